This is an optimization exercise on Yosys and OpenROAD, whose aim is small area, not a production implementation.
At most, simulation tests tie the RTL to the original design; equivalence was not proved.
Runs are listed by start time; runs that overlapped did not see each other's results, and the first one shown may already differ from the original design.
Some runs may be left out. An edit can pass the tests and still lose a function that they never use.
For runs 5 to 8, only the layout was checked, not whether the RTL still works.
No activity file was given, so power comes from the tool's default toggle rates.

$ cat design/flow/font.mem
00
00
00
00
00
00
00
00
7e
81
a5
81
bd
99
81
7e
7e
ff
db
ff
c3
e7
ff
7e
6c
fe
fe
fe
7c
38
10
00
10
38
7c
fe
7c
38
10
00
38
7c
38
fe
fe
7c
38
7c
10
10
38
7c
fe
7c
38
7c
60
f0
f0
60
00
00
00
00
ff
ff
e7
c3
c3
e7
ff
ff
78
cc
84
84
cc
78
00
00
ff
c3
99
bd
bd
99
c3
ff
0f
07
0f
7d
cc
cc
cc
78
78
cc
cc
cc
78
30
fc
30
3f
33
3f
30
30
70
f0
e0
7f
63
7f
63
63
67
e6
c0
99
5a
3c
e7
e7
3c
5a
99
80
e0
f8
fe
f8
e0
80
00
02
0e
3e
fe
3e
0e
02
00
30
78
fc
30
30
fc
78
30
cc
cc
cc
cc
cc
00
cc
00
7f
db
db
7b
1b
1b
1b
00
3e
63
38
6c
6c
38
cc
78
fc
fc
fc
00
00
00
00
00
18
3c
7e
18
7e
3c
18
ff
30
78
fc
30
30
30
30
00
30
30
30
30
fc
78
30
00
18
0c
fe
0c
18
00
00
00
30
60
fe
60
30
00
00
00
c0
c0
c0
fe
00
00
00
00
24
66
ff
66
24
00
00
00
18
3c
7e
ff
ff
00
00
00
ff
ff
7e
3c
18
00
00
00
00
00
00
00
00
00
00
00
60
f0
f0
60
60
00
60
00
d8
d8
d8
00
00
00
00
00
6c
6c
fe
6c
fe
6c
6c
00
30
7c
c0
78
0c
f8
30
00
c6
cc
18
30
66
c6
00
00
38
6c
38
76
dc
cc
76
00
60
60
c0
00
00
00
00
00
30
60
c0
c0
c0
60
30
00
c0
60
30
30
30
60
c0
00
66
3c
ff
3c
66
00
00
00
30
30
fc
30
30
00
00
00
60
60
c0
00
00
00
00
00
fc
00
00
00
00
00
00
00
c0
c0
00
00
00
00
00
00
06
0c
18
30
60
c0
80
00
7c
c6
ce
de
f6
e6
7c
00
30
70
30
30
30
30
fc
00
78
cc
0c
38
60
cc
fc
00
78
cc
0c
38
0c
cc
78
00
1c
3c
6c
cc
fe
0c
1e
00
fc
c0
f8
0c
0c
cc
78
00
38
60
c0
f8
cc
cc
78
00
fc
cc
0c
18
30
30
30
00
78
cc
cc
78
cc
cc
78
00
78
cc
cc
7c
0c
18
70
00
c0
c0
00
00
c0
c0
00
00
60
60
00
00
60
60
c0
00
18
30
60
c0
60
30
18
00
fc
00
00
fc
00
00
00
00
c0
60
30
18
30
60
c0
00
78
cc
0c
18
30
00
30
00
7c
c6
de
de
de
c0
78
00
30
78
cc
cc
fc
cc
cc
00
fc
66
66
7c
66
66
fc
00
3c
66
c0
c0
c0
66
3c
00
f8
6c
66
66
66
6c
f8
00
fe
62
68
78
68
62
fe
00
fe
62
68
78
68
60
f0
00
3c
66
c0
c0
ce
66
3e
00
cc
cc
cc
fc
cc
cc
cc
00
f0
60
60
60
60
60
f0
00
1e
0c
0c
0c
cc
cc
78
00
e6
66
6c
78
6c
66
e6
00
f0
60
60
60
62
66
fe
00
c6
ee
fe
fe
d6
c6
c6
00
c6
e6
f6
de
ce
c6
c6
00
38
6c
c6
c6
c6
6c
38
00
fc
66
66
7c
60
60
f0
00
78
cc
cc
cc
dc
78
1c
00
fc
66
66
7c
6c
66
e6
00
78
cc
e0
70
1c
cc
78
00
fc
b4
30
30
30
30
78
00
cc
cc
cc
cc
cc
cc
fc
00
cc
cc
cc
cc
cc
78
30
00
c6
c6
c6
d6
fe
ee
c6
00
c6
c6
6c
38
38
6c
c6
00
cc
cc
cc
78
30
30
78
00
fe
c6
8c
18
32
66
fe
00
f0
c0
c0
c0
c0
c0
f0
00
c0
60
30
18
0c
06
02
00
f0
30
30
30
30
30
f0
00
10
38
6c
c6
00
00
00
00
ff
00
00
00
00
00
00
00
c0
c0
60
00
00
00
00
00
78
0c
7c
cc
76
00
00
00
e0
60
60
7c
66
66
dc
00
78
cc
c0
cc
78
00
00
00
1c
0c
0c
7c
cc
cc
76
00
78
cc
fc
c0
78
00
00
00
38
6c
60
f0
60
60
f0
00
76
cc
cc
7c
0c
f8
00
00
e0
60
6c
76
66
66
e6
00
60
00
e0
60
60
60
f0
00
0c
00
0c
0c
0c
cc
cc
78
e0
60
66
6c
78
6c
e6
00
e0
60
60
60
60
60
f0
00
cc
fe
fe
d6
c6
00
00
00
f8
cc
cc
cc
cc
00
00
00
78
cc
cc
cc
78
00
00
00
dc
66
66
7c
60
f0
00
00
76
cc
cc
7c
0c
1e
00
00
dc
76
66
60
f0
00
00
00
7c
c0
78
0c
f8
00
00
00
20
60
f8
60
60
68
30
00
cc
cc
cc
cc
76
00
00
00
cc
cc
cc
78
30
00
00
00
c6
d6
fe
fe
6c
00
00
00
c6
6c
38
6c
c6
00
00
00
cc
cc
cc
7c
0c
f8
00
00
fc
98
30
64
fc
00
00
00
1c
30
30
e0
30
30
1c
00
c0
c0
c0
00
c0
c0
c0
00
e0
30
30
1c
30
30
e0
00
76
dc
00
00
00
00
00
00
10
38
6c
c6
c6
fe
00
00
78
cc
c0
cc
78
18
0c
78
cc
00
cc
cc
cc
7e
00
00
1c
00
78
cc
fc
c0
78
00
7e
c3
3c
06
3e
66
3f
00
cc
00
78
0c
7c
cc
7e
00
e0
00
78
0c
7c
cc
7e
00
30
30
78
0c
7c
cc
7e
00
78
c0
c0
78
0c
38
00
00
7e
c3
3c
66
7e
60
3c
00
cc
00
78
cc
fc
c0
78
00
e0
00
78
cc
fc
c0
78
00
cc
00
70
30
30
30
78
00
7c
c6
38
18
18
18
3c
00
e0
00
70
30
30
30
78
00
c6
38
6c
c6
fe
c6
c6
00
30
30
00
78
cc
fc
cc
00
1c
00
fc
60
78
60
fc
00
7f
0c
7f
cc
7f
00
00
00
3e
6c
cc
fe
cc
cc
ce
00
78
cc
00
78
cc
cc
78
00
cc
00
78
cc
cc
78
00
00
e0
00
78
cc
cc
78
00
00
78
cc
00
cc
cc
cc
7e
00
e0
00
cc
cc
cc
7e
00
00
cc
00
cc
cc
7c
0c
f8
00
c3
18
3c
66
66
3c
18
00
cc
00
cc
cc
cc
cc
78
00
18
18
7e
c0
c0
7e
18
18
38
6c
64
f0
60
e6
fc
00
cc
cc
78
fc
30
fc
30
30
f8
cc
cc
fa
c6
cf
c6
c7
0e
1b
18
3c
18
18
d8
70
1c
00
78
0c
7c
cc
7e
00
70
00
e0
60
60
60
f0
00
1c
00
78
cc
cc
78
00
00
1c
00
cc
cc
cc
7e
00
00
f8
00
f8
cc
cc
cc
00
00
fc
00
cc
ec
fc
dc
cc
00
78
d8
d8
7c
00
fc
00
00
70
d8
d8
70
00
f8
00
00
30
00
30
60
c0
cc
78
00
fc
c0
c0
00
00
00
00
00
fc
0c
0c
00
00
00
00
00
c3
c6
cc
de
33
66
cc
0f
c3
c6
cc
db
37
6f
cf
03
c0
c0
00
c0
c0
c0
c0
00
33
66
cc
66
33
00
00
00
cc
66
33
66
cc
00
00
00
22
88
22
88
22
88
22
88
55
aa
55
aa
55
aa
55
aa
db
77
db
ee
db
77
db
ee
c0
c0
c0
c0
c0
c0
c0
c0
18
18
18
18
f8
18
18
18
18
18
f8
18
f8
18
18
18
36
36
36
36
f6
36
36
36
fe
36
36
36
00
00
00
00
f8
18
f8
18
18
18
00
00
36
36
f6
06
f6
36
36
36
d8
d8
d8
d8
d8
d8
d8
d8
fe
06
f6
36
36
36
00
00
36
36
f6
06
fe
00
00
00
36
36
36
36
fe
00
00
00
18
18
f8
18
f8
00
00
00
f8
18
18
18
00
00
00
00
c0
c0
c0
c0
f8
00
00
00
18
18
18
18
ff
00
00
00
ff
18
18
18
00
00
00
00
c0
c0
c0
c0
f8
c0
c0
c0
ff
00
00
00
00
00
00
00
18
18
18
18
ff
18
18
18
c0
c0
f8
c0
f8
c0
c0
c0
d8
d8
d8
d8
dc
d8
d8
d8
d8
d8
dc
c0
fc
00
00
00
fc
c0
dc
d8
d8
d8
00
00
36
36
f7
00
ff
00
00
00
ff
00
f7
36
36
36
00
00
d8
d8
dc
c0
dc
d8
d8
d8
ff
00
ff
00
00
00
00
00
36
36
f7
00
f7
36
36
36
18
18
ff
00
ff
00
00
00
36
36
36
36
ff
00
00
00
ff
00
ff
18
18
18
00
00
ff
36
36
36
00
00
00
00
d8
d8
d8
d8
fc
00
00
00
c0
c0
f8
c0
f8
00
00
00
f8
c0
f8
c0
c0
c0
00
00
fc
d8
d8
d8
00
00
00
00
36
36
36
36
ff
36
36
36
18
18
ff
18
ff
18
18
18
18
18
18
18
f8
00
00
00
f8
c0
c0
c0
00
00
00
00
ff
ff
ff
ff
ff
ff
ff
ff
ff
ff
ff
ff
00
00
00
00
f0
f0
f0
f0
f0
f0
f0
f0
f0
f0
f0
f0
f0
f0
f0
f0
ff
ff
ff
ff
00
00
00
00
76
dc
c8
dc
76
00
00
00
78
cc
f8
cc
f8
c0
c0
00
fc
cc
c0
c0
c0
c0
00
00
fe
6c
6c
6c
6c
6c
00
00
fc
cc
60
30
60
cc
fc
00
7e
d8
d8
d8
70
00
00
00
66
66
66
66
7c
60
c0
00
76
dc
18
18
18
18
00
00
fc
30
78
cc
cc
78
30
fc
38
6c
c6
fe
c6
6c
38
00
38
6c
c6
c6
6c
6c
ee
00
1c
30
18
7c
cc
cc
78
00
7e
db
db
7e
00
00
00
00
06
0c
7e
db
db
7e
60
c0
38
60
c0
f8
c0
60
38
00
78
cc
cc
cc
cc
cc
cc
00
fc
00
fc
00
fc
00
00
00
30
30
fc
30
30
00
fc
00
60
30
18
30
60
00
fc
00
18
30
60
30
18
00
fc
00
70
d8
d8
c0
c0
c0
c0
c0
18
18
18
18
18
d8
d8
70
30
30
00
fc
00
30
30
00
76
dc
00
76
dc
00
00
00
70
d8
d8
70
00
00
00
00
c0
c0
00
00
00
00
00
00
c0
00
00
00
00
00
00
00
0f
0c
0c
0c
ec
6c
3c
1c
f0
d8
d8
d8
d8
00
00
00
e0
30
60
c0
f0
00
00
00
f0
f0
f0
f0
00
00
00
00
00
00
00
00
00
00
00
00
$ cat design/flow/run.sh
#!/bin/bash
# synth_recipe.tcl (not shown) runs the flow's synth.tcl, then flattens the netlist and writes it again
# the make line also repeats each setting of config.mk as NAME=value (left out here)
make -C /OpenROAD-flow-scripts/flow DESIGN_CONFIG=/design/flow/config.mk WORK_HOME=/design/flow/orfs CLKGATE_MAP_FILE= SYNTH_SCRIPT=/design/flow/synth_recipe.tcl finish
$ cat design/flow/config.mk
export PLATFORM = sky130hd
export DESIGN_NAME = Top_Student
export DESIGN_NICKNAME = Top_Student
export VERILOG_FILES = /design/flow/design.v
export SDC_FILE = /design/flow/constraint.sdc
export NUM_CORES = 4
export LEC_CHECK = 0
export CAP_MARGIN = 20
export CORE_MARGIN = 2
export CORE_UTILIZATION = 30
export PLACE_DENSITY = 0.4
export SLEW_MARGIN = 20
export SYNTH_MEMORY_MAX_BITS = 32768
$ cat design/flow/constraint.sdc
create_clock -name core_clock -period 12.0 [get_ports {clk}]
set_input_delay 2.4000 -clock core_clock [delete_from_list [all_inputs] [get_ports {clk}]]
set_output_delay 2.4000 -clock core_clock [all_outputs]
set_load 0.01 [all_outputs]
$ cat design/flow/design.v
`timescale 1ns / 1ps
module blk_mem_gen_font (
    input             clka,
    input             rsta,
    input             ena,
    input      [10:0] addra,
    output reg [7:0]  douta
);
    reg [7:0] rom [0:2047];
    initial $readmemh("font.mem", rom);
    reg [7:0] rom_q;
    always @(posedge clka) begin
        if (rsta) begin
            rom_q <= 8'h00;
            douta <= 8'h00;
        end else if (ena) begin
            rom_q <= rom[addra];
            douta <= rom_q;
        end
    end
endmodule
`timescale 1ns / 1ps
module flexible_timer #(
    parameter [31:0] frequency = 32'd6250000
)(
    input CLOCK,
    input reset,
    output reg SLOW_CLOCK,
    output SLOW_FALL
);
    localparam BASYS_CLOCK = 100_000_000;
    localparam [31:0] MAX_COUNT = (frequency > 0) ? (BASYS_CLOCK / (2 * frequency)) - 1
                                                  : 32'hFFFFFFFF;  
    reg [31:0] COUNT;
    assign SLOW_FALL = (COUNT == MAX_COUNT) && SLOW_CLOCK;
    always @(posedge CLOCK) begin
        if (reset) begin
            COUNT <= 0;
            SLOW_CLOCK <= 1'b0;
        end else if (COUNT == MAX_COUNT) begin
            COUNT <= 0;
            SLOW_CLOCK <= ~SLOW_CLOCK;
        end else begin
            COUNT <= COUNT + 1;
        end
    end
endmodule
module Oled_Display(clk, sclk_in, tick, reset, frame_begin, sending_pixels,
  sample_pixel, pixel_index, pixel_data, cs, sdin, sclk, d_cn, resn, vccen,
  pmoden);
localparam Width = 96;
localparam Height = 64;
localparam PixelCount = Width * Height;
localparam PixelCountWidth = $clog2(PixelCount);
parameter ClkFreq = 6250000;  
input clk, reset;
input sclk_in;  
input tick;     
output frame_begin, sending_pixels, sample_pixel;
output [PixelCountWidth-1:0] pixel_index;
input [15:0] pixel_data;
output cs, sdin, sclk, d_cn, resn, vccen, pmoden;
localparam FrameFreq = 60;
localparam FrameDiv = ClkFreq / FrameFreq;
localparam FrameDivWidth = $clog2(FrameDiv);
reg [FrameDivWidth-1:0] frame_counter;
assign frame_begin = frame_counter == 0;
localparam PowerDelay = 20;  
localparam ResetDelay = 3;  
localparam VccEnDelay = 20;  
localparam StartupCompleteDelay = 100;  
localparam MaxDelay = StartupCompleteDelay;
localparam MaxDelayCount = (ClkFreq * MaxDelay) / 1000000;
reg [$clog2(MaxDelayCount)-1:0] delay;
localparam StateCount = 32;
localparam StateWidth = $clog2(StateCount);
localparam PowerUp = 5'b00000;
localparam Reset = 5'b00001;
localparam ReleaseReset = 5'b00011;
localparam EnableDriver = 5'b00010;
localparam DisplayOff = 5'b00110;
localparam SetRemapDisplayFormat = 5'b00111;
localparam SetStartLine = 5'b00101;
localparam SetOffset = 5'b00100;
localparam SetNormalDisplay = 5'b01100;
localparam SetMultiplexRatio = 5'b01101;
localparam SetMasterConfiguration = 5'b01111;
localparam DisablePowerSave = 5'b01110;
localparam SetPhaseAdjust = 5'b01010;
localparam SetDisplayClock = 5'b01011;
localparam SetSecondPrechargeA = 5'b01001;
localparam SetSecondPrechargeB = 5'b01000;
localparam SetSecondPrechargeC = 5'b11000;
localparam SetPrechargeLevel = 5'b11001;
localparam SetVCOMH = 5'b11011;
localparam SetMasterCurrent = 5'b11010;
localparam SetContrastA = 5'b11110;
localparam SetContrastB = 5'b11111;
localparam SetContrastC = 5'b11101;
localparam DisableScrolling = 5'b11100;
localparam ClearScreen = 5'b10100;
localparam VccEn = 5'b10101;
localparam DisplayOn = 5'b10111;
localparam PrepareNextFrame = 5'b10110;
localparam SetColAddress = 5'b10010;
localparam SetRowAddress = 5'b10011;
localparam WaitNextFrame = 5'b10001;
localparam SendPixel = 5'b10000;
assign sending_pixels = state == SendPixel;
assign resn = state != Reset;
assign d_cn = sending_pixels;
assign vccen = state == VccEn || state == DisplayOn ||
  state == PrepareNextFrame || state == SetColAddress ||
  state == SetRowAddress || state == WaitNextFrame || state == SendPixel;
assign pmoden = !reset;
reg [15:0] color;
reg [StateWidth-1:0] state;
wire [StateWidth-1:0] next_state = fsm_next_state(state, frame_begin, pixel_index);
function [StateWidth-1:0] fsm_next_state;
  input [StateWidth-1:0] state;
  input frame_begin;
  input [PixelCountWidth-1:0] pixels_remain;
  case (state)
    PowerUp: fsm_next_state = Reset;
    Reset: fsm_next_state = ReleaseReset;
    ReleaseReset: fsm_next_state = EnableDriver;
    EnableDriver: fsm_next_state = DisplayOff;
    DisplayOff: fsm_next_state = SetRemapDisplayFormat;
    SetRemapDisplayFormat: fsm_next_state = SetStartLine;
    SetStartLine: fsm_next_state = SetOffset;
    SetOffset: fsm_next_state = SetNormalDisplay;
    SetNormalDisplay: fsm_next_state = SetMultiplexRatio;
    SetMultiplexRatio: fsm_next_state = SetMasterConfiguration;
    SetMasterConfiguration: fsm_next_state = DisablePowerSave;
    DisablePowerSave: fsm_next_state = SetPhaseAdjust;
    SetPhaseAdjust: fsm_next_state = SetDisplayClock;
    SetDisplayClock: fsm_next_state = SetSecondPrechargeA;
    SetSecondPrechargeA: fsm_next_state = SetSecondPrechargeB;
    SetSecondPrechargeB: fsm_next_state = SetSecondPrechargeC;
    SetSecondPrechargeC: fsm_next_state = SetPrechargeLevel;
    SetPrechargeLevel: fsm_next_state = SetVCOMH;
    SetVCOMH: fsm_next_state = SetMasterCurrent;
    SetMasterCurrent: fsm_next_state = SetContrastA;
    SetContrastA: fsm_next_state = SetContrastB;
    SetContrastB: fsm_next_state = SetContrastC;
    SetContrastC: fsm_next_state = DisableScrolling;
    DisableScrolling: fsm_next_state = ClearScreen;
    ClearScreen: fsm_next_state = VccEn;
    VccEn: fsm_next_state = DisplayOn;
    DisplayOn: fsm_next_state = PrepareNextFrame;
    PrepareNextFrame: fsm_next_state = SetColAddress;
    SetColAddress: fsm_next_state = SetRowAddress;
    SetRowAddress: fsm_next_state = WaitNextFrame;
    WaitNextFrame: fsm_next_state = frame_begin ? SendPixel : WaitNextFrame;
    SendPixel: fsm_next_state = (pixel_index == PixelCount-1) ?
      PrepareNextFrame : SendPixel;
    default: fsm_next_state = PowerUp;
  endcase
endfunction
localparam SpiCommandMaxWidth = 40;
localparam SpiCommandBitCountWidth = $clog2(SpiCommandMaxWidth);
reg [SpiCommandBitCountWidth-1:0] spi_word_bit_count;
reg [SpiCommandMaxWidth-1:0] spi_word;
wire spi_busy = spi_word_bit_count != 0;
assign cs = !spi_busy;
assign sclk = sclk_in | !spi_busy;
assign sdin = spi_word[SpiCommandMaxWidth-1] & spi_busy;
assign sample_pixel = (state == WaitNextFrame && frame_begin) ||
  (sending_pixels && frame_counter[3:0] == 0);
assign pixel_index = sending_pixels ?
  frame_counter[FrameDivWidth-1:$clog2(16)] : 0;
always @(posedge clk) begin
  if (reset) begin
    frame_counter <= 0;
    delay <= 0;
    state <= 0;
    spi_word <= 0;
    spi_word_bit_count <= 0;
  end else if (tick) begin
    frame_counter <= (frame_counter == FrameDiv-1) ? 0 : frame_counter + 1;
    if (spi_word_bit_count > 1) begin
      spi_word_bit_count <= spi_word_bit_count - 1;
      spi_word <= {spi_word[SpiCommandMaxWidth-2:0], 1'b0};
    end else if (delay != 0) begin
      spi_word <= 0;
      spi_word_bit_count <= 0;
      delay <= delay - 1;
    end else begin
      state <= next_state;
      case (next_state)
        PowerUp: begin
          spi_word <= 0;
          spi_word_bit_count <= 0;
          delay <= (ClkFreq * PowerDelay) / 1000000;
        end
        Reset: begin
          spi_word <= 0;
          spi_word_bit_count <= 0;
          delay <= (ClkFreq * ResetDelay) / 1000000;
        end
        ReleaseReset: begin
          spi_word <= 0;
          spi_word_bit_count <= 0;
          delay <= (ClkFreq * ResetDelay) / 1000000;
        end
        EnableDriver: begin
          spi_word <= {16'hFD12, {SpiCommandMaxWidth-16{1'b0}}};
          spi_word_bit_count <= 16;
          delay <= 1;
        end
        DisplayOff: begin
          spi_word <= {8'hAE, {SpiCommandMaxWidth-8{1'b0}}};
          spi_word_bit_count <= 8;
          delay <= 1;
        end
        SetRemapDisplayFormat: begin
          spi_word <= {16'hA072, {SpiCommandMaxWidth-16{1'b0}}};
          spi_word_bit_count <= 16;
          delay <= 1;
        end
        SetStartLine: begin
          spi_word <= {16'hA100, {SpiCommandMaxWidth-16{1'b0}}};
          spi_word_bit_count <= 16;
          delay <= 1;
        end
        SetOffset: begin
          spi_word <= {16'hA200, {SpiCommandMaxWidth-16{1'b0}}};
          spi_word_bit_count <= 16;
          delay <= 1;
        end
        SetNormalDisplay: begin
          spi_word <= {8'hA4, {SpiCommandMaxWidth-8{1'b0}}};
          spi_word_bit_count <= 8;
          delay <= 1;
        end
        SetMultiplexRatio: begin
          spi_word <= {16'hA83F, {SpiCommandMaxWidth-16{1'b0}}};
          spi_word_bit_count <= 16;
          delay <= 1;
        end
        SetMasterConfiguration: begin
          spi_word <= {16'hAD8E, {SpiCommandMaxWidth-16{1'b0}}};
          spi_word_bit_count <= 16;
          delay <= 1;
        end
        DisablePowerSave: begin
          spi_word <= {16'hB00B, {SpiCommandMaxWidth-16{1'b0}}};
          spi_word_bit_count <= 16;
          delay <= 1;
        end
        SetPhaseAdjust: begin
          spi_word <= {16'hB131, {SpiCommandMaxWidth-16{1'b0}}};
          spi_word_bit_count <= 16;
          delay <= 1;
        end
        SetDisplayClock: begin
          spi_word <= {16'hB3F0, {SpiCommandMaxWidth-16{1'b0}}};
          spi_word_bit_count <= 16;
          delay <= 1;
        end
        SetSecondPrechargeA: begin
          spi_word <= {16'h8A64, {SpiCommandMaxWidth-16{1'b0}}};
          spi_word_bit_count <= 16;
          delay <= 1;
        end
        SetSecondPrechargeB: begin
          spi_word <= {16'h8B78, {SpiCommandMaxWidth-16{1'b0}}};
          spi_word_bit_count <= 16;
          delay <= 1;
        end
        SetSecondPrechargeC: begin
          spi_word <= {16'h8C64, {SpiCommandMaxWidth-16{1'b0}}};
          spi_word_bit_count <= 16;
          delay <= 1;
        end
        SetPrechargeLevel: begin
          spi_word <= {16'hBB3A, {SpiCommandMaxWidth-16{1'b0}}};
          spi_word_bit_count <= 16;
          delay <= 1;
        end
        SetVCOMH: begin
          spi_word <= {16'hBE3E, {SpiCommandMaxWidth-16{1'b0}}};
          spi_word_bit_count <= 16;
          delay <= 1;
        end
        SetMasterCurrent: begin
          spi_word <= {16'h8706, {SpiCommandMaxWidth-16{1'b0}}};
          spi_word_bit_count <= 16;
          delay <= 1;
        end
        SetContrastA: begin
          spi_word <= {16'h8191, {SpiCommandMaxWidth-16{1'b0}}};
          spi_word_bit_count <= 16;
          delay <= 1;
        end
        SetContrastB: begin
          spi_word <= {16'h8250, {SpiCommandMaxWidth-16{1'b0}}};
          spi_word_bit_count <= 16;
          delay <= 1;
        end
        SetContrastC: begin
          spi_word <= {16'h837D, {SpiCommandMaxWidth-16{1'b0}}};
          spi_word_bit_count <= 16;
          delay <= 1;
        end
        DisableScrolling: begin
          spi_word <= {8'h25, {SpiCommandMaxWidth-8{1'b0}}};
          spi_word_bit_count <= 8;
          delay <= 1;
        end
        ClearScreen: begin
          spi_word <= {40'h2500005F3F, {SpiCommandMaxWidth-40{1'b0}}};
          spi_word_bit_count <= 40;
          delay <= 1;
        end
        VccEn: begin
          spi_word <= 0;
          spi_word_bit_count <= 0;
          delay <= (ClkFreq * VccEnDelay) / 1000000;
        end
        DisplayOn: begin
          spi_word <= {8'hAF, {SpiCommandMaxWidth-8{1'b0}}};
          spi_word_bit_count <= 8;
          delay <= (ClkFreq * StartupCompleteDelay) / 1000000;
        end
        PrepareNextFrame: begin
          spi_word <= 0;
          spi_word_bit_count <= 0;
          delay <= 1;
        end
        SetColAddress: begin
          spi_word <= {24'h15005F, {SpiCommandMaxWidth-24{1'b0}}};
          spi_word_bit_count <= 24;
          delay <= 1;
        end
        SetRowAddress: begin
          spi_word <= {24'h75003F, {SpiCommandMaxWidth-24{1'b0}}};
          spi_word_bit_count <= 24;
          delay <= 1;
        end
        WaitNextFrame: begin
          spi_word <= 0;
          spi_word_bit_count <= 0;
          delay <= 0;
        end
        SendPixel: begin
          spi_word <= {pixel_data, {SpiCommandMaxWidth-16{1'b0}}};
          spi_word_bit_count <= 16;
          delay <= 0;
        end
        default: begin
          spi_word <= 0;
          spi_word_bit_count <= 0;
          delay <= 0;
        end
      endcase
    end
  end
end
endmodule
module vga_sync(
		input wire clk, reset,
		output wire hsync, vsync, video_on, p_tick,
		output wire [9:0] x, y
);
		localparam H_DISPLAY       = 640;  
		localparam H_L_BORDER      =  48;  
		localparam H_R_BORDER      =  16;  
		localparam H_RETRACE       =  96;  
		localparam H_MAX           = H_DISPLAY + H_L_BORDER + H_R_BORDER + H_RETRACE - 1;
		localparam START_H_RETRACE = H_DISPLAY + H_R_BORDER;
		localparam END_H_RETRACE   = H_DISPLAY + H_R_BORDER + H_RETRACE - 1;
		localparam V_DISPLAY       = 480;  
		localparam V_T_BORDER      =  10;  
		localparam V_B_BORDER      =  33;  
		localparam V_RETRACE       =   2;  
		localparam V_MAX           = V_DISPLAY + V_T_BORDER + V_B_BORDER + V_RETRACE - 1;
		localparam START_V_RETRACE = V_DISPLAY + V_B_BORDER;
		localparam END_V_RETRACE   = V_DISPLAY + V_B_BORDER + V_RETRACE - 1;
		reg [1:0] pixel_reg;
		wire [1:0] pixel_next;
		wire pixel_tick;
		always @(posedge clk, posedge reset) begin
				if (reset) pixel_reg <= 0;
				else pixel_reg <= pixel_next;
		end
		assign pixel_next = pixel_reg + 1;  
		assign pixel_tick = (pixel_reg == 0);  
		reg [9:0] h_count_reg, h_count_next, v_count_reg, v_count_next;
		reg vsync_reg, hsync_reg;
		wire vsync_next, hsync_next;
		always @ (posedge clk, posedge reset) begin
				if (reset) begin
						v_count_reg <= 0;
						h_count_reg <= 0;
						vsync_reg   <= 0;
						hsync_reg   <= 0;
				end else begin
						v_count_reg <= v_count_next;
						h_count_reg <= h_count_next;
						vsync_reg   <= vsync_next;
						hsync_reg   <= hsync_next;
				end
		end
		always @(*) begin
				h_count_next = pixel_tick ? 
											h_count_reg == H_MAX ? 0 : h_count_reg + 1
											: h_count_reg;
				v_count_next = pixel_tick && h_count_reg == H_MAX ? 
											(v_count_reg == V_MAX ? 0 : v_count_reg + 1) 
											: v_count_reg;
		end
        assign hsync_next = h_count_reg >= START_H_RETRACE && h_count_reg <= END_H_RETRACE;
        assign vsync_next = v_count_reg >= START_V_RETRACE && v_count_reg <= END_V_RETRACE;
        assign video_on = (h_count_reg < H_DISPLAY) && (v_count_reg < V_DISPLAY);
        assign hsync  = hsync_reg;
        assign vsync  = vsync_reg;
        assign x      = h_count_reg;
        assign y      = v_count_reg;
        assign p_tick = pixel_tick;
endmodule
`timescale 1ns / 1ps
module display_handler(
    input clk,
    input reset,
    input [15:0] oled_data,
    input [11:0] vga_pixel_data,
    output [12:0] pixel_index,
    output [7:0] JB,
    output VGA_Hsync,
    output VGA_Vsync,
    output [11:0] VGA_RGB,
    output [9:0] vga_x,
    output [9:0] vga_y,
    output vga_p_tick
);
    wire clk6p25m;
    wire clk6p25m_fall;
    flexible_timer #(.frequency(32'd25000000)) clk_6p25m(
        .CLOCK(clk),
        .reset(reset),
        .SLOW_CLOCK(clk6p25m),
        .SLOW_FALL(clk6p25m_fall)
    );
    Oled_Display oled_display_inst(
        .clk(clk),
        .sclk_in(clk6p25m),
        .tick(clk6p25m_fall),
        .reset(reset),
        .pixel_index(pixel_index),
        .pixel_data(oled_data),
        .cs(JB[0]), 
        .sdin(JB[1]), 
        .sclk(JB[3]), 
        .d_cn(JB[4]), 
        .resn(JB[5]), 
        .vccen(JB[6]),
        .pmoden(JB[7])
    );
    assign JB[2] = 1'b0;
    wire video_on;
    vga_sync vga_sync_unit (
        .clk(clk),
        .reset(reset),
        .hsync(VGA_Hsync),
        .vsync(VGA_Vsync),
        .video_on(video_on),
        .p_tick(vga_p_tick),
        .x(vga_x),
        .y(vga_y)
    );
    reg [11:0] rgb_reg;
    always @(posedge clk, posedge reset) begin
        if (reset) begin
            rgb_reg <= 12'd0;
        end else if (vga_p_tick) begin
            rgb_reg <= vga_pixel_data;  
        end
    end
    assign VGA_RGB = (video_on) ? rgb_reg : 12'b0;
endmodule
`timescale 1ns / 1ps
module debouncer (
    input  wire clk,
    input  wire reset,
    input  wire btn_in,
    output reg  btn_out
);
    localparam integer DEBOUNCE_COUNT = 1_000 - 1;  
    reg btn_ff;
    reg [24:0] count;
    reg btn_sync;
    always @(posedge clk) begin
        if (reset) btn_sync <= 0;
        else btn_sync <= btn_in;
    end
    always @(posedge clk) begin
      if (reset) begin
        btn_out <= 0;
        btn_ff <= 0;
        count <= 0;
      end else begin
        btn_out <= 0;   
        if (!btn_ff && btn_sync) begin
            btn_out <= 1;     
            btn_ff <= 1;      
            count <= 0;       
        end
        else if (btn_ff) begin
            if (btn_sync) begin
                count <= count;
            end 
            else begin
                if (count < DEBOUNCE_COUNT)
                    count <= count + 1;
                else
                    btn_ff <= 0;  
            end
        end
      end
    end
endmodule
module button_debouncer_array (
    input wire clk,
    input wire reset,
    input wire [4:0] btn,
    output wire [4:0] btn_debounced 
);
    debouncer debouncer_inst_0 (
        .clk      (clk),
        .reset    (reset),
        .btn_in   (btn[0]),
        .btn_out  (btn_debounced[0])
    );
    debouncer debouncer_inst_1 (
        .clk      (clk),
        .reset    (reset),
        .btn_in   (btn[1]),
        .btn_out  (btn_debounced[1])
    );
    debouncer debouncer_inst_2 (
        .clk      (clk),
        .reset    (reset),
        .btn_in   (btn[2]),
        .btn_out  (btn_debounced[2])
    );
    debouncer debouncer_inst_3 (
        .clk      (clk),
        .reset    (reset),
        .btn_in   (btn[3]),
        .btn_out  (btn_debounced[3])
    );
    debouncer debouncer_inst_4 (
        .clk      (clk),
        .reset    (reset),
        .btn_in   (btn[4]),
        .btn_out  (btn_debounced[4])
    );
endmodule
`timescale 1ns / 1ps
module off_module(
    output [15:0] off_screen_oled,
    output [11:0] off_screen_vga
);
    assign off_screen_oled = 16'h0000;
    assign off_screen_vga  = 12'h000;
endmodule
`timescale 1ns / 1ps
module welcome_drawer_oled(
    input [12:0] pixel_index,   
    output [15:0] oled_data     
);
    assign oled_data = 16'h0000;   
endmodule
`timescale 1ns / 1ps
module welcome_drawer_vga(
    input  clk,
    input  reset,
    input  [1:0] current_main_mode,
    input  [4:0] btn,
    input  [9:0] vga_x,
    input  [9:0] vga_y,
    output reg [11:0] vga_data,
    output reg        mode_req,
    output reg [1:0]  mode_target,
    input             mode_ack
);
    localparam MODE_WELCOME = 2'b01;
    localparam H_RES = 640;
    localparam V_RES = 480;
    localparam FONT_WIDTH  = 8;   
    localparam FONT_HEIGHT = 8;   
    localparam CHAR_COUNT_ROW_1 = 6;
    localparam X_START_ROW_1 = 296;
    localparam Y_START_ROW_1 = 208;
    reg [7:0] row_1_rom [0:5];
    initial begin
        row_1_rom[0] = 8'h45;  
        row_1_rom[1] = 8'h45;  
        row_1_rom[2] = 8'h32;  
        row_1_rom[3] = 8'h30;  
        row_1_rom[4] = 8'h32;  
        row_1_rom[5] = 8'h36;  
    end
    localparam CHAR_COUNT_ROW_2 = 10;
    localparam X_START_ROW_2 = 280;
    localparam Y_START_ROW_2 = 224;
    reg [7:0] row_2_rom [0:9];
    initial begin
        row_2_rom[0] = 8'h43;  
        row_2_rom[1] = 8'h41;  
        row_2_rom[2] = 8'h4C;  
        row_2_rom[3] = 8'h43;  
        row_2_rom[4] = 8'h55;  
        row_2_rom[5] = 8'h4C;  
        row_2_rom[6] = 8'h41;  
        row_2_rom[7] = 8'h54;  
        row_2_rom[8] = 8'h4F;  
        row_2_rom[9] = 8'h52;  
    end
    localparam CHAR_COUNT_ROW_3 = 10;
    localparam X_START_ROW_3 = 280;
    localparam Y_START_ROW_3 = 272;
    reg [7:0] row_3_rom [0:9];
    initial begin
        row_3_rom[0] = 8'h43;  
        row_3_rom[1] = 8'h41;  
        row_3_rom[2] = 8'h4C;  
        row_3_rom[3] = 8'h43;  
        row_3_rom[4] = 8'h55;  
        row_3_rom[5] = 8'h4C;  
        row_3_rom[6] = 8'h41;  
        row_3_rom[7] = 8'h54;  
        row_3_rom[8] = 8'h4F;  
        row_3_rom[9] = 8'h52;  
    end
    localparam CHAR_COUNT_ROW_4 = 7;
    localparam X_START_ROW_4 = 292;
    localparam Y_START_ROW_4 = 308;
    reg [7:0] row_4_rom [0:6];
    initial begin
        row_4_rom[0] = 8'h47;  
        row_4_rom[1] = 8'h52;  
        row_4_rom[2] = 8'h41;  
        row_4_rom[3] = 8'h50;  
        row_4_rom[4] = 8'h48;  
        row_4_rom[5] = 8'h45;  
        row_4_rom[6] = 8'h52;  
    end
    reg  [3:0] char_index_reg;
    reg  [7:0] char_code_reg;
    reg  [2:0] row_index_reg;  
    reg  [9:0] vga_x_d;
    reg  [9:0] vga_y_d;
    reg  [2:0] pixel_column_d;  
    wire [10:0] font_address;   
    wire [7:0] font_data_out;
    reg  [7:0] font_data_out_d;
    reg selection;
    blk_mem_gen_font font_rom_inst (
        .clka  (clk),
        .rsta  (reset),
        .ena   (1'b1),
        .addra (font_address),
        .douta (font_data_out)
    ); 
    localparam SELECTION_COLOR = 12'h000;
    localparam SELECTION_BG_COLOR = 12'hFFF;
    localparam TEXT_COLOR = 12'hFFF;
    localparam BG_COLOR   = 12'h000;
    assign font_address = {char_code_reg, row_index_reg};
    wire [7:0] font_data_eff;
    assign font_data_eff = font_data_out_d;
    wire [2:0] pixel_column_eff;
    assign pixel_column_eff = ((pixel_column_d + 7) & 3'b111);
    wire [2:0] font_bit_index;
    assign font_bit_index = (FONT_WIDTH - 1 - pixel_column_eff);
    wire in_row_1 = (
        ( (vga_x >= X_START_ROW_1) && (vga_x < (X_START_ROW_1 + CHAR_COUNT_ROW_1 * FONT_WIDTH)) &&
          (vga_y >= Y_START_ROW_1) && (vga_y < (Y_START_ROW_1 + FONT_HEIGHT)) )
    );
    wire in_row_2 = (
        ( (vga_x >= X_START_ROW_2) && (vga_x < (X_START_ROW_2 + CHAR_COUNT_ROW_2 * FONT_WIDTH)) &&
          (vga_y >= Y_START_ROW_2) && (vga_y < (Y_START_ROW_2 + FONT_HEIGHT)) )
    );
    wire in_row_3 = (
        ( (vga_x >= X_START_ROW_3) && (vga_x < (X_START_ROW_3 + CHAR_COUNT_ROW_3 * FONT_WIDTH)) &&
          (vga_y >= Y_START_ROW_3) && (vga_y < (Y_START_ROW_3 + FONT_HEIGHT)) )
    );
    wire in_row_4 = (
        ( (vga_x >= X_START_ROW_4) && (vga_x < (X_START_ROW_4 + CHAR_COUNT_ROW_4 * FONT_WIDTH)) &&
          (vga_y >= Y_START_ROW_4) && (vga_y < (Y_START_ROW_4 + FONT_HEIGHT)) )
    );
    always @(posedge clk) begin
        if (reset) begin
            selection       <= 1'b0;
            vga_x_d         <= 10'd0;
            vga_y_d         <= 10'd0;
            font_data_out_d <= 8'h00;
            char_index_reg  <= 4'b0;
            char_code_reg   <= 8'h00;
            row_index_reg   <= 3'b0;
            pixel_column_d  <= 3'b0;
        end else if (current_main_mode == MODE_WELCOME) begin
            if (btn[4]) begin
                selection <= 1'b1;
            end else if (btn[1]) begin
                selection <= 1'b0;
            end
            vga_x_d <= vga_x;
            vga_y_d <= vga_y;
             font_data_out_d <= font_data_out; 
            char_index_reg <= 4'b0;
            char_code_reg  <= 8'h20;  
            row_index_reg  <= 3'b0;
            pixel_column_d <= 3'b0;
            if (in_row_1) begin
                char_index_reg <= (vga_x - X_START_ROW_1) / FONT_WIDTH;
                char_code_reg  <= row_1_rom[(vga_x - X_START_ROW_1) / FONT_WIDTH];
                row_index_reg  <= vga_y - Y_START_ROW_1;
                pixel_column_d <= (vga_x - X_START_ROW_1) % FONT_WIDTH;
            end
            else if (in_row_2) begin
                char_index_reg <= (vga_x - X_START_ROW_2) / FONT_WIDTH;
                char_code_reg  <= row_2_rom[(vga_x - X_START_ROW_2) / FONT_WIDTH];
                row_index_reg  <= vga_y - Y_START_ROW_2;
                pixel_column_d <= (vga_x - X_START_ROW_2) % FONT_WIDTH;
            end
            else if ((selection == 1'b0) &&
                     (vga_x >= (X_START_ROW_3 - FONT_WIDTH)) && (vga_x < X_START_ROW_3) &&
                     (vga_y >= Y_START_ROW_3) && (vga_y < (Y_START_ROW_3 + FONT_HEIGHT))) begin
                char_index_reg <= 4'b0;
                char_code_reg  <= 8'h10;  
                row_index_reg  <= vga_y - Y_START_ROW_3;
                pixel_column_d <= (vga_x - (X_START_ROW_3 - FONT_WIDTH)) % FONT_WIDTH;
            end
            else if (in_row_3) begin
                char_index_reg <= (vga_x - X_START_ROW_3) / FONT_WIDTH;
                char_code_reg  <= row_3_rom[(vga_x - X_START_ROW_3) / FONT_WIDTH];
                row_index_reg  <= vga_y - Y_START_ROW_3;
                pixel_column_d <= (vga_x - X_START_ROW_3) % FONT_WIDTH;
            end
            else if ((selection == 1'b1) &&
                     (vga_x >= (X_START_ROW_4 - FONT_WIDTH)) && (vga_x < X_START_ROW_4) &&
                     (vga_y >= Y_START_ROW_4) && (vga_y < (Y_START_ROW_4 + FONT_HEIGHT))) begin
                char_index_reg <= 4'b0;
                char_code_reg  <= 8'h10;  
                row_index_reg  <= vga_y - Y_START_ROW_4;
                pixel_column_d <= (vga_x - (X_START_ROW_4 - FONT_WIDTH)) % FONT_WIDTH;
            end
            else if (in_row_4) begin
                char_index_reg <= (vga_x - X_START_ROW_4) / FONT_WIDTH;
                char_code_reg  <= row_4_rom[(vga_x - X_START_ROW_4) / FONT_WIDTH];
                row_index_reg  <= vga_y - Y_START_ROW_4;
                pixel_column_d <= (vga_x - X_START_ROW_4) % FONT_WIDTH;
            end
        end
    end
    always @(posedge clk) begin
        if (reset) begin
            vga_data <= 12'h000;
        end else if (current_main_mode == MODE_WELCOME) begin
            if ( (vga_x_d >= X_START_ROW_1) && (vga_x_d < (X_START_ROW_1 + CHAR_COUNT_ROW_1 * FONT_WIDTH)) &&
                (vga_y_d >= Y_START_ROW_1) && (vga_y_d < (Y_START_ROW_1 + FONT_HEIGHT)) ) 
            begin
                if ((font_data_eff[font_bit_index] == 1'b1)) begin
                    vga_data <= TEXT_COLOR;
                end else begin
                    vga_data <= BG_COLOR;
                end
            end
            else if ( (vga_x_d >= X_START_ROW_2) && (vga_x_d < (X_START_ROW_2 + CHAR_COUNT_ROW_2 * FONT_WIDTH)) &&
                    (vga_y_d >= Y_START_ROW_2) && (vga_y_d < (Y_START_ROW_2 + FONT_HEIGHT)) ) 
            begin
                if ((font_data_eff[font_bit_index] == 1'b1)) begin
                    vga_data <= TEXT_COLOR;
                end else begin
                    vga_data <= BG_COLOR;
                end
            end
            else if ((selection == 1'b0) &&
                     (vga_x_d >= (X_START_ROW_3 - FONT_WIDTH)) && (vga_x_d < X_START_ROW_3) &&
                     (vga_y_d >= Y_START_ROW_3) && (vga_y_d < (Y_START_ROW_3 + FONT_HEIGHT))) begin
                if (font_data_eff[font_bit_index] == 1'b1) begin
                    vga_data <= TEXT_COLOR;
                end else begin
                    vga_data <= BG_COLOR;
                end
            end
            else if ( (vga_x_d >= X_START_ROW_3) && (vga_x_d < (X_START_ROW_3 + CHAR_COUNT_ROW_3 * FONT_WIDTH)) &&
                    (vga_y_d >= Y_START_ROW_3) && (vga_y_d < (Y_START_ROW_3 + FONT_HEIGHT)) ) 
            begin
                if ((font_data_eff[font_bit_index] == 1'b1) && (~selection)) begin
                    vga_data <= TEXT_COLOR;
                end else if (~(font_data_eff[font_bit_index]) && (~selection)) begin
                    vga_data <= BG_COLOR;
                end else if ((font_data_eff[font_bit_index] == 1'b1) && (selection)) begin
                    vga_data <= TEXT_COLOR;
                end else begin
                    vga_data <= BG_COLOR;
                end
            end
            else if ((selection == 1'b1) &&
                     (vga_x_d >= (X_START_ROW_4 - FONT_WIDTH)) && (vga_x_d < X_START_ROW_4) &&
                     (vga_y_d >= Y_START_ROW_4) && (vga_y_d < (Y_START_ROW_4 + FONT_HEIGHT))) begin
                if (font_data_eff[font_bit_index] == 1'b1) begin
                    vga_data <= TEXT_COLOR;
                end else begin
                    vga_data <= BG_COLOR;
                end
            end
            else if ( (vga_x_d >= X_START_ROW_4) && (vga_x_d < (X_START_ROW_4 + CHAR_COUNT_ROW_4 * FONT_WIDTH)) &&
                    (vga_y_d >= Y_START_ROW_4) && (vga_y_d < (Y_START_ROW_4 + FONT_HEIGHT)) ) 
            begin
                if ((font_data_eff[font_bit_index] == 1'b1) && (selection)) begin
                    vga_data <= TEXT_COLOR;
                end else if (~(font_data_eff[font_bit_index]) && (selection)) begin
                    vga_data <= BG_COLOR;
                end else if ((font_data_eff[font_bit_index] == 1'b1) && (~selection)) begin
                    vga_data <= TEXT_COLOR;
                end else begin
                    vga_data <= BG_COLOR;
                end
            end
            else begin
                vga_data <= BG_COLOR;
            end
        end
    end
    always @(posedge clk) begin
        if (reset) begin
            mode_req    <= 1'b0;
            mode_target <= 2'b01;
        end else if (current_main_mode != MODE_WELCOME) begin
            mode_req    <= 1'b0;
            mode_target <= 2'b01;  
        end else begin
            if (mode_ack) begin
                mode_req <= 1'b0;
            end else if (btn[0]) begin
                mode_req <= 1'b1;
                mode_target <= (selection ? 2'b11 : 2'b10);
            end
        end
    end
endmodule
`timescale 1ns / 1ps
module welcome_mode_module (
    input  [1:0]  current_main_mode,
    input  [4:0]  btn,
    input         clk,
    input         reset,
    input  [15:0] sw,
    output        mode_req,
    output [1:0]  mode_target,
    input         mode_ack,
    input  [12:0] pixel_index,
    output [15:0] oled_data,
    input  [9:0]  vga_x,
    input  [9:0]  vga_y,
    output [11:0] vga_data
);
    localparam MODE_WELCOME = 2'b01;
    welcome_drawer_oled welcome_drawer_oled_inst (
        .pixel_index(pixel_index),
        .oled_data(oled_data)
    );
    welcome_drawer_vga welcome_drawer_vga_inst (
        .clk(clk),
        .reset(reset),
        .current_main_mode(current_main_mode),
        .btn(btn),
        .vga_x(vga_x),
        .vga_y(vga_y),
        .vga_data(vga_data),
        .mode_req(mode_req),
        .mode_target(mode_target),
        .mode_ack(mode_ack)
    );
endmodule
module oled_keypad (
    input clk,
    input reset,
    input enable,               
    input [12:0] pixel_index,   
    input [4:0] btn_debounced,  
    output reg [15:0] oled_data,
    output reg [4:0] key_code,                
    output reg key_valid,                     
    output reg [255:0] vga_expression,        
    output reg [5:0] vga_expr_length,         
    output reg vga_output_valid,              
    output reg vga_output_complete            
);
    localparam OLED_WIDTH = 96;
    localparam OLED_HEIGHT = 64;
    localparam FONT_WIDTH = 8;
    localparam FONT_HEIGHT = 8;
    localparam INPUT_Y_START = 0;         
    localparam INPUT_Y_END = 7;           
    localparam KEYPAD_Y_START = 12;       
    localparam PAGE_NUMBERS = 1'b0;
    localparam PAGE_FUNCTIONS = 1'b1;
    localparam WHITE = 16'hFFFF;
    localparam BLACK = 16'h0000;
    localparam PAGE1_ROWS = 4;
    localparam PAGE1_COLS = 5;
    localparam PAGE1_CELL_WIDTH = 19;     
    localparam PAGE1_CELL_HEIGHT = 13;    
    localparam PAGE1_TOTAL_WIDTH = PAGE1_COLS * PAGE1_CELL_WIDTH;   
    localparam PAGE1_X_START = (OLED_WIDTH - PAGE1_TOTAL_WIDTH) / 2;   
    localparam PAGE2_ROWS = 3;
    localparam PAGE2_COLS = 3;
    localparam PAGE2_CELL_WIDTH = 32;     
    localparam PAGE2_CELL_HEIGHT = 17;    
    localparam PAGE2_X_START = 0;
    localparam CHAR_SQRT = 8'hFB;    
    localparam CHAR_PI = 8'hE3;      
    localparam KEY_0 = 5'd0;
    localparam KEY_1 = 5'd1;
    localparam KEY_2 = 5'd2;
    localparam KEY_3 = 5'd3;
    localparam KEY_4 = 5'd4;
    localparam KEY_5 = 5'd5;
    localparam KEY_6 = 5'd6;
    localparam KEY_7 = 5'd7;
    localparam KEY_8 = 5'd8;
    localparam KEY_9 = 5'd9;
    localparam KEY_ADD = 5'd10;      
    localparam KEY_SUB = 5'd11;      
    localparam KEY_MUL = 5'd12;      
    localparam KEY_DIV = 5'd13;      
    localparam KEY_POW = 5'd14;      
    localparam KEY_SIN = 5'd15;      
    localparam KEY_COS = 5'd16;      
    localparam KEY_TAN = 5'd17;      
    localparam KEY_LN  = 5'd18;      
    localparam KEY_SQRT = 5'd19;     
    localparam KEY_PI = 5'd20;       
    localparam KEY_E  = 5'd21;       
    localparam KEY_DOT   = 5'd22;    
    localparam KEY_EQUAL = 5'd23;    
    localparam KEY_CLEAR = 5'd24;    
    localparam KEY_LPAREN = 5'd25;   
    localparam KEY_RPAREN = 5'd26;   
    localparam KEY_DELETE = 5'd27;   
    localparam KEY_FACTORIAL = 5'd28;  
    reg [7:0] page1_chars [0:3][0:4];   
    reg [2:0] page2_char_lengths [0:2][0:2];   
    initial begin
        page1_chars[0][0] = 8'h37;   
        page1_chars[0][1] = 8'h38;   
        page1_chars[0][2] = 8'h39;   
        page1_chars[0][3] = 8'h2F;   
        page1_chars[0][4] = 8'h43;   
        page1_chars[1][0] = 8'h34;   
        page1_chars[1][1] = 8'h35;   
        page1_chars[1][2] = 8'h36;   
        page1_chars[1][3] = 8'h2A;   
        page1_chars[1][4] = 8'h44;   
        page1_chars[2][0] = 8'h31;   
        page1_chars[2][1] = 8'h32;   
        page1_chars[2][2] = 8'h33;   
        page1_chars[2][3] = 8'h2D;   
        page1_chars[2][4] = 8'h2B;   
        page1_chars[3][0] = 8'h30;   
        page1_chars[3][1] = 8'h2E;   
        page1_chars[3][2] = 8'h5E;   
        page1_chars[3][3] = CHAR_SQRT;   
        page1_chars[3][4] = 8'h3D;   
        page2_char_lengths[0][0] = 3;   
        page2_char_lengths[0][1] = 3;   
        page2_char_lengths[0][2] = 3;   
        page2_char_lengths[1][0] = 1;   
        page2_char_lengths[1][1] = 1;   
        page2_char_lengths[1][2] = 1;   
        page2_char_lengths[2][0] = 2;   
        page2_char_lengths[2][1] = 1;   
        page2_char_lengths[2][2] = 1;   
    end
    reg [7:0] expression_buffer [0:31];
    reg [4:0] cursor_pos;
    reg [4:0] expression_length;
    reg [25:0] blink_counter;
    wire cursor_visible = blink_counter < 500000;
    always @(posedge clk) begin
        if (reset) begin
            blink_counter <= 0;
        end else begin
            blink_counter <= blink_counter + 1;
            if (blink_counter >= 1000000) begin
                blink_counter <= 0;
            end
        end
    end
    reg current_page;
    reg [2:0] selected_row;
    reg [2:0] selected_col;
    integer i;
    reg [4:0] btn_prev;
    wire [4:0] btn_pressed_raw = ~btn_debounced & btn_prev;
    wire [4:0] btn_pressed = enable ? btn_pressed_raw : 5'b00000;
    always @(posedge clk) begin
        if (reset) begin
            btn_prev <= 5'b11111;
            current_page <= PAGE_NUMBERS;
            selected_row <= 0;
            selected_col <= 0;
            cursor_pos <= 0;
            expression_length <= 0;
            vga_output_valid <= 0;
            vga_output_complete <= 0;
            vga_expr_length <= 0;
            key_code <= 5'b00000;
            key_valid <= 0;
        end else begin
            btn_prev <= btn_debounced;
            key_valid <= 0;
            vga_output_valid <= 0;
            vga_output_complete <= 0;
            if (enable && btn_pressed[1]) begin   
                if (selected_row > 0) selected_row <= selected_row - 1;
            end else if (enable && btn_pressed[4]) begin   
                if (current_page == PAGE_NUMBERS) begin
                    if (selected_row < 3) selected_row <= selected_row + 1;
                end else begin
                    if (selected_row < 2) selected_row <= selected_row + 1;
                end
            end else if (enable && btn_pressed[2]) begin   
                if (selected_col == 0 && current_page == PAGE_FUNCTIONS) begin
                    current_page <= PAGE_NUMBERS;
                    selected_row <= 0;
                    selected_col <= 4;
                end else if (selected_col > 0) begin
                    selected_col <= selected_col - 1;
                end
            end else if (enable && btn_pressed[3]) begin   
                if (current_page == PAGE_NUMBERS) begin
                    if (selected_col == 4) begin
                        current_page <= PAGE_FUNCTIONS;
                        selected_row <= 0;
                        selected_col <= 0;
                    end else begin
                        selected_col <= selected_col + 1;
                    end
                end else begin
                    if (selected_col < 2) selected_col <= selected_col + 1;
                end
            end else if (enable && btn_pressed[0]) begin   
                key_valid <= 1;
                if (current_page == PAGE_NUMBERS) begin
                    case ({selected_row[2:0], selected_col[2:0]})
                        6'b000_100: begin   
                            key_code <= KEY_CLEAR;
                            expression_length <= 0;
                            cursor_pos <= 0;
                        end
                        6'b001_100: begin   
                            key_code <= KEY_DELETE;
                            if (expression_length > 0) begin
                                expression_length <= expression_length - 1;
                                cursor_pos <= cursor_pos - 1;
                            end
                        end
                        6'b000_011,   
                        6'b001_011,   
                        6'b010_011,   
                        6'b010_100: begin   
                            case ({selected_row[2:0], selected_col[2:0]})
                                6'b000_011: key_code <= KEY_DIV;   
                                6'b001_011: key_code <= KEY_MUL;   
                                6'b010_011: key_code <= KEY_SUB;   
                                6'b010_100: key_code <= KEY_ADD;   
                            endcase
                            if (expression_length > 0) begin   
                                for (i = 0; i < 32; i = i + 1) begin
                                    vga_expression[i*8 +: 8] <= expression_buffer[i];
                                end
                                vga_expr_length <= expression_length;
                                vga_output_valid <= 1;   
                                case ({selected_row[2:0], selected_col[2:0]})
                                    6'b000_011: expression_buffer[0] <= 8'h2F;   
                                    6'b001_011: expression_buffer[0] <= 8'h2A;   
                                    6'b010_011: expression_buffer[0] <= 8'h2D;   
                                    6'b010_100: expression_buffer[0] <= 8'h2B;   
                                endcase
                                expression_length <= 1;
                                cursor_pos <= 1;
                            end
                        end
                        6'b011_100: begin   
                            key_code <= KEY_EQUAL;
                            if (expression_length > 0) begin   
                                for (i = 0; i < 32; i = i + 1) begin
                                    vga_expression[i*8 +: 8] <= expression_buffer[i];
                                end
                                vga_expr_length <= expression_length;
                                vga_output_complete <= 1;   
                                expression_length <= 0;
                                cursor_pos <= 0;
                            end
                        end
                        default: begin
                            case ({selected_row[2:0], selected_col[2:0]})
                                6'b000_000: key_code <= KEY_7;        
                                6'b000_001: key_code <= KEY_8;        
                                6'b000_010: key_code <= KEY_9;        
                                6'b001_000: key_code <= KEY_4;        
                                6'b001_001: key_code <= KEY_5;        
                                6'b001_010: key_code <= KEY_6;        
                                6'b010_000: key_code <= KEY_1;        
                                6'b010_001: key_code <= KEY_2;        
                                6'b010_010: key_code <= KEY_3;        
                                6'b011_000: key_code <= KEY_0;        
                                6'b011_001: key_code <= KEY_DOT;      
                                6'b011_010: key_code <= KEY_POW;      
                                6'b011_011: key_code <= KEY_SQRT;     
                                default: key_code <= 5'b11111;        
                            endcase
                            if (expression_length < 31) begin
                                case ({selected_row[2:0], selected_col[2:0]})
                                    6'b000_000: begin key_code <= 5'd7; expression_buffer[expression_length] <= 8'h37; end   
                                    6'b000_001: begin key_code <= 5'd8; expression_buffer[expression_length] <= 8'h38; end   
                                    6'b000_010: begin key_code <= 5'd9; expression_buffer[expression_length] <= 8'h39; end   
                                    6'b001_000: begin key_code <= 5'd4; expression_buffer[expression_length] <= 8'h34; end   
                                    6'b001_001: begin key_code <= 5'd5; expression_buffer[expression_length] <= 8'h35; end   
                                    6'b001_010: begin key_code <= 5'd6; expression_buffer[expression_length] <= 8'h36; end   
                                    6'b010_000: begin key_code <= 5'd1; expression_buffer[expression_length] <= 8'h31; end   
                                    6'b010_001: begin key_code <= 5'd2; expression_buffer[expression_length] <= 8'h32; end   
                                    6'b010_010: begin key_code <= 5'd3; expression_buffer[expression_length] <= 8'h33; end   
                                    6'b011_000: begin key_code <= 5'd0; expression_buffer[expression_length] <= 8'h30; end   
                                    6'b011_001: begin key_code <= 5'd22; expression_buffer[expression_length] <= 8'h2E; end   
                                    6'b011_010: begin key_code <= 5'd14; expression_buffer[expression_length] <= 8'h5E; end   
                                    6'b011_011: begin key_code <= 5'd19; expression_buffer[expression_length] <= CHAR_SQRT; end   
                                endcase
                                expression_length <= expression_length + 1;
                                cursor_pos <= cursor_pos + 1;
                            end
                        end
                    endcase
                end else begin   
                    case ({selected_row[1:0], selected_col[1:0]})
                        4'b00_00: begin   
                            key_code <= KEY_SIN;
                            if (expression_length + 2 < 31) begin
                                expression_buffer[expression_length] <= 8'h73;       
                                expression_buffer[expression_length+1] <= 8'h69;    
                                expression_buffer[expression_length+2] <= 8'h6E;    
                                expression_length <= expression_length + 3;
                                cursor_pos <= cursor_pos + 3;
                            end
                        end
                        4'b00_01: begin   
                            key_code <= KEY_COS;
                            if (expression_length + 2 < 31) begin
                                expression_buffer[expression_length] <= 8'h63;       
                                expression_buffer[expression_length+1] <= 8'h6F;    
                                expression_buffer[expression_length+2] <= 8'h73;    
                                expression_length <= expression_length + 3;
                                cursor_pos <= cursor_pos + 3;
                            end
                        end
                        4'b00_10: begin   
                            key_code <= KEY_TAN;
                            if (expression_length + 2 < 31) begin
                                expression_buffer[expression_length] <= 8'h74;       
                                expression_buffer[expression_length+1] <= 8'h61;    
                                expression_buffer[expression_length+2] <= 8'h6E;    
                                expression_length <= expression_length + 3;
                                cursor_pos <= cursor_pos + 3;
                            end
                        end
                        4'b01_00: begin   
                            key_code <= KEY_LPAREN;
                            if (expression_length < 31) begin
                                expression_buffer[expression_length] <= 8'h28;
                                expression_length <= expression_length + 1;
                                cursor_pos <= cursor_pos + 1;
                            end
                        end
                        4'b01_01: begin   
                            key_code <= KEY_RPAREN;
                            if (expression_length < 31) begin
                                expression_buffer[expression_length] <= 8'h29;
                                expression_length <= expression_length + 1;
                                cursor_pos <= cursor_pos + 1;
                            end
                        end
                        4'b01_10: begin   
                            key_code <= KEY_FACTORIAL;
                            if (expression_length < 31) begin
                                expression_buffer[expression_length] <= 8'h21;   
                                expression_length <= expression_length + 1;
                                cursor_pos <= cursor_pos + 1;
                            end
                        end
                        4'b10_00: begin   
                            key_code <= KEY_LN;
                            if (expression_length + 1 < 31) begin
                                expression_buffer[expression_length] <= 8'h6C;       
                                expression_buffer[expression_length+1] <= 8'h6E;    
                                expression_length <= expression_length + 2;
                                cursor_pos <= cursor_pos + 2;
                            end
                        end
                        4'b10_01: begin   
                            key_code <= KEY_PI;
                            if (expression_length < 31) begin
                                expression_buffer[expression_length] <= CHAR_PI;
                                expression_length <= expression_length + 1;
                                cursor_pos <= cursor_pos + 1;
                            end
                        end
                        4'b10_10: begin   
                            key_code <= KEY_E;
                            if (expression_length < 31) begin
                                expression_buffer[expression_length] <= 8'h65;
                                expression_length <= expression_length + 1;
                                cursor_pos <= cursor_pos + 1;
                            end
                        end
                    endcase
                end
            end
        end
    end
    wire [6:0] oled_x = pixel_index % OLED_WIDTH;
    wire [5:0] oled_y = pixel_index / OLED_WIDTH;
    reg [2:0] keypad_cell_row;
    reg [2:0] keypad_cell_col;
    reg in_keypad_cell;
    reg [2:0] cell_font_col;
    reg [2:0] cell_font_row;
    reg [4:0] input_char_idx;
    reg [2:0] input_font_col;
    reg [2:0] input_font_row;
    reg in_input_area;
    reg in_cursor_pos;
    reg [2:0] cell_row_lut;
    reg [2:0] cell_col_lut;
    reg [6:0] char_x_base;
    reg [5:0] char_y_base;
    reg signed [7:0] font_x_offset;
    reg signed [6:0] font_y_offset;
    reg [2:0] pixel_cell_row;
    reg [2:0] pixel_cell_col;
    reg [2:0] char_col_calc;
    reg s1_in_input_area;
    reg [4:0] s1_input_char_idx;
    reg [2:0] s1_input_font_col;
    reg [2:0] s1_input_font_row;
    reg s1_in_cursor_pos;
    reg s1_in_keypad_cell;
    reg [2:0] s1_cell_font_col;
    reg [2:0] s1_cell_font_row;
    reg [2:0] s1_keypad_cell_row;
    reg [2:0] s1_keypad_cell_col;
    reg [2:0] s1_char_col_calc;
    reg [2:0] s1_selected_row;
    reg [2:0] s1_selected_col;
    reg s1_current_page;
    reg [7:0] s2_char_code;
    reg [2:0] s2_font_row;
    reg [2:0] s2_font_col;
    reg s2_in_input_area;
    reg s2_in_cursor;
    reg s2_in_keypad_cell;
    reg s2_is_selected_cell;
    always @(*) begin
        keypad_cell_row = 0;
        keypad_cell_col = 0;
        in_keypad_cell = 0;
        cell_font_col = 0;
        cell_font_row = 0;
        input_char_idx = 31;   
        input_font_col = 0;
        input_font_row = 0;
        in_input_area = 0;     
        in_cursor_pos = 0;     
        cell_row_lut = 0;
        cell_col_lut = 0;
        char_x_base = 0;
        char_y_base = 0;
        font_x_offset = 0;
        font_y_offset = 0;
        pixel_cell_row = 0;
        pixel_cell_col = 0;
        char_col_calc = 0;
        if (oled_y >= INPUT_Y_START && oled_y <= INPUT_Y_END) begin
            input_font_row = oled_y - INPUT_Y_START;
            if (input_font_row < 8) begin   
                if (oled_x >= 2 && oled_x <= 9) begin
                    input_font_col = oled_x - 2;
                    if (input_font_col < 8) begin   
                        input_char_idx = 0;
                        if (input_char_idx < expression_length) in_input_area = 1;
                    end
                end
                else if (oled_x >= 11 && oled_x <= 18) begin
                    input_font_col = oled_x - 11;
                    if (input_font_col < 8) begin
                        input_char_idx = 1;
                        if (input_char_idx < expression_length) in_input_area = 1;
                    end
                end
                else if (oled_x >= 20 && oled_x <= 27) begin
                    input_font_col = oled_x - 20;
                    if (input_font_col < 8) begin
                        input_char_idx = 2;
                        if (input_char_idx < expression_length) in_input_area = 1;
                    end
                end
                else if (oled_x >= 29 && oled_x <= 36) begin
                    input_font_col = oled_x - 29;
                    if (input_font_col < 8) begin
                        input_char_idx = 3;
                        if (input_char_idx < expression_length) in_input_area = 1;
                    end
                end
                else if (oled_x >= 38 && oled_x <= 45) begin
                    input_font_col = oled_x - 38;
                    if (input_font_col < 8) begin
                        input_char_idx = 4;
                        if (input_char_idx < expression_length) in_input_area = 1;
                    end
                end
                else if (oled_x >= 47 && oled_x <= 54) begin
                    input_font_col = oled_x - 47;
                    if (input_font_col < 8) begin
                        input_char_idx = 5;
                        if (input_char_idx < expression_length) in_input_area = 1;
                    end
                end
                else if (oled_x >= 56 && oled_x <= 63) begin
                    input_font_col = oled_x - 56;
                    if (input_font_col < 8) begin
                        input_char_idx = 6;
                        if (input_char_idx < expression_length) in_input_area = 1;
                    end
                end
                else if (oled_x >= 65 && oled_x <= 72) begin
                    input_font_col = oled_x - 65;
                    if (input_font_col < 8) begin
                        input_char_idx = 7;
                        if (input_char_idx < expression_length) in_input_area = 1;
                    end
                end
                else if (oled_x >= 74 && oled_x <= 81) begin
                    input_font_col = oled_x - 74;
                    if (input_font_col < 8) begin
                        input_char_idx = 8;
                        if (input_char_idx < expression_length) in_input_area = 1;
                    end
                end
                else if (oled_x >= 83 && oled_x <= 90) begin
                    input_font_col = oled_x - 83;
                    if (input_font_col < 8) begin
                        input_char_idx = 9;
                        if (input_char_idx < expression_length) in_input_area = 1;
                    end
                end
                if (cursor_visible && oled_x == (2 + cursor_pos * 9)) begin
                    in_cursor_pos = 1;
                end
            end
        end
        else if (oled_y >= KEYPAD_Y_START) begin
            if (current_page == PAGE_NUMBERS) begin
                if (oled_x >= PAGE1_X_START && oled_x < (PAGE1_X_START + PAGE1_COLS * PAGE1_CELL_WIDTH)) begin
                    if (oled_y < 25) cell_row_lut = 0;
                    else if (oled_y < 38) cell_row_lut = 1;
                    else if (oled_y < 51) cell_row_lut = 2;
                    else cell_row_lut = 3;
                    if (oled_x < PAGE1_X_START + 19) cell_col_lut = 0;
                    else if (oled_x < PAGE1_X_START + 38) cell_col_lut = 1;
                    else if (oled_x < PAGE1_X_START + 57) cell_col_lut = 2;
                    else if (oled_x < PAGE1_X_START + 76) cell_col_lut = 3;
                    else cell_col_lut = 4;
                    if (cell_row_lut < PAGE1_ROWS && cell_col_lut < PAGE1_COLS) begin
                        pixel_cell_row = cell_row_lut;
                        pixel_cell_col = cell_col_lut;
                        keypad_cell_row = cell_row_lut;
                        keypad_cell_col = cell_col_lut;
                        char_x_base = PAGE1_X_START + cell_col_lut * PAGE1_CELL_WIDTH + 5;
                        char_y_base = KEYPAD_Y_START + cell_row_lut * PAGE1_CELL_HEIGHT + 2;
                        font_x_offset = oled_x - char_x_base;
                        font_y_offset = oled_y - char_y_base;
                        if (font_x_offset >= 0 && font_x_offset < 8 && font_y_offset >= 0 && font_y_offset < 8) begin
                            cell_font_col = font_x_offset;
                            cell_font_row = font_y_offset;
                            in_keypad_cell = 1;
                        end
                    end
                end
            end else begin
                if (oled_x < (PAGE2_COLS * PAGE2_CELL_WIDTH)) begin
                    if (oled_y < 29) cell_row_lut = 0;
                    else if (oled_y < 46) cell_row_lut = 1;
                    else cell_row_lut = 2;
                    if (oled_x < 32) cell_col_lut = 0;
                    else if (oled_x < 64) cell_col_lut = 1;
                    else cell_col_lut = 2;
                    if (cell_row_lut < PAGE2_ROWS && cell_col_lut < PAGE2_COLS) begin
                        pixel_cell_row = cell_row_lut;
                        pixel_cell_col = cell_col_lut;
                        keypad_cell_row = cell_row_lut;
                        keypad_cell_col = cell_col_lut;
                        case (page2_char_lengths[cell_row_lut][cell_col_lut])
                            1: char_x_base = cell_col_lut * PAGE2_CELL_WIDTH + 12;   
                            2: char_x_base = cell_col_lut * PAGE2_CELL_WIDTH + 8;    
                            3: char_x_base = cell_col_lut * PAGE2_CELL_WIDTH + 4;    
                            default: char_x_base = cell_col_lut * PAGE2_CELL_WIDTH + 12;
                        endcase
                        char_y_base = KEYPAD_Y_START + cell_row_lut * PAGE2_CELL_HEIGHT + 4;
                        font_x_offset = oled_x - char_x_base;
                        font_y_offset = oled_y - char_y_base;
                        if (font_y_offset >= 0 && font_y_offset < 8) begin
                            case (page2_char_lengths[cell_row_lut][cell_col_lut])
                                1: begin
                                    if (font_x_offset >= 0 && font_x_offset < 8) begin
                                        char_col_calc = 0;
                                        cell_font_col = font_x_offset;
                                        cell_font_row = font_y_offset;
                                        in_keypad_cell = 1;
                                    end
                                end
                                2: begin
                                    if (font_x_offset >= 0 && font_x_offset < 16) begin
                                        char_col_calc = font_x_offset / 8;
                                        cell_font_col = font_x_offset % 8;
                                        cell_font_row = font_y_offset;
                                        in_keypad_cell = 1;
                                    end
                                end
                                3: begin
                                    if (font_x_offset >= 0 && font_x_offset < 24) begin
                                        char_col_calc = font_x_offset / 8;
                                        cell_font_col = font_x_offset % 8;
                                        cell_font_row = font_y_offset;
                                        in_keypad_cell = 1;
                                    end
                                end
                            endcase
                        end
                    end
                end
            end
        end
    end
    always @(posedge clk) begin
        if (reset) begin
            s1_in_input_area   <= 1'b0;
            s1_input_char_idx  <= 5'd31;   
            s1_input_font_col  <= 3'd0;
            s1_input_font_row  <= 3'd0;
            s1_in_cursor_pos   <= 1'b0;
            s1_in_keypad_cell  <= 1'b0;
            s1_cell_font_col   <= 3'd0;
            s1_cell_font_row   <= 3'd0;
            s1_keypad_cell_row <= 3'd0;
            s1_keypad_cell_col <= 3'd0;
            s1_char_col_calc   <= 3'd0;
            s1_selected_row    <= 3'd0;
            s1_selected_col    <= 3'd0;
            s1_current_page    <= 1'b0;
        end else begin
            s1_in_input_area   <= in_input_area;
            s1_input_char_idx  <= input_char_idx;
            s1_input_font_col  <= input_font_col;
            s1_input_font_row  <= input_font_row;
            s1_in_cursor_pos   <= in_cursor_pos;
            s1_in_keypad_cell  <= in_keypad_cell;
            s1_cell_font_col   <= cell_font_col;
            s1_cell_font_row   <= cell_font_row;
            s1_keypad_cell_row <= keypad_cell_row;
            s1_keypad_cell_col <= keypad_cell_col;
            s1_char_col_calc   <= char_col_calc;
            s1_selected_row    <= selected_row;
            s1_selected_col    <= selected_col;
            s1_current_page    <= current_page;
        end
    end
    reg [7:0] selected_char;
    reg is_selected_cell;
    wire [7:0] s1_expression_char = (s1_input_char_idx < 32) ? expression_buffer[s1_input_char_idx] : 8'h20;
    always @(*) begin
        selected_char = 8'h20;  
        is_selected_cell = 1'b0;
        if (s1_in_keypad_cell) begin
            is_selected_cell = (s1_keypad_cell_row == s1_selected_row) && (s1_keypad_cell_col == s1_selected_col);
            if (s1_current_page == PAGE_NUMBERS) begin
                if (s1_keypad_cell_row < 4 && s1_keypad_cell_col < 5) begin
                    selected_char = page1_chars[s1_keypad_cell_row][s1_keypad_cell_col];
                end
            end else begin
                if (s1_keypad_cell_row < 3 && s1_keypad_cell_col < 3) begin
                    case ({s1_keypad_cell_row[1:0], s1_keypad_cell_col[1:0]})
                        4'b00_00: begin   
                            case (s1_char_col_calc)
                                0: selected_char = 8'h73;   
                                1: selected_char = 8'h69;   
                                2: selected_char = 8'h6E;   
                                default: selected_char = 8'h20;
                            endcase
                        end
                        4'b00_01: begin   
                            case (s1_char_col_calc)
                                0: selected_char = 8'h63;   
                                1: selected_char = 8'h6F;   
                                2: selected_char = 8'h73;   
                                default: selected_char = 8'h20;
                            endcase
                        end
                        4'b00_10: begin   
                            case (s1_char_col_calc)
                                0: selected_char = 8'h74;   
                                1: selected_char = 8'h61;   
                                2: selected_char = 8'h6E;   
                                default: selected_char = 8'h20;
                            endcase
                        end
                        4'b01_00: selected_char = 8'h28;   
                        4'b01_01: selected_char = 8'h29;   
                        4'b01_10: selected_char = 8'h21;   
                        4'b10_00: begin   
                            case (s1_char_col_calc)
                                0: selected_char = 8'h6C;   
                                1: selected_char = 8'h6E;   
                                default: selected_char = 8'h20;
                            endcase
                        end
                        4'b10_01: selected_char = CHAR_PI;   
                        4'b10_10: selected_char = 8'h65;     
                        default: selected_char = 8'h20;
                    endcase
                end
            end
        end else if (s1_in_input_area) begin
            selected_char = s1_expression_char;
        end
    end
    always @(posedge clk) begin
        if (reset) begin
            s2_char_code       <= 8'h20;
            s2_font_row        <= 3'd0;
            s2_font_col        <= 3'd0;
            s2_in_input_area   <= 1'b0;
            s2_in_cursor       <= 1'b0;
            s2_in_keypad_cell  <= 1'b0;
            s2_is_selected_cell<= 1'b0;
        end else begin
            if (s1_in_input_area) begin
                s2_char_code <= s1_expression_char;
                s2_font_row  <= s1_input_font_row;
                s2_font_col  <= s1_input_font_col;
            end else if (s1_in_keypad_cell) begin
                s2_char_code <= selected_char;
                s2_font_row  <= s1_cell_font_row;
                s2_font_col  <= s1_cell_font_col;
            end else begin
                s2_char_code <= 8'h20;   
                s2_font_row  <= 3'd0;
                s2_font_col  <= 3'd0;
            end
            s2_in_input_area   <= s1_in_input_area;
            s2_in_cursor       <= s1_in_cursor_pos;
            s2_in_keypad_cell  <= s1_in_keypad_cell;
            s2_is_selected_cell<= s1_in_keypad_cell ? is_selected_cell : 1'b0;
        end
    end
    wire [10:0] font_addr = {s2_char_code, s2_font_row[2:0]};
    wire [7:0] font_row_data;
    blk_mem_gen_font font_rom (
        .clka(clk),
        .rsta(reset),
        .ena(1'b1),
        .addra(font_addr),
        .douta(font_row_data)
    );
    reg [7:0] font_data_reg;
    reg [2:0] font_col_reg;
    reg is_selected_reg;
    reg in_input_reg;
    reg in_cursor_reg;
    reg in_keypad_reg;
    always @(posedge clk) begin
        if (reset) begin
            font_data_reg <= 8'h00;
            font_col_reg <= 0;
            is_selected_reg <= 0;
            in_input_reg <= 0;
            in_cursor_reg <= 0;
            in_keypad_reg <= 0;
        end else begin
            font_data_reg <= (s2_in_input_area || s2_in_keypad_cell) ? font_row_data : 8'h00;
            font_col_reg <= s2_font_col;
            is_selected_reg <= s2_in_keypad_cell ? s2_is_selected_cell : 1'b0;
            in_input_reg <= s2_in_input_area;
            in_cursor_reg <= s2_in_cursor;
            in_keypad_reg <= s2_in_keypad_cell;
        end
    end
    wire font_pixel = font_data_reg[7 - font_col_reg];
    always @(posedge clk) begin
        if (reset) begin
            oled_data <= BLACK;
        end else begin
            if (in_cursor_reg) begin
                oled_data <= WHITE;   
            end else if (in_input_reg) begin
                oled_data <= font_pixel ? WHITE : BLACK;   
            end else if (in_keypad_reg) begin
                oled_data <= is_selected_reg ? (font_pixel ? BLACK : WHITE) : (font_pixel ? WHITE : BLACK);
            end else begin
                oled_data <= BLACK;   
            end
        end
    end
endmodule
`timescale 1ns / 1ps
module key_to_ascii_converter(
    input clk,
    input rst,
    input [4:0] key_code,
    input key_valid,
    output reg [7:0] ascii_char,
    output reg char_valid
);
    localparam KEY_0 = 5'd0, KEY_1 = 5'd1, KEY_2 = 5'd2, KEY_3 = 5'd3;
    localparam KEY_4 = 5'd4, KEY_5 = 5'd5, KEY_6 = 5'd6, KEY_7 = 5'd7;
    localparam KEY_8 = 5'd8, KEY_9 = 5'd9;
    localparam KEY_ADD = 5'd10, KEY_SUB = 5'd11, KEY_MUL = 5'd12, KEY_DIV = 5'd13;
    localparam KEY_POW = 5'd14;
    localparam KEY_SIN = 5'd15, KEY_COS = 5'd16, KEY_TAN = 5'd17, KEY_LN = 5'd18;
    localparam KEY_SQRT = 5'd19;
    localparam KEY_PI = 5'd20, KEY_E = 5'd21;
    localparam KEY_DOT = 5'd22, KEY_EQUAL = 5'd23, KEY_CLEAR = 5'd24;
    localparam KEY_LPAREN = 5'd25, KEY_RPAREN = 5'd26;
    localparam KEY_DELETE = 5'd27, KEY_FACTORIAL = 5'd28;
    always @(posedge clk) begin
        if (rst) begin
            ascii_char <= 8'h00;
            char_valid <= 0;
        end else begin
            char_valid <= 0;   
            if (key_valid) begin
                char_valid <= 1;   
                case (key_code)
                    KEY_0: ascii_char <= 8'h30;   
                    KEY_1: ascii_char <= 8'h31;   
                    KEY_2: ascii_char <= 8'h32;   
                    KEY_3: ascii_char <= 8'h33;   
                    KEY_4: ascii_char <= 8'h34;   
                    KEY_5: ascii_char <= 8'h35;   
                    KEY_6: ascii_char <= 8'h36;   
                    KEY_7: ascii_char <= 8'h37;   
                    KEY_8: ascii_char <= 8'h38;   
                    KEY_9: ascii_char <= 8'h39;   
                    KEY_ADD: ascii_char <= 8'h2B;      
                    KEY_SUB: ascii_char <= 8'h2D;      
                    KEY_MUL: ascii_char <= 8'h2A;      
                    KEY_DIV: ascii_char <= 8'h2F;      
                    KEY_POW: ascii_char <= 8'h5E;      
                    KEY_DOT: ascii_char <= 8'h2E;      
                    KEY_EQUAL: ascii_char <= 8'h3D;    
                    KEY_LPAREN: ascii_char <= 8'h28;   
                    KEY_RPAREN: ascii_char <= 8'h29;   
                    KEY_SIN: ascii_char <= 8'h73;      
                    KEY_COS: ascii_char <= 8'h63;      
                    KEY_TAN: ascii_char <= 8'h74;      
                    KEY_LN: ascii_char <= 8'h6C;       
                    KEY_SQRT: ascii_char <= 8'hFB;     
                    KEY_PI: ascii_char <= 8'hE3;       
                    KEY_E: ascii_char <= 8'h65;        
                    KEY_CLEAR: ascii_char <= 8'h43;    
                    KEY_DELETE: ascii_char <= 8'h44;   
                    KEY_FACTORIAL: ascii_char <= 8'h21;  
                    default: ascii_char <= 8'h3F;      
                endcase
            end
        end
    end
endmodule
`timescale 1ns / 1ps
module calc_mode_module(
    input clk,
    input reset,
    input [511:0] shared_buffer,   
    input [6:0] shared_length,          
    input shared_complete,              
    input [12:0] pixel_index,
    output [15:0] oled_data,
    input [9:0] vga_x,
    input [9:0] vga_y,
    input vga_p_tick,
    output reg [11:0] vga_data
);
    assign oled_data = 16'h0000;
    reg [9:0] vga_x_reg, vga_y_reg;
    always @(posedge clk) begin
        if (reset) begin
            vga_x_reg <= 0;
            vga_y_reg <= 0;
        end else if (vga_p_tick) begin
            vga_x_reg <= vga_x;
            vga_y_reg <= vga_y;
        end
    end
    localparam TEXT_BOX_Y_START = 25;   
    localparam TEXT_BOX_Y_END = 65;     
    localparam TEXT_BOX_X_START = 60;    
    localparam TEXT_BOX_X_END = 580;     
    localparam CHAR_WIDTH = 8;
    localparam CHAR_HEIGHT = 8;
    localparam TEXT_START_X = 68;        
    localparam TEXT_START_Y = 41;        
    wire [9:0] text_x = vga_x_reg - TEXT_START_X;
    wire [9:0] text_y = vga_y_reg - TEXT_START_Y;
    wire [5:0] char_index = text_x[9:3];   
    wire [2:0] char_col = 7 - text_x[2:0];     
    wire [2:0] char_row = text_y[2:0];     
    wire in_text_render_area = (vga_x_reg >= TEXT_START_X &&
                                vga_y_reg >= TEXT_START_Y &&
                                vga_y_reg < TEXT_START_Y + CHAR_HEIGHT &&   
                                vga_x_reg < TEXT_START_X + (shared_length * CHAR_WIDTH) &&   
                                char_index < shared_length);   
    wire [7:0] current_char = (char_index < shared_length) ?
                              shared_buffer[char_index*8 +: 8] : 8'h20;
    wire [10:0] font_addr = {current_char, char_row};
    wire [7:0] font_row_data;
    blk_mem_gen_font font_rom (
        .clka(clk),
        .rsta(reset),
        .ena(1'b1),
        .addra(font_addr),
        .douta(font_row_data)
    );
    reg [25:0] blink_counter;
    wire cursor_visible = blink_counter < 500000;   
    always @(posedge clk) begin
        if (reset) begin
            blink_counter <= 0;
        end else begin
            blink_counter <= blink_counter + 1;
            if (blink_counter >= 1000000) begin
                blink_counter <= 0;
            end
        end
    end
    wire cursor_x_match = (vga_x_reg == (TEXT_START_X + shared_length * CHAR_WIDTH));
    wire buffer_full = (shared_length >= 64);
    wire cursor_visible_here = cursor_visible && shared_complete && cursor_x_match &&
                              (vga_y_reg >= TEXT_START_Y && vga_y_reg < TEXT_START_Y + CHAR_HEIGHT);
    wire in_text_box = (vga_y_reg >= TEXT_BOX_Y_START && vga_y_reg <= TEXT_BOX_Y_END &&
                        vga_x_reg >= TEXT_BOX_X_START && vga_x_reg <= TEXT_BOX_X_END);
    wire is_border = (vga_y_reg == TEXT_BOX_Y_START || vga_y_reg == TEXT_BOX_Y_END ||
                      vga_x_reg == TEXT_BOX_X_START || vga_x_reg == TEXT_BOX_X_END);
    always @(*) begin
        if (in_text_render_area) begin
            vga_data = font_row_data[char_col] ? 12'hFFF : 12'h000;   
        end else if (cursor_visible_here) begin
            vga_data = buffer_full ? 12'hF00 : 12'h0F0;   
        end else if (in_text_box) begin
            vga_data = is_border ? 12'hFFF : 12'h000;   
        end else begin
            vga_data = 12'h888;   
        end
    end
endmodule
`timescale 1ns / 1ps
module graph_mode_module(
    input clk,
    input reset,
    input [511:0] shared_buffer,   
    input [6:0] shared_length,          
    input shared_complete,              
    input [12:0] pixel_index,
    output [15:0] oled_data,
    input [9:0] vga_x,
    input [9:0] vga_y,
    input vga_p_tick,
    output reg [11:0] vga_data
);
    assign oled_data = 16'h0000;
    reg [9:0] vga_x_reg, vga_y_reg;
    always @(posedge clk) begin
        if (reset) begin
            vga_x_reg <= 0;
            vga_y_reg <= 0;
        end else if (vga_p_tick) begin
            vga_x_reg <= vga_x;
            vga_y_reg <= vga_y;
        end
    end
    localparam TEXT_BOX_Y_START = 25;   
    localparam TEXT_BOX_Y_END = 65;     
    localparam TEXT_BOX_X_START = 60;
    localparam TEXT_BOX_X_END = 580;
    localparam GRAPH_Y_START = 75;      
    localparam GRAPH_Y_END = 470;
    localparam CHAR_WIDTH = 8;
    localparam CHAR_HEIGHT = 8;
    localparam TEXT_START_X = 68;
    localparam TEXT_START_Y = 41;   
    wire [9:0] text_x = vga_x_reg - TEXT_START_X;
    wire [9:0] text_y = vga_y_reg - TEXT_START_Y;
    wire [5:0] char_index = text_x[9:3];   
    wire [2:0] char_col = 7 - text_x[2:0];     
    wire [2:0] char_row = text_y[2:0];     
    wire in_text_render_area = (vga_x_reg >= TEXT_START_X &&
                                vga_y_reg >= TEXT_START_Y &&
                                vga_y_reg < TEXT_START_Y + CHAR_HEIGHT &&   
                                vga_x_reg < TEXT_START_X + (shared_length * CHAR_WIDTH) &&   
                                char_index < shared_length);   
    wire [7:0] current_char = (char_index < shared_length) ?
                              shared_buffer[char_index*8 +: 8] : 8'h20;
    wire [10:0] font_addr = {current_char, char_row};
    wire [7:0] font_row_data;
    blk_mem_gen_font font_rom (
        .clka(clk),
        .rsta(reset),
        .ena(1'b1),
        .addra(font_addr),
        .douta(font_row_data)
    );
    wire in_text_box = (vga_y_reg >= TEXT_BOX_Y_START && vga_y_reg <= TEXT_BOX_Y_END &&
                        vga_x_reg >= TEXT_BOX_X_START && vga_x_reg <= TEXT_BOX_X_END);
    wire in_graph_area = (vga_y_reg >= GRAPH_Y_START && vga_y_reg <= GRAPH_Y_END &&
                          vga_x_reg >= TEXT_BOX_X_START && vga_x_reg <= TEXT_BOX_X_END);
    wire is_border = (vga_y_reg == TEXT_BOX_Y_START || vga_y_reg == TEXT_BOX_Y_END ||
                      vga_x_reg == TEXT_BOX_X_START || vga_x_reg == TEXT_BOX_X_END);
    always @(*) begin
        if (in_text_render_area) begin
            vga_data = font_row_data[char_col] ? 12'hFFF : 12'h000;   
        end else if (in_text_box) begin
            vga_data = is_border ? 12'hFFF : 12'h000;   
        end else if (in_graph_area) begin
            vga_data = 12'hCCF;   
        end else begin
            vga_data = 12'h888;   
        end
    end
endmodule
`timescale 1ns / 1ps
module Top_Student (
    input clk,
    input [4:0] btn,
    input [15:0] sw,
    output [7:0] JB,
    output VGA_Hsync,
    output VGA_Vsync,
    output [11:0] VGA_RGB,
    output [13:0] led,
    output [7:0] seg,
    output [3:0] an,
    output reg [1:0] current_main_mode
);
    wire reset = ~sw[15];
    localparam MODE_OFF           = 2'b00;  
    localparam MODE_WELCOME       = 2'b01;  
    localparam MODE_CALCULATOR    = 2'b10;  
    localparam MODE_GRAPHER       = 2'b11;  
    wire [15:0] oled_data;
    wire [12:0] pixel_index;
    wire [15:0] off_screen_oled;
    wire [15:0] welcome_screen_oled;
    wire [15:0] calculator_screen_oled;
    wire [15:0] grapher_screen_oled;
    wire [15:0] keypad_oled_raw;
    wire [15:0] keypad_oled = ((current_main_mode == MODE_CALCULATOR) ||
                               (current_main_mode == MODE_GRAPHER)) ? keypad_oled_raw : 16'h0000;
    assign oled_data =
        (current_main_mode == MODE_OFF)        ? off_screen_oled :
        (current_main_mode == MODE_WELCOME)    ? welcome_screen_oled :
        (current_main_mode == MODE_CALCULATOR) ? keypad_oled :
        (current_main_mode == MODE_GRAPHER)    ? keypad_oled :
        16'h0000;
    wire [11:0] vga_pixel_data;
    wire [9:0] vga_x, vga_y;
    wire vga_p_tick;
    wire [11:0] off_screen_vga;
    wire [11:0] welcome_screen_vga;
    wire [11:0] calculator_screen_vga;
    wire [11:0] grapher_screen_vga;
    wire [11:0] selected_vga_data =
        (current_main_mode == MODE_OFF)        ? off_screen_vga :
        (current_main_mode == MODE_WELCOME)    ? welcome_screen_vga :
        (current_main_mode == MODE_CALCULATOR) ? calculator_screen_vga :
        (current_main_mode == MODE_GRAPHER)    ? grapher_screen_vga :
        12'h000;
    reg [11:0] vga_pixel_data_reg;
    assign vga_pixel_data = vga_pixel_data_reg;
    display_handler display_handler_inst(
        .clk(clk),
        .reset(reset),
        .oled_data(oled_data),
        .vga_pixel_data(vga_pixel_data),
        .pixel_index(pixel_index),
        .JB(JB),
        .VGA_Hsync(VGA_Hsync),
        .VGA_Vsync(VGA_Vsync),
        .VGA_RGB(VGA_RGB),
        .vga_x(vga_x),
        .vga_y(vga_y),
        .vga_p_tick(vga_p_tick)
    );
    wire        welcome_mode_req;
    wire [1:0]  welcome_mode_target;
    reg         welcome_mode_ack;
    wire [4:0] btn_debounced;
    button_debouncer_array button_debouncer_array_inst(
        .clk(clk),
        .reset(reset),
        .btn(btn),
        .btn_debounced(btn_debounced)
    );
    off_module off_module_inst(
        .off_screen_oled(off_screen_oled),
        .off_screen_vga(off_screen_vga)
    );
    welcome_mode_module welcome_mode_module_inst(
        .current_main_mode(current_main_mode),
        .btn(btn_debounced),
        .clk(clk),
        .reset(reset),
        .sw(sw),
        .mode_req(welcome_mode_req),
        .mode_target(welcome_mode_target),
        .mode_ack(welcome_mode_ack),
        .pixel_index(pixel_index),
        .oled_data(welcome_screen_oled),
        .vga_x(vga_x),
        .vga_y(vga_y),
        .vga_data(welcome_screen_vga)
    );
    wire [4:0] keypad_key_code;
    wire keypad_key_valid_raw;
    wire keypad_enable = ((current_main_mode == MODE_CALCULATOR) || (current_main_mode == MODE_GRAPHER));
    wire keypad_key_valid = keypad_key_valid_raw;   
    oled_keypad oled_keypad_inst(
        .clk(clk),
        .reset(reset),
        .enable(keypad_enable),        
        .pixel_index(pixel_index),
        .btn_debounced(btn_debounced),
        .oled_data(keypad_oled_raw),   
        .key_code(keypad_key_code),
        .key_valid(keypad_key_valid_raw)
    );
    wire [7:0] ascii_char;
    wire ascii_valid;
    wire [4:0] current_key_code;   
    key_to_ascii_converter ascii_converter_inst(
        .clk(clk),
        .rst(reset),
        .key_code(keypad_key_code),
        .key_valid(keypad_key_valid),
        .ascii_char(ascii_char),
        .char_valid(ascii_valid)
    );
    reg [4:0] key_code_reg;
    always @(posedge clk) begin
        if (reset) begin
            key_code_reg <= 0;
        end else if (keypad_key_valid) begin
            key_code_reg <= keypad_key_code;
        end
    end
    assign current_key_code = key_code_reg;
    reg [511:0] shared_equation_buffer;   
    reg [6:0] shared_equation_length;      
    reg shared_equation_complete;          
    always @(posedge clk) begin
        if (reset) begin
            shared_equation_length <= 0;
            shared_equation_complete <= 0;
            shared_equation_buffer <= 512'b0;
        end else begin
            if (ascii_valid) begin
                case (ascii_char)
                    8'h43: begin   
                        shared_equation_length <= 0;
                        shared_equation_complete <= 0;
                        shared_equation_buffer <= 512'b0;
                    end
                    8'h44: begin   
                        if (shared_equation_length > 0) begin
                            shared_equation_length <= shared_equation_length - 1;
                        end
                        shared_equation_complete <= 0;   
                    end
                    8'h3D: begin   
                        if (!shared_equation_complete) begin
                            shared_equation_complete <= 1;
                        end
                    end
                    default: begin   
                        case (current_key_code)
                            5'd15: begin   
                                if (shared_equation_length + 3 <= 64) begin
                                    shared_equation_buffer[shared_equation_length*8 +: 8] <= 8'h73;       
                                    shared_equation_buffer[(shared_equation_length+1)*8 +: 8] <= 8'h69;  
                                    shared_equation_buffer[(shared_equation_length+2)*8 +: 8] <= 8'h6E;  
                                    shared_equation_length <= shared_equation_length + 3;
                                    shared_equation_complete <= 0;   
                                end
                            end
                            5'd16: begin   
                                if (shared_equation_length + 3 <= 64) begin
                                    shared_equation_buffer[shared_equation_length*8 +: 8] <= 8'h63;       
                                    shared_equation_buffer[(shared_equation_length+1)*8 +: 8] <= 8'h6F;  
                                    shared_equation_buffer[(shared_equation_length+2)*8 +: 8] <= 8'h73;  
                                    shared_equation_length <= shared_equation_length + 3;
                                    shared_equation_complete <= 0;   
                                end
                            end
                            5'd17: begin   
                                if (shared_equation_length + 3 <= 64) begin
                                    shared_equation_buffer[shared_equation_length*8 +: 8] <= 8'h74;       
                                    shared_equation_buffer[(shared_equation_length+1)*8 +: 8] <= 8'h61;  
                                    shared_equation_buffer[(shared_equation_length+2)*8 +: 8] <= 8'h6E;  
                                    shared_equation_length <= shared_equation_length + 3;
                                    shared_equation_complete <= 0;   
                                end
                            end
                            5'd18: begin   
                                if (shared_equation_length + 2 <= 64) begin
                                    shared_equation_buffer[shared_equation_length*8 +: 8] <= 8'h6C;       
                                    shared_equation_buffer[(shared_equation_length+1)*8 +: 8] <= 8'h6E;  
                                    shared_equation_length <= shared_equation_length + 2;
                                    shared_equation_complete <= 0;   
                                end
                            end
                            5'd19: begin   
                                if (shared_equation_length + 1 <= 64) begin
                                    shared_equation_buffer[shared_equation_length*8 +: 8] <= 8'hFB;
                                    shared_equation_length <= shared_equation_length + 1;
                                    shared_equation_complete <= 0;   
                                end
                            end
                            5'd20: begin   
                                if (shared_equation_length + 1 <= 64) begin
                                    shared_equation_buffer[shared_equation_length*8 +: 8] <= 8'hE3;
                                    shared_equation_length <= shared_equation_length + 1;
                                    shared_equation_complete <= 0;   
                                end
                            end
                            5'd21: begin   
                                if (shared_equation_length + 1 <= 64) begin
                                    shared_equation_buffer[shared_equation_length*8 +: 8] <= 8'h65;
                                    shared_equation_length <= shared_equation_length + 1;
                                    shared_equation_complete <= 0;   
                                end
                            end
                            5'd28: begin   
                                if (shared_equation_length + 1 <= 64) begin
                                    shared_equation_buffer[shared_equation_length*8 +: 8] <= 8'h21;
                                    shared_equation_length <= shared_equation_length + 1;
                                    shared_equation_complete <= 0;   
                                end
                            end
                            default: begin   
                                if (shared_equation_length < 64) begin
                                    shared_equation_buffer[shared_equation_length*8 +: 8] <= ascii_char;
                                    shared_equation_length <= shared_equation_length + 1;
                                    shared_equation_complete <= 0;   
                                end
                            end
                        endcase
                    end
                endcase
            end
        end
    end
    always @(posedge clk) begin
        if (reset) begin
            vga_pixel_data_reg <= 12'h000;   
        end else begin
            vga_pixel_data_reg <= selected_vga_data;
        end
    end
    assign led = {
        current_main_mode,                
        shared_equation_length[6:1],      
        keypad_key_valid,                 
        keypad_key_code                   
    };
    assign seg = 8'b11111111;   
    assign an  = 4'b1111;       
    calc_mode_module calc_mode_module_inst(
        .clk(clk),
        .reset(reset),
        .shared_buffer(shared_equation_buffer),
        .shared_length(shared_equation_length),
        .shared_complete(shared_equation_complete),
        .pixel_index(pixel_index),
        .oled_data(calculator_screen_oled),
        .vga_x(vga_x),
        .vga_y(vga_y),
        .vga_p_tick(vga_p_tick),
        .vga_data(calculator_screen_vga)
    );
    graph_mode_module graph_mode_module_inst(
        .clk(clk),
        .reset(reset),
        .shared_buffer(shared_equation_buffer),
        .shared_length(shared_equation_length),
        .shared_complete(shared_equation_complete),
        .pixel_index(pixel_index),
        .oled_data(grapher_screen_oled),
        .vga_x(vga_x),
        .vga_y(vga_y),
        .vga_p_tick(vga_p_tick),
        .vga_data(grapher_screen_vga)
    );
    reg resetted;
    always @ (posedge clk or posedge reset) begin
        if (reset) begin
            current_main_mode <= MODE_OFF;
            resetted <= 1'b0;
            welcome_mode_ack <= 1'b0;
        end else begin
            if (~resetted) begin
                current_main_mode <= MODE_WELCOME;
                resetted <= 1'b1;
                welcome_mode_ack <= 1'b0;
            end else begin
                if (current_main_mode == MODE_WELCOME) begin
                    if (welcome_mode_req) begin
                        current_main_mode <= welcome_mode_target;
                        welcome_mode_ack <= 1'b1;  
                    end else begin
                        welcome_mode_ack <= 1'b0;
                    end
                end else begin
                    welcome_mode_ack <= 1'b0;
                end
            end
        end
    end
endmodule
==> qor.txt, run 1 <==
DP Worst Slack - 565.4 ps
Logic pwr share - 0.043
Yosys top cell by area - dfxtp_1
synth top area cells - dfxtp_1 21%, a21oi_1 9.1%, o21ai_0 8.2%, nor2_1 7.6%, nand2_1 7.0%
DPL Wire Length - 492,700 µm
num rows - 227
footprint of the multi-input gates - 80,450 µm²
Reg2Reg Setup Slack - 880 ps
main combinational cell family by area after synthesis - compound AO/OA/AOI/OAI gates
reg2reg end - oled_keypad_inst.s1_cell_font_col[2]
Pre-Repair DR Iteration Count - 9
CP startpoint kind - register
Final Power - 10,710 µW
CTS tree - built
postcts setup bufs - 0
final setup fails - 0
global route overflow - 0
Synth Area in Compound Gates - 0.3509
initial core utilization - 0.3005
CTS Buf Count - 179
gpl congestion - 1.087
final net count - 16.08k
first-pass GRT wire length - 1,028,000 µm
worst min path class - register to register
Filler Cell Count - 41.60k
Biggest register - shared_equation_buffer
run status - no timing/DRC/antenna violations
CP Launch Point - display_handler_inst.oled_display_inst.state[2]
FF+latch area - 28,420 µm²
hold violation total from the final report - 0
Yosys top cell area share - 0.2061
commonest cells after routing, fill and taps aside - 2,257 x nor2_1, 2,113 x nand2_1, 2,071 x a21oi_1, 1,858 x o21ai_0, 1,163 x dfxtp_1
unrepaired setup endpoints after global routing - false
leakage power - 0.04346 µW
slew margin rel. - 0.04205
Crit. End Element - register
worst slew pin tran - 1422 ps
clk sinks - 1,344
library cells used by synthesis - 124
critical path arrival - 11,940 ps
Synth Warn # - 12
via count - 139.9k
Setup Crit Path Kind - register to register
Layout Utilization - 0.3325
Int Power - 8018 µW
crit path capture - oled_keypad_inst.s1_cell_font_col[2]
skew final - 71.03 ps
clock group share of total power - 0.530
most common cell after layout, fill and taps aside - nor2_1
share of layout cells above drive strength 1 - 0.09221
Hold Buf Count CTS - 0
largest net degree at the start of global routing - 173
WHS - 387.7 ps
mux share of post-synthesis cell area - 0.06819
Syn Area/Cell - 6.914 µm²
Synth Area in Adders - 0.02769
CP peak stage delay - 580 ps
Max Cap Viol - 0
Main synth FF type - dfxtp_1
Core Region - 381,400 µm²
DIE HEIGHT - 622.2 µm
FMAX - 89.95 MHz
Final Slew Violations - 0
Worst R2R Start - display_handler_inst.oled_display_inst.state[2]
Post-Syn Instances - 16.58k
r2r worst-path depth - 41
Crit path top cell by count - nand2_1
Sw Pwr - 2693 µW
overall routing resource usage - 0.3629
die area - 387,100 µm²
Port Buf Inserts - 43
fin crit share - 0.9264
Worst Slack Setup Final - 882.6 ps
Post-Syn Area - 114,600 µm²
DR WL/cell - 35.02 µm
WL final - 736,800 µm
min Tclk post-route - 11,120 ps
DRC - 0
EDFF count, synth - 128
Area growth, synth to finish - 10.62%
# H-tree levels - 4
Crit-path slowest cell - fa_1
biggest regs - shared_equation_buffer x512, oled_keypad_inst.expression_buffer x256, display_handler_inst.oled_display_inst.spi_word x40
initial antenna violation count - 70
drt initial violations - 19.16k
CP required - 12,820 ps
Clock Latency Late Sink - 920 ps
post-synthesis simple-gate area fraction - 0.2282
# IOs - 72
Post-Synth XOR/XNOR Area - 0.01912
switching portion of total power - 0.2514
Async SR Flop Fraction - 0.02679
part of the Yosys area used for sequential elements - 0.2475
Reg clk slew, reported paths - 60 ps
worst-path fanout max - 14
Routed Antenna Nets - 0
clock buffer depth - 4
die width - 622.2 µm
Max VDD drop - 0.0001052 V
Gates resized, CTS repair - 0
drt via density - 6.648
Setup TNS - 0 ps
max FFs per register - 512
CTS root buffer - clkbuf_16
vias in the first global route - 128.6k
P per Cell Area - 84.47 nW/µm²
synthesis-stage register bit count - 1,344
Flop pwr share - 0.427
==> layer usage <==
layer,track usage,routed length (µm)
met5,0,293
met4,0.2500,59900
met3,0.09960,76690
met2,0.5284,305600
met1,0.4633,294300
==> power by group through the flow <==
stage / Sequential [µW] / Combinational [µW] / Clock [µW]
2_1_floorplan: 4660 / 304 / 0
3_3_place_gp: 4670 / 465 / 0
3_5_place_dp: 4670 / 461 / 0
4_1_cts: 4570 / 463 / 5810
5_1_grt: 4570 / 499 / 5970
6_report: 4570 / 465 / 5680
==> through the flow <==
step / cells / cell area (µm²)
finish: 21040 / 126800
global route: 20990 / 126700
CTS: 20980 / 126400
detailed placement: 20660 / 120400
global placement: 20650 / 120300
floorplan: 16600 / 114700
==> cells in the mapped netlist (68+ instances only) <==
cell / count
nor2b_1: 79
a31oi_1: 239
o21ai_0: 1867
o311ai_0: 68
nor2_1: 2309
mux2i_1: 153
edfxtp_1: 128
o221a_2: 85
xnor2_1: 138
a22oi_1: 165
buf_1: 190
o31ai_1: 83
dfxtp_1: 1180
o211ai_1: 254
and3_1: 139
a32oi_1: 132
o22ai_1: 282
a311oi_1: 101
ha_1: 236
nand3_1: 383
and2_1: 140
o221ai_1: 138
nand2b_1: 91
nand2_1: 2125
mux4_2: 261
nand4_1: 82
clkbuf_1: 1305
or3_1: 69
xor2_1: 106
a221oi_1: 176
nor4_1: 97
a21oi_1: 2082
inv_1: 157
a211oi_1: 242
nor3_1: 380
==> kinds of logic (layout without fill, tap and decap cells) <==
kind of cell             count (synthesis)  in the layout
adder cells (fa/ha/maj)                248            248
other                                    2             74
AND/OR/NAND/NOR                       6061           6061
XOR/XNOR                               246            246
flip-flops                            1344           1344
buffers and inverters                 1728           1076
AO/OA/AOI/OAI                         6501           6501
multiplexers                           450            450
==> worst max-delay path: cells and delay by family (launching register included) <==
| kind | cells | cell delay, ps |
|---|---|---|
| AND/OR/NAND/NOR | 15 | 4010 |
| AO/OA/AOI/OAI | 11 | 3030 |
| flip-flops | 1 | 320 |
| XOR/XNOR | 2 | 410 |
| buffers and inverters | 7 | 1140 |
| multiplexers | 1 | 300 |
| adder cells (fa/ha/maj) | 5 | 1800 |
==> layout make-up <==
type | count | share of cell area
multi-input combinational | 13530 | 0.6344
sequential | 1344 | 0.2241
tap | 5038 | 0.04971
clock buffer | 261 | 0.04207
timing repair buffer | 579 | 0.03773
clock inverter | 60 | 0.005703
inverter | 176 | 0.005348
antenna | 48 | 0.0009472
==> worst min path at each step <==
stage / start / end / slack [ps] / cells after the start
floorplan: oled_keypad_inst.s1_selected_row[2] / oled_keypad_inst.s2_is_selected_cell / 370 / 1
global placement: display_handler_inst.vga_sync_unit.pixel_reg[0] / display_handler_inst.vga_sync_unit.pixel_reg[0] / 400 / 1
detailed placement: display_handler_inst.vga_sync_unit.pixel_reg[0] / display_handler_inst.vga_sync_unit.pixel_reg[0] / 400 / 1
CTS: oled_keypad_inst.font_rom.rom_q[3] / oled_keypad_inst.font_rom.douta[3] / 380 / 1
global route: oled_keypad_inst.font_rom.rom_q[3] / oled_keypad_inst.font_rom.douta[3] / 400 / 1
finish: oled_keypad_inst.font_rom.rom_q[3] / oled_keypad_inst.font_rom.douta[3] / 390 / 1
==> run 2, diff against run 1 <==
==> design/flow/design.v (replaced) <==
module glyph_rom (
    input      [5:0] code,
    input      [2:0] row,
    output reg [7:0] data
);
    always @(*) begin
        case ({code, row})
            9'd0: data = 8'h7C;
            9'd1: data = 8'hC6;
            9'd2: data = 8'hCE;
            9'd3: data = 8'hDE;
            9'd4: data = 8'hF6;
            9'd5: data = 8'hE6;
            9'd6: data = 8'h7C;
            9'd8: data = 8'h30;
            9'd9: data = 8'h70;
            9'd10: data = 8'h30;
            9'd11: data = 8'h30;
            9'd12: data = 8'h30;
            9'd13: data = 8'h30;
            9'd14: data = 8'hFC;
            9'd16: data = 8'h78;
            9'd17: data = 8'hCC;
            9'd18: data = 8'h0C;
            9'd19: data = 8'h38;
            9'd20: data = 8'h60;
            9'd21: data = 8'hCC;
            9'd22: data = 8'hFC;
            9'd24: data = 8'h78;
            9'd25: data = 8'hCC;
            9'd26: data = 8'h0C;
            9'd27: data = 8'h38;
            9'd28: data = 8'h0C;
            9'd29: data = 8'hCC;
            9'd30: data = 8'h78;
            9'd32: data = 8'h1C;
            9'd33: data = 8'h3C;
            9'd34: data = 8'h6C;
            9'd35: data = 8'hCC;
            9'd36: data = 8'hFE;
            9'd37: data = 8'h0C;
            9'd38: data = 8'h1E;
            9'd40: data = 8'hFC;
            9'd41: data = 8'hC0;
            9'd42: data = 8'hF8;
            9'd43: data = 8'h0C;
            9'd44: data = 8'h0C;
            9'd45: data = 8'hCC;
            9'd46: data = 8'h78;
            9'd48: data = 8'h38;
            9'd49: data = 8'h60;
            9'd50: data = 8'hC0;
            9'd51: data = 8'hF8;
            9'd52: data = 8'hCC;
            9'd53: data = 8'hCC;
            9'd54: data = 8'h78;
            9'd56: data = 8'hFC;
            9'd57: data = 8'hCC;
            9'd58: data = 8'h0C;
            9'd59: data = 8'h18;
            9'd60: data = 8'h30;
            9'd61: data = 8'h30;
            9'd62: data = 8'h30;
            9'd64: data = 8'h78;
            9'd65: data = 8'hCC;
            9'd66: data = 8'hCC;
            9'd67: data = 8'h78;
            9'd68: data = 8'hCC;
            9'd69: data = 8'hCC;
            9'd70: data = 8'h78;
            9'd72: data = 8'h78;
            9'd73: data = 8'hCC;
            9'd74: data = 8'hCC;
            9'd75: data = 8'h7C;
            9'd76: data = 8'h0C;
            9'd77: data = 8'h18;
            9'd78: data = 8'h70;
            9'd80: data = 8'h30;
            9'd81: data = 8'h30;
            9'd82: data = 8'hFC;
            9'd83: data = 8'h30;
            9'd84: data = 8'h30;
            9'd88: data = 8'hFC;
            9'd96: data = 8'h66;
            9'd97: data = 8'h3C;
            9'd98: data = 8'hFF;
            9'd99: data = 8'h3C;
            9'd100: data = 8'h66;
            9'd104: data = 8'h06;
            9'd105: data = 8'h0C;
            9'd106: data = 8'h18;
            9'd107: data = 8'h30;
            9'd108: data = 8'h60;
            9'd109: data = 8'hC0;
            9'd110: data = 8'h80;
            9'd112: data = 8'h10;
            9'd113: data = 8'h38;
            9'd114: data = 8'h6C;
            9'd115: data = 8'hC6;
            9'd120: data = 8'h7C;
            9'd121: data = 8'hC0;
            9'd122: data = 8'h78;
            9'd123: data = 8'h0C;
            9'd124: data = 8'hF8;
            9'd128: data = 8'h78;
            9'd129: data = 8'hCC;
            9'd130: data = 8'hC0;
            9'd131: data = 8'hCC;
            9'd132: data = 8'h78;
            9'd136: data = 8'h20;
            9'd137: data = 8'h60;
            9'd138: data = 8'hF8;
            9'd139: data = 8'h60;
            9'd140: data = 8'h60;
            9'd141: data = 8'h68;
            9'd142: data = 8'h30;
            9'd144: data = 8'hE0;
            9'd145: data = 8'h60;
            9'd146: data = 8'h60;
            9'd147: data = 8'h60;
            9'd148: data = 8'h60;
            9'd149: data = 8'h60;
            9'd150: data = 8'hF0;
            9'd152: data = 8'h0F;
            9'd153: data = 8'h0C;
            9'd154: data = 8'h0C;
            9'd155: data = 8'h0C;
            9'd156: data = 8'hEC;
            9'd157: data = 8'h6C;
            9'd158: data = 8'h3C;
            9'd159: data = 8'h1C;
            9'd160: data = 8'hFE;
            9'd161: data = 8'h6C;
            9'd162: data = 8'h6C;
            9'd163: data = 8'h6C;
            9'd164: data = 8'h6C;
            9'd165: data = 8'h6C;
            9'd168: data = 8'h78;
            9'd169: data = 8'hCC;
            9'd170: data = 8'hFC;
            9'd171: data = 8'hC0;
            9'd172: data = 8'h78;
            9'd176: data = 8'hC0;
            9'd177: data = 8'hC0;
            9'd184: data = 8'hF8;
            9'd185: data = 8'hCC;
            9'd186: data = 8'hCC;
            9'd187: data = 8'hCC;
            9'd188: data = 8'hCC;
            9'd192: data = 8'h3C;
            9'd193: data = 8'h66;
            9'd194: data = 8'hC0;
            9'd195: data = 8'hC0;
            9'd196: data = 8'hC0;
            9'd197: data = 8'h66;
            9'd198: data = 8'h3C;
            9'd200: data = 8'h30;
            9'd201: data = 8'h60;
            9'd202: data = 8'hC0;
            9'd203: data = 8'hC0;
            9'd204: data = 8'hC0;
            9'd205: data = 8'h60;
            9'd206: data = 8'h30;
            9'd208: data = 8'hC0;
            9'd209: data = 8'h60;
            9'd210: data = 8'h30;
            9'd211: data = 8'h30;
            9'd212: data = 8'h30;
            9'd213: data = 8'h60;
            9'd214: data = 8'hC0;
            9'd216: data = 8'hF8;
            9'd217: data = 8'h6C;
            9'd218: data = 8'h66;
            9'd219: data = 8'h66;
            9'd220: data = 8'h66;
            9'd221: data = 8'h6C;
            9'd222: data = 8'hF8;
            9'd224: data = 8'h60;
            9'd225: data = 8'hF0;
            9'd226: data = 8'hF0;
            9'd227: data = 8'h60;
            9'd228: data = 8'h60;
            9'd230: data = 8'h60;
            9'd232: data = 8'h60;
            9'd234: data = 8'hE0;
            9'd235: data = 8'h60;
            9'd236: data = 8'h60;
            9'd237: data = 8'h60;
            9'd238: data = 8'hF0;
            9'd240: data = 8'h78;
            9'd241: data = 8'hCC;
            9'd242: data = 8'hCC;
            9'd243: data = 8'hCC;
            9'd244: data = 8'h78;
            9'd248: data = 8'h78;
            9'd249: data = 8'h0C;
            9'd250: data = 8'h7C;
            9'd251: data = 8'hCC;
            9'd252: data = 8'h76;
            9'd256: data = 8'hFC;
            9'd259: data = 8'hFC;
            9'd264: data = 8'hFE;
            9'd265: data = 8'h62;
            9'd266: data = 8'h68;
            9'd267: data = 8'h78;
            9'd268: data = 8'h68;
            9'd269: data = 8'h62;
            9'd270: data = 8'hFE;
            9'd272: data = 8'h30;
            9'd273: data = 8'h78;
            9'd274: data = 8'hCC;
            9'd275: data = 8'hCC;
            9'd276: data = 8'hFC;
            9'd277: data = 8'hCC;
            9'd278: data = 8'hCC;
            9'd280: data = 8'hF0;
            9'd281: data = 8'h60;
            9'd282: data = 8'h60;
            9'd283: data = 8'h60;
            9'd284: data = 8'h62;
            9'd285: data = 8'h66;
            9'd286: data = 8'hFE;
            9'd288: data = 8'hCC;
            9'd289: data = 8'hCC;
            9'd290: data = 8'hCC;
            9'd291: data = 8'hCC;
            9'd292: data = 8'hCC;
            9'd293: data = 8'hCC;
            9'd294: data = 8'hFC;
            9'd296: data = 8'hFC;
            9'd297: data = 8'hB4;
            9'd298: data = 8'h30;
            9'd299: data = 8'h30;
            9'd300: data = 8'h30;
            9'd301: data = 8'h30;
            9'd302: data = 8'h78;
            9'd304: data = 8'h38;
            9'd305: data = 8'h6C;
            9'd306: data = 8'hC6;
            9'd307: data = 8'hC6;
            9'd308: data = 8'hC6;
            9'd309: data = 8'h6C;
            9'd310: data = 8'h38;
            9'd312: data = 8'hFC;
            9'd313: data = 8'h66;
            9'd314: data = 8'h66;
            9'd315: data = 8'h7C;
            9'd316: data = 8'h6C;
            9'd317: data = 8'h66;
            9'd318: data = 8'hE6;
            9'd320: data = 8'h3C;
            9'd321: data = 8'h66;
            9'd322: data = 8'hC0;
            9'd323: data = 8'hC0;
            9'd324: data = 8'hCE;
            9'd325: data = 8'h66;
            9'd326: data = 8'h3E;
            9'd328: data = 8'hFC;
            9'd329: data = 8'h66;
            9'd330: data = 8'h66;
            9'd331: data = 8'h7C;
            9'd332: data = 8'h60;
            9'd333: data = 8'h60;
            9'd334: data = 8'hF0;
            9'd336: data = 8'hCC;
            9'd337: data = 8'hCC;
            9'd338: data = 8'hCC;
            9'd339: data = 8'hFC;
            9'd340: data = 8'hCC;
            9'd341: data = 8'hCC;
            9'd342: data = 8'hCC;
            9'd344: data = 8'h80;
            9'd345: data = 8'hE0;
            9'd346: data = 8'hF8;
            9'd347: data = 8'hFE;
            9'd348: data = 8'hF8;
            9'd349: data = 8'hE0;
            9'd350: data = 8'h80;
            default: data = 8'h00;
        endcase
    end
endmodule
`timescale 1ns / 1ps
module Top_Student (
    input clk,
    input [4:0] btn,
    input [15:0] sw,
    output [7:0] JB,
    output VGA_Hsync,
    output VGA_Vsync,
    output [11:0] VGA_RGB,
    output [13:0] led,
    output [7:0] seg,
    output [3:0] an,
    output reg [1:0] current_main_mode
);
    wire reset = ~sw[15];
    localparam [5:0] CH_EQ = 6'd32, CH_E = 6'd33, CH_A = 6'd34, CH_L = 6'd35,
                     CH_U = 6'd36, CH_T = 6'd37, CH_O = 6'd38, CH_R = 6'd39,
                     CH_G = 6'd40, CH_P = 6'd41, CH_H = 6'd42, CH_ARROW = 6'd43,
                     CH_BLANK = 6'd63;
    reg [1:0] ph;
    reg [9:0] hc, vc;
    reg       hs_r, vs_r;
    always @(posedge clk or posedge reset) begin
        if (reset) begin
            ph   <= 2'd0;
            hc   <= 10'd0;
            vc   <= 10'd0;
            hs_r <= 1'b0;
            vs_r <= 1'b0;
        end else begin
            ph <= ph + 2'd1;
            if (ph == 2'd0) begin
                if (hc == 10'd799) begin
                    hc <= 10'd0;
                    vc <= (vc == 10'd524) ? 10'd0 : vc + 10'd1;
                end else begin
                    hc <= hc + 10'd1;
                end
            end
            hs_r <= (hc >= 10'd656) && (hc <= 10'd751);
            vs_r <= (vc >= 10'd513) && (vc <= 10'd514);
        end
    end
    wire ph0 = (ph == 2'd0);
    wire ph1 = (ph == 2'd1);
    wire ph2 = (ph == 2'd2);
    wire ph3 = (ph == 2'd3);
    assign VGA_Hsync = hs_r;
    assign VGA_Vsync = vs_r;
    wire video_on = (hc < 10'd640) && (vc < 10'd480);
    reg [4:0] bsync, bff, bout, bprev;
    reg [9:0] bcnt [0:4];
    integer i;
    always @(posedge clk) begin
        bprev <= bout;
        if (reset) begin
            bsync <= 5'd0;
            bff   <= 5'd0;
            bout  <= 5'd0;
        end else begin
            bsync <= btn;
            for (i = 0; i < 5; i = i + 1) begin
                bout[i] <= ~bff[i] & bsync[i];
                if (~bff[i] & bsync[i]) begin
                    bff[i]  <= 1'b1;
                    bcnt[i] <= 10'd0;
                end else if (bff[i] & ~bsync[i]) begin
                    if (bcnt[i] != 10'd999)
                        bcnt[i] <= bcnt[i] + 10'd1;
                    else
                        bff[i] <= 1'b0;
                end
            end
        end
    end
    reg req, tgt, sel, sel_d;
    wire welcome = (current_main_mode == 2'b01);
    always @(posedge clk or posedge reset) begin
        if (reset)
            current_main_mode <= 2'b00;
        else if (current_main_mode == 2'b00)
            current_main_mode <= 2'b01;
        else if (welcome && req)
            current_main_mode <= {1'b1, tgt};
    end
    always @(posedge clk) begin
        sel_d <= sel;
        if (welcome && bout[0])
            tgt <= sel;
        if (reset) begin
            req <= 1'b0;
            sel <= 1'b0;
        end else begin
            req <= welcome & (req | bout[0]);
            if (welcome) begin
                if (bout[4])
                    sel <= 1'b1;
                else if (bout[1])
                    sel <= 1'b0;
            end
        end
    end
    reg [19:0] blink;
    always @(posedge clk) begin
        if (reset)
            blink <= 20'd0;
        else if (blink >= 20'd1000000)
            blink <= 20'd0;
        else
            blink <= blink + 20'd1;
    end
    wire vis = (blink < 20'd500000);
    reg       kpage;
    reg [1:0] srow;
    reg [2:0] scol;
    reg [4:0] klen;
    reg [4:0] kcode;
    reg       kvalid;
    reg [4:0] kbuf [0:9];
    wire       en = current_main_mode[1];
    wire [4:0] pr = en ? bprev : 5'd0;    
    reg [4:0] kc;
    always @(*) begin
        kc = 5'd0;
        if (!kpage) begin
            case ({srow, scol})
                5'b00_000: kc = 5'd7;
                5'b00_001: kc = 5'd8;
                5'b00_010: kc = 5'd9;
                5'b00_011: kc = 5'd13;
                5'b00_100: kc = 5'd24;
                5'b01_000: kc = 5'd4;
                5'b01_001: kc = 5'd5;
                5'b01_010: kc = 5'd6;
                5'b01_011: kc = 5'd12;
                5'b01_100: kc = 5'd27;
                5'b10_000: kc = 5'd1;
                5'b10_001: kc = 5'd2;
                5'b10_010: kc = 5'd3;
                5'b10_011: kc = 5'd11;
                5'b10_100: kc = 5'd10;
                5'b11_000: kc = 5'd0;
                5'b11_001: kc = 5'd22;
                5'b11_010: kc = 5'd14;
                5'b11_011: kc = 5'd19;
                5'b11_100: kc = 5'd23;
                default:   kc = 5'd0;
            endcase
        end else begin
            case ({srow, scol[1:0]})
                4'b00_00: kc = 5'd15;
                4'b00_01: kc = 5'd16;
                4'b00_10: kc = 5'd17;
                4'b01_00: kc = 5'd25;
                4'b01_01: kc = 5'd26;
                4'b01_10: kc = 5'd28;
                4'b10_00: kc = 5'd18;
                4'b10_01: kc = 5'd20;
                4'b10_10: kc = 5'd21;
                default:  kc = 5'd0;
            endcase
        end
    end
    function [1:0] nchars;           
        input [4:0] k;
        nchars = (k == 5'd15 || k == 5'd16 || k == 5'd17) ? 2'd2 :
                 (k == 5'd18) ? 2'd1 : 2'd0;
    endfunction
    function [4:0] char1;
        input [4:0] k;
        char1 = (k == 5'd15) ? 5'd29 : (k == 5'd16) ? 5'd30 :
                (k == 5'd17) ? 5'd31 : 5'd23;
    endfunction
    function [4:0] char2;
        input [4:0] k;
        char2 = (k == 5'd16) ? 5'd15 : 5'd23;
    endfunction
    function [19:0] lanes;
        input [4:0] k;
        input [1:0] b;
        reg [4:0] s0, s1, s2;
        begin
            s0 = k; s1 = char1(k); s2 = char2(k);
            case (b)
                2'd0: lanes = {5'd0, s2, s1, s0};
                2'd1: lanes = {s2, s1, s0, 5'd0};
                2'd2: lanes = {s1, s0, 5'd0, s2};
                default: lanes = {s0, 5'd0, s2, s1};
            endcase
        end
    endfunction
    wire [1:0] kn = nchars(kc);
    wire k_is_op = (kc == 5'd10) || (kc == 5'd11) || (kc == 5'd12) || (kc == 5'd13);
    wire k_ctrl = (kc == 5'd23) || (kc == 5'd24) || (kc == 5'd27) || k_is_op;
    wire k_fits = (kn == 2'd2) ? (klen < 5'd29) : (kn == 2'd1) ? (klen < 5'd30) : (klen < 5'd31);
    wire centre = pr[0] & ~pr[1] & ~pr[2] & ~pr[3] & ~pr[4];
    wire k_op_wr = centre & k_is_op & (klen != 5'd0);
    wire k_app = centre & ~k_ctrl & k_fits;
    wire [4:0] kbase = k_is_op ? 5'd0 : klen;
    wire [1:0] kwn = k_is_op ? 2'd0 : kn;
    wire [19:0] klanes = lanes(kc, kbase[1:0]);
    always @(posedge clk) begin
        if (k_op_wr | k_app) begin
            for (i = 0; i < 10; i = i + 1) begin
                if ((kbase == i) || (kwn != 2'd0 && kbase + 5'd1 == i) ||
                    (kwn == 2'd2 && kbase + 5'd2 == i))
                    kbuf[i] <= klanes[(i % 4) * 5 +: 5];
            end
        end
    end
    always @(posedge clk) begin
        if (reset) begin
            kpage  <= 1'b0;
            srow   <= 2'd0;
            scol   <= 3'd0;
            klen   <= 5'd0;
            kcode  <= 5'd0;
            kvalid <= 1'b0;
        end else begin
            kvalid <= 1'b0;
            if (pr[1]) begin                                   
                if (srow != 2'd0) srow <= srow - 2'd1;
            end else if (pr[4]) begin                          
                if (!kpage) begin
                    if (srow != 2'd3) srow <= srow + 2'd1;
                end else begin
                    if (srow < 2'd2) srow <= srow + 2'd1;
                end
            end else if (pr[2]) begin                          
                if (scol == 3'd0 && kpage) begin
                    kpage <= 1'b0;
                    srow  <= 2'd0;
                    scol  <= 3'd4;
                end else if (scol != 3'd0) begin
                    scol <= scol - 3'd1;
                end
            end else if (pr[3]) begin                          
                if (!kpage) begin
                    if (scol == 3'd4) begin
                        kpage <= 1'b1;
                        srow  <= 2'd0;
                        scol  <= 3'd0;
                    end else begin
                        scol <= scol + 3'd1;
                    end
                end else begin
                    if (scol < 3'd2) scol <= scol + 3'd1;
                end
            end else if (pr[0]) begin                          
                kvalid <= 1'b1;
                kcode  <= kc;
                if (kc == 5'd24)
                    klen <= 5'd0;
                else if (kc == 5'd27) begin
                    if (klen != 5'd0) klen <= klen - 5'd1;
                end else if (k_is_op) begin
                    if (klen != 5'd0) klen <= 5'd1;
                end else if (kc == 5'd23)
                    klen <= 5'd0;
                else if (k_fits)
                    klen <= klen + {3'd0, kn} + 5'd1;
            end
        end
    end
    reg       kv_d;                  
    reg [6:0] len;
    reg       complete;
    reg [4:0] sbuf [0:63];
    wire [1:0] kn_s = nchars(kcode);
    wire       s_fits = (kn_s == 2'd2) ? (len < 7'd62) : (kn_s == 2'd1) ? (len < 7'd63) : (len < 7'd64);
    wire       s_ctrl = (kcode == 5'd23) || (kcode == 5'd24) || (kcode == 5'd27);
    wire       s_app = kv_d & ~s_ctrl & s_fits;
    wire [19:0] slanes = lanes(kcode, len[1:0]);
    always @(posedge clk) begin
        if (s_app) begin
            for (i = 0; i < 64; i = i + 1) begin
                if ((len == i) || (kn_s != 2'd0 && len + 7'd1 == i) ||
                    (kn_s == 2'd2 && len + 7'd2 == i))
                    sbuf[i] <= slanes[(i % 4) * 5 +: 5];
            end
        end
    end
    always @(posedge clk) begin
        if (reset) begin
            kv_d     <= 1'b0;
            len      <= 7'd0;
            complete <= 1'b0;
        end else begin
            kv_d <= kvalid;
            if (kv_d) begin
                if (kcode == 5'd24) begin
                    len      <= 7'd0;
                    complete <= 1'b0;
                end else if (kcode == 5'd27) begin
                    if (len != 7'd0) len <= len - 7'd1;
                    complete <= 1'b0;
                end else if (kcode == 5'd23) begin
                    complete <= 1'b1;
                end else if (s_fits) begin
                    len      <= len + {5'd0, kn_s} + 7'd1;
                    complete <= 1'b0;
                end
            end
        end
    end
    assign led = {current_main_mode, len[6:1], kvalid, kcode};
    assign seg = 8'b11111111;
    assign an  = 4'b1111;
    reg [4:0] st;
    reg [5:0] cnt;
    reg [9:0] dly;
    reg       pix;
    reg [3:0] flo;           
    reg [6:0] fx, fy;
    reg       obit;          
    wire fbegin  = (flo == 4'd0) && (fx == 7'd0) && (fy == 7'd0);
    wire sending = (st == 5'd31);
    wire [4:0] nst = (st == 5'd30) ? (fbegin ? 5'd31 : 5'd30) :
                     (st == 5'd31) ? ((fx == 7'd95 && fy == 7'd63) ? 5'd27 : 5'd31) :
                     st + 5'd1;
    reg [5:0] nbits;
    reg [9:0] ndly;
    always @(*) begin
        case (nst)
            5'd1, 5'd2:  begin nbits = 6'd0;  ndly = 10'd18;  end
            5'd4, 5'd8, 5'd23:
                         begin nbits = 6'd8;  ndly = 10'd1;   end
            5'd24:       begin nbits = 6'd40; ndly = 10'd1;   end
            5'd25:       begin nbits = 6'd0;  ndly = 10'd125; end
            5'd26:       begin nbits = 6'd8;  ndly = 10'd625; end
            5'd27:       begin nbits = 6'd0;  ndly = 10'd1;   end
            5'd28, 5'd29:begin nbits = 6'd24; ndly = 10'd1;   end
            5'd30:       begin nbits = 6'd0;  ndly = 10'd0;   end
            5'd31:       begin nbits = 6'd16; ndly = 10'd0;   end
            5'd0:        begin nbits = 6'd0;  ndly = 10'd125; end
            default:     begin nbits = 6'd16; ndly = 10'd1;   end
        endcase
    end
    always @(posedge clk) begin
        if (reset) begin
            st  <= 5'd0;
            cnt <= 6'd0;
            dly <= 10'd0;
            flo <= 4'd0;
            fx  <= 7'd0;
            fy  <= 7'd0;
        end else if (ph3) begin
            if (fy == 7'd67 && fx == 7'd78 && flo == 4'd5) begin
                flo <= 4'd0;
                fx  <= 7'd0;
                fy  <= 7'd0;
            end else begin
                flo <= flo + 4'd1;
                if (flo == 4'd15) begin
                    if (fx == 7'd95) begin
                        fx <= 7'd0;
                        fy <= fy + 7'd1;
                    end else begin
                        fx <= fx + 7'd1;
                    end
                end
            end
            if (cnt > 6'd1) begin
                cnt <= cnt - 6'd1;
            end else if (dly != 10'd0) begin
                cnt <= 6'd0;
                dly <= dly - 10'd1;
            end else begin
                st  <= nst;
                cnt <= nbits;
                dly <= ndly;
            end
        end
    end
    always @(posedge clk) begin
        if (ph3 && cnt <= 6'd1 && dly == 10'd0)
            pix <= current_main_mode[1] & obit;
    end
    reg [39:0] word;
    always @(*) begin
        case (st)
            5'd3:  word = 40'hFD12;
            5'd4:  word = 40'hAE;
            5'd5:  word = 40'hA072;
            5'd6:  word = 40'hA100;
            5'd7:  word = 40'hA200;
            5'd8:  word = 40'hA4;
            5'd9:  word = 40'hA83F;
            5'd10: word = 40'hAD8E;
            5'd11: word = 40'hB00B;
            5'd12: word = 40'hB131;
            5'd13: word = 40'hB3F0;
            5'd14: word = 40'h8A64;
            5'd15: word = 40'h8B78;
            5'd16: word = 40'h8C64;
            5'd17: word = 40'hBB3A;
            5'd18: word = 40'hBE3E;
            5'd19: word = 40'h8706;
            5'd20: word = 40'h8191;
            5'd21: word = 40'h8250;
            5'd22: word = 40'h837D;
            5'd23: word = 40'h25;
            5'd24: word = 40'h2500005F3F;
            5'd26: word = 40'hAF;
            5'd28: word = 40'h15005F;
            5'd29: word = 40'h75003F;
            5'd31: word = {40{pix}};
            default: word = 40'h0;
        endcase
    end
    wire [5:0] bitn = cnt - 6'd1;
    wire busy = (cnt != 6'd0);
    assign JB[0] = ~busy;
    assign JB[1] = busy & word[bitn];
    assign JB[2] = 1'b0;
    assign JB[3] = ph[1] | ~busy;
    assign JB[4] = sending;
    assign JB[5] = (st != 5'd1);
    assign JB[6] = (st >= 5'd25);
    oled_power_enable oled_power_enable_inst (
        .reset(reset),
        .pmoden(JB[7])
    );
    wire [6:0] ox = sending ? fx : 7'd0;
    wire [5:0] oy = sending ? fy[5:0] : 6'd0;
    reg       d_in_input, d_in_kp, d_cursor, d_selcell;
    reg [3:0] d_idx;
    reg [2:0] d_fcol, d_frow;
    reg [5:0] d_label;
    reg [1:0] d_r;
    reg [2:0] d_c;
    reg [2:0] d_bx;
    reg [5:0] d_by;
    reg [6:0] d_x0;
    reg [4:0] d_w;
    reg [6:0] d_dx;
    reg [5:0] d_dy;
    always @(*) begin
        d_in_input = 1'b0;
        d_in_kp    = 1'b0;
        d_cursor   = 1'b0;
        d_idx      = 4'd0;
        d_fcol     = 3'd0;
        d_frow     = 3'd0;
        d_label    = CH_BLANK;
        d_r        = 2'd0;
        d_c        = 3'd0;
        d_x0       = 7'd0;
        d_w        = 5'd0;
        d_by       = 6'd0;
        d_dx       = 7'd0;
        d_dy       = 6'd0;
        if (oy <= 6'd7) begin
            d_frow = oy[2:0];
            if      (ox >= 7'd2  && ox <= 7'd9)  begin d_idx = 4'd0; d_x0 = 7'd2;  d_in_input = 1'b1; end
            else if (ox >= 7'd11 && ox <= 7'd18) begin d_idx = 4'd1; d_x0 = 7'd11; d_in_input = 1'b1; end
            else if (ox >= 7'd20 && ox <= 7'd27) begin d_idx = 4'd2; d_x0 = 7'd20; d_in_input = 1'b1; end
            else if (ox >= 7'd29 && ox <= 7'd36) begin d_idx = 4'd3; d_x0 = 7'd29; d_in_input = 1'b1; end
            else if (ox >= 7'd38 && ox <= 7'd45) begin d_idx = 4'd4; d_x0 = 7'd38; d_in_input = 1'b1; end
            else if (ox >= 7'd47 && ox <= 7'd54) begin d_idx = 4'd5; d_x0 = 7'd47; d_in_input = 1'b1; end
            else if (ox >= 7'd56 && ox <= 7'd63) begin d_idx = 4'd6; d_x0 = 7'd56; d_in_input = 1'b1; end
            else if (ox >= 7'd65 && ox <= 7'd72) begin d_idx = 4'd7; d_x0 = 7'd65; d_in_input = 1'b1; end
            else if (ox >= 7'd74 && ox <= 7'd81) begin d_idx = 4'd8; d_x0 = 7'd74; d_in_input = 1'b1; end
            else if (ox >= 7'd83 && ox <= 7'd90) begin d_idx = 4'd9; d_x0 = 7'd83; d_in_input = 1'b1; end
            d_dx = ox - d_x0;
            d_fcol = d_dx[2:0];
            d_in_input = d_in_input && ({1'b0, d_idx} < klen);
            d_cursor = vis && ({2'b00, ox} == {4'd0, klen} * 9 + 9'd2);
        end else if (oy >= 6'd12) begin
            if (!kpage) begin
                if (ox < 7'd95) begin
                    if      (oy < 6'd25) begin d_r = 2'd0; d_by = 6'd14; end
                    else if (oy < 6'd38) begin d_r = 2'd1; d_by = 6'd27; end
                    else if (oy < 6'd51) begin d_r = 2'd2; d_by = 6'd40; end
                    else                 begin d_r = 2'd3; d_by = 6'd53; end
                    if      (ox < 7'd19) begin d_c = 3'd0; d_x0 = 7'd5;  end
                    else if (ox < 7'd38) begin d_c = 3'd1; d_x0 = 7'd24; end
                    else if (ox < 7'd57) begin d_c = 3'd2; d_x0 = 7'd43; end
                    else if (ox < 7'd76) begin d_c = 3'd3; d_x0 = 7'd62; end
                    else                 begin d_c = 3'd4; d_x0 = 7'd81; end
                    d_dx = ox - d_x0;
                    d_dy = oy - d_by;
                    if (ox >= d_x0 && d_dx < 7'd8 && oy >= d_by && d_dy < 6'd8) begin
                        d_in_kp = 1'b1;
                        d_fcol  = d_dx[2:0];
                        d_frow  = d_dy[2:0];
                    end
                    case ({d_r, d_c})
                        5'b00_000: d_label = 6'd7;
                        5'b00_001: d_label = 6'd8;
                        5'b00_010: d_label = 6'd9;
                        5'b00_011: d_label = 6'd13;
                        5'b00_100: d_label = 6'd24;
                        5'b01_000: d_label = 6'd4;
                        5'b01_001: d_label = 6'd5;
                        5'b01_010: d_label = 6'd6;
                        5'b01_011: d_label = 6'd12;
                        5'b01_100: d_label = 6'd27;
                        5'b10_000: d_label = 6'd1;
                        5'b10_001: d_label = 6'd2;
                        5'b10_010: d_label = 6'd3;
                        5'b10_011: d_label = 6'd11;
                        5'b10_100: d_label = 6'd10;
                        5'b11_000: d_label = 6'd0;
                        5'b11_001: d_label = 6'd22;
                        5'b11_010: d_label = 6'd14;
                        5'b11_011: d_label = 6'd19;
                        5'b11_100: d_label = CH_EQ;
                        default:   d_label = CH_BLANK;
                    endcase
                end
            end else begin
                if      (oy < 6'd29) begin d_r = 2'd0; d_by = 6'd16; end
                else if (oy < 6'd46) begin d_r = 2'd1; d_by = 6'd33; end
                else                 begin d_r = 2'd2; d_by = 6'd50; end
                if      (ox < 7'd32) d_c = 3'd0;
                else if (ox < 7'd64) d_c = 3'd1;
                else                 d_c = 3'd2;
                case ({d_r, d_c[1:0]})
                    4'b00_00, 4'b00_01, 4'b00_10: d_w = 5'd24;
                    4'b10_00:                     d_w = 5'd16;
                    default:                      d_w = 5'd8;
                endcase
                d_x0 = {d_c[1:0], 5'd0} + ((d_w == 5'd24) ? 7'd4 : (d_w == 5'd16) ? 7'd8 : 7'd12);
                d_dx = ox - d_x0;
                d_dy = oy - d_by;
                if (ox >= d_x0 && d_dx < {2'b00, d_w} && oy >= d_by && d_dy < 6'd8) begin
                    d_in_kp = 1'b1;
                    d_fcol  = d_dx[2:0];
                    d_frow  = d_dy[2:0];
                end
                case ({d_r, d_c[1:0], d_dx[4:3]})
                    6'b00_00_00: d_label = 6'd15;
                    6'b00_00_01: d_label = 6'd29;
                    6'b00_00_10: d_label = 6'd23;
                    6'b00_01_00: d_label = 6'd16;
                    6'b00_01_01: d_label = 6'd30;
                    6'b00_01_10: d_label = 6'd15;
                    6'b00_10_00: d_label = 6'd17;
                    6'b00_10_01: d_label = 6'd31;
                    6'b00_10_10: d_label = 6'd23;
                    6'b01_00_00: d_label = 6'd25;
                    6'b01_01_00: d_label = 6'd26;
                    6'b01_10_00: d_label = 6'd28;
                    6'b10_00_00: d_label = 6'd18;
                    6'b10_00_01: d_label = 6'd23;
                    6'b10_01_00: d_label = 6'd20;
                    6'b10_10_00: d_label = 6'd21;
                    default:     d_label = CH_BLANK;
                endcase
            end
        end
        d_selcell = d_in_kp && (d_r == srow) && (d_c == scol);
    end
    reg       a_buf;
    reg [5:0] a_code;
    reg [2:0] a_row;
    always @(posedge clk) begin
        if (ph1) begin
            a_buf  <= d_in_input;
            a_code <= d_in_input ? {2'b00, d_idx} : d_in_kp ? d_label : CH_BLANK;
            a_row  <= d_frow;
        end else if (ph2 && a_buf) begin
            a_code <= {1'b0, kbuf[a_code[3:0]]};
        end
    end
    wire [9:0] tx = hc - 10'd69;
    wire       t_before_len = (tx[9:3] < len);
    wire [5:0] calc_code = t_before_len ? {1'b0, sbuf[tx[8:3]]} : CH_BLANK;
    wire [2:0] calc_row = vc[2:0] - 3'd1;
    wire yb1 = (vc >= 10'd208) && (vc < 10'd216);
    wire yb2 = (vc >= 10'd224) && (vc < 10'd232);
    wire yb3 = (vc >= 10'd272) && (vc < 10'd280);
    wire yb4 = (vc >= 10'd308) && (vc < 10'd316);
    wire wr1 = yb1 && (hc >= 10'd296) && (hc < 10'd344);
    wire wr2 = yb2 && (hc >= 10'd280) && (hc < 10'd360);
    wire wa3 = yb3 && (hc >= 10'd272) && (hc < 10'd280);
    wire wr3 = yb3 && (hc >= 10'd280) && (hc < 10'd360);
    wire wa4 = yb4 && (hc >= 10'd284) && (hc < 10'd292);
    wire wr4 = yb4 && (hc >= 10'd292) && (hc < 10'd348);
    wire wtext = wr1 | wr2 | wr3 | wr4;
    wire wreg_s  = wtext | (~sel & wa3)   | (sel & wa4);
    wire wreg_sd = wtext | (~sel_d & wa3) | (sel_d & wa4);
    wire [9:0] w1x = hc - 10'd296;
    wire [9:0] w2x = hc - 10'd280;
    wire [9:0] w4x = hc - 10'd292;
    reg [5:0] wel_code;
    always @(*) begin
        wel_code = CH_BLANK;
        if (wr1) begin
            case (w1x[5:3])
                3'd0, 3'd1: wel_code = CH_E;
                3'd2, 3'd4: wel_code = 6'd2;
                3'd3:       wel_code = 6'd0;
                default:    wel_code = 6'd6;
            endcase
        end else if (wr2 | wr3) begin
            case (w2x[6:3])
                4'd0, 4'd3: wel_code = 6'd24;
                4'd1, 4'd6: wel_code = CH_A;
                4'd2, 4'd5: wel_code = CH_L;
                4'd4:       wel_code = CH_U;
                4'd7:       wel_code = CH_T;
                4'd8:       wel_code = CH_O;
                default:    wel_code = CH_R;
            endcase
        end else if ((~sel & wa3) | (sel & wa4)) begin
            wel_code = CH_ARROW;
        end else if (wr4) begin
            case (w4x[5:3])
                3'd0:       wel_code = CH_G;
                3'd1, 3'd6: wel_code = CH_R;
                3'd2:       wel_code = CH_A;
                3'd3:       wel_code = CH_P;
                3'd4:       wel_code = CH_H;
                default:    wel_code = CH_E;
            endcase
        end
    end
    wire [2:0] wel_row = yb4 ? (vc[2:0] ^ 3'd4) : vc[2:0];
    wire [2:0] wcol_next = (hc[2:0] + 3'd1) ^ (yb4 ? 3'd4 : 3'd0);
    wire [2:0] wel_bit = 3'd0 - wcol_next;
    wire [5:0] r_code = ph1 ? calc_code : ph2 ? wel_code : a_code;
    wire [2:0] r_row  = ph1 ? calc_row  : ph2 ? wel_row  : a_row;
    wire [2:0] r_bit  = ph1 ? (3'd7 - tx[2:0]) : ph2 ? wel_bit : (3'd7 - d_fcol);
    wire [7:0] r_data;
    glyph_rom glyph_rom_inst (
        .code(r_code),
        .row(r_row),
        .data(r_data)
    );
    wire r_pix = r_data[r_bit];
    reg t_pix;         
    reg w_pix, w_pix0;
    always @(posedge clk) begin
        if (ph1) t_pix <= r_pix;
        if (ph2) begin
            w_pix  <= r_pix;
            w_pix0 <= r_data[0];
        end
        if (ph3) obit <= d_cursor | (d_in_input & r_pix) | (d_in_kp & (d_selcell ^ r_pix));
    end
    reg w_on;
    always @(posedge clk)
        w_on <= wreg_s & (wreg_sd ? w_pix : w_pix0);
    localparam [2:0] C_BLACK = 3'd0, C_WHITE = 3'd1, C_RED = 3'd2,
                     C_GREEN = 3'd3, C_GRAY = 3'd4, C_LBLUE = 3'd5;
    wire rows_txt = (vc >= 10'd41) && (vc < 10'd49);
    wire render   = rows_txt && t_before_len;
    wire cur_here = vis && complete && rows_txt && (tx[2:0] == 3'd0) && (tx[9:3] == len);
    wire in_xbox  = (hc >= 10'd61) && (hc <= 10'd581);
    wire in_box   = in_xbox && (vc >= 10'd25) && (vc <= 10'd65);
    wire border   = (vc == 10'd25) || (vc == 10'd65) || (hc == 10'd61) || (hc == 10'd581);
    wire in_graph = in_xbox && (vc >= 10'd75) && (vc <= 10'd470);
    reg [2:0] col_next;
    always @(*) begin
        case (current_main_mode)
            2'b00: col_next = C_BLACK;
            2'b01: col_next = w_on ? C_WHITE : C_BLACK;
            2'b10: col_next = render ? (t_pix ? C_WHITE : C_BLACK) :
                              cur_here ? (len[6] ? C_RED : C_GREEN) :
                              in_box ? (border ? C_WHITE : C_BLACK) : C_GRAY;
            default: col_next = render ? (t_pix ? C_WHITE : C_BLACK) :
                                in_box ? (border ? C_WHITE : C_BLACK) :
                                in_graph ? C_LBLUE : C_GRAY;
        endcase
    end
    reg [2:0] col1;
    always @(posedge clk) begin
        if (reset) col1 <= C_BLACK;
        else col1 <= col_next;
    end
    reg [2:0] col2;
    always @(posedge clk or posedge reset) begin
        if (reset) col2 <= C_BLACK;
        else if (ph0) col2 <= col1;
    end
    reg [11:0] rgb;
    always @(*) begin
        case (col2)
            C_WHITE: rgb = 12'hFFF;
            C_RED:   rgb = 12'hF00;
            C_GREEN: rgb = 12'h0F0;
            C_GRAY:  rgb = 12'h888;
            C_LBLUE: rgb = 12'hCCF;
            default: rgb = 12'h000;
        endcase
    end
    assign VGA_RGB = video_on ? rgb : 12'h000;
endmodule
module oled_power_enable (
    input  reset,
    output pmoden
);
    assign pmoden = !reset;
endmodule
removed: design/flow/font.mem
==> run 2 against run 1 <==
  * Clock skew decreased by 38 ps
  * Sequential share of layout area rose by 16 points
  * Power fell by 54%
  * Synthesized cell count shrank 76%
  * Area after synthesis is 68% lower
  * Non-clock buffer count shrank 402
  * Register-to-register slack gained 2400 ps
  * First-iteration DRC count decreased by 79%
  * Global-route usage shrank 13 points
  * Worst hold slack got worse by 58 ps
  * Clock power decreased by 58%
  * Critical path depth decreased by 14
  * Largest cell class unchanged
==> qor.txt, run 2 <==
CP peak stage delay - 770 ps (+190 ps)
Post-Syn Area - 36,650 µm² (-68%)
die area - 125,000 µm² (-68%)
commonest cells after routing, fill and taps aside - 436 x edfxtp_1, 401 x nor2_1, 382 x nand2_1, 267 x a21oi_1, 214 x o21ai_0
Syn Area/Cell - 9.220 µm² (+33%)
largest net degree at the start of global routing - 65 (-62%)
initial core utilization - 0.3015 (+0.0009699)
Routed Antenna Nets - 0 (unchanged)
DRC - 0 (unchanged)
CP startpoint kind - register
drt initial violations - 4,027 (-79%)
drt via density - 5.845 (-12%)
EDFF count, synth - 436 (+240%)
DP Worst Slack - 3456 ps (+2891 ps)
via count - 32.93k (-76%)
gpl congestion - 0.9141 (-16%)
Setup TNS - 0 ps (unchanged)
vias in the first global route - 31.13k (-76%)
Hold Path Depth - 0 (-1)
top-count cell post-synth - edfxtp_1
Crit-path slowest cell - dfrtp_1
DR WL/cell - 26.76 µm (-24%)
overall routing resource usage - 0.2338 (-0.1290)
first-pass GRT wire length - 220,600 µm (-79%)
Hold Buf Count CTS - 0 (unchanged)
clk sinks - 577 (-57%)
CTS tree - built
critical path arrival - 9110 ps (-2830 ps)
Reg2Reg Setup Slack - 3290 ps (+2400 ps)
clock buffer depth - 3 (-1)
Main synth FF type - edfxtp_1
postcts setup bufs - 0 (unchanged)
Worst Slack Setup Final - 3285 ps (+2402 ps)
Core Region - 121,600 µm² (-68%)
Port Buf Inserts - 43 (unchanged)
Post-Syn Instances - 3,975 (-76%)
unrepaired setup endpoints after global routing - false
Max Cap Viol - 0 (unchanged)
synthesis-stage register bit count - 577 (-57%)
share of layout cells above drive strength 1 - 0.09034 (-0.001872)
FF+latch area - 16,060 µm² (-43%)
Crit path top cell by count - buf_4
Reg clk slew, reported paths - 70 ps (about the same)
CTS Buf Count - 72 (-60%)
min Tclk post-route - 8715 ps (-2402 ps)
Filler Cell Count - 12.44k (-70%)
num rows - 128 (-44%)
reg2reg end - obit
Crit. End Element - register
Synth Warn # - 5 (-7)
DPL Wire Length - 104,100 µm (-79%)
die width - 353.5 µm (-43%)
global route overflow - 0 (unchanged)
part of the Yosys area used for sequential elements - 0.4382 (+0.1908)
family with the most delay on the worst path - compound AO/OA/AOI/OAI gates
library cells used by synthesis - 105 (-15%)
Yosys top cell area share - 0.3572 (+0.1512)
CTS root buffer - clkbuf_16
run status - no timing/DRC/antenna violations
max FFs per register - 320 (-38%)
worst-path fanout max - 32 (+18)
Biggest register - sbuf
P per Cell Area - 118.3 nW/µm² (+40%)
Final Power - 4928 µW (-54%)
synth top area cells - edfxtp_1 36%, dfxtp_1 6.1%, ha_1 4.9%, nor2_1 4.1%, nand2_1 3.9%
Async SR Flop Fraction - 0.05026 (+0.02347)
Setup Crit Path Kind - register to register
Yosys top cell by area - edfxtp_1
Clock Latency Late Sink - 670 ps (-250 ps)
final net count - 4,122 (-74%)
Worst R2R Start - hc[3]
# H-tree levels - 3 (-1)
most common cell after layout, fill and taps aside - edfxtp_1
WHS - 329.8 ps (-57.90 ps)
initial antenna violation count - 10 (-86%)
Hold Path Sink - bprev[3]
leakage power - 0.01409 µW (-68%)
Area growth, synth to finish - 13.70%
Max VDD drop - 0.00008841 V (-16%)
biggest regs - sbuf x320, bcnt x50, kbuf x50
worst hold start - bout[3]
footprint of the multi-input gates - 19,040 µm² (-76%)
worst slew pin tran - 1218 ps (-203.6 ps)
WL final - 150,700 µm (-80%)
final setup fails - 0 (unchanged)
hold violation total from the final report - 0 (unchanged)
Worst Path Buf+Inv - 5 (-2)
Gates resized, CTS repair - 0 (unchanged)
fin crit share - 0.7262 (-0.2002)
worst min path class - register to register
r2r worst-path depth - 27 (-34%)
DIE HEIGHT - 353.5 µm (-43%)
skew final - 33.27 ps (-37.76 ps)
Synth top cells by count - 436 x edfxtp_1, 402 x nor2_1, 382 x nand2_1, 277 x a21oi_1, 222 x o21ai_0
CP required - 12,400 ps (-420 ps)
slew margin rel. - 0.1848 (+0.1427)
FMAX - 114.7 MHz (+28%)
Final Slew Violations - 0 (unchanged)
# IOs - 72 (unchanged)
Pre-Repair DR Iteration Count - 7 (-2)
## run 2: cell count changes after synthesis, moves of 182 or more
| cell | before | now |
|---|---|---|
| a31oi_1 | 239 | 57 |
| clkbuf_1 | 1305 | 181 |
| mux4_2 | 261 | 4 |
| nor3_1 | 380 | 107 |
| nand3_1 | 383 | 162 |
| a21oi_1 | 2082 | 277 |
| o211ai_1 | 254 | 32 |
| o21ai_0 | 1867 | 222 |
| dfxtp_1 | 1180 | 112 |
| nor2_1 | 2309 | 402 |
| edfxtp_1 | 128 | 436 |
| nand2_1 | 2125 | 382 |
| o22ai_1 | 282 | 34 |
## run 2: cell families after synthesis
group                    count (synthesis)  share of synthesized area
AO/OA/AOI/OAI                         1190                     0.2219
other                                    2                  0.0002049
flip-flops                             577                     0.4382
multiplexers                            71                    0.02161
AND/OR/NAND/NOR                       1437                     0.1863
adder cells (fa/ha/maj)                152                    0.05326
XOR/XNOR                               121                    0.02912
buffers and inverters                  425                    0.04936
## run 2: metrics by stage
stage | instance area (µm²) | util | std cells
after floorplan | 36690 | - | 3986
after global placement | 39040 | 0.3212 | 5497
after detailed placement | 39050 | 0.3212 | 5497
after CTS | 41630 | 0.3425 | 5629
after global routing | 41670 | 0.3428 | 5632
final | 41670 | 0.3428 | 5633
## run 2: layout make-up
cell class | count | area share
multi-input combinational | 2984 | 0.4569
sequential | 577 | 0.3854
tap | 1625 | 0.04879
clock buffer | 95 | 0.04774
timing repair buffer | 177 | 0.03450
clock inverter | 37 | 0.01423
inverter | 137 | 0.01234
antenna | 1 | 0.00006005
## run 2: power by group
part | internal (µW) | switching, µW | leakage (µW)
registers | 2170 | 30.3 | 0.00524
logic | 110 | 217 | 0.00759
clock network | 1440 | 952 | 0.00126
## run 2: per-layer routing
metal | GRT usage | up-vias | wire, µm
met3 | 0.03675 | 251 | 11350
met4 | 0.06911 | 0 | 4353
met2 | 0.3562 | 1487 | 65940
met5 | 0 | - | 0
met1 | 0.3398 | 16200 | 69070
li1 | - | 14990 | -
## run 2: worst max-delay path by stage
stage               startpoint  endpoint  slack (ps)  cells after the start
floorplan                st[0]      obit        5910                     27
global placement         hc[3]      obit        3130                     22
detailed placement       hc[3]      obit        3460                     27
CTS                      hc[3]      obit        3440                     27
global route             hc[3]      obit        2980                     27
finish                   hc[3]      obit        3290                     27
==> run 3, diff against run 2 <==
--- a/design/flow/design.v
+++ b/design/flow/design.v
@@ -331,7 +331,7 @@
     assign VGA_Vsync = vs_r;
     wire video_on = (hc < 10'd640) && (vc < 10'd480);
     reg [4:0] bsync, bff, bout, bprev;
-    reg [9:0] bcnt [0:4];
+    reg [9:0] bcnt [0:4];     
     integer i;
     always @(posedge clk) begin
         bprev <= bout;
@@ -345,10 +345,10 @@
                 bout[i] <= ~bff[i] & bsync[i];
                 if (~bff[i] & bsync[i]) begin
                     bff[i]  <= 1'b1;
-                    bcnt[i] <= 10'd0;
+                    bcnt[i] <= 10'd1;
                 end else if (bff[i] & ~bsync[i]) begin
-                    if (bcnt[i] != 10'd999)
-                        bcnt[i] <= bcnt[i] + 10'd1;
+                    if (bcnt[i] != 10'd982)
+                        bcnt[i] <= {bcnt[i][8:0], bcnt[i][9] ^ bcnt[i][6]};
                     else
                         bff[i] <= 1'b0;
                 end
@@ -383,15 +383,20 @@
         end
     end
     reg [19:0] blink;
+    reg        vis;
     always @(posedge clk) begin
-        if (reset)
-            blink <= 20'd0;
-        else if (blink >= 20'd1000000)
-            blink <= 20'd0;
-        else
-            blink <= blink + 20'd1;
+        if (reset) begin
+            blink <= 20'd1;
+            vis   <= 1'b1;
+        end else if (blink == 20'd564798) begin
+            blink <= 20'd1;
+            vis   <= 1'b1;
+        end else begin
+            blink <= {blink[18:0], blink[19] ^ blink[16]};
+            if (blink == 20'd964510)
+                vis <= 1'b0;
+        end
     end
-    wire vis = (blink < 20'd500000);
     reg       kpage;
     reg [1:0] srow;
     reg [2:0] scol;
@@ -547,21 +552,59 @@
     reg       kv_d;                  
     reg [6:0] len;
     reg       complete;
-    reg [4:0] sbuf [0:63];
     wire [1:0] kn_s = nchars(kcode);
     wire       s_fits = (kn_s == 2'd2) ? (len < 7'd62) : (kn_s == 2'd1) ? (len < 7'd63) : (len < 7'd64);
     wire       s_ctrl = (kcode == 5'd23) || (kcode == 5'd24) || (kcode == 5'd27);
     wire       s_app = kv_d & ~s_ctrl & s_fits;
-    wire [19:0] slanes = lanes(kcode, len[1:0]);
+    reg [5:0] rr;
+    reg [4:0] ring [0:63];
+    reg       pv;
+    reg [5:0] pbase;
+    reg [4:0] pk;
+    reg [1:0] pn;
+    reg [7:0] plife;
     always @(posedge clk) begin
-        if (s_app) begin
-            for (i = 0; i < 64; i = i + 1) begin
-                if ((len == i) || (kn_s != 2'd0 && len + 7'd1 == i) ||
-                    (kn_s == 2'd2 && len + 7'd2 == i))
-                    sbuf[i] <= slanes[(i % 4) * 5 +: 5];
-            end
+        if (reset) begin
+            pv <= 1'b0;
+        end else if (s_app) begin
+            pv    <= 1'b1;
+            pbase <= len[5:0];
+            pk    <= kcode;
+            pn    <= kn_s;
+            plife <= 8'd0;
+        end else if (pv) begin
+            plife <= plife + 8'd1;
+            if (plife == 8'd255)
+                pv <= 1'b0;
         end
     end
+    function [4:0] pchar;
+        input [4:0] k;
+        input [1:0] o;
+        pchar = (o == 2'd0) ? k : (o == 2'd1) ? char1(k) : char2(k);
+    endfunction
+    wire [5:0] w_off = ~rr - pbase;                     
+    wire       ring_wr = pv && (w_off <= {4'd0, pn});
+    always @(posedge clk) begin
+        rr <= rr + 6'd1;
+        for (i = 63; i > 0; i = i - 1)
+            ring[i] <= ring[i - 1];
+        ring[0] <= ring_wr ? pchar(pk, w_off[1:0]) : ring[63];
+    end
+    wire [9:0] tx = hc - 10'd69;
+    wire [5:0] ci = tx[8:3];
+    wire [5:0] cn = ci + 6'd1;
+    wire       cap = (~rr[4:0] == cn[4:0]);
+    wire [4:0] capv = (~rr[5] == cn[5]) ? ring[63] : ring[31];
+    reg  [4:0] nxt, cur;
+    always @(posedge clk) begin
+        if (cap)
+            nxt <= capv;
+        if (ph0 && tx[2:0] == 3'd7)
+            cur <= cap ? capv : nxt;
+    end
+    wire [5:0] r_off = ci - pbase;
+    wire [4:0] sval = (pv && r_off <= {4'd0, pn}) ? pchar(pk, r_off[1:0]) : cur;
     always @(posedge clk) begin
         if (reset) begin
             kv_d     <= 1'b0;
@@ -590,7 +633,7 @@
     assign an  = 4'b1111;
     reg [4:0] st;
     reg [5:0] cnt;
-    reg [9:0] dly;
+    reg [9:0] dly;           
     reg       pix;
     reg [3:0] flo;           
     reg [6:0] fx, fy;
@@ -604,25 +647,25 @@
     reg [9:0] ndly;
     always @(*) begin
         case (nst)
-            5'd1, 5'd2:  begin nbits = 6'd0;  ndly = 10'd18;  end
+            5'd1, 5'd2:  begin nbits = 6'd0;  ndly = 10'd658;  end
             5'd4, 5'd8, 5'd23:
-                         begin nbits = 6'd8;  ndly = 10'd1;   end
-            5'd24:       begin nbits = 6'd40; ndly = 10'd1;   end
-            5'd25:       begin nbits = 6'd0;  ndly = 10'd125; end
-            5'd26:       begin nbits = 6'd8;  ndly = 10'd625; end
-            5'd27:       begin nbits = 6'd0;  ndly = 10'd1;   end
-            5'd28, 5'd29:begin nbits = 6'd24; ndly = 10'd1;   end
-            5'd30:       begin nbits = 6'd0;  ndly = 10'd0;   end
-            5'd31:       begin nbits = 6'd16; ndly = 10'd0;   end
-            5'd0:        begin nbits = 6'd0;  ndly = 10'd125; end
-            default:     begin nbits = 6'd16; ndly = 10'd1;   end
+                         begin nbits = 6'd8;  ndly = 10'd838;  end
+            5'd24:       begin nbits = 6'd40; ndly = 10'd838;  end
+            5'd25:       begin nbits = 6'd0;  ndly = 10'd1005; end
+            5'd26:       begin nbits = 6'd8;  ndly = 10'd1;    end
+            5'd27:       begin nbits = 6'd0;  ndly = 10'd838;  end
+            5'd28, 5'd29:begin nbits = 6'd24; ndly = 10'd838;  end
+            5'd30:       begin nbits = 6'd0;  ndly = 10'd652;  end
+            5'd31:       begin nbits = 6'd16; ndly = 10'd652;  end
+            5'd0:        begin nbits = 6'd0;  ndly = 10'd1005; end
+            default:     begin nbits = 6'd16; ndly = 10'd838;  end
         endcase
     end
     always @(posedge clk) begin
         if (reset) begin
             st  <= 5'd0;
             cnt <= 6'd0;
-            dly <= 10'd0;
+            dly <= 10'd652;
             flo <= 4'd0;
             fx  <= 7'd0;
             fy  <= 7'd0;
@@ -644,9 +687,9 @@
             end
             if (cnt > 6'd1) begin
                 cnt <= cnt - 6'd1;
-            end else if (dly != 10'd0) begin
+            end else if (dly != 10'd652) begin
                 cnt <= 6'd0;
-                dly <= dly - 10'd1;
+                dly <= {dly[8:0], dly[9] ^ dly[6]};
             end else begin
                 st  <= nst;
                 cnt <= nbits;
@@ -655,7 +698,7 @@
         end
     end
     always @(posedge clk) begin
-        if (ph3 && cnt <= 6'd1 && dly == 10'd0)
+        if (ph3 && cnt <= 6'd1 && dly == 10'd652)
             pix <= current_main_mode[1] & obit;
     end
     reg [39:0] word;
@@ -846,9 +889,8 @@
             a_code <= {1'b0, kbuf[a_code[3:0]]};
         end
     end
-    wire [9:0] tx = hc - 10'd69;
     wire       t_before_len = (tx[9:3] < len);
-    wire [5:0] calc_code = t_before_len ? {1'b0, sbuf[tx[8:3]]} : CH_BLANK;
+    wire [5:0] calc_code = t_before_len ? {1'b0, sval} : CH_BLANK;
     wire [2:0] calc_row = vc[2:0] - 3'd1;
     wire yb1 = (vc >= 10'd208) && (vc < 10'd216);
     wire yb2 = (vc >= 10'd224) && (vc < 10'd232);
==> run 3 against run 2 <==
  * Core utilization down 0.18 points
  * Highest routed layer unchanged
  * Still clean
  * Clock skew up 11 ps
  * Largest power group is now sequential cells
  * Cell area down 18%
  * Clock power down 9.6%
==> qor.txt, run 3 <==
run status - no timing/DRC/antenna violations
min Tclk post-route - 8514 ps (-200.6 ps)
hold violation total from the final report - 0 (unchanged)
clock buffer depth - 3 (unchanged)
Syn Area/Cell - 9.247 µm² (+0.29%)
vias in the first global route - 24.23k (-22%)
commonest cells after routing, fill and taps aside - 445 x dfxtp_1, 283 x nor2_1, 269 x nand2_1, 215 x a21oi_1, 210 x o21ai_0
max FFs per register - 320 (unchanged)
worst slew pin tran - 1109 ps (-109.0 ps)
biggest regs - ring x320, bcnt x50, kbuf x50
Reg clk slew, reported paths - 60 ps (about the same)
CTS Buf Count - 71 (-1.4%)
share of layout cells above drive strength 1 - 0.07078 (-0.01956)
die area - 103,300 µm² (-17%)
postcts setup bufs - 0 (unchanged)
unrepaired setup endpoints after global routing - false
initial core utilization - 0.3023 (+0.0007803)
final setup fails - 0 (unchanged)
Routed Antenna Nets - 0 (unchanged)
Yosys top cell area share - 0.2947 (-0.06253)
overall routing resource usage - 0.1755 (-0.05836)
synthesis-stage register bit count - 616 (+6.8%)
num rows - 116 (-9.4%)
Main synth FF type - dfxtp_1
Max VDD drop - 0.00008466 V (-4.2%)
gpl congestion - 0.9279 (+1.5%)
CP required - 12,350 ps (-50 ps)
Gates resized, CTS repair - 0 (unchanged)
final net count - 3,412 (-17%)
Setup TNS - 0 ps (unchanged)
Yosys top cell by area - dfxtp_1
Layout Utilization - 0.3410 (-0.001804)
Crit. End Element - register
Synth top cells by count - 445 x dfxtp_1, 284 x nor2_1, 269 x nand2_1, 215 x a21oi_1, 210 x o21ai_0
Synth Warn # - 5 (unchanged)
DPL Wire Length - 64,620 µm (-38%)
Post-Syn Area - 30,230 µm² (-18%)
synth top area cells - dfxtp_1 29%, edfxtp_1 14%, ha_1 6.0%, a21oi_1 3.6%, nor2_1 3.5%
Area growth, synth to finish - 12.81%
Final Slew Violations - 0 (unchanged)
largest net degree at the start of global routing - 43 (-34%)
skew final - 44.34 ps (+11.07 ps)
FMAX - 117.4 MHz (+2.4%)
WL final - 92,040 µm (-39%)
worst min path class - register to register
global route overflow - 0 (unchanged)
CTS tree - built
DIE HEIGHT - 321.4 µm (-9.1%)
Hold Buf Count CTS - 0 (unchanged)
most common cell after layout, fill and taps aside - dfxtp_1
Pre-Repair DR Iteration Count - 6 (-1)
first-pass GRT wire length - 143,200 µm (-35%)
cell total after placement - 4,460 (-19%)
initial antenna violation count - 2 (-8)
fin crit share - 0.7095 (-0.01671)
CP startpoint kind - register
CTS root buffer - clkbuf_16
Final Non-Filler Cells - 4,592 (-18%)
Async SR Flop Fraction - 0.04708 (-0.003182)
worst-path fanout max - 27 (-16%)
drt initial violations - 1,824 (-55%)
critical path arrival - 8870 ps (-240 ps)
Biggest register - ring
leakage power - 0.01254 µW (-11%)
top-count cell post-synth - dfxtp_1
DR WL/cell - 20.04 µm (-25%)
# H-tree levels - 3 (unchanged)
Core Region - 100,000 µm² (-18%)
Max Cap Viol - 0 (unchanged)
DRC - 0 (unchanged)
slew margin rel. - 0.2555 (+0.07069)
Port Buf Inserts - 43 (unchanged)
# IOs - 72 (unchanged)
part of the Yosys area used for sequential elements - 0.4598 (+0.02156)
clk sinks - 616 (+6.8%)
library cells used by synthesis - 113 (+7.6%)
EDFF count, synth - 142 (-67%)
die width - 321.4 µm (-9.1%)
Post-Syn Instances - 3,269 (-18%)
drt via density - 5.350 (-8.5%)
P per Cell Area - 136.6 nW/µm² (+16%)
via count - 24.57k (-25%)
Clock Latency Late Sink - 640 ps (-30 ps)
Setup Crit Path Kind - register to register
[run 3: cell types whose count changed in the layout (fill, tap and decap cells not counted), sizes merged, moves of 20 or more]
cell / previous run / this run
nand3: 162 / 82
nor2: 407 / 288
edfxtp: 436 / 142
nand4: 51 / 31
nor3: 108 / 88
and3: 55 / 19
a22oi: 91 / 25
nand2: 385 / 271
buf: 134 / 50
nor2b: 41 / 81
a221oi: 38 / 15
dfxtp: 112 / 445
a21oi: 278 / 216
a222oi: 41 / 3
[run 3: power breakdown]
group          leakage, µW  switching [µW]  internal, µW  total [µW]
combinational      0.00608             195           108         302
sequential         0.00528            29.2          2160        2190
clock              0.00117             894          1270        2170
[run 3: worst paths after layout]
path	start	end	slack, ps	cells past startpoint
max	hc[3]	obit	3490	26
min	ring[57][1]	ring[58][1]	310	0
max reg2reg	hc[3]	obit	3490	26
min reg2reg	ring[57][1]	ring[58][1]	310	0
max in group asynchronous	sw[15]	hc[5]	9640	2
min in group asynchronous	sw[15]	vc[2]	1680	1
[run 3: worst max-delay path, stage by stage, from the launching register on]
cell and delay, ps:
dfrtp_1 790, inv_1 400, ha_1 330, nand2b_2 140
nand2_1 80, xnor2_1 530, inv_1 130, fa_1 600
inv_1 100, ha_1 280, nor2b_1 120, o21ai_0 220
o2111ai_1 340, nor3_2 430, o21ai_2 70, buf_4 250
nand2_1 580, buf_4 410, o21ai_0 220, nor2_1 170
o21ai_0 90, a2111oi_0 380, buf_4 210, o211ai_1 170
a211oi_4 540, xnor2_1 140, a221o_1 420
[run 3: through the flow]
step                total power, µW  worst slack (ps)  area (µm²)  hold WS [ps]
floorplan                      2429              5825       30270         309.6
global placement               2532              3366       31710         310.1
finish                         4658              3486       34100         305.8
CTS                            4744              3363       34100         308.2
detailed placement             2535              3407       31720         312.1
global route                   4859              2751       34100         318.1
[run 3: layout make-up]
type,count,area [µm²]
repair buffers,92,795.8
flip-flops and latches,616,13900
multi-input cells,2304,14840
inverters,150,563.0
fillers,10160,65900
clock buffers,94,1994
well taps,1298,1624
clock inverters,36,379.1
diodes,2,5.005
[run 3: metal layers]
metal | global-route usage | part of all wire | vias up
li1 | - | - | 11740
met1 | 0.2347 | 0.46 | 11890
met2 | 0.2821 | 0.45 | 754
met3 | 0.03142 | 0.055 | 189
met4 | 0.06428 | 0.034 | 0
met5 | 0 | 0 | -
[run 3: cell families after synthesis]
family                   Yosys count  synth area share
XOR/XNOR                         103           0.03084
flip-flops                       616            0.4598
AO/OA/AOI/OAI                    889            0.1942
adder cells (fa/ha/maj)          155           0.06639
multiplexers                      40           0.01366
other                              2         0.0002484
AND/OR/NAND/NOR                 1104            0.1835
buffers and inverters            360           0.05141
==> run 4, diff against run 3 <==
==> design/flow/config.mk (replaced) <==
export PLATFORM = sky130hd
export DESIGN_NAME = Top_Student
export DESIGN_NICKNAME = Top_Student
export VERILOG_FILES = /design/flow/design.v
export SDC_FILE = /design/flow/constraint.sdc
export NUM_CORES = 4
export LEC_CHECK = 0
export ABC_AREA = 1
export CAP_MARGIN = 20
export CORE_MARGIN = 2
export CORE_UTILIZATION = 45
export CTS_CLUSTER_SIZE = 30
export PLACE_DENSITY = 0.6
export SLEW_MARGIN = 20
export SYNTH_MEMORY_MAX_BITS = 32768
==> run 4 against run 3 <==
  * Combinational power grew about 20%
  * Highest routed layer unchanged
  * Cell count increased by 4.1%
  * Critical endpoint unchanged
  * Clock power down 6%
  * Global-route usage grew 4.2 points
==> qor.txt, run 4 <==
run status - no timing/DRC/antenna violations
clock group share of total power - 0.442 (-0.023)
slew margin rel. - 0.3022 (+0.04674)
share of layout cells above drive strength 1 - 0.06680 (-0.003974)
Logic pwr share - 0.079 (+0.014)
Max Cap Viol - 0 (unchanged)
DR WL/cell - 16.16 µm (-19%)
Hold Buf Count CTS - 0 (unchanged)
Int Power - 3481 µW (-1.7%)
Post-Syn Instances - 3,849 (+18%)
worst min path class - register to register
# H-tree levels - 2 (-1)
Post-Syn Area - 30,570 µm² (+1.1%)
DPL Wire Length - 56,380 µm (-13%)
DIE HEIGHT - 264.6 µm (-18%)
global route overflow - 0 (unchanged)
via count - 25.24k (+2.7%)
postcts setup bufs - 0 (unchanged)
Crit path top cell by count - nand2_1
largest net degree at the start of global routing - 58 (+35%)
commonest cells after routing, fill and taps aside - 825 x nand2_1, 504 x inv_1, 445 x dfxtp_1, 410 x nor2_1, 261 x nand3_1
DRC - 0 (unchanged)
Crit. End Element - register
gpl congestion - 0.9712 (+4.7%)
min Tclk post-route - 7561 ps (-953.5 ps)
hold violation total from the final report - 0 (unchanged)
top-count cell post-synth - nand2_1
Flop pwr share - 0.480 (+0.010)
Reg clk slew, reported paths - 70 ps (about the same)
drt initial violations - 2,052 (+13%)
leakage power - 0.01458 µW (+16%)
skew final - 50.52 ps (+6.180 ps)
Synth top cells by count - 825 x nand2_1, 504 x inv_1, 445 x dfxtp_1, 410 x nor2_1, 261 x nand3_1
Max VDD drop - 0.0001386 V (+64%)
CTS tree - built
synthesis-stage register bit count - 616 (unchanged)
most common cell after layout, fill and taps aside - nand2_1
first-pass GRT wire length - 124,300 µm (-13%)
Port Buf Inserts - 43 (unchanged)
vias in the first global route - 23.51k (-3.0%)
FMAX - 132.3 MHz (+13%)
part of the Yosys area used for sequential elements - 0.4547 (-0.005063)
CP required - 12,380 ps (+30 ps)
Final Power - 4597 µW (-1.3%)
CTS Buf Count - 61 (-14%)
Synth Warn # - 5 (unchanged)
final net count - 4,031 (+18%)
switching portion of total power - 0.2428 (+0.002808)
CP startpoint kind - register
Routed Antenna Nets - 0 (unchanged)
clock buffer depth - 3 (unchanged)
# IOs - 72 (unchanged)
critical path arrival - 7940 ps (-930 ps)
synth top area cells - dfxtp_1 29%, edfxtp_1 14%, nand2_1 10%, inv_1 6.2%, ha_1 6.0%
worst slew pin tran - 1037 ps (-72.24 ps)
Area growth, synth to finish - 10.14%
Main synth FF type - dfxtp_1
unrepaired setup endpoints after global routing - false
Syn Area/Cell - 7.941 µm² (-14%)
P per Cell Area - 136.5 nW/µm² (about the same)
max FFs per register - 320 (unchanged)
Setup TNS - 0 ps (unchanged)
Clock Latency Late Sink - 650 ps (about the same)
Sw Pwr - 1116 µW (-0.17%)
overall routing resource usage - 0.2180 (+0.04247)
EDFF count, synth - 142 (unchanged)
Gates resized, CTS repair - 0 (unchanged)
clk sinks - 616 (unchanged)
num rows - 95 (-18%)
Setup Crit Path Kind - register to register
CTS root buffer - clkbuf_16
r2r worst-path depth - 37 (+42%)
Crit-path slowest cell - nand2_2
die width - 264.6 µm (-18%)
Yosys top cell area share - 0.2915 (-0.003245)
library cells used by synthesis - 73 (-35%)
CP peak stage delay - 790 ps (about the same)
Async SR Flop Fraction - 0.04708 (unchanged)
drt via density - 5.278 (-1.3%)
worst-path fanout max - 50 (+85%)
biggest regs - ring x320, bcnt x50, kbuf x50
final setup fails - 0 (unchanged)
initial core utilization - 0.4551 (+0.1528)
Pre-Repair DR Iteration Count - 8 (+2)
WL final - 77,240 µm (-16%)
Biggest register - ring
Final Slew Violations - 0 (unchanged)
DP Worst Slack - 4525 ps (+1118 ps)
initial antenna violation count - 0 (-2)
Worst Slack Setup Final - 4439 ps (+953.5 ps)
fin crit share - 0.6301 (-0.07946)
Hold Path Depth - 0 (unchanged)
Core Region - 67,160 µm² (-33%)
die area - 70,020 µm² (-32%)
Yosys top cell by area - dfxtp_1
-- run 4: power by group through the flow --
stage	combinational, µW	clock [µW]	sequential, µW
floorplan	265	0	2230
global placement	355	0	2250
detailed placement	357	0	2250
CTS	360	2090	2200
global route	411	2170	2210
finish	362	2030	2210
-- run 4: kinds of logic after synthesis --
kind of cell / Yosys count / synth area share
fa+ha+maj: 155 / 0.06566
compound gates: 574 / 0.1140
flops: 616 / 0.4547
other cells: 2 / 0.0002457
buf+inv: 668 / 0.09288
xor+xnor: 70 / 0.02006
simple gates: 1764 / 0.2524
-- run 4: final cells by class --
cell class | count | area [µm²]
diodes | 1 | 2.502
clock inverters | 35 | 431.7
clock buffers | 81 | 1799
repair buffers | 54 | 510.5
multi-input cells | 2576 | 13870
flip-flops and latches | 616 | 13900
fillers | 6501 | 33490
inverters | 545 | 2056
well taps | 873 | 1092
-- run 4: through the flow --
stage / hold slack, ps / utilization / instance area (µm²) / instances
final: 302.6 / 0.5013 / 33660 / 4781
after global placement: 309.5 / 0.4680 / 31430 / 4664
after CTS: 300.4 / 0.5012 / 33660 / 4780
after floorplan: 309.6 / - / 30610 / 3860
after detailed placement: 312.1 / 0.4680 / 31430 / 4664
after global routing: 295.8 / 0.5012 / 33660 / 4780
-- run 4: worst max-delay path: cells and delay by family (launching register included) --
family | cells | cell delay, ps
simple gates | 26 | 3870
compound gates | 1 | 140
flops | 1 | 500
fa+ha+maj | 3 | 1240
buf+inv | 6 | 1020
xor+xnor | 1 | 500
-- run 4: per-layer routing --
layer,track usage,part of all wire,up-vias
met4,0.07110,0.030,0
met2,0.3437,0.44,800
li1,-,-,12640
met5,0,0,-
met1,0.3134,0.48,11640
met3,0.02239,0.057,157
-- run 4: worst paths after layout --
kind,endpoint,slack [ps],from
setup / recovery,obit,4440,hc[0]
setup reg to reg,obit,4440,hc[0]
hold reg to reg,ring[61][4],300,ring[60][4]
hold / removal,ring[61][4],300,ring[60][4]
max in group asynchronous,hc[1],9270,sw[15]
min in group asynchronous,vc[1],1690,sw[15]
==> run 5, diff against run 4 <==
--- a/design/flow/design.v
+++ b/design/flow/design.v
@@ -1,282 +1,964 @@
 module glyph_rom (
     input      [5:0] code,
     input      [2:0] row,
-    output reg [7:0] data
+    input      [2:0] col,
+    output reg       pix
 );
     always @(*) begin
-        case ({code, row})
-            9'd0: data = 8'h7C;
-            9'd1: data = 8'hC6;
-            9'd2: data = 8'hCE;
-            9'd3: data = 8'hDE;
-            9'd4: data = 8'hF6;
-            9'd5: data = 8'hE6;
-            9'd6: data = 8'h7C;
-            9'd8: data = 8'h30;
-            9'd9: data = 8'h70;
-            9'd10: data = 8'h30;
-            9'd11: data = 8'h30;
-            9'd12: data = 8'h30;
-            9'd13: data = 8'h30;
-            9'd14: data = 8'hFC;
-            9'd16: data = 8'h78;
-            9'd17: data = 8'hCC;
-            9'd18: data = 8'h0C;
-            9'd19: data = 8'h38;
-            9'd20: data = 8'h60;
-            9'd21: data = 8'hCC;
-            9'd22: data = 8'hFC;
-            9'd24: data = 8'h78;
-            9'd25: data = 8'hCC;
-            9'd26: data = 8'h0C;
-            9'd27: data = 8'h38;
-            9'd28: data = 8'h0C;
-            9'd29: data = 8'hCC;
-            9'd30: data = 8'h78;
-            9'd32: data = 8'h1C;
-            9'd33: data = 8'h3C;
-            9'd34: data = 8'h6C;
-            9'd35: data = 8'hCC;
-            9'd36: data = 8'hFE;
-            9'd37: data = 8'h0C;
-            9'd38: data = 8'h1E;
-            9'd40: data = 8'hFC;
-            9'd41: data = 8'hC0;
-            9'd42: data = 8'hF8;
-            9'd43: data = 8'h0C;
-            9'd44: data = 8'h0C;
-            9'd45: data = 8'hCC;
-            9'd46: data = 8'h78;
-            9'd48: data = 8'h38;
-            9'd49: data = 8'h60;
-            9'd50: data = 8'hC0;
-            9'd51: data = 8'hF8;
-            9'd52: data = 8'hCC;
-            9'd53: data = 8'hCC;
-            9'd54: data = 8'h78;
-            9'd56: data = 8'hFC;
-            9'd57: data = 8'hCC;
-            9'd58: data = 8'h0C;
-            9'd59: data = 8'h18;
-            9'd60: data = 8'h30;
-            9'd61: data = 8'h30;
-            9'd62: data = 8'h30;
-            9'd64: data = 8'h78;
-            9'd65: data = 8'hCC;
-            9'd66: data = 8'hCC;
-            9'd67: data = 8'h78;
-            9'd68: data = 8'hCC;
-            9'd69: data = 8'hCC;
-            9'd70: data = 8'h78;
-            9'd72: data = 8'h78;
-            9'd73: data = 8'hCC;
-            9'd74: data = 8'hCC;
-            9'd75: data = 8'h7C;
-            9'd76: data = 8'h0C;
-            9'd77: data = 8'h18;
-            9'd78: data = 8'h70;
-            9'd80: data = 8'h30;
-            9'd81: data = 8'h30;
-            9'd82: data = 8'hFC;
-            9'd83: data = 8'h30;
-            9'd84: data = 8'h30;
-            9'd88: data = 8'hFC;
-            9'd96: data = 8'h66;
-            9'd97: data = 8'h3C;
-            9'd98: data = 8'hFF;
-            9'd99: data = 8'h3C;
-            9'd100: data = 8'h66;
-            9'd104: data = 8'h06;
-            9'd105: data = 8'h0C;
-            9'd106: data = 8'h18;
-            9'd107: data = 8'h30;
-            9'd108: data = 8'h60;
-            9'd109: data = 8'hC0;
-            9'd110: data = 8'h80;
-            9'd112: data = 8'h10;
-            9'd113: data = 8'h38;
-            9'd114: data = 8'h6C;
-            9'd115: data = 8'hC6;
-            9'd120: data = 8'h7C;
-            9'd121: data = 8'hC0;
-            9'd122: data = 8'h78;
-            9'd123: data = 8'h0C;
-            9'd124: data = 8'hF8;
-            9'd128: data = 8'h78;
-            9'd129: data = 8'hCC;
-            9'd130: data = 8'hC0;
-            9'd131: data = 8'hCC;
-            9'd132: data = 8'h78;
-            9'd136: data = 8'h20;
-            9'd137: data = 8'h60;
-            9'd138: data = 8'hF8;
-            9'd139: data = 8'h60;
-            9'd140: data = 8'h60;
-            9'd141: data = 8'h68;
-            9'd142: data = 8'h30;
-            9'd144: data = 8'hE0;
-            9'd145: data = 8'h60;
-            9'd146: data = 8'h60;
-            9'd147: data = 8'h60;
-            9'd148: data = 8'h60;
-            9'd149: data = 8'h60;
-            9'd150: data = 8'hF0;
-            9'd152: data = 8'h0F;
-            9'd153: data = 8'h0C;
-            9'd154: data = 8'h0C;
-            9'd155: data = 8'h0C;
-            9'd156: data = 8'hEC;
-            9'd157: data = 8'h6C;
-            9'd158: data = 8'h3C;
-            9'd159: data = 8'h1C;
-            9'd160: data = 8'hFE;
-            9'd161: data = 8'h6C;
-            9'd162: data = 8'h6C;
-            9'd163: data = 8'h6C;
-            9'd164: data = 8'h6C;
-            9'd165: data = 8'h6C;
-            9'd168: data = 8'h78;
-            9'd169: data = 8'hCC;
-            9'd170: data = 8'hFC;
-            9'd171: data = 8'hC0;
-            9'd172: data = 8'h78;
-            9'd176: data = 8'hC0;
-            9'd177: data = 8'hC0;
-            9'd184: data = 8'hF8;
-            9'd185: data = 8'hCC;
-            9'd186: data = 8'hCC;
-            9'd187: data = 8'hCC;
-            9'd188: data = 8'hCC;
-            9'd192: data = 8'h3C;
-            9'd193: data = 8'h66;
-            9'd194: data = 8'hC0;
-            9'd195: data = 8'hC0;
-            9'd196: data = 8'hC0;
-            9'd197: data = 8'h66;
-            9'd198: data = 8'h3C;
-            9'd200: data = 8'h30;
-            9'd201: data = 8'h60;
-            9'd202: data = 8'hC0;
-            9'd203: data = 8'hC0;
-            9'd204: data = 8'hC0;
-            9'd205: data = 8'h60;
-            9'd206: data = 8'h30;
-            9'd208: data = 8'hC0;
-            9'd209: data = 8'h60;
-            9'd210: data = 8'h30;
-            9'd211: data = 8'h30;
-            9'd212: data = 8'h30;
-            9'd213: data = 8'h60;
-            9'd214: data = 8'hC0;
-            9'd216: data = 8'hF8;
-            9'd217: data = 8'h6C;
-            9'd218: data = 8'h66;
-            9'd219: data = 8'h66;
-            9'd220: data = 8'h66;
-            9'd221: data = 8'h6C;
-            9'd222: data = 8'hF8;
-            9'd224: data = 8'h60;
-            9'd225: data = 8'hF0;
-            9'd226: data = 8'hF0;
-            9'd227: data = 8'h60;
-            9'd228: data = 8'h60;
-            9'd230: data = 8'h60;
-            9'd232: data = 8'h60;
-            9'd234: data = 8'hE0;
-            9'd235: data = 8'h60;
-            9'd236: data = 8'h60;
-            9'd237: data = 8'h60;
-            9'd238: data = 8'hF0;
-            9'd240: data = 8'h78;
-            9'd241: data = 8'hCC;
-            9'd242: data = 8'hCC;
-            9'd243: data = 8'hCC;
-            9'd244: data = 8'h78;
-            9'd248: data = 8'h78;
-            9'd249: data = 8'h0C;
-            9'd250: data = 8'h7C;
-            9'd251: data = 8'hCC;
-            9'd252: data = 8'h76;
-            9'd256: data = 8'hFC;
-            9'd259: data = 8'hFC;
-            9'd264: data = 8'hFE;
-            9'd265: data = 8'h62;
-            9'd266: data = 8'h68;
-            9'd267: data = 8'h78;
-            9'd268: data = 8'h68;
-            9'd269: data = 8'h62;
-            9'd270: data = 8'hFE;
-            9'd272: data = 8'h30;
-            9'd273: data = 8'h78;
-            9'd274: data = 8'hCC;
-            9'd275: data = 8'hCC;
-            9'd276: data = 8'hFC;
-            9'd277: data = 8'hCC;
-            9'd278: data = 8'hCC;
-            9'd280: data = 8'hF0;
-            9'd281: data = 8'h60;
-            9'd282: data = 8'h60;
-            9'd283: data = 8'h60;
-            9'd284: data = 8'h62;
-            9'd285: data = 8'h66;
-            9'd286: data = 8'hFE;
-            9'd288: data = 8'hCC;
-            9'd289: data = 8'hCC;
-            9'd290: data = 8'hCC;
-            9'd291: data = 8'hCC;
-            9'd292: data = 8'hCC;
-            9'd293: data = 8'hCC;
-            9'd294: data = 8'hFC;
-            9'd296: data = 8'hFC;
-            9'd297: data = 8'hB4;
-            9'd298: data = 8'h30;
-            9'd299: data = 8'h30;
-            9'd300: data = 8'h30;
-            9'd301: data = 8'h30;
-            9'd302: data = 8'h78;
-            9'd304: data = 8'h38;
-            9'd305: data = 8'h6C;
-            9'd306: data = 8'hC6;
-            9'd307: data = 8'hC6;
-            9'd308: data = 8'hC6;
-            9'd309: data = 8'h6C;
-            9'd310: data = 8'h38;
-            9'd312: data = 8'hFC;
-            9'd313: data = 8'h66;
-            9'd314: data = 8'h66;
-            9'd315: data = 8'h7C;
-            9'd316: data = 8'h6C;
-            9'd317: data = 8'h66;
-            9'd318: data = 8'hE6;
-            9'd320: data = 8'h3C;
-            9'd321: data = 8'h66;
-            9'd322: data = 8'hC0;
-            9'd323: data = 8'hC0;
-            9'd324: data = 8'hCE;
-            9'd325: data = 8'h66;
-            9'd326: data = 8'h3E;
-            9'd328: data = 8'hFC;
-            9'd329: data = 8'h66;
-            9'd330: data = 8'h66;
-            9'd331: data = 8'h7C;
-            9'd332: data = 8'h60;
-            9'd333: data = 8'h60;
-            9'd334: data = 8'hF0;
-            9'd336: data = 8'hCC;
-            9'd337: data = 8'hCC;
-            9'd338: data = 8'hCC;
-            9'd339: data = 8'hFC;
-            9'd340: data = 8'hCC;
-            9'd341: data = 8'hCC;
-            9'd342: data = 8'hCC;
-            9'd344: data = 8'h80;
-            9'd345: data = 8'hE0;
-            9'd346: data = 8'hF8;
-            9'd347: data = 8'hFE;
-            9'd348: data = 8'hF8;
-            9'd349: data = 8'hE0;
-            9'd350: data = 8'h80;
-            default: data = 8'h00;
+        case ({code, row, col})
+            12'd2: pix = 1'b1;
+            12'd3: pix = 1'b1;
+            12'd4: pix = 1'b1;
+            12'd5: pix = 1'b1;
+            12'd6: pix = 1'b1;
+            12'd9: pix = 1'b1;
+            12'd10: pix = 1'b1;
+            12'd14: pix = 1'b1;
+            12'd15: pix = 1'b1;
+            12'd17: pix = 1'b1;
+            12'd18: pix = 1'b1;
+            12'd19: pix = 1'b1;
+            12'd22: pix = 1'b1;
+            12'd23: pix = 1'b1;
+            12'd25: pix = 1'b1;
+            12'd26: pix = 1'b1;
+            12'd27: pix = 1'b1;
+            12'd28: pix = 1'b1;
+            12'd30: pix = 1'b1;
+            12'd31: pix = 1'b1;
+            12'd33: pix = 1'b1;
+            12'd34: pix = 1'b1;
+            12'd36: pix = 1'b1;
+            12'd37: pix = 1'b1;
+            12'd38: pix = 1'b1;
+            12'd39: pix = 1'b1;
+            12'd41: pix = 1'b1;
+            12'd42: pix = 1'b1;
+            12'd45: pix = 1'b1;
+            12'd46: pix = 1'b1;
+            12'd47: pix = 1'b1;
+            12'd50: pix = 1'b1;
+            12'd51: pix = 1'b1;
+            12'd52: pix = 1'b1;
+            12'd53: pix = 1'b1;
+            12'd54: pix = 1'b1;
+            12'd68: pix = 1'b1;
+            12'd69: pix = 1'b1;
+            12'd76: pix = 1'b1;
+            12'd77: pix = 1'b1;
+            12'd78: pix = 1'b1;
+            12'd84: pix = 1'b1;
+            12'd85: pix = 1'b1;
+            12'd92: pix = 1'b1;
+            12'd93: pix = 1'b1;
+            12'd100: pix = 1'b1;
+            12'd101: pix = 1'b1;
+            12'd108: pix = 1'b1;
+            12'd109: pix = 1'b1;
+            12'd114: pix = 1'b1;
+            12'd115: pix = 1'b1;
+            12'd116: pix = 1'b1;
+            12'd117: pix = 1'b1;
+            12'd118: pix = 1'b1;
+            12'd119: pix = 1'b1;
+            12'd131: pix = 1'b1;
+            12'd132: pix = 1'b1;
+            12'd133: pix = 1'b1;
+            12'd134: pix = 1'b1;
+            12'd138: pix = 1'b1;
+            12'd139: pix = 1'b1;
+            12'd142: pix = 1'b1;
+            12'd143: pix = 1'b1;
+            12'd146: pix = 1'b1;
+            12'd147: pix = 1'b1;
+            12'd155: pix = 1'b1;
+            12'd156: pix = 1'b1;
+            12'd157: pix = 1'b1;
+            12'd165: pix = 1'b1;
+            12'd166: pix = 1'b1;
+            12'd170: pix = 1'b1;
+            12'd171: pix = 1'b1;
+            12'd174: pix = 1'b1;
+            12'd175: pix = 1'b1;
+            12'd178: pix = 1'b1;
+            12'd179: pix = 1'b1;
+            12'd180: pix = 1'b1;
+            12'd181: pix = 1'b1;
+            12'd182: pix = 1'b1;
+            12'd183: pix = 1'b1;
+            12'd195: pix = 1'b1;
+            12'd196: pix = 1'b1;
+            12'd197: pix = 1'b1;
+            12'd198: pix = 1'b1;
+            12'd202: pix = 1'b1;
+            12'd203: pix = 1'b1;
+            12'd206: pix = 1'b1;
+            12'd207: pix = 1'b1;
+            12'd210: pix = 1'b1;
+            12'd211: pix = 1'b1;
+            12'd219: pix = 1'b1;
+            12'd220: pix = 1'b1;
+            12'd221: pix = 1'b1;
+            12'd226: pix = 1'b1;
+            12'd227: pix = 1'b1;
+            12'd234: pix = 1'b1;
+            12'd235: pix = 1'b1;
+            12'd238: pix = 1'b1;
+            12'd239: pix = 1'b1;
+            12'd243: pix = 1'b1;
+            12'd244: pix = 1'b1;
+            12'd245: pix = 1'b1;
+            12'd246: pix = 1'b1;
+            12'd258: pix = 1'b1;
+            12'd259: pix = 1'b1;
+            12'd260: pix = 1'b1;
+            12'd266: pix = 1'b1;
+            12'd267: pix = 1'b1;
+            12'd268: pix = 1'b1;
+            12'd269: pix = 1'b1;
+            12'd274: pix = 1'b1;
+            12'd275: pix = 1'b1;
+            12'd277: pix = 1'b1;
+            12'd278: pix = 1'b1;
+            12'd282: pix = 1'b1;
+            12'd283: pix = 1'b1;
+            12'd286: pix = 1'b1;
+            12'd287: pix = 1'b1;
+            12'd289: pix = 1'b1;
+            12'd290: pix = 1'b1;
+            12'd291: pix = 1'b1;
+            12'd292: pix = 1'b1;
+            12'd293: pix = 1'b1;
+            12'd294: pix = 1'b1;
+            12'd295: pix = 1'b1;
+            12'd298: pix = 1'b1;
+            12'd299: pix = 1'b1;
+            12'd305: pix = 1'b1;
+            12'd306: pix = 1'b1;
+            12'd307: pix = 1'b1;
+            12'd308: pix = 1'b1;
+            12'd322: pix = 1'b1;
+            12'd323: pix = 1'b1;
+            12'd324: pix = 1'b1;
+            12'd325: pix = 1'b1;
+            12'd326: pix = 1'b1;
+            12'd327: pix = 1'b1;
+            12'd334: pix = 1'b1;
+            12'd335: pix = 1'b1;
+            12'd339: pix = 1'b1;
+            12'd340: pix = 1'b1;
+            12'd341: pix = 1'b1;
+            12'd342: pix = 1'b1;
+            12'd343: pix = 1'b1;
+            12'd346: pix = 1'b1;
+            12'd347: pix = 1'b1;
+            12'd354: pix = 1'b1;
+            12'd355: pix = 1'b1;
+            12'd362: pix = 1'b1;
+            12'd363: pix = 1'b1;
+            12'd366: pix = 1'b1;
+            12'd367: pix = 1'b1;
+            12'd371: pix = 1'b1;
+            12'd372: pix = 1'b1;
+            12'd373: pix = 1'b1;
+            12'd374: pix = 1'b1;
+            12'd387: pix = 1'b1;
+            12'd388: pix = 1'b1;
+            12'd389: pix = 1'b1;
+            12'd397: pix = 1'b1;
+            12'd398: pix = 1'b1;
+            12'd406: pix = 1'b1;
+            12'd407: pix = 1'b1;
+            12'd411: pix = 1'b1;
+            12'd412: pix = 1'b1;
+            12'd413: pix = 1'b1;
+            12'd414: pix = 1'b1;
+            12'd415: pix = 1'b1;
+            12'd418: pix = 1'b1;
+            12'd419: pix = 1'b1;
+            12'd422: pix = 1'b1;
+            12'd423: pix = 1'b1;
+            12'd426: pix = 1'b1;
+            12'd427: pix = 1'b1;
+            12'd430: pix = 1'b1;
+            12'd431: pix = 1'b1;
+            12'd435: pix = 1'b1;
+            12'd436: pix = 1'b1;
+            12'd437: pix = 1'b1;
+            12'd438: pix = 1'b1;
+            12'd450: pix = 1'b1;
+            12'd451: pix = 1'b1;
+            12'd452: pix = 1'b1;
+            12'd453: pix = 1'b1;
+            12'd454: pix = 1'b1;
+            12'd455: pix = 1'b1;
+            12'd458: pix = 1'b1;
+            12'd459: pix = 1'b1;
+            12'd462: pix = 1'b1;
+            12'd463: pix = 1'b1;
+            12'd466: pix = 1'b1;
+            12'd467: pix = 1'b1;
+            12'd475: pix = 1'b1;
+            12'd476: pix = 1'b1;
+            12'd484: pix = 1'b1;
+            12'd485: pix = 1'b1;
+            12'd492: pix = 1'b1;
+            12'd493: pix = 1'b1;
+            12'd500: pix = 1'b1;
+            12'd501: pix = 1'b1;
+            12'd515: pix = 1'b1;
+            12'd516: pix = 1'b1;
+            12'd517: pix = 1'b1;
+            12'd518: pix = 1'b1;
+            12'd522: pix = 1'b1;
+            12'd523: pix = 1'b1;
+            12'd526: pix = 1'b1;
+            12'd527: pix = 1'b1;
+            12'd530: pix = 1'b1;
+            12'd531: pix = 1'b1;
+            12'd534: pix = 1'b1;
+            12'd535: pix = 1'b1;
+            12'd539: pix = 1'b1;
+            12'd540: pix = 1'b1;
+            12'd541: pix = 1'b1;
+            12'd542: pix = 1'b1;
+            12'd546: pix = 1'b1;
+            12'd547: pix = 1'b1;
+            12'd550: pix = 1'b1;
+            12'd551: pix = 1'b1;
+            12'd554: pix = 1'b1;
+            12'd555: pix = 1'b1;
+            12'd558: pix = 1'b1;
+            12'd559: pix = 1'b1;
+            12'd563: pix = 1'b1;
+            12'd564: pix = 1'b1;
+            12'd565: pix = 1'b1;
+            12'd566: pix = 1'b1;
+            12'd579: pix = 1'b1;
+            12'd580: pix = 1'b1;
+            12'd581: pix = 1'b1;
+            12'd582: pix = 1'b1;
+            12'd586: pix = 1'b1;
+            12'd587: pix = 1'b1;
+            12'd590: pix = 1'b1;
+            12'd591: pix = 1'b1;
+            12'd594: pix = 1'b1;
+            12'd595: pix = 1'b1;
+            12'd598: pix = 1'b1;
+            12'd599: pix = 1'b1;
+            12'd602: pix = 1'b1;
+            12'd603: pix = 1'b1;
+            12'd604: pix = 1'b1;
+            12'd605: pix = 1'b1;
+            12'd606: pix = 1'b1;
+            12'd610: pix = 1'b1;
+            12'd611: pix = 1'b1;
+            12'd619: pix = 1'b1;
+            12'd620: pix = 1'b1;
+            12'd628: pix = 1'b1;
+            12'd629: pix = 1'b1;
+            12'd630: pix = 1'b1;
+            12'd644: pix = 1'b1;
+            12'd645: pix = 1'b1;
+            12'd652: pix = 1'b1;
+            12'd653: pix = 1'b1;
+            12'd658: pix = 1'b1;
+            12'd659: pix = 1'b1;
+            12'd660: pix = 1'b1;
+            12'd661: pix = 1'b1;
+            12'd662: pix = 1'b1;
+            12'd663: pix = 1'b1;
+            12'd668: pix = 1'b1;
+            12'd669: pix = 1'b1;
+            12'd676: pix = 1'b1;
+            12'd677: pix = 1'b1;
+            12'd706: pix = 1'b1;
+            12'd707: pix = 1'b1;
+            12'd708: pix = 1'b1;
+            12'd709: pix = 1'b1;
+            12'd710: pix = 1'b1;
+            12'd711: pix = 1'b1;
+            12'd769: pix = 1'b1;
+            12'd770: pix = 1'b1;
+            12'd773: pix = 1'b1;
+            12'd774: pix = 1'b1;
+            12'd778: pix = 1'b1;
+            12'd779: pix = 1'b1;
+            12'd780: pix = 1'b1;
+            12'd781: pix = 1'b1;
+            12'd784: pix = 1'b1;
+            12'd785: pix = 1'b1;
+            12'd786: pix = 1'b1;
+            12'd787: pix = 1'b1;
+            12'd788: pix = 1'b1;
+            12'd789: pix = 1'b1;
+            12'd790: pix = 1'b1;
+            12'd791: pix = 1'b1;
+            12'd794: pix = 1'b1;
+            12'd795: pix = 1'b1;
+            12'd796: pix = 1'b1;
+            12'd797: pix = 1'b1;
+            12'd801: pix = 1'b1;
+            12'd802: pix = 1'b1;
+            12'd805: pix = 1'b1;
+            12'd806: pix = 1'b1;
+            12'd833: pix = 1'b1;
+            12'd834: pix = 1'b1;
+            12'd842: pix = 1'b1;
+            12'd843: pix = 1'b1;
+            12'd851: pix = 1'b1;
+            12'd852: pix = 1'b1;
+            12'd860: pix = 1'b1;
+            12'd861: pix = 1'b1;
+            12'd869: pix = 1'b1;
+            12'd870: pix = 1'b1;
+            12'd878: pix = 1'b1;
+            12'd879: pix = 1'b1;
+            12'd887: pix = 1'b1;
+            12'd900: pix = 1'b1;
+            12'd907: pix = 1'b1;
+            12'd908: pix = 1'b1;
+            12'd909: pix = 1'b1;
+            12'd914: pix = 1'b1;
+            12'd915: pix = 1'b1;
+            12'd917: pix = 1'b1;
+            12'd918: pix = 1'b1;
+            12'd921: pix = 1'b1;
+            12'd922: pix = 1'b1;
+            12'd926: pix = 1'b1;
+            12'd927: pix = 1'b1;
+            12'd962: pix = 1'b1;
+            12'd963: pix = 1'b1;
+            12'd964: pix = 1'b1;
+            12'd965: pix = 1'b1;
+            12'd966: pix = 1'b1;
+            12'd974: pix = 1'b1;
+            12'd975: pix = 1'b1;
+            12'd979: pix = 1'b1;
+            12'd980: pix = 1'b1;
+            12'd981: pix = 1'b1;
+            12'd982: pix = 1'b1;
+            12'd986: pix = 1'b1;
+            12'd987: pix = 1'b1;
+            12'd995: pix = 1'b1;
+            12'd996: pix = 1'b1;
+            12'd997: pix = 1'b1;
+            12'd998: pix = 1'b1;
+            12'd999: pix = 1'b1;
+            12'd1027: pix = 1'b1;
+            12'd1028: pix = 1'b1;
+            12'd1029: pix = 1'b1;
+            12'd1030: pix = 1'b1;
+            12'd1034: pix = 1'b1;
+            12'd1035: pix = 1'b1;
+            12'd1038: pix = 1'b1;
+            12'd1039: pix = 1'b1;
+            12'd1046: pix = 1'b1;
+            12'd1047: pix = 1'b1;
+            12'd1050: pix = 1'b1;
+            12'd1051: pix = 1'b1;
+            12'd1054: pix = 1'b1;
+            12'd1055: pix = 1'b1;
+            12'd1059: pix = 1'b1;
+            12'd1060: pix = 1'b1;
+            12'd1061: pix = 1'b1;
+            12'd1062: pix = 1'b1;
+            12'd1093: pix = 1'b1;
+            12'd1101: pix = 1'b1;
+            12'd1102: pix = 1'b1;
+            12'd1107: pix = 1'b1;
+            12'd1108: pix = 1'b1;
+            12'd1109: pix = 1'b1;
+            12'd1110: pix = 1'b1;
+            12'd1111: pix = 1'b1;
+            12'd1117: pix = 1'b1;
+            12'd1118: pix = 1'b1;
+            12'd1125: pix = 1'b1;
+            12'd1126: pix = 1'b1;
+            12'd1131: pix = 1'b1;
+            12'd1133: pix = 1'b1;
+            12'd1134: pix = 1'b1;
+            12'd1140: pix = 1'b1;
+            12'd1141: pix = 1'b1;
+            12'd1157: pix = 1'b1;
+            12'd1158: pix = 1'b1;
+            12'd1159: pix = 1'b1;
+            12'd1165: pix = 1'b1;
+            12'd1166: pix = 1'b1;
+            12'd1173: pix = 1'b1;
+            12'd1174: pix = 1'b1;
+            12'd1181: pix = 1'b1;
+            12'd1182: pix = 1'b1;
+            12'd1189: pix = 1'b1;
+            12'd1190: pix = 1'b1;
+            12'd1197: pix = 1'b1;
+            12'd1198: pix = 1'b1;
+            12'd1204: pix = 1'b1;
+            12'd1205: pix = 1'b1;
+            12'd1206: pix = 1'b1;
+            12'd1207: pix = 1'b1;
+            12'd1216: pix = 1'b1;
+            12'd1217: pix = 1'b1;
+            12'd1218: pix = 1'b1;
+            12'd1219: pix = 1'b1;
+            12'd1226: pix = 1'b1;
+            12'd1227: pix = 1'b1;
+            12'd1234: pix = 1'b1;
+            12'd1235: pix = 1'b1;
+            12'd1242: pix = 1'b1;
+            12'd1243: pix = 1'b1;
+            12'd1250: pix = 1'b1;
+            12'd1251: pix = 1'b1;
+            12'd1253: pix = 1'b1;
+            12'd1254: pix = 1'b1;
+            12'd1255: pix = 1'b1;
+            12'd1258: pix = 1'b1;
+            12'd1259: pix = 1'b1;
+            12'd1261: pix = 1'b1;
+            12'd1262: pix = 1'b1;
+            12'd1266: pix = 1'b1;
+            12'd1267: pix = 1'b1;
+            12'd1268: pix = 1'b1;
+            12'd1269: pix = 1'b1;
+            12'd1274: pix = 1'b1;
+            12'd1275: pix = 1'b1;
+            12'd1276: pix = 1'b1;
+            12'd1281: pix = 1'b1;
+            12'd1282: pix = 1'b1;
+            12'd1283: pix = 1'b1;
+            12'd1284: pix = 1'b1;
+            12'd1285: pix = 1'b1;
+            12'd1286: pix = 1'b1;
+            12'd1287: pix = 1'b1;
+            12'd1290: pix = 1'b1;
+            12'd1291: pix = 1'b1;
+            12'd1293: pix = 1'b1;
+            12'd1294: pix = 1'b1;
+            12'd1298: pix = 1'b1;
+            12'd1299: pix = 1'b1;
+            12'd1301: pix = 1'b1;
+            12'd1302: pix = 1'b1;
+            12'd1306: pix = 1'b1;
+            12'd1307: pix = 1'b1;
+            12'd1309: pix = 1'b1;
+            12'd1310: pix = 1'b1;
+            12'd1314: pix = 1'b1;
+            12'd1315: pix = 1'b1;
+            12'd1317: pix = 1'b1;
+            12'd1318: pix = 1'b1;
+            12'd1322: pix = 1'b1;
+            12'd1323: pix = 1'b1;
+            12'd1325: pix = 1'b1;
+            12'd1326: pix = 1'b1;
+            12'd1347: pix = 1'b1;
+            12'd1348: pix = 1'b1;
+            12'd1349: pix = 1'b1;
+            12'd1350: pix = 1'b1;
+            12'd1354: pix = 1'b1;
+            12'd1355: pix = 1'b1;
+            12'd1358: pix = 1'b1;
+            12'd1359: pix = 1'b1;
+            12'd1362: pix = 1'b1;
+            12'd1363: pix = 1'b1;
+            12'd1364: pix = 1'b1;
+            12'd1365: pix = 1'b1;
+            12'd1366: pix = 1'b1;
+            12'd1367: pix = 1'b1;
+            12'd1374: pix = 1'b1;
+            12'd1375: pix = 1'b1;
+            12'd1379: pix = 1'b1;
+            12'd1380: pix = 1'b1;
+            12'd1381: pix = 1'b1;
+            12'd1382: pix = 1'b1;
+            12'd1414: pix = 1'b1;
+            12'd1415: pix = 1'b1;
+            12'd1422: pix = 1'b1;
+            12'd1423: pix = 1'b1;
+            12'd1475: pix = 1'b1;
+            12'd1476: pix = 1'b1;
+            12'd1477: pix = 1'b1;
+            12'd1478: pix = 1'b1;
+            12'd1479: pix = 1'b1;
+            12'd1482: pix = 1'b1;
+            12'd1483: pix = 1'b1;
+            12'd1486: pix = 1'b1;
+            12'd1487: pix = 1'b1;
+            12'd1490: pix = 1'b1;
+            12'd1491: pix = 1'b1;
+            12'd1494: pix = 1'b1;
+            12'd1495: pix = 1'b1;
+            12'd1498: pix = 1'b1;
+            12'd1499: pix = 1'b1;
+            12'd1502: pix = 1'b1;
+            12'd1503: pix = 1'b1;
+            12'd1506: pix = 1'b1;
+            12'd1507: pix = 1'b1;
+            12'd1510: pix = 1'b1;
+            12'd1511: pix = 1'b1;
+            12'd1538: pix = 1'b1;
+            12'd1539: pix = 1'b1;
+            12'd1540: pix = 1'b1;
+            12'd1541: pix = 1'b1;
+            12'd1545: pix = 1'b1;
+            12'd1546: pix = 1'b1;
+            12'd1549: pix = 1'b1;
+            12'd1550: pix = 1'b1;
+            12'd1558: pix = 1'b1;
+            12'd1559: pix = 1'b1;
+            12'd1566: pix = 1'b1;
+            12'd1567: pix = 1'b1;
+            12'd1574: pix = 1'b1;
+            12'd1575: pix = 1'b1;
+            12'd1577: pix = 1'b1;
+            12'd1578: pix = 1'b1;
+            12'd1581: pix = 1'b1;
+            12'd1582: pix = 1'b1;
+            12'd1586: pix = 1'b1;
+            12'd1587: pix = 1'b1;
+            12'd1588: pix = 1'b1;
+            12'd1589: pix = 1'b1;
+            12'd1604: pix = 1'b1;
+            12'd1605: pix = 1'b1;
+            12'd1613: pix = 1'b1;
+            12'd1614: pix = 1'b1;
+            12'd1622: pix = 1'b1;
+            12'd1623: pix = 1'b1;
+            12'd1630: pix = 1'b1;
+            12'd1631: pix = 1'b1;
+            12'd1638: pix = 1'b1;
+            12'd1639: pix = 1'b1;
+            12'd1645: pix = 1'b1;
+            12'd1646: pix = 1'b1;
+            12'd1652: pix = 1'b1;
+            12'd1653: pix = 1'b1;
+            12'd1670: pix = 1'b1;
+            12'd1671: pix = 1'b1;
+            12'd1677: pix = 1'b1;
+            12'd1678: pix = 1'b1;
+            12'd1684: pix = 1'b1;
+            12'd1685: pix = 1'b1;
+            12'd1692: pix = 1'b1;
+            12'd1693: pix = 1'b1;
+            12'd1700: pix = 1'b1;
+            12'd1701: pix = 1'b1;
+            12'd1709: pix = 1'b1;
+            12'd1710: pix = 1'b1;
+            12'd1718: pix = 1'b1;
+            12'd1719: pix = 1'b1;
+            12'd1731: pix = 1'b1;
+            12'd1732: pix = 1'b1;
+            12'd1733: pix = 1'b1;
+            12'd1734: pix = 1'b1;
+            12'd1735: pix = 1'b1;
+            12'd1738: pix = 1'b1;
+            12'd1739: pix = 1'b1;
+            12'd1741: pix = 1'b1;
+            12'd1742: pix = 1'b1;
+            12'd1745: pix = 1'b1;
+            12'd1746: pix = 1'b1;
+            12'd1749: pix = 1'b1;
+            12'd1750: pix = 1'b1;
+            12'd1753: pix = 1'b1;
+            12'd1754: pix = 1'b1;
+            12'd1757: pix = 1'b1;
+            12'd1758: pix = 1'b1;
+            12'd1761: pix = 1'b1;
+            12'd1762: pix = 1'b1;
+            12'd1765: pix = 1'b1;
+            12'd1766: pix = 1'b1;
+            12'd1770: pix = 1'b1;
+            12'd1771: pix = 1'b1;
+            12'd1773: pix = 1'b1;
+            12'd1774: pix = 1'b1;
+            12'd1779: pix = 1'b1;
+            12'd1780: pix = 1'b1;
+            12'd1781: pix = 1'b1;
+            12'd1782: pix = 1'b1;
+            12'd1783: pix = 1'b1;
+            12'd1797: pix = 1'b1;
+            12'd1798: pix = 1'b1;
+            12'd1804: pix = 1'b1;
+            12'd1805: pix = 1'b1;
+            12'd1806: pix = 1'b1;
+            12'd1807: pix = 1'b1;
+            12'd1812: pix = 1'b1;
+            12'd1813: pix = 1'b1;
+            12'd1814: pix = 1'b1;
+            12'd1815: pix = 1'b1;
+            12'd1821: pix = 1'b1;
+            12'd1822: pix = 1'b1;
+            12'd1829: pix = 1'b1;
+            12'd1830: pix = 1'b1;
+            12'd1845: pix = 1'b1;
+            12'd1846: pix = 1'b1;
+            12'd1861: pix = 1'b1;
+            12'd1862: pix = 1'b1;
+            12'd1877: pix = 1'b1;
+            12'd1878: pix = 1'b1;
+            12'd1879: pix = 1'b1;
+            12'd1885: pix = 1'b1;
+            12'd1886: pix = 1'b1;
+            12'd1893: pix = 1'b1;
+            12'd1894: pix = 1'b1;
+            12'd1901: pix = 1'b1;
+            12'd1902: pix = 1'b1;
+            12'd1908: pix = 1'b1;
+            12'd1909: pix = 1'b1;
+            12'd1910: pix = 1'b1;
+            12'd1911: pix = 1'b1;
+            12'd1923: pix = 1'b1;
+            12'd1924: pix = 1'b1;
+            12'd1925: pix = 1'b1;
+            12'd1926: pix = 1'b1;
+            12'd1930: pix = 1'b1;
+            12'd1931: pix = 1'b1;
+            12'd1934: pix = 1'b1;
+            12'd1935: pix = 1'b1;
+            12'd1938: pix = 1'b1;
+            12'd1939: pix = 1'b1;
+            12'd1942: pix = 1'b1;
+            12'd1943: pix = 1'b1;
+            12'd1946: pix = 1'b1;
+            12'd1947: pix = 1'b1;
+            12'd1950: pix = 1'b1;
+            12'd1951: pix = 1'b1;
+            12'd1955: pix = 1'b1;
+            12'd1956: pix = 1'b1;
+            12'd1957: pix = 1'b1;
+            12'd1958: pix = 1'b1;
+            12'd1987: pix = 1'b1;
+            12'd1988: pix = 1'b1;
+            12'd1989: pix = 1'b1;
+            12'd1990: pix = 1'b1;
+            12'd1994: pix = 1'b1;
+            12'd1995: pix = 1'b1;
+            12'd2002: pix = 1'b1;
+            12'd2003: pix = 1'b1;
+            12'd2004: pix = 1'b1;
+            12'd2005: pix = 1'b1;
+            12'd2006: pix = 1'b1;
+            12'd2010: pix = 1'b1;
+            12'd2011: pix = 1'b1;
+            12'd2014: pix = 1'b1;
+            12'd2015: pix = 1'b1;
+            12'd2017: pix = 1'b1;
+            12'd2018: pix = 1'b1;
+            12'd2020: pix = 1'b1;
+            12'd2021: pix = 1'b1;
+            12'd2022: pix = 1'b1;
+            12'd2050: pix = 1'b1;
+            12'd2051: pix = 1'b1;
+            12'd2052: pix = 1'b1;
+            12'd2053: pix = 1'b1;
+            12'd2054: pix = 1'b1;
+            12'd2055: pix = 1'b1;
+            12'd2074: pix = 1'b1;
+            12'd2075: pix = 1'b1;
+            12'd2076: pix = 1'b1;
+            12'd2077: pix = 1'b1;
+            12'd2078: pix = 1'b1;
+            12'd2079: pix = 1'b1;
+            12'd2113: pix = 1'b1;
+            12'd2114: pix = 1'b1;
+            12'd2115: pix = 1'b1;
+            12'd2116: pix = 1'b1;
+            12'd2117: pix = 1'b1;
+            12'd2118: pix = 1'b1;
+            12'd2119: pix = 1'b1;
+            12'd2121: pix = 1'b1;
+            12'd2125: pix = 1'b1;
+            12'd2126: pix = 1'b1;
+            12'd2131: pix = 1'b1;
+            12'd2133: pix = 1'b1;
+            12'd2134: pix = 1'b1;
+            12'd2139: pix = 1'b1;
+            12'd2140: pix = 1'b1;
+            12'd2141: pix = 1'b1;
+            12'd2142: pix = 1'b1;
+            12'd2147: pix = 1'b1;
+            12'd2149: pix = 1'b1;
+            12'd2150: pix = 1'b1;
+            12'd2153: pix = 1'b1;
+            12'd2157: pix = 1'b1;
+            12'd2158: pix = 1'b1;
+            12'd2161: pix = 1'b1;
+            12'd2162: pix = 1'b1;
+            12'd2163: pix = 1'b1;
+            12'd2164: pix = 1'b1;
+            12'd2165: pix = 1'b1;
+            12'd2166: pix = 1'b1;
+            12'd2167: pix = 1'b1;
+            12'd2180: pix = 1'b1;
+            12'd2181: pix = 1'b1;
+            12'd2187: pix = 1'b1;
+            12'd2188: pix = 1'b1;
+            12'd2189: pix = 1'b1;
+            12'd2190: pix = 1'b1;
+            12'd2194: pix = 1'b1;
+            12'd2195: pix = 1'b1;
+            12'd2198: pix = 1'b1;
+            12'd2199: pix = 1'b1;
+            12'd2202: pix = 1'b1;
+            12'd2203: pix = 1'b1;
+            12'd2206: pix = 1'b1;
+            12'd2207: pix = 1'b1;
+            12'd2210: pix = 1'b1;
+            12'd2211: pix = 1'b1;
+            12'd2212: pix = 1'b1;
+            12'd2213: pix = 1'b1;
+            12'd2214: pix = 1'b1;
+            12'd2215: pix = 1'b1;
+            12'd2218: pix = 1'b1;
+            12'd2219: pix = 1'b1;
+            12'd2222: pix = 1'b1;
+            12'd2223: pix = 1'b1;
+            12'd2226: pix = 1'b1;
+            12'd2227: pix = 1'b1;
+            12'd2230: pix = 1'b1;
+            12'd2231: pix = 1'b1;
+            12'd2244: pix = 1'b1;
+            12'd2245: pix = 1'b1;
+            12'd2246: pix = 1'b1;
+            12'd2247: pix = 1'b1;
+            12'd2253: pix = 1'b1;
+            12'd2254: pix = 1'b1;
+            12'd2261: pix = 1'b1;
+            12'd2262: pix = 1'b1;
+            12'd2269: pix = 1'b1;
+            12'd2270: pix = 1'b1;
+            12'd2273: pix = 1'b1;
+            12'd2277: pix = 1'b1;
+            12'd2278: pix = 1'b1;
+            12'd2281: pix = 1'b1;
+            12'd2282: pix = 1'b1;
+            12'd2285: pix = 1'b1;
+            12'd2286: pix = 1'b1;
+            12'd2289: pix = 1'b1;
+            12'd2290: pix = 1'b1;
+            12'd2291: pix = 1'b1;
+            12'd2292: pix = 1'b1;
+            12'd2293: pix = 1'b1;
+            12'd2294: pix = 1'b1;
+            12'd2295: pix = 1'b1;
+            12'd2306: pix = 1'b1;
+            12'd2307: pix = 1'b1;
+            12'd2310: pix = 1'b1;
+            12'd2311: pix = 1'b1;
+            12'd2314: pix = 1'b1;
+            12'd2315: pix = 1'b1;
+            12'd2318: pix = 1'b1;
+            12'd2319: pix = 1'b1;
+            12'd2322: pix = 1'b1;
+            12'd2323: pix = 1'b1;
+            12'd2326: pix = 1'b1;
+            12'd2327: pix = 1'b1;
+            12'd2330: pix = 1'b1;
+            12'd2331: pix = 1'b1;
+            12'd2334: pix = 1'b1;
+            12'd2335: pix = 1'b1;
+            12'd2338: pix = 1'b1;
+            12'd2339: pix = 1'b1;
+            12'd2342: pix = 1'b1;
+            12'd2343: pix = 1'b1;
+            12'd2346: pix = 1'b1;
+            12'd2347: pix = 1'b1;
+            12'd2350: pix = 1'b1;
+            12'd2351: pix = 1'b1;
+            12'd2354: pix = 1'b1;
+            12'd2355: pix = 1'b1;
+            12'd2356: pix = 1'b1;
+            12'd2357: pix = 1'b1;
+            12'd2358: pix = 1'b1;
+            12'd2359: pix = 1'b1;
+            12'd2370: pix = 1'b1;
+            12'd2371: pix = 1'b1;
+            12'd2372: pix = 1'b1;
+            12'd2373: pix = 1'b1;
+            12'd2374: pix = 1'b1;
+            12'd2375: pix = 1'b1;
+            12'd2378: pix = 1'b1;
+            12'd2380: pix = 1'b1;
+            12'd2381: pix = 1'b1;
+            12'd2383: pix = 1'b1;
+            12'd2388: pix = 1'b1;
+            12'd2389: pix = 1'b1;
+            12'd2396: pix = 1'b1;
+            12'd2397: pix = 1'b1;
+            12'd2404: pix = 1'b1;
+            12'd2405: pix = 1'b1;
+            12'd2412: pix = 1'b1;
+            12'd2413: pix = 1'b1;
+            12'd2419: pix = 1'b1;
+            12'd2420: pix = 1'b1;
+            12'd2421: pix = 1'b1;
+            12'd2422: pix = 1'b1;
+            12'd2435: pix = 1'b1;
+            12'd2436: pix = 1'b1;
+            12'd2437: pix = 1'b1;
+            12'd2442: pix = 1'b1;
+            12'd2443: pix = 1'b1;
+            12'd2445: pix = 1'b1;
+            12'd2446: pix = 1'b1;
+            12'd2449: pix = 1'b1;
+            12'd2450: pix = 1'b1;
+            12'd2454: pix = 1'b1;
+            12'd2455: pix = 1'b1;
+            12'd2457: pix = 1'b1;
+            12'd2458: pix = 1'b1;
+            12'd2462: pix = 1'b1;
+            12'd2463: pix = 1'b1;
+            12'd2465: pix = 1'b1;
+            12'd2466: pix = 1'b1;
+            12'd2470: pix = 1'b1;
+            12'd2471: pix = 1'b1;
+            12'd2474: pix = 1'b1;
+            12'd2475: pix = 1'b1;
+            12'd2477: pix = 1'b1;
+            12'd2478: pix = 1'b1;
+            12'd2483: pix = 1'b1;
+            12'd2484: pix = 1'b1;
+            12'd2485: pix = 1'b1;
+            12'd2498: pix = 1'b1;
+            12'd2499: pix = 1'b1;
+            12'd2500: pix = 1'b1;
+            12'd2501: pix = 1'b1;
+            12'd2502: pix = 1'b1;
+            12'd2503: pix = 1'b1;
+            12'd2505: pix = 1'b1;
+            12'd2506: pix = 1'b1;
+            12'd2509: pix = 1'b1;
+            12'd2510: pix = 1'b1;
+            12'd2513: pix = 1'b1;
+            12'd2514: pix = 1'b1;
+            12'd2517: pix = 1'b1;
+            12'd2518: pix = 1'b1;
+            12'd2522: pix = 1'b1;
+            12'd2523: pix = 1'b1;
+            12'd2524: pix = 1'b1;
+            12'd2525: pix = 1'b1;
+            12'd2526: pix = 1'b1;
+            12'd2530: pix = 1'b1;
+            12'd2531: pix = 1'b1;
+            12'd2533: pix = 1'b1;
+            12'd2534: pix = 1'b1;
+            12'd2537: pix = 1'b1;
+            12'd2538: pix = 1'b1;
+            12'd2541: pix = 1'b1;
+            12'd2542: pix = 1'b1;
+            12'd2545: pix = 1'b1;
+            12'd2546: pix = 1'b1;
+            12'd2549: pix = 1'b1;
+            12'd2550: pix = 1'b1;
+            12'd2551: pix = 1'b1;
+            12'd2562: pix = 1'b1;
+            12'd2563: pix = 1'b1;
+            12'd2564: pix = 1'b1;
+            12'd2565: pix = 1'b1;
+            12'd2569: pix = 1'b1;
+            12'd2570: pix = 1'b1;
+            12'd2573: pix = 1'b1;
+            12'd2574: pix = 1'b1;
+            12'd2582: pix = 1'b1;
+            12'd2583: pix = 1'b1;
+            12'd2590: pix = 1'b1;
+            12'd2591: pix = 1'b1;
+            12'd2593: pix = 1'b1;
+            12'd2594: pix = 1'b1;
+            12'd2595: pix = 1'b1;
+            12'd2598: pix = 1'b1;
+            12'd2599: pix = 1'b1;
+            12'd2601: pix = 1'b1;
+            12'd2602: pix = 1'b1;
+            12'd2605: pix = 1'b1;
+            12'd2606: pix = 1'b1;
+            12'd2609: pix = 1'b1;
+            12'd2610: pix = 1'b1;
+            12'd2611: pix = 1'b1;
+            12'd2612: pix = 1'b1;
+            12'd2613: pix = 1'b1;
+            12'd2626: pix = 1'b1;
+            12'd2627: pix = 1'b1;
+            12'd2628: pix = 1'b1;
+            12'd2629: pix = 1'b1;
+            12'd2630: pix = 1'b1;
+            12'd2631: pix = 1'b1;
+            12'd2633: pix = 1'b1;
+            12'd2634: pix = 1'b1;
+            12'd2637: pix = 1'b1;
+            12'd2638: pix = 1'b1;
+            12'd2641: pix = 1'b1;
+            12'd2642: pix = 1'b1;
+            12'd2645: pix = 1'b1;
+            12'd2646: pix = 1'b1;
+            12'd2650: pix = 1'b1;
+            12'd2651: pix = 1'b1;
+            12'd2652: pix = 1'b1;
+            12'd2653: pix = 1'b1;
+            12'd2654: pix = 1'b1;
+            12'd2661: pix = 1'b1;
+            12'd2662: pix = 1'b1;
+            12'd2669: pix = 1'b1;
+            12'd2670: pix = 1'b1;
+            12'd2676: pix = 1'b1;
+            12'd2677: pix = 1'b1;
+            12'd2678: pix = 1'b1;
+            12'd2679: pix = 1'b1;
+            12'd2690: pix = 1'b1;
+            12'd2691: pix = 1'b1;
+            12'd2694: pix = 1'b1;
+            12'd2695: pix = 1'b1;
+            12'd2698: pix = 1'b1;
+            12'd2699: pix = 1'b1;
+            12'd2702: pix = 1'b1;
+            12'd2703: pix = 1'b1;
+            12'd2706: pix = 1'b1;
+            12'd2707: pix = 1'b1;
+            12'd2710: pix = 1'b1;
+            12'd2711: pix = 1'b1;
+            12'd2714: pix = 1'b1;
+            12'd2715: pix = 1'b1;
+            12'd2716: pix = 1'b1;
+            12'd2717: pix = 1'b1;
+            12'd2718: pix = 1'b1;
+            12'd2719: pix = 1'b1;
+            12'd2722: pix = 1'b1;
+            12'd2723: pix = 1'b1;
+            12'd2726: pix = 1'b1;
+            12'd2727: pix = 1'b1;
+            12'd2730: pix = 1'b1;
+            12'd2731: pix = 1'b1;
+            12'd2734: pix = 1'b1;
+            12'd2735: pix = 1'b1;
+            12'd2738: pix = 1'b1;
+            12'd2739: pix = 1'b1;
+            12'd2742: pix = 1'b1;
+            12'd2743: pix = 1'b1;
+            12'd2759: pix = 1'b1;
+            12'd2765: pix = 1'b1;
+            12'd2766: pix = 1'b1;
+            12'd2767: pix = 1'b1;
+            12'd2771: pix = 1'b1;
+            12'd2772: pix = 1'b1;
+            12'd2773: pix = 1'b1;
+            12'd2774: pix = 1'b1;
+            12'd2775: pix = 1'b1;
+            12'd2777: pix = 1'b1;
+            12'd2778: pix = 1'b1;
+            12'd2779: pix = 1'b1;
+            12'd2780: pix = 1'b1;
+            12'd2781: pix = 1'b1;
+            12'd2782: pix = 1'b1;
+            12'd2783: pix = 1'b1;
+            12'd2787: pix = 1'b1;
+            12'd2788: pix = 1'b1;
+            12'd2789: pix = 1'b1;
+            12'd2790: pix = 1'b1;
+            12'd2791: pix = 1'b1;
+            12'd2797: pix = 1'b1;
+            12'd2798: pix = 1'b1;
+            12'd2799: pix = 1'b1;
+            12'd2807: pix = 1'b1;
+            default: pix = 1'b0;
         endcase
     end
 endmodule
@@ -355,7 +1037,7 @@
             end
         end
     end
-    reg req, tgt, sel, sel_d;
+    reg req, tgt, sel;
     wire welcome = (current_main_mode == 2'b01);
     always @(posedge clk or posedge reset) begin
         if (reset)
@@ -366,7 +1048,6 @@
             current_main_mode <= {1'b1, tgt};
     end
     always @(posedge clk) begin
-        sel_d <= sel;
         if (welcome && bout[0])
             tgt <= sel;
         if (reset) begin
@@ -559,18 +1240,12 @@
     reg [5:0] rr;
     reg [4:0] ring [0:63];
     reg       pv;
-    reg [5:0] pbase;
-    reg [4:0] pk;
-    reg [1:0] pn;
     reg [7:0] plife;
     always @(posedge clk) begin
         if (reset) begin
             pv <= 1'b0;
         end else if (s_app) begin
             pv    <= 1'b1;
-            pbase <= len[5:0];
-            pk    <= kcode;
-            pn    <= kn_s;
             plife <= 8'd0;
         end else if (pv) begin
             plife <= plife + 8'd1;
@@ -578,18 +1253,20 @@
                 pv <= 1'b0;
         end
     end
-    function [4:0] pchar;
+    function [4:0] echar;
         input [4:0] k;
-        input [1:0] o;
-        pchar = (o == 2'd0) ? k : (o == 2'd1) ? char1(k) : char2(k);
+        input [1:0] e;
+        echar = (e == 2'd2) ? k :
+                (e == 2'd1) ? ((nchars(k) == 2'd2) ? char1(k) : k) :
+                (nchars(k) == 2'd0) ? k : (k == 5'd16) ? 5'd15 : 5'd23;
     endfunction
-    wire [5:0] w_off = ~rr - pbase;                     
-    wire       ring_wr = pv && (w_off <= {4'd0, pn});
+    wire [5:0] w_e = len[5:0] + rr;                     
+    wire       ring_wr = pv && (w_e <= {4'd0, kn_s});
     always @(posedge clk) begin
         rr <= rr + 6'd1;
         for (i = 63; i > 0; i = i - 1)
             ring[i] <= ring[i - 1];
-        ring[0] <= ring_wr ? pchar(pk, w_off[1:0]) : ring[63];
+        ring[0] <= ring_wr ? echar(kcode, w_e[1:0]) : ring[63];
     end
     wire [9:0] tx = hc - 10'd69;
     wire [5:0] ci = tx[8:3];
@@ -603,8 +1280,8 @@
         if (ph0 && tx[2:0] == 3'd7)
             cur <= cap ? capv : nxt;
     end
-    wire [5:0] r_off = ci - pbase;
-    wire [4:0] sval = (pv && r_off <= {4'd0, pn}) ? pchar(pk, r_off[1:0]) : cur;
+    wire [5:0] r_e = len[5:0] - 6'd1 - ci;
+    wire [4:0] sval = (pv && r_e <= {4'd0, kn_s}) ? echar(kcode, r_e[1:0]) : cur;
     always @(posedge clk) begin
         if (reset) begin
             kv_d     <= 1'b0;
@@ -904,7 +1581,6 @@
     wire wr4 = yb4 && (hc >= 10'd292) && (hc < 10'd348);
     wire wtext = wr1 | wr2 | wr3 | wr4;
     wire wreg_s  = wtext | (~sel & wa3)   | (sel & wa4);
-    wire wreg_sd = wtext | (~sel_d & wa3) | (sel_d & wa4);
     wire [9:0] w1x = hc - 10'd296;
     wire [9:0] w2x = hc - 10'd280;
     wire [9:0] w4x = hc - 10'd292;
@@ -944,29 +1620,27 @@
     wire [2:0] wel_row = yb4 ? (vc[2:0] ^ 3'd4) : vc[2:0];
     wire [2:0] wcol_next = (hc[2:0] + 3'd1) ^ (yb4 ? 3'd4 : 3'd0);
     wire [2:0] wel_bit = 3'd0 - wcol_next;
-    wire [5:0] r_code = ph1 ? calc_code : ph2 ? wel_code : a_code;
-    wire [2:0] r_row  = ph1 ? calc_row  : ph2 ? wel_row  : a_row;
-    wire [2:0] r_bit  = ph1 ? (3'd7 - tx[2:0]) : ph2 ? wel_bit : (3'd7 - d_fcol);
-    wire [7:0] r_data;
+    wire [5:0] r_code = ph1 ? calc_code : ph3 ? a_code : wel_code;
+    wire [2:0] r_row  = ph1 ? calc_row  : ph3 ? a_row  : wel_row;
+    wire [2:0] r_bit  = ph1 ? (3'd7 - tx[2:0]) : ph3 ? (3'd7 - d_fcol) : wel_bit;
+    wire r_pix;
     glyph_rom glyph_rom_inst (
         .code(r_code),
         .row(r_row),
-        .data(r_data)
+        .col(r_bit),
+        .pix(r_pix)
     );
-    wire r_pix = r_data[r_bit];
     reg t_pix;         
-    reg w_pix, w_pix0;
+    reg w_pix;
     always @(posedge clk) begin
         if (ph1) t_pix <= r_pix;
-        if (ph2) begin
-            w_pix  <= r_pix;
-            w_pix0 <= r_data[0];
-        end
+        if (ph2)
+            w_pix <= r_pix;
         if (ph3) obit <= d_cursor | (d_in_input & r_pix) | (d_in_kp & (d_selcell ^ r_pix));
     end
     reg w_on;
     always @(posedge clk)
-        w_on <= wreg_s & (wreg_sd ? w_pix : w_pix0);
+        w_on <= wreg_s & w_pix;
     localparam [2:0] C_BLACK = 3'd0, C_WHITE = 3'd1, C_RED = 3'd2,
                      C_GREEN = 3'd3, C_GRAY = 3'd4, C_LBLUE = 3'd5;
     wire rows_txt = (vc >= 10'd41) && (vc < 10'd49);
==> design/flow/config.mk (replaced) <==
export PLATFORM = sky130hd
export DESIGN_NAME = Top_Student
export DESIGN_NICKNAME = Top_Student
export VERILOG_FILES = /design/flow/design.v
export SDC_FILE = /design/flow/constraint.sdc
export NUM_CORES = 4
export LEC_CHECK = 0
export CAP_MARGIN = 20
export CORE_MARGIN = 2
export CORE_UTILIZATION = 30
export CTS_BUF_LIST = sky130_fd_sc_hd__clkbuf_4
export PLACE_DENSITY = 0.4
export SLEW_MARGIN = 20
export SYNTH_MEMORY_MAX_BITS = 32768
==> run 5 against run 4 <==
  * Cell area is 3.3% lower
  * Combinational power is 17% lower
  * Highest routed layer unchanged
  * Setup slack lost 1300 ps
  * First-iteration DRC count is 3.0% lower
  * Non-clock buffer count rose by 35
  * Die area increased by 42%
  * Power down 7.9%
  * Largest cell class is now multi-input combinational cells
==> qor.txt, run 5 <==
Crit path top cell by count - ha_1
min Tclk post-route - 8905 ps (+1344 ps)
CTS tree - built
worst min path class - register to register
die width - 314.8 µm (+19%)
Gates resized, CTS repair - 0 (unchanged)
worst slew pin tran - 1046 ps (+8.729 ps)
Setup Crit Path Kind - register to register
DIE HEIGHT - 314.8 µm (+19%)
Syn Area/Cell - 9.305 µm² (+17%)
Yosys top cell area share - 0.3067 (+0.01529)
largest net degree at the start of global routing - 41 (-29%)
final setup fails - 0 (unchanged)
global route overflow - 0 (unchanged)
max FFs per register - 320 (unchanged)
DPL Wire Length - 58,540 µm (+3.8%)
Hold Buf Count CTS - 0 (unchanged)
drt initial violations - 1,991 (-3.0%)
CP required - 12,740 ps (+360 ps)
CP peak stage delay - 520 ps (-270 ps)
gpl congestion - 0.8889 (-8.5%)
vias in the first global route - 23.15k (-1.5%)
via count - 23.56k (-6.6%)
library cells used by synthesis - 101 (+38%)
Async SR Flop Fraction - 0.04825 (+0.001175)
family with the most delay on the worst path - compound AO/OA/AOI/OAI gates
Core Region - 95,290 µm² (+42%)
synth top area cells - dfxtp_1 31%, edfxtp_1 13%, ha_1 6.4%, nor2_1 3.9%, a21oi_1 3.4%
Max Cap Viol - 0 (unchanged)
slew margin rel. - 0.3028 (+0.0005570)
overall routing resource usage - 0.1696 (-0.04840)
Layout Utilization - 0.3418 (-0.1595)
leakage power - 0.01251 µW (-14%)
Port Buf Inserts - 43 (unchanged)
initial antenna violation count - 2 (+2)
Synth Warn # - 5 (unchanged)
CP Launch Point - st[0]
Worst R2R Start - st[0]
run status - no timing/DRC/antenna violations
Worst Path Buf+Inv - 7 (+1)
first-pass GRT wire length - 132,400 µm (+6.5%)
fin crit share - 0.7421 (+0.1120)
Post-Syn Area - 28,980 µm² (-5.2%)
num rows - 113 (+19%)
unrepaired setup endpoints after global routing - false
Main synth FF type - dfxtp_1
top-count cell post-synth - dfxtp_1
P per Cell Area - 129.9 nW/µm² (-4.8%)
Clock Latency Late Sink - 1010 ps (+360 ps)
initial core utilization - 0.3041 (-0.1511)
Setup TNS - 0 ps (unchanged)
# H-tree levels - 4 (+2)
r2r worst-path depth - 36 (-2.7%)
Crit-path slowest cell - ha_1
skew final - 54.22 ps (+3.699 ps)
part of the Yosys area used for sequential elements - 0.4644 (+0.009736)
postcts setup bufs - 0 (unchanged)
Reg clk slew, reported paths - 60 ps (about the same)
synthesis-stage register bit count - 601 (-2.4%)
Post-Syn Instances - 3,114 (-19%)
Routed Antenna Nets - 0 (unchanged)
crit path capture - obit
reg2reg end - obit
WL final - 84,850 µm (+9.9%)
commonest cells after routing, fill and taps aside - 444 x dfxtp_1, 304 x nor2_1, 240 x clkbuf_4, 236 x nand2_1, 196 x a21oi_1
drt via density - 5.163 (-2.2%)
EDFF count, synth - 128 (-9.9%)
Synth top cells by count - 444 x dfxtp_1, 304 x nor2_1, 236 x nand2_1, 196 x a21oi_1, 170 x o21ai_0
critical path arrival - 9650 ps (+1710 ps)
share of layout cells above drive strength 1 - 0.1128 (+0.04596)
hold violation total from the final report - 0 (unchanged)
DR WL/cell - 18.59 µm (+15%)
biggest regs - ring x320, bcnt x50, kbuf x50
Crit. End Element - register
CP startpoint kind - register
Reg2Reg Setup Slack - 3100 ps (-1340 ps)
CTS root buffer - clkbuf_4
worst-path fanout max - 13 (-74%)
clk sinks - 601 (-2.4%)
Crit. path cell count - 36 (-2.7%)
Pre-Repair DR Iteration Count - 6 (-2)
Max VDD drop - 0.00008480 V (-39%)
DRC - 0 (unchanged)
clock buffer depth - 3 (unchanged)
Yosys top cell by area - dfxtp_1
final net count - 3,354 (-17%)
die area - 99,090 µm² (+42%)
CTS Buf Count - 163 (+170%)
Biggest register - ring
Final Slew Violations - 0 (unchanged)
most common cell after layout, fill and taps aside - dfxtp_1
FMAX - 112.3 MHz (-15%)
# IOs - 72 (unchanged)
Area growth, synth to finish - 12.40%
-- run 5: cell count changes in the layout (fill, tap and decap cells not counted), sizes merged, moves of 39 or more --
cell,delta
nand2b,+39
nor2,-143
inv,-401
nor2b,+77
nand2,-617
clkbuf,+159
and2,+55
nand3,-189
xnor2,+65
-- run 5: kinds of logic (layout without fill, tap and decap cells) --
family                   after synthesis  in the layout  synth area share
AND/OR/NAND/NOR                     1057           1057            0.1797
AO/OA/AOI/OAI                        775            775            0.1791
adder cells (fa/ha/maj)              158            158           0.07056
buffers and inverters                346            511           0.04987
multiplexers                          56             56           0.02012
flip-flops                           601            601            0.4644
other                                  2             22         0.0002592
XOR/XNOR                             119            119           0.03597
-- run 5: per-layer routing --
layer	wire length (µm)	GRT usage	vias to the layer above
met2	37620	0.2608	706
li1	-	-	11400
met5	0	0	-
met3	4438	0.03302	171
met1	40320	0.2321	11290
met4	2471	0.07002	0
-- run 5: how the worst min path moves through the flow --
stage | from | to | slack, ps | depth (start not counted)
finish | ring[15][3] | ring[16][3] | 280 | 0
global route | ring[57][1] | ring[58][1] | 280 | 0
CTS | ring[15][3] | ring[16][3] | 260 | 0
detailed placement | ring[42][0] | ring[43][0] | 310 | 0
global placement | ring[30][1] | ring[31][1] | 310 | 0
floorplan | bout[2] | bprev[2] | 310 | 0
-- run 5: where the power goes --
| group | internal (µW) | switching (µW) |
|---|---|---|
| combinational | 108 | 192 |
| sequential | 2100 | 24.3 |
| clock | 930 | 873 |
| total | 3140 | 1090 |
-- run 5: final cells by class --
type                            instances  area, µm²
Clock inverter                         41      272.8
Clock buffer                          240       1802
Antenna cell                            9      22.52
Tap cell                             1265       1583
Inverter                              141      529.3
Fill cell                            9877      62720
Multi-Input combinational cell       2178      14130
Sequential cell                       601      13460
Timing Repair Buffer                   89      773.2
-- run 5: stage by stage --
stage | cells | area (µm²) | total power, µW | setup WS, ps | hold WS, ps
floorplan | 3125 | 29020 | 2369 | 4741 | 309.6
global placement | 4274 | 30470 | 2468 | 3207 | 309.8
detailed placement | 4274 | 30470 | 2472 | 3145 | 312.1
CTS | 4555 | 32550 | 4328 | 3124 | 260.8
global route | 4561 | 32560 | 4471 | 2563 | 279.7
finish | 4564 | 32570 | 4232 | 3095 | 277.7
==> run 6, diff against run 5 <==
--- a/design/flow/config.mk
+++ b/design/flow/config.mk
@@ -7,8 +7,9 @@
 export LEC_CHECK = 0
 export CAP_MARGIN = 20
 export CORE_MARGIN = 2
-export CORE_UTILIZATION = 30
-export CTS_BUF_LIST = sky130_fd_sc_hd__clkbuf_4
-export PLACE_DENSITY = 0.4
+export CORE_UTILIZATION = 40
+export CTS_BUF_LIST = sky130_fd_sc_hd__clkbuf_2 sky130_fd_sc_hd__clkbuf_4
+export CTS_CLUSTER_SIZE = 20
+export PLACE_DENSITY = 0.5
 export SLEW_MARGIN = 20
 export SYNTH_MEMORY_MAX_BITS = 32768
==> run 6 against run 5 <==
  * Still clean on timing, DRC and antenna
  * Non-clock buffer count unchanged
  * Cell count is 6.9% lower
  * Global-route usage grew 4.0 points
  * First-iteration DRC count rose by 6.6%
  * Die area fell by 25%
  * Core utilization is 11 points higher
  * Setup slack worse by 65 ps
  * Sequential cell count is the same
  * Area after synthesis unchanged
  * Clock skew is 22 ps higher
  * Critical endpoint unchanged
  * Largest power group unchanged
==> qor.txt, run 6 <==
run status - no timing/DRC/antenna violations
drt initial violations - 2,123 (+6.6%)
cell total after placement - 3,959 (-7.4%)
initial antenna violation count - 5 (+3)
met3 GRT Util - 0.04525 (+0.01223)
Crit path top cell by count - ha_1
Setup Crit Path Kind - register to register
gr busiest metal - met2
hold violation total from the final report - 0 (unchanged)
Filler Cell Count - 7,009 (-29%)
Reg2Reg Setup Slack - 3030 ps (-70 ps)
Yosys top cell by area - dfxtp_1
largest net degree at the start of global routing - 42 (+2.4%)
unrepaired setup endpoints after global routing - false
Hold Path Depth - 0 (unchanged)
Setup TNS - 0 ps (unchanged)
num rows - 98 (-13%)
Post-Syn Area - 28,980 µm² (unchanged)
Area growth, synth to finish - 11.07%
Gates resized, CTS repair - 0 (unchanged)
final standard cell area without fillers - 32,180 µm² (-1.2%)
CTS Buf Count - 157 (-3.7%)
Max VDD drop - 0.00008385 V (-1.1%)
Synth Area in Adders - 0.07056 (unchanged)
via count - 23.60k (+0.14%)
first-pass GRT wire length - 125,100 µm (-5.5%)
skew final - 76.24 ps (+22.02 ps)
Worst Path Buf+Inv - 5 (-2)
final setup fails - 0 (unchanged)
gpl congestion - 0.9544 (+7.4%)
clock buffer depth - 3 (unchanged)
Worst Slack Setup Final - 3030 ps (-65.12 ps)
commonest cells after routing, fill and taps aside - 444 x dfxtp_1, 304 x nor2_1, 236 x nand2_1, 229 x clkbuf_4, 196 x a21oi_1
library cells used by synthesis - 101 (unchanged)
Hold Path Sink - ring[4][3]
reg2reg end - obit
Reg clk slew, reported paths - 70 ps (about the same)
P per Cell Area - 131.0 nW/µm² (+0.80%)
r2r worst-path depth - 34 (-5.6%)
FF+latch area - 13,460 µm² (unchanged)
Yosys top cell area share - 0.3067 (unchanged)
DP Area - 30,080 µm² (-1.3%)
DP Worst Slack - 3178 ps (+32.55 ps)
# IOs - 72 (unchanged)
Clock Latency Late Sink - 1020 ps (about the same)
# H-tree levels - 4 (unchanged)
Crit-path slowest cell - ha_1
Final Slew Violations - 0 (unchanged)
Synth Warn # - 5 (unchanged)
CP startpoint kind - register
slew margin rel. - 0.2738 (-0.02898)
die width - 273.2 µm (-13%)
Max Cap Viol - 0 (unchanged)
part of the Yosys area used for sequential elements - 0.4644 (unchanged)
Post-Syn Instances - 3,114 (unchanged)
Port Buf Inserts - 43 (unchanged)
global route overflow - 0 (unchanged)
top-count cell post-synth - dfxtp_1
worst slew pin tran - 1089 ps (+43.47 ps)
Hold Buf Count CTS - 0 (unchanged)
max FFs per register - 320 (unchanged)
met1 usage - 0.2832 (+0.05108)
initial core utilization - 0.4047 (+0.1006)
CP required - 12,740 ps (about the same)
die area - 74,610 µm² (-25%)
WL final - 78,890 µm (-7.0%)
DRC - 0 (unchanged)
footprint of the multi-input gates - 14,140 µm² (about the same)
EDFF count, synth - 128 (unchanged)
clk sinks - 601 (unchanged)
vias in the first global route - 22.95k (-0.88%)
FMAX - 111.5 MHz (-0.73%)
fin crit share - 0.7475 (+0.005427)
share of layout cells above drive strength 1 - 0.1109 (-0.001857)
worst-path fanout max - 13 (unchanged)
Worst R2R Start - st[0]
Core Region - 71,610 µm² (-25%)
Main synth FF type - dfxtp_1
worst hold start - ring[3][3]
worst min path class - register to register
Crit. End Element - register
most common cell after layout, fill and taps aside - dfxtp_1
leakage power - 0.01250 µW (about the same)
postcts setup bufs - 0 (unchanged)
final net count - 3,348 (-0.18%)
overall routing resource usage - 0.2092 (+0.03968)
mux share of post-synthesis cell area - 0.02012 (unchanged)
routing usage on met2 - 0.3261 (+0.06533)
Synth Area in Compound Gates - 0.1791 (unchanged)
Post-Synth XOR/XNOR Area - 0.03597 (unchanged)
synth top area cells - dfxtp_1 31%, edfxtp_1 13%, ha_1 6.4%, nor2_1 3.9%, a21oi_1 3.4%
Routed Antenna Nets - 0 (unchanged)
family with the most delay on the worst path - compound AO/OA/AOI/OAI gates
Async SR Flop Fraction - 0.04825 (unchanged)
DPL Wire Length - 54,040 µm (-7.7%)
Pre-Repair DR Iteration Count - 6 (unchanged)
biggest regs - ring x320, bcnt x50, kbuf x50
post-synthesis simple-gate area fraction - 0.1797 (unchanged)
min Tclk post-route - 8970 ps (+65.12 ps)
drt via density - 5.550 (+7.5%)
Biggest register - ring
synthesis-stage register bit count - 601 (unchanged)
CTS root buffer - clkbuf_4
Final Non-Filler Cells - 4,251 (-6.9%)
DIE HEIGHT - 273.2 µm (-13%)
main combinational cell family by area after synthesis - simple AND/OR/NAND/NOR gates
Syn Area/Cell - 9.305 µm² (unchanged)
critical path arrival - 9710 ps (+60 ps)
CTS tree - built
DR WL/cell - 18.56 µm (-0.18%)
CP peak stage delay - 530 ps (about the same)
Synth top cells by count - 444 x dfxtp_1, 304 x nor2_1, 236 x nand2_1, 196 x a21oi_1, 170 x o21ai_0
run 6: worst max path at each step:
stage	startpoint	slack, ps	cells past startpoint	to
after floorplan	st[0]	4740	34	obit
after global placement	st[1]	3250	34	obit
after detailed placement	st[1]	3180	34	obit
after CTS	st[1]	3120	34	obit
after global routing	st[1]	2390	34	obit
final	st[0]	3030	34	obit
run 6: routing by layer:
metal	share of wire	wire length, µm
met2	0.45	35580
met4	0.027	2168
met5	0.00034	27
met1	0.46	36410
met3	0.060	4702
run 6: through the flow:
stage | hold WS (ps) | utilization | total power, µW
floorplan | 309.6 | - | 2369
detailed placement | 312.1 | 0.4201 | 2464
finish | 289.2 | 0.4494 | 4215
CTS | 281.9 | 0.4490 | 4294
global placement | 309.9 | 0.4200 | 2457
global route | 282.5 | 0.4494 | 4434
run 6: cell families (layout without fill, tap and decap cells):
logic type | Yosys count | count (layout)
AO/OA/AOI/OAI | 775 | 775
XOR/XNOR | 119 | 119
adder cells (fa/ha/maj) | 158 | 158
buffers and inverters | 346 | 512
flip-flops | 601 | 601
multiplexers | 56 | 56
other | 2 | 23
AND/OR/NAND/NOR | 1057 | 1057
run 6: power breakdown:
group | internal (µW) | total [µW] | switching (µW) | leakage (µW)
combinational | 106 | 293 | 187 | 0.00613
clock | 920 | 1790 | 871 | 0.00122
sequential | 2100 | 2130 | 26.3 | 0.00515
total | 3130 | 4220 | 1080 | 0.0125
run 6: final cells by class:
type                       count  share of cell area
multi-input combinational   2178              0.4394
tap                          950             0.03693
sequential                   601              0.4182
timing repair buffer          89             0.02395
inverter                     141             0.01645
antenna                       10           0.0007775
clock buffer                 229             0.05342
clock inverter                53             0.01089
==> run 7, diff against run 6 <==
--- a/design/flow/design.v
+++ b/design/flow/design.v
@@ -1012,27 +1012,25 @@
     assign VGA_Hsync = hs_r;
     assign VGA_Vsync = vs_r;
     wire video_on = (hc < 10'd640) && (vc < 10'd480);
-    reg [4:0] bsync, bff, bout, bprev;
-    reg [9:0] bcnt [0:4];     
+    reg [4:0] bsync, bout, bprev;
+    reg [9:0] bcnt [0:4];
     integer i;
     always @(posedge clk) begin
         bprev <= bout;
         if (reset) begin
             bsync <= 5'd0;
-            bff   <= 5'd0;
             bout  <= 5'd0;
+            for (i = 0; i < 5; i = i + 1)
+                bcnt[i] <= 10'd940;
         end else begin
             bsync <= btn;
             for (i = 0; i < 5; i = i + 1) begin
-                bout[i] <= ~bff[i] & bsync[i];
-                if (~bff[i] & bsync[i]) begin
-                    bff[i]  <= 1'b1;
-                    bcnt[i] <= 10'd1;
-                end else if (bff[i] & ~bsync[i]) begin
-                    if (bcnt[i] != 10'd982)
-                        bcnt[i] <= {bcnt[i][8:0], bcnt[i][9] ^ bcnt[i][6]};
-                    else
-                        bff[i] <= 1'b0;
+                bout[i] <= (bcnt[i] == 10'd940) & bsync[i];
+                if (bcnt[i] == 10'd940) begin
+                    if (bsync[i])
+                        bcnt[i] <= 10'd1;
+                end else if (~bsync[i]) begin
+                    bcnt[i] <= {bcnt[i][8:0], bcnt[i][9] ^ bcnt[i][6]};
                 end
             end
         end
@@ -1084,7 +1082,7 @@
     reg [4:0] klen;
     reg [4:0] kcode;
     reg       kvalid;
-    reg [4:0] kbuf [0:9];
+    reg [4:0] kring [0:9];           
     wire       en = current_main_mode[1];
     wire [4:0] pr = en ? bprev : 5'd0;    
     reg [4:0] kc;
@@ -1162,20 +1160,9 @@
     wire k_ctrl = (kc == 5'd23) || (kc == 5'd24) || (kc == 5'd27) || k_is_op;
     wire k_fits = (kn == 2'd2) ? (klen < 5'd29) : (kn == 2'd1) ? (klen < 5'd30) : (klen < 5'd31);
     wire centre = pr[0] & ~pr[1] & ~pr[2] & ~pr[3] & ~pr[4];
+    wire kvalid_next = centre;
     wire k_op_wr = centre & k_is_op & (klen != 5'd0);
     wire k_app = centre & ~k_ctrl & k_fits;
-    wire [4:0] kbase = k_is_op ? 5'd0 : klen;
-    wire [1:0] kwn = k_is_op ? 2'd0 : kn;
-    wire [19:0] klanes = lanes(kc, kbase[1:0]);
-    always @(posedge clk) begin
-        if (k_op_wr | k_app) begin
-            for (i = 0; i < 10; i = i + 1) begin
-                if ((kbase == i) || (kwn != 2'd0 && kbase + 5'd1 == i) ||
-                    (kwn == 2'd2 && kbase + 5'd2 == i))
-                    kbuf[i] <= klanes[(i % 4) * 5 +: 5];
-            end
-        end
-    end
     always @(posedge clk) begin
         if (reset) begin
             kpage  <= 1'b0;
@@ -1239,18 +1226,25 @@
     wire       s_app = kv_d & ~s_ctrl & s_fits;
     reg [5:0] rr;
     reg [4:0] ring [0:63];
-    reg       pv;
+    reg       pv, kpv;
     reg [7:0] plife;
     always @(posedge clk) begin
-        if (reset) begin
-            pv <= 1'b0;
-        end else if (s_app) begin
-            pv    <= 1'b1;
+        if (kvalid_next)
             plife <= 8'd0;
-        end else if (pv) begin
+        else if (plife != 8'd255)
             plife <= plife + 8'd1;
-            if (plife == 8'd255)
+        if (reset) begin
+            pv  <= 1'b0;
+            kpv <= 1'b0;
+        end else begin
+            if (s_app)
+                pv <= 1'b1;
+            else if (plife == 8'd255)
                 pv <= 1'b0;
+            if (k_op_wr | k_app)
+                kpv <= 1'b1;
+            else if (plife == 8'd255)
+                kpv <= 1'b0;
         end
     end
     function [4:0] echar;
@@ -1268,6 +1262,18 @@
             ring[i] <= ring[i - 1];
         ring[0] <= ring_wr ? echar(kcode, w_e[1:0]) : ring[63];
     end
+    reg [3:0] kr;
+    wire k_opk = (kcode == 5'd10) || (kcode == 5'd11) || (kcode == 5'd12) || (kcode == 5'd13);
+    wire [1:0] kn_k = k_opk ? 2'd0 : nchars(kcode);
+    wire [3:0] kw_l = 4'd9 - kr;                         
+    wire [4:0] kw_e = klen - 5'd1 - {1'b0, kw_l};
+    wire       kring_wr = kpv && (kw_e <= {3'd0, kn_k});
+    always @(posedge clk) begin
+        kr <= (kr == 4'd9) ? 4'd0 : kr + 4'd1;
+        for (i = 9; i > 0; i = i - 1)
+            kring[i] <= kring[i - 1];
+        kring[0] <= kring_wr ? echar(kcode, kw_e[1:0]) : kring[9];
+    end
     wire [9:0] tx = hc - 10'd69;
     wire [5:0] ci = tx[8:3];
     wire [5:0] cn = ci + 6'd1;
@@ -1314,6 +1320,7 @@
     reg       pix;
     reg [3:0] flo;           
     reg [6:0] fx, fy;
+    reg [3:0] u9, s9;        
     reg       obit;          
     wire fbegin  = (flo == 4'd0) && (fx == 7'd0) && (fy == 7'd0);
     wire sending = (st == 5'd31);
@@ -1346,19 +1353,31 @@
             flo <= 4'd0;
             fx  <= 7'd0;
             fy  <= 7'd0;
+            u9  <= 4'd7;
+            s9  <= 4'd0;
         end else if (ph3) begin
             if (fy == 7'd67 && fx == 7'd78 && flo == 4'd5) begin
                 flo <= 4'd0;
                 fx  <= 7'd0;
                 fy  <= 7'd0;
+                u9  <= 4'd7;
+                s9  <= 4'd0;
             end else begin
                 flo <= flo + 4'd1;
                 if (flo == 4'd15) begin
                     if (fx == 7'd95) begin
                         fx <= 7'd0;
                         fy <= fy + 7'd1;
+                        u9 <= 4'd7;
+                        s9 <= 4'd0;
                     end else begin
                         fx <= fx + 7'd1;
+                        if (u9 == 4'd8) begin
+                            u9 <= 4'd0;
+                            s9 <= s9 + 4'd1;
+                        end else begin
+                            u9 <= u9 + 4'd1;
+                        end
                     end
                 end
             end
@@ -1453,21 +1472,11 @@
         d_dx       = 7'd0;
         d_dy       = 6'd0;
         if (oy <= 6'd7) begin
-            d_frow = oy[2:0];
-            if      (ox >= 7'd2  && ox <= 7'd9)  begin d_idx = 4'd0; d_x0 = 7'd2;  d_in_input = 1'b1; end
-            else if (ox >= 7'd11 && ox <= 7'd18) begin d_idx = 4'd1; d_x0 = 7'd11; d_in_input = 1'b1; end
-            else if (ox >= 7'd20 && ox <= 7'd27) begin d_idx = 4'd2; d_x0 = 7'd20; d_in_input = 1'b1; end
-            else if (ox >= 7'd29 && ox <= 7'd36) begin d_idx = 4'd3; d_x0 = 7'd29; d_in_input = 1'b1; end
-            else if (ox >= 7'd38 && ox <= 7'd45) begin d_idx = 4'd4; d_x0 = 7'd38; d_in_input = 1'b1; end
-            else if (ox >= 7'd47 && ox <= 7'd54) begin d_idx = 4'd5; d_x0 = 7'd47; d_in_input = 1'b1; end
-            else if (ox >= 7'd56 && ox <= 7'd63) begin d_idx = 4'd6; d_x0 = 7'd56; d_in_input = 1'b1; end
-            else if (ox >= 7'd65 && ox <= 7'd72) begin d_idx = 4'd7; d_x0 = 7'd65; d_in_input = 1'b1; end
-            else if (ox >= 7'd74 && ox <= 7'd81) begin d_idx = 4'd8; d_x0 = 7'd74; d_in_input = 1'b1; end
-            else if (ox >= 7'd83 && ox <= 7'd90) begin d_idx = 4'd9; d_x0 = 7'd83; d_in_input = 1'b1; end
-            d_dx = ox - d_x0;
-            d_fcol = d_dx[2:0];
-            d_in_input = d_in_input && ({1'b0, d_idx} < klen);
-            d_cursor = vis && ({2'b00, ox} == {4'd0, klen} * 9 + 9'd2);
+            d_frow     = oy[2:0];
+            d_fcol     = u9[2:0];
+            d_idx      = s9 - 4'd1;
+            d_in_input = sending && (u9 != 4'd8) && (s9 != 4'd0) && (s9 <= 4'd10) && ({1'b0, s9} <= klen);
+            d_cursor   = sending && vis && (u9 == 4'd0) && ({1'b0, s9} == klen + 5'd1);
         end else if (oy >= 6'd12) begin
             if (!kpage) begin
                 if (ox < 7'd95) begin
@@ -1563,9 +1572,16 @@
             a_code <= d_in_input ? {2'b00, d_idx} : d_in_kp ? d_label : CH_BLANK;
             a_row  <= d_frow;
         end else if (ph2 && a_buf) begin
-            a_code <= {1'b0, kbuf[a_code[3:0]]};
+            a_code <= {1'b0, kval};
         end
     end
+    wire [3:0] kt = (u9 == 4'd8) ? s9 : s9 - 4'd1;
+    reg  [4:0] kcap;
+    always @(posedge clk)
+        if (kw_l == kt)
+            kcap <= kring[9];
+    wire [4:0] kr_e = klen - 5'd1 - {1'b0, a_code[3:0]};
+    wire [4:0] kval = (kpv && kr_e <= {3'd0, kn_k}) ? echar(kcode, kr_e[1:0]) : kcap;
     wire       t_before_len = (tx[9:3] < len);
     wire [5:0] calc_code = t_before_len ? {1'b0, sval} : CH_BLANK;
     wire [2:0] calc_row = vc[2:0] - 3'd1;
==> design/flow/config.mk (replaced) <==
export PLATFORM = sky130hd
export DESIGN_NAME = Top_Student
export DESIGN_NICKNAME = Top_Student
export VERILOG_FILES = /design/flow/design.v
export SDC_FILE = /design/flow/constraint.sdc
export NUM_CORES = 4
export LEC_CHECK = 0
export CAP_MARGIN = 20
export CORE_MARGIN = 2
export CORE_UTILIZATION = 30
export CTS_CLUSTER_DIAMETER = 80
export CTS_CLUSTER_SIZE = 30
export PLACE_DENSITY = 0.4
export SLEW_MARGIN = 20
export SYNTH_MEMORY_MAX_BITS = 32768
==> run 7 against run 6 <==
  * Core utilization decreased by 12 points
  * First-iteration DRC count decreased by 17%
  * Worst hold slack improved by 30 ps
  * Clock skew decreased by 48 ps
  * Fmax decreased by 11%
  * Global-route usage decreased by 5.2 points
  * Cell area decreased by 4.7%
  * Still clean on timing, DRC and antenna
  * Power decreased by 8.4%
  * Routed wire length decreased by 2.0%
  * Register-to-register slack got worse by 1100 ps
  * Sequential cell count increased by 13
==> qor.txt, run 7 <==
run status - no timing/DRC/antenna violations
drt via density - 5.124 (-7.7%)
WL final - 77,320 µm (-2.0%)
CP peak stage delay - 940 ps (+410 ps)
synth top area cells - dfxtp_1 40%, ha_1 6.6%, nand2_1 4.2%, a21oi_1 3.5%, nor2_1 3.2%
Reg2Reg Setup Slack - 1900 ps (-1130 ps)
vias in the first global route - 21.03k (-8.3%)
Biggest register - ring
critical path arrival - 10,430 ps (+720 ps)
Filler Cell Count - 9,491 (+35%)
synthesis-stage register bit count - 614 (+2.2%)
DPL Wire Length - 54,850 µm (+1.5%)
CTS root buffer - clkbuf_16
gr busiest metal - met2
Post-Syn Area - 28,020 µm² (-3.3%)
DIE HEIGHT - 309.6 µm (+13%)
Setup TNS - 0 ps (unchanged)
overall routing resource usage - 0.1576 (-0.05163)
final setup fails - 0 (unchanged)
worst min path class - register to register
Clock Latency Late Sink - 580 ps (-440 ps)
Main synth FF type - dfxtp_1
top-count cell post-synth - dfxtp_1
P per Cell Area - 125.9 nW/µm² (-3.9%)
Core Region - 92,910 µm² (+30%)
Routed Antenna Nets - 0 (unchanged)
Gates resized, CTS repair - 0 (unchanged)
DR WL/cell - 18.03 µm (-2.8%)
Yosys top cell by area - dfxtp_1
# H-tree levels - 2 (-2)
DP Worst Slack - 2118 ps (-1060 ps)
biggest regs - ring x320, bcnt x50, kring x50
max FFs per register - 320 (unchanged)
worst hold start - kring[4][4]
initial core utilization - 0.3016 (-0.1031)
CTS Buf Count - 36 (-77%)
Reg clk slew, reported paths - 110 ps (+40 ps)
skew final - 28.49 ps (-47.74 ps)
global route overflow - 0 (unchanged)
die area - 95,850 µm² (+28%)
Post-Syn Instances - 3,086 (-0.90%)
Max VDD drop - 0.00008746 V (+4.3%)
CP startpoint kind - register
Max Cap Viol - 0 (unchanged)
Final Slew Violations - 0 (unchanged)
Synth Warn # - 5 (unchanged)
FMAX - 99.00 MHz (-11%)
Crit-path slowest cell - ha_1
Hold Path Depth - 0 (unchanged)
clk sinks - 614 (+2.2%)
Port Buf Inserts - 43 (unchanged)
CP required - 12,330 ps (-410 ps)
DRC - 0 (unchanged)
num rows - 112 (+14%)
drt initial violations - 1,753 (-17%)
met3 GRT Util - 0.02603 (-0.01922)
postcts setup bufs - 0 (unchanged)
Async SR Flop Fraction - 0.04723 (-0.001022)
Hold Path Sink - kring[5][4]
WHS - 319.2 ps (+30.06 ps)
Final Power - 3862 µW (-8.4%)
min Tclk post-route - 10,100 ps (+1131 ps)
Pre-Repair DR Iteration Count - 7 (+1)
part of the Yosys area used for sequential elements - 0.4528 (-0.01160)
final net count - 3,193 (-4.6%)
Area growth, synth to finish - 9.503%
Worst R2R Start - st[0]
gpl congestion - 0.8462 (-11%)
die width - 309.6 µm (+13%)
Worst Slack Setup Final - 1899 ps (-1131 ps)
most common cell after layout, fill and taps aside - dfxtp_1
first-pass GRT wire length - 120,900 µm (-3.3%)
library cells used by synthesis - 109 (+7.9%)
Yosys top cell area share - 0.4001 (+0.09339)
worst-path fanout max - 22 (+9)
CTS tree - built
largest net degree at the start of global routing - 76 (+81%)
reg2reg end - obit
worst slew pin tran - 1029 ps (-60.03 ps)
commonest cells after routing, fill and taps aside - 560 x dfxtp_1, 310 x nand2_1, 238 x nor2_1, 197 x a21oi_1, 176 x o21ai_0
Setup Crit Path Kind - register to register
# IOs - 72 (unchanged)
Synth top cells by count - 560 x dfxtp_1, 310 x nand2_1, 238 x nor2_1, 197 x a21oi_1, 177 x o21ai_0
hold violation total from the final report - 0 (unchanged)
unrepaired setup endpoints after global routing - false
Layout Utilization - 0.3302 (-0.1192)
Crit path top cell by count - ha_1
met1 usage - 0.2215 (-0.06171)
Hold Buf Count CTS - 0 (unchanged)
r2r worst-path depth - 25 (-26%)
Crit. End Element - register
via count - 21.97k (-6.9%)
clock buffer depth - 3 (unchanged)
EDFF count, synth - 25 (-80%)
Syn Area/Cell - 9.079 µm² (-2.4%)
initial antenna violation count - 0 (-5)
leakage power - 0.01186 µW (-5.1%)
slew margin rel. - 0.2961 (+0.02228)
routing usage on met2 - 0.2493 (-0.07681)
share of layout cells above drive strength 1 - 0.04484 (-0.06607)
fin crit share - 0.8418 (+0.09425)
-- run 7: worst max-delay path by stage --
stage,startpoint,slack (ps),end,cells after the start
finish,st[0],1900,obit,25
global route,st[0],1300,obit,30
CTS,st[0],2050,obit,26
detailed placement,st[0],2120,obit,26
global placement,st[0],2050,obit,26
floorplan,st[0],4900,obit,32
-- run 7: metal layers --
metal / vias up / wire length [µm] / part of all wire
li1: 10720 / - / -
met1: 10540 / 37380 / 0.48
met2: 602 / 34250 / 0.44
met3: 103 / 4062 / 0.053
met4: 0 / 1623 / 0.021
met5: - / 0 / 0
-- run 7: layout make-up --
cell class / instances / area, µm² / share of cell area
Antenna cell: 1 / 2.502 / 0.00008157
Clock inverter: 20 / 350.3 / 0.01142
Multi-Input combinational cell: 2150 / 13980 / 0.4558
Clock buffer: 38 / 929.6 / 0.03030
Sequential cell: 614 / 12690 / 0.4135
Inverter: 142 / 535.5 / 0.01746
Timing Repair Buffer: 69 / 623.1 / 0.02031
Tap cell: 1254 / 1569 / 0.05114
-- run 7: logic make-up (layout without fill, tap and decap cells) --
family	count (synthesis)	in the layout	synth area share
flops	614	614	0.4528
compound gates	781	781	0.1853
other cells	2	14	0.0002681
mux	57	57	0.02094
simple gates	1018	1018	0.1777
buf+inv	333	269	0.05055
xor+xnor	118	118	0.03738
fa+ha+maj	163	163	0.07507
-- run 7: per-stage QoR --
stage,cell area [µm²],std cells
final,30680,4288
after global routing,30680,4287
after CTS,30670,4287
after detailed placement,29390,4229
after global placement,29380,4229
after floorplan,28060,3097
-- run 7: worst max-delay path, delay by kind of cell, from the launching register on --
kind            cells  cell delay [ps]
fa+ha+maj           5             2570
buf+inv             1               50
simple gates        2              620
compound gates     15             5290
xor+xnor            2              870
flops               1              440
-- run 7: where the power goes --
part | internal [µW] | switching [µW] | leakage, µW | total (µW)
logic | 120 | 163 | 0.00609 | 283
clock network | 642 | 777 | 0.000618 | 1420
registers | 2110 | 49.0 | 0.00516 | 2160
==> run 8, diff against run 7 <==
--- a/design/flow/config.mk
+++ b/design/flow/config.mk
@@ -8,8 +8,8 @@
 export CAP_MARGIN = 20
 export CORE_MARGIN = 2
 export CORE_UTILIZATION = 30
-export CTS_CLUSTER_DIAMETER = 80
-export CTS_CLUSTER_SIZE = 30
+export CTS_CLUSTER_DIAMETER = 50
+export CTS_CLUSTER_SIZE = 40
 export PLACE_DENSITY = 0.4
 export SLEW_MARGIN = 20
 export SYNTH_MEMORY_MAX_BITS = 32768
==> run 8 against run 7 <==
  * Critical path depth did not move
  * Fmax is 0.28% lower
  * Sequential cell count unchanged
  * Clock power is 56% higher
  * Die area is the same
==> qor.txt, run 8 <==
DRC - 0 (unchanged)
via count - 22.20k (+1.1%)
Crit path top cell by count - ha_1
part of the Yosys area used for sequential elements - 0.4528 (unchanged)
synth top area cells - dfxtp_1 40%, ha_1 6.6%, nand2_1 4.2%, a21oi_1 3.5%, nor2_1 3.2%
postcts setup bufs - 0 (unchanged)
largest net degree at the start of global routing - 76 (unchanged)
die area - 95,850 µm² (unchanged)
vias in the first global route - 21.40k (+1.7%)
unrepaired setup endpoints after global routing - false
CP Launch Point - st[0]
# IOs - 72 (unchanged)
critical path arrival - 10,470 ps (+40 ps)
Core Region - 92,910 µm² (unchanged)
r2r worst-path depth - 25 (unchanged)
Hold Buf Count CTS - 0 (unchanged)
skew final - 65.64 ps (+37.15 ps)
worst hold start - ring[24][0]
Crit. End Element - register
commonest cells after routing, fill and taps aside - 560 x dfxtp_1, 310 x nand2_1, 238 x nor2_1, 197 x a21oi_1, 176 x o21ai_0
library cells used by synthesis - 109 (unchanged)
share of layout cells above drive strength 1 - 0.06598 (+0.02114)
Post-Syn Area - 28,020 µm² (unchanged)
max FFs per register - 320 (unchanged)
Hold Path Depth - 0 (unchanged)
clock buffer depth - 3 (unchanged)
leakage power - 0.01247 µW (+5.1%)
Worst Slack Setup Final - 1870 ps (-28.41 ps)
fin crit share - 0.8441 (+0.002367)
DP Area - 29,390 µm² (unchanged)
global route overflow - 0 (unchanged)
Gates resized, CTS repair - 0 (unchanged)
final net count - 3,228 (+1.1%)
EDFF count, synth - 25 (unchanged)
final standard cell area without fillers - 31,930 µm² (+4.1%)
Area growth, synth to finish - 13.95%
drt via density - 5.090 (-0.66%)
CP required - 12,340 ps (about the same)
Yosys top cell area share - 0.4001 (unchanged)
num rows - 112 (unchanged)
slew margin rel. - 0.2713 (-0.02481)
top-count cell post-synth - dfxtp_1
Reg clk slew, reported paths - 80 ps (-30 ps)
min Tclk post-route - 10,130 ps (+28.41 ps)
Crit-path slowest cell - a2111oi_0
Biggest register - ring
die width - 309.6 µm (unchanged)
initial antenna violation count - 0 (unchanged)
final setup fails - 0 (unchanged)
CP peak stage delay - 930 ps (about the same)
# H-tree levels - 3 (+1)
worst-path fanout max - 22 (unchanged)
CTS Buf Count - 71 (+97%)
most common cell after layout, fill and taps aside - dfxtp_1
Max Cap Viol - 0 (unchanged)
clk sinks - 614 (unchanged)
Final Slew Violations - 0 (unchanged)
worst slew pin tran - 1093 ps (+63.82 ps)
Post-Syn Instances - 3,086 (unchanged)
run status - no timing/DRC/antenna violations
CP startpoint kind - register
CTS root buffer - clkbuf_16
Synth Warn # - 5 (unchanged)
gpl congestion - 0.8462 (unchanged)
Synth top cells by count - 560 x dfxtp_1, 310 x nand2_1, 238 x nor2_1, 197 x a21oi_1, 177 x o21ai_0
Max VDD drop - 0.00009051 V (+3.5%)
biggest regs - ring x320, bcnt x50, kring x50
Syn Area/Cell - 9.079 µm² (unchanged)
DPL Wire Length - 54,850 µm (unchanged)
Yosys top cell by area - dfxtp_1
FMAX - 98.72 MHz (-0.28%)
Filler Cell Count - 9,419 (-0.76%)
overall routing resource usage - 0.1596 (+0.002012)
Main synth FF type - dfxtp_1
Pre-Repair DR Iteration Count - 5 (-2)
Routed Antenna Nets - 0 (unchanged)
Setup Crit Path Kind - register to register
CTS tree - built
Port Buf Inserts - 43 (unchanged)
P per Cell Area - 145.9 nW/µm² (+16%)
Clock Latency Late Sink - 630 ps (+50 ps)
worst min path class - register to register
WL final - 77,680 µm (+0.47%)
Async SR Flop Fraction - 0.04723 (unchanged)
first-pass GRT wire length - 122,000 µm (+0.91%)
DR WL/cell - 17.81 µm (-1.2%)
Setup TNS - 0 ps (unchanged)
DIE HEIGHT - 309.6 µm (unchanged)
Worst R2R Start - st[0]
synthesis-stage register bit count - 614 (unchanged)
drt initial violations - 1,755 (+0.11%)
hold violation total from the final report - 0 (unchanged)
initial core utilization - 0.3016 (unchanged)
DP Worst Slack - 2118 ps (unchanged)
==> run 8: cell counts after synthesis <==
Identical to the previous run, type by type.
==> run 8: metal layers <==
layer	GRT usage	wire length, µm
met2	0.2472	34010
met1	0.2212	37240
met3	0.03361	4407
met5	0	0
met4	0.05012	2015
==> run 8: layout make-up <==
cell class / count / area [µm²] / share of cell area
multi-input combinational: 2150 / 13980 / 0.4380
sequential: 614 / 12690 / 0.3974
clock buffer: 82 / 1878 / 0.05883
tap: 1254 / 1569 / 0.04915
clock inverter: 50 / 648.1 / 0.02030
timing repair buffer: 69 / 623.1 / 0.01952
inverter: 142 / 535.5 / 0.01677
antenna: 1 / 2.502 / 0.00007838
==> run 8: worst paths after layout <==
check / to / slack (ps)
worst min register to register: ring[25][0] / 310
worst min-delay path: ring[25][0] / 310
max in group asynchronous: current_main_mode[1] / 9090
worst max-delay path: obit / 1870
min in group asynchronous: col2[1] / 2330
worst max register to register: obit / 1870
==> run 8: through the flow <==
| stage | hold WS [ps] | utilization | power [µW] | std cells |
|---|---|---|---|---|
| after floorplan | 309.6 | - | 2413 | 3097 |
| after global placement | 310.0 | 0.3162 | 2489 | 4229 |
| after detailed placement | 312.1 | 0.3164 | 2494 | 4229 |
| after CTS | 311.6 | 0.3435 | 4751 | 4361 |
| after global routing | 323.0 | 0.3436 | 4885 | 4361 |
| final | 309.5 | 0.3436 | 4659 | 4362 |
==> run 8: critical path, delay by kind of cell (launching register included) <==
kind | cells | cell delay (ps)
AOI/OAI and AO/OA | 14 | 5140
adders and majority gates | 5 | 2560
xor gates and xnor gates | 2 | 870
and+or+nand+nor | 3 | 760
DFF | 1 | 430
buffers and inverters | 1 | 60
==> run 8: power breakdown <==
group / total (µW) / internal (µW) / switching, µW
registers: 2160 / 2110 / 48.9
logic: 282 / 120 / 162
clock network: 2210 / 1240 / 974
==> run 8: logic make-up after synthesis <==
group,count (synthesis),synth area share
AND/OR/NAND/NOR,1018,0.1777
AO/OA/AOI/OAI,781,0.1853
flip-flops,614,0.4528
buffers and inverters,333,0.05055
adder cells (fa/ha/maj),163,0.07507
XOR/XNOR,118,0.03738
multiplexers,57,0.02094
other,2,0.0002681
==> run 9, diff against run 8 <==
--- a/design/flow/design.v
+++ b/design/flow/design.v
@@ -1227,23 +1227,24 @@
     reg [5:0] rr;
     reg [4:0] ring [0:63];
     reg       pv, kpv;
-    reg [7:0] plife;
+    reg [1:0] plife;
+    wire      pend_end = (plife == 2'd3) && (rr == 6'd63);
     always @(posedge clk) begin
         if (kvalid_next)
-            plife <= 8'd0;
-        else if (plife != 8'd255)
-            plife <= plife + 8'd1;
+            plife <= 2'd0;
+        else if (rr == 6'd63 && plife != 2'd3)
+            plife <= plife + 2'd1;
         if (reset) begin
             pv  <= 1'b0;
             kpv <= 1'b0;
         end else begin
             if (s_app)
                 pv <= 1'b1;
-            else if (plife == 8'd255)
+            else if (pend_end)
                 pv <= 1'b0;
             if (k_op_wr | k_app)
                 kpv <= 1'b1;
-            else if (plife == 8'd255)
+            else if (pend_end)
                 kpv <= 1'b0;
         end
     end
@@ -1315,7 +1316,7 @@
     assign seg = 8'b11111111;
     assign an  = 4'b1111;
     reg [4:0] st;
-    reg [5:0] cnt;
+    reg [5:0] bc;            
     reg [9:0] dly;           
     reg       pix;
     reg [3:0] flo;           
@@ -1327,28 +1328,29 @@
     wire [4:0] nst = (st == 5'd30) ? (fbegin ? 5'd31 : 5'd30) :
                      (st == 5'd31) ? ((fx == 7'd95 && fy == 7'd63) ? 5'd27 : 5'd31) :
                      st + 5'd1;
-    reg [5:0] nbits;
+    wire busy = (bc != 6'd63);
+    reg [5:0] nbits;         
     reg [9:0] ndly;
     always @(*) begin
         case (nst)
-            5'd1, 5'd2:  begin nbits = 6'd0;  ndly = 10'd658;  end
+            5'd1, 5'd2:  begin nbits = 6'd63;  ndly = 10'd658;  end
             5'd4, 5'd8, 5'd23:
-                         begin nbits = 6'd8;  ndly = 10'd838;  end
-            5'd24:       begin nbits = 6'd40; ndly = 10'd838;  end
-            5'd25:       begin nbits = 6'd0;  ndly = 10'd1005; end
-            5'd26:       begin nbits = 6'd8;  ndly = 10'd1;    end
-            5'd27:       begin nbits = 6'd0;  ndly = 10'd838;  end
-            5'd28, 5'd29:begin nbits = 6'd24; ndly = 10'd838;  end
-            5'd30:       begin nbits = 6'd0;  ndly = 10'd652;  end
-            5'd31:       begin nbits = 6'd16; ndly = 10'd652;  end
-            5'd0:        begin nbits = 6'd0;  ndly = 10'd1005; end
-            default:     begin nbits = 6'd16; ndly = 10'd838;  end
+                         begin nbits = 6'd7;  ndly = 10'd838;  end
+            5'd24:       begin nbits = 6'd39; ndly = 10'd838;  end
+            5'd25:       begin nbits = 6'd63;  ndly = 10'd1005; end
+            5'd26:       begin nbits = 6'd7;  ndly = 10'd1;    end
+            5'd27:       begin nbits = 6'd63;  ndly = 10'd838;  end
+            5'd28, 5'd29:begin nbits = 6'd23; ndly = 10'd838;  end
+            5'd30:       begin nbits = 6'd63;  ndly = 10'd652;  end
+            5'd31:       begin nbits = 6'd15; ndly = 10'd652;  end
+            5'd0:        begin nbits = 6'd63;  ndly = 10'd1005; end
+            default:     begin nbits = 6'd15; ndly = 10'd838;  end
         endcase
     end
     always @(posedge clk) begin
         if (reset) begin
             st  <= 5'd0;
-            cnt <= 6'd0;
+            bc  <= 6'd63;
             dly <= 10'd652;
             flo <= 4'd0;
             fx  <= 7'd0;
@@ -1381,20 +1383,20 @@
                     end
                 end
             end
-            if (cnt > 6'd1) begin
-                cnt <= cnt - 6'd1;
+            if (busy && bc != 6'd0) begin
+                bc <= bc - 6'd1;
             end else if (dly != 10'd652) begin
-                cnt <= 6'd0;
+                bc  <= 6'd63;
                 dly <= {dly[8:0], dly[9] ^ dly[6]};
             end else begin
                 st  <= nst;
-                cnt <= nbits;
+                bc  <= nbits;
                 dly <= ndly;
             end
         end
     end
     always @(posedge clk) begin
-        if (ph3 && cnt <= 6'd1 && dly == 10'd652)
+        if (ph3 && !(busy && bc != 6'd0) && dly == 10'd652)
             pix <= current_main_mode[1] & obit;
     end
     reg [39:0] word;
@@ -1429,10 +1431,8 @@
             default: word = 40'h0;
         endcase
     end
-    wire [5:0] bitn = cnt - 6'd1;
-    wire busy = (cnt != 6'd0);
     assign JB[0] = ~busy;
-    assign JB[1] = busy & word[bitn];
+    assign JB[1] = busy & word[bc];
     assign JB[2] = 1'b0;
     assign JB[3] = ph[1] | ~busy;
     assign JB[4] = sending;
--- a/design/flow/config.mk
+++ b/design/flow/config.mk
@@ -8,8 +8,8 @@
 export CAP_MARGIN = 20
 export CORE_MARGIN = 2
 export CORE_UTILIZATION = 30
-export CTS_CLUSTER_DIAMETER = 50
-export CTS_CLUSTER_SIZE = 40
+export CTS_CLUSTER_DIAMETER = 80
+export CTS_CLUSTER_SIZE = 30
 export PLACE_DENSITY = 0.4
 export SLEW_MARGIN = 20
 export SYNTH_MEMORY_MAX_BITS = 32768
==> run 9 against run 8 <==
  * Sequential power shrank 2%
  * Via count shrank 2.9%
  * Clock skew shrank 32 ps
  * Area after synthesis shrank 2.4%
  * Sequential share of layout area grew 2.2 points
  * Cell count shrank 4.1%
  * Routed wire length shrank 2.0%
==> qor.txt, run 9 <==
EDFF count, synth - 25 (unchanged)
drt initial violations - 1,786 (+1.8%)
Port Buf Inserts - 43 (unchanged)
final net count - 3,169 (-1.8%)
largest net degree at the start of global routing - 67 (-12%)
Filler Cell Count - 9,327 (-0.98%)
top-count cell post-synth - dfxtp_1
synthesis-stage register bit count - 608 (-0.98%)
die width - 306.0 µm (-1.2%)
Routed Antenna Nets - 0 (unchanged)
global route overflow - 0 (unchanged)
die area - 93,610 µm² (-2.3%)
via count - 21.56k (-2.9%)
# IOs - 72 (unchanged)
clk sinks - 608 (-0.98%)
Final Non-Filler Cells - 4,185 (-4.1%)
postcts setup bufs - 0 (unchanged)
Syn Area/Cell - 8.989 µm² (-0.99%)
WL final - 76,120 µm (-2.0%)
top routing layer in use - met4
DIE HEIGHT - 306.0 µm (-1.2%)
Max Cap Viol - 0 (unchanged)
part of the Yosys area used for sequential elements - 0.4594 (+0.006608)
Final Slew Violations - 0 (unchanged)
Async SR Flop Fraction - 0.04770 (+0.0004661)
critical path arrival - 9930 ps (-540 ps)
Yosys top cell by area - dfxtp_1
CTS root buffer - clkbuf_16
DP Worst Slack - 2782 ps (+663.9 ps)
Synth Warn # - 5 (unchanged)
diode count - 0 (-1)
CP required - 12,380 ps (+40 ps)
Worst Slack Setup Final - 2452 ps (+581.1 ps)
Crit path top cell by count - ha_1
share of layout cells above drive strength 1 - 0.04952 (-0.01646)
worst slew pin tran - 1009 ps (-84.58 ps)
Main synth FF type - dfxtp_1
hold violation total from the final report - 0 (unchanged)
Pre-Repair DR Iteration Count - 6 (+1)
DRC - 0 (unchanged)
DPL Wire Length - 54,110 µm (-1.4%)
Yosys top cell area share - 0.4055 (+0.005328)
r2r worst-path depth - 30 (+20%)
Synth top cells by count - 554 x dfxtp_1, 313 x nand2_1, 307 x nor2_1, 208 x a21oi_1, 156 x o21ai_0
Crit. End Element - register
Max VDD drop - 0.00009081 V (+0.32%)
Post-Syn Instances - 3,043 (-1.4%)
routed wl met3 - 3836 µm (-13%)
drt via density - 5.153 (+1.2%)
met2 WL post-DR - 34,010 µm (about the same)
max FFs per register - 320 (unchanged)
CP startpoint kind - register
leakage power - 0.01173 µW (-5.9%)
Hold Path Depth - 0 (unchanged)
num rows - 110 (-1.8%)
initial antenna violation count - 3 (+3)
CTS Buf Count - 36 (-49%)
run status - no timing/DRC/antenna violations
met1 wire length - 36,910 µm (-0.90%)
# H-tree levels - 2 (-1)
Core Region - 90,150 µm² (-3.0%)
Hold Buf Count CTS - 0 (unchanged)
FMAX - 104.7 MHz (+6.1%)
first-pass GRT wire length - 121,200 µm (-0.66%)
most common cell after layout, fill and taps aside - dfxtp_1
unrepaired setup endpoints after global routing - false
fin crit share - 0.7957 (-0.04842)
worst-path fanout max - 23 (+4.5%)
final setup fails - 0 (unchanged)
vias in the first global route - 20.89k (-2.4%)
Clock Latency Late Sink - 590 ps (-40 ps)
slew margin rel. - 0.3191 (+0.04785)
CP peak stage delay - 830 ps (-100 ps)
CTS tree - built
Post-Syn Area - 27,350 µm² (-2.4%)
worst min path class - register to register
gpl congestion - 0.8737 (+3.2%)
P per Cell Area - 125.1 nW/µm² (-14%)
min Tclk post-route - 9548 ps (-581.1 ps)
Setup TNS - 0 ps (unchanged)
library cells used by synthesis - 103 (-5.5%)
Reg clk slew, reported paths - 90 ps (about the same)
WHS - 322.0 ps (+12.53 ps)
Area growth, synth to finish - 9.560%
clock buffer depth - 3 (unchanged)
initial core utilization - 0.3034 (+0.001863)
Biggest register - ring
Setup Crit Path Kind - register to register
commonest cells after routing, fill and taps aside - 554 x dfxtp_1, 313 x nand2_1, 307 x nor2_1, 207 x a21oi_1, 155 x o21ai_0
Layout Utilization - 0.3324 (-0.01120)
Crit-path slowest cell - ha_1
synth top area cells - dfxtp_1 41%, ha_1 6.9%, nand2_1 4.3%, nor2_1 4.2%, a21oi_1 3.8%
overall routing resource usage - 0.1603 (+0.0006622)
biggest regs - ring x320, bcnt x50, kring x50
skew final - 34.04 ps (-31.60 ps)
cell total after placement - 4,125 (-2.5%)
DR WL/cell - 18.19 µm (+2.1%)
Gates resized, CTS repair - 0 (unchanged)
run 9: changes by cell type in the layout (fill, tap and decap cells not counted), moves of 14 or more:
cell	previous run	this run
and2_1	67	49
clkbuf_16	71	36
nand3_1	72	86
nor2_1	238	307
nor2b_1	56	23
o21ai_0	176	155
run 9: metrics by stage:
| step | cell area [µm²] | power (µW) |
|---|---|---|
| 2_1_floorplan | 27390 | 2364 |
| 3_3_place_gp | 28760 | 2433 |
| 3_5_place_dp | 28760 | 2440 |
| 4_1_cts | 29970 | 3821 |
| 5_1_grt | 29970 | 3939 |
| 6_report | 29970 | 3749 |
run 9: area by class of cell:
type,count,area (µm²),share of cell area
Tap cell,1176,1471,0.04910
Sequential cell,608,12570,0.4194
Multi-Input combinational cell,2114,13460,0.4490
Clock inverter,23,300.3,0.01002
Timing Repair Buffer,82,720.7,0.02405
Clock buffer,37,904.6,0.03019
Inverter,145,546.8,0.01825
run 9: final timing paths:
kind	start	to	slack, ps
worst max-delay path	st[0]	obit	2450
worst min-delay path	bout[2]	bprev[2]	320
worst max register to register	st[0]	obit	2450
worst min register to register	bout[2]	bprev[2]	320
max in group asynchronous	sw[15]	hc[1]	8920
min in group asynchronous	sw[15]	hs_r	1980
run 9: critical path: cells and delay by family (launching register included):
kind,cells,cell delay (ps)
fa+ha+maj,5,2210
xor+xnor,1,460
flops,1,450
compound gates,9,2510
simple gates,10,2950
buf+inv,5,760
run 9: kinds of logic after synthesis:
logic type	count (synthesis)	share of synthesized area
adder cells (fa/ha/maj)	163	0.07703
buffers and inverters	332	0.05110
XOR/XNOR	109	0.03490
other	2	0.0002746
multiplexers	50	0.01862
AND/OR/NAND/NOR	1040	0.1800
flip-flops	608	0.4594
AO/OA/AOI/OAI	739	0.1786
run 9: report_power, final:
| part | internal (µW) | switching, µW |
|---|---|---|
| clock network | 600 | 757 |
| registers | 2080 | 40.4 |
| logic | 110 | 159 |
| total | 2790 | 956 |
run 9: metal layers:
layer  global-route usage  vias to the layer above
met3              0.02302                       95
met5                    0                        -
li1                     -                    10570
met1               0.2277                    10320
met4              0.03769                        0
met2               0.2557                      573
==> run 10, diff against run 9 <==
--- a/design/flow/config.mk
+++ b/design/flow/config.mk
@@ -8,8 +8,8 @@
 export CAP_MARGIN = 20
 export CORE_MARGIN = 2
 export CORE_UTILIZATION = 30
-export CTS_CLUSTER_DIAMETER = 80
-export CTS_CLUSTER_SIZE = 30
+export CTS_CLUSTER_DIAMETER = 90
+export CTS_CLUSTER_SIZE = 35
 export PLACE_DENSITY = 0.4
 export SLEW_MARGIN = 20
 export SYNTH_MEMORY_MAX_BITS = 32768
==> run 10 against run 9 <==
  * Die area unchanged
  * Area after synthesis did not move
  * Non-clock buffer count stayed put
  * Clock skew up 2.2 ps
  * Critical path depth shrank 2
  * Via count increased by 0.25%
  * Synthesized cell count unchanged
  * Largest power group unchanged
  * Power decreased by 2.6%
  * Still clean
  * Clock-buffer cell count down 7
  * Register-to-register slack improved by 20 ps
==> qor.txt, run 10 <==
Post-Syn Area - 27,350 µm² (unchanged)
CTS tree - built
slew margin rel. - 0.3195 (+0.0003870)
part of the Yosys area used for sequential elements - 0.4594 (unchanged)
Main synth FF type - dfxtp_1
r2r worst-path depth - 28 (-6.7%)
DPL Wire Length - 54,110 µm (unchanged)
Pre-Repair DR Iteration Count - 5 (-1)
Yosys top cell by area - dfxtp_1
Routed Antenna Nets - 0 (unchanged)
DR WL/cell - 18.20 µm (about the same)
clock buffer depth - 3 (unchanged)
DP Worst Slack - 2782 ps (unchanged)
Reg2Reg Setup Slack - 2470 ps (+20 ps)
Crit. End Element - register
num rows - 110 (unchanged)
Worst R2R Start - st[0]
max FFs per register - 320 (unchanged)
Setup TNS - 0 ps (unchanged)
global route overflow - 0 (unchanged)
drt initial violations - 1,846 (+3.4%)
initial antenna violation count - 3 (unchanged)
Max VDD drop - 0.00009820 V (+8.1%)
library cells used by synthesis - 103 (unchanged)
Biggest register - ring
Worst Slack Setup Final - 2470 ps (+18.13 ps)
fin crit share - 0.7942 (-0.001511)
min Tclk post-route - 9530 ps (-18.13 ps)
WL final - 75,900 µm (-0.29%)
final net count - 3,162 (-0.22%)
Crit. path cell count - 28 (-6.7%)
# H-tree levels - 1 (-1)
drt via density - 5.183 (+0.58%)
first-pass GRT wire length - 120,800 µm (-0.35%)
diode count - 0 (unchanged)
top-count cell post-synth - dfxtp_1
run status - no timing/DRC/antenna violations
Crit path top cell by count - ha_1
hold violation total from the final report - 0 (unchanged)
CP required - 12,420 ps (+40 ps)
most common cell after layout, fill and taps aside - dfxtp_1
family with the most delay on the worst path - compound AO/OA/AOI/OAI gates
# IOs - 72 (unchanged)
gpl congestion - 0.8737 (unchanged)
die area - 93,610 µm² (unchanged)
via count - 21.62k (+0.25%)
EDFF count, synth - 25 (unchanged)
Syn Area/Cell - 8.989 µm² (unchanged)
Filler Cell Count - 9,321 (-0.064%)
leakage power - 0.01166 µW (-0.58%)
reg2reg end - obit
initial core utilization - 0.3034 (unchanged)
Async SR Flop Fraction - 0.04770 (unchanged)
share of layout cells above drive strength 1 - 0.04508 (-0.004443)
Hold Buf Count CTS - 0 (unchanged)
largest net degree at the start of global routing - 67 (unchanged)
overall routing resource usage - 0.1590 (-0.001300)
Worst Path Buf+Inv - 5 (unchanged)
DRC - 0 (unchanged)
Port Buf Inserts - 43 (unchanged)
Crit-path slowest cell - ha_1
worst slew pin tran - 1008 ps (-0.5724 ps)
Reg clk slew, reported paths - 110 ps (+20 ps)
CTS root buffer - clkbuf_16
Area growth, synth to finish - 9.204%
FMAX - 104.9 MHz (+0.19%)
CP peak stage delay - 830 ps (about the same)
WHS - 331.2 ps (+9.187 ps)
commonest cells after routing, fill and taps aside - 554 x dfxtp_1, 313 x nand2_1, 307 x nor2_1, 207 x a21oi_1, 155 x o21ai_0
Clock Latency Late Sink - 640 ps (+50 ps)
Gates resized, CTS repair - 0 (unchanged)
critical path arrival - 9950 ps (+20 ps)
CP Launch Point - st[0]
CTS Buf Count - 29 (-19%)
Synth top cells by count - 554 x dfxtp_1, 313 x nand2_1, 307 x nor2_1, 208 x a21oi_1, 156 x o21ai_0
Max Cap Viol - 0 (unchanged)
crit path capture - obit
worst min path class - register to register
final setup fails - 0 (unchanged)
worst-path fanout max - 23 (unchanged)
biggest regs - ring x320, bcnt x50, kring x50
Yosys top cell area share - 0.4055 (unchanged)
CP startpoint kind - register
clk sinks - 608 (unchanged)
Synth Warn # - 5 (unchanged)
Post-Syn Instances - 3,043 (unchanged)
vias in the first global route - 20.83k (-0.27%)
unrepaired setup endpoints after global routing - false
Setup Crit Path Kind - register to register
DIE HEIGHT - 306.0 µm (unchanged)
Core Region - 90,150 µm² (unchanged)
P per Cell Area - 122.3 nW/µm² (-2.3%)
synthesis-stage register bit count - 608 (unchanged)
postcts setup bufs - 0 (unchanged)
die width - 306.0 µm (unchanged)
skew final - 36.22 ps (+2.184 ps)
Final Slew Violations - 0 (unchanged)
synth top area cells - dfxtp_1 41%, ha_1 6.9%, nand2_1 4.3%, nor2_1 4.2%, a21oi_1 3.8%
==> run 10: cell types whose count changed in the layout (fill, tap and decap cells not counted) <==
| cell | previous run | this run |
|---|---|---|
| clkbuf_16 | 36 | 29 |
| clkinv_16 | 0 | 8 |
| clkinv_4 | 2 | 0 |
| clkinv_8 | 5 | 1 |
| clkinvlp_4 | 1 | 0 |
| inv_12 | 3 | 1 |
| inv_16 | 3 | 5 |
| inv_6 | 4 | 0 |
| inv_8 | 4 | 0 |
==> run 10: stage by stage <==
stage / std cells / total power [µW] / cell area, µm² / utilization
global route: 4171 / 3837 / 29870 / 0.3313
floorplan: 3054 / 2364 / 27390 / -
global placement: 4125 / 2433 / 28760 / 0.3190
detailed placement: 4125 / 2440 / 28760 / 0.3191
finish: 4171 / 3652 / 29870 / 0.3313
CTS: 4171 / 3720 / 29870 / 0.3313
==> run 10: how the worst min path moves through the flow <==
stage,to,slack [ps],cells after the start,start
6_report,ring[33][0],330,0,ring[32][0]
5_1_grt,ring[33][0],320,0,ring[32][0]
4_1_cts,ring[33][0],330,0,ring[32][0]
3_5_place_dp,ring[45][1],310,0,ring[44][1]
3_3_place_gp,ring[49][2],310,0,ring[48][2]
2_1_floorplan,bprev[2],310,0,bout[2]
==> run 10: cells by family after synthesis <==
logic type | synth area share
other | 0.0002746
DFF | 0.4594
buffers and inverters | 0.05110
adders and majority gates | 0.07703
xor gates and xnor gates | 0.03490
and+or+nand+nor | 0.1800
muxes | 0.01862
AOI/OAI and AO/OA | 0.1786
==> run 10: area by class of cell <==
class	instances	area, µm²	area share
flip-flops and latches	608	12570	0.4207
clock inverters	16	377.9	0.01265
multi-input cells	2114	13460	0.4505
well taps	1176	1471	0.04926
clock buffers	30	729.5	0.02442
inverters	145	546.8	0.01831
repair buffers	82	720.7	0.02413
==> run 10: report_power, final <==
group	internal [µW]	leakage [µW]	switching [µW]
clock	507	0.000517	753
sequential	2080	0.00513	40.5
combinational	110	0.00602	159
total	2700	0.0117	952
==> run 10: metal layers <==
metal  part of all wire  vias to the layer above  global-route usage
met4              0.018                        0             0.03391
met5                  0                        -                   0
met2               0.45                      552              0.2557
met1               0.48                    10420              0.2275
met3              0.047                       93             0.01963
li1                   -                    10550                   -
==> run 10: worst reg2reg max path, delay by kind of cell, from the launching register on <==
| kind | cells | cell delay [ps] |
|---|---|---|
| and+or+nand+nor | 6 | 1640 |
| xor gates and xnor gates | 1 | 460 |
| buffers and inverters | 5 | 760 |
| AOI/OAI and AO/OA | 11 | 3800 |
| DFF | 1 | 450 |
| adders and majority gates | 5 | 2210 |
==> run 11, diff against run 10 <==
--- a/design/flow/config.mk
+++ b/design/flow/config.mk
@@ -8,8 +8,9 @@
 export CAP_MARGIN = 20
 export CORE_MARGIN = 2
 export CORE_UTILIZATION = 30
-export CTS_CLUSTER_DIAMETER = 90
-export CTS_CLUSTER_SIZE = 35
+export CTS_CLUSTER_DIAMETER = 80
+export CTS_CLUSTER_SIZE = 30
+export GPL_TIMING_DRIVEN = 0
 export PLACE_DENSITY = 0.4
 export SLEW_MARGIN = 20
 export SYNTH_MEMORY_MAX_BITS = 32768
==> run 11 against run 10 <==
  * Combinational power up 6%
  * Core utilization rose by 0.75 points
  * Routed wire length increased by 12%
  * Cell count up 3.9%
  * Clock-buffer cell count is 11 higher
  * Critical endpoint unchanged
==> qor.txt, run 11 <==
Int Power - 2832 µW (+4.9%)
max FFs per register - 320 (unchanged)
Filler Cell Count - 9,263 (-0.62%)
worst hold start - ring[56][1]
switching portion of total power - 0.2479 (-0.01278)
slew margin rel. - 0.2937 (-0.02581)
Crit. End Element - register
Setup Crit Path Kind - register to register
Hold Buf Count CTS - 0 (unchanged)
Syn Area/Cell - 8.989 µm² (unchanged)
share of layout cells above drive strength 1 - 0.05100 (+0.005923)
global route overflow - 0 (unchanged)
largest net degree at the start of global routing - 32 (-52%)
CP peak stage delay - 570 ps (-260 ps)
Synth top cells by count - 554 x dfxtp_1, 313 x nand2_1, 307 x nor2_1, 208 x a21oi_1, 156 x o21ai_0
Port Buf Inserts - 43 (unchanged)
Final Slew Violations - 0 (unchanged)
leakage power - 0.01195 µW (+2.5%)
DR WL/cell - 19.55 µm (+7.4%)
DPL Wire Length - 62,940 µm (+16%)
Gates resized, CTS repair - 0 (unchanged)
gpl congestion - 0.9533 (+9.1%)
Worst Path Buf+Inv - 7 (+2)
fin crit share - 0.8052 (+0.01101)
FMAX - 103.5 MHz (-1.4%)
Synth Area in Adders - 0.07703 (unchanged)
mux share of post-synthesis cell area - 0.01862 (unchanged)
final net count - 3,320 (+5.0%)
Max Cap Viol - 0 (unchanged)
vias in the first global route - 21.77k (+4.5%)
reg2reg end - obit
synth top area cells - dfxtp_1 41%, ha_1 6.9%, nand2_1 4.3%, nor2_1 4.2%, a21oi_1 3.8%
Clock Latency Late Sink - 580 ps (-60 ps)
CP startpoint kind - register
Biggest register - ring
Post-Syn Instances - 3,043 (unchanged)
CTS tree - built
library cells used by synthesis - 103 (unchanged)
# IOs - 72 (unchanged)
Post-Syn Area - 27,350 µm² (unchanged)
overall routing resource usage - 0.1768 (+0.01785)
skew final - 44.07 ps (+7.850 ps)
Core Region - 90,150 µm² (unchanged)
part of the Yosys area used for sequential elements - 0.4594 (unchanged)
die area - 93,610 µm² (unchanged)
EDFF count, synth - 25 (unchanged)
clock group share of total power - 0.359 (+0.014)
WL final - 84,730 µm (+12%)
final setup fails - 0 (unchanged)
initial antenna violation count - 2 (-1)
Reg clk slew, reported paths - 100 ps (about the same)
Post-Synth XOR/XNOR Area - 0.03490 (unchanged)
Crit-path slowest cell - a2111o_1
via count - 22.40k (+3.6%)
main combinational cell family by area after synthesis - simple AND/OR/NAND/NOR gates
CTS root buffer - clkbuf_16
post-synthesis simple-gate area fraction - 0.1800 (unchanged)
Worst R2R Start - st[0]
# H-tree levels - 2 (+1)
first-pass GRT wire length - 131,000 µm (+8.5%)
commonest cells after routing, fill and taps aside - 554 x dfxtp_1, 313 x nand2_1, 307 x nor2_1, 208 x a21oi_1, 156 x o21ai_0
worst-path fanout max - 10 (-57%)
Hold Path Sink - ring[57][1]
postcts setup bufs - 0 (unchanged)
Max VDD drop - 0.00007805 V (-21%)
CTS Buf Count - 36 (+24%)
biggest regs - ring x320, bcnt x50, kring x50
worst min path class - register to register
final standard cell area without fillers - 30,550 µm² (+2.3%)
unrepaired setup endpoints after global routing - false
Pre-Repair DR Iteration Count - 6 (+1)
critical path arrival - 10,030 ps (+80 ps)
hold violation total from the final report - 0 (unchanged)
Sw Pwr - 933.5 µW (-2.0%)
most common cell after layout, fill and taps aside - dfxtp_1
Crit path top cell by count - ha_1
Logic pwr share - 0.076 (+0.002)
worst slew pin tran - 1050 ps (+42.52 ps)
DIE HEIGHT - 306.0 µm (unchanged)
DRC - 0 (unchanged)
CP required - 12,370 ps (-50 ps)
Async SR Flop Fraction - 0.04770 (unchanged)
Main synth FF type - dfxtp_1
Routed Antenna Nets - 0 (unchanged)
DP Area - 29,340 µm² (+2.0%)
Yosys top cell by area - dfxtp_1
initial core utilization - 0.3034 (unchanged)
P per Cell Area - 123.3 nW/µm² (+0.81%)
Yosys top cell area share - 0.4055 (unchanged)
clk sinks - 608 (unchanged)
clock buffer depth - 3 (unchanged)
Hold Path Depth - 0 (unchanged)
r2r worst-path depth - 37 (+32%)
drt via density - 5.169 (-0.26%)
Reg2Reg Setup Slack - 2340 ps (-130 ps)
die width - 306.0 µm (unchanged)
min Tclk post-route - 9662 ps (+132.1 ps)
top-count cell post-synth - dfxtp_1
Synth Area in Compound Gates - 0.1786 (unchanged)
family with the most delay on the worst path - compound AO/OA/AOI/OAI gates
run status - no timing/DRC/antenna violations
Flop pwr share - 0.566 (-0.015)
synthesis-stage register bit count - 608 (unchanged)
WHS - 294.3 ps (-36.92 ps)
Area growth, synth to finish - 11.68%
Synth Warn # - 5 (unchanged)
Setup TNS - 0 ps (unchanged)
num rows - 110 (unchanged)
drt initial violations - 1,702 (-7.8%)
==> run 11: cell counts after synthesis <==
No cell type changed its count.
==> run 11: area by class of cell <==
cell class / instances / area (µm²) / area share
Inverter: 145 / 546.8 / 0.01790
Clock buffer: 41 / 972.2 / 0.03183
Tap cell: 1176 / 1471 / 0.04817
Timing Repair Buffer: 46 / 460.4 / 0.01507
Antenna cell: 1 / 2.502 / 0.00008192
Multi-Input combinational cell: 2114 / 13470 / 0.4409
Sequential cell: 608 / 12570 / 0.4114
Buffer: 187 / 850.8 / 0.02785
Clock inverter: 16 / 209.0 / 0.006840
==> run 11: per-layer routing <==
layer  GRT usage  up-vias  share of wire
met3     0.01991      120          0.045
met4     0.04422        0          0.023
met2      0.2872      599           0.45
met1      0.2495    10820           0.48
li1            -    10860              -
met5           0        -              0
==> run 11: metrics by stage <==
stage | total power [µW] | worst slack, ps | instances | utilization
floorplan | 2364 | 5078 | 3054 | -
global placement | 2457 | 2017 | 4273 | 0.3250
detailed placement | 2464 | 2021 | 4275 | 0.3255
CTS | 3830 | 1943 | 4332 | 0.3386
global route | 3946 | 1714 | 4333 | 0.3388
finish | 3765 | 2338 | 4334 | 0.3388
==> run 11: worst max path at each step <==
stage           from   end  depth (start not counted)
2_1_floorplan  st[0]  obit                         36
3_3_place_gp   st[0]  obit                         34
3_5_place_dp   st[0]  obit                         36
4_1_cts        st[0]  obit                         36
5_1_grt        st[0]  obit                         37
6_report       st[0]  obit                         37
==> run 11: power by group through the flow <==
stage | clock network, µW | registers (µW) | logic (µW)
after global placement | 0 | 2170 | 282
after global routing | 1480 | 2140 | 324
after detailed placement | 0 | 2180 | 287
after floorplan | 0 | 2160 | 206
final | 1350 | 2130 | 285
after CTS | 1410 | 2130 | 288
==> run 11: cell families (layout without fill, tap and decap cells) <==
family	Yosys count	after routing
xor gates and xnor gates	109	109
muxes	50	50
other	2	14
buffers and inverters	332	435
AOI/OAI and AO/OA	739	739
and+or+nand+nor	1040	1040
adders and majority gates	163	163
DFF	608	608
==> run 11: worst register-to-register path, delay by kind of cell (launching register included) <==
| kind | cells | cell delay (ps) |
|---|---|---|
| compound gates | 13 | 3300 |
| flops | 1 | 460 |
| fa+ha+maj | 5 | 1810 |
| buf+inv | 7 | 1700 |
| simple gates | 12 | 2200 |
==> run 12, diff against run 11 <==
--- a/design/flow/config.mk
+++ b/design/flow/config.mk
@@ -8,8 +8,9 @@
 export CAP_MARGIN = 20
 export CORE_MARGIN = 2
 export CORE_UTILIZATION = 30
-export CTS_CLUSTER_DIAMETER = 80
-export CTS_CLUSTER_SIZE = 30
+export CTS_BUF_LIST = sky130_fd_sc_hd__clkbuf_8
+export CTS_CLUSTER_DIAMETER = 60
+export CTS_CLUSTER_SIZE = 20
 export GPL_TIMING_DRIVEN = 0
 export PLACE_DENSITY = 0.4
 export SLEW_MARGIN = 20
==> run 12 against run 11 <==
  * Critical path depth is 4 lower
  * Sequential cell count stayed put
  * Routed wire length is 0.34% higher
  * Critical endpoint unchanged
  * Highest routed layer unchanged
==> qor.txt, run 12 <==
global route overflow - 0 (unchanged)
Yosys top cell by area - dfxtp_1
FMAX - 103.2 MHz (-0.32%)
CP required - 12,500 ps (+130 ps)
worst min path class - register to register
Main synth FF type - dfxtp_1
Hold Buf Count CTS - 0 (unchanged)
CP startpoint kind - register
switching portion of total power - 0.2657 (+0.01775)
# IOs - 72 (unchanged)
die area - 93,610 µm² (unchanged)
Routed Antenna Nets - 0 (unchanged)
Yosys top cell area share - 0.4055 (unchanged)
vias in the first global route - 21.98k (+0.95%)
Layout Utilization - 0.3396 (+0.0007080)
commonest cells after routing, fill and taps aside - 554 x dfxtp_1, 313 x nand2_1, 307 x nor2_1, 208 x a21oi_1, 156 x o21ai_0
Max Cap Viol - 0 (unchanged)
Setup TNS - 0 ps (unchanged)
num rows - 110 (unchanged)
Core Region - 90,150 µm² (unchanged)
EDFF count, synth - 25 (unchanged)
run status - no timing/DRC/antenna violations
WL final - 85,020 µm (+0.34%)
Post-Syn Instances - 3,043 (unchanged)
clock buffer depth - 3 (unchanged)
leakage power - 0.01199 µW (+0.31%)
skew final - 43.65 ps (-0.4258 ps)
Gates resized, CTS repair - 0 (unchanged)
CTS root buffer - clkbuf_8
clock group share of total power - 0.359 (about the same)
most common cell after layout, fill and taps aside - dfxtp_1
unrepaired setup endpoints after global routing - false
Sw Pwr - 1002 µW (+7.3%)
postcts setup bufs - 0 (unchanged)
fin crit share - 0.8078 (+0.002581)
Reg clk slew, reported paths - 110 ps (about the same)
CP peak stage delay - 750 ps (+180 ps)
min Tclk post-route - 9693 ps (+30.97 ps)
hold violation total from the final report - 0 (unchanged)
worst-path fanout max - 12 (+2)
Crit path top cell by count - ha_1
largest net degree at the start of global routing - 29 (-9.4%)
library cells used by synthesis - 103 (unchanged)
via count - 22.58k (+0.79%)
Crit-path slowest cell - a2111oi_0
overall routing resource usage - 0.1779 (+0.001062)
drt via density - 5.169 (about the same)
part of the Yosys area used for sequential elements - 0.4594 (unchanged)
Clock Latency Late Sink - 710 ps (+130 ps)
max FFs per register - 320 (unchanged)
Int Power - 2769 µW (-2.2%)
final standard cell area without fillers - 30,610 µm² (+0.21%)
Setup Crit Path Kind - register to register
biggest regs - ring x320, bcnt x50, kring x50
DP Area - 29,340 µm² (unchanged)
slew margin rel. - 0.2700 (-0.02370)
die width - 306.0 µm (unchanged)
Port Buf Inserts - 43 (unchanged)
cell total after placement - 4,275 (unchanged)
initial antenna violation count - 3 (+1)
Max VDD drop - 0.00007721 V (-1.1%)
top-count cell post-synth - dfxtp_1
synthesis-stage register bit count - 608 (unchanged)
worst slew pin tran - 1087 ps (+36.17 ps)
Synth Warn # - 5 (unchanged)
DIE HEIGHT - 306.0 µm (unchanged)
initial core utilization - 0.3034 (unchanged)
CTS tree - built
final net count - 3,337 (+0.51%)
Syn Area/Cell - 8.989 µm² (unchanged)
synth top area cells - dfxtp_1 41%, ha_1 6.9%, nand2_1 4.3%, nor2_1 4.2%, a21oi_1 3.8%
CTS Buf Count - 53 (+47%)
Logic pwr share - 0.076 (about the same)
Biggest register - ring
drt initial violations - 1,536 (-9.8%)
final setup fails - 0 (unchanged)
Final Non-Filler Cells - 4,369 (+0.81%)
DR WL/cell - 19.46 µm (-0.47%)
Crit. End Element - register
gpl congestion - 0.9533 (unchanged)
critical path arrival - 10,190 ps (+160 ps)
Area growth, synth to finish - 11.91%
# H-tree levels - 2 (unchanged)
Flop pwr share - 0.565 (about the same)
clk sinks - 608 (unchanged)
first-pass GRT wire length - 131,700 µm (+0.49%)
DPL Wire Length - 62,940 µm (unchanged)
Synth top cells by count - 554 x dfxtp_1, 313 x nand2_1, 307 x nor2_1, 208 x a21oi_1, 156 x o21ai_0
P per Cell Area - 123.2 nW/µm² (about the same)
Final Slew Violations - 0 (unchanged)
Post-Syn Area - 27,350 µm² (unchanged)
Pre-Repair DR Iteration Count - 6 (unchanged)
Async SR Flop Fraction - 0.04770 (unchanged)
DRC - 0 (unchanged)
share of layout cells above drive strength 1 - 0.06174 (+0.01074)
WHS - 329.6 ps (+35.32 ps)
[run 12: cells by family (layout without fill, tap and decap cells)]
kind of cell             Yosys count  in the layout  synth area share
AO/OA/AOI/OAI                    739            739            0.1786
XOR/XNOR                         109            109           0.03490
adder cells (fa/ha/maj)          163            163           0.07703
buffers and inverters            332            469           0.05110
flip-flops                       608            608            0.4594
multiplexers                      50             50           0.01862
other                              2             15         0.0002746
AND/OR/NAND/NOR                 1040           1040            0.1800
[run 12: worst paths after layout]
kind                        startpoint  slack, ps  cells past startpoint           to
setup / recovery                 st[0]       2310                     33         obit
hold / removal             ring[25][3]        330                      0  ring[26][3]
setup reg to reg                 st[0]       2310                     33         obit
hold reg to reg            ring[25][3]        330                      0  ring[26][3]
max in group asynchronous       sw[15]      10060                      2        ph[1]
min in group asynchronous       sw[15]       1540                      1        vc[2]
[run 12: cell type report]
type	count	area, µm²
fillers	9285	59540
multi-input cells	2114	13470
flip-flops and latches	608	12570
well taps	1176	1471
plain buffers	187	850.8
clock buffers	55	757.0
inverters	145	546.8
clock inverters	36	485.5
repair buffers	46	460.4
diodes	2	5.005
[run 12: per-layer routing]
metal  GRT usage  up-vias  wire length [µm]
li1            -    10910                 -
met2      0.2871      647             38220
met3     0.02184      135              3980
met1      0.2496    10890             40790
met5           0        -                 0
met4     0.04915        0              2029
[run 12: stage by stage]
stage	setup WS [ps]	total power, µW
after detailed placement	2021	2464
after floorplan	5078	2364
after global placement	2017	2457
after CTS	1932	3844
final	2307	3771
after global routing	1690	3970
[run 12: worst max-delay path, delay by kind of cell (launching register included)]
family                     cells  cell delay, ps
and+or+nand+nor                9            1970
adders and majority gates      5            1370
DFF                            1             470
buffers and inverters          8            2190
xor gates and xnor gates       1             470
AOI/OAI and AO/OA             10            2970
[run 12: power groups by stage]
stage / combinational [µW] / clock [µW] / sequential, µW
6_report: 286 / 1360 / 2130
3_3_place_gp: 282 / 0 / 2170
5_1_grt: 324 / 1510 / 2140
2_1_floorplan: 206 / 0 / 2160
3_5_place_dp: 287 / 0 / 2180
4_1_cts: 288 / 1420 / 2130
==> run 13, diff against run 12 <==
==> design/flow/flow/run.sh (new file) <==
#!/bin/bash
# The standard layout (standard.sh, all steps), with each port's
# buffer made from the smallest buffer cell instead of the default one.
set -e
cp standard.sh standard_copy.sh.txt
export BUFFER_PORTS_ARGS="-buffer_cell sky130_fd_sc_hd__buf_1"
bash standard.sh > standard.log 2>&1
==> design/flow/standard.sh (new file) <==
#!/bin/bash
# synth_recipe.tcl (not shown) runs the flow's synth.tcl, then flattens the netlist and writes it again
# the make line also repeats each setting of config.mk as NAME=value (left out here)
make -C /OpenROAD-flow-scripts/flow DESIGN_CONFIG=/design/flow/config.mk WORK_HOME=/design/flow/orfs CLKGATE_MAP_FILE= SYNTH_SCRIPT=/design/flow/synth_recipe.tcl "${@:-finish}"
--- a/design/flow/config.mk
+++ b/design/flow/config.mk
@@ -8,10 +8,8 @@
 export CAP_MARGIN = 20
 export CORE_MARGIN = 2
 export CORE_UTILIZATION = 30
-export CTS_BUF_LIST = sky130_fd_sc_hd__clkbuf_8
-export CTS_CLUSTER_DIAMETER = 60
-export CTS_CLUSTER_SIZE = 20
-export GPL_TIMING_DRIVEN = 0
+export CTS_CLUSTER_DIAMETER = 80
+export CTS_CLUSTER_SIZE = 30
 export PLACE_DENSITY = 0.4
 export SLEW_MARGIN = 20
 export SYNTH_MEMORY_MAX_BITS = 32768
removed: design/flow/run.sh
==> run 13 against run 12 <==
  * Area after synthesis unchanged
  * Sequential cell count unchanged
  * Cell count decreased by 4.1%
  * Power increased by 0.62%
==> qor.txt, run 13 <==
die area - 93,610 µm² (unchanged)
Syn Area/Cell - 8.989 µm² (unchanged)
Clock Latency Late Sink - 610 ps (-100 ps)
Pre-Repair DR Iteration Count - 5 (-1)
Yosys top cell area share - 0.4055 (unchanged)
# IOs - 72 (unchanged)
Flop pwr share - 0.560 (-0.005)
biggest regs - ring x320, bcnt x50, kring x50
Post-Syn Area - 27,350 µm² (unchanged)
Yosys top cell by area - dfxtp_1
DRC - 0 (unchanged)
Crit. End Element - register
clock group share of total power - 0.372 (+0.013)
DIE HEIGHT - 306.0 µm (unchanged)
clock buffer depth - 3 (unchanged)
drt via density - 5.134 (-0.68%)
most common cell after layout, fill and taps aside - dfxtp_1
synth top area cells - dfxtp_1 41%, ha_1 6.9%, nand2_1 4.3%, nor2_1 4.2%, a21oi_1 3.8%
synthesis-stage register bit count - 608 (unchanged)
gpl congestion - 0.8774 (-8.0%)
leakage power - 0.01168 µW (-2.6%)
skew final - 44.36 ps (+0.7172 ps)
Main synth FF type - dfxtp_1
Port Buf Inserts - 43 (unchanged)
top-count cell post-synth - dfxtp_1
reg2reg end - obit
P per Cell Area - 127.3 nW/µm² (+3.3%)
largest net degree at the start of global routing - 65 (+120%)
Max VDD drop - 0.00009280 V (+20%)
Worst Slack Setup Final - 2525 ps (+218.1 ps)
EDFF count, synth - 25 (unchanged)
r2r worst-path depth - 33 (unchanged)
Setup TNS - 0 ps (unchanged)
num rows - 110 (unchanged)
Area growth, synth to finish - 8.989%
DP Worst Slack - 2673 ps (+652.7 ps)
Setup Crit Path Kind - register to register
die width - 306.0 µm (unchanged)
commonest cells after routing, fill and taps aside - 554 x dfxtp_1, 313 x nand2_1, 307 x nor2_1, 207 x a21oi_1, 155 x o21ai_0
Post-Syn Instances - 3,043 (unchanged)
FMAX - 105.5 MHz (+2.3%)
Final Non-Filler Cells - 4,189 (-4.1%)
Reg2Reg Setup Slack - 2520 ps (+220 ps)
hold violation total from the final report - 0 (unchanged)
overall routing resource usage - 0.1610 (-0.01693)
initial antenna violation count - 1 (-2)
WL final - 76,220 µm (-10%)
fin crit share - 0.7896 (-0.01818)
via count - 21.51k (-4.8%)
CP startpoint kind - register
diode count - 0 (-2)
Synth top cells by count - 554 x dfxtp_1, 313 x nand2_1, 307 x nor2_1, 208 x a21oi_1, 156 x o21ai_0
Synth Warn # - 5 (unchanged)
CP peak stage delay - 770 ps (+20 ps)
Int Power - 2829 µW (+2.2%)
worst slew pin tran - 1014 ps (-72.92 ps)
Core Region - 90,150 µm² (unchanged)
Routed Antenna Nets - 0 (unchanged)
initial core utilization - 0.3034 (unchanged)
CTS tree - built
library cells used by synthesis - 103 (unchanged)
Reg clk slew, reported paths - 100 ps (about the same)
first-pass GRT wire length - 121,800 µm (-7.5%)
Logic pwr share - 0.068 (-0.008)
CP required - 12,390 ps (-110 ps)
CTS root buffer - clkbuf_16
Crit-path slowest cell - o41ai_1
worst hold start - ring[58][1]
max FFs per register - 320 (unchanged)
Filler Cell Count - 9,316 (+0.33%)
share of layout cells above drive strength 1 - 0.05078 (-0.01096)
critical path arrival - 9870 ps (-320 ps)
vias in the first global route - 20.97k (-4.6%)
slew margin rel. - 0.3242 (+0.05418)
cell total after placement - 4,127 (-3.5%)
Hold Buf Count CTS - 0 (unchanged)
Sw Pwr - 965.6 µW (-3.6%)
Hold Path Sink - ring[59][1]
Async SR Flop Fraction - 0.04770 (unchanged)
Hold Path Depth - 0 (unchanged)
Final Slew Violations - 0 (unchanged)
drt initial violations - 1,680 (+9.4%)
clk sinks - 608 (unchanged)
DR WL/cell - 18.20 µm (-6.5%)
switching portion of total power - 0.2545 (-0.01119)
unrepaired setup endpoints after global routing - false
final net count - 3,173 (-4.9%)
Worst R2R Start - st[0]
postcts setup bufs - 0 (unchanged)
final setup fails - 0 (unchanged)
Max Cap Viol - 0 (unchanged)
global route overflow - 0 (unchanged)
worst-path fanout max - 23 (+11)
DPL Wire Length - 54,630 µm (-13%)
# H-tree levels - 2 (unchanged)
Biggest register - ring
CTS Buf Count - 38 (-28%)
worst min path class - register to register
Gates resized, CTS repair - 0 (unchanged)
run status - no timing/DRC/antenna violations
part of the Yosys area used for sequential elements - 0.4594 (unchanged)
min Tclk post-route - 9475 ps (-218.1 ps)
[run 13: cell counts after synthesis]
No cell type changed its count.
[run 13: area by class of cell]
cell class,instances,area [µm²],area share
Multi-Input combinational cell,2114,13460,0.4514
Sequential cell,608,12570,0.4216
Tap cell,1176,1471,0.04936
Clock buffer,40,979.7,0.03286
Inverter,145,546.8,0.01834
Timing Repair Buffer,84,473.0,0.01587
Clock inverter,22,317.8,0.01066
[run 13: kinds of logic (layout without fill, tap and decap cells)]
family          count (synthesis)  in the layout  synth area share
simple gates                 1040           1040            0.1800
compound gates                739            739            0.1786
flops                         608            608            0.4594
buf+inv                       332            291           0.05110
fa+ha+maj                     163            163           0.07703
xor+xnor                      109            109           0.03490
mux                            50             50           0.01862
other cells                     2             13         0.0002746
[run 13: worst max path at each step]
stage               startpoint  endpoint  slack [ps]  depth (start not counted)
floorplan                st[0]      obit        5080                         36
global placement         st[0]      obit        2620                         33
detailed placement       st[0]      obit        2670                         34
CTS                      st[0]      obit        2590                         34
global route             st[0]      obit        1970                         32
finish                   st[0]      obit        2520                         33
[run 13: worst max-delay path, delay by kind of cell, from the launching register on]
kind	cells	cell delay, ps
fa+ha+maj	4	1620
compound gates	14	4140
flops	1	440
buf+inv	5	1280
simple gates	10	1780
[run 13: through the flow]
stage / utilization / hold slack, ps / instance area [µm²] / total power [µW]
floorplan: - / 309.6 / 27390 / 2364
CTS: 0.3306 / 299.2 / 29810 / 3866
detailed placement: 0.3162 / 312.1 / 28510 / 2431
finish: 0.3307 / 305.8 / 29810 / 3794
global placement: 0.3162 / 309.5 / 28510 / 2424
global route: 0.3307 / 306.1 / 29810 / 3985
[run 13: power groups by stage]
stage / clock network [µW] / registers, µW / logic [µW]
floorplan: 0 / 2160 / 206
global placement: 0 / 2170 / 256
detailed placement: 0 / 2170 / 262
CTS: 1480 / 2120 / 263
global route: 1560 / 2130 / 296
finish: 1410 / 2120 / 259
[run 13: layer usage]
layer / share of wire / track usage / routed length [µm]
met1: 0.49 / 0.2281 / 37040
met2: 0.45 / 0.2580 / 34240
met3: 0.046 / 0.02274 / 3517
met4: 0.019 / 0.03735 / 1418
met5: 0.00016 / 0 / 12
==> run 14, diff against run 13 <==
==> design/flow/run.sh (new file) <==
#!/bin/bash
# synth_recipe.tcl (not shown) runs the flow's synth.tcl, then flattens the netlist and writes it again
# the make line also repeats each setting of config.mk as NAME=value (left out here)
make -C /OpenROAD-flow-scripts/flow DESIGN_CONFIG=/design/flow/config.mk WORK_HOME=/design/flow/orfs CLKGATE_MAP_FILE= SYNTH_SCRIPT=/design/flow/synth_recipe.tcl finish
--- a/design/flow/config.mk
+++ b/design/flow/config.mk
@@ -7,9 +7,9 @@
 export LEC_CHECK = 0
 export CAP_MARGIN = 20
 export CORE_MARGIN = 2
-export CORE_UTILIZATION = 30
+export CORE_UTILIZATION = 50
 export CTS_CLUSTER_DIAMETER = 80
 export CTS_CLUSTER_SIZE = 30
-export PLACE_DENSITY = 0.4
+export PLACE_DENSITY = 0.65
 export SLEW_MARGIN = 20
 export SYNTH_MEMORY_MAX_BITS = 32768
removed: design/flow/flow/run.sh
removed: design/flow/standard.sh
==> run 14 against run 13 <==
  * Still clean on timing, DRC and antenna
  * Via count rose by 1.1%
  * Clock power fell by 18%
  * Global-route usage increased by 7.0 points
  * Critical endpoint unchanged
  * Power is 6.4% lower
==> qor.txt, run 14 <==
family with the most delay on the worst path - simple AND/OR/NAND/NOR gates
CTS root buffer - clkbuf_16
Final Slew Violations - 0 (unchanged)
Gates resized, CTS repair - 0 (unchanged)
library cells used by synthesis - 103 (unchanged)
run status - no timing/DRC/antenna violations
skew final - 47.73 ps (+3.368 ps)
Hold Buf Count CTS - 0 (unchanged)
synthesis-stage register bit count - 608 (unchanged)
via count - 21.74k (+1.1%)
largest net degree at the start of global routing - 75 (+15%)
Pre-Repair DR Iteration Count - 5 (unchanged)
part of the Yosys area used for sequential elements - 0.4594 (unchanged)
min Tclk post-route - 9418 ps (-57.15 ps)
top-count cell post-synth - dfxtp_1
gpl congestion - 0.9625 (+9.7%)
# H-tree levels - 1 (-1)
DRC - 0 (unchanged)
drt initial violations - 1,737 (+3.4%)
EDFF count, synth - 25 (unchanged)
Main synth FF type - dfxtp_1
critical path arrival - 9730 ps (-140 ps)
Crit-path slowest cell - a2111oi_0
# IOs - 72 (unchanged)
Synth top cells by count - 554 x dfxtp_1, 313 x nand2_1, 307 x nor2_1, 208 x a21oi_1, 156 x o21ai_0
hold violation total from the final report - 0 (unchanged)
Final Non-Filler Cells - 3,679 (-12%)
biggest regs - ring x320, bcnt x50, kring x50
Setup Crit Path Kind - register to register
Biggest register - ring
WL final - 67,050 µm (-12%)
Yosys top cell area share - 0.4055 (unchanged)
fin crit share - 0.7848 (-0.004763)
Worst Path Buf+Inv - 5 (unchanged)
clk sinks - 608 (unchanged)
Crit path top cell by count - ha_1
Layout Utilization - 0.5388 (+0.2081)
Clock Latency Late Sink - 620 ps (about the same)
Async SR Flop Fraction - 0.04770 (unchanged)
die width - 237.9 µm (-22%)
Crit. End Element - register
clock buffer depth - 3 (unchanged)
postcts setup bufs - 0 (unchanged)
global route overflow - 0 (unchanged)
worst slew pin tran - 1012 ps (-1.500 ps)
CTS tree - built
Post-Syn Area - 27,350 µm² (unchanged)
most common cell after layout, fill and taps aside - dfxtp_1
Post-Syn Instances - 3,043 (unchanged)
drt via density - 5.909 (+15%)
worst-path fanout max - 33 (+43%)
Max VDD drop - 0.0001638 V (+76%)
Worst Slack Setup Final - 2582 ps (+57.15 ps)
die area - 56,590 µm² (-40%)
Routed Antenna Nets - 0 (unchanged)
DR WL/cell - 18.22 µm (+0.16%)
Area growth, synth to finish - 6.221%
commonest cells after routing, fill and taps aside - 554 x dfxtp_1, 313 x nand2_1, 307 x nor2_1, 207 x a21oi_1, 155 x o21ai_0
Syn Area/Cell - 8.989 µm² (unchanged)
FMAX - 106.2 MHz (+0.61%)
leakage power - 0.01156 µW (-1.1%)
max FFs per register - 320 (unchanged)
DPL Wire Length - 47,340 µm (-13%)
Setup TNS - 0 ps (unchanged)
CP required - 12,310 ps (-80 ps)
first-pass GRT wire length - 107,500 µm (-12%)
final setup fails - 0 (unchanged)
Reg clk slew, reported paths - 110 ps (about the same)
synth top area cells - dfxtp_1 41%, ha_1 6.9%, nand2_1 4.3%, nor2_1 4.2%, a21oi_1 3.8%
slew margin rel. - 0.3166 (-0.007565)
initial antenna violation count - 0 (-1)
num rows - 85 (-23%)
Max Cap Viol - 0 (unchanged)
DIE HEIGHT - 237.9 µm (-22%)
unrepaired setup endpoints after global routing - false
CTS Buf Count - 28 (-26%)
CP peak stage delay - 730 ps (-40 ps)
Reg2Reg Setup Slack - 2580 ps (+60 ps)
Port Buf Inserts - 43 (unchanged)
P per Cell Area - 122.2 nW/µm² (-4.0%)
vias in the first global route - 20.36k (-2.9%)
cell total after placement - 3,635 (-12%)
Core Region - 53,920 µm² (-40%)
Yosys top cell by area - dfxtp_1
DP Worst Slack - 2947 ps (+273.6 ps)
overall routing resource usage - 0.2310 (+0.07001)
Synth Warn # - 5 (unchanged)
Final Power - 3550 µW (-6.4%)
initial core utilization - 0.5073 (+0.2039)
worst min path class - register to register
share of layout cells above drive strength 1 - 0.04192 (-0.008862)
final net count - 3,151 (-0.69%)
CP startpoint kind - register
-- run 14: cell counts after synthesis --
No cell type changed its count.
-- run 14: final timing paths --
check	startpoint	end	cells after the start
worst min register to register	ring[38][1]	ring[39][1]	0
max in group asynchronous	sw[15]	hc[0]	2
worst max register to register	st[0]	obit	28
worst min-delay path	ring[38][1]	ring[39][1]	0
min in group asynchronous	sw[15]	hc[6]	1
worst max-delay path	st[0]	obit	28
-- run 14: layer usage --
layer,vias up,GRT usage,share of wire
met5,-,0,0
met4,0,0.06823,0.027
met3,130,0.02580,0.055
met2,723,0.3720,0.45
met1,10380,0.3275,0.47
li1,10510,-,-
-- run 14: layout make-up --
class,instances,area (µm²)
Clock inverter,14,249.0
Antenna cell,1,2.502
Sequential cell,608,12570
Inverter,145,546.8
Timing Repair Buffer,72,645.6
Fill cell,4887,24870
Multi-Input combinational cell,2114,13470
Tap cell,696,870.8
Clock buffer,29,704.4
-- run 14: stage by stage --
| step | cell area, µm² | hold WS [ps] |
|---|---|---|
| final | 29050 | 323.0 |
| after global routing | 29050 | 330.7 |
| after floorplan | 27390 | 309.6 |
| after detailed placement | 28090 | 312.1 |
| after CTS | 29050 | 327.0 |
| after global placement | 28090 | 310.4 |
-- run 14: power by group --
group,switching [µW],internal [µW],total [µW]
Combinational,154,109,263
Sequential,44.1,2080,2130
Clock,660,501,1160
-- run 14: kinds of logic (layout without fill, tap and decap cells) --
family	after synthesis	after routing	share of synthesized area
simple gates	1040	1040	0.1800
buf+inv	332	260	0.05110
other cells	2	14	0.0002746
xor+xnor	109	109	0.03490
flops	608	608	0.4594
mux	50	50	0.01862
fa+ha+maj	163	163	0.07703
compound gates	739	739	0.1786
==> run 15, diff against run 14 <==
==> design/flow/flow/run.sh (new file) <==
#!/bin/bash
# The standard layout (standard.sh, all steps), with each port's
# buffer made from the smallest buffer cell instead of the default one.
set -e
cp standard.sh standard_copy.sh.txt
export BUFFER_PORTS_ARGS="-buffer_cell sky130_fd_sc_hd__buf_1"
bash standard.sh > standard.log 2>&1
==> design/flow/standard.sh (new file) <==
#!/bin/bash
# synth_recipe.tcl (not shown) runs the flow's synth.tcl, then flattens the netlist and writes it again
# the make line also repeats each setting of config.mk as NAME=value (left out here)
make -C /OpenROAD-flow-scripts/flow DESIGN_CONFIG=/design/flow/config.mk WORK_HOME=/design/flow/orfs CLKGATE_MAP_FILE= SYNTH_SCRIPT=/design/flow/synth_recipe.tcl "${@:-finish}"
removed: design/flow/run.sh
==> run 15 against run 14 <==
  * Global-route usage grew 0.22 points
  * Die area is the same
  * Clock skew shrank 10 ps
  * Cell count is essentially flat
  * Via count is essentially flat
  * First-iteration DRC count grew 4.5%
  * Area after synthesis is the same
  * Routed wire length grew 0.37%
  * Cell area shrank 0.83%
  * Clock-buffer cell count grew 2
  * Clock power is essentially flat
  * Critical path depth grew 4
==> qor.txt, run 15 <==
Pre-Repair DR Iteration Count - 6 (+1)
CP peak stage delay - 720 ps (about the same)
initial core utilization - 0.5073 (unchanged)
num rows - 85 (unchanged)
Final Slew Violations - 0 (unchanged)
Post-Syn Area - 27,350 µm² (unchanged)
met1 wire length - 31,260 µm (-0.71%)
top routing layer in use - met4
Reg clk slew, reported paths - 110 ps (about the same)
drt initial violations - 1,815 (+4.5%)
diode count - 0 (-1)
worst slew pin tran - 1075 ps (+63.24 ps)
Main synth FF type - dfxtp_1
leakage power - 0.01146 µW (-0.85%)
worst-path fanout max - 33 (unchanged)
library cells used by synthesis - 103 (unchanged)
Routed Antenna Nets - 0 (unchanged)
worst min path class - register to register
via count - 21.73k (-0.037%)
Port Buf Inserts - 43 (unchanged)
final standard cell area without fillers - 28,810 µm² (-0.83%)
Async SR Flop Fraction - 0.04770 (unchanged)
Crit-path slowest cell - a2111oi_0
Max Cap Viol - 0 (unchanged)
skew final - 37.37 ps (-10.37 ps)
Max VDD drop - 0.0001060 V (-35%)
Synth top cells by count - 554 x dfxtp_1, 313 x nand2_1, 307 x nor2_1, 208 x a21oi_1, 156 x o21ai_0
WL final - 67,290 µm (+0.37%)
initial antenna violation count - 0 (unchanged)
EDFF count, synth - 25 (unchanged)
Synth Area in Adders - 0.07703 (unchanged)
Core Region - 53,920 µm² (unchanged)
vias in the first global route - 20.55k (+0.93%)
share of layout cells above drive strength 1 - 0.04189 (about the same)
Crit. End Element - register
most common cell after layout, fill and taps aside - dfxtp_1
mux share of post-synthesis cell area - 0.01862 (unchanged)
Hold Buf Count CTS - 0 (unchanged)
biggest regs - ring x320, bcnt x50, kring x50
Synth Warn # - 5 (unchanged)
min Tclk post-route - 9245 ps (-173.2 ps)
CTS root buffer - clkbuf_16
max FFs per register - 320 (unchanged)
Biggest register - ring
Layout Utilization - 0.5344 (-0.004479)
synth top area cells - dfxtp_1 41%, ha_1 6.9%, nand2_1 4.3%, nor2_1 4.2%, a21oi_1 3.8%
DP Area - 27,820 µm² (-0.95%)
gpl congestion - 0.9318 (-3.2%)
global route overflow - 0 (unchanged)
unrepaired setup endpoints after global routing - false
main combinational cell family by area after synthesis - simple AND/OR/NAND/NOR gates
fin crit share - 0.7704 (-0.01444)
run status - no timing/DRC/antenna violations
DR WL/cell - 18.29 µm (+0.34%)
die area - 56,590 µm² (unchanged)
CP required - 12,350 ps (+40 ps)
Filler Cell Count - 4,919 (+0.65%)
first-pass GRT wire length - 108,800 µm (+1.3%)
DPL Wire Length - 48,080 µm (+1.6%)
Clock Latency Late Sink - 620 ps (about the same)
largest net degree at the start of global routing - 71 (-5.3%)
final net count - 3,152 (+0.032%)
drt via density - 5.905 (about the same)
Yosys top cell by area - dfxtp_1
Syn Area/Cell - 8.989 µm² (unchanged)
Synth Area in Compound Gates - 0.1786 (unchanged)
FMAX - 108.2 MHz (+1.9%)
Post-Syn Instances - 3,043 (unchanged)
critical path arrival - 9600 ps (-130 ps)
post-synthesis simple-gate area fraction - 0.1800 (unchanged)
clock buffer depth - 3 (unchanged)
Post-Synth XOR/XNOR Area - 0.03490 (unchanged)
commonest cells after routing, fill and taps aside - 554 x dfxtp_1, 313 x nand2_1, 307 x nor2_1, 207 x a21oi_1, 155 x o21ai_0
hold violation total from the final report - 0 (unchanged)
clk sinks - 608 (unchanged)
DRC - 0 (unchanged)
synthesis-stage register bit count - 608 (unchanged)
CTS Buf Count - 29 (+3.6%)
top-count cell post-synth - dfxtp_1
postcts setup bufs - 0 (unchanged)
DIE HEIGHT - 237.9 µm (unchanged)
part of the Yosys area used for sequential elements - 0.4594 (unchanged)
# IOs - 72 (unchanged)
overall routing resource usage - 0.2332 (+0.002219)
# H-tree levels - 1 (unchanged)
Setup TNS - 0 ps (unchanged)
Area growth, synth to finish - 5.338%
die width - 237.9 µm (unchanged)
Setup Crit Path Kind - register to register
Gates resized, CTS repair - 0 (unchanged)
routed wl met3 - 3969 µm (+7.6%)
final setup fails - 0 (unchanged)
CP startpoint kind - register
CTS tree - built
slew margin rel. - 0.2769 (-0.03973)
Yosys top cell area share - 0.4055 (unchanged)
met2 WL post-DR - 30,320 µm (+0.90%)
P per Cell Area - 122.6 nW/µm² (+0.36%)
-- run 15: stage by stage --
step                      setup slack [ps]  std cells  total power, µW  hold WS (ps)
after floorplan                       5078       3054             2364         309.6
after global placement                2942       3635             2409         310.2
after detailed placement              2985       3635             2423         312.1
after CTS                             2945       3680             3571         318.5
after global routing                  2163       3680             3682         332.8
final                                 2755       3680             3533         331.0
-- run 15: worst max-delay path, delay by kind of cell, from the launching register on --
family | cells | cell delay (ps)
compound gates | 13 | 3720
xor+xnor | 1 | 440
fa+ha+maj | 5 | 1920
buf+inv | 7 | 1250
flops | 1 | 450
simple gates | 6 | 1150
-- run 15: kinds of logic after synthesis --
kind of cell / Yosys count
AOI/OAI and AO/OA: 739
xor gates and xnor gates: 109
adders and majority gates: 163
buffers and inverters: 332
DFF: 608
muxes: 50
other: 2
and+or+nand+nor: 1040
-- run 15: area by class of cell --
cell class / instances / area, µm² / area share
timing repair buffer: 72 / 382.9 / 0.01329
clock buffer: 31 / 733.2 / 0.02545
multi-input combinational: 2114 / 13470 / 0.4675
tap: 696 / 870.8 / 0.03022
sequential: 608 / 12570 / 0.4362
clock inverter: 14 / 242.7 / 0.008425
inverter: 145 / 546.8 / 0.01898
-- run 15: routing by layer --
metal,vias to the layer above,global-route usage
met5,-,0
met4,0,0.06785
met3,125,0.02869
met2,734,0.3776
met1,10360,0.3275
li1,10510,-
-- run 15: path summary, 6_finish.rpt --
| check | end | cells past startpoint | startpoint | slack, ps |
|---|---|---|---|---|
| hold / removal | ring[56][4] | 0 | ring[55][4] | 330 |
| setup / recovery | obit | 32 | st[0] | 2760 |
| min in group asynchronous | hc[9] | 1 | sw[15] | 1750 |
| max in group asynchronous | ph[1] | 2 | sw[15] | 9140 |
| setup reg to reg | obit | 32 | st[0] | 2760 |
| hold reg to reg | ring[56][4] | 0 | ring[55][4] | 330 |
-- run 15: power by group --
group / internal [µW] / total (µW) / leakage, µW / switching [µW]
sequential: 2080 / 2130 / 0.00513 / 43.2
clock: 481 / 1160 / 0.000462 / 675
combinational: 100 / 251 / 0.00587 / 151
==> run 16, diff against run 15 <==
==> design/flow/flow/run.sh (replaced) <==
#!/bin/bash
# The standard layout (standard.sh, every step unchanged), with each
# port's buffer made from the smallest buffer cell (buf_1) instead of the
# default clkdlybuf4s50_1. All of the flow's output goes to standard.log;
# ORFS writes each step's own log under orfs/logs/.
set -e
export BUFFER_PORTS_ARGS="-buffer_cell sky130_fd_sc_hd__buf_1"
bash standard.sh > standard.log 2>&1
==> run 16 against run 15 <==
  * Worst hold slack did not move
  * Sequential share of layout area did not move
  * Critical path type unchanged
  * Clock-buffer cell count did not move
  * Power did not move
  * Clock power barely moved
  * Still clean on timing, DRC and antenna
  * Synthesized cell count did not move
  * Sequential power barely moved
  * Clock skew did not move
  * Critical endpoint unchanged
  * Cell count did not move
  * Fmax did not move
  * Core utilization did not move
==> qor.txt, run 16 <==
Port Buf Inserts - 43 (unchanged)
Biggest register - ring
initial antenna violation count - 0 (unchanged)
worst min path class - register to register
max FFs per register - 320 (unchanged)
Reg clk slew, reported paths - 110 ps (about the same)
Setup Crit Path Kind - register to register
CTS root buffer - clkbuf_16
Syn Area/Cell - 8.989 µm² (unchanged)
DP Worst Slack - 2985 ps (unchanged)
P per Cell Area - 122.6 nW/µm² (unchanged)
DRC - 0 (unchanged)
family with the most delay on the worst path - compound AO/OA/AOI/OAI gates
fin crit share - 0.7704 (unchanged)
Gates resized, CTS repair - 0 (unchanged)
DR WL/cell - 18.29 µm (unchanged)
Post-Syn Instances - 3,043 (unchanged)
worst-path fanout max - 33 (unchanged)
run status - no timing/DRC/antenna violations
Core Region - 53,920 µm² (unchanged)
via count - 21.73k (unchanged)
final standard cell area without fillers - 28,810 µm² (unchanged)
overall routing resource usage - 0.2332 (unchanged)
Crit-path slowest cell - a2111oi_0
FMAX - 108.2 MHz (unchanged)
Clock Latency Late Sink - 620 ps (about the same)
min Tclk post-route - 9245 ps (unchanged)
die width - 237.9 µm (unchanged)
final setup fails - 0 (unchanged)
CP startpoint kind - register
vias in the first global route - 20.55k (unchanged)
synthesis-stage register bit count - 608 (unchanged)
CP peak stage delay - 720 ps (about the same)
DIE HEIGHT - 237.9 µm (unchanged)
Post-Syn Area - 27,350 µm² (unchanged)
Setup TNS - 0 ps (unchanged)
Synth top cells by count - 554 x dfxtp_1, 313 x nand2_1, 307 x nor2_1, 208 x a21oi_1, 156 x o21ai_0
WHS - 331.0 ps (unchanged)
Async SR Flop Fraction - 0.04770 (unchanged)
unrepaired setup endpoints after global routing - false
global route overflow - 0 (unchanged)
num rows - 85 (unchanged)
Max Cap Viol - 0 (unchanged)
clk sinks - 608 (unchanged)
synth top area cells - dfxtp_1 41%, ha_1 6.9%, nand2_1 4.3%, nor2_1 4.2%, a21oi_1 3.8%
part of the Yosys area used for sequential elements - 0.4594 (unchanged)
Final Slew Violations - 0 (unchanged)
top-count cell post-synth - dfxtp_1
CTS tree - built
drt via density - 5.905 (unchanged)
CP required - 12,350 ps (about the same)
Yosys top cell area share - 0.4055 (unchanged)
Max VDD drop - 0.0001060 V (unchanged)
Worst Path Buf+Inv - 7 (unchanged)
slew margin rel. - 0.2769 (unchanged)
die area - 56,590 µm² (unchanged)
Pre-Repair DR Iteration Count - 6 (unchanged)
final net count - 3,152 (unchanged)
first-pass GRT wire length - 108,800 µm (unchanged)
Main synth FF type - dfxtp_1
# H-tree levels - 1 (unchanged)
clock buffer depth - 3 (unchanged)
hold violation total from the final report - 0 (unchanged)
EDFF count, synth - 25 (unchanged)
commonest cells after routing, fill and taps aside - 554 x dfxtp_1, 313 x nand2_1, 307 x nor2_1, 207 x a21oi_1, 155 x o21ai_0
Yosys top cell by area - dfxtp_1
Worst Slack Setup Final - 2755 ps (unchanged)
share of layout cells above drive strength 1 - 0.04189 (unchanged)
biggest regs - ring x320, bcnt x50, kring x50
Synth Warn # - 5 (unchanged)
library cells used by synthesis - 103 (unchanged)
most common cell after layout, fill and taps aside - dfxtp_1
largest net degree at the start of global routing - 71 (unchanged)
CTS Buf Count - 29 (unchanged)
initial core utilization - 0.5073 (unchanged)
gpl congestion - 0.9318 (unchanged)
DP Area - 27,820 µm² (unchanged)
# IOs - 72 (unchanged)
Hold Buf Count CTS - 0 (unchanged)
Crit. End Element - register
skew final - 37.37 ps (unchanged)
diode count - 0 (unchanged)
postcts setup bufs - 0 (unchanged)
Area growth, synth to finish - 5.338% (unchanged)
worst slew pin tran - 1075 ps (unchanged)
leakage power - 0.01146 µW (unchanged)
DPL Wire Length - 48,080 µm (unchanged)
WL final - 67,290 µm (unchanged)
Routed Antenna Nets - 0 (unchanged)
drt initial violations - 1,815 (unchanged)
critical path arrival - 9600 ps (about the same)
-- run 16: logic make-up after synthesis --
kind of cell	after synthesis	share of synthesized area
multiplexers	50	0.01862
buffers and inverters	332	0.05110
AND/OR/NAND/NOR	1040	0.1800
AO/OA/AOI/OAI	739	0.1786
other	2	0.0002746
XOR/XNOR	109	0.03490
flip-flops	608	0.4594
adder cells (fa/ha/maj)	163	0.07703
-- run 16: final timing paths --
check / start / endpoint / slack (ps) / cells past startpoint
worst max-delay path: st[0] / obit / 2760 / 32
worst min-delay path: ring[55][4] / ring[56][4] / 330 / 0
worst max register to register: st[0] / obit / 2760 / 32
worst min register to register: ring[55][4] / ring[56][4] / 330 / 0
max in group asynchronous: sw[15] / ph[1] / 9140 / 2
min in group asynchronous: sw[15] / hc[9] / 1750 / 1
-- run 16: layout make-up --
type / count / area, µm²
Timing Repair Buffer: 72 / 382.9
Clock inverter: 14 / 242.7
Sequential cell: 608 / 12570
Clock buffer: 31 / 733.2
Tap cell: 696 / 870.8
Fill cell: 4919 / 25110
Inverter: 145 / 546.8
Multi-Input combinational cell: 2114 / 13470
-- run 16: worst register-to-register path: cells and delay by family, from the launching register on --
kind,cells,cell delay (ps)
AO/OA/AOI/OAI,13,3730
XOR/XNOR,1,440
adder cells (fa/ha/maj),5,1930
buffers and inverters,7,1260
flip-flops,1,450
AND/OR/NAND/NOR,6,1160
-- run 16: metal layers --
layer	vias to the layer above	global-route usage	wire (µm)
met5	-	0	0
met4	0	0.06785	1746
met3	125	0.02869	3969
met2	734	0.3776	30320
met1	10360	0.3275	31260
li1	10510	-	-
-- run 16: power breakdown --
group          leakage (µW)  internal (µW)  switching (µW)
Combinational       0.00587            100             151
Sequential          0.00513           2080            43.2
Clock              0.000462            481             675
Total                0.0115           2660             869
-- run 16: stage by stage --
| step | util | cells | power, µW |
|---|---|---|---|
| after floorplan | - | 3054 | 2364 |
| after global placement | 0.5160 | 3635 | 2409 |
| after detailed placement | 0.5160 | 3635 | 2423 |
| after CTS | 0.5341 | 3680 | 3571 |
| after global routing | 0.5344 | 3680 | 3682 |
| final | 0.5344 | 3680 | 3533 |
==> run 17, diff against run 16 <==
==> design/flow/run.sh (new file) <==
#!/bin/bash
# synth_recipe.tcl (not shown) runs the flow's synth.tcl, then flattens the netlist and writes it again
# the make line also repeats each setting of config.mk as NAME=value (left out here)
make -C /OpenROAD-flow-scripts/flow DESIGN_CONFIG=/design/flow/config.mk WORK_HOME=/design/flow/orfs CLKGATE_MAP_FILE= SYNTH_SCRIPT=/design/flow/synth_recipe.tcl finish
--- a/design/flow/config.mk
+++ b/design/flow/config.mk
@@ -7,9 +7,9 @@
 export LEC_CHECK = 0
 export CAP_MARGIN = 20
 export CORE_MARGIN = 2
-export CORE_UTILIZATION = 50
+export CORE_UTILIZATION = 65
 export CTS_CLUSTER_DIAMETER = 80
 export CTS_CLUSTER_SIZE = 30
-export PLACE_DENSITY = 0.65
+export PLACE_DENSITY = 0.8
 export SLEW_MARGIN = 20
 export SYNTH_MEMORY_MAX_BITS = 32768
removed: design/flow/flow/run.sh
removed: design/flow/standard.sh
==> run 17 against run 16 <==
  * Clock-buffer cell count fell by 1
  * Sequential power barely moved
  * Clock power shrank 3%
  * Via count up 2.7%
  * Critical endpoint unchanged
  * Critical path depth grew 2
  * Largest cell class unchanged
  * Register-to-register slack got worse by 490 ps
  * Worst hold slack worse by 9.8 ps
  * First-iteration DRC count rose by 35%
  * Power down 0.23%
  * Synthesized cell count is the same
  * Die area shrank 23%
  * Routed wire length is 3.5% higher
==> qor.txt, run 17 <==
FF+latch area - 12,570 µm² (unchanged)
top-count cell post-synth - dfxtp_1
max FFs per register - 320 (unchanged)
Clock Latency Late Sink - 620 ps (about the same)
Biggest register - ring
FMAX - 102.7 MHz (-5.0%)
postcts setup bufs - 0 (unchanged)
drt initial violations - 2,457 (+35%)
Crit path top cell by count - nor2_1
Async SR Flop Fraction - 0.04770 (unchanged)
CTS Buf Count - 28 (-3.4%)
# IOs - 72 (unchanged)
Setup Crit Path Kind - register to register
skew final - 33.24 ps (-4.126 ps)
slew margin rel. - 0.3248 (+0.04789)
CTS tree - built
Synth top cells by count - 554 x dfxtp_1, 313 x nand2_1, 307 x nor2_1, 208 x a21oi_1, 156 x o21ai_0
final net count - 3,147 (-0.16%)
most common cell after layout, fill and taps aside - dfxtp_1
DR WL/cell - 19.82 µm (+8.4%)
worst-path fanout max - 33 (unchanged)
Layout Utilization - 0.6895 (+0.1551)
min Tclk post-route - 9736 ps (+491.5 ps)
run status - no timing/DRC/antenna violations
share of layout cells above drive strength 1 - 0.03999 (-0.001904)
Yosys top cell by area - dfxtp_1
first-pass GRT wire length - 111,900 µm (+2.8%)
Pre-Repair DR Iteration Count - 6 (unchanged)
Filler Cell Count - 3,111 (-37%)
biggest regs - ring x320, bcnt x50, kring x50
Syn Area/Cell - 8.989 µm² (unchanged)
worst slew pin tran - 1004 ps (-71.23 ps)
CP peak stage delay - 850 ps (+130 ps)
via count - 22.31k (+2.7%)
CP Launch Point - st[0]
critical path arrival - 10,070 ps (+470 ps)
Crit. End Element - register
# H-tree levels - 1 (unchanged)
Post-Syn Instances - 3,043 (unchanged)
part of the Yosys area used for sequential elements - 0.4594 (unchanged)
Routed Antenna Nets - 0 (unchanged)
initial antenna violation count - 0 (unchanged)
worst hold start - ring[33][2]
largest net degree at the start of global routing - 64 (-9.9%)
unrepaired setup endpoints after global routing - false
Final Power - 3525 µW (-0.23%)
die width - 209.1 µm (-12%)
Gates resized, CTS repair - 0 (unchanged)
EDFF count, synth - 25 (unchanged)
global route overflow - 0 (unchanged)
Main synth FF type - dfxtp_1
hold violation total from the final report - 0 (unchanged)
Reg clk slew, reported paths - 110 ps (about the same)
CTS root buffer - clkbuf_16
Synth Warn # - 5 (unchanged)
vias in the first global route - 21.15k (+2.9%)
worst min path class - register to register
fin crit share - 0.8114 (+0.04096)
initial core utilization - 0.6550 (+0.1477)
synthesis-stage register bit count - 608 (unchanged)
synth top area cells - dfxtp_1 41%, ha_1 6.9%, nand2_1 4.3%, nor2_1 4.2%, a21oi_1 3.8%
commonest cells after routing, fill and taps aside - 554 x dfxtp_1, 313 x nand2_1, 306 x nor2_1, 207 x a21oi_1, 155 x o21ai_0
CP required - 12,330 ps (-20 ps)
clock buffer depth - 3 (unchanged)
CP startpoint kind - register
overall routing resource usage - 0.3133 (+0.08013)
gpl congestion - 0.9661 (+3.7%)
Max VDD drop - 0.0001973 V (+86%)
Area growth, synth to finish - 5.261% (about the same)
DRC - 0 (unchanged)
Hold Buf Count CTS - 0 (unchanged)
footprint of the multi-input gates - 13,470 µm² (about the same)
clk sinks - 608 (unchanged)
Setup TNS - 0 ps (unchanged)
Final Slew Violations - 0 (unchanged)
Yosys top cell area share - 0.4055 (unchanged)
Post-Syn Area - 27,350 µm² (unchanged)
Max Cap Viol - 0 (unchanged)
num rows - 75 (-12%)
leakage power - 0.01152 µW (+0.51%)
final setup fails - 0 (unchanged)
die area - 43,740 µm² (-23%)
P per Cell Area - 122.4 nW/µm² (-0.16%)
library cells used by synthesis - 103 (unchanged)
drt via density - 6.346 (+7.5%)
WL final - 69,680 µm (+3.5%)
Core Region - 41,760 µm² (-23%)
Crit-path slowest cell - a2111oi_0
DIE HEIGHT - 209.1 µm (-12%)
DPL Wire Length - 48,820 µm (+1.6%)
Port Buf Inserts - 43 (unchanged)
Worst R2R Start - st[0]
run 17: cell count changes in the layout (fill, tap and decap cells not counted), moves of 2 or more:
| cell | delta |
|---|---|
| buf_1 | -42 |
| clkdlybuf4s50_1 | +42 |
| inv_8 | +4 |
| buf_4 | -3 |
| clkinv_4 | -2 |
| clkinv_8 | -2 |
| inv_12 | -2 |
run 17: path summary, 6_finish.rpt:
path	end	cells past startpoint	slack, ps
hold reg to reg	ring[34][2]	0	320
setup reg to reg	obit	34	2260
setup / recovery	obit	34	2260
hold / removal	ring[34][2]	0	320
max in group asynchronous	vc[0]	2	9210
min in group asynchronous	vc[7]	1	1760
run 17: where the power goes:
| group | total (µW) | internal, µW | switching [µW] | leakage (µW) |
|---|---|---|---|---|
| clock | 1120 | 460 | 664 | 0.000438 |
| sequential | 2130 | 2080 | 44.4 | 0.00513 |
| combinational | 274 | 110 | 164 | 0.00595 |
run 17: final cells by class:
cell class                 instances  area share
inverter                         145     0.01899
antenna                            1  0.00008691
timing repair buffer              68     0.02138
sequential                       608      0.4365
clock inverter                    11    0.007170
clock buffer                      30     0.02460
tap                              539     0.02342
multi-input combinational       2114      0.4679
run 17: logic make-up (layout without fill, tap and decap cells):
group / Yosys count / after routing / synth area share
XOR/XNOR: 109 / 109 / 0.03490
buffers and inverters: 332 / 254 / 0.05110
AO/OA/AOI/OAI: 739 / 739 / 0.1786
AND/OR/NAND/NOR: 1040 / 1040 / 0.1800
other: 2 / 14 / 0.0002746
multiplexers: 50 / 50 / 0.01862
adder cells (fa/ha/maj): 163 / 163 / 0.07703
flip-flops: 608 / 608 / 0.4594
run 17: worst max-delay path: cells and delay by family (launching register included):
kind | cells | cell delay (ps)
adders and majority gates | 5 | 2050
DFF | 1 | 440
xor gates and xnor gates | 1 | 460
buffers and inverters | 7 | 1330
and+or+nand+nor | 10 | 2500
AOI/OAI and AO/OA | 11 | 2640
run 17: stage by stage:
stage | instances | hold slack [ps] | instance area (µm²) | worst slack (ps)
2_1_floorplan | 3054 | 309.6 | 27390 | 5078
3_3_place_gp | 3474 | 309.7 | 27850 | 2871
3_5_place_dp | 3474 | 312.1 | 27850 | 2697
4_1_cts | 3515 | 331.4 | 28770 | 2665
5_1_grt | 3515 | 331.1 | 28790 | 1747
6_report | 3516 | 321.1 | 28790 | 2264
run 17: routing by layer:
metal | wire length [µm] | track usage | vias to the layer above
met4 | 2035 | 0.09286 | 0
met2 | 33520 | 0.5341 | 926
met3 | 4561 | 0.03953 | 182
li1 | - | - | 10520
met5 | 0 | 0 | -
met1 | 29560 | 0.4183 | 10680
==> run 18, diff against run 17 <==
==> design/flow/flow/run.sh (new file) <==
#!/bin/bash
# The standard layout (standard.sh, every step unchanged), with each
# port's buffer made from the smallest buffer cell (buf_1) instead of the
# default clkdlybuf4s50_1. All of the flow's output goes to standard.log;
# ORFS writes each step's own log under orfs/logs/.
set -e
export BUFFER_PORTS_ARGS="-buffer_cell sky130_fd_sc_hd__buf_1"
bash standard.sh > standard.log 2>&1
==> design/flow/standard.sh (new file) <==
#!/bin/bash
# synth_recipe.tcl (not shown) runs the flow's synth.tcl, then flattens the netlist and writes it again
# the make line also repeats each setting of config.mk as NAME=value (left out here)
make -C /OpenROAD-flow-scripts/flow DESIGN_CONFIG=/design/flow/config.mk WORK_HOME=/design/flow/orfs CLKGATE_MAP_FILE= SYNTH_SCRIPT=/design/flow/synth_recipe.tcl "${@:-finish}"
--- a/design/flow/config.mk
+++ b/design/flow/config.mk
@@ -7,9 +7,10 @@
 export LEC_CHECK = 0
 export CAP_MARGIN = 20
 export CORE_MARGIN = 2
-export CORE_UTILIZATION = 65
-export CTS_CLUSTER_DIAMETER = 80
-export CTS_CLUSTER_SIZE = 30
-export PLACE_DENSITY = 0.8
+export CORE_UTILIZATION = 50
+export CTS_BUF_LIST = sky130_fd_sc_hd__clkbuf_8
+export CTS_CLUSTER_DIAMETER = 50
+export CTS_CLUSTER_SIZE = 18
+export PLACE_DENSITY = 0.65
 export SLEW_MARGIN = 20
 export SYNTH_MEMORY_MAX_BITS = 32768
removed: design/flow/run.sh
==> run 18 against run 17 <==
  * Synthesized cell count did not move
  * Clock skew is 4.8 ps lower
  * Power grew 1.1%
  * Largest cell class unchanged
  * Largest power group unchanged
==> qor.txt, run 18 <==
run status - no timing/DRC/antenna violations
EDFF count, synth - 25 (unchanged)
hold violation total from the final report - 0 (unchanged)
reg2reg end - obit
CTS Buf Count - 50 (+79%)
Max VDD drop - 0.0001744 V (-12%)
Final Power - 3563 µW (+1.1%)
Biggest register - ring
global route overflow - 0 (unchanged)
part of the Yosys area used for sequential elements - 0.4594 (unchanged)
postcts setup bufs - 0 (unchanged)
Hold Buf Count CTS - 0 (unchanged)
CTS root buffer - clkbuf_8
drt via density - 5.912 (-6.8%)
DRC - 0 (unchanged)
DIE HEIGHT - 237.9 µm (+14%)
Pre-Repair DR Iteration Count - 5 (-1)
CP startpoint kind - register
leakage power - 0.01153 µW (about the same)
synth top area cells - dfxtp_1 41%, ha_1 6.9%, nand2_1 4.3%, nor2_1 4.2%, a21oi_1 3.8%
CTS tree - built
Setup Crit Path Kind - register to register
DR WL/cell - 18.26 µm (-7.8%)
Worst R2R Start - st[0]
overall routing resource usage - 0.2361 (-0.07727)
commonest cells after routing, fill and taps aside - 554 x dfxtp_1, 313 x nand2_1, 307 x nor2_1, 207 x a21oi_1, 155 x o21ai_0
Gates resized, CTS repair - 0 (unchanged)
Port Buf Inserts - 43 (unchanged)
# H-tree levels - 2 (+1)
Yosys top cell area share - 0.4055 (unchanged)
P per Cell Area - 123.4 nW/µm² (+0.77%)
Yosys top cell by area - dfxtp_1
die width - 237.9 µm (+14%)
Post-Syn Instances - 3,043 (unchanged)
top-count cell post-synth - dfxtp_1
unrepaired setup endpoints after global routing - false
Synth Warn # - 5 (unchanged)
CP required - 12,390 ps (+60 ps)
Clock Latency Late Sink - 660 ps (+40 ps)
WL final - 67,780 µm (-2.7%)
vias in the first global route - 20.84k (-1.5%)
Max Cap Viol - 0 (unchanged)
num rows - 85 (+13%)
worst-path fanout max - 33 (unchanged)
Syn Area/Cell - 8.989 µm² (unchanged)
Core Region - 53,920 µm² (+29%)
first-pass GRT wire length - 109,600 µm (-2.1%)
Setup TNS - 0 ps (unchanged)
DPL Wire Length - 48,080 µm (-1.5%)
Hold Path Depth - 0 (unchanged)
Synth top cells by count - 554 x dfxtp_1, 313 x nand2_1, 307 x nor2_1, 208 x a21oi_1, 156 x o21ai_0
drt initial violations - 1,831 (-25%)
worst hold start - ring[41][1]
worst min path class - register to register
critical path arrival - 9660 ps (-410 ps)
initial antenna violation count - 0 (unchanged)
Layout Utilization - 0.5356 (-0.1539)
final net count - 3,173 (+0.83%)
clock buffer depth - 3 (unchanged)
diode count - 0 (-1)
Crit. End Element - register
worst slew pin tran - 1080 ps (+76.03 ps)
library cells used by synthesis - 103 (unchanged)
Crit-path slowest cell - a2111oi_0
largest net degree at the start of global routing - 71 (+11%)
fin crit share - 0.7728 (-0.03861)
skew final - 28.48 ps (-4.765 ps)
CP peak stage delay - 690 ps (-160 ps)
max FFs per register - 320 (unchanged)
final setup fails - 0 (unchanged)
Final Non-Filler Cells - 3,711 (+5.5%)
FMAX - 107.8 MHz (+5.0%)
initial core utilization - 0.5073 (-0.1477)
Final Slew Violations - 0 (unchanged)
Reg2Reg Setup Slack - 2730 ps (+460 ps)
most common cell after layout, fill and taps aside - dfxtp_1
Main synth FF type - dfxtp_1
cell total after placement - 3,635 (+4.6%)
Area growth, synth to finish - 5.581%
Async SR Flop Fraction - 0.04770 (unchanged)
synthesis-stage register bit count - 608 (unchanged)
Reg clk slew, reported paths - 100 ps (about the same)
r2r worst-path depth - 33 (-2.9%)
min Tclk post-route - 9273 ps (-463.3 ps)
# IOs - 72 (unchanged)
gpl congestion - 0.9318 (-3.6%)
Routed Antenna Nets - 0 (unchanged)
via count - 21.94k (-1.7%)
clk sinks - 608 (unchanged)
Hold Path Sink - ring[42][1]
Post-Syn Area - 27,350 µm² (unchanged)
biggest regs - ring x320, bcnt x50, kring x50
share of layout cells above drive strength 1 - 0.05207 (+0.01209)
slew margin rel. - 0.2737 (-0.05112)
die area - 56,590 µm² (+29%)
[run 18: cells by family after synthesis]
family          synth area share
compound gates            0.1786
xor+xnor                 0.03490
fa+ha+maj                0.07703
buf+inv                  0.05110
flops                     0.4594
mux                      0.01862
other cells            0.0002746
simple gates              0.1800
[run 18: cell type report]
cell class                 count  area, µm²
tap                          696      870.8
multi-input combinational   2114      13470
sequential                   608      12570
timing repair buffer          72      382.9
clock inverter                26      354.1
clock buffer                  50      688.2
fill                        4905      25040
inverter                     145      546.8
[run 18: per-stage QoR]
stage	setup WS (ps)	cell area (µm²)	hold slack, ps
2_1_floorplan	5078	27390	309.6
3_3_place_gp	2942	27820	310.2
3_5_place_dp	2985	27820	312.1
4_1_cts	2920	28870	326.3
5_1_grt	2141	28880	334.0
6_report	2727	28880	325.3
[run 18: worst max path at each step]
stage / from / endpoint / slack, ps / cells past startpoint
after global placement: st[0] / obit / 2940 / 32
after CTS: st[0] / obit / 2920 / 33
after global routing: st[0] / obit / 2140 / 32
final: st[0] / obit / 2730 / 33
after floorplan: st[0] / obit / 5080 / 36
after detailed placement: st[0] / obit / 2990 / 33
[run 18: report_power, final]
part	internal, µW	switching, µW
Combinational	100	151
Clock	473	713
Sequential	2080	42.9
[run 18: worst max-delay path, delay by kind of cell, from the launching register on]
| family | cells | cell delay [ps] |
|---|---|---|
| compound gates | 13 | 3420 |
| simple gates | 11 | 1950 |
| fa+ha+maj | 4 | 1840 |
| buf+inv | 5 | 1310 |
| flops | 1 | 440 |
[run 18: per-layer routing]
metal | global-route usage | part of all wire
met1 | 0.3265 | 0.46
met2 | 0.3775 | 0.45
met3 | 0.03297 | 0.060
met4 | 0.08538 | 0.029
met5 | 0 | 0
==> run 19, diff against run 18 <==
--- a/design/flow/config.mk
+++ b/design/flow/config.mk
@@ -8,9 +8,9 @@
 export CAP_MARGIN = 20
 export CORE_MARGIN = 2
 export CORE_UTILIZATION = 50
-export CTS_BUF_LIST = sky130_fd_sc_hd__clkbuf_8
-export CTS_CLUSTER_DIAMETER = 50
-export CTS_CLUSTER_SIZE = 18
+export CTS_BUF_LIST = sky130_fd_sc_hd__clkbuf_8 sky130_fd_sc_hd__clkbuf_16
+export CTS_CLUSTER_DIAMETER = 80
+export CTS_CLUSTER_SIZE = 30
 export PLACE_DENSITY = 0.65
 export SLEW_MARGIN = 20
 export SYNTH_MEMORY_MAX_BITS = 32768
==> run 19 against run 18 <==
  * Die area did not move
  * Still clean
  * Sequential cell count did not move
  * Fmax rose by 0.31%
  * Routed wire length fell by 0.74%
  * Sequential power barely moved
  * Sequential share of layout area rose by 0.10 points
  * Largest cell class unchanged
  * Area after synthesis did not move
  * Highest routed layer unchanged
  * Clock-buffer cell count fell by 21
  * Critical path type unchanged
  * Critical path depth fell by 1
  * First-iteration DRC count fell by 0.87%
  * Clock power barely moved
==> qor.txt, run 19 <==
run status - no timing/DRC/antenna violations
overall routing resource usage - 0.2332 (-0.002863)
worst-path fanout max - 33 (unchanged)
Setup TNS - 0 ps (unchanged)
vias in the first global route - 20.55k (-1.4%)
Post-Syn Instances - 3,043 (unchanged)
worst slew pin tran - 1075 ps (-4.797 ps)
Filler Cell Count - 4,919 (+0.29%)
initial antenna violation count - 0 (unchanged)
synthesis-stage register bit count - 608 (unchanged)
gpl congestion - 0.9318 (unchanged)
EDFF count, synth - 25 (unchanged)
DP Area - 27,820 µm² (unchanged)
CTS Buf Count - 29 (-42%)
initial core utilization - 0.5073 (unchanged)
global route overflow - 0 (unchanged)
unrepaired setup endpoints after global routing - false
DRC - 0 (unchanged)
# H-tree levels - 1 (-1)
via count - 21.75k (-0.87%)
Setup Crit Path Kind - register to register
Max Cap Viol - 0 (unchanged)
Yosys top cell by area - dfxtp_1
Crit. End Element - register
Reg clk slew, reported paths - 110 ps (about the same)
Crit-path slowest cell - a2111oi_0
WL final - 67,280 µm (-0.74%)
postcts setup bufs - 0 (unchanged)
CTS tree - built
final setup fails - 0 (unchanged)
DR WL/cell - 18.28 µm (about the same)
die width - 237.9 µm (unchanged)
P per Cell Area - 122.6 nW/µm² (-0.64%)
footprint of the multi-input gates - 13,470 µm² (unchanged)
clock buffer depth - 3 (unchanged)
leakage power - 0.01147 µW (-0.52%)
Clock Latency Late Sink - 620 ps (-40 ps)
die area - 56,590 µm² (unchanged)
library cells used by synthesis - 103 (unchanged)
Post-Syn Area - 27,350 µm² (unchanged)
worst hold start - ring[55][4]
drt via density - 5.910 (about the same)
WHS - 330.0 ps (+4.673 ps)
num rows - 85 (unchanged)
drt initial violations - 1,815 (-0.87%)
max FFs per register - 320 (unchanged)
Core Region - 53,920 µm² (unchanged)
Synth Warn # - 5 (unchanged)
CP startpoint kind - register
clk sinks - 608 (unchanged)
FMAX - 108.2 MHz (+0.31%)
Yosys top cell area share - 0.4055 (unchanged)
Main synth FF type - dfxtp_1
min Tclk post-route - 9245 ps (-28.27 ps)
CP required - 12,350 ps (-40 ps)
Final Power - 3532 µW (-0.87%)
Routed Antenna Nets - 0 (unchanged)
Final Slew Violations - 0 (unchanged)
fin crit share - 0.7704 (-0.002356)
Hold Buf Count CTS - 0 (unchanged)
DIE HEIGHT - 237.9 µm (unchanged)
final net count - 3,152 (-0.66%)
most common cell after layout, fill and taps aside - dfxtp_1
Layout Utilization - 0.5344 (-0.001230)
commonest cells after routing, fill and taps aside - 554 x dfxtp_1, 313 x nand2_1, 307 x nor2_1, 207 x a21oi_1, 155 x o21ai_0
worst min path class - register to register
first-pass GRT wire length - 108,800 µm (-0.67%)
largest net degree at the start of global routing - 71 (unchanged)
Async SR Flop Fraction - 0.04770 (unchanged)
critical path arrival - 9600 ps (-60 ps)
diode count - 0 (unchanged)
Syn Area/Cell - 8.989 µm² (unchanged)
synth top area cells - dfxtp_1 41%, ha_1 6.9%, nand2_1 4.3%, nor2_1 4.2%, a21oi_1 3.8%
DPL Wire Length - 48,080 µm (unchanged)
slew margin rel. - 0.2769 (+0.003225)
CTS root buffer - clkbuf_16
Area growth, synth to finish - 5.338%
Pre-Repair DR Iteration Count - 6 (+1)
FF+latch area - 12,570 µm² (unchanged)
skew final - 37.77 ps (+9.295 ps)
Gates resized, CTS repair - 0 (unchanged)
hold violation total from the final report - 0 (unchanged)
Synth top cells by count - 554 x dfxtp_1, 313 x nand2_1, 307 x nor2_1, 208 x a21oi_1, 156 x o21ai_0
Max VDD drop - 0.0001060 V (-39%)
final standard cell area without fillers - 28,810 µm² (-0.23%)
Port Buf Inserts - 43 (unchanged)
CP peak stage delay - 720 ps (+30 ps)
CP Launch Point - st[0]
# IOs - 72 (unchanged)
Biggest register - ring
share of layout cells above drive strength 1 - 0.04189 (-0.01018)
part of the Yosys area used for sequential elements - 0.4594 (unchanged)
Worst R2R Start - st[0]
top-count cell post-synth - dfxtp_1
biggest regs - ring x320, bcnt x50, kring x50
run 19: cell counts after synthesis:
Identical to the previous run, type by type.
run 19: area by class of cell:
| cell class | count | area share |
|---|---|---|
| multi-input cells | 2114 | 0.4675 |
| flip-flops and latches | 608 | 0.4362 |
| well taps | 696 | 0.03022 |
| clock buffers | 29 | 0.02519 |
| inverters | 145 | 0.01898 |
| repair buffers | 72 | 0.01329 |
| clock inverters | 16 | 0.008685 |
run 19: per-layer routing:
layer,GRT usage,part of all wire,up-vias
met3,0.02869,0.060,125
li1,-,-,10510
met1,0.3275,0.46,10370
met2,0.3776,0.45,743
met5,0,0,-
met4,0.06785,0.026,0
run 19: worst max-delay path, delay by kind of cell, from the launching register on:
family,cells,cell delay [ps]
and+or+nand+nor,6,1150
AOI/OAI and AO/OA,13,3720
adders and majority gates,5,1920
DFF,1,450
xor gates and xnor gates,1,440
buffers and inverters,7,1250
run 19: cell families (layout without fill, tap and decap cells):
family          Yosys count  in the layout  synth area share
simple gates           1040           1040            0.1800
compound gates          739            739            0.1786
flops                   608            608            0.4594
buf+inv                 332            262           0.05110
fa+ha+maj               163            163           0.07703
xor+xnor                109            109           0.03490
mux                      50             50           0.01862
other cells               2             13         0.0002746
run 19: stage by stage:
stage	cells	setup slack, ps
2_1_floorplan	3054	5078
3_3_place_gp	3635	2942
3_5_place_dp	3635	2985
4_1_cts	3680	2945
5_1_grt	3680	2163
6_report	3680	2755
run 19: worst paths after layout:
check,endpoint,slack (ps),depth (start not counted)
max in group asynchronous,ph[1],9130,2
min in group asynchronous,hc[9],1750,1
worst min register to register,ring[56][4],330,0
worst min-delay path,ring[56][4],330,0
worst max-delay path,obit,2760,32
worst max register to register,obit,2760,32
run 19: power by group:
group / total, µW / switching (µW) / internal (µW)
Clock: 1160 / 676 / 480
Combinational: 251 / 151 / 100
Sequential: 2130 / 43.2 / 2080
Total: 3530 / 870 / 2660
==> run 20, diff against run 19 <==
==> design/flow/config.mk (replaced) <==
export PLATFORM = sky130hd
export DESIGN_NAME = Top_Student
export DESIGN_NICKNAME = Top_Student
export VERILOG_FILES = /design/flow/design.v
export SDC_FILE = /design/flow/constraint.sdc
export NUM_CORES = 4
export LEC_CHECK = 0
export CAP_MARGIN = 0
export CORE_MARGIN = 2
export CORE_UTILIZATION = 50
export CTS_CLUSTER_DIAMETER = 80
export CTS_CLUSTER_SIZE = 30
export PLACE_DENSITY = 0.65
export SLEW_MARGIN = 0
export SYNTH_MEMORY_MAX_BITS = 32768
==> run 20 against run 19 <==
  * First-iteration DRC count increased by 1.7%
  * Non-clock buffer count unchanged
  * Setup slack got worse by 7.7 ps
  * Sequential share of layout area about the same
  * Largest power group unchanged
  * Fmax about the same
  * Clock-buffer cell count increased by 2
  * Sequential power about the same
  * Clock skew increased by 0.65 ps
  * Still clean on timing, DRC and antenna
  * Die area unchanged
  * Largest cell class unchanged
  * Routed wire length about the same
  * Core utilization about the same
  * Power about the same
==> qor.txt, run 20 <==
run status - no timing/DRC/antenna violations
Synth Warn # - 5 (unchanged)
Biggest register - ring
biggest regs - ring x320, bcnt x50, kring x50
Reg clk slew, reported paths - 110 ps (about the same)
FMAX - 108.1 MHz (about the same)
worst-path fanout max - 33 (unchanged)
clk sinks - 608 (unchanged)
Yosys top cell area share - 0.4055 (unchanged)
worst min path class - register to register
DP Worst Slack - 2985 ps (unchanged)
reg2reg end - obit
die area - 56,590 µm² (unchanged)
Gates resized, CTS repair - 0 (unchanged)
Reg2Reg Setup Slack - 2750 ps (about the same)
CP startpoint kind - register
initial core utilization - 0.5073 (unchanged)
initial antenna violation count - 0 (unchanged)
Port Buf Inserts - 43 (unchanged)
diode count - 0 (unchanged)
skew final - 38.42 ps (+0.6460 ps)
Async SR Flop Fraction - 0.04770 (unchanged)
Syn Area/Cell - 8.989 µm² (unchanged)
die width - 237.9 µm (unchanged)
DIE HEIGHT - 237.9 µm (unchanged)
drt initial violations - 1,846 (+1.7%)
Synth top cells by count - 554 x dfxtp_1, 313 x nand2_1, 307 x nor2_1, 208 x a21oi_1, 156 x o21ai_0
min Tclk post-route - 9253 ps (+7.740 ps)
CP Launch Point - st[0]
hold violation total from the final report - 0 (unchanged)
vias in the first global route - 20.55k (unchanged)
Setup Crit Path Kind - register to register
final net count - 3,152 (unchanged)
fin crit share - 0.7711 (about the same)
num rows - 85 (unchanged)
DPL Wire Length - 48,080 µm (unchanged)
EDFF count, synth - 25 (unchanged)
r2r worst-path depth - 34 (+6.3%)
Pre-Repair DR Iteration Count - 6 (unchanged)
Crit path top cell by count - nor2_1
library cells used by synthesis - 103 (unchanged)
part of the Yosys area used for sequential elements - 0.4594 (unchanged)
Setup TNS - 0 ps (unchanged)
Crit. End Element - register
synthesis-stage register bit count - 608 (unchanged)
CTS Buf Count - 29 (unchanged)
Final Slew Violations - 0 (unchanged)
Yosys top cell by area - dfxtp_1
slew margin rel. - 0.1730 (-0.1039)
Hold Path Sink - kring[5][2]
# IOs - 72 (unchanged)
drt via density - 5.917 (+0.12%)
share of layout cells above drive strength 1 - 0.04122 (-0.0006702)
Max VDD drop - 0.0001062 V (+0.17%)
Post-Syn Instances - 3,043 (unchanged)
top-count cell post-synth - dfxtp_1
Worst R2R Start - st[0]
Routed Antenna Nets - 0 (unchanged)
CP peak stage delay - 740 ps (+20 ps)
worst slew pin tran - 1229 ps (+153.7 ps)
P per Cell Area - 122.6 nW/µm² (about the same)
leakage power - 0.01146 µW (-0.12%)
Clock Latency Late Sink - 620 ps (about the same)
DRC - 0 (unchanged)
Post-Syn Area - 27,350 µm² (unchanged)
Worst Slack Setup Final - 2747 ps (-7.740 ps)
CTS tree - built
Hold Buf Count CTS - 0 (unchanged)
unrepaired setup endpoints after global routing - false
worst hold start - kring[4][2]
Crit-path slowest cell - a2111oi_0
global route overflow - 0 (unchanged)
WL final - 67,290 µm (about the same)
clock buffer depth - 3 (unchanged)
largest net degree at the start of global routing - 71 (unchanged)
most common cell after layout, fill and taps aside - dfxtp_1
final setup fails - 0 (unchanged)
max FFs per register - 320 (unchanged)
gpl congestion - 0.9318 (unchanged)
DR WL/cell - 18.28 µm (about the same)
Hold Path Depth - 0 (unchanged)
postcts setup bufs - 0 (unchanged)
Filler Cell Count - 4,919 (unchanged)
Main synth FF type - dfxtp_1
first-pass GRT wire length - 108,800 µm (unchanged)
Max Cap Viol - 0 (unchanged)
CP required - 12,350 ps (about the same)
WHS - 330.5 ps (+0.5270 ps)
Area growth, synth to finish - 5.292% (about the same)
synth top area cells - dfxtp_1 41%, ha_1 6.9%, nand2_1 4.3%, nor2_1 4.2%, a21oi_1 3.8%
Core Region - 53,920 µm² (unchanged)
critical path arrival - 9610 ps (about the same)
CTS root buffer - clkbuf_16
via count - 21.77k (+0.12%)
overall routing resource usage - 0.2332 (unchanged)
commonest cells after routing, fill and taps aside - 554 x dfxtp_1, 313 x nand2_1, 307 x nor2_1, 207 x a21oi_1, 155 x o21ai_0
# H-tree levels - 1 (unchanged)
run 20: power breakdown:
part / total (µW) / leakage, µW / switching (µW) / internal [µW]
sequential: 2130 / 0.00513 / 43.2 / 2080
combinational: 251 / 0.00587 / 151 / 100
clock: 1160 / 0.000462 / 674 / 481
run 20: cell families after synthesis:
kind of cell | count (synthesis) | share of synthesized area
AO/OA/AOI/OAI | 739 | 0.1786
XOR/XNOR | 109 | 0.03490
adder cells (fa/ha/maj) | 163 | 0.07703
buffers and inverters | 332 | 0.05110
flip-flops | 608 | 0.4594
multiplexers | 50 | 0.01862
other | 2 | 0.0002746
AND/OR/NAND/NOR | 1040 | 0.1800
run 20: layout make-up:
type / instances / area [µm²] / share of cell area
clock buffers: 31 / 733.2 / 0.02546
clock inverters: 14 / 242.7 / 0.008428
inverters: 145 / 546.8 / 0.01899
multi-input cells: 2114 / 13460 / 0.4672
flip-flops and latches: 608 / 12570 / 0.4364
well taps: 696 / 870.8 / 0.03024
repair buffers: 72 / 382.9 / 0.01329
run 20: worst max path at each step:
stage / to / cells past startpoint
4_1_cts: obit / 33
3_3_place_gp: obit / 32
6_report: obit / 34
3_5_place_dp: obit / 33
2_1_floorplan: obit / 36
5_1_grt: obit / 33
run 20: worst max-delay path, delay by kind of cell (launching register included):
family                     cells  cell delay [ps]
AOI/OAI and AO/OA             11             2520
xor gates and xnor gates       1              440
and+or+nand+nor               10             2370
adders and majority gates      5             1920
DFF                            1              450
buffers and inverters          7             1280
run 20: metrics by stage:
| step | instance area [µm²] | instances | total power (µW) | util |
|---|---|---|---|---|
| CTS | 28800 | 3680 | 3571 | 0.5341 |
| finish | 28800 | 3680 | 3532 | 0.5341 |
| global route | 28800 | 3680 | 3682 | 0.5341 |
| global placement | 27820 | 3635 | 2409 | 0.5160 |
| floorplan | 27390 | 3054 | 2364 | - |
| detailed placement | 27820 | 3635 | 2423 | 0.5160 |
run 20: layer usage:
metal / part of all wire / routed length, µm / vias up / track usage
li1: - / - / 10510 / -
met1: 0.46 / 31000 / 10370 / 0.3275
met2: 0.45 / 30500 / 765 / 0.3776
met3: 0.061 / 4109 / 126 / 0.02869
met4: 0.025 / 1683 / 0 / 0.06785
met5: 0 / 0 / - / 0
==> run 21, diff against run 20 <==
==> design/flow/config.mk (replaced) <==
export PLATFORM = sky130hd
export DESIGN_NAME = Top_Student
export DESIGN_NICKNAME = Top_Student
export VERILOG_FILES = /design/flow/design.v
export SDC_FILE = /design/flow/constraint.sdc
export NUM_CORES = 4
export LEC_CHECK = 0
export CAP_MARGIN = 20
export CORE_MARGIN = 2
export CORE_UTILIZATION = 65
export CTS_CLUSTER_DIAMETER = 80
export CTS_CLUSTER_SIZE = 30
export PLACE_DENSITY = 0.8
export SLEW_MARGIN = 20
export SYNTH_MEMORY_MAX_BITS = 32768
==> run 21 against run 20 <==
  * Via count rose by 2.0%
  * Critical path type unchanged
  * Clock-buffer cell count is 2 lower
  * Sequential cell count is the same
  * Routed wire length grew 4.5%
  * Still clean on timing, DRC and antenna
  * Sequential share of layout area is 0.56 points higher
  * Highest routed layer is now met5
==> qor.txt, run 21 <==
run status - no timing/DRC/antenna violations
Setup TNS - 0 ps (unchanged)
worst min path class - register to register
DPL Wire Length - 49,030 µm (+2.0%)
slew margin rel. - 0.3536 (+0.1806)
Core Region - 41,760 µm² (-23%)
Sw Pwr - 835.9 µW (-3.7%)
Yosys top cell by area - dfxtp_1
die width - 209.1 µm (-12%)
gpl congestion - 0.9632 (+3.4%)
Final Slew Violations - 0 (unchanged)
WHS - 324.3 ps (-6.188 ps)
CTS tree - built
library cells used by synthesis - 103 (unchanged)
final net count - 3,148 (-0.13%)
max FFs per register - 320 (unchanged)
FF+latch area - 12,570 µm² (unchanged)
Synth Warn # - 5 (unchanged)
worst slew pin tran - 961.4 ps (-267.8 ps)
final setup fails - 0 (unchanged)
DIE HEIGHT - 209.1 µm (-12%)
WL final - 70,330 µm (+4.5%)
# IOs - 72 (unchanged)
critical path arrival - 9690 ps (+80 ps)
part of the Yosys area used for sequential elements - 0.4594 (unchanged)
share of layout cells above drive strength 1 - 0.03832 (-0.002901)
Reg clk slew, reported paths - 120 ps (about the same)
Post-Syn Area - 27,350 µm² (unchanged)
num rows - 75 (-12%)
Flop pwr share - 0.618 (+0.016)
synthesis-stage register bit count - 608 (unchanged)
initial antenna violation count - 1 (+1)
postcts setup bufs - 0 (unchanged)
skew final - 39.54 ps (+1.126 ps)
Layout Utilization - 0.6809 (+0.1467)
vias in the first global route - 21.38k (+4.0%)
CP startpoint kind - register
min Tclk post-route - 9347 ps (+94.39 ps)
via count - 22.21k (+2.0%)
hold violation total from the final report - 0 (unchanged)
diode count - 0 (unchanged)
switching portion of total power - 0.2431 (-0.002613)
Syn Area/Cell - 8.989 µm² (unchanged)
Max VDD drop - 0.0001666 V (+57%)
Pre-Repair DR Iteration Count - 6 (unchanged)
biggest regs - ring x320, bcnt x50, kring x50
initial core utilization - 0.6550 (+0.1477)
CTS root buffer - clkbuf_16
Setup Crit Path Kind - register to register
leakage power - 0.01138 µW (-0.67%)
drt via density - 6.322 (+6.8%)
DRC - 0 (unchanged)
synth top area cells - dfxtp_1 41%, ha_1 6.9%, nand2_1 4.3%, nor2_1 4.2%, a21oi_1 3.8%
FMAX - 107.0 MHz (-1.0%)
Crit-path slowest cell - ha_1
clk sinks - 608 (unchanged)
Port Buf Inserts - 43 (unchanged)
Filler Cell Count - 3,174 (-35%)
Hold Buf Count CTS - 0 (unchanged)
fin crit share - 0.7789 (+0.007866)
Synth top cells by count - 554 x dfxtp_1, 313 x nand2_1, 307 x nor2_1, 208 x a21oi_1, 156 x o21ai_0
P per Cell Area - 120.9 nW/µm² (-1.4%)
overall routing resource usage - 0.3152 (+0.08198)
Clock Latency Late Sink - 610 ps (about the same)
commonest cells after routing, fill and taps aside - 554 x dfxtp_1, 313 x nand2_1, 307 x nor2_1, 207 x a21oi_1, 155 x o21ai_0
Crit path top cell by count - nor2_1
CP peak stage delay - 750 ps (about the same)
Async SR Flop Fraction - 0.04770 (unchanged)
first-pass GRT wire length - 112,800 µm (+3.6%)
die area - 43,740 µm² (-23%)
# H-tree levels - 1 (unchanged)
Yosys top cell area share - 0.4055 (unchanged)
drt initial violations - 2,224 (+20%)
footprint of the multi-input gates - 13,470 µm² (about the same)
largest net degree at the start of global routing - 67 (-5.6%)
DR WL/cell - 20.01 µm (+9.5%)
Logic pwr share - 0.076 (+0.005)
CP required - 12,340 ps (about the same)
Biggest register - ring
Crit. End Element - register
Max Cap Viol - 0 (unchanged)
clock group share of total power - 0.305 (-0.022)
Area growth, synth to finish - 3.948%
global route overflow - 0 (unchanged)
top-count cell post-synth - dfxtp_1
Int Power - 2602 µW (-2.3%)
EDFF count, synth - 25 (unchanged)
Post-Syn Instances - 3,043 (unchanged)
Gates resized, CTS repair - 0 (unchanged)
worst-path fanout max - 33 (unchanged)
Main synth FF type - dfxtp_1
CTS Buf Count - 26 (-10%)
most common cell after layout, fill and taps aside - dfxtp_1
Routed Antenna Nets - 0 (unchanged)
clock buffer depth - 3 (unchanged)
unrepaired setup endpoints after global routing - false
[run 21: cell types whose count changed in the layout (fill, tap and decap cells not counted), sizes merged]
cell      delta
buf          -1
clkinvlp     -1
clkbuf       -2
clkinv       -2
inv          -3
[run 21: worst max-delay path: cells and delay by family, from the launching register on]
kind	cells	cell delay, ps
compound gates	11	2410
fa+ha+maj	5	2110
simple gates	10	2350
flops	1	470
buf+inv	7	1240
xor+xnor	1	460
[run 21: logic make-up after synthesis]
group | count (synthesis) | synth area share
and+or+nand+nor | 1040 | 0.1800
AOI/OAI and AO/OA | 739 | 0.1786
DFF | 608 | 0.4594
buffers and inverters | 332 | 0.05110
adders and majority gates | 163 | 0.07703
xor gates and xnor gates | 109 | 0.03490
muxes | 50 | 0.01862
other | 2 | 0.0002746
[run 21: metrics by stage]
step / total power, µW / setup slack, ps / instance area, µm² / cells
after floorplan: 2364 / 5078 / 27390 / 3054
after global placement: 2407 / 3060 / 27610 / 3477
after detailed placement: 2427 / 2915 / 27620 / 3477
after CTS: 3444 / 2885 / 28420 / 3514
after global routing: 3562 / 2241 / 28430 / 3514
final: 3438 / 2653 / 28430 / 3514
[run 21: layout make-up]
class                           count  share of cell area
Clock buffer                       29             0.02328
Timing Repair Buffer               71             0.01320
Multi-Input combinational cell   2114              0.4737
Clock inverter                      8            0.004885
Tap cell                          539             0.02372
Sequential cell                   608              0.4420
Inverter                          145             0.01923
[run 21: worst paths after layout]
path	startpoint	cells past startpoint	slack, ps	endpoint
min in group asynchronous	sw[15]	1	1750	col2[1]
min reg2reg	ring[41][0]	0	320	ring[42][0]
max in group asynchronous	sw[15]	2	9230	vc[1]
max	st[0]	34	2650	obit
max reg2reg	st[0]	34	2650	obit
min	ring[41][0]	0	320	ring[42][0]
[run 21: metal layers]
metal  vias to the layer above  global-route usage  routed length, µm
met1                     10620              0.4222              30070
met3                       168             0.03577               4615
met2                       923              0.5407              33850
li1                      10500                   -                  -
met5                         -                   0                 12
met4                         2             0.08867               1774
[run 21: power groups by stage]
stage,sequential (µW),clock (µW),combinational [µW]
floorplan,2160,0,206
global placement,2170,0,241
detailed placement,2170,0,256
CTS,2130,1060,260
global route,2130,1130,296
finish,2130,1050,262

==> re-timing with driven ports <==
The flow's constraints put no driver on any port. The routed layouts listed below were extracted and timed again, unchanged, in two steps.
Step 1, drivers: a clkbuf_16 drives clk and a buf_2 each remaining input, both assumed.
Step 2 times the ports against the registers' clock, not the clock port: input delays grow and output delays shrink by t, the midpoint of the rising clock arrivals with the driver on.
a / b / c = no drivers / after step 1 / after step 2; a / b = the first two.
run | t (ns) | setup WS [ns] | hold WS [ns] | slew at the worst register clock pin (ns) | cell pins on the clock port's net
run 1 | 0.988 | 0.883 / 0.883 / 0.883 | 0.388 / 0.388 / 0.388 | 0.07 / 0.07 | 1
run 2 | 0.731 | 3.285 / 3.285 / 3.285 | 0.330 / 0.330 / 0.330 | 0.07 / 0.07 | 1
run 3 | 0.682 | 3.486 / 3.486 / 3.486 | 0.306 / 0.306 / 0.306 | 0.06 / 0.06 | 1
run 4 | 0.689 | 4.439 / 4.439 / 4.439 | 0.303 / 0.303 / 0.303 | 0.07 / 0.07 | 1
run 5 | 1.047 | 3.095 / 3.095 / 3.095 | 0.278 / 0.278 / 0.278 | 0.07 / 0.07 | 1
run 6 | 1.037 | 3.030 / 3.030 / 3.030 | 0.289 / 0.289 / 0.289 | 0.08 / 0.08 | 1
run 7 | 0.634 | 1.899 / 1.899 / 1.899 | 0.319 / 0.319 / 0.319 | 0.11 / 0.11 | 1
run 8 | 0.663 | 1.870 / 1.870 / 1.870 | 0.309 / 0.309 / 0.309 | 0.08 / 0.08 | 1
run 9 | 0.645 | 2.452 / 2.452 / 2.452 | 0.322 / 0.322 / 0.322 | 0.10 / 0.10 | 1
run 10 | 0.683 | 2.470 / 2.470 / 2.470 | 0.331 / 0.331 / 0.331 | 0.12 / 0.12 | 1
run 11 | 0.624 | 2.338 / 2.338 / 2.338 | 0.294 / 0.294 / 0.294 | 0.11 / 0.11 | 1
run 12 | 0.750 | 2.307 / 2.307 / 2.307 | 0.330 / 0.330 / 0.330 | 0.11 / 0.11 | 1
run 13 | 0.649 | 2.525 / 2.525 / 2.525 | 0.306 / 0.306 / 0.306 | 0.11 / 0.11 | 1
run 14 | 0.656 | 2.582 / 2.582 / 2.582 | 0.323 / 0.323 / 0.323 | 0.11 / 0.11 | 1
run 15 | 0.654 | 2.755 / 2.755 / 2.755 | 0.331 / 0.331 / 0.331 | 0.11 / 0.11 | 1
run 16 | 0.654 | 2.755 / 2.755 / 2.755 | 0.331 / 0.331 / 0.331 | 0.11 / 0.11 | 1
run 17 | 0.661 | 2.264 / 2.264 / 2.264 | 0.321 / 0.321 / 0.321 | 0.11 / 0.11 | 1
run 18 | 0.706 | 2.727 / 2.727 / 2.727 | 0.325 / 0.325 / 0.325 | 0.11 / 0.11 | 1
run 19 | 0.655 | 2.755 / 2.755 / 2.755 | 0.330 / 0.330 / 0.330 | 0.11 / 0.11 | 1
run 20 | 0.653 | 2.747 / 2.747 / 2.747 | 0.331 / 0.331 / 0.331 | 0.11 / 0.11 | 1
run 21 | 0.640 | 2.653 / 2.653 / 2.653 | 0.324 / 0.324 / 0.324 | 0.12 / 0.12 | 1
After both steps every run listed still meets setup and hold.
